From an optimization exercise on the open Yosys and OpenROAD flow, aimed at small area, a short achievable clock period and few clock cycles per item; shortcuts taken in it are not production practice. At most, simulation tests tie the RTL to the original design; equivalence was not proved. Order is by start time. A run may have started before the one above it ended, and the first run may already hold edits. Some runs may be left out. An edit can pass the tests and still lose a function that they never use. Function not checked in runs 2, 5 and 6: the RTL went through the layout flow alone.

===== design.v =====
module fm_3d_norm (
  i_s,
  i_e,
  i_f,
  o_b
);
    input         i_s;           
    input  [4:0]  i_e;           
    input  [16:0] i_f;           
    output [21:0] o_b;           
    wire        w_carry;        
    wire [3:0]  w_penc;         
    wire        w_c_zero;       
    wire        w_ce_zero;      
    wire [15:0] w_lshifted;     
    wire [4:0]  w_lshift_val;   
    wire [15:0] w_c_fraction;
    wire [15:0] w_c_frac;
    wire [4:0]  w_c_exp;        
    wire        w_c_sign;       
    wire [5:0]  w_incdec_out;   
    assign w_carry  = i_f[16];
    assign w_c_zero = (i_f == 17'h0);
    assign w_penc = f_prenc(i_f[15:0]);
    assign w_incdec_out = f_incdec(i_e, w_penc, w_carry);
    assign  w_lshift_val = w_penc;
    assign w_lshifted = i_f[15:0] << w_lshift_val;
    assign w_c_frac = (w_carry) ? i_f[16:1] : w_lshifted;
    assign w_c_exp = (w_c_zero|w_incdec_out[5]) ? 5'h0 : w_incdec_out[4:0];
    assign w_ce_zero = (w_c_exp == 5'h0);
    assign w_c_sign = i_s & !w_ce_zero;
    assign w_c_fraction = (w_ce_zero) ? 16'h0 : w_c_frac;
    assign o_b = {w_c_sign, w_c_exp, w_c_fraction};
function [3:0] f_prenc;
  input [15:0] mat;
  begin
    if (mat[15] == 1'b1) begin
      f_prenc = 4'h0;
    end else if (mat[14] == 1'b1) begin
      f_prenc = 4'h1;
    end else if (mat[13] == 1'b1) begin
      f_prenc = 4'h2;
    end else if (mat[12] == 1'b1) begin
      f_prenc = 4'h3;
    end else if (mat[11] == 1'b1) begin
      f_prenc = 4'h4;
    end else if (mat[10] == 1'b1) begin
      f_prenc = 4'h5;
    end else if (mat[9] == 1'b1) begin
      f_prenc = 4'h6;
    end else if (mat[8] == 1'b1) begin
      f_prenc = 4'h7;
    end else if (mat[7] == 1'b1) begin
      f_prenc = 4'h8;
    end else if (mat[6] == 1'b1) begin
      f_prenc = 4'h9;
    end else if (mat[5] == 1'b1) begin
      f_prenc = 4'ha;
    end else if (mat[4] == 1'b1) begin
      f_prenc = 4'hb;
    end else if (mat[3] == 1'b1) begin
      f_prenc = 4'hc;
    end else if (mat[2] == 1'b1) begin
      f_prenc = 4'hd;
    end else if (mat[1] == 1'b1) begin
      f_prenc = 4'he;
    end else begin
      f_prenc = 4'hf;
    end
  end
endfunction
function [5:0] f_incdec;
  input [4:0] a;
  input [3:0] b;
  input       inc;
  reg   [5:0] r_inc;
  reg   [5:0] r_dec;
  reg         r_1f_flag;
  begin
    r_1f_flag = (a == 5'h1f);
    r_inc = a + !r_1f_flag;
    r_dec = a - b;
    f_incdec = (inc) ? r_inc : r_dec;
  end
endfunction
endmodule
module fm_3d_fadd (
  clk_core,
  i_en,
  i_a,
  i_b,
  i_adsb,
  o_c
);
    input         clk_core;
    input         i_en;
    input  [21:0] i_a;           
    input  [21:0] i_b;           
    input         i_adsb;        
    output [21:0] o_c;           
    reg    [21:0] r_c;          
    reg           r_sign_1z;
    reg    [4:0]  r_exp_1z;
    reg           r_sign_2z;
    reg    [4:0]  r_exp_2z;
    reg    [16:0] r_mats;
    wire         w_a_sign;
    wire [15:0]  w_a_fraction;
    wire [4:0]   w_a_exp;
    wire         w_b_sign;
    wire [15:0]  w_b_fraction;
    wire [4:0]   w_b_exp;
    wire        w_mag_frac;    
    wire        w_mag_exp;     
    wire [4:0]  w_amb;         
    wire [4:0]  w_bma;         
    wire [4:0]  w_ex0;         
    wire [4:0]  w_exp_l;      
    wire        w_mag;         
    wire [15:0] w_f0;          
    wire [15:0] w_f1_sa;       
    wire [15:0] w_f1_sb;       
    wire [15:0] w_f1t;         
    wire        w_sign;        
    wire        w_sub;         
    wire [16:0] w_mats;        
    wire [21:0] w_c;
    assign w_a_sign = i_a[21];
    assign w_a_exp  = i_a[20:16];
    assign w_a_fraction = i_a[15:0];
    assign w_b_sign = i_b[21];
    assign w_b_exp  = i_b[20:16];
    assign w_b_fraction = i_b[15:0];
    assign o_c = r_c;
    assign w_mag_frac = (w_a_fraction <= w_b_fraction );
    assign w_mag_exp = (w_a_exp <= w_b_exp );
    assign w_exp_l = (w_mag_exp) ?  w_b_exp : w_a_exp;
    assign w_amb = w_a_exp - w_b_exp;
    assign w_bma = w_b_exp - w_a_exp;
    assign w_ex0 = (w_mag_exp) ? w_bma : w_amb;
    assign w_mag = (w_ex0 == 4'b0) ? w_mag_frac : w_mag_exp;
    assign w_f0 = (!w_mag) ? w_a_fraction : w_b_fraction;
    assign w_sign = ( w_mag == 1'b0) ? w_a_sign : (i_adsb ^ w_b_sign);
    assign w_sub = ((w_a_sign ^ w_b_sign) & !i_adsb) |
                   (!(w_a_sign ^ w_b_sign) & i_adsb) ;
    assign w_f1_sa = w_a_fraction >> w_ex0;
    assign w_f1_sb = w_b_fraction >> w_ex0;
    assign w_f1t = (w_mag) ? w_f1_sa : w_f1_sb;
    reg         r_sub;
    reg  [15:0] r_f0;
    reg  [15:0] r_f1t;
    always @(posedge clk_core) begin
        if (i_en) begin
            r_sign_1z <= w_sign;
            r_exp_1z <= w_exp_l;
            r_sub <= w_sub;
            r_f0 <= w_f0;
            r_f1t <= w_f1t;
        end
    end
    assign w_mats =  (!r_sub) ? (r_f0 + r_f1t) : (r_f0 - r_f1t);
    always @(posedge clk_core) begin
        if (i_en) begin
            r_sign_2z <= r_sign_1z;
            r_exp_2z <= r_exp_1z;
            r_mats <= w_mats;
        end
    end
    fm_3d_norm norm (
        .i_s(r_sign_2z),
        .i_e(r_exp_2z),
        .i_f(r_mats),
        .o_b(w_c)
    );
    always @(posedge clk_core) begin
        if (i_en) r_c <= w_c;
    end
endmodule
module fm_3d_fmul (
  clk_core,
  i_en,
  i_a,
  i_b,
  o_c
);
    input         clk_core;
    input         i_en;
    input  [21:0] i_a;
    input  [21:0] i_b;
    output [21:0] o_c;
    reg    [21:0] r_c;
    reg           r_sign_1z;
    reg           r_sign_2z;
    reg    [17:0] r_cf_tmp;
    reg    [4:0]  r_ce_tmp_1z;
    reg    [4:0]  r_ce_tmp_2z;
    reg    [16:0] r_cf_tmp2;
    wire        w_a_sign;
    wire [15:0] w_a_fraction;
    wire [4:0]  w_a_exp;
    wire        w_b_sign;
    wire [15:0] w_b_fraction;
    wire [4:0]  w_b_exp;
    wire [5:0]  w_adder_out;    
    wire        w_sign;
    wire [31:0] w_cf_tmp;       
    wire [16:0] w_cf_tmp2;      
    wire [4:0]  w_ce_tmp;       
    wire [21:0] w_c;
    assign w_a_sign = i_a[21];
    assign w_a_exp  = i_a[20:16];
    assign w_a_fraction = i_a[15:0];
    assign w_b_sign = i_b[21];
    assign w_b_exp  = i_b[20:16];
    assign w_b_fraction = i_b[15:0];
    wire [5:0] w_exp_add;
    assign w_exp_add = w_a_exp + w_b_exp;
    assign w_adder_out = w_exp_add -  4'hf;
    assign w_ce_tmp = (w_exp_add < 5'hf) ? 5'h00 :
                      (w_adder_out[5])   ? 5'h1f :
                                           w_adder_out[4:0];
    assign w_sign = w_a_sign ^ w_b_sign;
    assign w_cf_tmp = w_a_fraction * w_b_fraction;
    always @(posedge clk_core) begin
        if (i_en) begin
            r_sign_1z <= w_sign;
            r_cf_tmp <= w_cf_tmp[31:14];
            r_ce_tmp_1z <= w_ce_tmp;
        end
    end
    wire [16:0] w_rounded;
    assign w_rounded = r_cf_tmp[17:1] + 1'b1;
    assign w_cf_tmp2 = r_cf_tmp[0] ?  w_rounded :                
                                      r_cf_tmp[17:1];
    always @(posedge clk_core) begin
        if (i_en) begin
            r_sign_2z <= r_sign_1z;
            r_ce_tmp_2z <= r_ce_tmp_1z;
            r_cf_tmp2 <= w_cf_tmp2;
        end
    end
    fm_3d_norm norm (
        .i_s(r_sign_2z),
        .i_e(r_ce_tmp_2z),
        .i_f(r_cf_tmp2),
        .o_b(w_c)
    );
    always @(posedge clk_core) begin
        if (i_en) r_c <= w_c;
    end
    assign o_c = r_c;
endmodule
module fm_3d_frcp_rom (
  clk_core,
  i_a,
  o_c
);
    input         clk_core;
    input  [6:0]  i_a;
    output [31:0] o_c;
(*rom_style="distributed" *) reg    [31:0] r_c;
    assign o_c = r_c;
    always @(posedge clk_core) begin
(* parallel_case *) case (i_a)
            7'd0:   r_c <= 32'h800001fc;
            7'd1:   r_c <= 32'h7f0101f4;
            7'd2:   r_c <= 32'h7e0701ec;
            7'd3:   r_c <= 32'h7d1101e5;
            7'd4:   r_c <= 32'h7c1f01dd;
            7'd5:   r_c <= 32'h7b3001d6;
            7'd6:   r_c <= 32'h7a4401cf;
            7'd7:   r_c <= 32'h795c01c8;
            7'd8:   r_c <= 32'h787801c2;
            7'd9:   r_c <= 32'h779701bb;
            7'd10:  r_c <= 32'h76b901b5;
            7'd11:  r_c <= 32'h75de01af;
            7'd12:  r_c <= 32'h750701a8;
            7'd13:  r_c <= 32'h743201a2;
            7'd14:  r_c <= 32'h7361019d;
            7'd15:  r_c <= 32'h72920197;
            7'd16:  r_c <= 32'h71c70191;
            7'd17:  r_c <= 32'h70fe018c;
            7'd18:  r_c <= 32'h70380186;
            7'd19:  r_c <= 32'h6f740181;
            7'd20:  r_c <= 32'h6eb3017c;
            7'd21:  r_c <= 32'h6df50177;
            7'd22:  r_c <= 32'h6d3a0172;
            7'd23:  r_c <= 32'h6c80016d;
            7'd24:  r_c <= 32'h6bca0168;
            7'd25:  r_c <= 32'h6b150164;
            7'd26:  r_c <= 32'h6a63015f;
            7'd27:  r_c <= 32'h69b4015a;
            7'd28:  r_c <= 32'h69060156;
            7'd29:  r_c <= 32'h685b0152;
            7'd30:  r_c <= 32'h67b2014d;
            7'd31:  r_c <= 32'h670b0149;
            7'd32:  r_c <= 32'h66660145;
            7'd33:  r_c <= 32'h65c30141;
            7'd34:  r_c <= 32'h6522013d;
            7'd35:  r_c <= 32'h64830139;
            7'd36:  r_c <= 32'h63e70136;
            7'd37:  r_c <= 32'h634c0132;
            7'd38:  r_c <= 32'h62b2012e;
            7'd39:  r_c <= 32'h621b012a;
            7'd40:  r_c <= 32'h61860127;
            7'd41:  r_c <= 32'h60f20123;
            7'd42:  r_c <= 32'h60600120;
            7'd43:  r_c <= 32'h5fd0011d;
            7'd44:  r_c <= 32'h5f410119;
            7'd45:  r_c <= 32'h5eb40116;
            7'd46:  r_c <= 32'h5e290113;
            7'd47:  r_c <= 32'h5d9f0110;
            7'd48:  r_c <= 32'h5d17010d;
            7'd49:  r_c <= 32'h5c90010a;
            7'd50:  r_c <= 32'h5c0b0107;
            7'd51:  r_c <= 32'h5b870104;
            7'd52:  r_c <= 32'h5b050101;
            7'd53:  r_c <= 32'h5a8400fe;
            7'd54:  r_c <= 32'h5a0500fb;
            7'd55:  r_c <= 32'h598700f9;
            7'd56:  r_c <= 32'h590b00f6;
            7'd57:  r_c <= 32'h588f00f3;
            7'd58:  r_c <= 32'h581600f1;
            7'd59:  r_c <= 32'h579d00ee;
            7'd60:  r_c <= 32'h572600ec;
            7'd61:  r_c <= 32'h56b000e9;
            7'd62:  r_c <= 32'h563b00e7;
            7'd63:  r_c <= 32'h55c700e4;
            7'd64:  r_c <= 32'h555500e2;
            7'd65:  r_c <= 32'h54e400e0;
            7'd66:  r_c <= 32'h547400dd;
            7'd67:  r_c <= 32'h540500db;
            7'd68:  r_c <= 32'h539700d9;
            7'd69:  r_c <= 32'h532a00d7;
            7'd70:  r_c <= 32'h52bf00d4;
            7'd71:  r_c <= 32'h525400d2;
            7'd72:  r_c <= 32'h51eb00d0;
            7'd73:  r_c <= 32'h518300ce;
            7'd74:  r_c <= 32'h511b00cc;
            7'd75:  r_c <= 32'h50b500ca;
            7'd76:  r_c <= 32'h505000c8;
            7'd77:  r_c <= 32'h4fec00c6;
            7'd78:  r_c <= 32'h4f8800c4;
            7'd79:  r_c <= 32'h4f2600c2;
            7'd80:  r_c <= 32'h4ec400c0;
            7'd81:  r_c <= 32'h4e6400bf;
            7'd82:  r_c <= 32'h4e0400bd;
            7'd83:  r_c <= 32'h4da600bb;
            7'd84:  r_c <= 32'h4d4800b9;
            7'd85:  r_c <= 32'h4ceb00b8;
            7'd86:  r_c <= 32'h4c8f00b6;
            7'd87:  r_c <= 32'h4c3400b4;
            7'd88:  r_c <= 32'h4bda00b2;
            7'd89:  r_c <= 32'h4b8000b1;
            7'd90:  r_c <= 32'h4b2700af;
            7'd91:  r_c <= 32'h4ad000ae;
            7'd92:  r_c <= 32'h4a7900ac;
            7'd93:  r_c <= 32'h4a2200aa;
            7'd94:  r_c <= 32'h49cd00a9;
            7'd95:  r_c <= 32'h497800a7;
            7'd96:  r_c <= 32'h492400a6;
            7'd97:  r_c <= 32'h48d100a4;
            7'd98:  r_c <= 32'h487e00a3;
            7'd99:  r_c <= 32'h482d00a2;
            7'd100: r_c <= 32'h47dc00a0;
            7'd101: r_c <= 32'h478b009f;
            7'd102: r_c <= 32'h473c009d;
            7'd103: r_c <= 32'h46ed009c;
            7'd104: r_c <= 32'h469e009b;
            7'd105: r_c <= 32'h46510099;
            7'd106: r_c <= 32'h46040098;
            7'd107: r_c <= 32'h45b80097;
            7'd108: r_c <= 32'h456c0095;
            7'd109: r_c <= 32'h45210094;
            7'd110: r_c <= 32'h44d70093;
            7'd111: r_c <= 32'h448d0092;
            7'd112: r_c <= 32'h44440091;
            7'd113: r_c <= 32'h43fb008f;
            7'd114: r_c <= 32'h43b3008e;
            7'd115: r_c <= 32'h436c008d;
            7'd116: r_c <= 32'h4325008c;
            7'd117: r_c <= 32'h42df008b;
            7'd118: r_c <= 32'h429a008a;
            7'd119: r_c <= 32'h42540088;
            7'd120: r_c <= 32'h42100087;
            7'd121: r_c <= 32'h41cc0086;
            7'd122: r_c <= 32'h41890085;
            7'd123: r_c <= 32'h41460084;
            7'd124: r_c <= 32'h41040083;
            7'd125: r_c <= 32'h40c20082;
            7'd126: r_c <= 32'h40810081;
            7'd127: r_c <= 32'h40400080;
            default: r_c <= 32'h0;
        endcase
    end
endmodule
module fm_3d_frcp (
  clk_core,
  i_en,
  i_a,
  o_c
);
    input         clk_core;
    input         i_en;
    input  [21:0] i_a;           
    output [21:0] o_c;           
    reg    [21:0] r_c;            
    reg           r_a_sign;
    reg    [4:0]  r_ce_tmp;
    reg    [7:0]  r_a_frac_l;
    reg           r_zero_flag;
    wire          w_a_sign;
    wire   [4:0]  w_a_exp;
    wire   [15:0] w_a_fraction;
    wire   [4:0]  w_2bias;
    wire   [4:0]  w_ce_tmp;
    wire   [15:0] w_cf_tmp;
    wire   [31:0] w_rom_out;
    wire   [15:0] w_rom_base;
    wire   [15:0] w_rom_diff;
    wire   [6:0]  w_rom_address;
    wire   [7:0]  w_a_frac_l;
    wire   [23:0] w_rom_correct;
    wire   [21:0] w_c;
    wire          w_zero_flag;
    assign w_a_sign = i_a[21];
    assign w_a_exp = i_a[20:16];
    assign w_a_fraction = i_a[15:0];
    assign w_2bias = 5'h1e;   
    assign w_ce_tmp = w_2bias - w_a_exp;
    assign w_rom_address = w_a_fraction[14:8];
    assign w_a_frac_l = w_a_fraction[7:0];
    assign w_rom_base = w_rom_out[31:16];    
    assign w_rom_diff = w_rom_out[15:0];     
    assign w_rom_correct = w_rom_diff * r_a_frac_l;
    assign w_cf_tmp = w_rom_base - {1'b0,w_rom_correct[23:9]};
    assign w_zero_flag = (w_a_exp == 5'h0);
    assign o_c = r_c;
    always @(posedge clk_core) begin
        if (i_en) begin
            r_a_sign <= w_a_sign;
            r_ce_tmp <= w_ce_tmp;
            r_a_frac_l <= w_a_frac_l;
            r_zero_flag <= w_zero_flag;
        end
    end
    always @(posedge clk_core) begin
        if (i_en) begin
            r_c <= (r_zero_flag) ? 22'h0 : w_c;
        end
    end
    fm_3d_frcp_rom frcp_rom (
        .clk_core(clk_core),
        .i_a(w_rom_address),
        .o_c(w_rom_out)
    );
    fm_3d_norm norm (
        .i_s(r_a_sign),
        .i_e(r_ce_tmp),
        .i_f({1'b0,w_cf_tmp[15:0]}),
        .o_b(w_c)
    );
endmodule
module fm_3d_delay (
    clk_core,
    i_en,
    i_data,
    o_data
);
    parameter P_WIDTH     = 8;
    parameter P_NUM_DELAY = 8;
    input                clk_core;
    input                i_en;
    input  [P_WIDTH-1:0] i_data;
    output [P_WIDTH-1:0] o_data;
    reg   [P_WIDTH-1:0] r_delay[0:P_NUM_DELAY-1];
    assign o_data = r_delay[P_NUM_DELAY-1];
    always @(posedge clk_core) begin
        if (i_en) r_delay[0] <= i_data;
    end
    integer i;
    always @(posedge clk_core) begin
        if ( P_NUM_DELAY > 1 ) begin
            for ( i = 1; i < P_NUM_DELAY; i = i + 1) begin
                if (i_en) r_delay[i] <= r_delay[i-1];
            end
        end
    end
endmodule
module fm_3d_ru_span_delta (
    clk_core,
    rst_x,
    i_start,
    o_finish,
    i_x_l,
    i_x_r,
    o_delta_t,
    o_delta_a
);
    parameter P_SETUP0   = 3'h0;
    parameter P_SETUP1   = 3'h1;
    parameter P_SETUP2   = 3'h2;
    parameter P_SETUP3   = 3'h3;
    parameter P_SETUP4   = 3'h4;
    parameter P_SETUP5   = 3'h5;
    parameter P_SETUP6   = 3'h6;
    input         clk_core;
    input         rst_x;
    input         i_start;
    output        o_finish;
    input  [20:0] i_x_l;
    input  [20:0] i_x_r;
    output [21:0] o_delta_t;
    output [21:0] o_delta_a;
    reg    [2:0]  r_state;
    reg    [21:0] r_delta_t;
    reg           r_is_delta_x_zero;
    wire  [21:0]  w_adder_out;
    wire  [21:0]  w_recip_out;
    wire          w_set_delta_t;
    wire          w_set_dx_zero;
    wire  [21:0]  w_05;
    wire  [21:0]  w_00;
    wire          w_is_zero;
    assign w_05 = 22'he8000;
    assign w_00 = 22'h00000;
    assign w_set_dx_zero = (r_state == P_SETUP3);
    assign w_is_zero = (w_adder_out == w_00);   
    assign w_set_delta_t = (r_state == P_SETUP5);
    assign o_delta_t = r_delta_t;
    assign o_delta_a = (r_is_delta_x_zero) ? w_00 : w_05;
    assign o_finish = (r_state == P_SETUP6);
    always @(posedge clk_core or negedge rst_x) begin
        if (~rst_x) begin
            r_state <= P_SETUP0;
        end else begin
            case (r_state)
                P_SETUP0: if (i_start) r_state <= P_SETUP1;
                P_SETUP1: r_state <= P_SETUP2;
                P_SETUP2: r_state <= P_SETUP3;
                P_SETUP3: r_state <= P_SETUP4;
                P_SETUP4: r_state <= P_SETUP5;
                P_SETUP5: r_state <= P_SETUP6;
                P_SETUP6: r_state <= P_SETUP0;   
            endcase
        end
    end
    always @(posedge clk_core) begin
        if (w_set_delta_t) r_delta_t <= w_recip_out;
    end
    always @(posedge clk_core or negedge rst_x) begin
        if (~rst_x) begin
            r_is_delta_x_zero <= 1'b0;
        end else begin
            if (w_set_dx_zero) r_is_delta_x_zero <= w_is_zero;
        end
    end
    fm_3d_fadd fadd (
        .clk_core(clk_core),
        .i_en(1'b1),
        .i_a({1'b0,i_x_r}),
        .i_b({1'b0,i_x_l}),
        .i_adsb(1'b1),
        .o_c(w_adder_out)
    );
    fm_3d_frcp frcp (
        .clk_core(clk_core),
        .i_en(1'b1),
        .i_a(w_adder_out),
        .o_c(w_recip_out)
    );
endmodule
module fm_3d_ru_span_step_core (
    clk_core,
    rst_x,
    i_en,
    i_valid,
    i_kind,
    i_end_flag,
    i_start_p,
    i_end_p,
    i_delta_t,
    o_valid,
    o_kind,
    o_end_flag,
    o_start_p,
    o_step_p
);
    input         clk_core;
    input         rst_x;
    input         i_en;
    input         i_valid;
    input  [3:0]  i_kind;
    input         i_end_flag;
    input  [21:0] i_start_p;
    input  [21:0] i_end_p;
    input  [21:0] i_delta_t;
    output        o_valid;
    output [3:0]  o_kind;
    output        o_end_flag;
    output [21:0] o_start_p;
    output [21:0] o_step_p;
    wire  [21:0]  w_end_p;
    wire  [21:0]  w_start_p;
    wire  [21:0]  w_delta_p;
    fm_3d_fadd fadd (
        .clk_core(clk_core),
        .i_en(i_en),
        .i_a(i_end_p),
        .i_b(i_start_p),
        .i_adsb(1'b1),
        .o_c(w_delta_p)
    );
    fm_3d_fmul mul_delta_tp (
        .clk_core(clk_core),
        .i_en(i_en),
        .i_a(w_delta_p),
        .i_b(i_delta_t),
        .o_c(o_step_p)
    );
    fm_3d_delay #(22,6) delay_p (
        .clk_core(clk_core),
        .i_en(i_en),
        .i_data(i_start_p),
        .o_data(o_start_p)
    );
    reg   [5:0]   r_valid_d;
    reg   [5:0]   r_end_flag_d;
    assign o_valid = r_valid_d[5];
    assign o_end_flag = r_end_flag_d[5];
    always @(posedge clk_core or negedge rst_x) begin
        if (~rst_x) begin
            r_valid_d <= 6'h0;
            r_end_flag_d <= 6'h0;
        end else if (i_en) begin
            r_valid_d <= {r_valid_d[4:0], i_valid};
            r_end_flag_d <= {r_end_flag_d[4:0], i_end_flag};
        end
    end
    fm_3d_delay #(4,6) delay_kind (
        .clk_core(clk_core),
        .i_en(i_en),
        .i_data(i_kind),
        .o_data(o_kind)
    );
endmodule
module fm_3d_ru_span_step (
    clk_core,
    rst_x,
    i_start,
    o_finish,
    i_delta_t,
    i_x_l,
    i_z_l,
    i_iw_l,
    i_param00_l,
    i_param01_l,
    i_param02_l,
    i_param03_l,
    i_param10_l,
    i_param11_l,
    i_param12_l,
    i_param13_l,
    i_z_r,
    i_iw_r,
    i_param00_r,
    i_param01_r,
    i_param02_r,
    i_param03_r,
    i_param10_r,
    i_param11_r,
    i_param12_r,
    i_param13_r,
    i_param0_en,
    i_param1_en,
    i_param0_size,
    i_param1_size,
    o_valid,
    o_param_kind,
    o_initial_val,
    o_step_val,
    o_end_flag,
    i_busy
);
    parameter P_SETUP_IW    = 4'h0;
    parameter P_SETUP_X     = 4'h1;
    parameter P_SETUP_Z     = 4'h2;
    parameter P_SETUP_P00   = 4'h3;
    parameter P_SETUP_P01   = 4'h4;
    parameter P_SETUP_P02   = 4'h5;
    parameter P_SETUP_P03   = 4'h6;
    parameter P_SETUP_P10   = 4'h7;
    parameter P_SETUP_P11   = 4'h8;
    parameter P_SETUP_P12   = 4'h9;
    parameter P_SETUP_P13   = 4'ha;
    parameter P_SETUP_WAIT  = 4'hb;
    input         clk_core;
    input         rst_x;
    input         i_start;
    output        o_finish;
    input  [21:0] i_delta_t;
    input  [20:0] i_x_l;
    input  [20:0] i_z_l;
    input  [20:0] i_iw_l;
    input  [20:0] i_param00_l;
    input  [20:0] i_param01_l;
    input  [20:0] i_param02_l;
    input  [20:0] i_param03_l;
    input  [20:0] i_param10_l;
    input  [20:0] i_param11_l;
    input  [20:0] i_param12_l;
    input  [20:0] i_param13_l;
    input  [20:0] i_z_r;
    input  [20:0] i_iw_r;
    input  [20:0] i_param00_r;
    input  [20:0] i_param01_r;
    input  [20:0] i_param02_r;
    input  [20:0] i_param03_r;
    input  [20:0] i_param10_r;
    input  [20:0] i_param11_r;
    input  [20:0] i_param12_r;
    input  [20:0] i_param13_r;
    input         i_param0_en;
    input         i_param1_en;
    input  [1:0]  i_param0_size;
    input  [1:0]  i_param1_size;
    output        o_valid;
    output [3:0]  o_param_kind;
    output [21:0] o_initial_val;
    output [21:0] o_step_val;
    output        o_end_flag;
    input         i_busy;
    reg    [3:0]  r_state;
    wire  [20:0]  w_end_p;
    wire  [20:0]  w_start_p;
    wire          w_valid;
    wire          w_end_flag;
    wire          w_end_flag_z;
    wire          w_end_flag_p00;
    wire          w_end_flag_p01;
    wire          w_end_flag_p02;
    wire          w_end_flag_p03;
    wire          w_end_flag_p10;
    wire          w_end_flag_p11;
    wire          w_end_flag_p12;
    wire          w_end_flag_p13;
    wire  [3:0]   w_param_kind;
    wire          w_finish;
    wire          w_busy;
    assign w_busy = o_valid & i_busy;
    assign o_finish = w_finish & !i_busy;
    assign o_end_flag = w_finish;
    assign w_valid=  (r_state != P_SETUP_WAIT) & 
                     ((r_state != P_SETUP_IW) | ((r_state == P_SETUP_IW)&i_start));
    assign w_end_flag_z   = (r_state == P_SETUP_Z) & !i_param0_en & !i_param1_en;
    assign w_end_flag_p00 = (r_state == P_SETUP_P00) &
                            (i_param0_en & (i_param0_size == 2'd0)) &
                            !i_param1_en;
    assign w_end_flag_p01 = (r_state == P_SETUP_P01) &
                            (i_param0_size == 2'd1) & !i_param1_en;
    assign w_end_flag_p02 = (r_state == P_SETUP_P02) &
                            (i_param0_size == 2'd2) & !i_param1_en;
    assign w_end_flag_p03 = (r_state == P_SETUP_P03) & !i_param1_en;
    assign w_end_flag_p10 = (r_state == P_SETUP_P10) & (i_param1_size == 2'd0);
    assign w_end_flag_p11 = (r_state == P_SETUP_P11) & (i_param1_size == 2'd1);
    assign w_end_flag_p12 = (r_state == P_SETUP_P12) & (i_param1_size == 2'd2);
    assign w_end_flag_p13 = (r_state == P_SETUP_P13);
    assign w_end_flag = w_end_flag_z |
                        w_end_flag_p00 | w_end_flag_p01 | w_end_flag_p02 | w_end_flag_p03|
                        w_end_flag_p10 | w_end_flag_p11 | w_end_flag_p12 | w_end_flag_p13;
    assign w_start_p =  (r_state == P_SETUP_IW)  ? i_iw_l :
                        (r_state == P_SETUP_X)   ? i_x_l :
                        (r_state == P_SETUP_Z)   ? i_z_l :
                        (r_state == P_SETUP_P00) ? i_param00_l :
                        (r_state == P_SETUP_P01) ? i_param01_l :
                        (r_state == P_SETUP_P02) ? i_param02_l :
                        (r_state == P_SETUP_P03) ? i_param03_l :
                        (r_state == P_SETUP_P10) ? i_param10_l :
                        (r_state == P_SETUP_P11) ? i_param11_l :
                        (r_state == P_SETUP_P12) ? i_param12_l :
                                                   i_param13_l;
    assign w_end_p   =  (r_state == P_SETUP_IW)  ? i_iw_r :
                        (r_state == P_SETUP_Z)   ? i_z_r :
                        (r_state == P_SETUP_P00) ? i_param00_r :
                        (r_state == P_SETUP_P01) ? i_param01_r :
                        (r_state == P_SETUP_P02) ? i_param02_r :
                        (r_state == P_SETUP_P03) ? i_param03_r :
                        (r_state == P_SETUP_P10) ? i_param10_r :
                        (r_state == P_SETUP_P11) ? i_param11_r :
                        (r_state == P_SETUP_P12) ? i_param12_r :
                                                   i_param13_r;
    assign w_param_kind = (r_state == P_SETUP_IW)  ? 4'h3 :
                          (r_state == P_SETUP_X)   ? 4'h0  :
                          (r_state == P_SETUP_Z)   ? 4'h2 :
                          (r_state == P_SETUP_P00) ? 4'h4 :
                          (r_state == P_SETUP_P01) ? 4'h5 :
                          (r_state == P_SETUP_P02) ? 4'h6 :
                          (r_state == P_SETUP_P03) ? 4'h7 :
                          (r_state == P_SETUP_P10) ? 4'h8 :
                          (r_state == P_SETUP_P11) ? 4'h9 :
                          (r_state == P_SETUP_P12) ? 4'ha :
                                                     4'hb;
    always @(posedge clk_core or negedge rst_x) begin
        if (~rst_x) begin
            r_state <= P_SETUP_IW;
        end else begin
            if (!w_busy) begin
                case (r_state)
                    P_SETUP_IW: begin
                        if (i_start) r_state <= P_SETUP_X;
                    end
                    P_SETUP_X: begin
                        r_state <= P_SETUP_Z;
                    end
                    P_SETUP_Z: begin
                        if (i_param0_en) r_state <= P_SETUP_P00;
                        else if (i_param1_en) r_state <= P_SETUP_P10;
                        else r_state <= P_SETUP_WAIT;
                    end
                    P_SETUP_P00: begin
                        if (i_param0_size == 2'd0) begin
                            if (i_param1_en) r_state <= P_SETUP_P10;
                            else  r_state <= P_SETUP_WAIT;
                        end else begin
                            r_state <= P_SETUP_P01;
                        end
                    end
                    P_SETUP_P01: begin
                        if (i_param0_size == 2'd1) begin
                            if (i_param1_en) r_state <= P_SETUP_P10;
                            else  r_state <= P_SETUP_WAIT;
                        end else begin
                            r_state <= P_SETUP_P02;
                        end
                    end
                    P_SETUP_P02: begin
                        if (i_param0_size == 2'd2) begin
                            if (i_param1_en) r_state <= P_SETUP_P10;
                            else  r_state <= P_SETUP_WAIT;
                        end else begin
                            r_state <= P_SETUP_P03;
                        end
                    end
                    P_SETUP_P03: begin
                       if (i_param1_en) r_state <= P_SETUP_P10;
                       else  r_state <= P_SETUP_WAIT;
                    end
                    P_SETUP_P10: begin
                        if (i_param1_size == 2'd0) begin
                            r_state <= P_SETUP_WAIT;
                        end else begin
                            r_state <= P_SETUP_P11;
                        end
                    end
                    P_SETUP_P11: begin
                        if (i_param1_size == 2'd1) begin
                            r_state <= P_SETUP_WAIT;
                        end else begin
                            r_state <= P_SETUP_P12;
                        end
                    end
                    P_SETUP_P12: begin
                        if (i_param1_size == 2'd2) begin
                            r_state <= P_SETUP_WAIT;
                        end else begin
                            r_state <= P_SETUP_P13;
                        end
                    end
                    P_SETUP_P13: begin
                        r_state <= P_SETUP_WAIT;
                    end
                    P_SETUP_WAIT: begin
                        if (o_finish) r_state <= P_SETUP_IW;
                    end
                endcase
            end
        end
    end
    fm_3d_ru_span_step_core span_step_core (
        .clk_core(clk_core),
        .rst_x(rst_x),
        .i_en(!w_busy),
        .i_valid(w_valid),
        .i_kind(w_param_kind),
        .i_end_flag(w_end_flag),
        .i_start_p({1'b0,w_start_p}),
        .i_end_p({1'b0,w_end_p}),
        .i_delta_t(i_delta_t),
        .o_valid(o_valid),
        .o_kind(o_param_kind),
        .o_end_flag(w_finish),
        .o_start_p(o_initial_val),
        .o_step_p(o_step_val)
    );
endmodule
module fm_3d_ru_span_setup (
    clk_core,
    rst_x,
    i_valid,
    i_aa_mode,
    i_x_l,
    i_y_l,
    i_z_l,
    i_iw_l,
    i_param00_l,
    i_param01_l,
    i_param02_l,
    i_param03_l,
    i_param10_l,
    i_param11_l,
    i_param12_l,
    i_param13_l,
    i_x_r,
    i_y_r,
    i_z_r,
    i_iw_r,
    i_param00_r,
    i_param01_r,
    i_param02_r,
    i_param03_r,
    i_param10_r,
    i_param11_r,
    i_param12_r,
    i_param13_r,
    o_ack,
    i_param0_en,
    i_param1_en,
    i_param0_size,
    i_param1_size,
    o_idle,
    o_valid,
    o_aa_mode,
    o_kind,
    o_initial_val,
    o_step_val,
    o_delta_a,
    o_y,
    o_end_flag,
    o_end_x,
    i_busy
);
    parameter P_IDLE      = 2'h0;
    parameter P_GEN_DELTA = 2'h1;
    parameter P_GEN_STEP  = 2'h2;
    input         clk_core;
    input         rst_x;
    input         i_valid;
    input         i_aa_mode;
    input  [20:0] i_x_l;
    input  [8:0]  i_y_l;
    input  [20:0] i_z_l;
    input  [20:0] i_iw_l;
    input  [20:0] i_param00_l;
    input  [20:0] i_param01_l;
    input  [20:0] i_param02_l;
    input  [20:0] i_param03_l;
    input  [20:0] i_param10_l;
    input  [20:0] i_param11_l;
    input  [20:0] i_param12_l;
    input  [20:0] i_param13_l;
    input  [20:0] i_x_r;
    input  [8:0]  i_y_r;
    input  [20:0] i_z_r;
    input  [20:0] i_iw_r;
    input  [20:0] i_param00_r;
    input  [20:0] i_param01_r;
    input  [20:0] i_param02_r;
    input  [20:0] i_param03_r;
    input  [20:0] i_param10_r;
    input  [20:0] i_param11_r;
    input  [20:0] i_param12_r;
    input  [20:0] i_param13_r;
    output        o_ack;
    input         i_param0_en;
    input         i_param1_en;
    input  [1:0]  i_param0_size;
    input  [1:0]  i_param1_size;
    output        o_idle;
    output        o_valid;
    output        o_aa_mode;
    output [3:0]  o_kind;
    output [21:0] o_initial_val;
    output [21:0] o_step_val;
    output [21:0] o_delta_a;
    output [8:0]  o_y;
    output        o_end_flag;
    output [20:0] o_end_x;
    input         i_busy;
    reg    [1:0]   r_state;
    reg            r_aa_mode;
    wire          w_start_delta;
    wire          w_start_step;
    wire          w_finish_delta;
    wire          w_finish_step;
    wire   [21:0] w_delta_t;
    assign w_start_delta = (r_state == P_IDLE) & i_valid;
    assign w_start_step = (r_state == P_GEN_DELTA) & w_finish_delta;
    assign o_y = i_y_l;
    assign o_end_x = i_x_r;
    assign o_ack = w_finish_step & (r_state == P_GEN_STEP);
    assign o_idle = (r_state == P_IDLE);
    assign o_aa_mode = r_aa_mode;
    always @(posedge clk_core or negedge rst_x) begin
        if (~rst_x) begin
            r_state <= P_IDLE;
        end else begin
            case (r_state)
                P_IDLE: begin
                    if (i_valid) r_state <= P_GEN_DELTA;
                end
                P_GEN_DELTA: begin   
                    if (w_finish_delta) r_state <= P_GEN_STEP;
                end
                P_GEN_STEP: begin
                    if (w_finish_step) r_state <= P_IDLE;
                end
            endcase
        end
    end
    always @(posedge clk_core or negedge rst_x) begin
        if (~rst_x) begin
            r_aa_mode <= 1'b0;
        end else begin
            if (w_start_delta) r_aa_mode <= i_aa_mode;
        end
    end
    fm_3d_ru_span_delta span_delta (
        .clk_core(clk_core),
        .rst_x(rst_x),
        .i_start(w_start_delta),
        .o_finish(w_finish_delta),
        .i_x_l(i_x_l),
        .i_x_r(i_x_r),
        .o_delta_t(w_delta_t),
        .o_delta_a(o_delta_a)
    );
    fm_3d_ru_span_step span_step (
        .clk_core(clk_core),
        .rst_x(rst_x),
        .i_start(w_start_step),
        .o_finish(w_finish_step),
        .i_delta_t(w_delta_t),
        .i_x_l(i_x_l),
        .i_z_l(i_z_l),
        .i_iw_l(i_iw_l),
        .i_param00_l(i_param00_l),
        .i_param01_l(i_param01_l),
        .i_param02_l(i_param02_l),
        .i_param03_l(i_param03_l),
        .i_param10_l(i_param10_l),
        .i_param11_l(i_param11_l),
        .i_param12_l(i_param12_l),
        .i_param13_l(i_param13_l),
        .i_z_r(i_z_r),
        .i_iw_r(i_iw_r),
        .i_param00_r(i_param00_r),
        .i_param01_r(i_param01_r),
        .i_param02_r(i_param02_r),
        .i_param03_r(i_param03_r),
        .i_param10_r(i_param10_r),
        .i_param11_r(i_param11_r),
        .i_param12_r(i_param12_r),
        .i_param13_r(i_param13_r),
        .i_param0_en(i_param0_en),
        .i_param1_en(i_param1_en),
        .i_param0_size(i_param0_size),
        .i_param1_size(i_param1_size),
        .o_valid(o_valid),
        .o_param_kind(o_kind),
        .o_initial_val(o_initial_val),
        .o_step_val(o_step_val),
        .o_end_flag(o_end_flag),
        .i_busy(i_busy)
    );
endmodule

===== run.sh =====
#!/bin/bash
# synth_recipe.tcl (not shown) runs the flow's synth.tcl, then flattens the netlist and writes it again
# the make line also repeats each setting of config.mk as NAME=value (left out here)
make -C /OpenROAD-flow-scripts/flow DESIGN_CONFIG=/design/flow/config.mk WORK_HOME=/design/flow/orfs CLKGATE_MAP_FILE= SYNTH_SCRIPT=/design/flow/synth_recipe.tcl finish

===== config.mk =====
export PLATFORM = sky130hd
export DESIGN_NAME = fm_3d_ru_span_setup
export DESIGN_NICKNAME = fm_3d_ru_span_setup
export VERILOG_FILES = /design/flow/design.v
export SDC_FILE = /design/flow/constraint.sdc
export NUM_CORES = 4
export LEC_CHECK = 0
export CAP_MARGIN = 20
export CORE_MARGIN = 2
export CORE_UTILIZATION = 40
export PLACE_DENSITY = 0.6
export SLEW_MARGIN = 20

===== constraint.sdc =====
create_clock -name core_clock -period 10.0 [get_ports {clk_core}]
set_input_delay 2.0000 -clock core_clock [delete_from_list [all_inputs] [get_ports {clk_core}]]
set_output_delay 2.0000 -clock core_clock [all_outputs]
set_load 0.01 [all_outputs]

==> impl_metrics.tcl, run 1 <==
set metrics [dict create \
    critPathSlowestCell "o31ai_1" \
    worstPathArrival_ns 9.64 \
    die_y_um 330 \
    initial_core_util 0.404 \
    setup_tns_ns 0 \
    synthAdderAreaFrac 0.199 \
    synth_top_family_by_area "adder cells" \
    grt_max_degree 88 \
    synth_compound_area_frac 0.170 \
    cpPeakStageDelay_ns 0.55 \
    fin_skew_ns 0.0717 \
    vias 36678 \
    yosysTopAreaCell "edfxtp_1" \
    rr_worst_depth 37 \
    ys_warn_count 13 \
    num-nets-final 6080 \
    slew_headroom 0.313 \
    routed_wl_mm 157 \
    cts_resized 0 \
    fillCellCount 10040 \
    hp-class "reg2reg" \
    clockBufferDepth 3 \
    avgViaCountPerCell 5.63 \
    final_cell_mix "clkdlybuf4s50_1 (549), inv_1 (456), nand2_1 (400), nor2_1 (377), a21oi_1 (342)" \
    synth_cell_types 101 \
    syn_area_sq_mm 0.0425 \
    synthTopCellsByArea "edfxtp_1 (23%), fa_1 (12%), ha_1 (8.3%)" \
    grt_pass1_vias 36142 \
    io_buffer_count 549 \
    syn_avg_cell_area_sq_um 9.10 \
    grt_pass1_wl_mm 232 \
    syn-instance-count 4670 \
    fmaxAchievable_mhz 109 \
    cts_tree "yes" \
    whs_path_depth 0 \
    clk_latency_ns 0.65 \
    grt-ovfl-total 0 \
    cts_root_buf "clkbuf_16" \
    final_common_cell "clkdlybuf4s50_1" \
    syn2layout_area_growth_pct 20.1 \
    rows 119 \
    grt_usage 0.284 \
    synthSimpleGateAreaFrac 0.155 \
    path_max_fanout 9 \
    core_area_sq_mm 0.105 \
    dp.cells 6392 \
    post-route-period-util 0.914 \
    critPathLaunchType "register" \
    clkTransAtPathRegs_ns 0.06 \
    wl_per_cell_um 24.1 \
    crit_type "reg2reg" \
    slew_violations 0 \
    regArea_sq_mm 0.0132 \
    muxShareOfSynthArea 0.0689 \
    maxCapViolCount 0 \
    worst_slew_pin_slew_ns 1.03 \
    antenna_found_initial 26 \
    ys_seq_elements 492 \
    gp_congestion 1.02 \
    synth-main-ff-cell "edfxtp_1" \
    synth-async-reset-ratio 0.0467 \
    setup_slack_ns 0.865 \
    status "complete, no violations" \
    postCtsSetupBuffers 0 \
    clock-sinks 492 \
    postRouteAntennaNets 0 \
    rsz0062_at_grt "false" \
    design.portCount 596 \
    synth-xor-area-share 0.0225 \
    firstDrtPassIters 6 \
    post_cts_hold_buffer_count 0 \
    setup-violations-final 0 \
    place_ws_ns 0.778 \
    required_ns 10.51 \
    finalHoldViolCount 0 \
    multi_input_area_sq_mm 0.0263 \
    ys_seq_area_frac 0.311 \
    finalCriticalPeriod_ns 9.14 \
    synth_top_area_frac 0.229 \
    dp.final_hpwl_mm 126 \
    drcViolationCount 0 \
    h-tree-depth 2 \
    drtIter0Drc 3682 \
    cts_buffers 56 \
    dieArea_sq_mm 0.109 \
    die_x_um 330 \
    layout.cells.non_filler 6510 \
    end_kind "register" \
    layout-drive-gt1-share 0.0594 \
    synth_edf_count 324 \
]
## critical path: cells and delay by family (launching register included)
family	cells	cell delay, ns
XOR/XNOR	2	0.27
flip-flops	1	0.40
adder cells (fa/ha/maj)	8	3.19
AND/OR/NAND/NOR	7	1.20
buffers and inverters	4	0.31
AO/OA/AOI/OAI	16	3.62
## layout make-up
cell class | instances | area share
sequential | 492 | 0.259
clock buffer | 67 | 0.0307
multi-input combinational | 3437 | 0.516
tap | 1391 | 0.0341
antenna | 17 | 0.000834
clock inverter | 33 | 0.00856
timing repair buffer | 611 | 0.117
inverter | 462 | 0.0340
## Yosys cell counts (12+ instances only)
cell type and number:
a2111oi_0 12, a211o_1 12, a211oi_1 46, a21boi_0 13
a21o_1 44, a21oi_1 342, a221oi_1 33, a22oi_1 36
a311oi_1 14, a31oi_1 31, and2_1 239, and3_1 12
buf_1 36, buf_2 20, buf_4 53, clkbuf_1 182
dfrtp_1 23, dfxtp_1 145, edfxtp_1 324, fa_1 246
ha_1 283, inv_1 458, mux2_2 66, mux2i_1 164
mux4_2 19, nand2_1 401, nand2b_1 51, nand3_1 50
nand4_1 21, nor2_1 379, nor2b_1 50, nor3_1 90
nor4_1 25, o211ai_1 33, o21a_1 21, o21ai_0 276
o21ai_1 12, o221ai_1 16, o22ai_1 61, o31ai_1 17
or2_2 12, or3_1 16, xnor2_1 76, xor2_1 30
## state kept, by name (all words and copies together), names as in the netlist, 6 cells and up
name                                             flops
span_step.span_step_core.delay_p.r_delay           126
span_delta.frcp.frcp_rom.r_c                        25
span_step.span_step_core.delay_kind.r_delay         24
span_delta.fadd.r_c                                 22
span_delta.frcp.r_c                                 22
span_delta.r_delta_t                                22
span_step.span_step_core.fadd.r_c                   22
span_step.span_step_core.mul_delta_tp.r_c           22
span_step.span_step_core.mul_delta_tp.r_cf_tmp      18
span_delta.fadd.r_mats                              17
span_step.span_step_core.fadd.r_mats                17
span_step.span_step_core.mul_delta_tp.r_cf_tmp2     17
span_delta.fadd.r_f0                                16
span_delta.fadd.r_f1t                               16
span_step.span_step_core.fadd.r_f0                  16
span_step.span_step_core.fadd.r_f1t                 16
span_delta.frcp.r_a_frac_l                           8
span_step.span_step_core.r_end_flag_d                6
span_step.span_step_core.r_valid_d                   6
## final timing paths
path	start	endpoint	slack, ns
worst max-delay path	span_delta.frcp.r_a_frac_l[2]	span_delta.frcp.r_c[10]	0.86
worst min-delay path	span_delta.fadd.r_sign_1z	span_delta.fadd.r_sign_2z	0.32
worst max register to register	span_delta.frcp.r_a_frac_l[2]	span_delta.frcp.r_c[10]	0.86
worst min register to register	span_delta.fadd.r_sign_1z	span_delta.fadd.r_sign_2z	0.32
max in group asynchronous	rst_x	span_step.r_state[1]	7.90
min in group asynchronous	rst_x	r_state[1]	1.77
## per-stage QoR
step | hold slack (ns) | area, sq um | utilization
finish | 0.324 | 51000 | 0.485
global route | 0.330 | 51000 | 0.485
CTS | 0.326 | 51000 | 0.484
detailed placement | 0.312 | 49000 | 0.465
global placement | 0.310 | 49000 | 0.465
floorplan | 0.310 | 42600 | -
## metal layers
metal  vias to the layer above  GRT usage  wire, um
li1                      17128          -         -
met1                     17726      0.352     61800
met2                      1480      0.468     73000
met3                       328     0.0457     10900
met4                        16      0.168     11000
met5                         -          0        96
## kinds of logic (layout without fill, tap and decap cells)
family / count (synthesis) / count (layout)
compound gates: 1142 / 1142
xor+xnor: 107 / 107
fa+ha+maj: 529 / 529
buf+inv: 759 / 1173
flops: 492 / 492
mux: 257 / 257
other cells: 1 / 36
simple gates: 1383 / 1383
Testbench counts, summed over its fixed seeds: cycles 95,350, spans 4,800.
Power of run 1 is not shown: default switching activity piles up to over one toggle a cycle in this logic, so the estimate is an artifact.
==> inputs of run 2 (changes only) <==
--- a/design.v
+++ b/design.v
@@ -251,146 +251,144 @@
     assign o_c = r_c;
 endmodule
 module fm_3d_frcp_rom (
-  clk_core,
   i_a,
   o_c
 );
-    input         clk_core;
     input  [6:0]  i_a;
     output [31:0] o_c;
-(*rom_style="distributed" *) reg    [31:0] r_c;
+    reg    [31:0] r_c;
     assign o_c = r_c;
-    always @(posedge clk_core) begin
-(* parallel_case *) case (i_a)
-            7'd0:   r_c <= 32'h800001fc;
-            7'd1:   r_c <= 32'h7f0101f4;
-            7'd2:   r_c <= 32'h7e0701ec;
-            7'd3:   r_c <= 32'h7d1101e5;
-            7'd4:   r_c <= 32'h7c1f01dd;
-            7'd5:   r_c <= 32'h7b3001d6;
-            7'd6:   r_c <= 32'h7a4401cf;
-            7'd7:   r_c <= 32'h795c01c8;
-            7'd8:   r_c <= 32'h787801c2;
-            7'd9:   r_c <= 32'h779701bb;
-            7'd10:  r_c <= 32'h76b901b5;
-            7'd11:  r_c <= 32'h75de01af;
-            7'd12:  r_c <= 32'h750701a8;
-            7'd13:  r_c <= 32'h743201a2;
-            7'd14:  r_c <= 32'h7361019d;
-            7'd15:  r_c <= 32'h72920197;
-            7'd16:  r_c <= 32'h71c70191;
-            7'd17:  r_c <= 32'h70fe018c;
-            7'd18:  r_c <= 32'h70380186;
-            7'd19:  r_c <= 32'h6f740181;
-            7'd20:  r_c <= 32'h6eb3017c;
-            7'd21:  r_c <= 32'h6df50177;
-            7'd22:  r_c <= 32'h6d3a0172;
-            7'd23:  r_c <= 32'h6c80016d;
-            7'd24:  r_c <= 32'h6bca0168;
-            7'd25:  r_c <= 32'h6b150164;
-            7'd26:  r_c <= 32'h6a63015f;
-            7'd27:  r_c <= 32'h69b4015a;
-            7'd28:  r_c <= 32'h69060156;
-            7'd29:  r_c <= 32'h685b0152;
-            7'd30:  r_c <= 32'h67b2014d;
-            7'd31:  r_c <= 32'h670b0149;
-            7'd32:  r_c <= 32'h66660145;
-            7'd33:  r_c <= 32'h65c30141;
-            7'd34:  r_c <= 32'h6522013d;
-            7'd35:  r_c <= 32'h64830139;
-            7'd36:  r_c <= 32'h63e70136;
-            7'd37:  r_c <= 32'h634c0132;
-            7'd38:  r_c <= 32'h62b2012e;
-            7'd39:  r_c <= 32'h621b012a;
-            7'd40:  r_c <= 32'h61860127;
-            7'd41:  r_c <= 32'h60f20123;
-            7'd42:  r_c <= 32'h60600120;
-            7'd43:  r_c <= 32'h5fd0011d;
-            7'd44:  r_c <= 32'h5f410119;
-            7'd45:  r_c <= 32'h5eb40116;
-            7'd46:  r_c <= 32'h5e290113;
-            7'd47:  r_c <= 32'h5d9f0110;
-            7'd48:  r_c <= 32'h5d17010d;
-            7'd49:  r_c <= 32'h5c90010a;
-            7'd50:  r_c <= 32'h5c0b0107;
-            7'd51:  r_c <= 32'h5b870104;
-            7'd52:  r_c <= 32'h5b050101;
-            7'd53:  r_c <= 32'h5a8400fe;
-            7'd54:  r_c <= 32'h5a0500fb;
-            7'd55:  r_c <= 32'h598700f9;
-            7'd56:  r_c <= 32'h590b00f6;
-            7'd57:  r_c <= 32'h588f00f3;
-            7'd58:  r_c <= 32'h581600f1;
-            7'd59:  r_c <= 32'h579d00ee;
-            7'd60:  r_c <= 32'h572600ec;
-            7'd61:  r_c <= 32'h56b000e9;
-            7'd62:  r_c <= 32'h563b00e7;
-            7'd63:  r_c <= 32'h55c700e4;
-            7'd64:  r_c <= 32'h555500e2;
-            7'd65:  r_c <= 32'h54e400e0;
-            7'd66:  r_c <= 32'h547400dd;
-            7'd67:  r_c <= 32'h540500db;
-            7'd68:  r_c <= 32'h539700d9;
-            7'd69:  r_c <= 32'h532a00d7;
-            7'd70:  r_c <= 32'h52bf00d4;
-            7'd71:  r_c <= 32'h525400d2;
-            7'd72:  r_c <= 32'h51eb00d0;
-            7'd73:  r_c <= 32'h518300ce;
-            7'd74:  r_c <= 32'h511b00cc;
-            7'd75:  r_c <= 32'h50b500ca;
-            7'd76:  r_c <= 32'h505000c8;
-            7'd77:  r_c <= 32'h4fec00c6;
-            7'd78:  r_c <= 32'h4f8800c4;
-            7'd79:  r_c <= 32'h4f2600c2;
-            7'd80:  r_c <= 32'h4ec400c0;
-            7'd81:  r_c <= 32'h4e6400bf;
-            7'd82:  r_c <= 32'h4e0400bd;
-            7'd83:  r_c <= 32'h4da600bb;
-            7'd84:  r_c <= 32'h4d4800b9;
-            7'd85:  r_c <= 32'h4ceb00b8;
-            7'd86:  r_c <= 32'h4c8f00b6;
-            7'd87:  r_c <= 32'h4c3400b4;
-            7'd88:  r_c <= 32'h4bda00b2;
-            7'd89:  r_c <= 32'h4b8000b1;
-            7'd90:  r_c <= 32'h4b2700af;
-            7'd91:  r_c <= 32'h4ad000ae;
-            7'd92:  r_c <= 32'h4a7900ac;
-            7'd93:  r_c <= 32'h4a2200aa;
-            7'd94:  r_c <= 32'h49cd00a9;
-            7'd95:  r_c <= 32'h497800a7;
-            7'd96:  r_c <= 32'h492400a6;
-            7'd97:  r_c <= 32'h48d100a4;
-            7'd98:  r_c <= 32'h487e00a3;
-            7'd99:  r_c <= 32'h482d00a2;
-            7'd100: r_c <= 32'h47dc00a0;
-            7'd101: r_c <= 32'h478b009f;
-            7'd102: r_c <= 32'h473c009d;
-            7'd103: r_c <= 32'h46ed009c;
-            7'd104: r_c <= 32'h469e009b;
-            7'd105: r_c <= 32'h46510099;
-            7'd106: r_c <= 32'h46040098;
-            7'd107: r_c <= 32'h45b80097;
-            7'd108: r_c <= 32'h456c0095;
-            7'd109: r_c <= 32'h45210094;
-            7'd110: r_c <= 32'h44d70093;
-            7'd111: r_c <= 32'h448d0092;
-            7'd112: r_c <= 32'h44440091;
-            7'd113: r_c <= 32'h43fb008f;
-            7'd114: r_c <= 32'h43b3008e;
-            7'd115: r_c <= 32'h436c008d;
-            7'd116: r_c <= 32'h4325008c;
-            7'd117: r_c <= 32'h42df008b;
-            7'd118: r_c <= 32'h429a008a;
-            7'd119: r_c <= 32'h42540088;
-            7'd120: r_c <= 32'h42100087;
-            7'd121: r_c <= 32'h41cc0086;
-            7'd122: r_c <= 32'h41890085;
-            7'd123: r_c <= 32'h41460084;
-            7'd124: r_c <= 32'h41040083;
-            7'd125: r_c <= 32'h40c20082;
-            7'd126: r_c <= 32'h40810081;
-            7'd127: r_c <= 32'h40400080;
-            default: r_c <= 32'h0;
+    always @(*) begin
+        case (i_a)
+            7'd0: r_c = 32'h800001fc;
+            7'd1: r_c = 32'h7f0101f4;
+            7'd2: r_c = 32'h7e0701ec;
+            7'd3: r_c = 32'h7d1101e5;
+            7'd4: r_c = 32'h7c1f01dd;
+            7'd5: r_c = 32'h7b3001d6;
+            7'd6: r_c = 32'h7a4401cf;
+            7'd7: r_c = 32'h795c01c8;
+            7'd8: r_c = 32'h787801c2;
+            7'd9: r_c = 32'h779701bb;
+            7'd10: r_c = 32'h76b901b5;
+            7'd11: r_c = 32'h75de01af;
+            7'd12: r_c = 32'h750701a8;
+            7'd13: r_c = 32'h743201a2;
+            7'd14: r_c = 32'h7361019d;
+            7'd15: r_c = 32'h72920197;
+            7'd16: r_c = 32'h71c70191;
+            7'd17: r_c = 32'h70fe018c;
+            7'd18: r_c = 32'h70380186;
+            7'd19: r_c = 32'h6f740181;
+            7'd20: r_c = 32'h6eb3017c;
+            7'd21: r_c = 32'h6df50177;
+            7'd22: r_c = 32'h6d3a0172;
+            7'd23: r_c = 32'h6c80016d;
+            7'd24: r_c = 32'h6bca0168;
+            7'd25: r_c = 32'h6b150164;
+            7'd26: r_c = 32'h6a63015f;
+            7'd27: r_c = 32'h69b4015a;
+            7'd28: r_c = 32'h69060156;
+            7'd29: r_c = 32'h685b0152;
+            7'd30: r_c = 32'h67b2014d;
+            7'd31: r_c = 32'h670b0149;
+            7'd32: r_c = 32'h66660145;
+            7'd33: r_c = 32'h65c30141;
+            7'd34: r_c = 32'h6522013d;
+            7'd35: r_c = 32'h64830139;
+            7'd36: r_c = 32'h63e70136;
+            7'd37: r_c = 32'h634c0132;
+            7'd38: r_c = 32'h62b2012e;
+            7'd39: r_c = 32'h621b012a;
+            7'd40: r_c = 32'h61860127;
+            7'd41: r_c = 32'h60f20123;
+            7'd42: r_c = 32'h60600120;
+            7'd43: r_c = 32'h5fd0011d;
+            7'd44: r_c = 32'h5f410119;
+            7'd45: r_c = 32'h5eb40116;
+            7'd46: r_c = 32'h5e290113;
+            7'd47: r_c = 32'h5d9f0110;
+            7'd48: r_c = 32'h5d17010d;
+            7'd49: r_c = 32'h5c90010a;
+            7'd50: r_c = 32'h5c0b0107;
+            7'd51: r_c = 32'h5b870104;
+            7'd52: r_c = 32'h5b050101;
+            7'd53: r_c = 32'h5a8400fe;
+            7'd54: r_c = 32'h5a0500fb;
+            7'd55: r_c = 32'h598700f9;
+            7'd56: r_c = 32'h590b00f6;
+            7'd57: r_c = 32'h588f00f3;
+            7'd58: r_c = 32'h581600f1;
+            7'd59: r_c = 32'h579d00ee;
+            7'd60: r_c = 32'h572600ec;
+            7'd61: r_c = 32'h56b000e9;
+            7'd62: r_c = 32'h563b00e7;
+            7'd63: r_c = 32'h55c700e4;
+            7'd64: r_c = 32'h555500e2;
+            7'd65: r_c = 32'h54e400e0;
+            7'd66: r_c = 32'h547400dd;
+            7'd67: r_c = 32'h540500db;
+            7'd68: r_c = 32'h539700d9;
+            7'd69: r_c = 32'h532a00d7;
+            7'd70: r_c = 32'h52bf00d4;
+            7'd71: r_c = 32'h525400d2;
+            7'd72: r_c = 32'h51eb00d0;
+            7'd73: r_c = 32'h518300ce;
+            7'd74: r_c = 32'h511b00cc;
+            7'd75: r_c = 32'h50b500ca;
+            7'd76: r_c = 32'h505000c8;
+            7'd77: r_c = 32'h4fec00c6;
+            7'd78: r_c = 32'h4f8800c4;
+            7'd79: r_c = 32'h4f2600c2;
+            7'd80: r_c = 32'h4ec400c0;
+            7'd81: r_c = 32'h4e6400bf;
+            7'd82: r_c = 32'h4e0400bd;
+            7'd83: r_c = 32'h4da600bb;
+            7'd84: r_c = 32'h4d4800b9;
+            7'd85: r_c = 32'h4ceb00b8;
+            7'd86: r_c = 32'h4c8f00b6;
+            7'd87: r_c = 32'h4c3400b4;
+            7'd88: r_c = 32'h4bda00b2;
+            7'd89: r_c = 32'h4b8000b1;
+            7'd90: r_c = 32'h4b2700af;
+            7'd91: r_c = 32'h4ad000ae;
+            7'd92: r_c = 32'h4a7900ac;
+            7'd93: r_c = 32'h4a2200aa;
+            7'd94: r_c = 32'h49cd00a9;
+            7'd95: r_c = 32'h497800a7;
+            7'd96: r_c = 32'h492400a6;
+            7'd97: r_c = 32'h48d100a4;
+            7'd98: r_c = 32'h487e00a3;
+            7'd99: r_c = 32'h482d00a2;
+            7'd100: r_c = 32'h47dc00a0;
+            7'd101: r_c = 32'h478b009f;
+            7'd102: r_c = 32'h473c009d;
+            7'd103: r_c = 32'h46ed009c;
+            7'd104: r_c = 32'h469e009b;
+            7'd105: r_c = 32'h46510099;
+            7'd106: r_c = 32'h46040098;
+            7'd107: r_c = 32'h45b80097;
+            7'd108: r_c = 32'h456c0095;
+            7'd109: r_c = 32'h45210094;
+            7'd110: r_c = 32'h44d70093;
+            7'd111: r_c = 32'h448d0092;
+            7'd112: r_c = 32'h44440091;
+            7'd113: r_c = 32'h43fb008f;
+            7'd114: r_c = 32'h43b3008e;
+            7'd115: r_c = 32'h436c008d;
+            7'd116: r_c = 32'h4325008c;
+            7'd117: r_c = 32'h42df008b;
+            7'd118: r_c = 32'h429a008a;
+            7'd119: r_c = 32'h42540088;
+            7'd120: r_c = 32'h42100087;
+            7'd121: r_c = 32'h41cc0086;
+            7'd122: r_c = 32'h41890085;
+            7'd123: r_c = 32'h41460084;
+            7'd124: r_c = 32'h41040083;
+            7'd125: r_c = 32'h40c20082;
+            7'd126: r_c = 32'h40810081;
+            7'd127: r_c = 32'h40400080;
+            default: r_c = 32'h0;
         endcase
     end
 endmodule
@@ -939,9 +937,6 @@
     o_end_x,
     i_busy
 );
-    parameter P_IDLE      = 2'h0;
-    parameter P_GEN_DELTA = 2'h1;
-    parameter P_GEN_STEP  = 2'h2;
     input         clk_core;
     input         rst_x;
     input         i_valid;
@@ -986,90 +981,312 @@
     output        o_end_flag;
     output [20:0] o_end_x;
     input         i_busy;
-    reg    [1:0]   r_state;
-    reg            r_aa_mode;
-    wire          w_start_delta;
-    wire          w_start_step;
-    wire          w_finish_delta;
-    wire          w_finish_step;
-    wire   [21:0] w_delta_t;
-    assign w_start_delta = (r_state == P_IDLE) & i_valid;
-    assign w_start_step = (r_state == P_GEN_DELTA) & w_finish_delta;
-    assign o_y = i_y_l;
-    assign o_end_x = i_x_r;
-    assign o_ack = w_finish_step & (r_state == P_GEN_STEP);
-    assign o_idle = (r_state == P_IDLE);
-    assign o_aa_mode = r_aa_mode;
+    reg    [3:0]  r_idx;
+    reg           r_last;       
+    reg           r_p0en, r_p1en;
+    reg    [1:0]  r_p0s, r_p1s;
+    reg           r_pres;       
+    reg    [30:0] r_ctx0, r_ctx1;
+    reg           r_wp, r_rp;
+    reg    [1:0]  r_cnt;
+    wire          w_en;         
+    wire          w_first = (r_idx == 4'd0);
+    wire          w_pop;
+    wire          w_room = (r_cnt != 2'd2) | w_pop;
+    wire          w_issue = w_en & (w_first ? (i_valid & w_room) : 1'b1);
+    assign o_ack = w_en & r_last;
+    reg    [3:0]  w_nidx;
+    reg           w_nlast;
+    always @(*) begin
+        w_nidx = r_idx + 4'd1;
+        w_nlast = 1'b0;
+        case (r_idx)
+            4'd0: begin
+                w_nidx = 4'd1;
+                w_nlast = 1'b0;
+            end
+            4'd1: begin
+                w_nidx = 4'd2;
+                w_nlast = !r_p0en & !r_p1en;
+            end
+            4'd2: begin
+                w_nidx = r_p0en ? 4'd3 : 4'd7;
+                w_nlast = r_p0en ? ((r_p0s == 2'd0) & !r_p1en)
+                                 : (r_p1s == 2'd0);
+            end
+            4'd3, 4'd4, 4'd5, 4'd6: begin
+                if (r_idx[1:0] == (r_p0s + 2'd3)) begin
+                    w_nidx = 4'd7;
+                    w_nlast = (r_p1s == 2'd0);
+                end else begin
+                    w_nidx = r_idx + 4'd1;
+                    w_nlast = ((r_idx[1:0] - 2'd2) == r_p0s) & !r_p1en;
+                end
+            end
+            default: begin
+                w_nidx = r_idx + 4'd1;
+                w_nlast = ((r_idx[1:0] + 2'd2) == r_p1s);
+            end
+        endcase
+        if (r_last) begin
+            w_nidx = 4'd0;
+            w_nlast = 1'b0;
+        end
+    end
     always @(posedge clk_core or negedge rst_x) begin
         if (~rst_x) begin
-            r_state <= P_IDLE;
-        end else begin
-            case (r_state)
-                P_IDLE: begin
-                    if (i_valid) r_state <= P_GEN_DELTA;
-                end
-                P_GEN_DELTA: begin   
-                    if (w_finish_delta) r_state <= P_GEN_STEP;
-                end
-                P_GEN_STEP: begin
-                    if (w_finish_step) r_state <= P_IDLE;
-                end
-            endcase
+            r_idx <= 4'd0;
+            r_last <= 1'b0;
+        end else if (w_issue) begin
+            r_idx <= w_nidx;
+            r_last <= w_nlast;
         end
     end
     always @(posedge clk_core or negedge rst_x) begin
         if (~rst_x) begin
-            r_aa_mode <= 1'b0;
-        end else begin
-            if (w_start_delta) r_aa_mode <= i_aa_mode;
+            r_p0en <= 1'b0;
+            r_p1en <= 1'b0;
+            r_p0s <= 2'd0;
+            r_p1s <= 2'd0;
+        end else if (w_issue & w_first) begin
+            r_p0en <= i_param0_en;
+            r_p1en <= i_param1_en;
+            r_p0s <= i_param0_size;
+            r_p1s <= i_param1_size;
         end
     end
-    fm_3d_ru_span_delta span_delta (
-        .clk_core(clk_core),
-        .rst_x(rst_x),
-        .i_start(w_start_delta),
-        .o_finish(w_finish_delta),
-        .i_x_l(i_x_l),
-        .i_x_r(i_x_r),
-        .o_delta_t(w_delta_t),
-        .o_delta_a(o_delta_a)
-    );
-    fm_3d_ru_span_step span_step (
-        .clk_core(clk_core),
-        .rst_x(rst_x),
-        .i_start(w_start_step),
-        .o_finish(w_finish_step),
-        .i_delta_t(w_delta_t),
-        .i_x_l(i_x_l),
-        .i_z_l(i_z_l),
-        .i_iw_l(i_iw_l),
-        .i_param00_l(i_param00_l),
-        .i_param01_l(i_param01_l),
-        .i_param02_l(i_param02_l),
-        .i_param03_l(i_param03_l),
-        .i_param10_l(i_param10_l),
-        .i_param11_l(i_param11_l),
-        .i_param12_l(i_param12_l),
-        .i_param13_l(i_param13_l),
-        .i_z_r(i_z_r),
-        .i_iw_r(i_iw_r),
-        .i_param00_r(i_param00_r),
-        .i_param01_r(i_param01_r),
-        .i_param02_r(i_param02_r),
-        .i_param03_r(i_param03_r),
-        .i_param10_r(i_param10_r),
-        .i_param11_r(i_param11_r),
-        .i_param12_r(i_param12_r),
-        .i_param13_r(i_param13_r),
-        .i_param0_en(i_param0_en),
-        .i_param1_en(i_param1_en),
-        .i_param0_size(i_param0_size),
-        .i_param1_size(i_param1_size),
-        .o_valid(o_valid),
-        .o_param_kind(o_kind),
-        .o_initial_val(o_initial_val),
-        .o_step_val(o_step_val),
-        .o_end_flag(o_end_flag),
-        .i_busy(i_busy)
+    always @(posedge clk_core or negedge rst_x) begin
+        if (~rst_x) r_pres <= 1'b0;
+        else r_pres <= i_valid & !o_ack;
+    end
+    reg    [20:0] w_l, w_r;
+    reg    [3:0]  w_kind;
+    always @(*) begin
+        case (r_idx)
+            4'd0:    begin w_l = i_iw_l;      w_r = i_iw_r;      w_kind = 4'h3;  end
+            4'd1:    begin w_l = i_x_l;       w_r = i_param13_r; w_kind = 4'h0;   end
+            4'd2:    begin w_l = i_z_l;       w_r = i_z_r;       w_kind = 4'h2;   end
+            4'd3:    begin w_l = i_param00_l; w_r = i_param00_r; w_kind = 4'h4; end
+            4'd4:    begin w_l = i_param01_l; w_r = i_param01_r; w_kind = 4'h5; end
+            4'd5:    begin w_l = i_param02_l; w_r = i_param02_r; w_kind = 4'h6; end
+            4'd6:    begin w_l = i_param03_l; w_r = i_param03_r; w_kind = 4'h7; end
+            4'd7:    begin w_l = i_param10_l; w_r = i_param10_r; w_kind = 4'h8; end
+            4'd8:    begin w_l = i_param11_l; w_r = i_param11_r; w_kind = 4'h9; end
+            4'd9:    begin w_l = i_param12_l; w_r = i_param12_r; w_kind = 4'ha; end
+            default: begin w_l = i_param13_l; w_r = i_param13_r; w_kind = 4'hb; end
+        endcase
+    end
+    reg           r1_valid, r1_end;
+    reg    [3:0]  r1_kind;
+    reg    [20:0] r1_init;
+    reg           r1_s,  r1_xs;
+    reg    [4:0]  r1_e,  r1_xe;
+    reg    [4:0]  r1_d,  r1_xd;
+    reg    [15:0] r1_fb, r1_xfb;
+    reg    [15:0] r1_fs, r1_xfs;
+    wire          w_mag  = (w_r <= w_l);
+    wire   [20:0] w_big  = w_mag ? w_l : w_r;
+    wire   [20:0] w_sml  = w_mag ? w_r : w_l;
+    wire          w_xmag = (i_x_r <= i_x_l);
+    wire   [20:0] w_xbig = w_xmag ? i_x_l : i_x_r;
+    wire   [20:0] w_xsml = w_xmag ? i_x_r : i_x_l;
+    always @(posedge clk_core or negedge rst_x) begin
+        if (~rst_x) begin
+            r1_valid <= 1'b0;
+            r1_end <= 1'b0;
+        end else if (w_en) begin
+            r1_valid <= w_issue;
+            r1_end <= r_last;
+        end
+    end
+    always @(posedge clk_core) begin
+        if (w_en) begin
+            r1_kind <= w_kind;
+            r1_init <= w_l;
+            r1_s  <= w_mag;
+            r1_e  <= w_big[20:16];
+            r1_d  <= w_big[20:16] - w_sml[20:16];
+            r1_fb <= w_big[15:0];
+            r1_fs <= w_sml[15:0];
+            r1_xs  <= w_xmag;
+            r1_xe  <= w_xbig[20:16];
+            r1_xd  <= w_xbig[20:16] - w_xsml[20:16];
+            r1_xfb <= w_xbig[15:0];
+            r1_xfs <= w_xsml[15:0];
+        end
+    end
+    wire   [21:0] w_dp = f_subnorm(r1_s,  r1_e,  r1_d,  r1_fb,  r1_fs);
+    wire   [21:0] w_dx = f_subnorm(r1_xs, r1_xe, r1_xd, r1_xfb, r1_xfs);
+    reg           r2_valid, r2_end;
+    reg    [3:0]  r2_kind;
+    reg    [20:0] r2_init;
+    reg    [21:0] r2_dp;
+    reg           r2_xs;
+    reg    [4:0]  r2_xce;
+    reg           r2_xz;
+    reg    [14:0] r2_xf;
+    always @(posedge clk_core or negedge rst_x) begin
+        if (~rst_x) begin
+            r2_valid <= 1'b0;
+            r2_end <= 1'b0;
+        end else if (w_en) begin
+            r2_valid <= r1_valid;
+            r2_end <= r1_end;
+        end
+    end
+    always @(posedge clk_core) begin
+        if (w_en) begin
+            r2_kind <= r1_kind;
+            r2_init <= r1_init;
+            r2_dp <= w_dp;
+            r2_xs <= w_dx[21];
+            r2_xce <= 5'h1e - w_dx[20:16];
+            r2_xz <= (w_dx[20:16] == 5'h0);
+            r2_xf <= w_dx[14:0];
+        end
+    end
+    wire   [31:0] w_rom;
+    fm_3d_frcp_rom frcp_rom (
+        .i_a(r2_xf[14:8]),
+        .o_c(w_rom)
     );
+    wire   [23:0] w_corr = w_rom[15:0] * r2_xf[7:0];
+    wire   [15:0] w_cf = w_rom[31:16] - {1'b0, w_corr[23:9]};
+    wire   [4:0]  w_tce = w_cf[15] ? r2_xce : (r2_xce - 5'd1);
+    wire          w_tz = r2_xz | (w_tce == 5'd0) | (!w_cf[15] & (r2_xce == 5'd0));
+    wire   [15:0] w_tf = w_cf[15] ? w_cf : {w_cf[14:0], 1'b0};
+    reg           r3_valid, r3_end;
+    reg    [3:0]  r3_kind;
+    reg    [20:0] r3_init;
+    reg    [21:0] r3_dp;
+    reg    [21:0] r3_dt;
+    reg           r3_da;
+    always @(posedge clk_core or negedge rst_x) begin
+        if (~rst_x) begin
+            r3_valid <= 1'b0;
+            r3_end <= 1'b0;
+        end else if (w_en) begin
+            r3_valid <= r2_valid;
+            r3_end <= r2_end;
+        end
+    end
+    always @(posedge clk_core) begin
+        if (w_en) begin
+            r3_kind <= r2_kind;
+            r3_init <= r2_init;
+            r3_dp <= r2_dp;
+            r3_dt <= w_tz ? 22'h0 : {r2_xs, w_tce, w_tf};
+            r3_da <= !r2_xz;
+        end
+    end
+    wire   [5:0]  w_ea = r3_dp[20:16] + r3_dt[20:16];
+    wire   [5:0]  w_eo = w_ea - 6'd15;
+    wire   [4:0]  w_ce = (w_ea < 6'd15) ? 5'h00 :
+                         (w_eo[5])      ? 5'h1f : w_eo[4:0];
+    wire   [31:0] w_p = r3_dp[15:0] * r3_dt[15:0];
+    reg           r4_valid, r4_end;
+    reg    [3:0]  r4_kind;
+    reg    [20:0] r4_init;
+    reg    [17:0] r4_p;
+    reg    [4:0]  r4_ce;
+    reg           r4_s;
+    reg           r4_da;
+    always @(posedge clk_core or negedge rst_x) begin
+        if (~rst_x) begin
+            r4_valid <= 1'b0;
+            r4_end <= 1'b0;
+        end else if (w_en) begin
+            r4_valid <= r3_valid;
+            r4_end <= r3_end;
+        end
+    end
+    always @(posedge clk_core) begin
+        if (w_en) begin
+            r4_kind <= r3_kind;
+            r4_init <= r3_init;
+            r4_p <= w_p[31:14];
+            r4_ce <= w_ce;
+            r4_s <= r3_dp[21] ^ r3_dt[21];
+            r4_da <= r3_da;
+        end
+    end
+    wire   [16:0] w_c2 = r4_p[0] ? (r4_p[17:1] + 17'd1) : r4_p[17:1];
+    wire   [4:0]  w_se = w_c2[16] ? (r4_ce + {4'd0, (r4_ce != 5'h1f)}) : r4_ce;
+    wire          w_sz = (w_c2 == 17'd0) | (w_se == 5'd0);
+    wire   [15:0] w_sf = w_c2[16] ? w_c2[16:1] : w_c2[15:0];
+    reg           r5_valid, r5_end;
+    reg    [3:0]  r5_kind;
+    reg    [20:0] r5_init;
+    reg    [21:0] r5_step;
+    reg           r5_da;
+    always @(posedge clk_core or negedge rst_x) begin
+        if (~rst_x) begin
+            r5_valid <= 1'b0;
+            r5_end <= 1'b0;
+        end else if (w_en) begin
+            r5_valid <= r4_valid;
+            r5_end <= r4_end;
+        end
+    end
+    always @(posedge clk_core) begin
+        if (w_en) begin
+            r5_kind <= r4_kind;
+            r5_init <= r4_init;
+            r5_step <= w_sz ? 22'h0 : {r4_s, w_se, w_sf};
+            r5_da <= r4_da;
+        end
+    end
+    assign w_en = !(r5_valid & i_busy);
+    assign w_pop = r5_valid & r5_end & !i_busy;
+    wire          w_push = w_issue & w_first;
+    always @(posedge clk_core or negedge rst_x) begin
+        if (~rst_x) begin
+            r_wp <= 1'b0;
+            r_rp <= 1'b0;
+            r_cnt <= 2'd0;
+        end else begin
+            if (w_push) r_wp <= !r_wp;
+            if (w_pop) r_rp <= !r_rp;
+            r_cnt <= r_cnt + {1'b0, w_push} - {1'b0, w_pop};
+        end
+    end
+    always @(posedge clk_core) begin
+        if (w_push & !r_wp) r_ctx0 <= {i_aa_mode, i_x_r, i_y_l};
+        if (w_push &  r_wp) r_ctx1 <= {i_aa_mode, i_x_r, i_y_l};
+    end
+    wire   [30:0] w_ctx = r_rp ? r_ctx1 : r_ctx0;
+    assign o_valid = r5_valid;
+    assign o_end_flag = r5_end;
+    assign o_kind = r5_kind;
+    assign o_initial_val = {1'b0, r5_init};
+    assign o_step_val = r5_step;
+    assign o_delta_a = r5_da ? 22'h0e8000 : 22'h0;
+    assign o_aa_mode = w_ctx[30];
+    assign o_end_x = w_ctx[29:9];
+    assign o_y = w_ctx[8:0];
+    assign o_idle = !(r_pres | (r_cnt != 2'd0));
+    function [21:0] f_subnorm;
+        input        s;
+        input [4:0]  e;
+        input [4:0]  d;
+        input [15:0] fb;
+        input [15:0] fs;
+        reg   [15:0] m;
+        reg   [3:0]  pe;
+        reg   [5:0]  ne;
+        reg   [15:0] nf;
+        integer k;
+        begin
+            m = fb - (fs >> d);
+            pe = 4'hf;
+            for (k = 1; k <= 15; k = k + 1)
+                if (m[k]) pe = 15 - k;
+            ne = {1'b0, e} - {2'b0, pe};
+            nf = m << pe;
+            if ((m == 16'h0) | ne[5] | (ne[4:0] == 5'h0))
+                f_subnorm = 22'h0;
+            else
+                f_subnorm = {s, ne[4:0], nf};
+        end
+    endfunction
 endmodule
==> impl_metrics.tcl, run 2 <==
set metrics [dict create \
    grt_max_degree 83 \
    ys_warn_count 2 \
    worst_slew_pin_slew_ns 1.31 \
    critPathSlowestCell "xnor2_1" \
    end_kind "register" \
    grt_pass1_vias 34538 \
    design.portCount 596 \
    syn_area_sq_mm 0.0400 \
    core_area_sq_mm 0.0997 \
    grt_pass1_wl_mm 235 \
    yosysMostFrequentCell "nand2_1" \
    required_ns 10.51 \
    initial_core_util 0.401 \
    crit_type "reg2reg" \
    syn-instance-count 4160 \
    h-tree-depth 2 \
    post_cts_hold_buffer_count 0 \
    rsz0062_at_grt "false" \
    num-nets-final 5715 \
    finalCriticalPeriod_ns 9.33 \
    clockBufferDepth 3 \
    use_met2 0.509 \
    clk_latency_ns 0.66 \
    cpPeakStageDelay_ns 0.71 \
    grt-ovfl-total 0 \
    final_cell_mix "clkdlybuf4s50_1 (567), nand2_1 (472), inv_1 (417), edfxtp_1 (410), ha_1 (259)" \
    busiest_layer "met2" \
    setup_slack_ns 0.665 \
    grt_use_met3 0.0552 \
    critPathLaunchType "register" \
    vias 35123 \
    dp.final_hpwl_mm 131 \
    final_common_cell "clkdlybuf4s50_1" \
    synthTopCellsByArea "edfxtp_1 (31%), fa_1 (12%), ha_1 (8.1%)" \
    syn2layout_area_growth_pct 23.9 \
    finalHoldViolCount 0 \
    drcViolationCount 0 \
    place_ws_ns 0.578 \
    firstDrtPassIters 6 \
    postRouteAntennaNets 0 \
    synth-main-ff-cell "edfxtp_1" \
    synth-async-reset-ratio 0.0564 \
    fin_skew_ns 0.0362 \
    synth_top_area_frac 0.308 \
    slew_headroom 0.123 \
    use_met1 0.362 \
    syn_avg_cell_area_sq_um 9.62 \
    worstPathArrival_ns 9.84 \
    setup_tns_ns 0 \
    yosysTopAreaCell "edfxtp_1" \
    grt_usage 0.313 \
    clock-sinks 461 \
    drtIter0Drc 3159 \
    cts_root_buf "clkbuf_16" \
    routed_wl_mm 163 \
    rows 116 \
    fmaxAchievable_mhz 107 \
    ys_top_cells_by_count "nand2_1 (473), inv_1 (418), edfxtp_1 (410)" \
    path_max_fanout 12 \
    gp_congestion 0.983 \
    dieArea_sq_mm 0.103 \
    ys_seq_elements 461 \
    die_y_um 320 \
    ys_seq_area_frac 0.336 \
    maxCapViolCount 0 \
    cts_buffers 55 \
    avgViaCountPerCell 5.74 \
    hp-class "reg2reg" \
    status "complete, no violations" \
    clkTransAtPathRegs_ns 0.06 \
    cts_tree "yes" \
    die_x_um 320 \
    synth_edf_count 410 \
    layout-drive-gt1-share 0.0847 \
    antenna_found_initial 69 \
    synth_cell_types 105 \
    setup-violations-final 0 \
    post-route-period-util 0.933 \
    io_buffer_count 567 \
    slew_violations 0 \
    wl_per_cell_um 26.7 \
]
[run 2: worst max-delay path, delay by kind of cell (launching register included)]
| family | cells | cell delay [ns] |
|---|---|---|
| flip-flops | 1 | 0.67 |
| adder cells (fa/ha/maj) | 5 | 1.35 |
| AND/OR/NAND/NOR | 10 | 2.80 |
| buffers and inverters | 3 | 0.41 |
| XOR/XNOR | 2 | 0.91 |
| multiplexers | 1 | 0.25 |
| AO/OA/AOI/OAI | 13 | 2.78 |
[run 2: path summary, 6_finish.rpt]
path | from | to | slack [ns] | depth (start not counted)
setup / recovery | r1_xd[1] | w_rom[24] | 0.67 | 34
min in group asynchronous | rst_x | r_p1en | 1.78 | 2
setup reg to reg | r1_xd[1] | w_rom[24] | 0.67 | 34
max in group asynchronous | rst_x | r5_end | 7.87 | 2
hold reg to reg | r3_init[1] | r4_init[1] | 0.41 | 0
hold / removal | r3_init[1] | r4_init[1] | 0.41 | 0
[run 2: cell type report]
| cell class | count | area, sq um |
|---|---|---|
| Fill cell | 9364 | 50100 |
| Multi-Input combinational cell | 3039 | 24000 |
| Sequential cell | 461 | 13500 |
| Timing Repair Buffer | 744 | 7050 |
| Tap cell | 1298 | 1620 |
| Inverter | 424 | 1600 |
| Clock buffer | 63 | 1430 |
| Clock inverter | 36 | 279 |
| Antenna cell | 55 | 138 |
[run 2: through the flow]
stage,hold WS [ns],cells,util,area (sq um)
after floorplan,0.400,4178,-,40100
after global placement,0.401,5965,0.479,47700
after detailed placement,0.405,5965,0.479,47700
after CTS,0.414,6064,0.496,49400
after global routing,0.418,6114,0.497,49600
final,0.414,6120,0.497,49600
[run 2: what timing repair did]
action	4_1_cts	5_1_grt
hold endpoints to repair	0	0
buffers inserted	0	1
setup endpoints to repair	0	34
resized for setup	0	3
[run 2: kinds of logic after synthesis]
kind of cell	count (synthesis)	synth area share
AND/OR/NAND/NOR	1275	0.153
flip-flops	461	0.336
XOR/XNOR	112	0.0245
AO/OA/AOI/OAI	958	0.168
adder cells (fa/ha/maj)	501	0.202
multiplexers	174	0.0488
other	1	0.0000937
buffers and inverters	678	0.0675
[run 2: per-layer routing]
metal / vias to the layer above / routed length [um]
met5: - / 53
met1: 17180 / 61300
met4: 10 / 15200
li1: 16051 / -
met2: 1459 / 76100
met3: 423 / 10500
Power of run 2 is left out for the same reason.
==> inputs of run 3 (changes only) <==
==> design.v (replaced) <==
module fm_3d_fmul (
    i_a,
    i_b,
    o_s,
    o_c
);
    input  [15:0] i_a;
    input  [15:0] i_b;
    output [31:0] o_s;
    output [31:0] o_c;
    wire w0 = i_b[0] ^ 1'b0;
    wire w1 = (i_b[1] & ~i_b[0] & ~1'b0) | (~i_b[1] & i_b[0] & 1'b0);
    wire w2 = i_b[1];
    wire w3 = ((w0 & i_a[0]) | (w1 & 1'b0)) ^ w2;
    wire w4 = ((w0 & i_a[1]) | (w1 & i_a[0])) ^ w2;
    wire w5 = ((w0 & i_a[2]) | (w1 & i_a[1])) ^ w2;
    wire w6 = ((w0 & i_a[3]) | (w1 & i_a[2])) ^ w2;
    wire w7 = ((w0 & i_a[4]) | (w1 & i_a[3])) ^ w2;
    wire w8 = ((w0 & i_a[5]) | (w1 & i_a[4])) ^ w2;
    wire w9 = ((w0 & i_a[6]) | (w1 & i_a[5])) ^ w2;
    wire w10 = ((w0 & i_a[7]) | (w1 & i_a[6])) ^ w2;
    wire w11 = ((w0 & i_a[8]) | (w1 & i_a[7])) ^ w2;
    wire w12 = ((w0 & i_a[9]) | (w1 & i_a[8])) ^ w2;
    wire w13 = ((w0 & i_a[10]) | (w1 & i_a[9])) ^ w2;
    wire w14 = ((w0 & i_a[11]) | (w1 & i_a[10])) ^ w2;
    wire w15 = ((w0 & i_a[12]) | (w1 & i_a[11])) ^ w2;
    wire w16 = ((w0 & i_a[13]) | (w1 & i_a[12])) ^ w2;
    wire w17 = ((w0 & i_a[14]) | (w1 & i_a[13])) ^ w2;
    wire w18 = ((w0 & i_a[15]) | (w1 & i_a[14])) ^ w2;
    wire w19 = ((w0 & 1'b0) | (w1 & i_a[15])) ^ w2;
    wire w20 = ~w2;
    wire w21 = i_b[2] ^ i_b[1];
    wire w22 = (i_b[3] & ~i_b[2] & ~i_b[1]) | (~i_b[3] & i_b[2] & i_b[1]);
    wire w23 = i_b[3];
    wire w24 = ((w21 & i_a[0]) | (w22 & 1'b0)) ^ w23;
    wire w25 = ((w21 & i_a[1]) | (w22 & i_a[0])) ^ w23;
    wire w26 = ((w21 & i_a[2]) | (w22 & i_a[1])) ^ w23;
    wire w27 = ((w21 & i_a[3]) | (w22 & i_a[2])) ^ w23;
    wire w28 = ((w21 & i_a[4]) | (w22 & i_a[3])) ^ w23;
    wire w29 = ((w21 & i_a[5]) | (w22 & i_a[4])) ^ w23;
    wire w30 = ((w21 & i_a[6]) | (w22 & i_a[5])) ^ w23;
    wire w31 = ((w21 & i_a[7]) | (w22 & i_a[6])) ^ w23;
    wire w32 = ((w21 & i_a[8]) | (w22 & i_a[7])) ^ w23;
    wire w33 = ((w21 & i_a[9]) | (w22 & i_a[8])) ^ w23;
    wire w34 = ((w21 & i_a[10]) | (w22 & i_a[9])) ^ w23;
    wire w35 = ((w21 & i_a[11]) | (w22 & i_a[10])) ^ w23;
    wire w36 = ((w21 & i_a[12]) | (w22 & i_a[11])) ^ w23;
    wire w37 = ((w21 & i_a[13]) | (w22 & i_a[12])) ^ w23;
    wire w38 = ((w21 & i_a[14]) | (w22 & i_a[13])) ^ w23;
    wire w39 = ((w21 & i_a[15]) | (w22 & i_a[14])) ^ w23;
    wire w40 = ((w21 & 1'b0) | (w22 & i_a[15])) ^ w23;
    wire w41 = ~w23;
    wire w42 = i_b[4] ^ i_b[3];
    wire w43 = (i_b[5] & ~i_b[4] & ~i_b[3]) | (~i_b[5] & i_b[4] & i_b[3]);
    wire w44 = i_b[5];
    wire w45 = ((w42 & i_a[0]) | (w43 & 1'b0)) ^ w44;
    wire w46 = ((w42 & i_a[1]) | (w43 & i_a[0])) ^ w44;
    wire w47 = ((w42 & i_a[2]) | (w43 & i_a[1])) ^ w44;
    wire w48 = ((w42 & i_a[3]) | (w43 & i_a[2])) ^ w44;
    wire w49 = ((w42 & i_a[4]) | (w43 & i_a[3])) ^ w44;
    wire w50 = ((w42 & i_a[5]) | (w43 & i_a[4])) ^ w44;
    wire w51 = ((w42 & i_a[6]) | (w43 & i_a[5])) ^ w44;
    wire w52 = ((w42 & i_a[7]) | (w43 & i_a[6])) ^ w44;
    wire w53 = ((w42 & i_a[8]) | (w43 & i_a[7])) ^ w44;
    wire w54 = ((w42 & i_a[9]) | (w43 & i_a[8])) ^ w44;
    wire w55 = ((w42 & i_a[10]) | (w43 & i_a[9])) ^ w44;
    wire w56 = ((w42 & i_a[11]) | (w43 & i_a[10])) ^ w44;
    wire w57 = ((w42 & i_a[12]) | (w43 & i_a[11])) ^ w44;
    wire w58 = ((w42 & i_a[13]) | (w43 & i_a[12])) ^ w44;
    wire w59 = ((w42 & i_a[14]) | (w43 & i_a[13])) ^ w44;
    wire w60 = ((w42 & i_a[15]) | (w43 & i_a[14])) ^ w44;
    wire w61 = ((w42 & 1'b0) | (w43 & i_a[15])) ^ w44;
    wire w62 = ~w44;
    wire w63 = i_b[6] ^ i_b[5];
    wire w64 = (i_b[7] & ~i_b[6] & ~i_b[5]) | (~i_b[7] & i_b[6] & i_b[5]);
    wire w65 = i_b[7];
    wire w66 = ((w63 & i_a[0]) | (w64 & 1'b0)) ^ w65;
    wire w67 = ((w63 & i_a[1]) | (w64 & i_a[0])) ^ w65;
    wire w68 = ((w63 & i_a[2]) | (w64 & i_a[1])) ^ w65;
    wire w69 = ((w63 & i_a[3]) | (w64 & i_a[2])) ^ w65;
    wire w70 = ((w63 & i_a[4]) | (w64 & i_a[3])) ^ w65;
    wire w71 = ((w63 & i_a[5]) | (w64 & i_a[4])) ^ w65;
    wire w72 = ((w63 & i_a[6]) | (w64 & i_a[5])) ^ w65;
    wire w73 = ((w63 & i_a[7]) | (w64 & i_a[6])) ^ w65;
    wire w74 = ((w63 & i_a[8]) | (w64 & i_a[7])) ^ w65;
    wire w75 = ((w63 & i_a[9]) | (w64 & i_a[8])) ^ w65;
    wire w76 = ((w63 & i_a[10]) | (w64 & i_a[9])) ^ w65;
    wire w77 = ((w63 & i_a[11]) | (w64 & i_a[10])) ^ w65;
    wire w78 = ((w63 & i_a[12]) | (w64 & i_a[11])) ^ w65;
    wire w79 = ((w63 & i_a[13]) | (w64 & i_a[12])) ^ w65;
    wire w80 = ((w63 & i_a[14]) | (w64 & i_a[13])) ^ w65;
    wire w81 = ((w63 & i_a[15]) | (w64 & i_a[14])) ^ w65;
    wire w82 = ((w63 & 1'b0) | (w64 & i_a[15])) ^ w65;
    wire w83 = ~w65;
    wire w84 = i_b[8] ^ i_b[7];
    wire w85 = (i_b[9] & ~i_b[8] & ~i_b[7]) | (~i_b[9] & i_b[8] & i_b[7]);
    wire w86 = i_b[9];
    wire w87 = ((w84 & i_a[0]) | (w85 & 1'b0)) ^ w86;
    wire w88 = ((w84 & i_a[1]) | (w85 & i_a[0])) ^ w86;
    wire w89 = ((w84 & i_a[2]) | (w85 & i_a[1])) ^ w86;
    wire w90 = ((w84 & i_a[3]) | (w85 & i_a[2])) ^ w86;
    wire w91 = ((w84 & i_a[4]) | (w85 & i_a[3])) ^ w86;
    wire w92 = ((w84 & i_a[5]) | (w85 & i_a[4])) ^ w86;
    wire w93 = ((w84 & i_a[6]) | (w85 & i_a[5])) ^ w86;
    wire w94 = ((w84 & i_a[7]) | (w85 & i_a[6])) ^ w86;
    wire w95 = ((w84 & i_a[8]) | (w85 & i_a[7])) ^ w86;
    wire w96 = ((w84 & i_a[9]) | (w85 & i_a[8])) ^ w86;
    wire w97 = ((w84 & i_a[10]) | (w85 & i_a[9])) ^ w86;
    wire w98 = ((w84 & i_a[11]) | (w85 & i_a[10])) ^ w86;
    wire w99 = ((w84 & i_a[12]) | (w85 & i_a[11])) ^ w86;
    wire w100 = ((w84 & i_a[13]) | (w85 & i_a[12])) ^ w86;
    wire w101 = ((w84 & i_a[14]) | (w85 & i_a[13])) ^ w86;
    wire w102 = ((w84 & i_a[15]) | (w85 & i_a[14])) ^ w86;
    wire w103 = ((w84 & 1'b0) | (w85 & i_a[15])) ^ w86;
    wire w104 = ~w86;
    wire w105 = i_b[10] ^ i_b[9];
    wire w106 = (i_b[11] & ~i_b[10] & ~i_b[9]) | (~i_b[11] & i_b[10] & i_b[9]);
    wire w107 = i_b[11];
    wire w108 = ((w105 & i_a[0]) | (w106 & 1'b0)) ^ w107;
    wire w109 = ((w105 & i_a[1]) | (w106 & i_a[0])) ^ w107;
    wire w110 = ((w105 & i_a[2]) | (w106 & i_a[1])) ^ w107;
    wire w111 = ((w105 & i_a[3]) | (w106 & i_a[2])) ^ w107;
    wire w112 = ((w105 & i_a[4]) | (w106 & i_a[3])) ^ w107;
    wire w113 = ((w105 & i_a[5]) | (w106 & i_a[4])) ^ w107;
    wire w114 = ((w105 & i_a[6]) | (w106 & i_a[5])) ^ w107;
    wire w115 = ((w105 & i_a[7]) | (w106 & i_a[6])) ^ w107;
    wire w116 = ((w105 & i_a[8]) | (w106 & i_a[7])) ^ w107;
    wire w117 = ((w105 & i_a[9]) | (w106 & i_a[8])) ^ w107;
    wire w118 = ((w105 & i_a[10]) | (w106 & i_a[9])) ^ w107;
    wire w119 = ((w105 & i_a[11]) | (w106 & i_a[10])) ^ w107;
    wire w120 = ((w105 & i_a[12]) | (w106 & i_a[11])) ^ w107;
    wire w121 = ((w105 & i_a[13]) | (w106 & i_a[12])) ^ w107;
    wire w122 = ((w105 & i_a[14]) | (w106 & i_a[13])) ^ w107;
    wire w123 = ((w105 & i_a[15]) | (w106 & i_a[14])) ^ w107;
    wire w124 = ((w105 & 1'b0) | (w106 & i_a[15])) ^ w107;
    wire w125 = ~w107;
    wire w126 = i_b[12] ^ i_b[11];
    wire w127 = (i_b[13] & ~i_b[12] & ~i_b[11]) | (~i_b[13] & i_b[12] & i_b[11]);
    wire w128 = i_b[13];
    wire w129 = ((w126 & i_a[0]) | (w127 & 1'b0)) ^ w128;
    wire w130 = ((w126 & i_a[1]) | (w127 & i_a[0])) ^ w128;
    wire w131 = ((w126 & i_a[2]) | (w127 & i_a[1])) ^ w128;
    wire w132 = ((w126 & i_a[3]) | (w127 & i_a[2])) ^ w128;
    wire w133 = ((w126 & i_a[4]) | (w127 & i_a[3])) ^ w128;
    wire w134 = ((w126 & i_a[5]) | (w127 & i_a[4])) ^ w128;
    wire w135 = ((w126 & i_a[6]) | (w127 & i_a[5])) ^ w128;
    wire w136 = ((w126 & i_a[7]) | (w127 & i_a[6])) ^ w128;
    wire w137 = ((w126 & i_a[8]) | (w127 & i_a[7])) ^ w128;
    wire w138 = ((w126 & i_a[9]) | (w127 & i_a[8])) ^ w128;
    wire w139 = ((w126 & i_a[10]) | (w127 & i_a[9])) ^ w128;
    wire w140 = ((w126 & i_a[11]) | (w127 & i_a[10])) ^ w128;
    wire w141 = ((w126 & i_a[12]) | (w127 & i_a[11])) ^ w128;
    wire w142 = ((w126 & i_a[13]) | (w127 & i_a[12])) ^ w128;
    wire w143 = ((w126 & i_a[14]) | (w127 & i_a[13])) ^ w128;
    wire w144 = ((w126 & i_a[15]) | (w127 & i_a[14])) ^ w128;
    wire w145 = ((w126 & 1'b0) | (w127 & i_a[15])) ^ w128;
    wire w146 = ~w128;
    wire w147 = i_b[14] ^ i_b[13];
    wire w148 = (i_b[15] & ~i_b[14] & ~i_b[13]) | (~i_b[15] & i_b[14] & i_b[13]);
    wire w149 = i_b[15];
    wire w150 = ((w147 & i_a[0]) | (w148 & 1'b0)) ^ w149;
    wire w151 = ((w147 & i_a[1]) | (w148 & i_a[0])) ^ w149;
    wire w152 = ((w147 & i_a[2]) | (w148 & i_a[1])) ^ w149;
    wire w153 = ((w147 & i_a[3]) | (w148 & i_a[2])) ^ w149;
    wire w154 = ((w147 & i_a[4]) | (w148 & i_a[3])) ^ w149;
    wire w155 = ((w147 & i_a[5]) | (w148 & i_a[4])) ^ w149;
    wire w156 = ((w147 & i_a[6]) | (w148 & i_a[5])) ^ w149;
    wire w157 = ((w147 & i_a[7]) | (w148 & i_a[6])) ^ w149;
    wire w158 = ((w147 & i_a[8]) | (w148 & i_a[7])) ^ w149;
    wire w159 = ((w147 & i_a[9]) | (w148 & i_a[8])) ^ w149;
    wire w160 = ((w147 & i_a[10]) | (w148 & i_a[9])) ^ w149;
    wire w161 = ((w147 & i_a[11]) | (w148 & i_a[10])) ^ w149;
    wire w162 = ((w147 & i_a[12]) | (w148 & i_a[11])) ^ w149;
    wire w163 = ((w147 & i_a[13]) | (w148 & i_a[12])) ^ w149;
    wire w164 = ((w147 & i_a[14]) | (w148 & i_a[13])) ^ w149;
    wire w165 = ((w147 & i_a[15]) | (w148 & i_a[14])) ^ w149;
    wire w166 = ((w147 & 1'b0) | (w148 & i_a[15])) ^ w149;
    wire w167 = ~w149;
    wire w168 = 1'b0 ^ i_b[15];
    wire w169 = (1'b0 & ~1'b0 & ~i_b[15]) | (~1'b0 & 1'b0 & i_b[15]);
    wire w170 = 1'b0;
    wire w171 = ((w168 & i_a[0]) | (w169 & 1'b0)) ^ w170;
    wire w172 = ((w168 & i_a[1]) | (w169 & i_a[0])) ^ w170;
    wire w173 = ((w168 & i_a[2]) | (w169 & i_a[1])) ^ w170;
    wire w174 = ((w168 & i_a[3]) | (w169 & i_a[2])) ^ w170;
    wire w175 = ((w168 & i_a[4]) | (w169 & i_a[3])) ^ w170;
    wire w176 = ((w168 & i_a[5]) | (w169 & i_a[4])) ^ w170;
    wire w177 = ((w168 & i_a[6]) | (w169 & i_a[5])) ^ w170;
    wire w178 = ((w168 & i_a[7]) | (w169 & i_a[6])) ^ w170;
    wire w179 = ((w168 & i_a[8]) | (w169 & i_a[7])) ^ w170;
    wire w180 = ((w168 & i_a[9]) | (w169 & i_a[8])) ^ w170;
    wire w181 = ((w168 & i_a[10]) | (w169 & i_a[9])) ^ w170;
    wire w182 = ((w168 & i_a[11]) | (w169 & i_a[10])) ^ w170;
    wire w183 = ((w168 & i_a[12]) | (w169 & i_a[11])) ^ w170;
    wire w184 = ((w168 & i_a[13]) | (w169 & i_a[12])) ^ w170;
    wire w185 = ((w168 & i_a[14]) | (w169 & i_a[13])) ^ w170;
    wire w186 = ((w168 & i_a[15]) | (w169 & i_a[14])) ^ w170;
    wire w187 = ((w168 & 1'b0) | (w169 & i_a[15])) ^ w170;
    wire w188 = ~w170;
    wire w189 = w17 ^ w36;
    wire w190 = w17 & w36;
    wire w191 = w19 ^ w38;
    wire w192 = w19 & w38;
    wire w193 = w20 ^ w39 ^ w58;
    wire w194 = (w20 & w39) | (w20 & w58) | (w39 & w58);
    wire w195 = w40 ^ w59;
    wire w196 = w40 & w59;
    wire w197 = w13 ^ w32;
    wire w198 = w13 & w32;
    wire w199 = w14 ^ w33;
    wire w200 = w14 & w33;
    wire w201 = w15 ^ w34 ^ w53;
    wire w202 = (w15 & w34) | (w15 & w53) | (w34 & w53);
    wire w203 = w72 ^ w91;
    wire w204 = w72 & w91;
    wire w205 = w16 ^ w35 ^ w54;
    wire w206 = (w16 & w35) | (w16 & w54) | (w35 & w54);
    wire w207 = w73 ^ w92;
    wire w208 = w73 & w92;
    wire w209 = w189 ^ w55 ^ w74;
    wire w210 = (w189 & w55) | (w189 & w74) | (w55 & w74);
    wire w211 = w93 ^ w112 ^ w131;
    wire w212 = (w93 & w112) | (w93 & w131) | (w112 & w131);
    wire w213 = w150 ^ w149;
    wire w214 = w150 & w149;
    wire w215 = w190 ^ w18 ^ w37;
    wire w216 = (w190 & w18) | (w190 & w37) | (w18 & w37);
    wire w217 = w56 ^ w75 ^ w94;
    wire w218 = (w56 & w75) | (w56 & w94) | (w75 & w94);
    wire w219 = w113 ^ w132 ^ w151;
    wire w220 = (w113 & w132) | (w113 & w151) | (w132 & w151);
    wire w221 = w191 ^ w57 ^ w76;
    wire w222 = (w191 & w57) | (w191 & w76) | (w57 & w76);
    wire w223 = w95 ^ w114 ^ w133;
    wire w224 = (w95 & w114) | (w95 & w133) | (w114 & w133);
    wire w225 = w152 ^ w171 ^ w170;
    wire w226 = (w152 & w171) | (w152 & w170) | (w171 & w170);
    wire w227 = w192 ^ w193 ^ w77;
    wire w228 = (w192 & w193) | (w192 & w77) | (w193 & w77);
    wire w229 = w96 ^ w115 ^ w134;
    wire w230 = (w96 & w115) | (w96 & w134) | (w115 & w134);
    wire w231 = w153 ^ w172 ^ 1'b1;
    wire w232 = (w153 & w172) | (w153 & 1'b1) | (w172 & 1'b1);
    wire w233 = w194 ^ w195 ^ w78;
    wire w234 = (w194 & w195) | (w194 & w78) | (w195 & w78);
    wire w235 = w97 ^ w116 ^ w135;
    wire w236 = (w97 & w116) | (w97 & w135) | (w116 & w135);
    wire w237 = w154 ^ w173 ^ 1'b1;
    wire w238 = (w154 & w173) | (w154 & 1'b1) | (w173 & 1'b1);
    wire w239 = w196 ^ w41 ^ w60;
    wire w240 = (w196 & w41) | (w196 & w60) | (w41 & w60);
    wire w241 = w79 ^ w98 ^ w117;
    wire w242 = (w79 & w98) | (w79 & w117) | (w98 & w117);
    wire w243 = w136 ^ w155 ^ w174;
    wire w244 = (w136 & w155) | (w136 & w174) | (w155 & w174);
    wire w245 = w61 ^ w80 ^ w99;
    wire w246 = (w61 & w80) | (w61 & w99) | (w80 & w99);
    wire w247 = w118 ^ w137 ^ w156;
    wire w248 = (w118 & w137) | (w118 & w156) | (w137 & w156);
    wire w249 = w175 ^ 1'b1;
    wire w250 = w175 & 1'b1;
    wire w251 = w62 ^ w81 ^ w100;
    wire w252 = (w62 & w81) | (w62 & w100) | (w81 & w100);
    wire w253 = w119 ^ w138 ^ w157;
    wire w254 = (w119 & w138) | (w119 & w157) | (w138 & w157);
    wire w255 = w82 ^ w101 ^ w120;
    wire w256 = (w82 & w101) | (w82 & w120) | (w101 & w120);
    wire w257 = w139 ^ w158;
    wire w258 = w139 & w158;
    wire w259 = w83 ^ w102 ^ w121;
    wire w260 = (w83 & w102) | (w83 & w121) | (w102 & w121);
    wire w261 = w103 ^ w122;
    wire w262 = w103 & w122;
    wire w263 = w9 ^ w28;
    wire w264 = w9 & w28;
    wire w265 = w10 ^ w29;
    wire w266 = w10 & w29;
    wire w267 = w11 ^ w30 ^ w49;
    wire w268 = (w11 & w30) | (w11 & w49) | (w30 & w49);
    wire w269 = w68 ^ w87;
    wire w270 = w68 & w87;
    wire w271 = w12 ^ w31 ^ w50;
    wire w272 = (w12 & w31) | (w12 & w50) | (w31 & w50);
    wire w273 = w69 ^ w88;
    wire w274 = w69 & w88;
    wire w275 = w197 ^ w51 ^ w70;
    wire w276 = (w197 & w51) | (w197 & w70) | (w51 & w70);
    wire w277 = w89 ^ w108 ^ w107;
    wire w278 = (w89 & w108) | (w89 & w107) | (w108 & w107);
    wire w279 = w198 ^ w199 ^ w52;
    wire w280 = (w198 & w199) | (w198 & w52) | (w199 & w52);
    wire w281 = w71 ^ w90 ^ w109;
    wire w282 = (w71 & w90) | (w71 & w109) | (w90 & w109);
    wire w283 = w200 ^ w201 ^ w203;
    wire w284 = (w200 & w201) | (w200 & w203) | (w201 & w203);
    wire w285 = w110 ^ w129 ^ w128;
    wire w286 = (w110 & w129) | (w110 & w128) | (w129 & w128);
    wire w287 = w202 ^ w204 ^ w205;
    wire w288 = (w202 & w204) | (w202 & w205) | (w204 & w205);
    wire w289 = w207 ^ w111 ^ w130;
    wire w290 = (w207 & w111) | (w207 & w130) | (w111 & w130);
    wire w291 = w206 ^ w208 ^ w209;
    wire w292 = (w206 & w208) | (w206 & w209) | (w208 & w209);
    wire w293 = w211 ^ w213 ^ 1'b1;
    wire w294 = (w211 & w213) | (w211 & 1'b1) | (w213 & 1'b1);
    wire w295 = w210 ^ w212 ^ w214;
    wire w296 = (w210 & w212) | (w210 & w214) | (w212 & w214);
    wire w297 = w215 ^ w217 ^ w219;
    wire w298 = (w215 & w217) | (w215 & w219) | (w217 & w219);
    wire w299 = w216 ^ w218 ^ w220;
    wire w300 = (w216 & w218) | (w216 & w220) | (w218 & w220);
    wire w301 = w221 ^ w223 ^ w225;
    wire w302 = (w221 & w223) | (w221 & w225) | (w223 & w225);
    wire w303 = w222 ^ w224 ^ w226;
    wire w304 = (w222 & w224) | (w222 & w226) | (w224 & w226);
    wire w305 = w227 ^ w229 ^ w231;
    wire w306 = (w227 & w229) | (w227 & w231) | (w229 & w231);
    wire w307 = w228 ^ w230 ^ w232;
    wire w308 = (w228 & w230) | (w228 & w232) | (w230 & w232);
    wire w309 = w233 ^ w235 ^ w237;
    wire w310 = (w233 & w235) | (w233 & w237) | (w235 & w237);
    wire w311 = w234 ^ w236 ^ w238;
    wire w312 = (w234 & w236) | (w234 & w238) | (w236 & w238);
    wire w313 = w239 ^ w241 ^ w243;
    wire w314 = (w239 & w241) | (w239 & w243) | (w241 & w243);
    wire w315 = w240 ^ w242 ^ w244;
    wire w316 = (w240 & w242) | (w240 & w244) | (w242 & w244);
    wire w317 = w245 ^ w247 ^ w249;
    wire w318 = (w245 & w247) | (w245 & w249) | (w247 & w249);
    wire w319 = w246 ^ w248 ^ w250;
    wire w320 = (w246 & w248) | (w246 & w250) | (w248 & w250);
    wire w321 = w251 ^ w253 ^ w176;
    wire w322 = (w251 & w253) | (w251 & w176) | (w253 & w176);
    wire w323 = w252 ^ w254 ^ w255;
    wire w324 = (w252 & w254) | (w252 & w255) | (w254 & w255);
    wire w325 = w257 ^ w177 ^ 1'b1;
    wire w326 = (w257 & w177) | (w257 & 1'b1) | (w177 & 1'b1);
    wire w327 = w256 ^ w258 ^ w259;
    wire w328 = (w256 & w258) | (w256 & w259) | (w258 & w259);
    wire w329 = w140 ^ w159 ^ w178;
    wire w330 = (w140 & w159) | (w140 & w178) | (w159 & w178);
    wire w331 = w260 ^ w261 ^ w141;
    wire w332 = (w260 & w261) | (w260 & w141) | (w261 & w141);
    wire w333 = w160 ^ w179 ^ 1'b1;
    wire w334 = (w160 & w179) | (w160 & 1'b1) | (w179 & 1'b1);
    wire w335 = w262 ^ w104 ^ w123;
    wire w336 = (w262 & w104) | (w262 & w123) | (w104 & w123);
    wire w337 = w142 ^ w161 ^ w180;
    wire w338 = (w142 & w161) | (w142 & w180) | (w161 & w180);
    wire w339 = w124 ^ w143 ^ w162;
    wire w340 = (w124 & w143) | (w124 & w162) | (w143 & w162);
    wire w341 = w181 ^ 1'b1;
    wire w342 = w181 & 1'b1;
    wire w343 = w125 ^ w144 ^ w163;
    wire w344 = (w125 & w144) | (w125 & w163) | (w144 & w163);
    wire w345 = w145 ^ w164;
    wire w346 = w145 & w164;
    wire w347 = w7 ^ w26;
    wire w348 = w7 & w26;
    wire w349 = w8 ^ w27;
    wire w350 = w8 & w27;
    wire w351 = w263 ^ w47 ^ w66;
    wire w352 = (w263 & w47) | (w263 & w66) | (w47 & w66);
    wire w353 = w264 ^ w265 ^ w48;
    wire w354 = (w264 & w265) | (w264 & w48) | (w265 & w48);
    wire w355 = w266 ^ w267 ^ w269;
    wire w356 = (w266 & w267) | (w266 & w269) | (w267 & w269);
    wire w357 = w268 ^ w270 ^ w271;
    wire w358 = (w268 & w270) | (w268 & w271) | (w270 & w271);
    wire w359 = w272 ^ w274 ^ w275;
    wire w360 = (w272 & w274) | (w272 & w275) | (w274 & w275);
    wire w361 = w276 ^ w278 ^ w279;
    wire w362 = (w276 & w278) | (w276 & w279) | (w278 & w279);
    wire w363 = w280 ^ w282 ^ w283;
    wire w364 = (w280 & w282) | (w280 & w283) | (w282 & w283);
    wire w365 = w284 ^ w286 ^ w287;
    wire w366 = (w284 & w286) | (w284 & w287) | (w286 & w287);
    wire w367 = w288 ^ w290 ^ w291;
    wire w368 = (w288 & w290) | (w288 & w291) | (w290 & w291);
    wire w369 = w292 ^ w294 ^ w295;
    wire w370 = (w292 & w294) | (w292 & w295) | (w294 & w295);
    wire w371 = w296 ^ w298 ^ w299;
    wire w372 = (w296 & w298) | (w296 & w299) | (w298 & w299);
    wire w373 = w300 ^ w302 ^ w303;
    wire w374 = (w300 & w302) | (w300 & w303) | (w302 & w303);
    wire w375 = w304 ^ w306 ^ w307;
    wire w376 = (w304 & w306) | (w304 & w307) | (w306 & w307);
    wire w377 = w308 ^ w310 ^ w311;
    wire w378 = (w308 & w310) | (w308 & w311) | (w310 & w311);
    wire w379 = w312 ^ w314 ^ w315;
    wire w380 = (w312 & w314) | (w312 & w315) | (w314 & w315);
    wire w381 = w316 ^ w318 ^ w319;
    wire w382 = (w316 & w318) | (w316 & w319) | (w318 & w319);
    wire w383 = w320 ^ w322 ^ w323;
    wire w384 = (w320 & w322) | (w320 & w323) | (w322 & w323);
    wire w385 = w324 ^ w326 ^ w327;
    wire w386 = (w324 & w326) | (w324 & w327) | (w326 & w327);
    wire w387 = w328 ^ w330 ^ w331;
    wire w388 = (w328 & w330) | (w328 & w331) | (w330 & w331);
    wire w389 = w332 ^ w334 ^ w335;
    wire w390 = (w332 & w334) | (w332 & w335) | (w334 & w335);
    wire w391 = w336 ^ w338 ^ w339;
    wire w392 = (w336 & w338) | (w336 & w339) | (w338 & w339);
    wire w393 = w340 ^ w342 ^ w343;
    wire w394 = (w340 & w342) | (w340 & w343) | (w342 & w343);
    wire w395 = w344 ^ w345 ^ w183;
    wire w396 = (w344 & w345) | (w344 & w183) | (w345 & w183);
    wire w397 = w346 ^ w146 ^ w165;
    wire w398 = (w346 & w146) | (w346 & w165) | (w146 & w165);
    wire w399 = w166 ^ w185;
    wire w400 = w166 & w185;
    wire w401 = w5 ^ w24;
    wire w402 = w5 & w24;
    wire w403 = w6 ^ w25;
    wire w404 = w6 & w25;
    wire w405 = w347 ^ w45 ^ w44;
    wire w406 = (w347 & w45) | (w347 & w44) | (w45 & w44);
    wire w407 = w348 ^ w349 ^ w46;
    wire w408 = (w348 & w349) | (w348 & w46) | (w349 & w46);
    wire w409 = w350 ^ w351 ^ w65;
    wire w410 = (w350 & w351) | (w350 & w65) | (w351 & w65);
    wire w411 = w352 ^ w353 ^ w67;
    wire w412 = (w352 & w353) | (w352 & w67) | (w353 & w67);
    wire w413 = w354 ^ w355 ^ w86;
    wire w414 = (w354 & w355) | (w354 & w86) | (w355 & w86);
    wire w415 = w356 ^ w357 ^ w273;
    wire w416 = (w356 & w357) | (w356 & w273) | (w357 & w273);
    wire w417 = w358 ^ w359 ^ w277;
    wire w418 = (w358 & w359) | (w358 & w277) | (w359 & w277);
    wire w419 = w360 ^ w361 ^ w281;
    wire w420 = (w360 & w361) | (w360 & w281) | (w361 & w281);
    wire w421 = w362 ^ w363 ^ w285;
    wire w422 = (w362 & w363) | (w362 & w285) | (w363 & w285);
    wire w423 = w364 ^ w365 ^ w289;
    wire w424 = (w364 & w365) | (w364 & w289) | (w365 & w289);
    wire w425 = w366 ^ w367 ^ w293;
    wire w426 = (w366 & w367) | (w366 & w293) | (w367 & w293);
    wire w427 = w368 ^ w369 ^ w297;
    wire w428 = (w368 & w369) | (w368 & w297) | (w369 & w297);
    wire w429 = w370 ^ w371 ^ w301;
    wire w430 = (w370 & w371) | (w370 & w301) | (w371 & w301);
    wire w431 = w372 ^ w373 ^ w305;
    wire w432 = (w372 & w373) | (w372 & w305) | (w373 & w305);
    wire w433 = w374 ^ w375 ^ w309;
    wire w434 = (w374 & w375) | (w374 & w309) | (w375 & w309);
    wire w435 = w376 ^ w377 ^ w313;
    wire w436 = (w376 & w377) | (w376 & w313) | (w377 & w313);
    wire w437 = w378 ^ w379 ^ w317;
    wire w438 = (w378 & w379) | (w378 & w317) | (w379 & w317);
    wire w439 = w380 ^ w381 ^ w321;
    wire w440 = (w380 & w381) | (w380 & w321) | (w381 & w321);
    wire w441 = w382 ^ w383 ^ w325;
    wire w442 = (w382 & w383) | (w382 & w325) | (w383 & w325);
    wire w443 = w384 ^ w385 ^ w329;
    wire w444 = (w384 & w385) | (w384 & w329) | (w385 & w329);
    wire w445 = w386 ^ w387 ^ w333;
    wire w446 = (w386 & w387) | (w386 & w333) | (w387 & w333);
    wire w447 = w388 ^ w389 ^ w337;
    wire w448 = (w388 & w389) | (w388 & w337) | (w389 & w337);
    wire w449 = w390 ^ w391 ^ w341;
    wire w450 = (w390 & w391) | (w390 & w341) | (w391 & w341);
    wire w451 = w392 ^ w393 ^ w182;
    wire w452 = (w392 & w393) | (w392 & w182) | (w393 & w182);
    wire w453 = w394 ^ w395 ^ 1'b1;
    wire w454 = (w394 & w395) | (w394 & 1'b1) | (w395 & 1'b1);
    wire w455 = w396 ^ w397 ^ w184;
    wire w456 = (w396 & w397) | (w396 & w184) | (w397 & w184);
    wire w457 = w398 ^ w399 ^ 1'b1;
    wire w458 = (w398 & w399) | (w398 & 1'b1) | (w399 & 1'b1);
    wire w459 = w400 ^ w167 ^ w186;
    wire w460 = (w400 & w167) | (w400 & w186) | (w167 & w186);
    assign o_s[0] = w3;
    assign o_c[0] = w2;
    assign o_s[1] = w4;
    assign o_c[1] = 1'b0;
    assign o_s[2] = w401;
    assign o_c[2] = w23;
    assign o_s[3] = w402;
    assign o_c[3] = w403;
    assign o_s[4] = w404;
    assign o_c[4] = w405;
    assign o_s[5] = w406;
    assign o_c[5] = w407;
    assign o_s[6] = w408;
    assign o_c[6] = w409;
    assign o_s[7] = w410;
    assign o_c[7] = w411;
    assign o_s[8] = w412;
    assign o_c[8] = w413;
    assign o_s[9] = w414;
    assign o_c[9] = w415;
    assign o_s[10] = w416;
    assign o_c[10] = w417;
    assign o_s[11] = w418;
    assign o_c[11] = w419;
    assign o_s[12] = w420;
    assign o_c[12] = w421;
    assign o_s[13] = w422;
    assign o_c[13] = w423;
    assign o_s[14] = w424;
    assign o_c[14] = w425;
    assign o_s[15] = w426;
    assign o_c[15] = w427;
    assign o_s[16] = w428;
    assign o_c[16] = w429;
    assign o_s[17] = w430;
    assign o_c[17] = w431;
    assign o_s[18] = w432;
    assign o_c[18] = w433;
    assign o_s[19] = w434;
    assign o_c[19] = w435;
    assign o_s[20] = w436;
    assign o_c[20] = w437;
    assign o_s[21] = w438;
    assign o_c[21] = w439;
    assign o_s[22] = w440;
    assign o_c[22] = w441;
    assign o_s[23] = w442;
    assign o_c[23] = w443;
    assign o_s[24] = w444;
    assign o_c[24] = w445;
    assign o_s[25] = w446;
    assign o_c[25] = w447;
    assign o_s[26] = w448;
    assign o_c[26] = w449;
    assign o_s[27] = w450;
    assign o_c[27] = w451;
    assign o_s[28] = w452;
    assign o_c[28] = w453;
    assign o_s[29] = w454;
    assign o_c[29] = w455;
    assign o_s[30] = w456;
    assign o_c[30] = w457;
    assign o_s[31] = w458;
    assign o_c[31] = w459;
endmodule
module fm_3d_frcp_rom (
  i_a,
  o_c
);
    input  [6:0]  i_a;
    output [31:0] o_c;
    wire [4095:0] w_table = {
        256'h404000804081008140c2008241040083414600844189008541cc008642100087,
        256'h42540088429a008a42df008b4325008c436c008d43b3008e43fb008f44440091,
        256'h448d009244d7009345210094456c009545b800974604009846510099469e009b,
        256'h46ed009c473c009d478b009f47dc00a0482d00a2487e00a348d100a4492400a6,
        256'h497800a749cd00a94a2200aa4a7900ac4ad000ae4b2700af4b8000b14bda00b2,
        256'h4c3400b44c8f00b64ceb00b84d4800b94da600bb4e0400bd4e6400bf4ec400c0,
        256'h4f2600c24f8800c44fec00c6505000c850b500ca511b00cc518300ce51eb00d0,
        256'h525400d252bf00d4532a00d7539700d9540500db547400dd54e400e0555500e2,
        256'h55c700e4563b00e756b000e9572600ec579d00ee581600f1588f00f3590b00f6,
        256'h598700f95a0500fb5a8400fe5b0501015b8701045c0b01075c90010a5d17010d,
        256'h5d9f01105e2901135eb401165f4101195fd0011d6060012060f2012361860127,
        256'h621b012a62b2012e634c013263e70136648301396522013d65c3014166660145,
        256'h670b014967b2014d685b01526906015669b4015a6a63015f6b1501646bca0168,
        256'h6c80016d6d3a01726df501776eb3017c6f7401817038018670fe018c71c70191,
        256'h729201977361019d743201a2750701a875de01af76b901b5779701bb787801c2,
        256'h795c01c87a4401cf7b3001d67c1f01dd7d1101e57e0701ec7f0101f4800001fc
    };
    assign o_c = w_table[{i_a, 5'b0} +: 32];
endmodule
module fm_3d_frcp (
    i_base,
    i_diff,
    i_fl,
    o_s,
    o_c
);
    input  [15:0] i_base;
    input  [8:0]  i_diff;
    input  [7:0]  i_fl;
    output [24:0] o_s;
    output [24:0] o_c;
    wire w0 = i_fl[0] ^ 1'b0;
    wire w1 = (i_fl[1] & ~i_fl[0] & ~1'b0) | (~i_fl[1] & i_fl[0] & 1'b0);
    wire w2 = ~i_fl[1];
    wire w3 = ((w0 & i_diff[0]) | (w1 & 1'b0)) ^ w2;
    wire w4 = ((w0 & i_diff[1]) | (w1 & i_diff[0])) ^ w2;
    wire w5 = ((w0 & i_diff[2]) | (w1 & i_diff[1])) ^ w2;
    wire w6 = ((w0 & i_diff[3]) | (w1 & i_diff[2])) ^ w2;
    wire w7 = ((w0 & i_diff[4]) | (w1 & i_diff[3])) ^ w2;
    wire w8 = ((w0 & i_diff[5]) | (w1 & i_diff[4])) ^ w2;
    wire w9 = ((w0 & i_diff[6]) | (w1 & i_diff[5])) ^ w2;
    wire w10 = ((w0 & i_diff[7]) | (w1 & i_diff[6])) ^ w2;
    wire w11 = ((w0 & i_diff[8]) | (w1 & i_diff[7])) ^ w2;
    wire w12 = ((w0 & 1'b0) | (w1 & i_diff[8])) ^ w2;
    wire w13 = ~w2;
    wire w14 = i_fl[2] ^ i_fl[1];
    wire w15 = (i_fl[3] & ~i_fl[2] & ~i_fl[1]) | (~i_fl[3] & i_fl[2] & i_fl[1]);
    wire w16 = ~i_fl[3];
    wire w17 = ((w14 & i_diff[0]) | (w15 & 1'b0)) ^ w16;
    wire w18 = ((w14 & i_diff[1]) | (w15 & i_diff[0])) ^ w16;
    wire w19 = ((w14 & i_diff[2]) | (w15 & i_diff[1])) ^ w16;
    wire w20 = ((w14 & i_diff[3]) | (w15 & i_diff[2])) ^ w16;
    wire w21 = ((w14 & i_diff[4]) | (w15 & i_diff[3])) ^ w16;
    wire w22 = ((w14 & i_diff[5]) | (w15 & i_diff[4])) ^ w16;
    wire w23 = ((w14 & i_diff[6]) | (w15 & i_diff[5])) ^ w16;
    wire w24 = ((w14 & i_diff[7]) | (w15 & i_diff[6])) ^ w16;
    wire w25 = ((w14 & i_diff[8]) | (w15 & i_diff[7])) ^ w16;
    wire w26 = ((w14 & 1'b0) | (w15 & i_diff[8])) ^ w16;
    wire w27 = ~w16;
    wire w28 = i_fl[4] ^ i_fl[3];
    wire w29 = (i_fl[5] & ~i_fl[4] & ~i_fl[3]) | (~i_fl[5] & i_fl[4] & i_fl[3]);
    wire w30 = ~i_fl[5];
    wire w31 = ((w28 & i_diff[0]) | (w29 & 1'b0)) ^ w30;
    wire w32 = ((w28 & i_diff[1]) | (w29 & i_diff[0])) ^ w30;
    wire w33 = ((w28 & i_diff[2]) | (w29 & i_diff[1])) ^ w30;
    wire w34 = ((w28 & i_diff[3]) | (w29 & i_diff[2])) ^ w30;
    wire w35 = ((w28 & i_diff[4]) | (w29 & i_diff[3])) ^ w30;
    wire w36 = ((w28 & i_diff[5]) | (w29 & i_diff[4])) ^ w30;
    wire w37 = ((w28 & i_diff[6]) | (w29 & i_diff[5])) ^ w30;
    wire w38 = ((w28 & i_diff[7]) | (w29 & i_diff[6])) ^ w30;
    wire w39 = ((w28 & i_diff[8]) | (w29 & i_diff[7])) ^ w30;
    wire w40 = ((w28 & 1'b0) | (w29 & i_diff[8])) ^ w30;
    wire w41 = ~w30;
    wire w42 = i_fl[6] ^ i_fl[5];
    wire w43 = (i_fl[7] & ~i_fl[6] & ~i_fl[5]) | (~i_fl[7] & i_fl[6] & i_fl[5]);
    wire w44 = ~i_fl[7];
    wire w45 = ((w42 & i_diff[0]) | (w43 & 1'b0)) ^ w44;
    wire w46 = ((w42 & i_diff[1]) | (w43 & i_diff[0])) ^ w44;
    wire w47 = ((w42 & i_diff[2]) | (w43 & i_diff[1])) ^ w44;
    wire w48 = ((w42 & i_diff[3]) | (w43 & i_diff[2])) ^ w44;
    wire w49 = ((w42 & i_diff[4]) | (w43 & i_diff[3])) ^ w44;
    wire w50 = ((w42 & i_diff[5]) | (w43 & i_diff[4])) ^ w44;
    wire w51 = ((w42 & i_diff[6]) | (w43 & i_diff[5])) ^ w44;
    wire w52 = ((w42 & i_diff[7]) | (w43 & i_diff[6])) ^ w44;
    wire w53 = ((w42 & i_diff[8]) | (w43 & i_diff[7])) ^ w44;
    wire w54 = ((w42 & 1'b0) | (w43 & i_diff[8])) ^ w44;
    wire w55 = ~w44;
    wire w56 = 1'b0 ^ i_fl[7];
    wire w57 = (1'b0 & ~1'b0 & ~i_fl[7]) | (~1'b0 & 1'b0 & i_fl[7]);
    wire w58 = ~1'b0;
    wire w59 = ((w56 & i_diff[0]) | (w57 & 1'b0)) ^ w58;
    wire w60 = ((w56 & i_diff[1]) | (w57 & i_diff[0])) ^ w58;
    wire w61 = ((w56 & i_diff[2]) | (w57 & i_diff[1])) ^ w58;
    wire w62 = ((w56 & i_diff[3]) | (w57 & i_diff[2])) ^ w58;
    wire w63 = ((w56 & i_diff[4]) | (w57 & i_diff[3])) ^ w58;
    wire w64 = ((w56 & i_diff[5]) | (w57 & i_diff[4])) ^ w58;
    wire w65 = ((w56 & i_diff[6]) | (w57 & i_diff[5])) ^ w58;
    wire w66 = ((w56 & i_diff[7]) | (w57 & i_diff[6])) ^ w58;
    wire w67 = ((w56 & i_diff[8]) | (w57 & i_diff[7])) ^ w58;
    wire w68 = ((w56 & 1'b0) | (w57 & i_diff[8])) ^ w58;
    wire w69 = ~w58;
    wire w70 = w11 ^ w23;
    wire w71 = w11 & w23;
    wire w72 = i_base[0] ^ w12;
    wire w73 = i_base[0] & w12;
    wire w74 = i_base[1] ^ w13 ^ w25;
    wire w75 = (i_base[1] & w13) | (i_base[1] & w25) | (w13 & w25);
    wire w76 = i_base[2] ^ w26;
    wire w77 = i_base[2] & w26;
    wire w78 = w7 ^ w19;
    wire w79 = w7 & w19;
    wire w80 = w8 ^ w20;
    wire w81 = w8 & w20;
    wire w82 = w9 ^ w21 ^ w33;
    wire w83 = (w9 & w21) | (w9 & w33) | (w21 & w33);
    wire w84 = w45 ^ w44;
    wire w85 = w45 & w44;
    wire w86 = w10 ^ w22 ^ w34;
    wire w87 = (w10 & w22) | (w10 & w34) | (w22 & w34);
    wire w88 = w46 ^ 1'b1;
    wire w89 = w46 & 1'b1;
    wire w90 = w70 ^ w35 ^ w47;
    wire w91 = (w70 & w35) | (w70 & w47) | (w35 & w47);
    wire w92 = w59 ^ w58 ^ 1'b1;
    wire w93 = (w59 & w58) | (w59 & 1'b1) | (w58 & 1'b1);
    wire w94 = w71 ^ w72 ^ w24;
    wire w95 = (w71 & w72) | (w71 & w24) | (w72 & w24);
    wire w96 = w36 ^ w48 ^ w60;
    wire w97 = (w36 & w48) | (w36 & w60) | (w48 & w60);
    wire w98 = w73 ^ w74 ^ w37;
    wire w99 = (w73 & w74) | (w73 & w37) | (w74 & w37);
    wire w100 = w49 ^ w61 ^ 1'b1;
    wire w101 = (w49 & w61) | (w49 & 1'b1) | (w61 & 1'b1);
    wire w102 = w75 ^ w76 ^ w38;
    wire w103 = (w75 & w76) | (w75 & w38) | (w76 & w38);
    wire w104 = w50 ^ w62 ^ 1'b1;
    wire w105 = (w50 & w62) | (w50 & 1'b1) | (w62 & 1'b1);
    wire w106 = w77 ^ i_base[3] ^ w27;
    wire w107 = (w77 & i_base[3]) | (w77 & w27) | (i_base[3] & w27);
    wire w108 = w39 ^ w51 ^ w63;
    wire w109 = (w39 & w51) | (w39 & w63) | (w51 & w63);
    wire w110 = i_base[4] ^ w40 ^ w52;
    wire w111 = (i_base[4] & w40) | (i_base[4] & w52) | (w40 & w52);
    wire w112 = w64 ^ 1'b1;
    wire w113 = w64 & 1'b1;
    wire w114 = i_base[5] ^ w41 ^ w53;
    wire w115 = (i_base[5] & w41) | (i_base[5] & w53) | (w41 & w53);
    wire w116 = i_base[6] ^ w54;
    wire w117 = i_base[6] & w54;
    wire w118 = w5 ^ w17;
    wire w119 = w5 & w17;
    wire w120 = w6 ^ w18;
    wire w121 = w6 & w18;
    wire w122 = w78 ^ w31 ^ w30;
    wire w123 = (w78 & w31) | (w78 & w30) | (w31 & w30);
    wire w124 = w79 ^ w80 ^ w32;
    wire w125 = (w79 & w80) | (w79 & w32) | (w80 & w32);
    wire w126 = w81 ^ w82 ^ w84;
    wire w127 = (w81 & w82) | (w81 & w84) | (w82 & w84);
    wire w128 = w83 ^ w85 ^ w86;
    wire w129 = (w83 & w85) | (w83 & w86) | (w85 & w86);
    wire w130 = w87 ^ w89 ^ w90;
    wire w131 = (w87 & w89) | (w87 & w90) | (w89 & w90);
    wire w132 = w91 ^ w93 ^ w94;
    wire w133 = (w91 & w93) | (w91 & w94) | (w93 & w94);
    wire w134 = w95 ^ w97 ^ w98;
    wire w135 = (w95 & w97) | (w95 & w98) | (w97 & w98);
    wire w136 = w99 ^ w101 ^ w102;
    wire w137 = (w99 & w101) | (w99 & w102) | (w101 & w102);
    wire w138 = w103 ^ w105 ^ w106;
    wire w139 = (w103 & w105) | (w103 & w106) | (w105 & w106);
    wire w140 = w107 ^ w109 ^ w110;
    wire w141 = (w107 & w109) | (w107 & w110) | (w109 & w110);
    wire w142 = w111 ^ w113 ^ w114;
    wire w143 = (w111 & w113) | (w111 & w114) | (w113 & w114);
    wire w144 = w115 ^ w116 ^ w66;
    wire w145 = (w115 & w116) | (w115 & w66) | (w116 & w66);
    wire w146 = w117 ^ i_base[7] ^ w55;
    wire w147 = (w117 & i_base[7]) | (w117 & w55) | (i_base[7] & w55);
    wire w148 = i_base[8] ^ w68;
    wire w149 = i_base[8] & w68;
    wire w150 = w3 ^ w2;
    wire w151 = w3 & w2;
    wire w152 = w4 ^ 1'b1;
    wire w153 = w4 & 1'b1;
    wire w154 = w118 ^ w16 ^ 1'b1;
    wire w155 = (w118 & w16) | (w118 & 1'b1) | (w16 & 1'b1);
    wire w156 = w119 ^ w120 ^ 1'b1;
    wire w157 = (w119 & w120) | (w119 & 1'b1) | (w120 & 1'b1);
    wire w158 = w121 ^ w122 ^ 1'b1;
    wire w159 = (w121 & w122) | (w121 & 1'b1) | (w122 & 1'b1);
    wire w160 = w123 ^ w124 ^ 1'b1;
    wire w161 = (w123 & w124) | (w123 & 1'b1) | (w124 & 1'b1);
    wire w162 = w125 ^ w126 ^ 1'b1;
    wire w163 = (w125 & w126) | (w125 & 1'b1) | (w126 & 1'b1);
    wire w164 = w127 ^ w128 ^ w88;
    wire w165 = (w127 & w128) | (w127 & w88) | (w128 & w88);
    wire w166 = w129 ^ w130 ^ w92;
    wire w167 = (w129 & w130) | (w129 & w92) | (w130 & w92);
    wire w168 = w131 ^ w132 ^ w96;
    wire w169 = (w131 & w132) | (w131 & w96) | (w132 & w96);
    wire w170 = w133 ^ w134 ^ w100;
    wire w171 = (w133 & w134) | (w133 & w100) | (w134 & w100);
    wire w172 = w135 ^ w136 ^ w104;
    wire w173 = (w135 & w136) | (w135 & w104) | (w136 & w104);
    wire w174 = w137 ^ w138 ^ w108;
    wire w175 = (w137 & w138) | (w137 & w108) | (w138 & w108);
    wire w176 = w139 ^ w140 ^ w112;
    wire w177 = (w139 & w140) | (w139 & w112) | (w140 & w112);
    wire w178 = w141 ^ w142 ^ w65;
    wire w179 = (w141 & w142) | (w141 & w65) | (w142 & w65);
    wire w180 = w143 ^ w144 ^ 1'b1;
    wire w181 = (w143 & w144) | (w143 & 1'b1) | (w144 & 1'b1);
    wire w182 = w145 ^ w146 ^ w67;
    wire w183 = (w145 & w146) | (w145 & w67) | (w146 & w67);
    wire w184 = w147 ^ w148 ^ 1'b1;
    wire w185 = (w147 & w148) | (w147 & 1'b1) | (w148 & 1'b1);
    wire w186 = w149 ^ i_base[9] ^ w69;
    wire w187 = (w149 & i_base[9]) | (w149 & w69) | (i_base[9] & w69);
    wire w188 = i_base[10] ^ 1'b1;
    wire w189 = i_base[10] & 1'b1;
    wire w190 = i_base[11] ^ 1'b1;
    wire w191 = i_base[11] & 1'b1;
    wire w192 = i_base[12] ^ 1'b1;
    wire w193 = i_base[12] & 1'b1;
    wire w194 = i_base[13] ^ 1'b1;
    wire w195 = i_base[13] & 1'b1;
    wire w196 = i_base[14] ^ 1'b1;
    wire w197 = i_base[14] & 1'b1;
    wire w198 = i_base[15] ^ 1'b1;
    wire w199 = i_base[15] & 1'b1;
    assign o_s[0] = w150;
    assign o_c[0] = 1'b1;
    assign o_s[1] = w151;
    assign o_c[1] = w152;
    assign o_s[2] = w153;
    assign o_c[2] = w154;
    assign o_s[3] = w155;
    assign o_c[3] = w156;
    assign o_s[4] = w157;
    assign o_c[4] = w158;
    assign o_s[5] = w159;
    assign o_c[5] = w160;
    assign o_s[6] = w161;
    assign o_c[6] = w162;
    assign o_s[7] = w163;
    assign o_c[7] = w164;
    assign o_s[8] = w165;
    assign o_c[8] = w166;
    assign o_s[9] = w167;
    assign o_c[9] = w168;
    assign o_s[10] = w169;
    assign o_c[10] = w170;
    assign o_s[11] = w171;
    assign o_c[11] = w172;
    assign o_s[12] = w173;
    assign o_c[12] = w174;
    assign o_s[13] = w175;
    assign o_c[13] = w176;
    assign o_s[14] = w177;
    assign o_c[14] = w178;
    assign o_s[15] = w179;
    assign o_c[15] = w180;
    assign o_s[16] = w181;
    assign o_c[16] = w182;
    assign o_s[17] = w183;
    assign o_c[17] = w184;
    assign o_s[18] = w185;
    assign o_c[18] = w186;
    assign o_s[19] = w187;
    assign o_c[19] = w188;
    assign o_s[20] = w189;
    assign o_c[20] = w190;
    assign o_s[21] = w191;
    assign o_c[21] = w192;
    assign o_s[22] = w193;
    assign o_c[22] = w194;
    assign o_s[23] = w195;
    assign o_c[23] = w196;
    assign o_s[24] = w197;
    assign o_c[24] = w198;
endmodule
module fm_3d_ru_span_setup (
    clk_core,
    rst_x,
    i_valid,
    i_aa_mode,
    i_x_l,
    i_y_l,
    i_z_l,
    i_iw_l,
    i_param00_l,
    i_param01_l,
    i_param02_l,
    i_param03_l,
    i_param10_l,
    i_param11_l,
    i_param12_l,
    i_param13_l,
    i_x_r,
    i_y_r,
    i_z_r,
    i_iw_r,
    i_param00_r,
    i_param01_r,
    i_param02_r,
    i_param03_r,
    i_param10_r,
    i_param11_r,
    i_param12_r,
    i_param13_r,
    o_ack,
    i_param0_en,
    i_param1_en,
    i_param0_size,
    i_param1_size,
    o_idle,
    o_valid,
    o_aa_mode,
    o_kind,
    o_initial_val,
    o_step_val,
    o_delta_a,
    o_y,
    o_end_flag,
    o_end_x,
    i_busy
);
    input         clk_core;
    input         rst_x;
    input         i_valid;
    input         i_aa_mode;
    input  [20:0] i_x_l;
    input  [8:0]  i_y_l;
    input  [20:0] i_z_l;
    input  [20:0] i_iw_l;
    input  [20:0] i_param00_l;
    input  [20:0] i_param01_l;
    input  [20:0] i_param02_l;
    input  [20:0] i_param03_l;
    input  [20:0] i_param10_l;
    input  [20:0] i_param11_l;
    input  [20:0] i_param12_l;
    input  [20:0] i_param13_l;
    input  [20:0] i_x_r;
    input  [8:0]  i_y_r;
    input  [20:0] i_z_r;
    input  [20:0] i_iw_r;
    input  [20:0] i_param00_r;
    input  [20:0] i_param01_r;
    input  [20:0] i_param02_r;
    input  [20:0] i_param03_r;
    input  [20:0] i_param10_r;
    input  [20:0] i_param11_r;
    input  [20:0] i_param12_r;
    input  [20:0] i_param13_r;
    output        o_ack;
    input         i_param0_en;
    input         i_param1_en;
    input  [1:0]  i_param0_size;
    input  [1:0]  i_param1_size;
    output        o_idle;
    output        o_valid;
    output        o_aa_mode;
    output [3:0]  o_kind;
    output [21:0] o_initial_val;
    output [21:0] o_step_val;
    output [21:0] o_delta_a;
    output [8:0]  o_y;
    output        o_end_flag;
    output [20:0] o_end_x;
    input         i_busy;
    reg    [3:0]  r_idx;
    reg           r_last;       
    reg           r_p0en, r_p1en;
    reg    [1:0]  r_p0s, r_p1s;
    reg           r_pres;       
    reg    [30:0] r_ctx0, r_ctx1;
    reg           r_wp, r_rp;
    reg    [1:0]  r_cnt;
    wire          w_en;         
    wire          w_first = (r_idx == 4'd0);
    wire          w_pop;
    wire          w_room = (r_cnt != 2'd2) | w_pop;
    wire          w_issue = w_en & (w_first ? (i_valid & w_room) : 1'b1);
    assign o_ack = w_en & r_last;
    reg    [3:0]  w_nidx;
    reg           w_nlast;
    always @(*) begin
        w_nidx = r_idx + 4'd1;
        w_nlast = 1'b0;
        case (r_idx)
            4'd0: begin
                w_nidx = 4'd1;
                w_nlast = 1'b0;
            end
            4'd1: begin
                w_nidx = 4'd2;
                w_nlast = !r_p0en & !r_p1en;
            end
            4'd2: begin
                w_nidx = r_p0en ? 4'd3 : 4'd7;
                w_nlast = r_p0en ? ((r_p0s == 2'd0) & !r_p1en)
                                 : (r_p1s == 2'd0);
            end
            4'd3, 4'd4, 4'd5, 4'd6: begin
                if (r_idx[1:0] == (r_p0s + 2'd3)) begin
                    w_nidx = 4'd7;
                    w_nlast = (r_p1s == 2'd0);
                end else begin
                    w_nidx = r_idx + 4'd1;
                    w_nlast = ((r_idx[1:0] - 2'd2) == r_p0s) & !r_p1en;
                end
            end
            default: begin
                w_nidx = r_idx + 4'd1;
                w_nlast = ((r_idx[1:0] + 2'd2) == r_p1s);
            end
        endcase
        if (r_last) begin
            w_nidx = 4'd0;
            w_nlast = 1'b0;
        end
    end
    always @(posedge clk_core or negedge rst_x) begin
        if (~rst_x) begin
            r_idx <= 4'd0;
            r_last <= 1'b0;
        end else if (w_issue) begin
            r_idx <= w_nidx;
            r_last <= w_nlast;
        end
    end
    always @(posedge clk_core or negedge rst_x) begin
        if (~rst_x) begin
            r_p0en <= 1'b0;
            r_p1en <= 1'b0;
            r_p0s <= 2'd0;
            r_p1s <= 2'd0;
        end else if (w_issue & w_first) begin
            r_p0en <= i_param0_en;
            r_p1en <= i_param1_en;
            r_p0s <= i_param0_size;
            r_p1s <= i_param1_size;
        end
    end
    always @(posedge clk_core or negedge rst_x) begin
        if (~rst_x) r_pres <= 1'b0;
        else r_pres <= i_valid & !o_ack;
    end
    reg    [20:0] w_l, w_r;
    reg    [3:0]  w_kind;
    always @(*) begin
        case (r_idx)
            4'd0:    begin w_l = i_iw_l;      w_r = i_iw_r;      w_kind = 4'h3;  end
            4'd1:    begin w_l = i_x_l;       w_r = i_param13_r; w_kind = 4'h0;   end
            4'd2:    begin w_l = i_z_l;       w_r = i_z_r;       w_kind = 4'h2;   end
            4'd3:    begin w_l = i_param00_l; w_r = i_param00_r; w_kind = 4'h4; end
            4'd4:    begin w_l = i_param01_l; w_r = i_param01_r; w_kind = 4'h5; end
            4'd5:    begin w_l = i_param02_l; w_r = i_param02_r; w_kind = 4'h6; end
            4'd6:    begin w_l = i_param03_l; w_r = i_param03_r; w_kind = 4'h7; end
            4'd7:    begin w_l = i_param10_l; w_r = i_param10_r; w_kind = 4'h8; end
            4'd8:    begin w_l = i_param11_l; w_r = i_param11_r; w_kind = 4'h9; end
            4'd9:    begin w_l = i_param12_l; w_r = i_param12_r; w_kind = 4'ha; end
            default: begin w_l = i_param13_l; w_r = i_param13_r; w_kind = 4'hb; end
        endcase
    end
    reg           r1_valid, r1_end;
    reg    [3:0]  r1_kind;
    reg    [20:0] r1_l, r1_r;
    reg           r1_mag;
    reg           r1_xs;
    reg    [4:0]  r1_xe;
    reg    [4:0]  r1_xd;
    reg    [15:0] r1_xfb;
    reg    [15:0] r1_xfs;
    wire          w_xmag = (i_x_r <= i_x_l);
    wire   [20:0] w_xbig = w_xmag ? i_x_l : i_x_r;
    wire   [20:0] w_xsml = w_xmag ? i_x_r : i_x_l;
    always @(posedge clk_core or negedge rst_x) begin
        if (~rst_x) begin
            r1_valid <= 1'b0;
            r1_end <= 1'b0;
        end else if (w_en) begin
            r1_valid <= w_issue;
            r1_end <= r_last;
        end
    end
    always @(posedge clk_core) begin
        if (w_en) begin
            r1_kind <= w_kind;
            r1_l <= w_l;
            r1_r <= w_r;
            r1_mag <= (w_r <= w_l);
            r1_xs  <= w_xmag;
            r1_xe  <= w_xbig[20:16];
            r1_xd  <= w_xbig[20:16] - w_xsml[20:16];
            r1_xfb <= w_xbig[15:0];
            r1_xfs <= w_xsml[15:0];
        end
    end
    wire   [20:0] w_big = r1_mag ? r1_l : r1_r;
    wire   [20:0] w_sml = r1_mag ? r1_r : r1_l;
    wire   [4:0]  w_d = w_big[20:16] - w_sml[20:16];
    wire   [15:0] w_m = w_big[15:0] - (w_sml[15:0] >> w_d);
    wire          w_xfar = (r1_xd[4:1] != 4'd0);
    wire   [15:0] w_xmf = r1_xfb - (r1_xfs >> r1_xd);
    wire   [15:0] w_xmn = r1_xfb - (r1_xd[0] ? {1'b0, r1_xfs[15:1]} : r1_xfs);
    wire   [3:0]  w_xpn = f_prenc(w_xmn);
    reg           r2_valid, r2_end;
    reg    [3:0]  r2_kind;
    reg    [20:0] r2_init;
    reg           r2_s;
    reg    [4:0]  r2_e;
    reg    [15:0] r2_m;
    reg           r2_xs;
    reg    [4:0]  r2_xe;
    reg    [15:0] r2_xm;
    reg    [3:0]  r2_xp;
    always @(posedge clk_core or negedge rst_x) begin
        if (~rst_x) begin
            r2_valid <= 1'b0;
            r2_end <= 1'b0;
        end else if (w_en) begin
            r2_valid <= r1_valid;
            r2_end <= r1_end;
        end
    end
    always @(posedge clk_core) begin
        if (w_en) begin
            r2_kind <= r1_kind;
            r2_init <= r1_l;
            r2_s <= r1_mag;
            r2_e <= w_big[20:16];
            r2_m <= w_m;
            r2_xs <= r1_xs;
            r2_xe <= r1_xe;
            r2_xm <= w_xfar ? w_xmf : w_xmn;
            r2_xp <= w_xfar ? {3'd0, !w_xmf[15]} : w_xpn;
        end
    end
    wire   [21:0] w_dp = f_norm(r2_s, r2_e, r2_m, f_prenc(r2_m));
    wire   [21:0] w_dx = f_norm(r2_xs, r2_xe, r2_xm, r2_xp);
    wire   [31:0] w_rom;
    fm_3d_frcp_rom frcp_rom (
        .i_a(w_dx[14:8]),
        .o_c(w_rom)
    );
    wire          w_xz = (w_dx[20:16] == 5'h0);
    wire          w_cf15 = (w_dx[14:1] == 14'h0);
    wire   [4:0]  w_ce = 5'h1e - w_dx[20:16];
    reg           r3_valid, r3_end;
    reg    [3:0]  r3_kind;
    reg    [20:0] r3_init;
    reg    [21:0] r3_dp;
    reg    [15:0] r3_base;
    reg    [8:0]  r3_diff;
    reg    [7:0]  r3_fl;
    reg           r3_xs;
    reg    [4:0]  r3_tce;
    reg           r3_tz;
    reg           r3_cf15;
    reg           r3_da;
    always @(posedge clk_core or negedge rst_x) begin
        if (~rst_x) begin
            r3_valid <= 1'b0;
            r3_end <= 1'b0;
        end else if (w_en) begin
            r3_valid <= r2_valid;
            r3_end <= r2_end;
        end
    end
    always @(posedge clk_core) begin
        if (w_en) begin
            r3_kind <= r2_kind;
            r3_init <= r2_init;
            r3_dp <= w_dp;
            r3_base <= w_rom[31:16];
            r3_diff <= w_rom[8:0];
            r3_fl <= w_dx[7:0];
            r3_xs <= w_dx[21];
            r3_tce <= w_cf15 ? w_ce : (w_ce - 5'd1);
            r3_tz <= w_xz | (w_cf15 ? (w_ce == 5'd0) : (w_ce[4:1] == 4'd0));
            r3_cf15 <= w_cf15;
            r3_da <= !w_xz;
        end
    end
    wire   [24:0] w_rs, w_rc;
    fm_3d_frcp frcp (
        .i_base(r3_base),
        .i_diff(r3_diff),
        .i_fl(r3_fl),
        .o_s(w_rs),
        .o_c(w_rc)
    );
    wire   [24:0] w_rt = w_rs + w_rc;
    wire   [15:0] w_tf = r3_cf15 ? 16'h8000 : {w_rt[23:9], 1'b0};
    reg           r4_valid, r4_end;
    reg    [3:0]  r4_kind;
    reg    [20:0] r4_init;
    reg    [21:0] r4_dp;
    reg    [21:0] r4_dt;
    reg           r4_da;
    always @(posedge clk_core or negedge rst_x) begin
        if (~rst_x) begin
            r4_valid <= 1'b0;
            r4_end <= 1'b0;
        end else if (w_en) begin
            r4_valid <= r3_valid;
            r4_end <= r3_end;
        end
    end
    always @(posedge clk_core) begin
        if (w_en) begin
            r4_kind <= r3_kind;
            r4_init <= r3_init;
            r4_dp <= r3_dp;
            r4_dt <= r3_tz ? 22'h0 : {r3_xs, r3_tce, w_tf};
            r4_da <= r3_da;
        end
    end
    wire   [5:0]  w_ea = r4_dp[20:16] + r4_dt[20:16];
    wire   [5:0]  w_eo = w_ea - 6'd15;
    wire   [4:0]  w_pe = (w_ea < 6'd15) ? 5'h00 :
                         (w_eo[5])      ? 5'h1f : w_eo[4:0];
    wire   [31:0] w_ps, w_pc;
    fm_3d_fmul fmul (
        .i_a(r4_dp[15:0]),
        .i_b(r4_dt[15:0]),
        .o_s(w_ps),
        .o_c(w_pc)
    );
    wire   [15:0] w_plo = {1'b0, w_ps[14:0]} + {1'b0, w_pc[14:0]};
    reg           r5_valid, r5_end;
    reg    [3:0]  r5_kind;
    reg    [20:0] r5_init;
    reg    [16:0] r5_ps, r5_pc;
    reg           r5_pl;
    reg    [4:0]  r5_ce;
    reg           r5_s;
    reg           r5_da;
    always @(posedge clk_core or negedge rst_x) begin
        if (~rst_x) begin
            r5_valid <= 1'b0;
            r5_end <= 1'b0;
        end else if (w_en) begin
            r5_valid <= r4_valid;
            r5_end <= r4_end;
        end
    end
    always @(posedge clk_core) begin
        if (w_en) begin
            r5_kind <= r4_kind;
            r5_init <= r4_init;
            r5_ps <= w_ps[31:15];
            r5_pc <= w_pc[31:15];
            r5_pl <= w_plo[15];
            r5_ce <= w_pe;
            r5_s <= r4_dp[21] ^ r4_dt[21];
            r5_da <= r4_da;
        end
    end
    wire   [16:0] w_c2 = r5_ps + r5_pc + {16'd0, r5_pl};
    wire   [4:0]  w_se = w_c2[16] ? (r5_ce + {4'd0, (r5_ce != 5'h1f)}) : r5_ce;
    wire          w_sz = (w_c2 == 17'd0) | (w_se == 5'd0);
    wire   [15:0] w_sf = w_c2[16] ? w_c2[16:1] : w_c2[15:0];
    assign w_en = !(r5_valid & i_busy);
    assign w_pop = r5_valid & r5_end & !i_busy;
    wire          w_push = w_issue & w_first;
    always @(posedge clk_core or negedge rst_x) begin
        if (~rst_x) begin
            r_wp <= 1'b0;
            r_rp <= 1'b0;
            r_cnt <= 2'd0;
        end else begin
            if (w_push) r_wp <= !r_wp;
            if (w_pop) r_rp <= !r_rp;
            r_cnt <= r_cnt + {1'b0, w_push} - {1'b0, w_pop};
        end
    end
    always @(posedge clk_core) begin
        if (w_push & !r_wp) r_ctx0 <= {i_aa_mode, i_x_r, i_y_l};
        if (w_push &  r_wp) r_ctx1 <= {i_aa_mode, i_x_r, i_y_l};
    end
    wire   [30:0] w_ctx = r_rp ? r_ctx1 : r_ctx0;
    assign o_valid = r5_valid;
    assign o_end_flag = r5_end;
    assign o_kind = r5_kind;
    assign o_initial_val = {1'b0, r5_init};
    assign o_step_val = w_sz ? 22'h0 : {r5_s, w_se, w_sf};
    assign o_delta_a = r5_da ? 22'h0e8000 : 22'h0;
    assign o_aa_mode = w_ctx[30];
    assign o_end_x = w_ctx[29:9];
    assign o_y = w_ctx[8:0];
    assign o_idle = !(r_pres | (r_cnt != 2'd0));
    function [3:0] f_prenc;
        input [15:0] m;
        integer k;
        begin
            f_prenc = 4'hf;
            for (k = 1; k <= 15; k = k + 1)
                if (m[k]) f_prenc = 15 - k;
        end
    endfunction
    function [21:0] f_norm;
        input        s;
        input [4:0]  e;
        input [15:0] m;
        input [3:0]  pe;
        reg   [5:0]  ne;
        begin
            ne = {1'b0, e} - {2'b0, pe};
            if ((m == 16'h0) | ne[5] | (ne[4:0] == 5'h0))
                f_norm = 22'h0;
            else
                f_norm = {s, ne[4:0], m << pe};
        end
    endfunction
endmodule
--- a/config.mk
+++ b/config.mk
@@ -5,8 +5,10 @@
 export SDC_FILE = /design/flow/constraint.sdc
 export NUM_CORES = 4
 export LEC_CHECK = 0
+export ABC_AREA = 1
 export CAP_MARGIN = 20
 export CORE_MARGIN = 2
 export CORE_UTILIZATION = 40
 export PLACE_DENSITY = 0.6
+export SETUP_SLACK_MARGIN = 5
 export SLEW_MARGIN = 20
==> impl_metrics.tcl, run 3 <==
set metrics [dict create \
    status "complete, no violations" \
    clk_latency_ns 0.67 \
    drtIter0Drc 3420 \
    hp-class "reg2reg" \
    rows 114 \
    crit_type "reg2out" \
    worstPathArrival_ns 3.41 \
    drcViolationCount 0 \
    dp.final_hpwl_mm 121 \
    path_buf_inv 6 \
    synthTopCellsByArea "edfxtp_1 (34%), nand2_1 (11%), ha_1 (7.4%)" \
    post-route-period-util 0.541 \
    final_cell_mix "nand2_1 (1095), inv_1 (634), clkdlybuf4s50_1 (543), edfxtp_1 (449), nor2_1 (317)" \
    grt_pass1_vias 34751 \
    clockBufferDepth 3 \
    syn-instance-count 4791 \
    post_cts_hold_buffer_count 0 \
    critical_path.cell_chain "fa_2 > inv_2 > fa_2 > inv_2 > nand3_2 > nand3_2 > nand4_1 > nand2_2 > nand3_4 > nand3_4 > nand2_8 > clkinvlp_4 > buf_4 > nand4_1 > buf_6 > nand2_8 > nor2_1 > buf_2" \
    routed_wl_mm 153 \
    critPathLaunchType "register" \
    hold_ws_ns 0.417 \
    critPathSlowestCell "fa_2" \
    r2r_slack_ns 5.03 \
    ys_top_cells_by_count "nand2_1 (1115), inv_1 (647), edfxtp_1 (449)" \
    required_ns 8.00 \
    setup_tns_ns 0 \
    rsz0062_at_grt "true" \
    path_max_fanout 6 \
    vias 36093 \
    grt_pass1_wl_mm 223 \
    layout-drive-gt1-share 0.0815 \
    cts_buffers 55 \
    end_kind "output port" \
    place_ws_ns 3.78 \
    synth-async-reset-ratio 0.0547 \
    core_area_sq_mm 0.0970 \
    clkTransAtPathRegs_ns 0.06 \
    wl_per_cell_um 22.9 \
    grt_usage 0.296 \
    io_buffer_count 567 \
    avgViaCountPerCell 5.40 \
    setup_slack_ns 4.59 \
    synth_top_area_frac 0.343 \
    synth_edf_count 449 \
    cts_root_buf "clkbuf_16" \
    antenna_found_initial 60 \
    grt_max_degree 146 \
    ys_seq_elements 475 \
    synth_cell_types 65 \
    cts_tree "yes" \
    maxCapViolCount 0 \
    postRouteAntennaNets 0 \
    fmaxAchievable_mhz 185 \
    dieArea_sq_mm 0.101 \
    cpPeakStageDelay_ns 0.42 \
    yosysMostFrequentCell "nand2_1" \
    syn2layout_area_growth_pct 24.5 \
    yosysTopAreaCell "edfxtp_1" \
    design.portCount 596 \
    ys_warn_count 1 \
    initial_core_util 0.405 \
    slew_violations 0 \
    syn_area_sq_mm 0.0393 \
    h-tree-depth 2 \
    final_common_cell "nand2_1" \
    die_x_um 318 \
    cp_top_family "simple AND/OR/NAND/NOR gates" \
    finalCriticalPeriod_ns 5.41 \
    place_area_sq_mm 0.0460 \
    clock-sinks 475 \
    worst_slew_pin_slew_ns 1.03 \
    finalHoldViolCount 0 \
    ys_seq_area_frac 0.359 \
    num-nets-final 6195 \
    grt-ovfl-total 0 \
    firstDrtPassIters 6 \
    synth-main-ff-cell "edfxtp_1" \
    die_y_um 318 \
    gp_congestion 0.975 \
    fin_skew_ns 0.0381 \
    setup-violations-final 0 \
    slew_headroom 0.308 \
    final_cell_area_sq_mm 0.0490 \
    syn_avg_cell_area_sq_um 8.21 \
]
==> run 3: per-stage QoR <==
step	utilization	instances
floorplan	-	4809
global route	0.505	6684
CTS	0.497	6612
finish	0.505	6688
global placement	0.474	6470
detailed placement	0.474	6470
==> run 3: worst paths after layout <==
path                       startpoint            end  depth (start not counted)
max                             r5_pl  o_step_val[1]                         18
min                        r3_init[0]     r4_init[0]                          0
max reg2reg                  r3_fl[1]      r4_dt[13]                         24
min reg2reg                r3_init[0]     r4_init[0]                          0
max in group asynchronous       rst_x       r_p0s[1]                          2
min in group asynchronous       rst_x           r_wp                          2
==> run 3: repair_timing <==
| item | CTS | global route |
|---|---|---|
| buffers inserted | 32 | 39 |
| resized for setup | 172 | 106 |
| endpoints found under the hold margin | 0 | 0 |
| pin swaps | 21 | 32 |
| endpoints found under the setup margin | 71 | 75 |
| gates cloned | 9 | 0 |
==> run 3: cell type report <==
cell class / instances / area [sq um]
repair buffers: 674 / 6430
repair inverters: 2 / 15.0
flip-flops and latches: 475 / 14100
inverters: 681 / 2580
fillers: 9481 / 48000
multi-input cells: 3442 / 22400
clock buffers: 70 / 1490
well taps: 1276 / 1600
diodes: 37 / 92.6
clock inverters: 31 / 250
==> run 3: kinds of logic (layout without fill, tap and decap cells) <==
| family | after synthesis | count (layout) | share of synthesized area |
|---|---|---|---|
| AO/OA/AOI/OAI | 908 | 908 | 0.144 |
| multiplexers | 32 | 32 | 0.00824 |
| buffers and inverters | 899 | 1458 | 0.0917 |
| adder cells (fa/ha/maj) | 375 | 375 | 0.146 |
| other | 1 | 56 | 0.0000954 |
| XOR/XNOR | 228 | 228 | 0.0508 |
| AND/OR/NAND/NOR | 1873 | 1880 | 0.199 |
| flip-flops | 475 | 475 | 0.359 |
==> run 3: layer usage <==
layer	global-route usage	wire [um]	part of all wire	vias to the layer above
met5	0	156	0.0010	-
met4	0.154	8140	0.053	24
met3	0.0505	11200	0.073	307
met2	0.497	73100	0.48	1449
met1	0.365	60700	0.40	17052
li1	-	-	-	17261
Testbench counts for the RTL of run 3, summed over its fixed seeds: cycles 37,790, spans 4,800.
Power of run 3 is left out for the same reason.
==> inputs of run 4 (changes only) <==
--- a/config.mk
+++ b/config.mk
@@ -10,5 +10,5 @@
 export CORE_MARGIN = 2
 export CORE_UTILIZATION = 40
 export PLACE_DENSITY = 0.6
-export SETUP_SLACK_MARGIN = 5
+export SETUP_SLACK_MARGIN = 4.5
 export SLEW_MARGIN = 20
==> impl_metrics.tcl, run 4 <==
set metrics [dict create \
    ys_top_cells_by_count "nand2_1 (1115), inv_1 (647), edfxtp_1 (449)" \
    hp-class "reg2reg" \
    num-nets-final 6161 \
    final_util 0.499 \
    grt_usage 0.293 \
    fillCellCount 9439 \
    finalHoldViolCount 0 \
    crit_type "reg2out" \
    final_common_cell "nand2_1" \
    layout-drive-gt1-share 0.0631 \
    antenna_found_initial 49 \
    cts_tree "yes" \
    h-tree-depth 2 \
    grt_pass1_wl_mm 222 \
    postRouteAntennaNets 0 \
    synth_cell_types 65 \
    synthAdderAreaFrac 0.146 \
    ys_seq_elements 475 \
    finalCriticalPeriod_ns 5.46 \
    drtIter0Drc 2797 \
    min_from "r1_xe[1]" \
    core_area_sq_mm 0.0970 \
    clock-sinks 475 \
    die_x_um 318 \
    gp_congestion 0.972 \
    synth_edf_count 449 \
    slew_violations 0 \
    synth-async-reset-ratio 0.0547 \
    ys_warn_count 1 \
    post-route-period-util 0.546 \
    dp.final_hpwl_mm 121 \
    whs_path_depth 0 \
    multi_input_area_sq_mm 0.0220 \
    synth_top_area_frac 0.343 \
    cts_root_buf "clkbuf_16" \
    syn_area_sq_mm 0.0393 \
    routed_wl_mm 152 \
    yosysMostFrequentCell "nand2_1" \
    path_max_fanout 5 \
    clockBufferDepth 3 \
    synth-main-ff-cell "edfxtp_1" \
    grt-ovfl-total 0 \
    critPathLaunchType "register" \
    syn_avg_cell_area_sq_um 8.21 \
    grt_max_degree 154 \
    end_kind "output port" \
    wl_per_cell_um 22.8 \
    regArea_sq_mm 0.0141 \
    met1_length_mm 56.5 \
    vias 35964 \
    worstPathArrival_ns 3.46 \
    min_to "r2_xe[1]" \
    rsz0062_at_grt "true" \
    design.portCount 596 \
    rr_worst_depth 18 \
    fmaxAchievable_mhz 183 \
    top_layer "met5" \
    dr_wl_met3_mm 10.1 \
    slew_headroom 0.198 \
    firstDrtPassIters 7 \
    clk_latency_ns 0.63 \
    io_buffer_count 567 \
    setup-violations-final 0 \
    final_cell_mix "nand2_1 (1106), inv_1 (638), clkdlybuf4s50_1 (544), edfxtp_1 (449), nor2_1 (329)" \
    syn2layout_area_growth_pct 23.1 \
    synth-xor-area-share 0.0508 \
    dieArea_sq_mm 0.101 \
    required_ns 8.00 \
    synth_top_family_by_area "simple AND/OR/NAND/NOR gates" \
    clkTransAtPathRegs_ns 0.06 \
    rows 114 \
    place_ws_ns 3.82 \
    initial_core_util 0.405 \
    maxCapViolCount 0 \
    synthSimpleGateAreaFrac 0.199 \
    r2r_slack_ns 4.67 \
    wl_met2_mm 74.2 \
    synthTopCellsByArea "edfxtp_1 (34%), nand2_1 (11%), ha_1 (7.4%)" \
    setup_slack_ns 4.54 \
    setup_tns_ns 0 \
    synth_compound_area_frac 0.144 \
    ys_seq_area_frac 0.359 \
    worst_slew_pin_slew_ns 1.19 \
    drcViolationCount 0 \
    r2r-end "r5_pl" \
    cts_buffers 53 \
    syn-instance-count 4791 \
    grt_pass1_vias 34844 \
    muxShareOfSynthArea 0.00824 \
    r2r_start "r4_dt[7]" \
    fin_skew_ns 0.0324 \
    die_y_um 318 \
    avgViaCountPerCell 5.41 \
    yosysTopAreaCell "edfxtp_1" \
    status "complete, no violations" \
]
[run 4: layout make-up]
cell class	instances	area share
Clock inverter	34	0.00716
Multi-Input combinational cell	3442	0.456
Tap cell	1276	0.0330
Clock buffer	64	0.0283
Timing Repair Buffer	643	0.129
Timing Repair inverter	1	0.000155
Inverter	681	0.0531
Sequential cell	475	0.292
Antenna cell	34	0.00176
[run 4: timing repair]
action,4_1_cts,5_1_grt
cloned,7,1
setup endpoints to repair,29,57
setup buffers,18,20
hold buffers,0,0
pin swaps,14,14
resized for setup,127,56
hold endpoints to repair,0,0
[run 4: worst max-delay path by stage]
stage / startpoint / to / slack, ns
floorplan: r3_fl[1] / r4_dt[13] / 4.74
global placement: r5_ps[0] / o_step_val[8] / 3.93
detailed placement: r5_ps[0] / o_step_val[18] / 3.82
CTS: r5_pl / o_step_val[18] / 4.41
global route: r5_ps[0] / o_step_val[19] / 4.35
finish: r5_ps[0] / o_step_val[1] / 4.54
[run 4: cell families after synthesis]
group	count (synthesis)
AOI/OAI and AO/OA	908
other	1
and+or+nand+nor	1873
DFF	475
xor gates and xnor gates	228
buffers and inverters	899
muxes	32
adders and majority gates	375
[run 4: critical path: stages (launching register included)]
cell,delay [ns]
edfxtp_1,0.40
fa_2,0.41
inv_2,0.07
fa_2,0.22
inv_2,0.05
nand3_2,0.05
nand3_2,0.07
nand4_1,0.10
nand2_2,0.12
nand3_4,0.11
nand3_4,0.12
buf_4,0.19
nand2_4,0.09
nand2_1,0.08
o21ai_2,0.08
nand4_1,0.13
buf_6,0.18
nand2_8,0.10
buf_6,0.11
nor2_1,0.03
buf_2,0.13
[run 4: stage by stage]
| step | cell area (sq um) | cells | hold WS (ns) |
|---|---|---|---|
| finish | 48400 | 6650 | 0.417 |
| floorplan | 39400 | 4809 | 0.400 |
| global placement | 46000 | 6471 | 0.401 |
| global route | 48400 | 6642 | 0.415 |
| CTS | 47900 | 6594 | 0.411 |
| detailed placement | 46000 | 6471 | 0.405 |
[run 4: per-layer routing]
metal | vias to the layer above | global-route usage
li1 | 17201 | -
met2 | 1453 | 0.510
met1 | 16953 | 0.334
met4 | 14 | 0.189
met3 | 343 | 0.0465
met5 | - | 0
Power of run 4 is left out for the same reason.
==> inputs of run 5 (changes only) <==
==> design.v (replaced) <==
module fm_3d_fmul (
    i_a,
    i_b,
    o_s,
    o_c
);
    input  [15:0] i_a;
    input  [15:0] i_b;
    output [31:0] o_s;
    output [31:0] o_c;
    wire w0 = i_a[0] & i_b[0];
    wire w1 = i_a[1] & i_b[0];
    wire w2 = i_a[2] & i_b[0];
    wire w3 = i_a[3] & i_b[0];
    wire w4 = i_a[4] & i_b[0];
    wire w5 = i_a[5] & i_b[0];
    wire w6 = i_a[6] & i_b[0];
    wire w7 = i_a[7] & i_b[0];
    wire w8 = i_a[8] & i_b[0];
    wire w9 = i_a[9] & i_b[0];
    wire w10 = i_a[10] & i_b[0];
    wire w11 = i_a[11] & i_b[0];
    wire w12 = i_a[12] & i_b[0];
    wire w13 = i_a[13] & i_b[0];
    wire w14 = i_a[14] & i_b[0];
    wire w15 = i_a[15] & i_b[0];
    wire w16 = i_a[0] & i_b[1];
    wire w17 = i_a[1] & i_b[1];
    wire w18 = i_a[2] & i_b[1];
    wire w19 = i_a[3] & i_b[1];
    wire w20 = i_a[4] & i_b[1];
    wire w21 = i_a[5] & i_b[1];
    wire w22 = i_a[6] & i_b[1];
    wire w23 = i_a[7] & i_b[1];
    wire w24 = i_a[8] & i_b[1];
    wire w25 = i_a[9] & i_b[1];
    wire w26 = i_a[10] & i_b[1];
    wire w27 = i_a[11] & i_b[1];
    wire w28 = i_a[12] & i_b[1];
    wire w29 = i_a[13] & i_b[1];
    wire w30 = i_a[14] & i_b[1];
    wire w31 = i_a[15] & i_b[1];
    wire w32 = i_a[0] & i_b[2];
    wire w33 = i_a[1] & i_b[2];
    wire w34 = i_a[2] & i_b[2];
    wire w35 = i_a[3] & i_b[2];
    wire w36 = i_a[4] & i_b[2];
    wire w37 = i_a[5] & i_b[2];
    wire w38 = i_a[6] & i_b[2];
    wire w39 = i_a[7] & i_b[2];
    wire w40 = i_a[8] & i_b[2];
    wire w41 = i_a[9] & i_b[2];
    wire w42 = i_a[10] & i_b[2];
    wire w43 = i_a[11] & i_b[2];
    wire w44 = i_a[12] & i_b[2];
    wire w45 = i_a[13] & i_b[2];
    wire w46 = i_a[14] & i_b[2];
    wire w47 = i_a[15] & i_b[2];
    wire w48 = i_a[0] & i_b[3];
    wire w49 = i_a[1] & i_b[3];
    wire w50 = i_a[2] & i_b[3];
    wire w51 = i_a[3] & i_b[3];
    wire w52 = i_a[4] & i_b[3];
    wire w53 = i_a[5] & i_b[3];
    wire w54 = i_a[6] & i_b[3];
    wire w55 = i_a[7] & i_b[3];
    wire w56 = i_a[8] & i_b[3];
    wire w57 = i_a[9] & i_b[3];
    wire w58 = i_a[10] & i_b[3];
    wire w59 = i_a[11] & i_b[3];
    wire w60 = i_a[12] & i_b[3];
    wire w61 = i_a[13] & i_b[3];
    wire w62 = i_a[14] & i_b[3];
    wire w63 = i_a[15] & i_b[3];
    wire w64 = i_a[0] & i_b[4];
    wire w65 = i_a[1] & i_b[4];
    wire w66 = i_a[2] & i_b[4];
    wire w67 = i_a[3] & i_b[4];
    wire w68 = i_a[4] & i_b[4];
    wire w69 = i_a[5] & i_b[4];
    wire w70 = i_a[6] & i_b[4];
    wire w71 = i_a[7] & i_b[4];
    wire w72 = i_a[8] & i_b[4];
    wire w73 = i_a[9] & i_b[4];
    wire w74 = i_a[10] & i_b[4];
    wire w75 = i_a[11] & i_b[4];
    wire w76 = i_a[12] & i_b[4];
    wire w77 = i_a[13] & i_b[4];
    wire w78 = i_a[14] & i_b[4];
    wire w79 = i_a[15] & i_b[4];
    wire w80 = i_a[0] & i_b[5];
    wire w81 = i_a[1] & i_b[5];
    wire w82 = i_a[2] & i_b[5];
    wire w83 = i_a[3] & i_b[5];
    wire w84 = i_a[4] & i_b[5];
    wire w85 = i_a[5] & i_b[5];
    wire w86 = i_a[6] & i_b[5];
    wire w87 = i_a[7] & i_b[5];
    wire w88 = i_a[8] & i_b[5];
    wire w89 = i_a[9] & i_b[5];
    wire w90 = i_a[10] & i_b[5];
    wire w91 = i_a[11] & i_b[5];
    wire w92 = i_a[12] & i_b[5];
    wire w93 = i_a[13] & i_b[5];
    wire w94 = i_a[14] & i_b[5];
    wire w95 = i_a[15] & i_b[5];
    wire w96 = i_a[0] & i_b[6];
    wire w97 = i_a[1] & i_b[6];
    wire w98 = i_a[2] & i_b[6];
    wire w99 = i_a[3] & i_b[6];
    wire w100 = i_a[4] & i_b[6];
    wire w101 = i_a[5] & i_b[6];
    wire w102 = i_a[6] & i_b[6];
    wire w103 = i_a[7] & i_b[6];
    wire w104 = i_a[8] & i_b[6];
    wire w105 = i_a[9] & i_b[6];
    wire w106 = i_a[10] & i_b[6];
    wire w107 = i_a[11] & i_b[6];
    wire w108 = i_a[12] & i_b[6];
    wire w109 = i_a[13] & i_b[6];
    wire w110 = i_a[14] & i_b[6];
    wire w111 = i_a[15] & i_b[6];
    wire w112 = i_a[0] & i_b[7];
    wire w113 = i_a[1] & i_b[7];
    wire w114 = i_a[2] & i_b[7];
    wire w115 = i_a[3] & i_b[7];
    wire w116 = i_a[4] & i_b[7];
    wire w117 = i_a[5] & i_b[7];
    wire w118 = i_a[6] & i_b[7];
    wire w119 = i_a[7] & i_b[7];
    wire w120 = i_a[8] & i_b[7];
    wire w121 = i_a[9] & i_b[7];
    wire w122 = i_a[10] & i_b[7];
    wire w123 = i_a[11] & i_b[7];
    wire w124 = i_a[12] & i_b[7];
    wire w125 = i_a[13] & i_b[7];
    wire w126 = i_a[14] & i_b[7];
    wire w127 = i_a[15] & i_b[7];
    wire w128 = i_a[0] & i_b[8];
    wire w129 = i_a[1] & i_b[8];
    wire w130 = i_a[2] & i_b[8];
    wire w131 = i_a[3] & i_b[8];
    wire w132 = i_a[4] & i_b[8];
    wire w133 = i_a[5] & i_b[8];
    wire w134 = i_a[6] & i_b[8];
    wire w135 = i_a[7] & i_b[8];
    wire w136 = i_a[8] & i_b[8];
    wire w137 = i_a[9] & i_b[8];
    wire w138 = i_a[10] & i_b[8];
    wire w139 = i_a[11] & i_b[8];
    wire w140 = i_a[12] & i_b[8];
    wire w141 = i_a[13] & i_b[8];
    wire w142 = i_a[14] & i_b[8];
    wire w143 = i_a[15] & i_b[8];
    wire w144 = i_a[0] & i_b[9];
    wire w145 = i_a[1] & i_b[9];
    wire w146 = i_a[2] & i_b[9];
    wire w147 = i_a[3] & i_b[9];
    wire w148 = i_a[4] & i_b[9];
    wire w149 = i_a[5] & i_b[9];
    wire w150 = i_a[6] & i_b[9];
    wire w151 = i_a[7] & i_b[9];
    wire w152 = i_a[8] & i_b[9];
    wire w153 = i_a[9] & i_b[9];
    wire w154 = i_a[10] & i_b[9];
    wire w155 = i_a[11] & i_b[9];
    wire w156 = i_a[12] & i_b[9];
    wire w157 = i_a[13] & i_b[9];
    wire w158 = i_a[14] & i_b[9];
    wire w159 = i_a[15] & i_b[9];
    wire w160 = i_a[0] & i_b[10];
    wire w161 = i_a[1] & i_b[10];
    wire w162 = i_a[2] & i_b[10];
    wire w163 = i_a[3] & i_b[10];
    wire w164 = i_a[4] & i_b[10];
    wire w165 = i_a[5] & i_b[10];
    wire w166 = i_a[6] & i_b[10];
    wire w167 = i_a[7] & i_b[10];
    wire w168 = i_a[8] & i_b[10];
    wire w169 = i_a[9] & i_b[10];
    wire w170 = i_a[10] & i_b[10];
    wire w171 = i_a[11] & i_b[10];
    wire w172 = i_a[12] & i_b[10];
    wire w173 = i_a[13] & i_b[10];
    wire w174 = i_a[14] & i_b[10];
    wire w175 = i_a[15] & i_b[10];
    wire w176 = i_a[0] & i_b[11];
    wire w177 = i_a[1] & i_b[11];
    wire w178 = i_a[2] & i_b[11];
    wire w179 = i_a[3] & i_b[11];
    wire w180 = i_a[4] & i_b[11];
    wire w181 = i_a[5] & i_b[11];
    wire w182 = i_a[6] & i_b[11];
    wire w183 = i_a[7] & i_b[11];
    wire w184 = i_a[8] & i_b[11];
    wire w185 = i_a[9] & i_b[11];
    wire w186 = i_a[10] & i_b[11];
    wire w187 = i_a[11] & i_b[11];
    wire w188 = i_a[12] & i_b[11];
    wire w189 = i_a[13] & i_b[11];
    wire w190 = i_a[14] & i_b[11];
    wire w191 = i_a[15] & i_b[11];
    wire w192 = i_a[0] & i_b[12];
    wire w193 = i_a[1] & i_b[12];
    wire w194 = i_a[2] & i_b[12];
    wire w195 = i_a[3] & i_b[12];
    wire w196 = i_a[4] & i_b[12];
    wire w197 = i_a[5] & i_b[12];
    wire w198 = i_a[6] & i_b[12];
    wire w199 = i_a[7] & i_b[12];
    wire w200 = i_a[8] & i_b[12];
    wire w201 = i_a[9] & i_b[12];
    wire w202 = i_a[10] & i_b[12];
    wire w203 = i_a[11] & i_b[12];
    wire w204 = i_a[12] & i_b[12];
    wire w205 = i_a[13] & i_b[12];
    wire w206 = i_a[14] & i_b[12];
    wire w207 = i_a[15] & i_b[12];
    wire w208 = i_a[0] & i_b[13];
    wire w209 = i_a[1] & i_b[13];
    wire w210 = i_a[2] & i_b[13];
    wire w211 = i_a[3] & i_b[13];
    wire w212 = i_a[4] & i_b[13];
    wire w213 = i_a[5] & i_b[13];
    wire w214 = i_a[6] & i_b[13];
    wire w215 = i_a[7] & i_b[13];
    wire w216 = i_a[8] & i_b[13];
    wire w217 = i_a[9] & i_b[13];
    wire w218 = i_a[10] & i_b[13];
    wire w219 = i_a[11] & i_b[13];
    wire w220 = i_a[12] & i_b[13];
    wire w221 = i_a[13] & i_b[13];
    wire w222 = i_a[14] & i_b[13];
    wire w223 = i_a[15] & i_b[13];
    wire w224 = i_a[0] & i_b[14];
    wire w225 = i_a[1] & i_b[14];
    wire w226 = i_a[2] & i_b[14];
    wire w227 = i_a[3] & i_b[14];
    wire w228 = i_a[4] & i_b[14];
    wire w229 = i_a[5] & i_b[14];
    wire w230 = i_a[6] & i_b[14];
    wire w231 = i_a[7] & i_b[14];
    wire w232 = i_a[8] & i_b[14];
    wire w233 = i_a[9] & i_b[14];
    wire w234 = i_a[10] & i_b[14];
    wire w235 = i_a[11] & i_b[14];
    wire w236 = i_a[12] & i_b[14];
    wire w237 = i_a[13] & i_b[14];
    wire w238 = i_a[14] & i_b[14];
    wire w239 = i_a[15] & i_b[14];
    wire w240 = i_a[0] & i_b[15];
    wire w241 = i_a[1] & i_b[15];
    wire w242 = i_a[2] & i_b[15];
    wire w243 = i_a[3] & i_b[15];
    wire w244 = i_a[4] & i_b[15];
    wire w245 = i_a[5] & i_b[15];
    wire w246 = i_a[6] & i_b[15];
    wire w247 = i_a[7] & i_b[15];
    wire w248 = i_a[8] & i_b[15];
    wire w249 = i_a[9] & i_b[15];
    wire w250 = i_a[10] & i_b[15];
    wire w251 = i_a[11] & i_b[15];
    wire w252 = i_a[12] & i_b[15];
    wire w253 = i_a[13] & i_b[15];
    wire w254 = i_a[14] & i_b[15];
    wire w255 = i_a[15] & i_b[15];
    wire w256 = w13 ^ w28;
    wire w257 = w13 & w28;
    wire w258 = w14 ^ w29 ^ w44;
    wire w259 = (w14 & w29) | (w14 & w44) | (w29 & w44);
    wire w260 = w59 ^ w74 ^ w89;
    wire w261 = (w59 & w74) | (w59 & w89) | (w74 & w89);
    wire w262 = w15 ^ w30 ^ w45;
    wire w263 = (w15 & w30) | (w15 & w45) | (w30 & w45);
    wire w264 = w60 ^ w75 ^ w90;
    wire w265 = (w60 & w75) | (w60 & w90) | (w75 & w90);
    wire w266 = w105 ^ w120;
    wire w267 = w105 & w120;
    wire w268 = w31 ^ w46 ^ w61;
    wire w269 = (w31 & w46) | (w31 & w61) | (w46 & w61);
    wire w270 = w76 ^ w91 ^ w106;
    wire w271 = (w76 & w91) | (w76 & w106) | (w91 & w106);
    wire w272 = w121 ^ w136;
    wire w273 = w121 & w136;
    wire w274 = w47 ^ w62 ^ w77;
    wire w275 = (w47 & w62) | (w47 & w77) | (w62 & w77);
    wire w276 = w92 ^ w107 ^ w122;
    wire w277 = (w92 & w107) | (w92 & w122) | (w107 & w122);
    wire w278 = w63 ^ w78 ^ w93;
    wire w279 = (w63 & w78) | (w63 & w93) | (w78 & w93);
    wire w280 = w9 ^ w24;
    wire w281 = w9 & w24;
    wire w282 = w10 ^ w25 ^ w40;
    wire w283 = (w10 & w25) | (w10 & w40) | (w25 & w40);
    wire w284 = w55 ^ w70;
    wire w285 = w55 & w70;
    wire w286 = w11 ^ w26 ^ w41;
    wire w287 = (w11 & w26) | (w11 & w41) | (w26 & w41);
    wire w288 = w56 ^ w71 ^ w86;
    wire w289 = (w56 & w71) | (w56 & w86) | (w71 & w86);
    wire w290 = w101 ^ w116;
    wire w291 = w101 & w116;
    wire w292 = w12 ^ w27 ^ w42;
    wire w293 = (w12 & w27) | (w12 & w42) | (w27 & w42);
    wire w294 = w57 ^ w72 ^ w87;
    wire w295 = (w57 & w72) | (w57 & w87) | (w72 & w87);
    wire w296 = w102 ^ w117 ^ w132;
    wire w297 = (w102 & w117) | (w102 & w132) | (w117 & w132);
    wire w298 = w147 ^ w162;
    wire w299 = w147 & w162;
    wire w300 = w256 ^ w43 ^ w58;
    wire w301 = (w256 & w43) | (w256 & w58) | (w43 & w58);
    wire w302 = w73 ^ w88 ^ w103;
    wire w303 = (w73 & w88) | (w73 & w103) | (w88 & w103);
    wire w304 = w118 ^ w133 ^ w148;
    wire w305 = (w118 & w133) | (w118 & w148) | (w133 & w148);
    wire w306 = w163 ^ w178 ^ w193;
    wire w307 = (w163 & w178) | (w163 & w193) | (w178 & w193);
    wire w308 = w257 ^ w258 ^ w260;
    wire w309 = (w257 & w258) | (w257 & w260) | (w258 & w260);
    wire w310 = w104 ^ w119 ^ w134;
    wire w311 = (w104 & w119) | (w104 & w134) | (w119 & w134);
    wire w312 = w149 ^ w164 ^ w179;
    wire w313 = (w149 & w164) | (w149 & w179) | (w164 & w179);
    wire w314 = w194 ^ w209 ^ w224;
    wire w315 = (w194 & w209) | (w194 & w224) | (w209 & w224);
    wire w316 = w259 ^ w261 ^ w262;
    wire w317 = (w259 & w261) | (w259 & w262) | (w261 & w262);
    wire w318 = w264 ^ w266 ^ w135;
    wire w319 = (w264 & w266) | (w264 & w135) | (w266 & w135);
    wire w320 = w150 ^ w165 ^ w180;
    wire w321 = (w150 & w165) | (w150 & w180) | (w165 & w180);
    wire w322 = w195 ^ w210 ^ w225;
    wire w323 = (w195 & w210) | (w195 & w225) | (w210 & w225);
    wire w324 = w263 ^ w265 ^ w267;
    wire w325 = (w263 & w265) | (w263 & w267) | (w265 & w267);
    wire w326 = w268 ^ w270 ^ w272;
    wire w327 = (w268 & w270) | (w268 & w272) | (w270 & w272);
    wire w328 = w151 ^ w166 ^ w181;
    wire w329 = (w151 & w166) | (w151 & w181) | (w166 & w181);
    wire w330 = w196 ^ w211 ^ w226;
    wire w331 = (w196 & w211) | (w196 & w226) | (w211 & w226);
    wire w332 = w269 ^ w271 ^ w273;
    wire w333 = (w269 & w271) | (w269 & w273) | (w271 & w273);
    wire w334 = w274 ^ w276 ^ w137;
    wire w335 = (w274 & w276) | (w274 & w137) | (w276 & w137);
    wire w336 = w152 ^ w167 ^ w182;
    wire w337 = (w152 & w167) | (w152 & w182) | (w167 & w182);
    wire w338 = w197 ^ w212 ^ w227;
    wire w339 = (w197 & w212) | (w197 & w227) | (w212 & w227);
    wire w340 = w275 ^ w277 ^ w278;
    wire w341 = (w275 & w277) | (w275 & w278) | (w277 & w278);
    wire w342 = w108 ^ w123 ^ w138;
    wire w343 = (w108 & w123) | (w108 & w138) | (w123 & w138);
    wire w344 = w153 ^ w168 ^ w183;
    wire w345 = (w153 & w168) | (w153 & w183) | (w168 & w183);
    wire w346 = w198 ^ w213 ^ w228;
    wire w347 = (w198 & w213) | (w198 & w228) | (w213 & w228);
    wire w348 = w279 ^ w79 ^ w94;
    wire w349 = (w279 & w79) | (w279 & w94) | (w79 & w94);
    wire w350 = w109 ^ w124 ^ w139;
    wire w351 = (w109 & w124) | (w109 & w139) | (w124 & w139);
    wire w352 = w154 ^ w169 ^ w184;
    wire w353 = (w154 & w169) | (w154 & w184) | (w169 & w184);
    wire w354 = w199 ^ w214 ^ w229;
    wire w355 = (w199 & w214) | (w199 & w229) | (w214 & w229);
    wire w356 = w95 ^ w110 ^ w125;
    wire w357 = (w95 & w110) | (w95 & w125) | (w110 & w125);
    wire w358 = w140 ^ w155 ^ w170;
    wire w359 = (w140 & w155) | (w140 & w170) | (w155 & w170);
    wire w360 = w185 ^ w200 ^ w215;
    wire w361 = (w185 & w200) | (w185 & w215) | (w200 & w215);
    wire w362 = w111 ^ w126 ^ w141;
    wire w363 = (w111 & w126) | (w111 & w141) | (w126 & w141);
    wire w364 = w156 ^ w171 ^ w186;
    wire w365 = (w156 & w171) | (w156 & w186) | (w171 & w186);
    wire w366 = w127 ^ w142 ^ w157;
    wire w367 = (w127 & w142) | (w127 & w157) | (w142 & w157);
    wire w368 = w6 ^ w21;
    wire w369 = w6 & w21;
    wire w370 = w7 ^ w22 ^ w37;
    wire w371 = (w7 & w22) | (w7 & w37) | (w22 & w37);
    wire w372 = w52 ^ w67;
    wire w373 = w52 & w67;
    wire w374 = w8 ^ w23 ^ w38;
    wire w375 = (w8 & w23) | (w8 & w38) | (w23 & w38);
    wire w376 = w53 ^ w68 ^ w83;
    wire w377 = (w53 & w68) | (w53 & w83) | (w68 & w83);
    wire w378 = w98 ^ w113;
    wire w379 = w98 & w113;
    wire w380 = w280 ^ w39 ^ w54;
    wire w381 = (w280 & w39) | (w280 & w54) | (w39 & w54);
    wire w382 = w69 ^ w84 ^ w99;
    wire w383 = (w69 & w84) | (w69 & w99) | (w84 & w99);
    wire w384 = w114 ^ w129 ^ w144;
    wire w385 = (w114 & w129) | (w114 & w144) | (w129 & w144);
    wire w386 = w281 ^ w282 ^ w284;
    wire w387 = (w281 & w282) | (w281 & w284) | (w282 & w284);
    wire w388 = w85 ^ w100 ^ w115;
    wire w389 = (w85 & w100) | (w85 & w115) | (w100 & w115);
    wire w390 = w130 ^ w145 ^ w160;
    wire w391 = (w130 & w145) | (w130 & w160) | (w145 & w160);
    wire w392 = w283 ^ w285 ^ w286;
    wire w393 = (w283 & w285) | (w283 & w286) | (w285 & w286);
    wire w394 = w288 ^ w290 ^ w131;
    wire w395 = (w288 & w290) | (w288 & w131) | (w290 & w131);
    wire w396 = w146 ^ w161 ^ w176;
    wire w397 = (w146 & w161) | (w146 & w176) | (w161 & w176);
    wire w398 = w287 ^ w289 ^ w291;
    wire w399 = (w287 & w289) | (w287 & w291) | (w289 & w291);
    wire w400 = w292 ^ w294 ^ w296;
    wire w401 = (w292 & w294) | (w292 & w296) | (w294 & w296);
    wire w402 = w298 ^ w177 ^ w192;
    wire w403 = (w298 & w177) | (w298 & w192) | (w177 & w192);
    wire w404 = w293 ^ w295 ^ w297;
    wire w405 = (w293 & w295) | (w293 & w297) | (w295 & w297);
    wire w406 = w299 ^ w300 ^ w302;
    wire w407 = (w299 & w300) | (w299 & w302) | (w300 & w302);
    wire w408 = w304 ^ w306 ^ w208;
    wire w409 = (w304 & w306) | (w304 & w208) | (w306 & w208);
    wire w410 = w301 ^ w303 ^ w305;
    wire w411 = (w301 & w303) | (w301 & w305) | (w303 & w305);
    wire w412 = w307 ^ w308 ^ w310;
    wire w413 = (w307 & w308) | (w307 & w310) | (w308 & w310);
    wire w414 = w312 ^ w314 ^ 1'b1;
    wire w415 = (w312 & w314) | (w312 & 1'b1) | (w314 & 1'b1);
    wire w416 = w309 ^ w311 ^ w313;
    wire w417 = (w309 & w311) | (w309 & w313) | (w311 & w313);
    wire w418 = w315 ^ w316 ^ w318;
    wire w419 = (w315 & w316) | (w315 & w318) | (w316 & w318);
    wire w420 = w320 ^ w322 ^ w240;
    wire w421 = (w320 & w322) | (w320 & w240) | (w322 & w240);
    wire w422 = w317 ^ w319 ^ w321;
    wire w423 = (w317 & w319) | (w317 & w321) | (w319 & w321);
    wire w424 = w323 ^ w324 ^ w326;
    wire w425 = (w323 & w324) | (w323 & w326) | (w324 & w326);
    wire w426 = w328 ^ w330 ^ w241;
    wire w427 = (w328 & w330) | (w328 & w241) | (w330 & w241);
    wire w428 = w325 ^ w327 ^ w329;
    wire w429 = (w325 & w327) | (w325 & w329) | (w327 & w329);
    wire w430 = w331 ^ w332 ^ w334;
    wire w431 = (w331 & w332) | (w331 & w334) | (w332 & w334);
    wire w432 = w336 ^ w338 ^ w242;
    wire w433 = (w336 & w338) | (w336 & w242) | (w338 & w242);
    wire w434 = w333 ^ w335 ^ w337;
    wire w435 = (w333 & w335) | (w333 & w337) | (w335 & w337);
    wire w436 = w339 ^ w340 ^ w342;
    wire w437 = (w339 & w340) | (w339 & w342) | (w340 & w342);
    wire w438 = w344 ^ w346 ^ w243;
    wire w439 = (w344 & w346) | (w344 & w243) | (w346 & w243);
    wire w440 = w341 ^ w343 ^ w345;
    wire w441 = (w341 & w343) | (w341 & w345) | (w343 & w345);
    wire w442 = w347 ^ w348 ^ w350;
    wire w443 = (w347 & w348) | (w347 & w350) | (w348 & w350);
    wire w444 = w352 ^ w354 ^ w244;
    wire w445 = (w352 & w354) | (w352 & w244) | (w354 & w244);
    wire w446 = w349 ^ w351 ^ w353;
    wire w447 = (w349 & w351) | (w349 & w353) | (w351 & w353);
    wire w448 = w355 ^ w356 ^ w358;
    wire w449 = (w355 & w356) | (w355 & w358) | (w356 & w358);
    wire w450 = w360 ^ w230 ^ w245;
    wire w451 = (w360 & w230) | (w360 & w245) | (w230 & w245);
    wire w452 = w357 ^ w359 ^ w361;
    wire w453 = (w357 & w359) | (w357 & w361) | (w359 & w361);
    wire w454 = w362 ^ w364 ^ w201;
    wire w455 = (w362 & w364) | (w362 & w201) | (w364 & w201);
    wire w456 = w216 ^ w231 ^ w246;
    wire w457 = (w216 & w231) | (w216 & w246) | (w231 & w246);
    wire w458 = w363 ^ w365 ^ w366;
    wire w459 = (w363 & w365) | (w363 & w366) | (w365 & w366);
    wire w460 = w172 ^ w187 ^ w202;
    wire w461 = (w172 & w187) | (w172 & w202) | (w187 & w202);
    wire w462 = w217 ^ w232 ^ w247;
    wire w463 = (w217 & w232) | (w217 & w247) | (w232 & w247);
    wire w464 = w367 ^ w143 ^ w158;
    wire w465 = (w367 & w143) | (w367 & w158) | (w143 & w158);
    wire w466 = w173 ^ w188 ^ w203;
    wire w467 = (w173 & w188) | (w173 & w203) | (w188 & w203);
    wire w468 = w218 ^ w233 ^ w248;
    wire w469 = (w218 & w233) | (w218 & w248) | (w233 & w248);
    wire w470 = w159 ^ w174 ^ w189;
    wire w471 = (w159 & w174) | (w159 & w189) | (w174 & w189);
    wire w472 = w204 ^ w219 ^ w234;
    wire w473 = (w204 & w219) | (w204 & w234) | (w219 & w234);
    wire w474 = w175 ^ w190 ^ w205;
    wire w475 = (w175 & w190) | (w175 & w205) | (w190 & w205);
    wire w476 = w4 ^ w19;
    wire w477 = w4 & w19;
    wire w478 = w5 ^ w20 ^ w35;
    wire w479 = (w5 & w20) | (w5 & w35) | (w20 & w35);
    wire w480 = w50 ^ w65;
    wire w481 = w50 & w65;
    wire w482 = w368 ^ w36 ^ w51;
    wire w483 = (w368 & w36) | (w368 & w51) | (w36 & w51);
    wire w484 = w66 ^ w81 ^ w96;
    wire w485 = (w66 & w81) | (w66 & w96) | (w81 & w96);
    wire w486 = w369 ^ w370 ^ w372;
    wire w487 = (w369 & w370) | (w369 & w372) | (w370 & w372);
    wire w488 = w82 ^ w97 ^ w112;
    wire w489 = (w82 & w97) | (w82 & w112) | (w97 & w112);
    wire w490 = w371 ^ w373 ^ w374;
    wire w491 = (w371 & w373) | (w371 & w374) | (w373 & w374);
    wire w492 = w376 ^ w378 ^ w128;
    wire w493 = (w376 & w378) | (w376 & w128) | (w378 & w128);
    wire w494 = w375 ^ w377 ^ w379;
    wire w495 = (w375 & w377) | (w375 & w379) | (w377 & w379);
    wire w496 = w380 ^ w382 ^ w384;
    wire w497 = (w380 & w382) | (w380 & w384) | (w382 & w384);
    wire w498 = w381 ^ w383 ^ w385;
    wire w499 = (w381 & w383) | (w381 & w385) | (w383 & w385);
    wire w500 = w386 ^ w388 ^ w390;
    wire w501 = (w386 & w388) | (w386 & w390) | (w388 & w390);
    wire w502 = w387 ^ w389 ^ w391;
    wire w503 = (w387 & w389) | (w387 & w391) | (w389 & w391);
    wire w504 = w392 ^ w394 ^ w396;
    wire w505 = (w392 & w394) | (w392 & w396) | (w394 & w396);
    wire w506 = w393 ^ w395 ^ w397;
    wire w507 = (w393 & w395) | (w393 & w397) | (w395 & w397);
    wire w508 = w398 ^ w400 ^ w402;
    wire w509 = (w398 & w400) | (w398 & w402) | (w400 & w402);
    wire w510 = w399 ^ w401 ^ w403;
    wire w511 = (w399 & w401) | (w399 & w403) | (w401 & w403);
    wire w512 = w404 ^ w406 ^ w408;
    wire w513 = (w404 & w406) | (w404 & w408) | (w406 & w408);
    wire w514 = w405 ^ w407 ^ w409;
    wire w515 = (w405 & w407) | (w405 & w409) | (w407 & w409);
    wire w516 = w410 ^ w412 ^ w414;
    wire w517 = (w410 & w412) | (w410 & w414) | (w412 & w414);
    wire w518 = w411 ^ w413 ^ w415;
    wire w519 = (w411 & w413) | (w411 & w415) | (w413 & w415);
    wire w520 = w416 ^ w418 ^ w420;
    wire w521 = (w416 & w418) | (w416 & w420) | (w418 & w420);
    wire w522 = w417 ^ w419 ^ w421;
    wire w523 = (w417 & w419) | (w417 & w421) | (w419 & w421);
    wire w524 = w422 ^ w424 ^ w426;
    wire w525 = (w422 & w424) | (w422 & w426) | (w424 & w426);
    wire w526 = w423 ^ w425 ^ w427;
    wire w527 = (w423 & w425) | (w423 & w427) | (w425 & w427);
    wire w528 = w428 ^ w430 ^ w432;
    wire w529 = (w428 & w430) | (w428 & w432) | (w430 & w432);
    wire w530 = w429 ^ w431 ^ w433;
    wire w531 = (w429 & w431) | (w429 & w433) | (w431 & w433);
    wire w532 = w434 ^ w436 ^ w438;
    wire w533 = (w434 & w436) | (w434 & w438) | (w436 & w438);
    wire w534 = w435 ^ w437 ^ w439;
    wire w535 = (w435 & w437) | (w435 & w439) | (w437 & w439);
    wire w536 = w440 ^ w442 ^ w444;
    wire w537 = (w440 & w442) | (w440 & w444) | (w442 & w444);
    wire w538 = w441 ^ w443 ^ w445;
    wire w539 = (w441 & w443) | (w441 & w445) | (w443 & w445);
    wire w540 = w446 ^ w448 ^ w450;
    wire w541 = (w446 & w448) | (w446 & w450) | (w448 & w450);
    wire w542 = w447 ^ w449 ^ w451;
    wire w543 = (w447 & w449) | (w447 & w451) | (w449 & w451);
    wire w544 = w452 ^ w454 ^ w456;
    wire w545 = (w452 & w454) | (w452 & w456) | (w454 & w456);
    wire w546 = w453 ^ w455 ^ w457;
    wire w547 = (w453 & w455) | (w453 & w457) | (w455 & w457);
    wire w548 = w458 ^ w460 ^ w462;
    wire w549 = (w458 & w460) | (w458 & w462) | (w460 & w462);
    wire w550 = w459 ^ w461 ^ w463;
    wire w551 = (w459 & w461) | (w459 & w463) | (w461 & w463);
    wire w552 = w464 ^ w466 ^ w468;
    wire w553 = (w464 & w466) | (w464 & w468) | (w466 & w468);
    wire w554 = w465 ^ w467 ^ w469;
    wire w555 = (w465 & w467) | (w465 & w469) | (w467 & w469);
    wire w556 = w470 ^ w472 ^ w249;
    wire w557 = (w470 & w472) | (w470 & w249) | (w472 & w249);
    wire w558 = w471 ^ w473 ^ w474;
    wire w559 = (w471 & w473) | (w471 & w474) | (w473 & w474);
    wire w560 = w220 ^ w235 ^ w250;
    wire w561 = (w220 & w235) | (w220 & w250) | (w235 & w250);
    wire w562 = w475 ^ w191 ^ w206;
    wire w563 = (w475 & w191) | (w475 & w206) | (w191 & w206);
    wire w564 = w221 ^ w236 ^ w251;
    wire w565 = (w221 & w236) | (w221 & w251) | (w236 & w251);
    wire w566 = w207 ^ w222 ^ w237;
    wire w567 = (w207 & w222) | (w207 & w237) | (w222 & w237);
    wire w568 = w3 ^ w18;
    wire w569 = w3 & w18;
    wire w570 = w476 ^ w34 ^ w49;
    wire w571 = (w476 & w34) | (w476 & w49) | (w34 & w49);
    wire w572 = w477 ^ w478 ^ w480;
    wire w573 = (w477 & w478) | (w477 & w480) | (w478 & w480);
    wire w574 = w479 ^ w481 ^ w482;
    wire w575 = (w479 & w481) | (w479 & w482) | (w481 & w482);
    wire w576 = w483 ^ w485 ^ w486;
    wire w577 = (w483 & w485) | (w483 & w486) | (w485 & w486);
    wire w578 = w487 ^ w489 ^ w490;
    wire w579 = (w487 & w489) | (w487 & w490) | (w489 & w490);
    wire w580 = w491 ^ w493 ^ w494;
    wire w581 = (w491 & w493) | (w491 & w494) | (w493 & w494);
    wire w582 = w495 ^ w497 ^ w498;
    wire w583 = (w495 & w497) | (w495 & w498) | (w497 & w498);
    wire w584 = w499 ^ w501 ^ w502;
    wire w585 = (w499 & w501) | (w499 & w502) | (w501 & w502);
    wire w586 = w503 ^ w505 ^ w506;
    wire w587 = (w503 & w505) | (w503 & w506) | (w505 & w506);
    wire w588 = w507 ^ w509 ^ w510;
    wire w589 = (w507 & w509) | (w507 & w510) | (w509 & w510);
    wire w590 = w511 ^ w513 ^ w514;
    wire w591 = (w511 & w513) | (w511 & w514) | (w513 & w514);
    wire w592 = w515 ^ w517 ^ w518;
    wire w593 = (w515 & w517) | (w515 & w518) | (w517 & w518);
    wire w594 = w519 ^ w521 ^ w522;
    wire w595 = (w519 & w521) | (w519 & w522) | (w521 & w522);
    wire w596 = w523 ^ w525 ^ w526;
    wire w597 = (w523 & w525) | (w523 & w526) | (w525 & w526);
    wire w598 = w527 ^ w529 ^ w530;
    wire w599 = (w527 & w529) | (w527 & w530) | (w529 & w530);
    wire w600 = w531 ^ w533 ^ w534;
    wire w601 = (w531 & w533) | (w531 & w534) | (w533 & w534);
    wire w602 = w535 ^ w537 ^ w538;
    wire w603 = (w535 & w537) | (w535 & w538) | (w537 & w538);
    wire w604 = w539 ^ w541 ^ w542;
    wire w605 = (w539 & w541) | (w539 & w542) | (w541 & w542);
    wire w606 = w543 ^ w545 ^ w546;
    wire w607 = (w543 & w545) | (w543 & w546) | (w545 & w546);
    wire w608 = w547 ^ w549 ^ w550;
    wire w609 = (w547 & w549) | (w547 & w550) | (w549 & w550);
    wire w610 = w551 ^ w553 ^ w554;
    wire w611 = (w551 & w553) | (w551 & w554) | (w553 & w554);
    wire w612 = w555 ^ w557 ^ w558;
    wire w613 = (w555 & w557) | (w555 & w558) | (w557 & w558);
    wire w614 = w559 ^ w561 ^ w562;
    wire w615 = (w559 & w561) | (w559 & w562) | (w561 & w562);
    wire w616 = w563 ^ w565 ^ w566;
    wire w617 = (w563 & w565) | (w563 & w566) | (w565 & w566);
    wire w618 = w567 ^ w223 ^ w238;
    wire w619 = (w567 & w223) | (w567 & w238) | (w223 & w238);
    wire w620 = w2 ^ w17;
    wire w621 = w2 & w17;
    wire w622 = w568 ^ w33 ^ w48;
    wire w623 = (w568 & w33) | (w568 & w48) | (w33 & w48);
    wire w624 = w569 ^ w570 ^ w64;
    wire w625 = (w569 & w570) | (w569 & w64) | (w570 & w64);
    wire w626 = w571 ^ w572 ^ w80;
    wire w627 = (w571 & w572) | (w571 & w80) | (w572 & w80);
    wire w628 = w573 ^ w574 ^ w484;
    wire w629 = (w573 & w574) | (w573 & w484) | (w574 & w484);
    wire w630 = w575 ^ w576 ^ w488;
    wire w631 = (w575 & w576) | (w575 & w488) | (w576 & w488);
    wire w632 = w577 ^ w578 ^ w492;
    wire w633 = (w577 & w578) | (w577 & w492) | (w578 & w492);
    wire w634 = w579 ^ w580 ^ w496;
    wire w635 = (w579 & w580) | (w579 & w496) | (w580 & w496);
    wire w636 = w581 ^ w582 ^ w500;
    wire w637 = (w581 & w582) | (w581 & w500) | (w582 & w500);
    wire w638 = w583 ^ w584 ^ w504;
    wire w639 = (w583 & w584) | (w583 & w504) | (w584 & w504);
    wire w640 = w585 ^ w586 ^ w508;
    wire w641 = (w585 & w586) | (w585 & w508) | (w586 & w508);
    wire w642 = w587 ^ w588 ^ w512;
    wire w643 = (w587 & w588) | (w587 & w512) | (w588 & w512);
    wire w644 = w589 ^ w590 ^ w516;
    wire w645 = (w589 & w590) | (w589 & w516) | (w590 & w516);
    wire w646 = w591 ^ w592 ^ w520;
    wire w647 = (w591 & w592) | (w591 & w520) | (w592 & w520);
    wire w648 = w593 ^ w594 ^ w524;
    wire w649 = (w593 & w594) | (w593 & w524) | (w594 & w524);
    wire w650 = w595 ^ w596 ^ w528;
    wire w651 = (w595 & w596) | (w595 & w528) | (w596 & w528);
    wire w652 = w597 ^ w598 ^ w532;
    wire w653 = (w597 & w598) | (w597 & w532) | (w598 & w532);
    wire w654 = w599 ^ w600 ^ w536;
    wire w655 = (w599 & w600) | (w599 & w536) | (w600 & w536);
    wire w656 = w601 ^ w602 ^ w540;
    wire w657 = (w601 & w602) | (w601 & w540) | (w602 & w540);
    wire w658 = w603 ^ w604 ^ w544;
    wire w659 = (w603 & w604) | (w603 & w544) | (w604 & w544);
    wire w660 = w605 ^ w606 ^ w548;
    wire w661 = (w605 & w606) | (w605 & w548) | (w606 & w548);
    wire w662 = w607 ^ w608 ^ w552;
    wire w663 = (w607 & w608) | (w607 & w552) | (w608 & w552);
    wire w664 = w609 ^ w610 ^ w556;
    wire w665 = (w609 & w610) | (w609 & w556) | (w610 & w556);
    wire w666 = w611 ^ w612 ^ w560;
    wire w667 = (w611 & w612) | (w611 & w560) | (w612 & w560);
    wire w668 = w613 ^ w614 ^ w564;
    wire w669 = (w613 & w614) | (w613 & w564) | (w614 & w564);
    wire w670 = w615 ^ w616 ^ w252;
    wire w671 = (w615 & w616) | (w615 & w252) | (w616 & w252);
    wire w672 = w617 ^ w618 ^ w253;
    wire w673 = (w617 & w618) | (w617 & w253) | (w618 & w253);
    wire w674 = w619 ^ w239 ^ w254;
    wire w675 = (w619 & w239) | (w619 & w254) | (w239 & w254);
    assign o_s[0] = w0;
    assign o_c[0] = 1'b0;
    assign o_s[1] = w1;
    assign o_c[1] = w16;
    assign o_s[2] = w620;
    assign o_c[2] = w32;
    assign o_s[3] = w621;
    assign o_c[3] = w622;
    assign o_s[4] = w623;
    assign o_c[4] = w624;
    assign o_s[5] = w625;
    assign o_c[5] = w626;
    assign o_s[6] = w627;
    assign o_c[6] = w628;
    assign o_s[7] = w629;
    assign o_c[7] = w630;
    assign o_s[8] = w631;
    assign o_c[8] = w632;
    assign o_s[9] = w633;
    assign o_c[9] = w634;
    assign o_s[10] = w635;
    assign o_c[10] = w636;
    assign o_s[11] = w637;
    assign o_c[11] = w638;
    assign o_s[12] = w639;
    assign o_c[12] = w640;
    assign o_s[13] = w641;
    assign o_c[13] = w642;
    assign o_s[14] = w643;
    assign o_c[14] = w644;
    assign o_s[15] = w645;
    assign o_c[15] = w646;
    assign o_s[16] = w647;
    assign o_c[16] = w648;
    assign o_s[17] = w649;
    assign o_c[17] = w650;
    assign o_s[18] = w651;
    assign o_c[18] = w652;
    assign o_s[19] = w653;
    assign o_c[19] = w654;
    assign o_s[20] = w655;
    assign o_c[20] = w656;
    assign o_s[21] = w657;
    assign o_c[21] = w658;
    assign o_s[22] = w659;
    assign o_c[22] = w660;
    assign o_s[23] = w661;
    assign o_c[23] = w662;
    assign o_s[24] = w663;
    assign o_c[24] = w664;
    assign o_s[25] = w665;
    assign o_c[25] = w666;
    assign o_s[26] = w667;
    assign o_c[26] = w668;
    assign o_s[27] = w669;
    assign o_c[27] = w670;
    assign o_s[28] = w671;
    assign o_c[28] = w672;
    assign o_s[29] = w673;
    assign o_c[29] = w674;
    assign o_s[30] = w675;
    assign o_c[30] = w255;
    assign o_s[31] = 1'b0;
    assign o_c[31] = 1'b0;
endmodule
module fm_3d_frcp_rom (
  i_a,
  o_c
);
    input  [6:0]  i_a;
    output [31:0] o_c;
    wire [4095:0] w_table = {
        256'h404000804081008140c2008241040083414600844189008541cc008642100087,
        256'h42540088429a008a42df008b4325008c436c008d43b3008e43fb008f44440091,
        256'h448d009244d7009345210094456c009545b800974604009846510099469e009b,
        256'h46ed009c473c009d478b009f47dc00a0482d00a2487e00a348d100a4492400a6,
        256'h497800a749cd00a94a2200aa4a7900ac4ad000ae4b2700af4b8000b14bda00b2,
        256'h4c3400b44c8f00b64ceb00b84d4800b94da600bb4e0400bd4e6400bf4ec400c0,
        256'h4f2600c24f8800c44fec00c6505000c850b500ca511b00cc518300ce51eb00d0,
        256'h525400d252bf00d4532a00d7539700d9540500db547400dd54e400e0555500e2,
        256'h55c700e4563b00e756b000e9572600ec579d00ee581600f1588f00f3590b00f6,
        256'h598700f95a0500fb5a8400fe5b0501015b8701045c0b01075c90010a5d17010d,
        256'h5d9f01105e2901135eb401165f4101195fd0011d6060012060f2012361860127,
        256'h621b012a62b2012e634c013263e70136648301396522013d65c3014166660145,
        256'h670b014967b2014d685b01526906015669b4015a6a63015f6b1501646bca0168,
        256'h6c80016d6d3a01726df501776eb3017c6f7401817038018670fe018c71c70191,
        256'h729201977361019d743201a2750701a875de01af76b901b5779701bb787801c2,
        256'h795c01c87a4401cf7b3001d67c1f01dd7d1101e57e0701ec7f0101f4800001fc
    };
    assign o_c = w_table[{i_a, 5'b0} +: 32];
endmodule
module fm_3d_frcp (
    i_base,
    i_diff,
    i_fl,
    o_s,
    o_c
);
    input  [15:0] i_base;
    input  [8:0]  i_diff;
    input  [7:0]  i_fl;
    output [24:0] o_s;
    output [24:0] o_c;
    wire w0 = ~(i_diff[0] & i_fl[0]);
    wire w1 = ~(i_diff[1] & i_fl[0]);
    wire w2 = ~(i_diff[2] & i_fl[0]);
    wire w3 = ~(i_diff[3] & i_fl[0]);
    wire w4 = ~(i_diff[4] & i_fl[0]);
    wire w5 = ~(i_diff[5] & i_fl[0]);
    wire w6 = ~(i_diff[6] & i_fl[0]);
    wire w7 = ~(i_diff[7] & i_fl[0]);
    wire w8 = ~(i_diff[8] & i_fl[0]);
    wire w9 = ~(i_diff[0] & i_fl[1]);
    wire w10 = ~(i_diff[1] & i_fl[1]);
    wire w11 = ~(i_diff[2] & i_fl[1]);
    wire w12 = ~(i_diff[3] & i_fl[1]);
    wire w13 = ~(i_diff[4] & i_fl[1]);
    wire w14 = ~(i_diff[5] & i_fl[1]);
    wire w15 = ~(i_diff[6] & i_fl[1]);
    wire w16 = ~(i_diff[7] & i_fl[1]);
    wire w17 = ~(i_diff[8] & i_fl[1]);
    wire w18 = ~(i_diff[0] & i_fl[2]);
    wire w19 = ~(i_diff[1] & i_fl[2]);
    wire w20 = ~(i_diff[2] & i_fl[2]);
    wire w21 = ~(i_diff[3] & i_fl[2]);
    wire w22 = ~(i_diff[4] & i_fl[2]);
    wire w23 = ~(i_diff[5] & i_fl[2]);
    wire w24 = ~(i_diff[6] & i_fl[2]);
    wire w25 = ~(i_diff[7] & i_fl[2]);
    wire w26 = ~(i_diff[8] & i_fl[2]);
    wire w27 = ~(i_diff[0] & i_fl[3]);
    wire w28 = ~(i_diff[1] & i_fl[3]);
    wire w29 = ~(i_diff[2] & i_fl[3]);
    wire w30 = ~(i_diff[3] & i_fl[3]);
    wire w31 = ~(i_diff[4] & i_fl[3]);
    wire w32 = ~(i_diff[5] & i_fl[3]);
    wire w33 = ~(i_diff[6] & i_fl[3]);
    wire w34 = ~(i_diff[7] & i_fl[3]);
    wire w35 = ~(i_diff[8] & i_fl[3]);
    wire w36 = ~(i_diff[0] & i_fl[4]);
    wire w37 = ~(i_diff[1] & i_fl[4]);
    wire w38 = ~(i_diff[2] & i_fl[4]);
    wire w39 = ~(i_diff[3] & i_fl[4]);
    wire w40 = ~(i_diff[4] & i_fl[4]);
    wire w41 = ~(i_diff[5] & i_fl[4]);
    wire w42 = ~(i_diff[6] & i_fl[4]);
    wire w43 = ~(i_diff[7] & i_fl[4]);
    wire w44 = ~(i_diff[8] & i_fl[4]);
    wire w45 = ~(i_diff[0] & i_fl[5]);
    wire w46 = ~(i_diff[1] & i_fl[5]);
    wire w47 = ~(i_diff[2] & i_fl[5]);
    wire w48 = ~(i_diff[3] & i_fl[5]);
    wire w49 = ~(i_diff[4] & i_fl[5]);
    wire w50 = ~(i_diff[5] & i_fl[5]);
    wire w51 = ~(i_diff[6] & i_fl[5]);
    wire w52 = ~(i_diff[7] & i_fl[5]);
    wire w53 = ~(i_diff[8] & i_fl[5]);
    wire w54 = ~(i_diff[0] & i_fl[6]);
    wire w55 = ~(i_diff[1] & i_fl[6]);
    wire w56 = ~(i_diff[2] & i_fl[6]);
    wire w57 = ~(i_diff[3] & i_fl[6]);
    wire w58 = ~(i_diff[4] & i_fl[6]);
    wire w59 = ~(i_diff[5] & i_fl[6]);
    wire w60 = ~(i_diff[6] & i_fl[6]);
    wire w61 = ~(i_diff[7] & i_fl[6]);
    wire w62 = ~(i_diff[8] & i_fl[6]);
    wire w63 = ~(i_diff[0] & i_fl[7]);
    wire w64 = ~(i_diff[1] & i_fl[7]);
    wire w65 = ~(i_diff[2] & i_fl[7]);
    wire w66 = ~(i_diff[3] & i_fl[7]);
    wire w67 = ~(i_diff[4] & i_fl[7]);
    wire w68 = ~(i_diff[5] & i_fl[7]);
    wire w69 = ~(i_diff[6] & i_fl[7]);
    wire w70 = ~(i_diff[7] & i_fl[7]);
    wire w71 = ~(i_diff[8] & i_fl[7]);
    wire w72 = w5 ^ w13;
    wire w73 = w5 & w13;
    wire w74 = w6 ^ w14 ^ w22;
    wire w75 = (w6 & w14) | (w6 & w22) | (w14 & w22);
    wire w76 = w30 ^ w38;
    wire w77 = w30 & w38;
    wire w78 = w7 ^ w15 ^ w23;
    wire w79 = (w7 & w15) | (w7 & w23) | (w15 & w23);
    wire w80 = w31 ^ w39 ^ w47;
    wire w81 = (w31 & w39) | (w31 & w47) | (w39 & w47);
    wire w82 = w55 ^ w63;
    wire w83 = w55 & w63;
    wire w84 = w8 ^ w16 ^ w24;
    wire w85 = (w8 & w16) | (w8 & w24) | (w16 & w24);
    wire w86 = w32 ^ w40 ^ w48;
    wire w87 = (w32 & w40) | (w32 & w48) | (w40 & w48);
    wire w88 = w56 ^ w64;
    wire w89 = w56 & w64;
    wire w90 = i_base[0] ^ w17 ^ w25;
    wire w91 = (i_base[0] & w17) | (i_base[0] & w25) | (w17 & w25);
    wire w92 = w33 ^ w41 ^ w49;
    wire w93 = (w33 & w41) | (w33 & w49) | (w41 & w49);
    wire w94 = w57 ^ w65;
    wire w95 = w57 & w65;
    wire w96 = i_base[1] ^ w26 ^ w34;
    wire w97 = (i_base[1] & w26) | (i_base[1] & w34) | (w26 & w34);
    wire w98 = w42 ^ w50 ^ w58;
    wire w99 = (w42 & w50) | (w42 & w58) | (w50 & w58);
    wire w100 = w66 ^ 1'b1;
    wire w101 = w66 & 1'b1;
    wire w102 = i_base[2] ^ w35 ^ w43;
    wire w103 = (i_base[2] & w35) | (i_base[2] & w43) | (w35 & w43);
    wire w104 = w51 ^ w59;
    wire w105 = w51 & w59;
    wire w106 = i_base[3] ^ w44;
    wire w107 = i_base[3] & w44;
    wire w108 = w3 ^ w11;
    wire w109 = w3 & w11;
    wire w110 = w4 ^ w12 ^ w20;
    wire w111 = (w4 & w12) | (w4 & w20) | (w12 & w20);
    wire w112 = w28 ^ w36;
    wire w113 = w28 & w36;
    wire w114 = w72 ^ w21 ^ w29;
    wire w115 = (w72 & w21) | (w72 & w29) | (w21 & w29);
    wire w116 = w37 ^ w45 ^ 1'b1;
    wire w117 = (w37 & w45) | (w37 & 1'b1) | (w45 & 1'b1);
    wire w118 = w73 ^ w74 ^ w76;
    wire w119 = (w73 & w74) | (w73 & w76) | (w74 & w76);
    wire w120 = w46 ^ w54 ^ 1'b1;
    wire w121 = (w46 & w54) | (w46 & 1'b1) | (w54 & 1'b1);
    wire w122 = w75 ^ w77 ^ w78;
    wire w123 = (w75 & w77) | (w75 & w78) | (w77 & w78);
    wire w124 = w80 ^ w82 ^ 1'b1;
    wire w125 = (w80 & w82) | (w80 & 1'b1) | (w82 & 1'b1);
    wire w126 = w79 ^ w81 ^ w83;
    wire w127 = (w79 & w81) | (w79 & w83) | (w81 & w83);
    wire w128 = w84 ^ w86 ^ w88;
    wire w129 = (w84 & w86) | (w84 & w88) | (w86 & w88);
    wire w130 = w85 ^ w87 ^ w89;
    wire w131 = (w85 & w87) | (w85 & w89) | (w87 & w89);
    wire w132 = w90 ^ w92 ^ w94;
    wire w133 = (w90 & w92) | (w90 & w94) | (w92 & w94);
    wire w134 = w91 ^ w93 ^ w95;
    wire w135 = (w91 & w93) | (w91 & w95) | (w93 & w95);
    wire w136 = w96 ^ w98 ^ w100;
    wire w137 = (w96 & w98) | (w96 & w100) | (w98 & w100);
    wire w138 = w97 ^ w99 ^ w101;
    wire w139 = (w97 & w99) | (w97 & w101) | (w99 & w101);
    wire w140 = w102 ^ w104 ^ w67;
    wire w141 = (w102 & w104) | (w102 & w67) | (w104 & w67);
    wire w142 = w103 ^ w105 ^ w106;
    wire w143 = (w103 & w105) | (w103 & w106) | (w105 & w106);
    wire w144 = w52 ^ w60 ^ w68;
    wire w145 = (w52 & w60) | (w52 & w68) | (w60 & w68);
    wire w146 = w107 ^ i_base[4] ^ w53;
    wire w147 = (w107 & i_base[4]) | (w107 & w53) | (i_base[4] & w53);
    wire w148 = w61 ^ w69;
    wire w149 = w61 & w69;
    wire w150 = i_base[5] ^ w62;
    wire w151 = i_base[5] & w62;
    wire w152 = w2 ^ w10;
    wire w153 = w2 & w10;
    wire w154 = w108 ^ w19 ^ w27;
    wire w155 = (w108 & w19) | (w108 & w27) | (w19 & w27);
    wire w156 = w109 ^ w110 ^ w112;
    wire w157 = (w109 & w110) | (w109 & w112) | (w110 & w112);
    wire w158 = w111 ^ w113 ^ w114;
    wire w159 = (w111 & w113) | (w111 & w114) | (w113 & w114);
    wire w160 = w115 ^ w117 ^ w118;
    wire w161 = (w115 & w117) | (w115 & w118) | (w117 & w118);
    wire w162 = w119 ^ w121 ^ w122;
    wire w163 = (w119 & w121) | (w119 & w122) | (w121 & w122);
    wire w164 = w123 ^ w125 ^ w126;
    wire w165 = (w123 & w125) | (w123 & w126) | (w125 & w126);
    wire w166 = w127 ^ w129 ^ w130;
    wire w167 = (w127 & w129) | (w127 & w130) | (w129 & w130);
    wire w168 = w131 ^ w133 ^ w134;
    wire w169 = (w131 & w133) | (w131 & w134) | (w133 & w134);
    wire w170 = w135 ^ w137 ^ w138;
    wire w171 = (w135 & w137) | (w135 & w138) | (w137 & w138);
    wire w172 = w139 ^ w141 ^ w142;
    wire w173 = (w139 & w141) | (w139 & w142) | (w141 & w142);
    wire w174 = w143 ^ w145 ^ w146;
    wire w175 = (w143 & w145) | (w143 & w146) | (w145 & w146);
    wire w176 = w147 ^ w149 ^ w150;
    wire w177 = (w147 & w149) | (w147 & w150) | (w149 & w150);
    wire w178 = w151 ^ i_base[6];
    wire w179 = w151 & i_base[6];
    wire w180 = w1 ^ w9;
    wire w181 = w1 & w9;
    wire w182 = w152 ^ w18 ^ 1'b1;
    wire w183 = (w152 & w18) | (w152 & 1'b1) | (w18 & 1'b1);
    wire w184 = w153 ^ w154 ^ 1'b1;
    wire w185 = (w153 & w154) | (w153 & 1'b1) | (w154 & 1'b1);
    wire w186 = w155 ^ w156 ^ 1'b1;
    wire w187 = (w155 & w156) | (w155 & 1'b1) | (w156 & 1'b1);
    wire w188 = w157 ^ w158 ^ w116;
    wire w189 = (w157 & w158) | (w157 & w116) | (w158 & w116);
    wire w190 = w159 ^ w160 ^ w120;
    wire w191 = (w159 & w160) | (w159 & w120) | (w160 & w120);
    wire w192 = w161 ^ w162 ^ w124;
    wire w193 = (w161 & w162) | (w161 & w124) | (w162 & w124);
    wire w194 = w163 ^ w164 ^ w128;
    wire w195 = (w163 & w164) | (w163 & w128) | (w164 & w128);
    wire w196 = w165 ^ w166 ^ w132;
    wire w197 = (w165 & w166) | (w165 & w132) | (w166 & w132);
    wire w198 = w167 ^ w168 ^ w136;
    wire w199 = (w167 & w168) | (w167 & w136) | (w168 & w136);
    wire w200 = w169 ^ w170 ^ w140;
    wire w201 = (w169 & w170) | (w169 & w140) | (w170 & w140);
    wire w202 = w171 ^ w172 ^ w144;
    wire w203 = (w171 & w172) | (w171 & w144) | (w172 & w144);
    wire w204 = w173 ^ w174 ^ w148;
    wire w205 = (w173 & w174) | (w173 & w148) | (w174 & w148);
    wire w206 = w175 ^ w176 ^ w70;
    wire w207 = (w175 & w176) | (w175 & w70) | (w176 & w70);
    wire w208 = w177 ^ w178 ^ w71;
    wire w209 = (w177 & w178) | (w177 & w71) | (w178 & w71);
    wire w210 = w179 ^ i_base[7];
    wire w211 = w179 & i_base[7];
    wire w212 = i_base[8] ^ 1'b1;
    wire w213 = i_base[8] & 1'b1;
    wire w214 = i_base[9] ^ 1'b1;
    wire w215 = i_base[9] & 1'b1;
    wire w216 = i_base[10] ^ 1'b1;
    wire w217 = i_base[10] & 1'b1;
    wire w218 = i_base[11] ^ 1'b1;
    wire w219 = i_base[11] & 1'b1;
    wire w220 = i_base[12] ^ 1'b1;
    wire w221 = i_base[12] & 1'b1;
    wire w222 = i_base[13] ^ 1'b1;
    wire w223 = i_base[13] & 1'b1;
    wire w224 = i_base[14] ^ 1'b1;
    wire w225 = i_base[14] & 1'b1;
    wire w226 = i_base[15] ^ 1'b1;
    wire w227 = i_base[15] & 1'b1;
    assign o_s[0] = w0;
    assign o_c[0] = 1'b0;
    assign o_s[1] = w180;
    assign o_c[1] = 1'b1;
    assign o_s[2] = w181;
    assign o_c[2] = w182;
    assign o_s[3] = w183;
    assign o_c[3] = w184;
    assign o_s[4] = w185;
    assign o_c[4] = w186;
    assign o_s[5] = w187;
    assign o_c[5] = w188;
    assign o_s[6] = w189;
    assign o_c[6] = w190;
    assign o_s[7] = w191;
    assign o_c[7] = w192;
    assign o_s[8] = w193;
    assign o_c[8] = w194;
    assign o_s[9] = w195;
    assign o_c[9] = w196;
    assign o_s[10] = w197;
    assign o_c[10] = w198;
    assign o_s[11] = w199;
    assign o_c[11] = w200;
    assign o_s[12] = w201;
    assign o_c[12] = w202;
    assign o_s[13] = w203;
    assign o_c[13] = w204;
    assign o_s[14] = w205;
    assign o_c[14] = w206;
    assign o_s[15] = w207;
    assign o_c[15] = w208;
    assign o_s[16] = w209;
    assign o_c[16] = w210;
    assign o_s[17] = w211;
    assign o_c[17] = w212;
    assign o_s[18] = w213;
    assign o_c[18] = w214;
    assign o_s[19] = w215;
    assign o_c[19] = w216;
    assign o_s[20] = w217;
    assign o_c[20] = w218;
    assign o_s[21] = w219;
    assign o_c[21] = w220;
    assign o_s[22] = w221;
    assign o_c[22] = w222;
    assign o_s[23] = w223;
    assign o_c[23] = w224;
    assign o_s[24] = w225;
    assign o_c[24] = w226;
endmodule
module fm_3d_ru_span_setup (
    clk_core,
    rst_x,
    i_valid,
    i_aa_mode,
    i_x_l,
    i_y_l,
    i_z_l,
    i_iw_l,
    i_param00_l,
    i_param01_l,
    i_param02_l,
    i_param03_l,
    i_param10_l,
    i_param11_l,
    i_param12_l,
    i_param13_l,
    i_x_r,
    i_y_r,
    i_z_r,
    i_iw_r,
    i_param00_r,
    i_param01_r,
    i_param02_r,
    i_param03_r,
    i_param10_r,
    i_param11_r,
    i_param12_r,
    i_param13_r,
    o_ack,
    i_param0_en,
    i_param1_en,
    i_param0_size,
    i_param1_size,
    o_idle,
    o_valid,
    o_aa_mode,
    o_kind,
    o_initial_val,
    o_step_val,
    o_delta_a,
    o_y,
    o_end_flag,
    o_end_x,
    i_busy
);
    input         clk_core;
    input         rst_x;
    input         i_valid;
    input         i_aa_mode;
    input  [20:0] i_x_l;
    input  [8:0]  i_y_l;
    input  [20:0] i_z_l;
    input  [20:0] i_iw_l;
    input  [20:0] i_param00_l;
    input  [20:0] i_param01_l;
    input  [20:0] i_param02_l;
    input  [20:0] i_param03_l;
    input  [20:0] i_param10_l;
    input  [20:0] i_param11_l;
    input  [20:0] i_param12_l;
    input  [20:0] i_param13_l;
    input  [20:0] i_x_r;
    input  [8:0]  i_y_r;
    input  [20:0] i_z_r;
    input  [20:0] i_iw_r;
    input  [20:0] i_param00_r;
    input  [20:0] i_param01_r;
    input  [20:0] i_param02_r;
    input  [20:0] i_param03_r;
    input  [20:0] i_param10_r;
    input  [20:0] i_param11_r;
    input  [20:0] i_param12_r;
    input  [20:0] i_param13_r;
    output        o_ack;
    input         i_param0_en;
    input         i_param1_en;
    input  [1:0]  i_param0_size;
    input  [1:0]  i_param1_size;
    output        o_idle;
    output        o_valid;
    output        o_aa_mode;
    output [3:0]  o_kind;
    output [21:0] o_initial_val;
    output [21:0] o_step_val;
    output [21:0] o_delta_a;
    output [8:0]  o_y;
    output        o_end_flag;
    output [20:0] o_end_x;
    input         i_busy;
    reg    [3:0]  r_idx;
    reg           r_last;       
    reg           r_p0en, r_p1en;
    reg    [1:0]  r_p0s, r_p1s;
    reg           r_pres;       
    reg    [30:0] r_ctx0, r_ctx1;
    reg           r_wp, r_rp;
    reg    [1:0]  r_cnt;
    wire          w_en;         
    wire          w_first = (r_idx == 4'd0);
    wire          w_pop;
    wire          w_room = (r_cnt != 2'd2) | w_pop;
    wire          w_issue = w_en & (w_first ? (i_valid & w_room) : 1'b1);
    assign o_ack = w_en & r_last;
    reg    [3:0]  w_nidx;
    reg           w_nlast;
    always @(*) begin
        w_nidx = r_idx + 4'd1;
        w_nlast = 1'b0;
        case (r_idx)
            4'd0: begin
                w_nidx = 4'd1;
                w_nlast = 1'b0;
            end
            4'd1: begin
                w_nidx = 4'd2;
                w_nlast = !r_p0en & !r_p1en;
            end
            4'd2: begin
                w_nidx = r_p0en ? 4'd3 : 4'd7;
                w_nlast = r_p0en ? ((r_p0s == 2'd0) & !r_p1en)
                                 : (r_p1s == 2'd0);
            end
            4'd3, 4'd4, 4'd5, 4'd6: begin
                if (r_idx[1:0] == (r_p0s + 2'd3)) begin
                    w_nidx = 4'd7;
                    w_nlast = (r_p1s == 2'd0);
                end else begin
                    w_nidx = r_idx + 4'd1;
                    w_nlast = ((r_idx[1:0] - 2'd2) == r_p0s) & !r_p1en;
                end
            end
            default: begin
                w_nidx = r_idx + 4'd1;
                w_nlast = ((r_idx[1:0] + 2'd2) == r_p1s);
            end
        endcase
        if (r_last) begin
            w_nidx = 4'd0;
            w_nlast = 1'b0;
        end
    end
    always @(posedge clk_core or negedge rst_x) begin
        if (~rst_x) begin
            r_idx <= 4'd0;
            r_last <= 1'b0;
        end else if (w_issue) begin
            r_idx <= w_nidx;
            r_last <= w_nlast;
        end
    end
    always @(posedge clk_core or negedge rst_x) begin
        if (~rst_x) begin
            r_p0en <= 1'b0;
            r_p1en <= 1'b0;
            r_p0s <= 2'd0;
            r_p1s <= 2'd0;
        end else if (w_issue & w_first) begin
            r_p0en <= i_param0_en;
            r_p1en <= i_param1_en;
            r_p0s <= i_param0_size;
            r_p1s <= i_param1_size;
        end
    end
    always @(posedge clk_core or negedge rst_x) begin
        if (~rst_x) r_pres <= 1'b0;
        else r_pres <= i_valid & !o_ack;
    end
    reg    [20:0] w_l, w_r;
    reg    [3:0]  w_kind;
    always @(*) begin
        case (r_idx)
            4'd0:    begin w_l = i_iw_l;      w_r = i_iw_r;      w_kind = 4'h3;  end
            4'd1:    begin w_l = i_x_l;       w_r = i_param13_r; w_kind = 4'h0;   end
            4'd2:    begin w_l = i_z_l;       w_r = i_z_r;       w_kind = 4'h2;   end
            4'd3:    begin w_l = i_param00_l; w_r = i_param00_r; w_kind = 4'h4; end
            4'd4:    begin w_l = i_param01_l; w_r = i_param01_r; w_kind = 4'h5; end
            4'd5:    begin w_l = i_param02_l; w_r = i_param02_r; w_kind = 4'h6; end
            4'd6:    begin w_l = i_param03_l; w_r = i_param03_r; w_kind = 4'h7; end
            4'd7:    begin w_l = i_param10_l; w_r = i_param10_r; w_kind = 4'h8; end
            4'd8:    begin w_l = i_param11_l; w_r = i_param11_r; w_kind = 4'h9; end
            4'd9:    begin w_l = i_param12_l; w_r = i_param12_r; w_kind = 4'ha; end
            default: begin w_l = i_param13_l; w_r = i_param13_r; w_kind = 4'hb; end
        endcase
    end
    reg           r1_valid, r1_end;
    reg    [3:0]  r1_kind;
    reg    [20:0] r1_l, r1_r;
    reg           r1_mag;
    reg           r1_xs;
    reg    [4:0]  r1_xe;
    reg    [4:0]  r1_xd;
    reg    [15:0] r1_xfb;
    reg    [15:0] r1_xfs;
    wire          w_xmag = (i_x_r <= i_x_l);
    wire   [20:0] w_xbig = w_xmag ? i_x_l : i_x_r;
    wire   [20:0] w_xsml = w_xmag ? i_x_r : i_x_l;
    always @(posedge clk_core or negedge rst_x) begin
        if (~rst_x) begin
            r1_valid <= 1'b0;
            r1_end <= 1'b0;
        end else if (w_en) begin
            r1_valid <= w_issue;
            r1_end <= r_last;
        end
    end
    always @(posedge clk_core) begin
        if (w_en) begin
            r1_kind <= w_kind;
            r1_l <= w_l;
            r1_r <= w_r;
            r1_mag <= (w_r <= w_l);
            r1_xs  <= w_xmag;
            r1_xe  <= w_xbig[20:16];
            r1_xd  <= w_xbig[20:16] - w_xsml[20:16];
            r1_xfb <= w_xbig[15:0];
            r1_xfs <= w_xsml[15:0];
        end
    end
    wire   [20:0] w_big = r1_mag ? r1_l : r1_r;
    wire   [20:0] w_sml = r1_mag ? r1_r : r1_l;
    wire   [4:0]  w_d = w_big[20:16] - w_sml[20:16];
    wire   [15:0] w_m = w_big[15:0] - (w_sml[15:0] >> w_d);
    wire          w_xfar = (r1_xd[4:1] != 4'd0);
    wire   [15:0] w_xmf = r1_xfb - (r1_xfs >> r1_xd);
    wire   [15:0] w_xmn = r1_xfb - (r1_xd[0] ? {1'b0, r1_xfs[15:1]} : r1_xfs);
    wire   [3:0]  w_xpn = f_prenc(w_xmn);
    reg           r2_valid, r2_end;
    reg    [3:0]  r2_kind;
    reg    [20:0] r2_init;
    reg           r2_s;
    reg    [4:0]  r2_e;
    reg    [15:0] r2_m;
    reg           r2_xs;
    reg    [4:0]  r2_xe;
    reg    [15:0] r2_xm;
    reg    [3:0]  r2_xp;
    always @(posedge clk_core or negedge rst_x) begin
        if (~rst_x) begin
            r2_valid <= 1'b0;
            r2_end <= 1'b0;
        end else if (w_en) begin
            r2_valid <= r1_valid;
            r2_end <= r1_end;
        end
    end
    always @(posedge clk_core) begin
        if (w_en) begin
            r2_kind <= r1_kind;
            r2_init <= r1_l;
            r2_s <= r1_mag;
            r2_e <= w_big[20:16];
            r2_m <= w_m;
            r2_xs <= r1_xs;
            r2_xe <= r1_xe;
            r2_xm <= w_xfar ? w_xmf : w_xmn;
            r2_xp <= w_xfar ? {3'd0, !w_xmf[15]} : w_xpn;
        end
    end
    wire   [21:0] w_dp = f_norm(r2_s, r2_e, r2_m, f_prenc(r2_m));
    wire   [21:0] w_dx = f_norm(r2_xs, r2_xe, r2_xm, r2_xp);
    wire   [31:0] w_rom;
    fm_3d_frcp_rom frcp_rom (
        .i_a(w_dx[14:8]),
        .o_c(w_rom)
    );
    wire          w_xz = (w_dx[20:16] == 5'h0);
    wire          w_cf15 = (w_dx[14:1] == 14'h0);
    wire   [4:0]  w_ce = 5'h1e - w_dx[20:16];
    reg           r3_valid, r3_end;
    reg    [3:0]  r3_kind;
    reg    [20:0] r3_init;
    reg    [21:0] r3_dp;
    reg    [15:0] r3_base;
    reg    [8:0]  r3_diff;
    reg    [7:0]  r3_fl;
    reg           r3_xs;
    reg    [4:0]  r3_tce;
    reg           r3_tz;
    reg           r3_cf15;
    reg           r3_da;
    always @(posedge clk_core or negedge rst_x) begin
        if (~rst_x) begin
            r3_valid <= 1'b0;
            r3_end <= 1'b0;
        end else if (w_en) begin
            r3_valid <= r2_valid;
            r3_end <= r2_end;
        end
    end
    always @(posedge clk_core) begin
        if (w_en) begin
            r3_kind <= r2_kind;
            r3_init <= r2_init;
            r3_dp <= w_dp;
            r3_base <= w_rom[31:16];
            r3_diff <= w_rom[8:0];
            r3_fl <= w_dx[7:0];
            r3_xs <= w_dx[21];
            r3_tce <= w_cf15 ? w_ce : (w_ce - 5'd1);
            r3_tz <= w_xz | (w_cf15 ? (w_ce == 5'd0) : (w_ce[4:1] == 4'd0));
            r3_cf15 <= w_cf15;
            r3_da <= !w_xz;
        end
    end
    wire   [24:0] w_rs, w_rc;
    fm_3d_frcp frcp (
        .i_base(r3_base),
        .i_diff(r3_diff),
        .i_fl(r3_fl),
        .o_s(w_rs),
        .o_c(w_rc)
    );
    wire   [24:0] w_rt = w_rs + w_rc;
    wire   [15:0] w_tf = r3_cf15 ? 16'h8000 : {w_rt[23:9], 1'b0};
    reg           r4_valid, r4_end;
    reg    [3:0]  r4_kind;
    reg    [20:0] r4_init;
    reg    [21:0] r4_dp;
    reg    [21:0] r4_dt;
    reg           r4_da;
    always @(posedge clk_core or negedge rst_x) begin
        if (~rst_x) begin
            r4_valid <= 1'b0;
            r4_end <= 1'b0;
        end else if (w_en) begin
            r4_valid <= r3_valid;
            r4_end <= r3_end;
        end
    end
    always @(posedge clk_core) begin
        if (w_en) begin
            r4_kind <= r3_kind;
            r4_init <= r3_init;
            r4_dp <= r3_dp;
            r4_dt <= r3_tz ? 22'h0 : {r3_xs, r3_tce, w_tf};
            r4_da <= r3_da;
        end
    end
    wire   [5:0]  w_ea = r4_dp[20:16] + r4_dt[20:16];
    wire   [5:0]  w_eo = w_ea - 6'd15;
    wire   [4:0]  w_pe = (w_ea < 6'd15) ? 5'h00 :
                         (w_eo[5])      ? 5'h1f : w_eo[4:0];
    wire   [31:0] w_ps, w_pc;
    fm_3d_fmul fmul (
        .i_a(r4_dp[15:0]),
        .i_b(r4_dt[15:0]),
        .o_s(w_ps),
        .o_c(w_pc)
    );
    wire   [15:0] w_plo = {1'b0, w_ps[14:0]} + {1'b0, w_pc[14:0]};
    reg           r5_valid, r5_end;
    reg    [3:0]  r5_kind;
    reg    [20:0] r5_init;
    reg    [16:0] r5_ps, r5_pc;
    reg           r5_pl;
    reg    [4:0]  r5_ce;
    reg           r5_s;
    reg           r5_da;
    always @(posedge clk_core or negedge rst_x) begin
        if (~rst_x) begin
            r5_valid <= 1'b0;
            r5_end <= 1'b0;
        end else if (w_en) begin
            r5_valid <= r4_valid;
            r5_end <= r4_end;
        end
    end
    always @(posedge clk_core) begin
        if (w_en) begin
            r5_kind <= r4_kind;
            r5_init <= r4_init;
            r5_ps <= w_ps[31:15];
            r5_pc <= w_pc[31:15];
            r5_pl <= w_plo[15];
            r5_ce <= w_pe;
            r5_s <= r4_dp[21] ^ r4_dt[21];
            r5_da <= r4_da;
        end
    end
    wire   [16:0] w_c2 = r5_ps + r5_pc + {16'd0, r5_pl};
    wire   [4:0]  w_se = w_c2[16] ? (r5_ce + {4'd0, (r5_ce != 5'h1f)}) : r5_ce;
    wire          w_sz = (w_c2 == 17'd0) | (w_se == 5'd0);
    wire   [15:0] w_sf = w_c2[16] ? w_c2[16:1] : w_c2[15:0];
    reg           r6_valid, r6_end;
    reg    [3:0]  r6_kind;
    reg    [20:0] r6_init;
    reg    [21:0] r6_step;
    reg           r6_da;
    always @(posedge clk_core or negedge rst_x) begin
        if (~rst_x) begin
            r6_valid <= 1'b0;
            r6_end <= 1'b0;
        end else if (w_en) begin
            r6_valid <= r5_valid;
            r6_end <= r5_end;
        end
    end
    always @(posedge clk_core) begin
        if (w_en) begin
            r6_kind <= r5_kind;
            r6_init <= r5_init;
            r6_step <= w_sz ? 22'h0 : {r5_s, w_se, w_sf};
            r6_da <= r5_da;
        end
    end
    assign w_en = !(r6_valid & i_busy);
    assign w_pop = r6_valid & r6_end & !i_busy;
    wire          w_push = w_issue & w_first;
    always @(posedge clk_core or negedge rst_x) begin
        if (~rst_x) begin
            r_wp <= 1'b0;
            r_rp <= 1'b0;
            r_cnt <= 2'd0;
        end else begin
            if (w_push) r_wp <= !r_wp;
            if (w_pop) r_rp <= !r_rp;
            r_cnt <= r_cnt + {1'b0, w_push} - {1'b0, w_pop};
        end
    end
    always @(posedge clk_core) begin
        if (w_push & !r_wp) r_ctx0 <= {i_aa_mode, i_x_r, i_y_l};
        if (w_push &  r_wp) r_ctx1 <= {i_aa_mode, i_x_r, i_y_l};
    end
    wire   [30:0] w_ctx = r_rp ? r_ctx1 : r_ctx0;
    assign o_valid = r6_valid;
    assign o_end_flag = r6_end;
    assign o_kind = r6_kind;
    assign o_initial_val = {1'b0, r6_init};
    assign o_step_val = r6_step;
    assign o_delta_a = r6_da ? 22'h0e8000 : 22'h0;
    assign o_aa_mode = w_ctx[30];
    assign o_end_x = w_ctx[29:9];
    assign o_y = w_ctx[8:0];
    assign o_idle = !(r_pres | (r_cnt != 2'd0));
    function [3:0] f_prenc;
        input [15:0] m;
        integer k;
        begin
            f_prenc = 4'hf;
            for (k = 1; k <= 15; k = k + 1)
                if (m[k]) f_prenc = 15 - k;
        end
    endfunction
    function [21:0] f_norm;
        input        s;
        input [4:0]  e;
        input [15:0] m;
        input [3:0]  pe;
        reg   [5:0]  ne;
        begin
            ne = {1'b0, e} - {2'b0, pe};
            if ((m == 16'h0) | ne[5] | (ne[4:0] == 5'h0))
                f_norm = 22'h0;
            else
                f_norm = {s, ne[4:0], m << pe};
        end
    endfunction
endmodule
--- a/config.mk
+++ b/config.mk
@@ -10,5 +10,5 @@
 export CORE_MARGIN = 2
 export CORE_UTILIZATION = 40
 export PLACE_DENSITY = 0.6
-export SETUP_SLACK_MARGIN = 4.5
+export SETUP_SLACK_MARGIN = 5
 export SLEW_MARGIN = 20
==> impl_metrics.tcl, run 5 <==
set metrics [dict create \
    post_cts_hold_buffer_count 0 \
    finalCriticalPeriod_ns 4.88 \
    whs_path_depth 0 \
    final_common_cell "nand2_1" \
    synth_cell_types 72 \
    h-tree-depth 2 \
    die_x_um 327 \
    dieArea_sq_mm 0.107 \
    grt_pass1_wl_mm 221 \
    fin_skew_ns 0.0597 \
    synthTopCellsByArea "edfxtp_1 (36%), nand2_1 (13%), fa_1 (11%)" \
    fillCellCount 10013 \
    maxCapViolCount 0 \
    io_buffer_count 567 \
    yosysMostFrequentCell "nand2_1" \
    slew_headroom 0.244 \
    end_kind "output port" \
    slew_violations 0 \
    setup_tns_ns 0 \
    drcViolationCount 0 \
    clkTransAtPathRegs_ns 0.07 \
    hp-class "reg2reg" \
    cts_tree "yes" \
    grt_pass1_vias 35399 \
    rsz0062_at_grt "true" \
    die_y_um 327 \
    crit_type "in2out" \
    setup-violations-final 0 \
    num-nets-final 6492 \
    syn-instance-count 5040 \
    grt_max_degree 182 \
    post-route-period-util 0.488 \
    syn_avg_cell_area_sq_um 8.29 \
    postRouteAntennaNets 0 \
    grt_usage 0.275 \
    antenna_found_initial 34 \
    ys_warn_count 1 \
    final_cell_mix "nand2_1 (1391), inv_1 (869), clkdlybuf4s50_1 (565), edfxtp_1 (495), nand3_1 (295)" \
    worst_slew_pin_slew_ns 1.12 \
    grt-ovfl-total 0 \
    clockBufferDepth 3 \
    ys_top_cells_by_count "nand2_1 (1394), inv_1 (872), edfxtp_1 (495)" \
    synth-main-ff-cell "edfxtp_1" \
    firstDrtPassIters 6 \
    ys_seq_area_frac 0.372 \
    synth_top_area_frac 0.356 \
    layout-drive-gt1-share 0.0512 \
    min_to "r4_kind[0]" \
    ys_seq_elements 523 \
    finalHoldViolCount 0 \
    worstPathArrival_ns 2.88 \
    avgViaCountPerCell 5.13 \
    fmaxAchievable_mhz 205 \
    required_ns 8.00 \
    status "complete, no violations" \
    yosysTopAreaCell "edfxtp_1" \
    r2r_slack_ns 5.27 \
    cts_buffers 61 \
    r2r_start "r3_diff[6]" \
    syn_area_sq_mm 0.0418 \
    cts_root_buf "clkbuf_16" \
    path_max_fanout 11 \
    core_area_sq_mm 0.104 \
    initial_core_util 0.403 \
    routed_wl_mm 150 \
    rows 118 \
    clk_latency_ns 0.69 \
    design.portCount 596 \
    gp_congestion 0.956 \
    syn2layout_area_growth_pct 22.3 \
    clock-sinks 523 \
    synth_edf_count 495 \
    rr_worst_depth 18 \
    min_from "r3_kind[0]" \
    vias 35893 \
    synth-async-reset-ratio 0.0535 \
    wl_per_cell_um 21.4 \
    critPathLaunchType "primary input" \
    drtIter0Drc 3159 \
    r2r-end "r4_dt[9]" \
    dp.final_hpwl_mm 118 \
]
-- run 5: changes by cell type after synthesis, sizes merged, moves of 23 or more --
| cell | before | now |
|---|---|---|
| o22ai | 152 | 9 |
| clkbuf | 121 | 144 |
| xor2 | 195 | 45 |
| nand3 | 259 | 300 |
| inv | 671 | 891 |
| edfxtp | 449 | 495 |
| nor2 | 369 | 279 |
| fa | 140 | 237 |
| nand2 | 1131 | 1407 |
-- run 5: metrics by stage --
step / instance area [sq um] / util / hold slack, ns / std cells / setup slack, ns
2_1_floorplan: 41900 / - / 0.400 / 5058 / 5.06
3_3_place_gp: 48500 / 0.468 / 0.401 / 6812 / 4.22
3_5_place_dp: 48500 / 0.468 / 0.405 / 6812 / 4.22
4_1_cts: 50700 / 0.489 / 0.396 / 6934 / 4.96
5_1_grt: 51100 / 0.493 / 0.410 / 6990 / 4.91
6_report: 51100 / 0.493 / 0.382 / 6994 / 5.12
-- run 5: how the worst max path moves through the flow --
stage	depth (start not counted)	start	slack (ns)	endpoint
floorplan	31	r1_mag	5.06	r2_m[10]
global placement	5	i_busy	4.22	o_ack
detailed placement	5	i_busy	4.22	o_ack
CTS	5	i_busy	4.96	o_ack
global route	23	r1_mag	4.91	r2_m[10]
finish	5	i_busy	5.12	o_ack
-- run 5: layer usage --
metal | track usage | up-vias | wire (um)
met4 | 0.146 | 8 | 8900
met1 | 0.327 | 16988 | 58300
met3 | 0.0448 | 295 | 8640
met5 | 0 | - | 56
li1 | - | 17378 | -
met2 | 0.478 | 1224 | 73600
-- run 5: area by class of cell --
| class | instances | area (sq um) | area share |
|---|---|---|---|
| Inverter | 897 | 3380 | 0.0661 |
| Antenna cell | 27 | 67.6 | 0.00132 |
| Sequential cell | 523 | 15600 | 0.305 |
| Clock inverter | 41 | 459 | 0.00898 |
| Timing Repair inverter | 1 | 7.51 | 0.000147 |
| Tap cell | 1380 | 1730 | 0.0338 |
| Clock buffer | 72 | 1590 | 0.0311 |
| Timing Repair Buffer | 637 | 6230 | 0.122 |
| Multi-Input combinational cell | 3416 | 22100 | 0.432 |
-- run 5: worst max-delay path, cell delays in order --
cell and delay [ns]:
clkdlybuf4s15_2 0.32, nand2_8 0.18, nand2_1 0.09, inv_1 0.10, clkbuf_2 0.18
-- run 5: cell families after synthesis --
logic type      synth area share
xor+xnor                  0.0150
simple gates               0.211
fa+ha+maj                  0.181
mux                      0.00638
buf+inv                    0.106
other cells            0.0000897
compound gates             0.108
flops                      0.372
-- run 5: repair_timing --
| action | 4_1_cts | 5_1_grt |
|---|---|---|
| gates resized for setup | 14 | 31 |
| gates cloned | 2 | 1 |
| setup buffers | 7 | 31 |
| pin swaps | 2 | 6 |
| endpoints found under the setup margin | 18 | 36 |
Power of run 5 is left out for the same reason.
==> inputs of run 6 (changes only) <==
==> flow/run.sh (new file) <==
#!/bin/bash
# The standard layout (standard.sh: ORFS synthesis to final layout),
# with the port buffers that placement inserts made the smallest buffer
# cell instead of ORFS's default choice; the resizer still upsizes them
# where timing needs it. Make's output goes to flow_make.log here; ORFS
# keeps each step's own log under orfs/logs/.
set -euo pipefail
bash standard.sh BUFFER_PORTS_ARGS="-buffer_cell sky130_fd_sc_hd__buf_1" finish > flow_make.log 2>&1
==> standard.sh (new file) <==
#!/bin/bash
# synth_recipe.tcl (not shown) runs the flow's synth.tcl, then flattens the netlist and writes it again
# the make line also repeats each setting of config.mk as NAME=value (left out here)
make -C /OpenROAD-flow-scripts/flow DESIGN_CONFIG=/design/flow/config.mk WORK_HOME=/design/flow/orfs CLKGATE_MAP_FILE= SYNTH_SCRIPT=/design/flow/synth_recipe.tcl "${@:-finish}"
removed: run.sh
==> impl_metrics.tcl, run 6 <==
set metrics [dict create \
    syn_avg_cell_area_sq_um 8.29 \
    fmaxAchievable_mhz 202 \
    end_kind "output port" \
    cts_root_buf "clkbuf_16" \
    syn-instance-count 5040 \
    grt-ovfl-total 0 \
    slew_headroom 0.261 \
    final_cell_area_sq_mm 0.0474 \
    path_max_fanout 30 \
    worst_slew_pin_slew_ns 1.11 \
    routed_wl_mm 147 \
    dp.final_hpwl_mm 117 \
    final_util 0.457 \
    worstPathArrival_ns 2.95 \
    io_buffer_count 567 \
    status "complete, no violations" \
    synth_cell_types 72 \
    grt_usage 0.272 \
    vias 36362 \
    rows 118 \
    grt_pass1_vias 35605 \
    layout-drive-gt1-share 0.0480 \
    num-nets-final 6484 \
    clock-sinks 523 \
    maxCapViolCount 0 \
    cts_buffers 59 \
    yosysTopAreaCell "edfxtp_1" \
    ys_seq_area_frac 0.372 \
    syn2layout_area_growth_pct 13.4 \
    synth-main-ff-cell "edfxtp_1" \
    yosysMostFrequentCell "nand2_1" \
    die_y_um 327 \
    post_cts_hold_buffer_count 0 \
    antenna_found_initial 43 \
    core_area_sq_mm 0.104 \
    drcViolationCount 0 \
    final_cell_mix "nand2_1 (1391), inv_1 (870), buf_1 (566), edfxtp_1 (495), nand3_1 (295)" \
    synthTopCellsByArea "edfxtp_1 (36%), nand2_1 (13%), fa_1 (11%)" \
    grt_pass1_wl_mm 218 \
    setup-violations-final 0 \
    fillCellCount 10399 \
    synth-async-reset-ratio 0.0535 \
    clk_latency_ns 0.69 \
    gp_congestion 1.02 \
    finalHoldViolCount 0 \
    wl_per_cell_um 21.1 \
    hold_ws_ns 0.413 \
    cts_tree "yes" \
    rsz0062_at_grt "true" \
    ys_seq_elements 523 \
    h-tree-depth 2 \
    clockBufferDepth 3 \
    final_common_cell "nand2_1" \
    fin_skew_ns 0.0788 \
    hp-class "reg2reg" \
    dieArea_sq_mm 0.107 \
    firstDrtPassIters 5 \
    synth_edf_count 495 \
    initial_core_util 0.403 \
    finalCriticalPeriod_ns 4.95 \
    avgViaCountPerCell 5.20 \
    design.portCount 596 \
    slew_violations 0 \
    required_ns 8.00 \
    crit_type "in2out" \
    die_x_um 327 \
    synth_top_area_frac 0.356 \
    setup_tns_ns 0 \
    post-route-period-util 0.495 \
    clkTransAtPathRegs_ns 0.06 \
    grt_max_degree 176 \
    place_area_sq_mm 0.0450 \
    critPathLaunchType "primary input" \
    drtIter0Drc 3058 \
    syn_area_sq_mm 0.0418 \
    ys_warn_count 1 \
    ys_top_cells_by_count "nand2_1 (1394), inv_1 (872), edfxtp_1 (495)" \
    postRouteAntennaNets 0 \
]
==> run 6: layer usage <==
metal | vias up | share of wire | track usage
met4 | 14 | 0.062 | 0.161
met5 | - | 0.00064 | 0
li1 | 17376 | - | -
met2 | 1379 | 0.47 | 0.443
met3 | 308 | 0.075 | 0.0541
met1 | 17285 | 0.40 | 0.334
==> run 6: worst paths after layout <==
path	startpoint	end	slack (ns)	cells past startpoint
max reg2reg	r4_dt[12]	r5_pl	5.24	14
max in group asynchronous	rst_x	r2_valid	8.41	2
min reg2reg	r5_init[7]	r6_init[7]	0.41	0
max	i_busy	o_ack	5.05	5
min in group asynchronous	rst_x	r_wp	1.31	2
min	r5_init[7]	r6_init[7]	0.41	0
==> run 6: logic make-up after synthesis <==
logic type                 count (synthesis)  share of synthesized area
adders and majority gates                464                      0.181
muxes                                     26                    0.00638
other                                      1                  0.0000897
buffers and inverters                   1121                      0.106
xor gates and xnor gates                  69                     0.0150
and+or+nand+nor                         2102                      0.211
AOI/OAI and AO/OA                        734                      0.108
DFF                                      523                      0.372
==> run 6: metrics by stage <==
| step | std cells | setup slack, ns |
|---|---|---|
| floorplan | 5058 | 5.06 |
| global placement | 6816 | 4.52 |
| CTS | 6930 | 5.00 |
| detailed placement | 6816 | 4.48 |
| finish | 6995 | 5.05 |
| global route | 6987 | 4.87 |
==> run 6: area by class of cell <==
type                            instances  area [sq um]  share of cell area
Clock buffer                           64          1500              0.0316
Sequential cell                       523         15600               0.328
Multi-Input combinational cell       3415         22000               0.464
Antenna cell                           36          90.1             0.00190
Timing Repair Buffer                  633          2640              0.0557
Inverter                              897          3380              0.0713
Clock inverter                         47           495              0.0105
Tap cell                             1380          1730              0.0364
==> run 6: critical path, cell delays in order <==
cell     delay, ns
buf_2         0.18
nand2_8       0.25
nand2_1       0.13
inv_1         0.11
buf_1         0.27
==> run 6: what timing repair did <==
action | in CTS | in global routing
pin swaps | 2 | 2
hold endpoints to repair | 0 | 0
buffers inserted | 2 | 29
resized for setup | 9 | 17
setup endpoints to repair | 13 | 29
gates cloned | 1 | 0
Power of run 6 is left out for the same reason.
==> inputs of run 7 (changes only) <==
--- a/design.v
+++ b/design.v
@@ -1263,6 +1263,8 @@
     wire          w_xmag = (i_x_r <= i_x_l);
     wire   [20:0] w_xbig = w_xmag ? i_x_l : i_x_r;
     wire   [20:0] w_xsml = w_xmag ? i_x_r : i_x_l;
+    wire   [4:0]  w_xdlr = i_x_l[20:16] - i_x_r[20:16];
+    wire   [4:0]  w_xdrl = i_x_r[20:16] - i_x_l[20:16];
     always @(posedge clk_core or negedge rst_x) begin
         if (~rst_x) begin
             r1_valid <= 1'b0;
@@ -1280,14 +1282,16 @@
             r1_mag <= (w_r <= w_l);
             r1_xs  <= w_xmag;
             r1_xe  <= w_xbig[20:16];
-            r1_xd  <= w_xbig[20:16] - w_xsml[20:16];
+            r1_xd  <= w_xmag ? w_xdlr : w_xdrl;
             r1_xfb <= w_xbig[15:0];
             r1_xfs <= w_xsml[15:0];
         end
     end
     wire   [20:0] w_big = r1_mag ? r1_l : r1_r;
     wire   [20:0] w_sml = r1_mag ? r1_r : r1_l;
-    wire   [4:0]  w_d = w_big[20:16] - w_sml[20:16];
+    wire   [4:0]  w_dlr = r1_l[20:16] - r1_r[20:16];
+    wire   [4:0]  w_drl = r1_r[20:16] - r1_l[20:16];
+    wire   [4:0]  w_d = r1_mag ? w_dlr : w_drl;
     wire   [15:0] w_m = w_big[15:0] - (w_sml[15:0] >> w_d);
     wire          w_xfar = (r1_xd[4:1] != 4'd0);
     wire   [15:0] w_xmf = r1_xfb - (r1_xfs >> r1_xd);
==> run.sh (new file) <==
#!/bin/bash
# synth_recipe.tcl (not shown) runs the flow's synth.tcl, then flattens the netlist and writes it again
# the make line also repeats each setting of config.mk as NAME=value (left out here)
make -C /OpenROAD-flow-scripts/flow DESIGN_CONFIG=/design/flow/config.mk WORK_HOME=/design/flow/orfs CLKGATE_MAP_FILE= SYNTH_SCRIPT=/design/flow/synth_recipe.tcl finish
--- a/config.mk
+++ b/config.mk
@@ -9,6 +9,7 @@
 export CAP_MARGIN = 20
 export CORE_MARGIN = 2
 export CORE_UTILIZATION = 40
+export CTS_BUF_LIST = sky130_fd_sc_hd__clkbuf_4 sky130_fd_sc_hd__clkbuf_8
 export PLACE_DENSITY = 0.6
 export SETUP_SLACK_MARGIN = 5
 export SLEW_MARGIN = 20
removed: flow/run.sh
removed: standard.sh
==> impl_metrics.tcl, run 7 <==
set metrics [dict create \
    synth_top_area_frac 0.356 \
    gp_congestion 0.975 \
    clockBufferDepth 3 \
    post-route-period-util 0.487 \
    final_cell_mix "nand2_1 (1377), inv_1 (904), clkdlybuf4s50_1 (564), edfxtp_1 (495), o21ai_0 (271)" \
    synth-main-ff-cell "edfxtp_1" \
    syn_area_sq_mm 0.0418 \
    end_kind "output port" \
    path_max_fanout 6 \
    syn-instance-count 5036 \
    muxShareOfSynthArea 0.00620 \
    die_x_um 327 \
    setup_slack_ns 5.13 \
    initial_core_util 0.403 \
    grt_usage 0.293 \
    drtIter0Drc 2369 \
    synth_top_family_by_area "simple AND/OR/NAND/NOR gates" \
    synth_compound_area_frac 0.111 \
    critPathLaunchType "primary input" \
    yosysMostFrequentCell "nand2_1" \
    fmaxAchievable_mhz 205 \
    yosysTopAreaCell "edfxtp_1" \
    drcViolationCount 0 \
    synth-async-reset-ratio 0.0535 \
    synthTopCellsByArea "edfxtp_1 (36%), nand2_1 (12%), fa_1 (12%)" \
    finalHoldViolCount 0 \
    r2r_start "r3_fl[0]" \
    hp-class "reg2reg" \
    synth-xor-area-share 0.0145 \
    io_buffer_count 567 \
    postRouteAntennaNets 0 \
    worstPathArrival_ns 2.87 \
    cts_tree "yes" \
    slew_headroom 0.249 \
    cts_root_buf "clkbuf_8" \
    synth_cell_types 66 \
    grt-ovfl-total 0 \
    die_y_um 327 \
    synthAdderAreaFrac 0.186 \
    h-tree-depth 3 \
    rows 118 \
    grt_pass1_wl_mm 232 \
    synth_edf_count 495 \
    critPathLaunch "i_busy" \
    dp.final_hpwl_mm 127 \
    ys_seq_area_frac 0.372 \
    crit_type "in2out" \
    min_from "r3_init[13]" \
    ys_top_cells_by_count "nand2_1 (1379), inv_1 (910), edfxtp_1 (495)" \
    finalCriticalPeriod_ns 4.87 \
    num-nets-final 6547 \
    syn2layout_area_growth_pct 22.3 \
    grt_pass1_vias 36046 \
    syn_avg_cell_area_sq_um 8.30 \
    slew_violations 0 \
    final_common_cell "nand2_1" \
    firstDrtPassIters 5 \
    core_area_sq_mm 0.104 \
    wl_per_cell_um 22.6 \
    worst_slew_pin_slew_ns 1.13 \
    synthSimpleGateAreaFrac 0.202 \
    cts_buffers 92 \
    dieArea_sq_mm 0.107 \
    design.portCount 596 \
    setup_tns_ns 0 \
    layout-drive-gt1-share 0.0594 \
    required_ns 8.00 \
    status "complete, no violations" \
    final_cell_area_sq_mm 0.0511 \
    fin_skew_ns 0.0668 \
    clkTransAtPathRegs_ns 0.06 \
    ys_warn_count 1 \
    post_cts_hold_buffer_count 0 \
    place_area_sq_mm 0.0486 \
    maxCapViolCount 0 \
    vias 36125 \
    grt_max_degree 165 \
    place_ws_ns 3.79 \
    rsz0062_at_grt "true" \
    avgViaCountPerCell 5.13 \
    routed_wl_mm 159 \
    antenna_found_initial 27 \
    ys_seq_elements 523 \
    clock-sinks 523 \
    setup-violations-final 0 \
    clk_latency_ns 0.73 \
]
==> run 7: changes by cell type in the layout (fill, tap and decap cells not counted), sizes merged, moves of 16 or more <==
cell           delta
clkbuf           +58
o211ai           +16
diode            -24
inv              +25
buf             -551
nand3            -35
clkdlybuf4s50   +564
==> run 7: area by class of cell <==
class / instances / area [sq um]
diodes: 12 / 30.0
clock buffers: 121 / 1490
clock inverters: 49 / 467
fillers: 10167 / 52600
inverters: 923 / 3490
multi-input cells: 3389 / 22000
flip-flops and latches: 523 / 15600
well taps: 1380 / 1730
repair buffers: 648 / 6300
repair inverters: 3 / 20.0
==> run 7: repair_timing <==
item | in CTS | in global routing
pin swaps | 2 | 3
gates resized for setup | 18 | 26
setup buffers | 1 | 47
gates cloned | 4 | 1
hold endpoints to repair | 0 | 0
endpoints found under the setup margin | 55 | 32
==> run 7: metal layers <==
layer | vias to the layer above | global-route usage | wire (um)
met2 | 1128 | 0.505 | 78500
met5 | - | 0 | 97
met4 | 14 | 0.121 | 6530
met3 | 236 | 0.0478 | 8400
met1 | 17295 | 0.365 | 65500
li1 | 17452 | - | -
==> run 7: path summary, 6_finish.rpt <==
check / endpoint / slack, ns / cells after the start
worst max-delay path: o_ack / 5.13 / 5
worst min-delay path: r4_init[13] / 0.38 / 0
worst max register to register: r4_dt[9] / 5.28 / 21
worst min register to register: r4_init[13] / 0.38 / 0
max in group asynchronous: r_p0en / 8.16 / 1
min in group asynchronous: r_p1en / 1.35 / 1
==> run 7: through the flow <==
| stage | util | hold slack (ns) | std cells |
|---|---|---|---|
| detailed placement | 0.469 | 0.405 | 6813 |
| global placement | 0.469 | 0.401 | 6813 |
| floorplan | - | 0.400 | 5054 |
| finish | 0.493 | 0.376 | 7048 |
| global route | 0.493 | 0.369 | 7045 |
| CTS | 0.489 | 0.361 | 6988 |
==> run 7: logic make-up after synthesis <==
group                      Yosys count
AOI/OAI and AO/OA                  750
xor gates and xnor gates            69
adders and majority gates          476
buffers and inverters             1144
DFF                                523
muxes                               25
other                                1
and+or+nand+nor                   2048
==> run 7: worst max-delay path, cell delays in order <==
cell and delay [ns]:
clkdlybuf4s15_2 0.33, nand2_8 0.13, nand2_1 0.08, inv_2 0.14, clkbuf_2 0.18
Testbench counts for the RTL of run 7, summed over its fixed seeds: cycles 37,798, spans 4,800.
Power of run 7 is left out for the same reason.
==> inputs of run 8 (changes only) <==
==> flow/run.sh (new file) <==
#!/bin/bash
# The standard layout (standard.sh: ORFS synthesis to final layout),
# with the port buffers that placement inserts made the smallest buffer
# cell instead of ORFS's default choice; the resizer still upsizes them
# where timing needs it. Make's output goes to flow_make.log here; ORFS
# keeps each step's own log under orfs/logs/.
set -euo pipefail
bash standard.sh BUFFER_PORTS_ARGS="-buffer_cell sky130_fd_sc_hd__buf_1" finish > flow_make.log 2>&1
==> standard.sh (new file) <==
#!/bin/bash
# synth_recipe.tcl (not shown) runs the flow's synth.tcl, then flattens the netlist and writes it again
# the make line also repeats each setting of config.mk as NAME=value (left out here)
make -C /OpenROAD-flow-scripts/flow DESIGN_CONFIG=/design/flow/config.mk WORK_HOME=/design/flow/orfs CLKGATE_MAP_FILE= SYNTH_SCRIPT=/design/flow/synth_recipe.tcl "${@:-finish}"
--- a/config.mk
+++ b/config.mk
@@ -8,8 +8,8 @@
 export ABC_AREA = 1
 export CAP_MARGIN = 20
 export CORE_MARGIN = 2
-export CORE_UTILIZATION = 40
+export CORE_UTILIZATION = 55
 export CTS_BUF_LIST = sky130_fd_sc_hd__clkbuf_4 sky130_fd_sc_hd__clkbuf_8
-export PLACE_DENSITY = 0.6
+export PLACE_DENSITY = 0.65
 export SETUP_SLACK_MARGIN = 5
 export SLEW_MARGIN = 20
removed: run.sh
==> impl_metrics.tcl, run 8 <==
set metrics [dict create \
    maxCapViolCount 0 \
    worst_slew_pin_slew_ns 1.17 \
    critPathSlowestCell "dfrtp_1" \
    syn_area_sq_mm 0.0418 \
    h-tree-depth 3 \
    r2r-end "r1_mag" \
    post_cts_hold_buffer_count 0 \
    ys_top_cells_by_count "nand2_1 (1379), inv_1 (910), edfxtp_1 (495)" \
    cts_tree "yes" \
    io_buffer_count 567 \
    required_ns 10.48 \
    crit_type "reg2reg" \
    die_x_um 280 \
    wl_per_cell_um 22.0 \
    hp-class "reg2reg" \
    ys_seq_elements 523 \
    rsz0062_at_grt "false" \
    finalCriticalPeriod_ns 4.78 \
    clockBufferDepth 3 \
    slew_headroom 0.211 \
    synth_cell_types 66 \
    grt_usage 0.368 \
    grt_max_degree 87 \
    post-route-period-util 0.478 \
    cts_root_buf "clkbuf_8" \
    synth_top_area_frac 0.356 \
    path_max_fanout 41 \
    grt_pass1_wl_mm 213 \
    clock-sinks 523 \
    whs_path_depth 0 \
    num-nets-final 6524 \
    fmaxAchievable_mhz 209 \
    worstPathArrival_ns 5.26 \
    core_area_sq_mm 0.0756 \
    cts_buffers 86 \
    slew_violations 0 \
    dieArea_sq_mm 0.0782 \
    r2r_start "r_idx[0]" \
    yosysMostFrequentCell "nand2_1" \
    critPathLaunchType "register" \
    setup-violations-final 0 \
    syn_avg_cell_area_sq_um 8.30 \
    status "complete, no violations" \
    final_util 0.618 \
    syn-instance-count 5036 \
    min_to "r4_dp[7]" \
    vias 36995 \
    final_common_cell "nand2_1" \
    avgViaCountPerCell 5.57 \
    drcViolationCount 0 \
    fillCellCount 6852 \
    initial_core_util 0.553 \
    ys_seq_area_frac 0.372 \
    rows 101 \
    cpPeakStageDelay_ns 0.49 \
    postRouteAntennaNets 0 \
    rr_worst_depth 21 \
    gp_congestion 1.01 \
    die_y_um 280 \
    setup_tns_ns 0 \
    yosysTopAreaCell "edfxtp_1" \
    synth_edf_count 495 \
    grt-ovfl-total 0 \
    critical_path.cell_chain "inv_1 > ha_1 > inv_1 > nor2_4 > buf_4 > nor2_1 > nand2_1 > nor2_1 > inv_1 > nor2_4 > clkinvlp_4 > nand3b_1 > o21ai_0 > ha_1 > nand2_1 > inv_1 > nand2_1 > o221ai_1 > nand4_1 > nand3_1 > o41ai_1" \
    drtIter0Drc 3871 \
    dp.final_hpwl_mm 116 \
    end_kind "register" \
    layout-drive-gt1-share 0.0533 \
    min_from "r3_dp[7]" \
    clkTransAtPathRegs_ns 0.06 \
    final_cell_mix "nand2_1 (1378), inv_1 (907), buf_1 (566), edfxtp_1 (495), o21ai_0 (267)" \
    critPathLaunch "r_idx[0]" \
    grt_pass1_vias 34904 \
    routed_wl_mm 146 \
    r2r_slack_ns 5.22 \
    synthTopCellsByArea "edfxtp_1 (36%), nand2_1 (12%), fa_1 (12%)" \
    synth-async-reset-ratio 0.0535 \
    synth-main-ff-cell "edfxtp_1" \
    design.portCount 596 \
    ys_warn_count 1 \
    fin_skew_ns 0.0553 \
    syn2layout_area_growth_pct 11.7 \
    clk_latency_ns 0.75 \
    finalHoldViolCount 0 \
    crit_top_cell "inv_1" \
    antenna_found_initial 39 \
    firstDrtPassIters 6 \
]
## run 8: worst max-delay path, delay by kind of cell, from the launching register on
kind / cells / cell delay (ns)
flops: 1 / 0.49
simple gates: 10 / 1.64
compound gates: 3 / 0.53
buf+inv: 6 / 1.23
fa+ha+maj: 2 / 0.63
## run 8: cells by family (layout without fill, tap and decap cells)
logic type	Yosys count	in the layout	share of synthesized area
AOI/OAI and AO/OA	750	750	0.111
xor gates and xnor gates	69	69	0.0145
adders and majority gates	476	476	0.186
buffers and inverters	1144	1715	0.108
DFF	523	523	0.372
muxes	25	25	0.00620
other	1	56	0.0000897
and+or+nand+nor	2048	2048	0.202
## run 8: routing by layer
metal	vias to the layer above	global-route usage	share of wire
met4	6	0.277	0.081
li1	17429	-	-
met3	429	0.0667	0.083
met1	17297	0.449	0.38
met2	1834	0.585	0.46
met5	-	0	0.00026
## run 8: how the worst max path moves through the flow
stage                     depth (start not counted)   endpoint
after floorplan                                   8  r_ctx0[0]
after global placement                           24   r2_m[14]
after detailed placement                         20     r1_mag
after CTS                                        20     r1_mag
after global routing                             18   r4_dt[8]
final                                            21     r1_mag
## run 8: per-stage QoR
step,hold slack [ns],instances,area [sq um],setup WS [ns]
after floorplan,0.400,5054,41900,5.15
after global placement,0.400,6411,44500,4.67
after detailed placement,0.405,6411,44500,4.62
after CTS,0.389,6569,46300,4.88
after global routing,0.400,6638,46700,5.00
final,0.391,6640,46700,5.22
## run 8: cell type report
class                   instances  area (sq um)  share of cell area
multi-input cells            3387         21900               0.470
flip-flops and latches        523         15600               0.333
inverters                     923          3480              0.0745
repair buffers                634          2630              0.0564
clock buffers                 110          1360              0.0292
well taps                     978          1220              0.0262
clock inverters                46           389             0.00833
diodes                         37          92.6             0.00198
repair inverters                2          12.5            0.000268
## run 8: timing repair
item / 4_1_cts / 5_1_grt
gates resized for setup: 10 / 20
cloned: 0 / 2
buffers inserted: 2 / 32
setup endpoints to repair: 8 / 19
pin swaps: 0 / 1
Power of run 8 is left out for the same reason.
==> inputs of run 9 (changes only) <==
==> flow/run.sh (replaced) <==
#!/bin/bash
# The standard layout (standard.sh: ORFS synthesis to final layout)
# with two changes to how it is built:
#  - the port buffers that placement inserts are the smallest buffer cell
#    instead of ORFS's default choice (the resizer still upsizes them where
#    timing needs it);
#  - clock tree synthesis runs with ORFS's usual arguments and buffer list
#    but without dummy loads.
# Make's output goes to flow_make.log here; ORFS keeps each step's own log
# under orfs/logs/.
set -euo pipefail
bash standard.sh \
  BUFFER_PORTS_ARGS="-buffer_cell sky130_fd_sc_hd__buf_1" \
  CTS_ARGS="-sink_clustering_enable -repair_clock_nets -dont_use_dummy_load -buf_list {sky130_fd_sc_hd__clkbuf_4 sky130_fd_sc_hd__clkbuf_8}" \
  finish > flow_make.log 2>&1
==> impl_metrics.tcl, run 9 <==
set metrics [dict create \
    grt_max_degree 87 \
    post-route-period-util 0.476 \
    clock-sinks 523 \
    synth_top_area_frac 0.356 \
    synth_edf_count 495 \
    avgViaCountPerCell 5.64 \
    grt_usage 0.368 \
    postRouteAntennaNets 0 \
    dp.cells 6411 \
    slew_violations 0 \
    end_kind "register" \
    syn-instance-count 5036 \
    io_buffer_count 567 \
    syn_avg_cell_area_sq_um 8.30 \
    yosysMostFrequentCell "nand2_1" \
    whs_path_depth 0 \
    status "complete, no violations" \
    syn_area_sq_mm 0.0418 \
    worstPathArrival_ns 5.19 \
    wl_met2_mm 67.3 \
    met1_length_mm 54.3 \
    fillCellCount 6901 \
    rsz0062_at_grt "false" \
    rows 101 \
    drcViolationCount 0 \
    dr_wl_met3_mm 13.2 \
    finalHoldViolCount 0 \
    path_max_fanout 41 \
    min_from "r3_dp[7]" \
    grt-ovfl-total 0 \
    crit_type "reg2reg" \
    core_area_sq_mm 0.0756 \
    clk_latency_ns 0.73 \
    worst_slew_pin_slew_ns 1.11 \
    dp.final_hpwl_mm 116 \
    syn2layout_area_growth_pct 10.4 \
    die_x_um 280 \
    rr_worst_depth 21 \
    setup_slack_ns 5.24 \
    maxCapViolCount 0 \
    vias 37073 \
    path_buf_inv 6 \
    final_cell_mix "nand2_1 (1378), inv_1 (907), buf_1 (566), edfxtp_1 (495), o21ai_0 (267)" \
    critPathLaunchType "register" \
    ys_seq_elements 523 \
    r2r_start "r_idx[0]" \
    fin_skew_ns 0.0871 \
    layout-drive-gt1-share 0.0454 \
    top_layer "met5" \
    min_to "r4_dp[7]" \
    r2r-end "r1_mag" \
    crit_top_cell "inv_1" \
    die_y_um 280 \
    synth-async-reset-ratio 0.0535 \
    initial_core_util 0.553 \
    gp_congestion 1.01 \
    cts_root_buf "clkbuf_8" \
    routed_wl_mm 147 \
    cpPeakStageDelay_ns 0.48 \
    setup_tns_ns 0 \
    final_common_cell "nand2_1" \
    finalCriticalPeriod_ns 4.76 \
    fmaxAchievable_mhz 210 \
    hp-class "reg2reg" \
    ys_top_cells_by_count "nand2_1 (1379), inv_1 (910), edfxtp_1 (495)" \
    synth-main-ff-cell "edfxtp_1" \
    post_cts_hold_buffer_count 0 \
    grt_pass1_wl_mm 213 \
    synth_cell_types 66 \
    setup-violations-final 0 \
    wl_per_cell_um 22.3 \
    clockBufferDepth 3 \
    synthTopCellsByArea "edfxtp_1 (36%), nand2_1 (12%), fa_1 (12%)" \
    design.portCount 596 \
    firstDrtPassIters 6 \
    slew_headroom 0.260 \
    ys_seq_area_frac 0.372 \
    cts_tree "yes" \
    place_ws_ns 4.62 \
    ys_warn_count 1 \
    clkTransAtPathRegs_ns 0.06 \
    r2r_slack_ns 5.24 \
    cp_top_family "simple AND/OR/NAND/NOR gates" \
    antenna_found_initial 42 \
    cts_buffers 86 \
    required_ns 10.43 \
    layout.cells.non_filler 6573 \
    critPathSlowestCell "dfrtp_1" \
    h-tree-depth 3 \
    yosysTopAreaCell "edfxtp_1" \
    drtIter0Drc 3778 \
    num-nets-final 6524 \
    grt_pass1_vias 34739 \
    critical_path.cell_chain "inv_1 > ha_1 > inv_1 > nor2_4 > buf_4 > nor2_1 > nand2_1 > nor2_1 > inv_1 > nor2_4 > clkinvlp_4 > nand3b_1 > o21ai_0 > ha_1 > nand2_1 > inv_1 > nand2_1 > o221ai_1 > nand4_1 > nand3_1 > o41ai_1" \
    dieArea_sq_mm 0.0782 \
]
-- run 9: cell counts after synthesis --
No cell type changed its count.
-- run 9: through the flow --
step	area [sq um]	utilization	hold slack, ns
after floorplan	41900	-	0.400
after global placement	44500	0.589	0.400
after detailed placement	44500	0.589	0.405
after CTS	45700	0.605	0.381
after global routing	46100	0.610	0.390
final	46100	0.610	0.385
-- run 9: worst max-delay path by stage --
| stage | from | end | slack, ns | cells after the start |
|---|---|---|---|---|
| after floorplan | i_busy | r_ctx0[0] | 5.15 | 8 |
| after global placement | r1_l[16] | r2_m[14] | 4.67 | 24 |
| after detailed placement | r_idx[0] | r1_mag | 4.62 | 20 |
| after CTS | r1_l[16] | r2_m[14] | 5.05 | 24 |
| after global routing | r1_l[16] | r2_m[14] | 4.97 | 24 |
| final | r_idx[0] | r1_mag | 5.24 | 21 |
-- run 9: layout make-up --
cell class | instances | area, sq um | share of cell area
Tap cell | 978 | 1220 | 0.0265
Antenna cell | 40 | 100 | 0.00217
Timing Repair Buffer | 634 | 2630 | 0.0571
Sequential cell | 523 | 15600 | 0.337
Inverter | 923 | 3480 | 0.0754
Clock buffer | 86 | 1180 | 0.0257
Timing Repair inverter | 2 | 12.5 | 0.000271
Multi-Input combinational cell | 3387 | 21900 | 0.475
-- run 9: cells by family (layout without fill, tap and decap cells) --
group	after synthesis	in the layout	share of synthesized area
flip-flops	523	523	0.372
AND/OR/NAND/NOR	2048	2048	0.202
XOR/XNOR	69	69	0.0145
adder cells (fa/ha/maj)	476	476	0.186
multiplexers	25	25	0.00620
AO/OA/AOI/OAI	750	750	0.111
buffers and inverters	1144	1645	0.108
other	1	59	0.0000897
-- run 9: metal layers --
metal / GRT usage / up-vias
li1: - / 17365
met1: 0.449 / 17373
met2: 0.583 / 1916
met3: 0.0687 / 413
met4: 0.276 / 6
met5: 0 / -
-- run 9: timing repair --
action | 4_1_cts | 5_1_grt
buffers inserted | 2 | 32
cloned | 1 | 1
setup endpoints to repair | 8 | 19
pin swaps | 0 | 1
resized for setup | 14 | 15
Power of run 9 is left out for the same reason.
==> inputs of run 10 (changes only) <==
==> flow/run.sh (replaced) <==
#!/bin/bash
# The standard layout (standard.sh: ORFS synthesis to final layout)
# with these changes to how it is built:
#  - after the standard synthesis, fapol.py flips the polarity of full
#    adders in the synthesized netlist where that removes inverters
#    (a full adder is self-dual); registers and their names are untouched;
#  - the port buffers that placement inserts are the smallest buffer cell
#    instead of ORFS's default choice (the resizer still upsizes them where
#    timing needs it);
#  - clock tree synthesis runs with ORFS's usual arguments and buffer list
#    but without dummy loads.
# Each tool's output goes to a log file here: flow_synth.log,
# flow_fapol.log and flow_make.log; ORFS keeps each step's own log under
# orfs/logs/.
set -euo pipefail
ARGS=(
  BUFFER_PORTS_ARGS="-buffer_cell sky130_fd_sc_hd__buf_1"
  CTS_ARGS="-sink_clustering_enable -repair_clock_nets -dont_use_dummy_load -buf_list {sky130_fd_sc_hd__clkbuf_4 sky130_fd_sc_hd__clkbuf_8}"
)
RES=orfs/results/${FLOW_PLATFORM:-sky130hd}/fm_3d_ru_span_setup/base
bash standard.sh "${ARGS[@]}" synth > flow_synth.log 2>&1
python3 flow/fapol.py $RES/1_2_yosys.v > flow_fapol.log 2>&1
rm -f $RES/1_synth.odb $RES/1_synth.sdc
bash standard.sh "${ARGS[@]}" finish > flow_make.log 2>&1
==> flow/fapol.py (new file) <==
#!/usr/bin/env python3
"""Full-adder polarity clean-up on ORFS's synthesized netlist (1_2_yosys.v).

Yosys's extract_fa often maps a full adder with inverted inputs and outputs,
leaving chains such as fa -> inv -> fa.  A full adder is self-dual:
FA(~a, ~b, ~c) = (~sum, ~cout).  Flipping a full adder's polarity therefore
removes the inverters on its inputs and outputs and adds one wherever a
signal of the old polarity is still needed.  This script flips full adders
greedily while that lowers the inverter count, then removes inverter pairs.
The netlist's function, registers and names of existing nets are unchanged.

usage: fapol.py NETLIST   (rewritten in place; a copy is kept as NETLIST.orig)
"""
import re
import shutil
import sys

OUT_PINS = {'X', 'Y', 'Q', 'Q_N', 'SUM', 'COUT', 'HI', 'LO'}
INV = 'sky130_fd_sc_hd__inv_1'


def is_inv(typ):
    return typ.startswith('sky130_fd_sc_hd__inv_') or typ.startswith('sky130_fd_sc_hd__clkinv_')


def is_fa(typ):
    return re.match(r'sky130_fd_sc_hd__fa_\d+$', typ) is not None


def main(path):
    text = open(path).read()
    first = re.search(r'^\s*sky130_fd_sc_hd__\w+\s+\S+\s*\(', text, re.M)
    end = text.rindex('endmodule')
    header, body, footer = text[:first.start()], text[first.start():end], text[end:]
    cells = {}
    order = []
    for m in re.finditer(r'(sky130_fd_sc_hd__\w+)\s+(\S+)\s*\((.*?)\);', body, re.S):
        typ, name, conn = m.group(1), m.group(2), m.group(3)
        pins = [(p, n.strip()) for p, n in re.findall(r'\.(\w+)\(([^()]*)\)', conn)]
        cells[name] = [typ, pins]
        order.append(name)
    # ports: nets that leave or enter the module
    ports = set()
    for m in re.finditer(r'^\s*(input|output|inout)\s+(\[(\d+):(\d+)\]\s+)?(\S+?)\s*;', header, re.M):
        base = m.group(5)
        if m.group(2):
            hi, lo = int(m.group(3)), int(m.group(4))
            for i in range(min(hi, lo), max(hi, lo) + 1):
                ports.add('%s[%d]' % (base, i))
        else:
            ports.add(base)

    drv = {}
    loads = {}

    def rebuild():
        drv.clear()
        loads.clear()
        for c, (typ, pins) in cells.items():
            for p, n in pins:
                if p in OUT_PINS:
                    drv[n] = c
                else:
                    loads.setdefault(n, []).append((c, p))

    rebuild()
    counter = [0]
    new_wires = []

    def fresh():
        counter[0] += 1
        n = 'fapol_n%d' % counter[0]
        new_wires.append(n)
        return n

    def pin(c, p):
        for q, n in cells[c][1]:
            if q == p:
                return n
        raise KeyError(p)

    def setpin(c, p, net):
        old = pin(c, p)
        cells[c][1] = [(q, net if q == p else n) for q, n in cells[c][1]]
        if p in OUT_PINS:
            if drv.get(old) == c:
                del drv[old]
            drv[net] = c
        else:
            loads[old].remove((c, p))
            loads.setdefault(net, []).append((c, p))

    def inv_of(n):
        """an existing inverter whose input is n"""
        for c, p in loads.get(n, []):
            if is_inv(cells[c][0]):
                return c
        return None

    def add_inv(a, y):
        counter[0] += 1
        name = 'fapol_i%d' % counter[0]
        cells[name] = [INV, [('A', a), ('Y', y)]]
        order.append(name)
        drv[y] = name
        loads.setdefault(a, []).append((name, 'A'))
        return name

    def del_cell(c):
        for p, n in cells[c][1]:
            if p in OUT_PINS:
                if drv.get(n) == c:
                    del drv[n]
            else:
                loads[n].remove((c, p))
        del cells[c]

    def gain(f):
        g = 0
        ins = [pin(f, p) for p in ('A', 'B', 'CIN')]
        for n in set(ins):
            k = ins.count(n)
            d = drv.get(n)
            if d is not None and is_inv(cells[d][0]):
                if len(loads.get(n, [])) == k and n not in ports:
                    g += 1
            elif inv_of(n) is None:
                g -= 1
        for p in ('SUM', 'COUT'):
            o = pin(f, p)
            need = o in ports
            for c, q in loads.get(o, []):
                if is_inv(cells[c][0]) and pin(c, 'Y') not in ports:
                    g += 1
                else:
                    need = True
            if need:
                g -= 1
        return g

    def flip(f):
        for p in ('A', 'B', 'CIN'):
            n = pin(f, p)
            d = drv.get(n)
            if d is not None and is_inv(cells[d][0]):
                setpin(f, p, pin(d, 'A'))
                if not loads.get(n) and n not in ports:
                    del_cell(d)
            else:
                j = inv_of(n)
                if j is None:
                    y = fresh()
                    j = add_inv(n, y)
                setpin(f, p, pin(j, 'Y'))
        for p in ('SUM', 'COUT'):
            o = pin(f, p)
            o2 = fresh()
            setpin(f, p, o2)
            need = o in ports
            for c, q in list(loads.get(o, [])):
                y = pin(c, 'Y') if is_inv(cells[c][0]) else None
                if y is not None and y not in ports:
                    for c2, q2 in list(loads.get(y, [])):
                        setpin(c2, q2, o2)
                    del_cell(c)
                else:
                    need = True
            if need:
                add_inv(o2, o)

    before = sum(1 for c in cells if is_inv(cells[c][0]))
    fas = [c for c in order if is_fa(cells[c][0])]
    flips = 0
    while True:
        best, bg = None, 0
        for f in fas:
            g = gain(f)
            if g > bg:
                best, bg = f, g
        if best is None:
            break
        flip(best)
        flips += 1
    # inverter pairs: y = ~~x
    changed = True
    while changed:
        changed = False
        for c in list(cells):
            if c not in cells or not is_inv(cells[c][0]):
                continue
            a, y = pin(c, 'A'), pin(c, 'Y')
            d = drv.get(a)
            if d is None or not is_inv(cells[d][0]) or y in ports:
                continue
            x = pin(d, 'A')
            for c2, q2 in list(loads.get(y, [])):
                setpin(c2, q2, x)
            del_cell(c)
            if not loads.get(a) and a not in ports:
                del_cell(d)
            changed = True
    after = sum(1 for c in cells if is_inv(cells[c][0]))
    used = set()
    for c in cells:
        for p, n in cells[c][1]:
            used.add(n)
    shutil.copyfile(path, path + '.orig')
    out = [header.rstrip('\n') + '\n']
    for n in new_wires:
        if n in used:
            out.append('  wire %s;\n' % n)
    for c in order:
        if c not in cells:
            continue
        typ, pins = cells[c]
        out.append('  %s %s (\n%s\n  );\n' % (typ, c, ',\n'.join('    .%s(%s)' % (p, n + ' ' if n.startswith('\\') else n) for p, n in pins)))
    out.append(footer)
    open(path, 'w').write(''.join(out))
    print('fapol: %d flips, inverters %d -> %d' % (flips, before, after))


if __name__ == '__main__':
    main(sys.argv[1])
--- a/config.mk
+++ b/config.mk
@@ -8,8 +8,8 @@
 export ABC_AREA = 1
 export CAP_MARGIN = 20
 export CORE_MARGIN = 2
-export CORE_UTILIZATION = 55
+export CORE_UTILIZATION = 68
 export CTS_BUF_LIST = sky130_fd_sc_hd__clkbuf_4 sky130_fd_sc_hd__clkbuf_8
-export PLACE_DENSITY = 0.65
+export PLACE_DENSITY = 0.75
 export SETUP_SLACK_MARGIN = 5
 export SLEW_MARGIN = 20
==> impl_metrics.tcl, run 10 <==
set metrics [dict create \
    grt_pass1_vias 35672 \
    worstPathArrival_ns 2.94 \
    core_area_sq_mm 0.0589 \
    status "complete, no violations" \
    final_common_cell "nand2_1" \
    fin_skew_ns 0.0649 \
    clk_latency_ns 0.70 \
    setup_slack_ns 5.06 \
    cts_root_buf "clkbuf_8" \
    io_buffer_count 567 \
    h-tree-depth 3 \
    final_util 0.757 \
    antenna_found_initial 41 \
    critPathLaunchType "primary input" \
    crit_top_cell "buf_1" \
    syn_avg_cell_area_sq_um 8.64 \
    place_area_sq_mm 0.0429 \
    r2r_slack_ns 5.11 \
    firstDrtPassIters 9 \
    clkTransAtPathRegs_ns 0.06 \
    fmaxAchievable_mhz 203 \
    path_buf_inv 3 \
    initial_core_util 0.687 \
    final_cell_mix "nand2_1 (1376), buf_1 (567), inv_1 (557), edfxtp_1 (495), o21ai_0 (269)" \
    path_max_fanout 37 \
    clock-sinks 523 \
    hp-class "reg2reg" \
    layout-drive-gt1-share 0.0473 \
    critPathSlowestCell "buf_1" \
    slew_headroom 0.137 \
    drtIter0Drc 5260 \
    die_x_um 248 \
    dieArea_sq_mm 0.0615 \
    post-route-period-util 0.494 \
    setup_tns_ns 0 \
    syn2layout_area_growth_pct 10.1 \
    clockBufferDepth 3 \
    fillCellCount 4302 \
    finalCriticalPeriod_ns 4.94 \
    die_y_um 248 \
    place_ws_ns 4.24 \
    design.portCount 596 \
    ys_warn_count 1 \
    grt_max_degree 90 \
    grt-ovfl-total 0 \
    crit_type "in2out" \
    grt_usage 0.469 \
    wl_per_cell_um 24.2 \
    rows 89 \
    post_cts_hold_buffer_count 0 \
    vias 37902 \
    setup-violations-final 0 \
    critical_path.cell_chain "buf_1 > nand2_8 > nand2_1 > inv_1 > buf_1" \
    syn_area_sq_mm 0.0405 \
    rsz0062_at_grt "true" \
    cts_tree "yes" \
    required_ns 8.00 \
    avgViaCountPerCell 6.30 \
    routed_wl_mm 146 \
    end_kind "output port" \
    finalHoldViolCount 0 \
    drcViolationCount 0 \
    grt_pass1_wl_mm 211 \
    dp.final_hpwl_mm 111 \
    num-nets-final 6172 \
    postRouteAntennaNets 0 \
    final_cell_area_sq_mm 0.0446 \
    cpPeakStageDelay_ns 0.27 \
    cts_buffers 86 \
    maxCapViolCount 0 \
    syn-instance-count 4684 \
    worst_slew_pin_slew_ns 1.29 \
    slew_violations 0 \
    gp_congestion 1.12 \
    cp_top_family "buffers and inverters" \
]
==> run 10: worst register-to-register path, cell delays in order (launching register included) <==
cell        delay (ns)
dfrtp_1           0.50
inv_1             0.15
ha_1              0.23
inv_1             0.19
nor2_4            0.06
nor2_1            0.24
nand2_1           0.11
nor2_1            0.18
inv_1             0.12
nor2_2            0.54
clkinvlp_4        0.55
o21ai_1           0.66
ha_1              0.34
nand2_1           0.09
inv_1             0.04
nand3_1           0.20
inv_1             0.07
a21oi_1           0.20
nand3_1           0.14
o41ai_1           0.09
==> run 10: final timing paths <==
check | start | to | depth (start not counted)
worst max-delay path | i_busy | o_ack | 5
worst min-delay path | r3_init[12] | r4_init[12] | 0
worst max register to register | r_idx[0] | r1_mag | 19
worst min register to register | r3_init[12] | r4_init[12] | 0
max in group asynchronous | rst_x | r_cnt[0] | 2
min in group asynchronous | rst_x | r5_end | 2
==> run 10: what timing repair did <==
item                       4_1_cts  5_1_grt
resized for setup               10       20
setup endpoints to repair       51      205
pin swaps                        0        2
setup buffers                    1       32
cloned                           0        1
==> run 10: final cells by class <==
type	instances	area (sq um)	area share
repair inverters	1	7.51	0.000168
clock buffers	86	1180	0.0266
flip-flops and latches	523	15600	0.349
repair buffers	635	2670	0.0598
inverters	571	2150	0.0483
multi-input cells	3387	21900	0.492
diodes	41	103	0.00230
well taps	773	967	0.0217
==> run 10: metal layers <==
layer,up-vias,track usage,routed length (um)
li1,16641,-,-
met4,14,0.356,13400
met2,3018,0.695,63100
met3,733,0.166,21200
met5,-,0.0358,329
met1,17496,0.559,47600
==> run 10: metrics by stage <==
stage / hold WS (ns) / std cells
detailed placement: 0.405 / 5856
CTS: 0.407 / 5943
finish: 0.410 / 6017
floorplan: 0.400 / 4702
global route: 0.405 / 6004
global placement: 0.400 / 5856
Power of run 10 is left out for the same reason.
==> inputs of run 11 (changes only) <==
--- a/config.mk
+++ b/config.mk
@@ -8,8 +8,8 @@
 export ABC_AREA = 1
 export CAP_MARGIN = 20
 export CORE_MARGIN = 2
-export CORE_UTILIZATION = 68
+export CORE_UTILIZATION = 55
 export CTS_BUF_LIST = sky130_fd_sc_hd__clkbuf_4 sky130_fd_sc_hd__clkbuf_8
-export PLACE_DENSITY = 0.75
+export PLACE_DENSITY = 0.65
 export SETUP_SLACK_MARGIN = 5
 export SLEW_MARGIN = 20
==> impl_metrics.tcl, run 11 <==
set metrics [dict create \
    routed_wl_mm 144 \
    ys_warn_count 1 \
    end_kind "output port" \
    hp-class "reg2reg" \
    syn_area_sq_mm 0.0405 \
    clk_latency_ns 0.73 \
    clock-sinks 523 \
    clockBufferDepth 3 \
    antenna_found_initial 48 \
    syn-instance-count 4684 \
    die_x_um 275 \
    final_cell_mix "nand2_1 (1377), buf_1 (565), inv_1 (556), edfxtp_1 (495), o21ai_0 (268)" \
    io_buffer_count 567 \
    firstDrtPassIters 8 \
    initial_core_util 0.555 \
    vias 36249 \
    design.portCount 596 \
    cts_tree "yes" \
    grt_max_degree 183 \
    slew_headroom 0.236 \
    worstPathArrival_ns 2.88 \
    layout-drive-gt1-share 0.0460 \
    path_max_fanout 44 \
    h-tree-depth 3 \
    post-route-period-util 0.488 \
    maxCapViolCount 0 \
    gp_congestion 1.07 \
    grt-ovfl-total 0 \
    syn2layout_area_growth_pct 10.7 \
    postRouteAntennaNets 0 \
    critPathLaunchType "primary input" \
    cts_buffers 91 \
    drtIter0Drc 3896 \
    crit_type "in2out" \
    fillCellCount 6578 \
    grt_pass1_wl_mm 210 \
    dp.final_hpwl_mm 113 \
    dieArea_sq_mm 0.0758 \
    grt_pass1_vias 33788 \
    drcViolationCount 0 \
    grt_usage 0.376 \
    syn_avg_cell_area_sq_um 8.64 \
    finalHoldViolCount 0 \
    core_area_sq_mm 0.0730 \
    required_ns 8.00 \
    wl_per_cell_um 23.2 \
    fmaxAchievable_mhz 205 \
    finalCriticalPeriod_ns 4.88 \
    rows 99 \
    final_common_cell "nand2_1" \
    status "complete, no violations" \
    clkTransAtPathRegs_ns 0.06 \
    setup_tns_ns 0 \
    cts_root_buf "clkbuf_8" \
    avgViaCountPerCell 5.85 \
    num-nets-final 6166 \
    rsz0062_at_grt "true" \
    post_cts_hold_buffer_count 0 \
    die_y_um 275 \
    setup-violations-final 0 \
    slew_violations 0 \
    worst_slew_pin_slew_ns 1.13 \
    fin_skew_ns 0.122 \
]
-- run 11: worst max-delay path: stages --
cell,delay (ns)
clkbuf_2,0.16
nand2_8,0.28
nand2_1,0.12
inv_1,0.12
buf_1,0.19
-- run 11: area by class of cell --
class,count,area (sq um),area share
antenna,41,103,0.00229
clock buffer,91,1250,0.0280
inverter,571,2160,0.0481
multi-input combinational,3387,21900,0.490
sequential,523,15600,0.348
tap,959,1200,0.0268
timing repair buffer,624,2570,0.0575
timing repair inverter,1,7.51,0.000168
-- run 11: worst paths after layout --
check	from	to	slack [ns]	cells past startpoint
min	r4_init[16]	r5_init[16]	0.39	0
min in group asynchronous	rst_x	r_cnt[1]	1.34	1
max in group asynchronous	rst_x	r_p0s[1]	8.17	1
max reg2reg	r2_xp[0]	r3_diff[1]	5.27	20
min reg2reg	r4_init[16]	r5_init[16]	0.39	0
max	i_busy	o_ack	5.12	5
-- run 11: metrics by stage --
| step | instance area, sq um | hold WS, ns | setup slack, ns | cells | utilization |
|---|---|---|---|---|---|
| finish | 44800 | 0.391 | 5.12 | 6197 | 0.614 |
| detailed placement | 43200 | 0.405 | 4.39 | 6040 | 0.592 |
| global route | 44800 | 0.410 | 4.96 | 6193 | 0.614 |
| CTS | 44500 | 0.393 | 4.99 | 6134 | 0.610 |
| floorplan | 40500 | 0.400 | 5.15 | 4702 | - |
| global placement | 43200 | 0.401 | 4.45 | 6040 | 0.592 |
-- run 11: metal layers --
metal,vias up,share of wire,track usage
met4,4,0.074,0.241
met5,-,0.00075,0.00877
met2,2146,0.45,0.582
met1,17021,0.38,0.484
li1,16664,-,-
met3,414,0.096,0.0749
-- run 11: repair_timing --
item,4_1_cts,5_1_grt
gates cloned,0,1
setup buffers,3,21
setup endpoints to repair,10,30
pin swaps,0,2
resized for setup,12,15
Power of run 11 is left out for the same reason.
==> inputs of run 12 (changes only) <==
--- a/flow/run.sh
+++ b/flow/run.sh
@@ -8,14 +8,15 @@
 #    instead of ORFS's default choice (the resizer still upsizes them where
 #    timing needs it);
 #  - clock tree synthesis runs with ORFS's usual arguments and buffer list
-#    but without dummy loads.
+#    but without dummy loads, with at most 16 sinks within 90 um per
+#    leaf cluster and clkbuf_16 also allowed, so fewer leaf buffers.
 # Each tool's output goes to a log file here: flow_synth.log,
 # flow_fapol.log and flow_make.log; ORFS keeps each step's own log under
 # orfs/logs/.
 set -euo pipefail
 ARGS=(
   BUFFER_PORTS_ARGS="-buffer_cell sky130_fd_sc_hd__buf_1"
-  CTS_ARGS="-sink_clustering_enable -repair_clock_nets -dont_use_dummy_load -buf_list {sky130_fd_sc_hd__clkbuf_4 sky130_fd_sc_hd__clkbuf_8}"
+  CTS_ARGS="-sink_clustering_enable -repair_clock_nets -dont_use_dummy_load -sink_clustering_size 16 -sink_clustering_max_diameter 90 -buf_list {sky130_fd_sc_hd__clkbuf_4 sky130_fd_sc_hd__clkbuf_8 sky130_fd_sc_hd__clkbuf_16}"
 )
 RES=orfs/results/${FLOW_PLATFORM:-sky130hd}/fm_3d_ru_span_setup/base
 bash standard.sh "${ARGS[@]}" synth > flow_synth.log 2>&1
==> impl_metrics.tcl, run 12 <==
set metrics [dict create \
    syn_area_sq_mm 0.0405 \
    gp_congestion 1.07 \
    r2r_slack_ns 5.04 \
    clockBufferDepth 3 \
    cts_tree "yes" \
    critPathLaunchType "register" \
    rsz0062_at_grt "true" \
    post-route-period-util 0.496 \
    grt_max_degree 183 \
    drtIter0Drc 3831 \
    slew_headroom 0.163 \
    clock-sinks 523 \
    vias 36077 \
    r2r-end "r1_mag" \
    path_max_fanout 43 \
    wl_per_cell_um 23.4 \
    slew_violations 0 \
    postRouteAntennaNets 0 \
    finalHoldViolCount 0 \
    worstPathArrival_ns 5.32 \
    busiest_layer "met2" \
    antenna_found_initial 52 \
    whs_path_depth 0 \
    grt_pass1_vias 33435 \
    rr_worst_depth 18 \
    routed_wl_mm 144 \
    final_common_cell "nand2_1" \
    min_to "r4_init[9]" \
    finalCriticalPeriod_ns 4.96 \
    worst_slew_pin_slew_ns 1.24 \
    fin_skew_ns 0.0984 \
    dieArea_sq_mm 0.0758 \
    fmaxAchievable_mhz 202 \
    cts_root_buf "clkbuf_16" \
    syn_avg_cell_area_sq_um 8.64 \
    rows 99 \
    hp-class "reg2reg" \
    status "complete, no violations" \
    crit_type "reg2reg" \
    grt_usage 0.375 \
    maxCapViolCount 0 \
    place_ws_ns 4.39 \
    design.portCount 596 \
    cpPeakStageDelay_ns 0.66 \
    avgViaCountPerCell 5.86 \
    hold_ws_ns 0.402 \
    setup_tns_ns 0 \
    min_from "r3_init[9]" \
    use_met1 0.482 \
    setup_slack_ns 5.04 \
    ys_warn_count 1 \
    grt-ovfl-total 0 \
    clk_latency_ns 0.61 \
    use_met2 0.589 \
    drcViolationCount 0 \
    setup-violations-final 0 \
    final_cell_mix "nand2_1 (1377), buf_1 (565), inv_1 (556), edfxtp_1 (495), o21ai_0 (267)" \
    die_x_um 275 \
    end_kind "register" \
    h-tree-depth 2 \
    grt_pass1_wl_mm 209 \
    num-nets-final 6125 \
    critical_path.cell_chain "inv_1 > ha_1 > inv_1 > nor3_2 > buf_4 > nor3_1 > inv_1 > nor2_2 > clkinvlp_4 > o21ai_1 > ha_1 > nand2_1 > nor2_1 > o21ai_0 > o211ai_1 > nand2_1 > nand3_1 > o41ai_1" \
    required_ns 10.35 \
    dp.final_hpwl_mm 113 \
    initial_core_util 0.555 \
    firstDrtPassIters 13 \
    clkTransAtPathRegs_ns 0.08 \
    critPathSlowestCell "o21ai_1" \
    layout-drive-gt1-share 0.0384 \
    syn2layout_area_growth_pct 10.3 \
    die_y_um 275 \
    io_buffer_count 567 \
    crit_top_cell "inv_1" \
    cts_buffers 41 \
    grt_use_met3 0.0680 \
    core_area_sq_mm 0.0730 \
    syn-instance-count 4684 \
    r2r_start "r_idx[1]" \
]
==> run 12: worst max path at each step <==
stage,startpoint,endpoint,slack [ns],cells past startpoint
6_report,r_idx[1],r1_mag,5.04,18
5_1_grt,r_idx[1],r1_mag,4.89,18
4_1_cts,r1_l[16],r2_m[14],4.99,24
3_5_place_dp,i_busy,r6_init[17],4.39,5
3_3_place_gp,i_busy,r6_init[11],4.45,5
2_1_floorplan,i_busy,r_ctx0[0],5.15,8
==> run 12: metal layers <==
metal / vias up / share of wire
met5: - / 0.00074
met4: 6 / 0.069
met3: 397 / 0.094
met2: 1987 / 0.46
met1: 17100 / 0.38
li1: 16587 / -
==> run 12: cell type report <==
| class | instances | area (sq um) |
|---|---|---|
| fillers | 6569 | 28300 |
| multi-input cells | 3387 | 21900 |
| flip-flops and latches | 523 | 15600 |
| repair buffers | 633 | 2640 |
| inverters | 571 | 2160 |
| well taps | 959 | 1200 |
| clock buffers | 41 | 1030 |
| diodes | 40 | 100 |
| repair inverters | 1 | 7.51 |
==> run 12: what timing repair did <==
action / CTS / global route
endpoints found under the setup margin: 10 / 95
resized for setup: 10 / 19
hold buffers: 0 / 0
setup buffers: 3 / 30
pin swaps: 0 / 2
gates cloned: 0 / 1
==> run 12: per-stage QoR <==
stage                     instances  cell area (sq um)  utilization
after floorplan                4702              40500            -
after global placement         6040              43200        0.592
after detailed placement       6040              43200        0.592
after CTS                      6084              44200        0.607
after global routing           6150              44600        0.612
final                          6155              44600        0.612
==> run 12: critical path, delay by kind of cell, from the launching register on <==
kind,cells,cell delay [ns]
AO/OA/AOI/OAI,4,0.97
buffers and inverters,5,1.27
adder cells (fa/ha/maj),2,0.50
AND/OR/NAND/NOR,7,1.47
flip-flops,1,0.48
Power of run 12 is left out for the same reason.
==> inputs of run 13 (changes only) <==
--- a/flow/run.sh
+++ b/flow/run.sh
@@ -8,15 +8,14 @@
 #    instead of ORFS's default choice (the resizer still upsizes them where
 #    timing needs it);
 #  - clock tree synthesis runs with ORFS's usual arguments and buffer list
-#    but without dummy loads, with at most 16 sinks within 90 um per
-#    leaf cluster and clkbuf_16 also allowed, so fewer leaf buffers.
+#    but without dummy loads.
 # Each tool's output goes to a log file here: flow_synth.log,
 # flow_fapol.log and flow_make.log; ORFS keeps each step's own log under
 # orfs/logs/.
 set -euo pipefail
 ARGS=(
   BUFFER_PORTS_ARGS="-buffer_cell sky130_fd_sc_hd__buf_1"
-  CTS_ARGS="-sink_clustering_enable -repair_clock_nets -dont_use_dummy_load -sink_clustering_size 16 -sink_clustering_max_diameter 90 -buf_list {sky130_fd_sc_hd__clkbuf_4 sky130_fd_sc_hd__clkbuf_8 sky130_fd_sc_hd__clkbuf_16}"
+  CTS_ARGS="-sink_clustering_enable -repair_clock_nets -dont_use_dummy_load -buf_list {sky130_fd_sc_hd__clkbuf_4 sky130_fd_sc_hd__clkbuf_8}"
 )
 RES=orfs/results/${FLOW_PLATFORM:-sky130hd}/fm_3d_ru_span_setup/base
 bash standard.sh "${ARGS[@]}" synth > flow_synth.log 2>&1
--- a/config.mk
+++ b/config.mk
@@ -10,6 +10,7 @@
 export CORE_MARGIN = 2
 export CORE_UTILIZATION = 55
 export CTS_BUF_LIST = sky130_fd_sc_hd__clkbuf_4 sky130_fd_sc_hd__clkbuf_8
+export GPL_TIMING_DRIVEN = 0
 export PLACE_DENSITY = 0.65
 export SETUP_SLACK_MARGIN = 5
 export SLEW_MARGIN = 20
==> impl_metrics.tcl, run 13 <==
set metrics [dict create \
    status "complete, no violations" \
    path_max_fanout 10 \
    syn_area_sq_mm 0.0405 \
    whs_path_depth 0 \
    end_kind "register" \
    crit_type "reg2reg" \
    crit_top_cell "nor2_1" \
    critPathLaunchType "register" \
    io_buffer_count 567 \
    critPathSlowestCell "nor2_1" \
    core_area_sq_mm 0.0730 \
    cpPeakStageDelay_ns 0.67 \
    slew_violations 0 \
    num-nets-final 6338 \
    initial_core_util 0.555 \
    h-tree-depth 3 \
    hp-class "reg2reg" \
    die_x_um 275 \
    routed_wl_mm 162 \
    design.portCount 596 \
    rr_worst_depth 20 \
    maxCapViolCount 0 \
    drtIter0Drc 4725 \
    final_util 0.624 \
    postRouteAntennaNets 0 \
    slew_headroom 0.183 \
    finalCriticalPeriod_ns 4.94 \
    place_ws_ns 4.56 \
    drcViolationCount 0 \
    finalHoldViolCount 0 \
    grt_pass1_wl_mm 231 \
    fin_skew_ns 0.0973 \
    final_common_cell "nand2_1" \
    setup_tns_ns 0 \
    hold_ws_ns 0.387 \
    grt_pass1_vias 36786 \
    post_cts_hold_buffer_count 0 \
    syn-instance-count 4684 \
    clock-sinks 523 \
    setup_slack_ns 5.06 \
    required_ns 10.41 \
    cts_buffers 87 \
    grt-ovfl-total 0 \
    syn2layout_area_growth_pct 12.6 \
    cts_root_buf "clkbuf_8" \
    syn_avg_cell_area_sq_um 8.64 \
    layout-drive-gt1-share 0.0523 \
    critical_path.cell_chain "inv_1 > ha_1 > inv_1 > nor2_1 > nor2_1 > nand2_1 > nor2_1 > inv_1 > nor2_1 > inv_1 > clkbuf_1 > o21ai_0 > ha_1 > nand2_1 > nor2_1 > o21ai_0 > o211ai_1 > nand2_1 > nand3_1 > o41ai_1" \
    post-route-period-util 0.494 \
    ys_warn_count 1 \
    worst_slew_pin_slew_ns 1.21 \
    clockBufferDepth 3 \
    die_y_um 275 \
    avgViaCountPerCell 5.98 \
    worstPathArrival_ns 5.35 \
    vias 38165 \
    firstDrtPassIters 7 \
    dp.final_hpwl_mm 132 \
    antenna_found_initial 55 \
    cts_tree "yes" \
    rows 99 \
    setup-violations-final 0 \
    clkTransAtPathRegs_ns 0.06 \
    dieArea_sq_mm 0.0758 \
    gp_congestion 1.07 \
    fmaxAchievable_mhz 203 \
    wl_per_cell_um 25.4 \
    grt_max_degree 140 \
    final_cell_mix "nand2_1 (1377), buf_1 (579), inv_1 (558), edfxtp_1 (495), o21ai_0 (272)" \
    clk_latency_ns 0.73 \
    rsz0062_at_grt "true" \
    grt_usage 0.422 \
]
## run 13: cell type report
| type | count | area [sq um] |
|---|---|---|
| antenna | 49 | 123 |
| timing repair buffer | 580 | 2330 |
| fill | 6396 | 27400 |
| buffer | 221 | 1110 |
| tap | 959 | 1200 |
| inverter | 571 | 2140 |
| clock buffer | 87 | 1200 |
| multi-input combinational | 3387 | 21900 |
| sequential | 523 | 15600 |
## run 13: stage by stage
step                area, sq um  cells
global route              45500   6362
floorplan                 40500   4702
finish                    45600   6377
global placement          43900   6228
detailed placement        44000   6233
CTS                       45300   6320
## run 13: worst paths after layout
check / slack (ns) / from / endpoint
min in group asynchronous: 1.31 / rst_x / r_cnt[1]
setup / recovery: 5.06 / r_idx[0] / r1_mag
setup reg to reg: 5.06 / r_idx[0] / r1_mag
hold reg to reg: 0.39 / r3_dp[18] / r4_dp[18]
max in group asynchronous: 8.17 / rst_x / r_idx[2]
hold / removal: 0.39 / r3_dp[18] / r4_dp[18]
## run 13: critical path: cells and delay by family (launching register included)
family                   cells  cell delay (ns)
AND/OR/NAND/NOR              9             1.66
buffers and inverters        5             0.91
AO/OA/AOI/OAI                4             0.91
adder cells (fa/ha/maj)      2             0.70
flip-flops                   1             0.47
## run 13: what timing repair did
item / 4_1_cts / 5_1_grt
resized for setup: 14 / 75
setup buffers: 0 / 8
endpoints found under the setup margin: 20 / 19
hold endpoints to repair: 0 / 0
pin swaps: 0 / 1
## run 13: layer usage
metal  wire, um  GRT usage  part of all wire
met5         72          0           0.00044
met1      56600      0.491              0.35
met2      72300      0.652              0.45
met3      16800      0.109              0.10
met4      16200      0.367              0.10
Power of run 13 is left out for the same reason.
==> inputs of run 14 (changes only) <==
--- a/config.mk
+++ b/config.mk
@@ -10,7 +10,6 @@
 export CORE_MARGIN = 2
 export CORE_UTILIZATION = 55
 export CTS_BUF_LIST = sky130_fd_sc_hd__clkbuf_4 sky130_fd_sc_hd__clkbuf_8
-export GPL_TIMING_DRIVEN = 0
 export PLACE_DENSITY = 0.65
-export SETUP_SLACK_MARGIN = 5
+export SETUP_SLACK_MARGIN = 4.8
 export SLEW_MARGIN = 20
==> impl_metrics.tcl, run 14 <==
set metrics [dict create \
    vias 36170 \
    cts_buffers 91 \
    fin_skew_ns 0.119 \
    r2r_slack_ns 5.14 \
    rsz0062_at_grt "true" \
    setup_tns_ns 0 \
    worstPathArrival_ns 3.08 \
    dp.final_hpwl_mm 113 \
    grt_max_degree 183 \
    grt_pass1_wl_mm 209 \
    required_ns 8.00 \
    slew_headroom 0.178 \
    gp_congestion 1.07 \
    regArea_sq_mm 0.0156 \
    initial_core_util 0.555 \
    num-nets-final 6161 \
    fillCellCount 6592 \
    finalCriticalPeriod_ns 5.08 \
    h-tree-depth 3 \
    dieArea_sq_mm 0.0758 \
    r2r-end "r1_mag" \
    avgViaCountPerCell 5.84 \
    ys_warn_count 1 \
    design.portCount 596 \
    finalHoldViolCount 0 \
    critPathSlowestCell "nand2_4" \
    postRouteAntennaNets 0 \
    io_buffer_count 567 \
    maxCapViolCount 0 \
    end_kind "output port" \
    crit_type "in2out" \
    place_ws_ns 4.39 \
    setup_slack_ns 4.92 \
    final_common_cell "nand2_1" \
    die_x_um 275 \
    clockBufferDepth 3 \
    rows 99 \
    fmaxAchievable_mhz 197 \
    firstDrtPassIters 6 \
    worst_slew_pin_slew_ns 1.22 \
    antenna_found_initial 53 \
    hp-class "reg2reg" \
    rr_worst_depth 21 \
    clock-sinks 523 \
    grt_usage 0.375 \
    grt-ovfl-total 0 \
    drcViolationCount 0 \
    core_area_sq_mm 0.0730 \
    wl_per_cell_um 23.2 \
    final_cell_mix "nand2_1 (1377), buf_1 (566), inv_1 (555), edfxtp_1 (495), o21ai_0 (269)" \
    post_cts_hold_buffer_count 0 \
    r2r_start "r_idx[1]" \
    critPathLaunch "i_busy" \
    critical_path.cell_chain "buf_1 > nand2_4 > nand2_1 > inv_1 > buf_1" \
    grt_pass1_vias 33781 \
    status "complete, no violations" \
    syn2layout_area_growth_pct 10.5 \
    routed_wl_mm 144 \
    critPathCapture "o_ack" \
    cts_tree "yes" \
    cts_root_buf "clkbuf_8" \
    critPathLaunchType "primary input" \
    slew_violations 0 \
    syn-instance-count 4684 \
    drtIter0Drc 4023 \
    syn_avg_cell_area_sq_um 8.64 \
    path_max_fanout 44 \
    cpPeakStageDelay_ns 0.43 \
    layout-drive-gt1-share 0.0445 \
    clk_latency_ns 0.74 \
    die_y_um 275 \
    setup-violations-final 0 \
    clkTransAtPathRegs_ns 0.06 \
    crit_top_cell "buf_1" \
    syn_area_sq_mm 0.0405 \
    post-route-period-util 0.508 \
    multi_input_area_sq_mm 0.0219 \
]
[run 14: worst max-delay path: cells and delay by family]
| kind | cells | cell delay [ns] |
|---|---|---|
| buffers and inverters | 3 | 0.49 |
| and+or+nand+nor | 2 | 0.58 |
[run 14: timing repair]
action | CTS | global route
pin swaps | 0 | 1
setup endpoints to repair | 3 | 15
resized for setup | 2 | 16
buffers inserted | 0 | 19
gates cloned | 0 | 1
[run 14: final cells by class]
type	instances	area share
Sequential cell	523	0.348
Timing Repair Buffer	619	0.0566
Antenna cell	43	0.00241
Inverter	571	0.0483
Tap cell	959	0.0268
Clock buffer	91	0.0280
Multi-Input combinational cell	3387	0.490
Timing Repair inverter	1	0.000168
[run 14: stage by stage]
| step | hold WS, ns | instances | area (sq um) | utilization |
|---|---|---|---|---|
| 4_1_cts | 0.393 | 6131 | 44400 | 0.609 |
| 5_1_grt | 0.410 | 6192 | 44700 | 0.613 |
| 3_3_place_gp | 0.401 | 6040 | 43200 | 0.592 |
| 6_report | 0.388 | 6194 | 44700 | 0.613 |
| 3_5_place_dp | 0.405 | 6040 | 43200 | 0.592 |
| 2_1_floorplan | 0.400 | 4702 | 40500 | - |
[run 14: metal layers]
metal | global-route usage | vias up | routed length, um | share of wire
li1 | - | 16649 | - | -
met1 | 0.481 | 17033 | 54400 | 0.38
met2 | 0.579 | 2092 | 65000 | 0.45
met3 | 0.0762 | 392 | 14000 | 0.097
met4 | 0.247 | 4 | 10300 | 0.071
met5 | 0.00877 | - | 104 | 0.00072
[run 14: worst min path at each step]
stage	startpoint	endpoint	slack (ns)	depth (start not counted)
floorplan	r1_kind[0]	r2_kind[0]	0.40	0
global placement	r3_dp[8]	r4_dp[8]	0.40	0
detailed placement	r3_dp[10]	r4_dp[10]	0.40	0
CTS	r4_init[16]	r5_init[16]	0.39	0
global route	r4_init[16]	r5_init[16]	0.41	0
finish	r4_init[16]	r5_init[16]	0.39	0
Power of run 14 is left out for the same reason.

==> re-timing with driven ports <==
Ports are ideal in the flow. The routed layouts listed here were re-timed in OpenROAD. Step 1, drivers: a clkbuf_16 drives clk_core and a buf_2 each remaining input, both assumed. Step 2 adds t to the input delays and takes it off the output delays; t is the mean of the earliest and latest rising clock arrival at the registers after step 1. Input paths then give back, and output paths get back, about the clock's delay inside the block. a / b / c = no drivers / after step 1 / after step 2; a / b = the first two.
| run | shift t [ns] | slack for setup (ns) | worst register clock-pin slew, ns | cell pins on the clock port's net |
|---|---|---|---|---|
| run 1 | 0.666 | 0.865 / 0.865 / 0.865 | 0.07 / 0.07 | 1 |
| run 2 | 0.708 | 0.665 / 0.665 / 0.665 | 0.06 / 0.06 | 1 |
| run 3 | 0.734 | 4.595 / 4.515 / 4.567 | 0.07 / 0.07 | 1 |
| run 4 | 0.692 | 4.544 / 4.466 / 4.447 | 0.06 / 0.06 | 1 |
| run 5 | 0.739 | 5.122 / 5.045 / 4.423 | 0.07 / 0.07 | 1 |
| run 6 | 0.736 | 5.049 / 4.976 / 4.636 | 0.07 / 0.07 | 1 |
| run 7 | 0.776 | 5.130 / 5.071 / 4.738 | 0.06 / 0.06 | 1 |
| run 8 | 0.787 | 5.220 / 5.220 / 4.724 | 0.07 / 0.07 | 1 |
| run 9 | 0.754 | 5.237 / 5.237 / 4.748 | 0.07 / 0.07 | 1 |
| run 10 | 0.746 | 5.063 / 5.008 / 4.768 | 0.06 / 0.06 | 1 |
| run 11 | 0.743 | 5.121 / 5.085 / 4.582 | 0.06 / 0.06 | 1 |
| run 12 | 0.639 | 5.038 / 5.038 / 4.910 | 0.08 / 0.08 | 1 |
| run 13 | 0.759 | 5.064 / 5.064 / 4.725 | 0.07 / 0.07 | 1 |
| run 14 | 0.745 | 4.923 / 4.887 / 4.356 | 0.06 / 0.06 | 1 |
After both steps every run listed still meets setup and hold. For run 5, which loses most, drivers alone change the setup slack by -0.077 ns; drivers and shift together by -0.699 ns.
